What follows belongs to an exercise in optimizing a design on an open flow for small area and a short achievable clock period; a production flow would make more cautious choices.
Where RTL was checked, it was by simulation tests only, not by an equivalence proof against the original.
Order is by start time. A run may have started before the one above it ended, and the first run may already hold edits.
Some runs may be left out. An edit can pass the tests and still lose a function that they never use.
Only the layout flow was run in runs 2 to 16, 18, 22, 23, 29 and 33; the RTL was not checked for function there.
Power and IR drop assume default switching activity.

==> design/flow/design.v <==
module mul_unpack(
    input [31:0] A,
    input [31:0] B,
    output sign_A,          
    output sign_B,
    output [7:0] exp_A,     
    output [7:0] exp_B,
    output [23:0] mant_A,   
    output [23:0] mant_B
);
    assign sign_A = A[31];
    assign sign_B = B[31];
    assign exp_A = A[30:23];
    assign exp_B = B[30:23];
    assign mant_A = {1'b1, A[22:0]};
    assign mant_B = {1'b1, B[22:0]};
endmodule
module sign_multiplication(
    input sign_A,
    input sign_B,
    input [7:0] exp_A,     
    input [7:0] exp_B,
    input [23:0] mant_A,   
    input [23:0] mant_B,
    output [47:0] mant_result,
    output [7:0] exp_result,
    output sign_result
);
    wire [23:0] sign_mant_A, sign_mant_B;
    assign mant_result = mant_A * mant_B;
    assign exp_result = exp_A + exp_B - 8'd127;
    assign sign_result = sign_A ^ sign_B;
endmodule
module mul_normalization(
    input [47:0] mant_conv,
    input [7:0] exp_result,
    output [22:0] mant_norm,
    output [7:0] exp_norm,
    output gaurd_bit,
    output round_bit,
    output sticky_bit
);
    assign mant_norm = mant_conv[47] ? mant_conv[46:24] : mant_conv[45:23];
    assign exp_norm  = mant_conv[47] ? exp_result + 1'b1 : exp_result;
    assign gaurd_bit  = mant_conv[47] ? mant_conv[23] : mant_conv[22];
    assign round_bit  = mant_conv[47] ? mant_conv[22] : mant_conv[21];
    assign sticky_bit  = mant_conv[47] ? mant_conv[21] : mant_conv[20];
endmodule
module mul_rounding(
    input [22:0] mant_norm,
    input round_bit,
    input sticky_bit,
    input gaurd_bit,
    output [22:0] mant_rounded
);
    wire [22:0] temp;
    wire sticky_temp;
    assign sticky_temp = (~mant_norm[0] && sticky_bit ) ? 23'b1 : 23'b0;
    assign mant_rounded = (gaurd_bit) ? 23'b1 + mant_norm : mant_norm;
endmodule
module mul_packing(
    input sign_result,
    input [7:0] exp_norm,
    input [22:0] mant_rounded,
    output [31:0] result
);
    assign result = {sign_result, exp_norm, mant_rounded[22:0]};
endmodule
module FLP_mul(
    input [31:0] A,
    input [31:0] B,
    output [31:0] result
);
    wire sign_A, sign_B, sign_result;
    wire [7:0] exp_A, exp_B, exp_result, exp_norm;
    wire [47:0] mant_result, mant_conv;
    wire [23:0] mant_A, mant_B;
    wire [24:0] mant_A_align, mant_B_align;
    wire [24:0] mant_sum;
    wire [22:0] mant_rounded;
    wire round_bit, sign_norm, sticky_bit, gaurd_bit;
    mul_unpack unpackAB(
        .A(A), .B(B), .sign_A(sign_A), .sign_B(sign_B), .exp_A(exp_A), .exp_B(exp_B), .mant_A(mant_A), .mant_B(mant_B)
    );
    sign_multiplication mulAB(
        .sign_A(sign_A), .sign_B(sign_B), .exp_A(exp_A), .exp_B(exp_B), .mant_A(mant_A), .mant_B(mant_B),
        .mant_result(mant_result), .exp_result(exp_result), .sign_result(sign_result)
    );
    wire [22:0] mant_norm;
    mul_normalization normAB(
        .mant_conv(mant_result), .exp_result(exp_result), 
        .mant_norm(mant_norm), .exp_norm(exp_norm),.gaurd_bit(gaurd_bit), .round_bit(round_bit),.sticky_bit(sticky_bit)
    );
    mul_rounding roundAB(
        .mant_norm(mant_norm),.round_bit(round_bit),.sticky_bit(sticky_bit),.gaurd_bit(gaurd_bit), .mant_rounded(mant_rounded)
    );
    mul_packing packAB(
        .sign_result(sign_result), .exp_norm(exp_norm), .mant_rounded(mant_rounded), .result(result)
    );
endmodule
module D_FF_unpack_mul(
    input sign_A,
    input sign_B,
    input [7:0] exp_A,     
    input [7:0] exp_B,
    input [23:0] mant_A,   
    input [23:0] mant_B,
    input clk,
    output reg sign_A_out,
    output reg sign_B_out,
    output reg [7:0] exp_A_out,     
    output reg [7:0] exp_B_out,
    output reg [23:0] mant_A_out,   
    output reg [23:0] mant_B_out
);
    always @( posedge clk) begin
        sign_A_out <= sign_A;
        sign_B_out <= sign_B;
        mant_A_out <= mant_A;
        mant_B_out <= mant_B;
        exp_A_out <= exp_A;
        exp_B_out <= exp_B;
    end
endmodule
module D_FF_multi(
    input [47:0] mant_result,
    input [7:0] exp_result,
    input sign_result,
    input clk,
    output reg [47:0] mant_result_out,
    output reg [7:0] exp_result_out,
    output reg sign_result_out
);
    always @( posedge clk ) begin
        mant_result_out <= mant_result;
        sign_result_out <= sign_result;
        exp_result_out <= exp_result;
    end
endmodule
module mul_stage3(
    input [47:0] mant_conv,
    input [7:0] exp_result,
    input sign_result,
    output [31:0] result
);
    wire [22:0] mant_norm;
    wire round_bit, sign_norm, sticky_bit, gaurd_bit;
    wire [7:0] exp_norm;
    wire [22:0] mant_rounded;
    mul_normalization normAB(
        .mant_conv(mant_conv), .exp_result(exp_result), 
        .mant_norm(mant_norm), .exp_norm(exp_norm),.gaurd_bit(gaurd_bit), .round_bit(round_bit),.sticky_bit(sticky_bit)
    );
    mul_rounding roundAB(
        .mant_norm(mant_norm),.round_bit(round_bit),.sticky_bit(sticky_bit),.gaurd_bit(gaurd_bit), .mant_rounded(mant_rounded)
    );
    mul_packing packAB(
        .sign_result(sign_result), .exp_norm(exp_norm), .mant_rounded(mant_rounded), .result(result)
    );
endmodule
module FLP_multiplier_4(
    input [31:0] A,
    input [31:0] B,
    input rst,
    input clk,
    output [31:0] result
);
    wire sign_A, sign_B, sign_result, sign_result_out, sign_result_out2;
    wire [7:0] exp_A, exp_B, exp_result, exp_norm, exp_A_out, exp_B_out, exp_result_out, exp_result_out2;
    wire [47:0] mant_result, mant_conv, mant_result_out, mant_result_out2;
    wire [23:0] mant_A, mant_B;
    wire [23:0] mant_A_out, mant_B_out;
    wire [24:0] mant_sum;
    wire [22:0] mant_rounded;
    wire round_bit, sign_norm, sticky_bit, gaurd_bit;
    wire sign_A_out, sign_B_out;
    mul_unpack unpackAB(
        .A(A), .B(B), .sign_A(sign_A), .sign_B(sign_B), .exp_A(exp_A), .exp_B(exp_B), .mant_A(mant_A), .mant_B(mant_B)
    );
    D_FF_unpack_mul pipe1(
        .sign_A(sign_A), .sign_B(sign_B), .exp_A(exp_A), .exp_B(exp_B), .mant_A(mant_A), .mant_B(mant_B), .clk(clk),
        .sign_A_out(sign_A_out), .sign_B_out(sign_B_out), .exp_A_out(exp_A_out), .exp_B_out(exp_B_out), .mant_A_out(mant_A_out), .mant_B_out(mant_B_out)        
    );
    sign_multiplication mulAB(
        .sign_A(sign_A_out), .sign_B(sign_B_out), .exp_A(exp_A_out), .exp_B(exp_B_out), .mant_A(mant_A_out), .mant_B(mant_B_out),
        .mant_result(mant_result), .exp_result(exp_result), .sign_result(sign_result)
    );
    D_FF_multi pipe2(
        .mant_result(mant_result), .exp_result(exp_result), .sign_result(sign_result), .clk(clk),
        .mant_result_out(mant_result_out2), .exp_result_out(exp_result_out2), .sign_result_out(sign_result_out2)
    );
    D_FF_multi pipe3(
        .mant_result(mant_result_out2), .exp_result(exp_result_out2), .sign_result(sign_result_out2), .clk(clk),
        .mant_result_out(mant_result_out), .exp_result_out(exp_result_out), .sign_result_out(sign_result_out)
    );
    wire [22:0] mant_norm;
    mul_stage3 mul_stage3(
        .mant_conv(mant_result_out), .exp_result(exp_result_out), .sign_result(sign_result_out),.result(result)
    );
endmodule
==> design/flow/run.sh <==
#!/bin/bash
# synth_recipe.tcl (not shown) runs the flow's synth.tcl, then flattens the netlist and writes it again
# the make line also repeats each setting of config.mk as NAME=value (left out here)
make -C /OpenROAD-flow-scripts/flow DESIGN_CONFIG=/design/flow/config.mk WORK_HOME=/design/flow/orfs CLKGATE_MAP_FILE= SYNTH_SCRIPT=/design/flow/synth_recipe.tcl finish
==> design/flow/config.mk <==
export PLATFORM = sky130hd
export DESIGN_NAME = FLP_multiplier_4
export DESIGN_NICKNAME = FLP_multiplier_4
export VERILOG_FILES = /design/flow/design.v
export SDC_FILE = /design/flow/constraint.sdc
export NUM_CORES = 4
export LEC_CHECK = 0
export CAP_MARGIN = 20
export CORE_MARGIN = 2
export CORE_UTILIZATION = 40
export SETUP_SLACK_MARGIN = 3.0
export SLEW_MARGIN = 20
==> design/flow/constraint.sdc <==
create_clock -name core_clock -period 7.0 [get_ports {clk}]
set_input_delay 1.4000 -clock core_clock [delete_from_list [all_inputs] [get_ports {clk}]]
set_output_delay 1.4000 -clock core_clock [all_outputs]
set_load 0.01 [all_outputs]
==> results of run 1 <==
final timing paths:
| kind | startpoint | slack [ns] | cells past startpoint | endpoint |
|---|---|---|---|---|
| worst max-delay path | pipe1.mant_A_out[19]$_DFF_P_ | 0.33 | 24 | pipe2.mant_result_out[46]$_DFF_P_ |
| worst min-delay path | pipe2.mant_result_out[27]$_DFF_P_ | 0.30 | 0 | pipe3.mant_result_out[27]$_DFF_P_ |
| worst max register to register | pipe1.mant_A_out[19]$_DFF_P_ | 0.33 | 24 | pipe2.mant_result_out[46]$_DFF_P_ |
| worst min register to register | pipe2.mant_result_out[27]$_DFF_P_ | 0.30 | 0 | pipe3.mant_result_out[27]$_DFF_P_ |
per-layer routing:
| metal | wire [um] | global-route usage, % |
|---|---|---|
| met1 | 26700 | 29.9 |
| met2 | 29900 | 38.0 |
| met3 | 4520 | 5.40 |
| met4 | 3890 | 12.7 |
| met5 | 0 | 0 |
critical path: cells and delay by family (launching register included):
family	cells	cell delay, ns
AOI/OAI and AO/OA	4	0.73
xor gates and xnor gates	1	0.14
adders and majority gates	8	3.83
buffers and inverters	6	0.44
DFF	1	0.39
and+or+nand+nor	5	0.99
cells in the final DEF (no fill, tap or decap), types with 8 or more instances in the layout:
cell / n
buf_4: 168
nand3_1: 21
fa_2: 20
o21ai_0: 12
dfxtp_4: 33
dfxtp_2: 8
ha_4: 16
buf_12: 36
nand4_1: 10
clkdlybuf4s50_1: 78
dfxtp_1: 93
a21oi_1: 45
fa_1: 462
mux2i_1: 9
a21o_1: 23
nand2_1: 283
and2_1: 229
clkbuf_16: 19
a21oi_2: 13
xnor2_1: 44
buf_6: 32
and3_1: 10
nor2b_1: 9
ha_1: 167
buf_2: 9
inv_2: 20
and2_4: 15
nand2_2: 10
xor2_1: 28
nor2_1: 46
inv_1: 569
per-stage QoR:
step	instance area, um2	hold slack (ns)
floorplan	23300	0.310
global route	28100	0.318
detailed placement	25700	0.312
global placement	25700	0.311
CTS	27600	0.302
finish	28100	0.301
layout make-up:
cell class              instances  area (um2)  share of cell area [%]
multi-input cells            1595       18000                    64.0
repair buffers                343        3530                    12.6
flip-flops and latches        134        2820                    10.0
inverters                     593        2230                    7.96
well taps                     748         936                    3.33
clock buffers                  17         425                    1.52
clock inverters                15         153                   0.544
cells by family after synthesis:
kind of cell	after synthesis
buf+inv	707
flops	134
xor+xnor	78
fa+ha+maj	666
mux	13
compound gates	148
simple gates	690
registers in the layout, indices dropped and copies added (netlist names):
name / cells
pipe2.exp_result_out: 8
pipe1.exp_B_out: 8
pipe2.sign_result_out: 1
pipe1.exp_A_out: 8
pipe3.exp_result_out: 8
pipe3.sign_result_out: 1
pipe3.mant_result_out: 26
pipe1.mant_B_out: 23
pipe1.sign_A_out: 1
pipe1.mant_A_out: 23
pipe1.sign_B_out: 1
pipe2.mant_result_out: 26
what timing repair did:
| action | in CTS | in global routing |
|---|---|---|
| cloned | 7 | 2 |
| resized for setup | 193 | 69 |
| buffers inserted | 77 | 16 |
| pin swaps | 64 | 43 |
| endpoints found under the setup margin | 47 | 42 |
==> impl_metrics.py, run 1 <==
metrics = {
    "outcome": {
        "run_status": "complete, no violations",
    },
    "route": {
        "detail_route.wirelength_um": 65000,
        "detail-route-antenna-nets": 0,
        "initialDrtViolationCount": 903,
        "drcViolationCount": 0,
        "route.detailed.vias_per_inst": 4.91,
        "avgRoutedWirePerCell_um": 18.9,
        "route.vias.total": 16900,
        "drt-pass1-iter-count": 7,
    },
    "worst_setup_path": {
        "critPathRequiredTime_ns": 7.36,
        "sequence_of_cells_on_the_critical_path": "buf_12 > buf_12 > and2_4 > fa_1 > fa_1 > inv_2 > fa_1 > inv_2 > fa_1 > fa_1 > fa_1 > inv_2 > fa_1 > inv_2 > ha_4 > and3_4 > nand2_2 > or4_4 > a31oi_4 > a211oi_4 > a21oi_2 > o2111a_1 > nor4_2 > xnor2_1",
        "slowest_delay_ns": 0.55,
        "crit_path_end_kind": "flop",
        "cp_max_fo": 5,
        "crit_path_arrival_time_ns": 7.02,
        "worstSetupStartpointType": "flop",
        "worst_path_max_delay_cell": "or4_4",
        "timing_worst_setup_path_type": "reg -> reg",
        "critical_path.most_common_cell": "fa_1",
    },
    "grt": {
        "global_route.overflow_total": 0,
        "first_pass_grt_wire_length_um": 103000,
        "number_of_antenna_violations_at_the_first_check_in_global_routing": 1,
        "groute.usage.overall_pct": 23.7,
        "first_global_vias": 18700,
        "pin_count_of_the_biggest_net_entering_global_routing": 32,
    },
    "synthesis": {
        "netlist_area_pre_place_mm2": 0.0225,
        "synth-xor-area-share_pct": 3.03,
        "synth_area_per_cell_um2": 9.24,
        "top_post_synthesis_cells_by_area": "fa_1, dfxtp_1, ha_1",
        "synth_fa_ha_area_share_pct": 53.1,
        "synth-simple-area-share_pct": 15.3,
        "yosysWarnings": 2,
        "ys_types": 60,
        "syn-instance-count": 2436,
        "yosys.area.top_type": "fa_1",
        "synth_enable_flop_cells": 0,
        "synth_nets": 3168,
        "synth_commonest_cells": "inv_1, fa_1, nand2_1",
        "synth-compound-area-share_pct": 4.26,
        "synth_seq_area_share_pct": 11.9,
        "yosys-mux-area-fraction_pct": 0.600,
        "share_of_flip_flops_with_an_asynchronous_set_or_reset_after_synthesis_pct": 0,
        "synthMostInstantiatedCell": "inv_1",
        "yosys_register_bits": 134,
        "dominantRegCellSynth": "dfxtp_1",
        "synth_top_family_by_area": "adder cells",
        "synth_top_area_share_pct": 42.8,
    },
    "sta": {
        "finalWorstSetupSlack_ns": 0.335,
        "post-route-min-period_ns": 6.67,
        "timing_max_transition_violations_final": 0,
        "rsz_0062_raised_after_global_routing": "true",
        "timing.slew.headroom_pct": 72.5,
        "timing_worst_slew_pin_value_ns": 0.411,
        "clock.fmax_ghz": 0.150,
        "timing_hold_violations_final": 0,
        "skew_ns": 0.0237,
        "setup_tns_ns": 0,
        "setup_viol": 0,
        "period_utilization_post_route_pct": 95.2,
    },
    "die": {
        "initial_utilization_pct": 40.6,
        "floorplan.die.width_um": 241,
        "die-height_um": 241,
        "core-area_mm2": 0.0554,
        "ios": 98,
        "number_of_placement_rows": 86,
        "die-area_mm2": 0.0582,
    },
    "placed_design": {
        "hpwl_um": 49200,
        "dp.cells": 3311,
        "gp_congestion": 0.894,
        "post_place_worst_slack_ns": 0.0927,
        "buffer_ports.inserted": 96,
    },
    "cells_and_area": {
        "final_util_pct": 50.7,
        "nets": 3416,
        "final_cells": 3445,
        "nFillCells": 5126,
        "antenna_cells": 0,
        "area_growth_pct": 24.7,
        "layout-drive-gt1-share_pct": 18.7,
    },
    "clocking": {
        "postCtsHoldBufs": 0,
        "tritoncts_num_sinks": 134,
        "ctsLongestPathBuffers": 2,
        "maximum_level_of_the_cts_h_tree": 4,
        "cts.clk_slew.worst_paths_ns": 0.09,
        "cts.root.buffer_cell": "clkbuf_16",
        "numCtsBuffers": 17,
        "insertion_delay_ns": 0.49,
        "cts_tree": "done",
    },
    "hold_path": {
        "min-delay-path-class": "reg -> reg",
    },
    "job": {
        "cap_violations": 0,
    },
}
Power of run 1 is not shown: default switching activity piles up to over one toggle a cycle in this logic, so the estimate is an artifact.
==> inputs of run 2 (changes only) <==
==> design/flow/design.v (replaced) <==
module mul_tree(
    input  [22:0] a,
    input  [22:0] b,
    output [47:22] s,
    output [47:22] c,
    output cin
);
    wire neg1 = b[1];
    wire one2 = b[0] ^ 1'b0;
    wire two3 = (b[1] & ~b[0] & ~1'b0) | (~b[1] & b[0] & 1'b0);
    wire pp4 = ((one2 & a[0])) ^ neg1;
    wire pp5 = ((one2 & a[1]) | (two3 & a[0])) ^ neg1;
    wire pp6 = ((one2 & a[2]) | (two3 & a[1])) ^ neg1;
    wire pp7 = ((one2 & a[3]) | (two3 & a[2])) ^ neg1;
    wire pp8 = ((one2 & a[4]) | (two3 & a[3])) ^ neg1;
    wire pp9 = ((one2 & a[5]) | (two3 & a[4])) ^ neg1;
    wire pp10 = ((one2 & a[6]) | (two3 & a[5])) ^ neg1;
    wire pp11 = ((one2 & a[7]) | (two3 & a[6])) ^ neg1;
    wire pp12 = ((one2 & a[8]) | (two3 & a[7])) ^ neg1;
    wire pp13 = ((one2 & a[9]) | (two3 & a[8])) ^ neg1;
    wire pp14 = ((one2 & a[10]) | (two3 & a[9])) ^ neg1;
    wire pp15 = ((one2 & a[11]) | (two3 & a[10])) ^ neg1;
    wire pp16 = ((one2 & a[12]) | (two3 & a[11])) ^ neg1;
    wire pp17 = ((one2 & a[13]) | (two3 & a[12])) ^ neg1;
    wire pp18 = ((one2 & a[14]) | (two3 & a[13])) ^ neg1;
    wire pp19 = ((one2 & a[15]) | (two3 & a[14])) ^ neg1;
    wire pp20 = ((one2 & a[16]) | (two3 & a[15])) ^ neg1;
    wire pp21 = ((one2 & a[17]) | (two3 & a[16])) ^ neg1;
    wire pp22 = ((one2 & a[18]) | (two3 & a[17])) ^ neg1;
    wire pp23 = ((one2 & a[19]) | (two3 & a[18])) ^ neg1;
    wire pp24 = ((one2 & a[20]) | (two3 & a[19])) ^ neg1;
    wire pp25 = ((one2 & a[21]) | (two3 & a[20])) ^ neg1;
    wire pp26 = ((one2 & a[22]) | (two3 & a[21])) ^ neg1;
    wire pp27 = (one2 | (two3 & a[22])) ^ neg1;
    wire pp28 = (two3) ^ neg1;
    wire nn29 = ~neg1;
    wire neg30 = b[3];
    wire one31 = b[2] ^ b[1];
    wire two32 = (b[3] & ~b[2] & ~b[1]) | (~b[3] & b[2] & b[1]);
    wire pp33 = ((one31 & a[0])) ^ neg30;
    wire pp34 = ((one31 & a[1]) | (two32 & a[0])) ^ neg30;
    wire pp35 = ((one31 & a[2]) | (two32 & a[1])) ^ neg30;
    wire pp36 = ((one31 & a[3]) | (two32 & a[2])) ^ neg30;
    wire pp37 = ((one31 & a[4]) | (two32 & a[3])) ^ neg30;
    wire pp38 = ((one31 & a[5]) | (two32 & a[4])) ^ neg30;
    wire pp39 = ((one31 & a[6]) | (two32 & a[5])) ^ neg30;
    wire pp40 = ((one31 & a[7]) | (two32 & a[6])) ^ neg30;
    wire pp41 = ((one31 & a[8]) | (two32 & a[7])) ^ neg30;
    wire pp42 = ((one31 & a[9]) | (two32 & a[8])) ^ neg30;
    wire pp43 = ((one31 & a[10]) | (two32 & a[9])) ^ neg30;
    wire pp44 = ((one31 & a[11]) | (two32 & a[10])) ^ neg30;
    wire pp45 = ((one31 & a[12]) | (two32 & a[11])) ^ neg30;
    wire pp46 = ((one31 & a[13]) | (two32 & a[12])) ^ neg30;
    wire pp47 = ((one31 & a[14]) | (two32 & a[13])) ^ neg30;
    wire pp48 = ((one31 & a[15]) | (two32 & a[14])) ^ neg30;
    wire pp49 = ((one31 & a[16]) | (two32 & a[15])) ^ neg30;
    wire pp50 = ((one31 & a[17]) | (two32 & a[16])) ^ neg30;
    wire pp51 = ((one31 & a[18]) | (two32 & a[17])) ^ neg30;
    wire pp52 = ((one31 & a[19]) | (two32 & a[18])) ^ neg30;
    wire pp53 = ((one31 & a[20]) | (two32 & a[19])) ^ neg30;
    wire pp54 = ((one31 & a[21]) | (two32 & a[20])) ^ neg30;
    wire pp55 = ((one31 & a[22]) | (two32 & a[21])) ^ neg30;
    wire pp56 = (one31 | (two32 & a[22])) ^ neg30;
    wire pp57 = (two32) ^ neg30;
    wire nn58 = ~neg30;
    wire neg59 = b[5];
    wire one60 = b[4] ^ b[3];
    wire two61 = (b[5] & ~b[4] & ~b[3]) | (~b[5] & b[4] & b[3]);
    wire pp62 = ((one60 & a[0])) ^ neg59;
    wire pp63 = ((one60 & a[1]) | (two61 & a[0])) ^ neg59;
    wire pp64 = ((one60 & a[2]) | (two61 & a[1])) ^ neg59;
    wire pp65 = ((one60 & a[3]) | (two61 & a[2])) ^ neg59;
    wire pp66 = ((one60 & a[4]) | (two61 & a[3])) ^ neg59;
    wire pp67 = ((one60 & a[5]) | (two61 & a[4])) ^ neg59;
    wire pp68 = ((one60 & a[6]) | (two61 & a[5])) ^ neg59;
    wire pp69 = ((one60 & a[7]) | (two61 & a[6])) ^ neg59;
    wire pp70 = ((one60 & a[8]) | (two61 & a[7])) ^ neg59;
    wire pp71 = ((one60 & a[9]) | (two61 & a[8])) ^ neg59;
    wire pp72 = ((one60 & a[10]) | (two61 & a[9])) ^ neg59;
    wire pp73 = ((one60 & a[11]) | (two61 & a[10])) ^ neg59;
    wire pp74 = ((one60 & a[12]) | (two61 & a[11])) ^ neg59;
    wire pp75 = ((one60 & a[13]) | (two61 & a[12])) ^ neg59;
    wire pp76 = ((one60 & a[14]) | (two61 & a[13])) ^ neg59;
    wire pp77 = ((one60 & a[15]) | (two61 & a[14])) ^ neg59;
    wire pp78 = ((one60 & a[16]) | (two61 & a[15])) ^ neg59;
    wire pp79 = ((one60 & a[17]) | (two61 & a[16])) ^ neg59;
    wire pp80 = ((one60 & a[18]) | (two61 & a[17])) ^ neg59;
    wire pp81 = ((one60 & a[19]) | (two61 & a[18])) ^ neg59;
    wire pp82 = ((one60 & a[20]) | (two61 & a[19])) ^ neg59;
    wire pp83 = ((one60 & a[21]) | (two61 & a[20])) ^ neg59;
    wire pp84 = ((one60 & a[22]) | (two61 & a[21])) ^ neg59;
    wire pp85 = (one60 | (two61 & a[22])) ^ neg59;
    wire pp86 = (two61) ^ neg59;
    wire nn87 = ~neg59;
    wire neg88 = b[7];
    wire one89 = b[6] ^ b[5];
    wire two90 = (b[7] & ~b[6] & ~b[5]) | (~b[7] & b[6] & b[5]);
    wire pp91 = ((one89 & a[0])) ^ neg88;
    wire pp92 = ((one89 & a[1]) | (two90 & a[0])) ^ neg88;
    wire pp93 = ((one89 & a[2]) | (two90 & a[1])) ^ neg88;
    wire pp94 = ((one89 & a[3]) | (two90 & a[2])) ^ neg88;
    wire pp95 = ((one89 & a[4]) | (two90 & a[3])) ^ neg88;
    wire pp96 = ((one89 & a[5]) | (two90 & a[4])) ^ neg88;
    wire pp97 = ((one89 & a[6]) | (two90 & a[5])) ^ neg88;
    wire pp98 = ((one89 & a[7]) | (two90 & a[6])) ^ neg88;
    wire pp99 = ((one89 & a[8]) | (two90 & a[7])) ^ neg88;
    wire pp100 = ((one89 & a[9]) | (two90 & a[8])) ^ neg88;
    wire pp101 = ((one89 & a[10]) | (two90 & a[9])) ^ neg88;
    wire pp102 = ((one89 & a[11]) | (two90 & a[10])) ^ neg88;
    wire pp103 = ((one89 & a[12]) | (two90 & a[11])) ^ neg88;
    wire pp104 = ((one89 & a[13]) | (two90 & a[12])) ^ neg88;
    wire pp105 = ((one89 & a[14]) | (two90 & a[13])) ^ neg88;
    wire pp106 = ((one89 & a[15]) | (two90 & a[14])) ^ neg88;
    wire pp107 = ((one89 & a[16]) | (two90 & a[15])) ^ neg88;
    wire pp108 = ((one89 & a[17]) | (two90 & a[16])) ^ neg88;
    wire pp109 = ((one89 & a[18]) | (two90 & a[17])) ^ neg88;
    wire pp110 = ((one89 & a[19]) | (two90 & a[18])) ^ neg88;
    wire pp111 = ((one89 & a[20]) | (two90 & a[19])) ^ neg88;
    wire pp112 = ((one89 & a[21]) | (two90 & a[20])) ^ neg88;
    wire pp113 = ((one89 & a[22]) | (two90 & a[21])) ^ neg88;
    wire pp114 = (one89 | (two90 & a[22])) ^ neg88;
    wire pp115 = (two90) ^ neg88;
    wire nn116 = ~neg88;
    wire neg117 = b[9];
    wire one118 = b[8] ^ b[7];
    wire two119 = (b[9] & ~b[8] & ~b[7]) | (~b[9] & b[8] & b[7]);
    wire pp120 = ((one118 & a[0])) ^ neg117;
    wire pp121 = ((one118 & a[1]) | (two119 & a[0])) ^ neg117;
    wire pp122 = ((one118 & a[2]) | (two119 & a[1])) ^ neg117;
    wire pp123 = ((one118 & a[3]) | (two119 & a[2])) ^ neg117;
    wire pp124 = ((one118 & a[4]) | (two119 & a[3])) ^ neg117;
    wire pp125 = ((one118 & a[5]) | (two119 & a[4])) ^ neg117;
    wire pp126 = ((one118 & a[6]) | (two119 & a[5])) ^ neg117;
    wire pp127 = ((one118 & a[7]) | (two119 & a[6])) ^ neg117;
    wire pp128 = ((one118 & a[8]) | (two119 & a[7])) ^ neg117;
    wire pp129 = ((one118 & a[9]) | (two119 & a[8])) ^ neg117;
    wire pp130 = ((one118 & a[10]) | (two119 & a[9])) ^ neg117;
    wire pp131 = ((one118 & a[11]) | (two119 & a[10])) ^ neg117;
    wire pp132 = ((one118 & a[12]) | (two119 & a[11])) ^ neg117;
    wire pp133 = ((one118 & a[13]) | (two119 & a[12])) ^ neg117;
    wire pp134 = ((one118 & a[14]) | (two119 & a[13])) ^ neg117;
    wire pp135 = ((one118 & a[15]) | (two119 & a[14])) ^ neg117;
    wire pp136 = ((one118 & a[16]) | (two119 & a[15])) ^ neg117;
    wire pp137 = ((one118 & a[17]) | (two119 & a[16])) ^ neg117;
    wire pp138 = ((one118 & a[18]) | (two119 & a[17])) ^ neg117;
    wire pp139 = ((one118 & a[19]) | (two119 & a[18])) ^ neg117;
    wire pp140 = ((one118 & a[20]) | (two119 & a[19])) ^ neg117;
    wire pp141 = ((one118 & a[21]) | (two119 & a[20])) ^ neg117;
    wire pp142 = ((one118 & a[22]) | (two119 & a[21])) ^ neg117;
    wire pp143 = (one118 | (two119 & a[22])) ^ neg117;
    wire pp144 = (two119) ^ neg117;
    wire nn145 = ~neg117;
    wire neg146 = b[11];
    wire one147 = b[10] ^ b[9];
    wire two148 = (b[11] & ~b[10] & ~b[9]) | (~b[11] & b[10] & b[9]);
    wire pp149 = ((one147 & a[0])) ^ neg146;
    wire pp150 = ((one147 & a[1]) | (two148 & a[0])) ^ neg146;
    wire pp151 = ((one147 & a[2]) | (two148 & a[1])) ^ neg146;
    wire pp152 = ((one147 & a[3]) | (two148 & a[2])) ^ neg146;
    wire pp153 = ((one147 & a[4]) | (two148 & a[3])) ^ neg146;
    wire pp154 = ((one147 & a[5]) | (two148 & a[4])) ^ neg146;
    wire pp155 = ((one147 & a[6]) | (two148 & a[5])) ^ neg146;
    wire pp156 = ((one147 & a[7]) | (two148 & a[6])) ^ neg146;
    wire pp157 = ((one147 & a[8]) | (two148 & a[7])) ^ neg146;
    wire pp158 = ((one147 & a[9]) | (two148 & a[8])) ^ neg146;
    wire pp159 = ((one147 & a[10]) | (two148 & a[9])) ^ neg146;
    wire pp160 = ((one147 & a[11]) | (two148 & a[10])) ^ neg146;
    wire pp161 = ((one147 & a[12]) | (two148 & a[11])) ^ neg146;
    wire pp162 = ((one147 & a[13]) | (two148 & a[12])) ^ neg146;
    wire pp163 = ((one147 & a[14]) | (two148 & a[13])) ^ neg146;
    wire pp164 = ((one147 & a[15]) | (two148 & a[14])) ^ neg146;
    wire pp165 = ((one147 & a[16]) | (two148 & a[15])) ^ neg146;
    wire pp166 = ((one147 & a[17]) | (two148 & a[16])) ^ neg146;
    wire pp167 = ((one147 & a[18]) | (two148 & a[17])) ^ neg146;
    wire pp168 = ((one147 & a[19]) | (two148 & a[18])) ^ neg146;
    wire pp169 = ((one147 & a[20]) | (two148 & a[19])) ^ neg146;
    wire pp170 = ((one147 & a[21]) | (two148 & a[20])) ^ neg146;
    wire pp171 = ((one147 & a[22]) | (two148 & a[21])) ^ neg146;
    wire pp172 = (one147 | (two148 & a[22])) ^ neg146;
    wire pp173 = (two148) ^ neg146;
    wire nn174 = ~neg146;
    wire neg175 = b[13];
    wire one176 = b[12] ^ b[11];
    wire two177 = (b[13] & ~b[12] & ~b[11]) | (~b[13] & b[12] & b[11]);
    wire pp178 = ((one176 & a[0])) ^ neg175;
    wire pp179 = ((one176 & a[1]) | (two177 & a[0])) ^ neg175;
    wire pp180 = ((one176 & a[2]) | (two177 & a[1])) ^ neg175;
    wire pp181 = ((one176 & a[3]) | (two177 & a[2])) ^ neg175;
    wire pp182 = ((one176 & a[4]) | (two177 & a[3])) ^ neg175;
    wire pp183 = ((one176 & a[5]) | (two177 & a[4])) ^ neg175;
    wire pp184 = ((one176 & a[6]) | (two177 & a[5])) ^ neg175;
    wire pp185 = ((one176 & a[7]) | (two177 & a[6])) ^ neg175;
    wire pp186 = ((one176 & a[8]) | (two177 & a[7])) ^ neg175;
    wire pp187 = ((one176 & a[9]) | (two177 & a[8])) ^ neg175;
    wire pp188 = ((one176 & a[10]) | (two177 & a[9])) ^ neg175;
    wire pp189 = ((one176 & a[11]) | (two177 & a[10])) ^ neg175;
    wire pp190 = ((one176 & a[12]) | (two177 & a[11])) ^ neg175;
    wire pp191 = ((one176 & a[13]) | (two177 & a[12])) ^ neg175;
    wire pp192 = ((one176 & a[14]) | (two177 & a[13])) ^ neg175;
    wire pp193 = ((one176 & a[15]) | (two177 & a[14])) ^ neg175;
    wire pp194 = ((one176 & a[16]) | (two177 & a[15])) ^ neg175;
    wire pp195 = ((one176 & a[17]) | (two177 & a[16])) ^ neg175;
    wire pp196 = ((one176 & a[18]) | (two177 & a[17])) ^ neg175;
    wire pp197 = ((one176 & a[19]) | (two177 & a[18])) ^ neg175;
    wire pp198 = ((one176 & a[20]) | (two177 & a[19])) ^ neg175;
    wire pp199 = ((one176 & a[21]) | (two177 & a[20])) ^ neg175;
    wire pp200 = ((one176 & a[22]) | (two177 & a[21])) ^ neg175;
    wire pp201 = (one176 | (two177 & a[22])) ^ neg175;
    wire pp202 = (two177) ^ neg175;
    wire nn203 = ~neg175;
    wire neg204 = b[15];
    wire one205 = b[14] ^ b[13];
    wire two206 = (b[15] & ~b[14] & ~b[13]) | (~b[15] & b[14] & b[13]);
    wire pp207 = ((one205 & a[0])) ^ neg204;
    wire pp208 = ((one205 & a[1]) | (two206 & a[0])) ^ neg204;
    wire pp209 = ((one205 & a[2]) | (two206 & a[1])) ^ neg204;
    wire pp210 = ((one205 & a[3]) | (two206 & a[2])) ^ neg204;
    wire pp211 = ((one205 & a[4]) | (two206 & a[3])) ^ neg204;
    wire pp212 = ((one205 & a[5]) | (two206 & a[4])) ^ neg204;
    wire pp213 = ((one205 & a[6]) | (two206 & a[5])) ^ neg204;
    wire pp214 = ((one205 & a[7]) | (two206 & a[6])) ^ neg204;
    wire pp215 = ((one205 & a[8]) | (two206 & a[7])) ^ neg204;
    wire pp216 = ((one205 & a[9]) | (two206 & a[8])) ^ neg204;
    wire pp217 = ((one205 & a[10]) | (two206 & a[9])) ^ neg204;
    wire pp218 = ((one205 & a[11]) | (two206 & a[10])) ^ neg204;
    wire pp219 = ((one205 & a[12]) | (two206 & a[11])) ^ neg204;
    wire pp220 = ((one205 & a[13]) | (two206 & a[12])) ^ neg204;
    wire pp221 = ((one205 & a[14]) | (two206 & a[13])) ^ neg204;
    wire pp222 = ((one205 & a[15]) | (two206 & a[14])) ^ neg204;
    wire pp223 = ((one205 & a[16]) | (two206 & a[15])) ^ neg204;
    wire pp224 = ((one205 & a[17]) | (two206 & a[16])) ^ neg204;
    wire pp225 = ((one205 & a[18]) | (two206 & a[17])) ^ neg204;
    wire pp226 = ((one205 & a[19]) | (two206 & a[18])) ^ neg204;
    wire pp227 = ((one205 & a[20]) | (two206 & a[19])) ^ neg204;
    wire pp228 = ((one205 & a[21]) | (two206 & a[20])) ^ neg204;
    wire pp229 = ((one205 & a[22]) | (two206 & a[21])) ^ neg204;
    wire pp230 = (one205 | (two206 & a[22])) ^ neg204;
    wire pp231 = (two206) ^ neg204;
    wire nn232 = ~neg204;
    wire neg233 = b[17];
    wire one234 = b[16] ^ b[15];
    wire two235 = (b[17] & ~b[16] & ~b[15]) | (~b[17] & b[16] & b[15]);
    wire pp236 = ((one234 & a[0])) ^ neg233;
    wire pp237 = ((one234 & a[1]) | (two235 & a[0])) ^ neg233;
    wire pp238 = ((one234 & a[2]) | (two235 & a[1])) ^ neg233;
    wire pp239 = ((one234 & a[3]) | (two235 & a[2])) ^ neg233;
    wire pp240 = ((one234 & a[4]) | (two235 & a[3])) ^ neg233;
    wire pp241 = ((one234 & a[5]) | (two235 & a[4])) ^ neg233;
    wire pp242 = ((one234 & a[6]) | (two235 & a[5])) ^ neg233;
    wire pp243 = ((one234 & a[7]) | (two235 & a[6])) ^ neg233;
    wire pp244 = ((one234 & a[8]) | (two235 & a[7])) ^ neg233;
    wire pp245 = ((one234 & a[9]) | (two235 & a[8])) ^ neg233;
    wire pp246 = ((one234 & a[10]) | (two235 & a[9])) ^ neg233;
    wire pp247 = ((one234 & a[11]) | (two235 & a[10])) ^ neg233;
    wire pp248 = ((one234 & a[12]) | (two235 & a[11])) ^ neg233;
    wire pp249 = ((one234 & a[13]) | (two235 & a[12])) ^ neg233;
    wire pp250 = ((one234 & a[14]) | (two235 & a[13])) ^ neg233;
    wire pp251 = ((one234 & a[15]) | (two235 & a[14])) ^ neg233;
    wire pp252 = ((one234 & a[16]) | (two235 & a[15])) ^ neg233;
    wire pp253 = ((one234 & a[17]) | (two235 & a[16])) ^ neg233;
    wire pp254 = ((one234 & a[18]) | (two235 & a[17])) ^ neg233;
    wire pp255 = ((one234 & a[19]) | (two235 & a[18])) ^ neg233;
    wire pp256 = ((one234 & a[20]) | (two235 & a[19])) ^ neg233;
    wire pp257 = ((one234 & a[21]) | (two235 & a[20])) ^ neg233;
    wire pp258 = ((one234 & a[22]) | (two235 & a[21])) ^ neg233;
    wire pp259 = (one234 | (two235 & a[22])) ^ neg233;
    wire pp260 = (two235) ^ neg233;
    wire nn261 = ~neg233;
    wire neg262 = b[19];
    wire one263 = b[18] ^ b[17];
    wire two264 = (b[19] & ~b[18] & ~b[17]) | (~b[19] & b[18] & b[17]);
    wire pp265 = ((one263 & a[0])) ^ neg262;
    wire pp266 = ((one263 & a[1]) | (two264 & a[0])) ^ neg262;
    wire pp267 = ((one263 & a[2]) | (two264 & a[1])) ^ neg262;
    wire pp268 = ((one263 & a[3]) | (two264 & a[2])) ^ neg262;
    wire pp269 = ((one263 & a[4]) | (two264 & a[3])) ^ neg262;
    wire pp270 = ((one263 & a[5]) | (two264 & a[4])) ^ neg262;
    wire pp271 = ((one263 & a[6]) | (two264 & a[5])) ^ neg262;
    wire pp272 = ((one263 & a[7]) | (two264 & a[6])) ^ neg262;
    wire pp273 = ((one263 & a[8]) | (two264 & a[7])) ^ neg262;
    wire pp274 = ((one263 & a[9]) | (two264 & a[8])) ^ neg262;
    wire pp275 = ((one263 & a[10]) | (two264 & a[9])) ^ neg262;
    wire pp276 = ((one263 & a[11]) | (two264 & a[10])) ^ neg262;
    wire pp277 = ((one263 & a[12]) | (two264 & a[11])) ^ neg262;
    wire pp278 = ((one263 & a[13]) | (two264 & a[12])) ^ neg262;
    wire pp279 = ((one263 & a[14]) | (two264 & a[13])) ^ neg262;
    wire pp280 = ((one263 & a[15]) | (two264 & a[14])) ^ neg262;
    wire pp281 = ((one263 & a[16]) | (two264 & a[15])) ^ neg262;
    wire pp282 = ((one263 & a[17]) | (two264 & a[16])) ^ neg262;
    wire pp283 = ((one263 & a[18]) | (two264 & a[17])) ^ neg262;
    wire pp284 = ((one263 & a[19]) | (two264 & a[18])) ^ neg262;
    wire pp285 = ((one263 & a[20]) | (two264 & a[19])) ^ neg262;
    wire pp286 = ((one263 & a[21]) | (two264 & a[20])) ^ neg262;
    wire pp287 = ((one263 & a[22]) | (two264 & a[21])) ^ neg262;
    wire pp288 = (one263 | (two264 & a[22])) ^ neg262;
    wire pp289 = (two264) ^ neg262;
    wire nn290 = ~neg262;
    wire neg291 = b[21];
    wire one292 = b[20] ^ b[19];
    wire two293 = (b[21] & ~b[20] & ~b[19]) | (~b[21] & b[20] & b[19]);
    wire pp294 = ((one292 & a[0])) ^ neg291;
    wire pp295 = ((one292 & a[1]) | (two293 & a[0])) ^ neg291;
    wire pp296 = ((one292 & a[2]) | (two293 & a[1])) ^ neg291;
    wire pp297 = ((one292 & a[3]) | (two293 & a[2])) ^ neg291;
    wire pp298 = ((one292 & a[4]) | (two293 & a[3])) ^ neg291;
    wire pp299 = ((one292 & a[5]) | (two293 & a[4])) ^ neg291;
    wire pp300 = ((one292 & a[6]) | (two293 & a[5])) ^ neg291;
    wire pp301 = ((one292 & a[7]) | (two293 & a[6])) ^ neg291;
    wire pp302 = ((one292 & a[8]) | (two293 & a[7])) ^ neg291;
    wire pp303 = ((one292 & a[9]) | (two293 & a[8])) ^ neg291;
    wire pp304 = ((one292 & a[10]) | (two293 & a[9])) ^ neg291;
    wire pp305 = ((one292 & a[11]) | (two293 & a[10])) ^ neg291;
    wire pp306 = ((one292 & a[12]) | (two293 & a[11])) ^ neg291;
    wire pp307 = ((one292 & a[13]) | (two293 & a[12])) ^ neg291;
    wire pp308 = ((one292 & a[14]) | (two293 & a[13])) ^ neg291;
    wire pp309 = ((one292 & a[15]) | (two293 & a[14])) ^ neg291;
    wire pp310 = ((one292 & a[16]) | (two293 & a[15])) ^ neg291;
    wire pp311 = ((one292 & a[17]) | (two293 & a[16])) ^ neg291;
    wire pp312 = ((one292 & a[18]) | (two293 & a[17])) ^ neg291;
    wire pp313 = ((one292 & a[19]) | (two293 & a[18])) ^ neg291;
    wire pp314 = ((one292 & a[20]) | (two293 & a[19])) ^ neg291;
    wire pp315 = ((one292 & a[21]) | (two293 & a[20])) ^ neg291;
    wire pp316 = ((one292 & a[22]) | (two293 & a[21])) ^ neg291;
    wire pp317 = (one292 | (two293 & a[22])) ^ neg291;
    wire pp318 = (two293) ^ neg291;
    wire nn319 = ~neg291;
    wire neg320 = 1'b1;
    wire one321 = b[22] ^ b[21];
    wire two322 = (1'b1 & ~b[22] & ~b[21]) | (~1'b1 & b[22] & b[21]);
    wire pp323 = ((one321 & a[0])) ^ neg320;
    wire pp324 = ((one321 & a[1]) | (two322 & a[0])) ^ neg320;
    wire pp325 = ((one321 & a[2]) | (two322 & a[1])) ^ neg320;
    wire pp326 = ((one321 & a[3]) | (two322 & a[2])) ^ neg320;
    wire pp327 = ((one321 & a[4]) | (two322 & a[3])) ^ neg320;
    wire pp328 = ((one321 & a[5]) | (two322 & a[4])) ^ neg320;
    wire pp329 = ((one321 & a[6]) | (two322 & a[5])) ^ neg320;
    wire pp330 = ((one321 & a[7]) | (two322 & a[6])) ^ neg320;
    wire pp331 = ((one321 & a[8]) | (two322 & a[7])) ^ neg320;
    wire pp332 = ((one321 & a[9]) | (two322 & a[8])) ^ neg320;
    wire pp333 = ((one321 & a[10]) | (two322 & a[9])) ^ neg320;
    wire pp334 = ((one321 & a[11]) | (two322 & a[10])) ^ neg320;
    wire pp335 = ((one321 & a[12]) | (two322 & a[11])) ^ neg320;
    wire pp336 = ((one321 & a[13]) | (two322 & a[12])) ^ neg320;
    wire pp337 = ((one321 & a[14]) | (two322 & a[13])) ^ neg320;
    wire pp338 = ((one321 & a[15]) | (two322 & a[14])) ^ neg320;
    wire pp339 = ((one321 & a[16]) | (two322 & a[15])) ^ neg320;
    wire pp340 = ((one321 & a[17]) | (two322 & a[16])) ^ neg320;
    wire pp341 = ((one321 & a[18]) | (two322 & a[17])) ^ neg320;
    wire pp342 = ((one321 & a[19]) | (two322 & a[18])) ^ neg320;
    wire pp343 = ((one321 & a[20]) | (two322 & a[19])) ^ neg320;
    wire pp344 = ((one321 & a[21]) | (two322 & a[20])) ^ neg320;
    wire pp345 = ((one321 & a[22]) | (two322 & a[21])) ^ neg320;
    wire pp346 = (one321 | (two322 & a[22])) ^ neg320;
    wire pp347 = (two322) ^ neg320;
    wire nn348 = ~neg320;
    wire s349 = neg30 ^ pp6;
    wire c350 = neg30 & pp6;
    wire s351 = pp7 ^ pp34;
    wire c352 = pp7 & pp34;
    wire s353 = neg59 ^ pp8 ^ pp35;
    wire c354 = (neg59 & pp8) | (pp35 & (neg59 ^ pp8));
    wire s355 = pp62 ^ c352;
    wire c356 = pp62 & c352;
    wire s357 = pp9 ^ pp36 ^ pp63;
    wire c358 = (pp9 & pp36) | (pp63 & (pp9 ^ pp36));
    wire s359 = c356 ^ c354;
    wire c360 = c356 & c354;
    wire s361 = neg88 ^ pp10 ^ pp37;
    wire c362 = (neg88 & pp10) | (pp37 & (neg88 ^ pp10));
    wire s363 = pp64 ^ pp91 ^ c358;
    wire c364 = (pp64 & pp91) | (c358 & (pp64 ^ pp91));
    wire s365 = s361 ^ c360;
    wire c366 = s361 & c360;
    wire s367 = pp11 ^ pp38 ^ pp65;
    wire c368 = (pp11 & pp38) | (pp65 & (pp11 ^ pp38));
    wire s369 = pp92 ^ c362 ^ s367;
    wire c370 = (pp92 & c362) | (s367 & (pp92 ^ c362));
    wire s371 = c366 ^ c364;
    wire c372 = c366 & c364;
    wire s373 = neg117 ^ pp12 ^ pp39;
    wire c374 = (neg117 & pp12) | (pp39 & (neg117 ^ pp12));
    wire s375 = pp66 ^ pp93 ^ pp120;
    wire c376 = (pp66 & pp93) | (pp120 & (pp66 ^ pp93));
    wire s377 = c368 ^ s373 ^ s375;
    wire c378 = (c368 & s373) | (s375 & (c368 ^ s373));
    wire s379 = c370 ^ s377;
    wire c380 = c370 & s377;
    wire s381 = pp13 ^ pp40 ^ pp67;
    wire c382 = (pp13 & pp40) | (pp67 & (pp13 ^ pp40));
    wire s383 = pp94 ^ pp121 ^ c374;
    wire c384 = (pp94 & pp121) | (c374 & (pp94 ^ pp121));
    wire s385 = c376 ^ s381 ^ c378;
    wire c386 = (c376 & s381) | (c378 & (c376 ^ s381));
    wire s387 = s383 ^ c380;
    wire c388 = s383 & c380;
    wire s389 = neg146 ^ pp14 ^ pp41;
    wire c390 = (neg146 & pp14) | (pp41 & (neg146 ^ pp14));
    wire s391 = pp68 ^ pp95 ^ pp122;
    wire c392 = (pp68 & pp95) | (pp122 & (pp68 ^ pp95));
    wire s393 = pp149 ^ c382 ^ s389;
    wire c394 = (pp149 & c382) | (s389 & (pp149 ^ c382));
    wire s395 = s391 ^ c384 ^ s393;
    wire c396 = (s391 & c384) | (s393 & (s391 ^ c384));
    wire s397 = c386 ^ c388;
    wire c398 = c386 & c388;
    wire s399 = pp15 ^ pp42 ^ pp69;
    wire c400 = (pp15 & pp42) | (pp69 & (pp15 ^ pp42));
    wire s401 = pp96 ^ pp123 ^ pp150;
    wire c402 = (pp96 & pp123) | (pp150 & (pp96 ^ pp123));
    wire s403 = c390 ^ c392 ^ s399;
    wire c404 = (c390 & c392) | (s399 & (c390 ^ c392));
    wire s405 = s401 ^ c394 ^ s403;
    wire c406 = (s401 & c394) | (s403 & (s401 ^ c394));
    wire s407 = c396 ^ s405;
    wire c408 = c396 & s405;
    wire s409 = neg175 ^ pp16 ^ pp43;
    wire c410 = (neg175 & pp16) | (pp43 & (neg175 ^ pp16));
    wire s411 = pp70 ^ pp97 ^ pp124;
    wire c412 = (pp70 & pp97) | (pp124 & (pp70 ^ pp97));
    wire s413 = pp151 ^ pp178 ^ c400;
    wire c414 = (pp151 & pp178) | (c400 & (pp151 ^ pp178));
    wire s415 = c402 ^ s409 ^ s411;
    wire c416 = (c402 & s409) | (s411 & (c402 ^ s409));
    wire s417 = c404 ^ s413 ^ s415;
    wire c418 = (c404 & s413) | (s415 & (c404 ^ s413));
    wire s419 = c406 ^ s417;
    wire c420 = c406 & s417;
    wire s421 = pp17 ^ pp44 ^ pp71;
    wire c422 = (pp17 & pp44) | (pp71 & (pp17 ^ pp44));
    wire s423 = pp98 ^ pp125 ^ pp152;
    wire c424 = (pp98 & pp125) | (pp152 & (pp98 ^ pp125));
    wire s425 = pp179 ^ c410 ^ c412;
    wire c426 = (pp179 & c410) | (c412 & (pp179 ^ c410));
    wire s427 = s421 ^ s423 ^ c414;
    wire c428 = (s421 & s423) | (c414 & (s421 ^ s423));
    wire s429 = c416 ^ s425 ^ s427;
    wire c430 = (c416 & s425) | (s427 & (c416 ^ s425));
    wire s431 = c418 ^ c420;
    wire c432 = c418 & c420;
    wire s433 = neg204 ^ pp18 ^ pp45;
    wire c434 = (neg204 & pp18) | (pp45 & (neg204 ^ pp18));
    wire s435 = pp72 ^ pp99 ^ pp126;
    wire c436 = (pp72 & pp99) | (pp126 & (pp72 ^ pp99));
    wire s437 = pp153 ^ pp180 ^ pp207;
    wire c438 = (pp153 & pp180) | (pp207 & (pp153 ^ pp180));
    wire s439 = c422 ^ c424 ^ s433;
    wire c440 = (c422 & c424) | (s433 & (c422 ^ c424));
    wire s441 = s435 ^ s437 ^ c426;
    wire c442 = (s435 & s437) | (c426 & (s435 ^ s437));
    wire s443 = s439 ^ c428 ^ s441;
    wire c444 = (s439 & c428) | (s441 & (s439 ^ c428));
    wire s445 = c430 ^ s443;
    wire c446 = c430 & s443;
    wire s447 = pp19 ^ pp46 ^ pp73;
    wire c448 = (pp19 & pp46) | (pp73 & (pp19 ^ pp46));
    wire s449 = pp100 ^ pp127 ^ pp154;
    wire c450 = (pp100 & pp127) | (pp154 & (pp100 ^ pp127));
    wire s451 = pp181 ^ pp208 ^ c434;
    wire c452 = (pp181 & pp208) | (c434 & (pp181 ^ pp208));
    wire s453 = c436 ^ c438 ^ s447;
    wire c454 = (c436 & c438) | (s447 & (c436 ^ c438));
    wire s455 = s449 ^ c440 ^ s451;
    wire c456 = (s449 & c440) | (s451 & (s449 ^ c440));
    wire s457 = s453 ^ c442 ^ s455;
    wire c458 = (s453 & c442) | (s455 & (s453 ^ c442));
    wire s459 = c444 ^ s457;
    wire c460 = c444 & s457;
    wire s461 = neg233 ^ pp20 ^ pp47;
    wire c462 = (neg233 & pp20) | (pp47 & (neg233 ^ pp20));
    wire s463 = pp74 ^ pp101 ^ pp128;
    wire c464 = (pp74 & pp101) | (pp128 & (pp74 ^ pp101));
    wire s465 = pp155 ^ pp182 ^ pp209;
    wire c466 = (pp155 & pp182) | (pp209 & (pp155 ^ pp182));
    wire s467 = pp236 ^ c448 ^ c450;
    wire c468 = (pp236 & c448) | (c450 & (pp236 ^ c448));
    wire s469 = s461 ^ s463 ^ s465;
    wire c470 = (s461 & s463) | (s465 & (s461 ^ s463));
    wire s471 = c452 ^ c454 ^ s467;
    wire c472 = (c452 & c454) | (s467 & (c452 ^ c454));
    wire s473 = s469 ^ c456 ^ s471;
    wire c474 = (s469 & c456) | (s471 & (s469 ^ c456));
    wire s475 = c458 ^ s473;
    wire c476 = c458 & s473;
    wire s477 = pp21 ^ pp48 ^ pp75;
    wire c478 = (pp21 & pp48) | (pp75 & (pp21 ^ pp48));
    wire s479 = pp102 ^ pp129 ^ pp156;
    wire c480 = (pp102 & pp129) | (pp156 & (pp102 ^ pp129));
    wire s481 = pp183 ^ pp210 ^ pp237;
    wire c482 = (pp183 & pp210) | (pp237 & (pp183 ^ pp210));
    wire s483 = c462 ^ c464 ^ c466;
    wire c484 = (c462 & c464) | (c466 & (c462 ^ c464));
    wire s485 = s477 ^ s479 ^ s481;
    wire c486 = (s477 & s479) | (s481 & (s477 ^ s479));
    wire s487 = c468 ^ c470 ^ s483;
    wire c488 = (c468 & c470) | (s483 & (c468 ^ c470));
    wire s489 = s485 ^ c472 ^ s487;
    wire c490 = (s485 & c472) | (s487 & (s485 ^ c472));
    wire s491 = c474 ^ s489;
    wire c492 = c474 & s489;
    wire s493 = neg262 ^ pp22 ^ pp49;
    wire c494 = (neg262 & pp22) | (pp49 & (neg262 ^ pp22));
    wire s495 = pp76 ^ pp103 ^ pp130;
    wire c496 = (pp76 & pp103) | (pp130 & (pp76 ^ pp103));
    wire s497 = pp157 ^ pp184 ^ pp211;
    wire c498 = (pp157 & pp184) | (pp211 & (pp157 ^ pp184));
    wire s499 = pp238 ^ pp265 ^ c478;
    wire c500 = (pp238 & pp265) | (c478 & (pp238 ^ pp265));
    wire s501 = c480 ^ c482 ^ s493;
    wire c502 = (c480 & c482) | (s493 & (c480 ^ c482));
    wire s503 = s495 ^ s497 ^ c484;
    wire c504 = (s495 & s497) | (c484 & (s495 ^ s497));
    wire s505 = c486 ^ s499 ^ s501;
    wire c506 = (c486 & s499) | (s501 & (c486 ^ s499));
    wire s507 = c488 ^ s503 ^ s505;
    wire c508 = (c488 & s503) | (s505 & (c488 ^ s503));
    wire s509 = c490 ^ s507;
    wire c510 = c490 & s507;
    wire s511 = pp23 ^ pp50 ^ pp77;
    wire c512 = (pp23 & pp50) | (pp77 & (pp23 ^ pp50));
    wire s513 = pp104 ^ pp131 ^ pp158;
    wire c514 = (pp104 & pp131) | (pp158 & (pp104 ^ pp131));
    wire s515 = pp185 ^ pp212 ^ pp239;
    wire c516 = (pp185 & pp212) | (pp239 & (pp185 ^ pp212));
    wire s517 = pp266 ^ c494 ^ c496;
    wire c518 = (pp266 & c494) | (c496 & (pp266 ^ c494));
    wire s519 = c498 ^ s511 ^ s513;
    wire c520 = (c498 & s511) | (s513 & (c498 ^ s511));
    wire s521 = s515 ^ c500 ^ c502;
    wire c522 = (s515 & c500) | (c502 & (s515 ^ c500));
    wire s523 = s517 ^ s519 ^ c504;
    wire c524 = (s517 & s519) | (c504 & (s517 ^ s519));
    wire s525 = c506 ^ s521 ^ s523;
    wire c526 = (c506 & s521) | (s523 & (c506 ^ s521));
    wire s527 = c508 ^ c510;
    wire c528 = c508 & c510;
    wire s529 = neg291 ^ pp24 ^ pp51;
    wire c530 = (neg291 & pp24) | (pp51 & (neg291 ^ pp24));
    wire s531 = pp78 ^ pp105 ^ pp132;
    wire c532 = (pp78 & pp105) | (pp132 & (pp78 ^ pp105));
    wire s533 = pp159 ^ pp186 ^ pp213;
    wire c534 = (pp159 & pp186) | (pp213 & (pp159 ^ pp186));
    wire s535 = pp240 ^ pp267 ^ pp294;
    wire c536 = (pp240 & pp267) | (pp294 & (pp240 ^ pp267));
    wire s537 = c512 ^ c514 ^ c516;
    wire c538 = (c512 & c514) | (c516 & (c512 ^ c514));
    wire s539 = s529 ^ s531 ^ s533;
    wire c540 = (s529 & s531) | (s533 & (s529 ^ s531));
    wire s541 = s535 ^ c518 ^ c520;
    wire c542 = (s535 & c518) | (c520 & (s535 ^ c518));
    wire s543 = s537 ^ s539 ^ c522;
    wire c544 = (s537 & s539) | (c522 & (s537 ^ s539));
    wire s545 = s541 ^ c524 ^ s543;
    wire c546 = (s541 & c524) | (s543 & (s541 ^ c524));
    wire s547 = c526 ^ s545;
    wire c548 = c526 & s545;
    wire s549 = pp25 ^ pp52 ^ pp79;
    wire c550 = (pp25 & pp52) | (pp79 & (pp25 ^ pp52));
    wire s551 = pp106 ^ pp133 ^ pp160;
    wire c552 = (pp106 & pp133) | (pp160 & (pp106 ^ pp133));
    wire s553 = pp187 ^ pp214 ^ pp241;
    wire c554 = (pp187 & pp214) | (pp241 & (pp187 ^ pp214));
    wire s555 = pp268 ^ pp295 ^ c530;
    wire c556 = (pp268 & pp295) | (c530 & (pp268 ^ pp295));
    wire s557 = c532 ^ c534 ^ c536;
    wire c558 = (c532 & c534) | (c536 & (c532 ^ c534));
    wire s559 = s549 ^ s551 ^ s553;
    wire c560 = (s549 & s551) | (s553 & (s549 ^ s551));
    wire s561 = c538 ^ c540 ^ s555;
    wire c562 = (c538 & c540) | (s555 & (c538 ^ c540));
    wire s563 = s557 ^ s559 ^ c542;
    wire c564 = (s557 & s559) | (c542 & (s557 ^ s559));
    wire s565 = s561 ^ c544 ^ s563;
    wire c566 = (s561 & c544) | (s563 & (s561 ^ c544));
    wire s567 = c546 ^ s565;
    wire c568 = c546 & s565;
    wire s569 = neg320 ^ pp26 ^ pp53;
    wire c570 = (neg320 & pp26) | (pp53 & (neg320 ^ pp26));
    wire s571 = pp80 ^ pp107 ^ pp134;
    wire c572 = (pp80 & pp107) | (pp134 & (pp80 ^ pp107));
    wire s573 = pp161 ^ pp188 ^ pp215;
    wire c574 = (pp161 & pp188) | (pp215 & (pp161 ^ pp188));
    wire s575 = pp242 ^ pp269 ^ pp296;
    wire c576 = (pp242 & pp269) | (pp296 & (pp242 ^ pp269));
    wire s577 = pp323 ^ c550 ^ c552;
    wire c578 = (pp323 & c550) | (c552 & (pp323 ^ c550));
    wire s579 = c554 ^ s569 ^ s571;
    wire c580 = (c554 & s569) | (s571 & (c554 ^ s569));
    wire s581 = s573 ^ s575 ^ c556;
    wire c582 = (s573 & s575) | (c556 & (s573 ^ s575));
    wire s583 = c558 ^ c560 ^ s577;
    wire c584 = (c558 & c560) | (s577 & (c558 ^ c560));
    wire s585 = s579 ^ c562 ^ s581;
    wire c586 = (s579 & c562) | (s581 & (s579 ^ c562));
    wire s587 = s583 ^ c564 ^ s585;
    wire c588 = (s583 & c564) | (s585 & (s583 ^ c564));
    wire s589 = c566 ^ s587;
    wire c590 = c566 & s587;
    wire s591 = pp27 ^ pp54 ^ pp81;
    wire c592 = (pp27 & pp54) | (pp81 & (pp27 ^ pp54));
    wire s593 = pp108 ^ pp135 ^ pp162;
    wire c594 = (pp108 & pp135) | (pp162 & (pp108 ^ pp135));
    wire s595 = pp189 ^ pp216 ^ pp243;
    wire c596 = (pp189 & pp216) | (pp243 & (pp189 ^ pp216));
    wire s597 = pp270 ^ pp297 ^ pp324;
    wire c598 = (pp270 & pp297) | (pp324 & (pp270 ^ pp297));
    wire s599 = c570 ^ c572 ^ c574;
    wire c600 = (c570 & c572) | (c574 & (c570 ^ c572));
    wire s601 = c576 ^ s591 ^ s593;
    wire c602 = (c576 & s591) | (s593 & (c576 ^ s591));
    wire s603 = s595 ^ s597 ^ c578;
    wire c604 = (s595 & s597) | (c578 & (s595 ^ s597));
    wire s605 = c580 ^ s599 ^ s601;
    wire c606 = (c580 & s599) | (s601 & (c580 ^ s599));
    wire s607 = c582 ^ c584 ^ s603;
    wire c608 = (c582 & c584) | (s603 & (c582 ^ c584));
    wire s609 = s605 ^ c586 ^ s607;
    wire c610 = (s605 & c586) | (s607 & (s605 ^ c586));
    wire s611 = c588 ^ s609;
    wire c612 = c588 & s609;
    wire s613 = a[0] ^ pp28 ^ pp55;
    wire c614 = (a[0] & pp28) | (pp55 & (a[0] ^ pp28));
    wire s615 = pp82 ^ pp109 ^ pp136;
    wire c616 = (pp82 & pp109) | (pp136 & (pp82 ^ pp109));
    wire s617 = pp163 ^ pp190 ^ pp217;
    wire c618 = (pp163 & pp190) | (pp217 & (pp163 ^ pp190));
    wire s619 = pp244 ^ pp271 ^ pp298;
    wire c620 = (pp244 & pp271) | (pp298 & (pp244 ^ pp271));
    wire s621 = pp325 ^ c592 ^ c594;
    wire c622 = (pp325 & c592) | (c594 & (pp325 ^ c592));
    wire s623 = c596 ^ c598 ^ s613;
    wire c624 = (c596 & c598) | (s613 & (c596 ^ c598));
    wire s625 = s615 ^ s617 ^ s619;
    wire c626 = (s615 & s617) | (s619 & (s615 ^ s617));
    wire s627 = c600 ^ c602 ^ s621;
    wire c628 = (c600 & c602) | (s621 & (c600 ^ c602));
    wire s629 = s623 ^ s625 ^ c604;
    wire c630 = (s623 & s625) | (c604 & (s623 ^ s625));
    wire s631 = c606 ^ s627 ^ c608;
    wire c632 = (c606 & s627) | (c608 & (c606 ^ s627));
    wire s633 = s629 ^ c610 ^ s631;
    wire c634 = (s629 & c610) | (s631 & (s629 ^ c610));
    wire s635 = a[1] ^ 1'b1 ^ nn29;
    wire c636 = (a[1] & 1'b1) | (nn29 & (a[1] ^ 1'b1));
    wire s637 = s635 ^ pp56 ^ pp83;
    wire c638 = (s635 & pp56) | (pp83 & (s635 ^ pp56));
    wire s639 = pp110 ^ pp137 ^ pp164;
    wire c640 = (pp110 & pp137) | (pp164 & (pp110 ^ pp137));
    wire s641 = pp191 ^ pp218 ^ pp245;
    wire c642 = (pp191 & pp218) | (pp245 & (pp191 ^ pp218));
    wire s643 = pp272 ^ pp299 ^ pp326;
    wire c644 = (pp272 & pp299) | (pp326 & (pp272 ^ pp299));
    wire s645 = c614 ^ c616 ^ c618;
    wire c646 = (c614 & c616) | (c618 & (c614 ^ c616));
    wire s647 = c620 ^ s637 ^ s639;
    wire c648 = (c620 & s637) | (s639 & (c620 ^ s637));
    wire s649 = s641 ^ s643 ^ c622;
    wire c650 = (s641 & s643) | (c622 & (s641 ^ s643));
    wire s651 = c624 ^ c626 ^ s645;
    wire c652 = (c624 & c626) | (s645 & (c624 ^ c626));
    wire s653 = s647 ^ c628 ^ s649;
    wire c654 = (s647 & c628) | (s649 & (s647 ^ c628));
    wire s655 = s651 ^ c630 ^ s653;
    wire c656 = (s651 & c630) | (s653 & (s651 ^ c630));
    wire s657 = c632 ^ s655;
    wire c658 = c632 & s655;
    wire s659 = a[2] ^ 1'b1 ^ c636;
    wire c660 = (a[2] & 1'b1) | (c636 & (a[2] ^ 1'b1));
    wire s661 = pp57 ^ pp84 ^ pp111;
    wire c662 = (pp57 & pp84) | (pp111 & (pp57 ^ pp84));
    wire s663 = pp138 ^ pp165 ^ pp192;
    wire c664 = (pp138 & pp165) | (pp192 & (pp138 ^ pp165));
    wire s665 = pp219 ^ pp246 ^ pp273;
    wire c666 = (pp219 & pp246) | (pp273 & (pp219 ^ pp246));
    wire s667 = pp300 ^ pp327 ^ s659;
    wire c668 = (pp300 & pp327) | (s659 & (pp300 ^ pp327));
    wire s669 = c638 ^ c640 ^ c642;
    wire c670 = (c638 & c640) | (c642 & (c638 ^ c640));
    wire s671 = c644 ^ s661 ^ s663;
    wire c672 = (c644 & s661) | (s663 & (c644 ^ s661));
    wire s673 = s665 ^ c646 ^ s667;
    wire c674 = (s665 & c646) | (s667 & (s665 ^ c646));
    wire s675 = c648 ^ s669 ^ s671;
    wire c676 = (c648 & s669) | (s671 & (c648 ^ s669));
    wire s677 = c650 ^ c652 ^ s673;
    wire c678 = (c650 & c652) | (s673 & (c650 ^ c652));
    wire s679 = s675 ^ c654 ^ s677;
    wire c680 = (s675 & c654) | (s677 & (s675 ^ c654));
    wire s681 = c656 ^ s679;
    wire c682 = c656 & s679;
    wire s683 = a[3] ^ nn58 ^ pp85;
    wire c684 = (a[3] & nn58) | (pp85 & (a[3] ^ nn58));
    wire s685 = pp112 ^ pp139 ^ pp166;
    wire c686 = (pp112 & pp139) | (pp166 & (pp112 ^ pp139));
    wire s687 = pp193 ^ pp220 ^ pp247;
    wire c688 = (pp193 & pp220) | (pp247 & (pp193 ^ pp220));
    wire s689 = pp274 ^ pp301 ^ pp328;
    wire c690 = (pp274 & pp301) | (pp328 & (pp274 ^ pp301));
    wire s691 = c660 ^ c662 ^ c664;
    wire c692 = (c660 & c662) | (c664 & (c660 ^ c662));
    wire s693 = c666 ^ s683 ^ s685;
    wire c694 = (c666 & s683) | (s685 & (c666 ^ s683));
    wire s695 = s687 ^ s689 ^ c668;
    wire c696 = (s687 & s689) | (c668 & (s687 ^ s689));
    wire s697 = c670 ^ c672 ^ s691;
    wire c698 = (c670 & c672) | (s691 & (c670 ^ c672));
    wire s699 = s693 ^ c674 ^ s695;
    wire c700 = (s693 & c674) | (s695 & (s693 ^ c674));
    wire s701 = c676 ^ s697 ^ c678;
    wire c702 = (c676 & s697) | (c678 & (c676 ^ s697));
    wire s703 = s699 ^ c680 ^ s701;
    wire c704 = (s699 & c680) | (s701 & (s699 ^ c680));
    wire s705 = a[4] ^ 1'b1 ^ pp86;
    wire c706 = (a[4] & 1'b1) | (pp86 & (a[4] ^ 1'b1));
    wire s707 = pp113 ^ pp140 ^ pp167;
    wire c708 = (pp113 & pp140) | (pp167 & (pp113 ^ pp140));
    wire s709 = pp194 ^ pp221 ^ pp248;
    wire c710 = (pp194 & pp221) | (pp248 & (pp194 ^ pp221));
    wire s711 = pp275 ^ pp302 ^ pp329;
    wire c712 = (pp275 & pp302) | (pp329 & (pp275 ^ pp302));
    wire s713 = c684 ^ c686 ^ c688;
    wire c714 = (c684 & c686) | (c688 & (c684 ^ c686));
    wire s715 = c690 ^ s705 ^ s707;
    wire c716 = (c690 & s705) | (s707 & (c690 ^ s705));
    wire s717 = s709 ^ s711 ^ c692;
    wire c718 = (s709 & s711) | (c692 & (s709 ^ s711));
    wire s719 = c694 ^ s713 ^ s715;
    wire c720 = (c694 & s713) | (s715 & (c694 ^ s713));
    wire s721 = c696 ^ c698 ^ s717;
    wire c722 = (c696 & c698) | (s717 & (c696 ^ c698));
    wire s723 = s719 ^ c700 ^ s721;
    wire c724 = (s719 & c700) | (s721 & (s719 ^ c700));
    wire s725 = c702 ^ s723;
    wire c726 = c702 & s723;
    wire s727 = a[5] ^ nn87 ^ pp114;
    wire c728 = (a[5] & nn87) | (pp114 & (a[5] ^ nn87));
    wire s729 = pp141 ^ pp168 ^ pp195;
    wire c730 = (pp141 & pp168) | (pp195 & (pp141 ^ pp168));
    wire s731 = pp222 ^ pp249 ^ pp276;
    wire c732 = (pp222 & pp249) | (pp276 & (pp222 ^ pp249));
    wire s733 = pp303 ^ pp330 ^ c706;
    wire c734 = (pp303 & pp330) | (c706 & (pp303 ^ pp330));
    wire s735 = c708 ^ c710 ^ c712;
    wire c736 = (c708 & c710) | (c712 & (c708 ^ c710));
    wire s737 = s727 ^ s729 ^ s731;
    wire c738 = (s727 & s729) | (s731 & (s727 ^ s729));
    wire s739 = c714 ^ c716 ^ s733;
    wire c740 = (c714 & c716) | (s733 & (c714 ^ c716));
    wire s741 = s735 ^ s737 ^ c718;
    wire c742 = (s735 & s737) | (c718 & (s735 ^ s737));
    wire s743 = c720 ^ s739 ^ c722;
    wire c744 = (c720 & s739) | (c722 & (c720 ^ s739));
    wire s745 = s741 ^ c724 ^ s743;
    wire c746 = (s741 & c724) | (s743 & (s741 ^ c724));
    wire s747 = a[6] ^ 1'b1 ^ pp115;
    wire c748 = (a[6] & 1'b1) | (pp115 & (a[6] ^ 1'b1));
    wire s749 = pp142 ^ pp169 ^ pp196;
    wire c750 = (pp142 & pp169) | (pp196 & (pp142 ^ pp169));
    wire s751 = pp223 ^ pp250 ^ pp277;
    wire c752 = (pp223 & pp250) | (pp277 & (pp223 ^ pp250));
    wire s753 = pp304 ^ pp331 ^ c728;
    wire c754 = (pp304 & pp331) | (c728 & (pp304 ^ pp331));
    wire s755 = c730 ^ c732 ^ s747;
    wire c756 = (c730 & c732) | (s747 & (c730 ^ c732));
    wire s757 = s749 ^ s751 ^ c734;
    wire c758 = (s749 & s751) | (c734 & (s749 ^ s751));
    wire s759 = c736 ^ c738 ^ s753;
    wire c760 = (c736 & c738) | (s753 & (c736 ^ c738));
    wire s761 = s755 ^ c740 ^ s757;
    wire c762 = (s755 & c740) | (s757 & (s755 ^ c740));
    wire s763 = s759 ^ c742 ^ s761;
    wire c764 = (s759 & c742) | (s761 & (s759 ^ c742));
    wire s765 = c744 ^ s763;
    wire c766 = c744 & s763;
    wire s767 = a[7] ^ nn116 ^ pp143;
    wire c768 = (a[7] & nn116) | (pp143 & (a[7] ^ nn116));
    wire s769 = pp170 ^ pp197 ^ pp224;
    wire c770 = (pp170 & pp197) | (pp224 & (pp170 ^ pp197));
    wire s771 = pp251 ^ pp278 ^ pp305;
    wire c772 = (pp251 & pp278) | (pp305 & (pp251 ^ pp278));
    wire s773 = pp332 ^ c748 ^ c750;
    wire c774 = (pp332 & c748) | (c750 & (pp332 ^ c748));
    wire s775 = c752 ^ s767 ^ s769;
    wire c776 = (c752 & s767) | (s769 & (c752 ^ s767));
    wire s777 = s771 ^ c754 ^ c756;
    wire c778 = (s771 & c754) | (c756 & (s771 ^ c754));
    wire s779 = s773 ^ s775 ^ c758;
    wire c780 = (s773 & s775) | (c758 & (s773 ^ s775));
    wire s781 = c760 ^ s777 ^ c762;
    wire c782 = (c760 & s777) | (c762 & (c760 ^ s777));
    wire s783 = s779 ^ c764 ^ s781;
    wire c784 = (s779 & c764) | (s781 & (s779 ^ c764));
    wire s785 = a[8] ^ 1'b1 ^ pp144;
    wire c786 = (a[8] & 1'b1) | (pp144 & (a[8] ^ 1'b1));
    wire s787 = pp171 ^ pp198 ^ pp225;
    wire c788 = (pp171 & pp198) | (pp225 & (pp171 ^ pp198));
    wire s789 = pp252 ^ pp279 ^ pp306;
    wire c790 = (pp252 & pp279) | (pp306 & (pp252 ^ pp279));
    wire s791 = pp333 ^ c768 ^ c770;
    wire c792 = (pp333 & c768) | (c770 & (pp333 ^ c768));
    wire s793 = c772 ^ s785 ^ s787;
    wire c794 = (c772 & s785) | (s787 & (c772 ^ s785));
    wire s795 = s789 ^ c774 ^ c776;
    wire c796 = (s789 & c774) | (c776 & (s789 ^ c774));
    wire s797 = s791 ^ s793 ^ c778;
    wire c798 = (s791 & s793) | (c778 & (s791 ^ s793));
    wire s799 = s795 ^ c780 ^ s797;
    wire c800 = (s795 & c780) | (s797 & (s795 ^ c780));
    wire s801 = c782 ^ s799;
    wire c802 = c782 & s799;
    wire s803 = a[9] ^ nn145 ^ pp172;
    wire c804 = (a[9] & nn145) | (pp172 & (a[9] ^ nn145));
    wire s805 = pp199 ^ pp226 ^ pp253;
    wire c806 = (pp199 & pp226) | (pp253 & (pp199 ^ pp226));
    wire s807 = pp280 ^ pp307 ^ pp334;
    wire c808 = (pp280 & pp307) | (pp334 & (pp280 ^ pp307));
    wire s809 = c786 ^ c788 ^ c790;
    wire c810 = (c786 & c788) | (c790 & (c786 ^ c788));
    wire s811 = s803 ^ s805 ^ s807;
    wire c812 = (s803 & s805) | (s807 & (s803 ^ s805));
    wire s813 = c792 ^ c794 ^ s809;
    wire c814 = (c792 & c794) | (s809 & (c792 ^ c794));
    wire s815 = s811 ^ c796 ^ s813;
    wire c816 = (s811 & c796) | (s813 & (s811 ^ c796));
    wire s817 = c798 ^ s815 ^ c800;
    wire c818 = (c798 & s815) | (c800 & (c798 ^ s815));
    wire s819 = a[10] ^ 1'b1 ^ pp173;
    wire c820 = (a[10] & 1'b1) | (pp173 & (a[10] ^ 1'b1));
    wire s821 = pp200 ^ pp227 ^ pp254;
    wire c822 = (pp200 & pp227) | (pp254 & (pp200 ^ pp227));
    wire s823 = pp281 ^ pp308 ^ pp335;
    wire c824 = (pp281 & pp308) | (pp335 & (pp281 ^ pp308));
    wire s825 = c804 ^ c806 ^ c808;
    wire c826 = (c804 & c806) | (c808 & (c804 ^ c806));
    wire s827 = s819 ^ s821 ^ s823;
    wire c828 = (s819 & s821) | (s823 & (s819 ^ s821));
    wire s829 = c810 ^ c812 ^ s825;
    wire c830 = (c810 & c812) | (s825 & (c810 ^ c812));
    wire s831 = s827 ^ c814 ^ s829;
    wire c832 = (s827 & c814) | (s829 & (s827 ^ c814));
    wire s833 = c816 ^ s831;
    wire c834 = c816 & s831;
    wire s835 = a[11] ^ nn174 ^ pp201;
    wire c836 = (a[11] & nn174) | (pp201 & (a[11] ^ nn174));
    wire s837 = pp228 ^ pp255 ^ pp282;
    wire c838 = (pp228 & pp255) | (pp282 & (pp228 ^ pp255));
    wire s839 = pp309 ^ pp336 ^ c820;
    wire c840 = (pp309 & pp336) | (c820 & (pp309 ^ pp336));
    wire s841 = c822 ^ c824 ^ s835;
    wire c842 = (c822 & c824) | (s835 & (c822 ^ c824));
    wire s843 = s837 ^ c826 ^ c828;
    wire c844 = (s837 & c826) | (c828 & (s837 ^ c826));
    wire s845 = s839 ^ s841 ^ c830;
    wire c846 = (s839 & s841) | (c830 & (s839 ^ s841));
    wire s847 = s843 ^ c832 ^ s845;
    wire c848 = (s843 & c832) | (s845 & (s843 ^ c832));
    wire s849 = a[12] ^ 1'b1 ^ pp202;
    wire c850 = (a[12] & 1'b1) | (pp202 & (a[12] ^ 1'b1));
    wire s851 = pp229 ^ pp256 ^ pp283;
    wire c852 = (pp229 & pp256) | (pp283 & (pp229 ^ pp256));
    wire s853 = pp310 ^ pp337 ^ c836;
    wire c854 = (pp310 & pp337) | (c836 & (pp310 ^ pp337));
    wire s855 = c838 ^ s849 ^ s851;
    wire c856 = (c838 & s849) | (s851 & (c838 ^ s849));
    wire s857 = c840 ^ c842 ^ s853;
    wire c858 = (c840 & c842) | (s853 & (c840 ^ c842));
    wire s859 = s855 ^ c844 ^ s857;
    wire c860 = (s855 & c844) | (s857 & (s855 ^ c844));
    wire s861 = c846 ^ s859;
    wire c862 = c846 & s859;
    wire s863 = a[13] ^ nn203 ^ pp230;
    wire c864 = (a[13] & nn203) | (pp230 & (a[13] ^ nn203));
    wire s865 = pp257 ^ pp284 ^ pp311;
    wire c866 = (pp257 & pp284) | (pp311 & (pp257 ^ pp284));
    wire s867 = pp338 ^ c850 ^ c852;
    wire c868 = (pp338 & c850) | (c852 & (pp338 ^ c850));
    wire s869 = s863 ^ s865 ^ c854;
    wire c870 = (s863 & s865) | (c854 & (s863 ^ s865));
    wire s871 = c856 ^ s867 ^ c858;
    wire c872 = (c856 & s867) | (c858 & (c856 ^ s867));
    wire s873 = s869 ^ c860 ^ s871;
    wire c874 = (s869 & c860) | (s871 & (s869 ^ c860));
    wire s875 = a[14] ^ 1'b1 ^ pp231;
    wire c876 = (a[14] & 1'b1) | (pp231 & (a[14] ^ 1'b1));
    wire s877 = pp258 ^ pp285 ^ pp312;
    wire c878 = (pp258 & pp285) | (pp312 & (pp258 ^ pp285));
    wire s879 = pp339 ^ c864 ^ c866;
    wire c880 = (pp339 & c864) | (c866 & (pp339 ^ c864));
    wire s881 = s875 ^ s877 ^ c868;
    wire c882 = (s875 & s877) | (c868 & (s875 ^ s877));
    wire s883 = s879 ^ c870 ^ s881;
    wire c884 = (s879 & c870) | (s881 & (s879 ^ c870));
    wire s885 = c872 ^ s883;
    wire c886 = c872 & s883;
    wire s887 = a[15] ^ nn232 ^ pp259;
    wire c888 = (a[15] & nn232) | (pp259 & (a[15] ^ nn232));
    wire s889 = pp286 ^ pp313 ^ pp340;
    wire c890 = (pp286 & pp313) | (pp340 & (pp286 ^ pp313));
    wire s891 = c876 ^ c878 ^ s887;
    wire c892 = (c876 & c878) | (s887 & (c876 ^ c878));
    wire s893 = s889 ^ c880 ^ s891;
    wire c894 = (s889 & c880) | (s891 & (s889 ^ c880));
    wire s895 = c882 ^ s893 ^ c884;
    wire c896 = (c882 & s893) | (c884 & (c882 ^ s893));
    wire s897 = a[16] ^ 1'b1 ^ pp260;
    wire c898 = (a[16] & 1'b1) | (pp260 & (a[16] ^ 1'b1));
    wire s899 = pp287 ^ pp314 ^ pp341;
    wire c900 = (pp287 & pp314) | (pp341 & (pp287 ^ pp314));
    wire s901 = c888 ^ c890 ^ s897;
    wire c902 = (c888 & c890) | (s897 & (c888 ^ c890));
    wire s903 = s899 ^ c892 ^ s901;
    wire c904 = (s899 & c892) | (s901 & (s899 ^ c892));
    wire s905 = c894 ^ s903;
    wire c906 = c894 & s903;
    wire s907 = a[17] ^ nn261 ^ pp288;
    wire c908 = (a[17] & nn261) | (pp288 & (a[17] ^ nn261));
    wire s909 = pp315 ^ pp342 ^ c898;
    wire c910 = (pp315 & pp342) | (c898 & (pp315 ^ pp342));
    wire s911 = c900 ^ s907 ^ c902;
    wire c912 = (c900 & s907) | (c902 & (c900 ^ s907));
    wire s913 = s909 ^ c904 ^ s911;
    wire c914 = (s909 & c904) | (s911 & (s909 ^ c904));
    wire s915 = a[18] ^ 1'b1 ^ pp289;
    wire c916 = (a[18] & 1'b1) | (pp289 & (a[18] ^ 1'b1));
    wire s917 = pp316 ^ pp343 ^ c908;
    wire c918 = (pp316 & pp343) | (c908 & (pp316 ^ pp343));
    wire s919 = s915 ^ c910 ^ s917;
    wire c920 = (s915 & c910) | (s917 & (s915 ^ c910));
    wire s921 = c912 ^ s919;
    wire c922 = c912 & s919;
    wire s923 = a[19] ^ nn290 ^ pp317;
    wire c924 = (a[19] & nn290) | (pp317 & (a[19] ^ nn290));
    wire s925 = pp344 ^ c916 ^ s923;
    wire c926 = (pp344 & c916) | (s923 & (pp344 ^ c916));
    wire s927 = c918 ^ s925 ^ c920;
    wire c928 = (c918 & s925) | (c920 & (c918 ^ s925));
    wire s929 = a[20] ^ 1'b1 ^ pp318;
    wire c930 = (a[20] & 1'b1) | (pp318 & (a[20] ^ 1'b1));
    wire s931 = pp345 ^ c924 ^ s929;
    wire c932 = (pp345 & c924) | (s929 & (pp345 ^ c924));
    wire s933 = c926 ^ s931;
    wire c934 = c926 & s931;
    wire s935 = a[21] ^ nn319 ^ pp346;
    wire c936 = (a[21] & nn319) | (pp346 & (a[21] ^ nn319));
    wire s937 = c930 ^ s935 ^ c932;
    wire c938 = (c930 & s935) | (c932 & (c930 ^ s935));
    wire s939 = a[22] ^ 1'b1 ^ pp347;
    wire c940 = (a[22] & 1'b1) | (pp347 & (a[22] ^ 1'b1));
    wire s941 = c936 ^ s939;
    wire c942 = c936 & s939;
    wire s943 = 1'b1 ^ nn348 ^ c940;
    wire c944 = (1'b1 & nn348) | (c940 & (1'b1 ^ nn348));
    wire [47:0] r0 = {c942, s941, c934, s933, c922, s921, c906, s905, c886, s885, c862, s861, c834, s833, c802, s801, c766, s765, c726, s725, c682, c658, s657, c612, c590, c568, c548, c528, s525, c492, c476, c460, c446, c432, s429, c408, c398, s395, s385, c372, s369, s365, s357, s355, c350, pp33, pp5, neg1};
    wire [47:0] r1 = {s943, c938, s937, c928, s927, c914, s913, c896, s895, c874, s873, c848, s847, c818, s817, c784, s783, c746, s745, c704, s703, s681, c634, s633, s611, s589, s567, s547, s527, s509, s491, s475, s459, s445, s431, s419, s407, s397, s387, s379, s371, s363, s359, s353, s351, s349, 1'b0, pp4};
    wire [22:0] lowsum = {1'b0, r0[21:0]} + {1'b0, r1[21:0]};
    assign cin = lowsum[22];
    assign s = r0[47:22];
    assign c = r1[47:22];
endmodule
module FLP_multiplier_4(
    input [31:0] A,
    input [31:0] B,
    input rst,
    input clk,
    output [31:0] result
);
    reg [22:0] a1, b1;
    reg [7:0] ea1, eb1;
    reg s1;
    always @(posedge clk) begin
        a1 <= A[22:0];
        b1 <= B[22:0];
        ea1 <= A[30:23];
        eb1 <= B[30:23];
        s1 <= A[31] ^ B[31];
    end
    wire [47:22] ts, tc;
    wire tcin;
    mul_tree tree(.a(a1), .b(b1), .s(ts), .c(tc), .cin(tcin));
    wire [7:0] e1 = ea1 + eb1 - 8'd127;
    reg [47:22] s2, c2;
    reg cin2;
    reg [7:0] e2;
    reg sg2;
    always @(posedge clk) begin
        s2 <= ts;
        c2 <= tc;
        cin2 <= tcin;
        e2 <= e1;
        sg2 <= s1;
    end
    wire [47:22] p = s2 + c2 + cin2;
    wire hi = p[47];
    wire [23:0] inc_hi = p[46:23] + 24'd1;
    wire [23:0] inc_lo = p[45:22] + 24'd1;
    wire [22:0] m = hi ? inc_hi[23:1] : inc_lo[23:1];
    wire [7:0] e = e2 + {7'd0, hi};
    reg [31:0] r3;
    always @(posedge clk) begin
        r3 <= {sg2, e, m};
    end
    assign result = r3;
endmodule
--- a/design/flow/config.mk
+++ b/design/flow/config.mk
@@ -6,7 +6,8 @@
 export NUM_CORES = 4
 export LEC_CHECK = 0
+export ABC_CLOCK_PERIOD_IN_PS = 2500
 export CAP_MARGIN = 20
 export CORE_MARGIN = 2
 export CORE_UTILIZATION = 40
-export SETUP_SLACK_MARGIN = 3.0
+export SETUP_SLACK_MARGIN = 4.5
 export SLEW_MARGIN = 20
==> run 2 against run 1 <==
Effect of this change: final cell count increased by 11%; synthesized cell count increased by 20%; worst setup slack gained 1.8 ns; design area grew 6.2%; maximum frequency increased by 37%; largest cell class unchanged.
==> impl_metrics.py, run 2 <==
metrics = {
    "outcome": {
        "run_status": "complete, no violations",
    },
    "clocking": {
        "cts.clk_slew.worst_paths_ns": 0.09,
        "ctsLongestPathBuffers": 2,
        "postCtsHoldBufs": 0,
        "cts.root.buffer_cell": "clkbuf_16",
        "maximum_level_of_the_cts_h_tree": 4,
        "numCtsBuffers": 17,
        "tritoncts_num_sinks": 157,
        "cts_tree": "done",
        "insertion_delay_ns": 0.49,
    },
    "cells_and_area": {
        "regMostFlops": "r3",
        "area_growth_pct": 31.7,
        "layout-drive-gt1-share_pct": 27.2,
        "final_util_pct": 53.1,
        "nFillCells": 5240,
        "max_ffs_per_register": 32,
        "nets": 3465,
        "final_common_cell": "nor2_1",
        "mostFrequentLayoutCells": "nor2_1, a21oi_1, inv_1",
        "largest_registers": "r3: 32 flops, c2: 26 flops, s2: 26 flops",
    },
    "power": {
        "pwr-share-comb_pct": 80.4,
        "power-per-cell-area_mw_per_mm2": 408,
        "switching_share_of_total_power_pct": 49.5,
        "irDropWorstVdd_v": 0.000290,
        "static-leakage-power_uw": 0.0118,
        "cell_internal_power_dissipation_uw": 6150,
        "p_switching_uw": 6020,
        "pwr-share-seq_pct": 11.7,
        "clkPwrFrac_pct": 7.9,
    },
    "worst_setup_path": {
        "critical_path_depth": 19,
        "startpoint_of_the_most_critical_register_to_register_path": "b1[4]$_DFF_P_",
        "endpoint": "cin2$_DFF_P_",
        "critPathRequiredTime_ns": 7.37,
        "worst-path-buf-inv": 5,
        "worst_path_max_delay_cell": "fa_1",
        "crit_path_end_kind": "flop",
        "sequence_of_cells_on_the_critical_path": "buf_12 > inv_8 > buf_12 > buf_8 > o311a_1 > o22ai_2 > fa_1 > fa_2 > fa_1 > inv_2 > fa_1 > ha_1 > ha_4 > nand4_1 > nor3_2 > a221oi_2 > o21ai_1 > nor2_1 > o21ai_1",
        "slowest_delay_ns": 0.52,
        "cp_top_family": "adder cells",
        "worst-r2r-cell-count": 19,
        "crit_path_arrival_time_ns": 5.25,
        "timing_worst_setup_path_type": "reg -> reg",
        "cp_max_fo": 7,
        "worstSetupStartpointType": "flop",
        "crit_start": "b1[4]$_DFF_P_",
        "worstReg2RegEnd": "cin2$_DFF_P_",
        "critical_path.most_common_cell": "fa_1",
        "setup.reg_to_reg.worst_slack_ns": 2.12,
    },
    "route": {
        "avgRoutedWirePerCell_um": 24.6,
        "route.detailed.vias_per_inst": 6.36,
        "detail_route.wirelength_um": 93500,
        "detail-route-antenna-nets": 0,
        "route.vias.total": 24200,
        "drt-pass1-iter-count": 7,
        "initialDrtViolationCount": 3205,
        "drcViolationCount": 0,
    },
    "synthesis": {
        "synth_area_per_cell_um2": 7.73,
        "dominantRegCellSynth": "dfxtp_1",
        "synth_nets": 3356,
        "synth_top_area_share_pct": 22.4,
        "yosys.area.top_type": "fa_1",
        "synth_commonest_cells": "nor2_1, clkbuf_1, fa_1",
        "synth_enable_flop_cells": 0,
        "netlist_area_pre_place_mm2": 0.0226,
        "syn-instance-count": 2928,
        "yosys_register_bits": 157,
        "ys_types": 79,
        "top_post_synthesis_cells_by_area": "fa_1, dfxtp_1, ha_1",
        "yosysWarnings": 1,
        "synthMostInstantiatedCell": "nor2_1",
        "synth_seq_area_share_pct": 13.9,
        "share_of_flip_flops_with_an_asynchronous_set_or_reset_after_synthesis_pct": 0,
    },
    "placed_design": {
        "hpwl_um": 58900,
        "gp_congestion": 0.967,
        "buffer_ports.inserted": 96,
    },
    "grt": {
        "first_pass_grt_wire_length_um": 140000,
        "global_route.overflow_total": 0,
        "number_of_antenna_violations_at_the_first_check_in_global_routing": 2,
        "groute.usage.overall_pct": 31.0,
        "pin_count_of_the_biggest_net_entering_global_routing": 72,
        "first_global_vias": 23100,
    },
    "sta": {
        "timing.slew.headroom_pct": 45.7,
        "skew_ns": 0.0213,
        "timing_worst_slew_pin_value_ns": 0.809,
        "setup_viol": 0,
        "timing_max_transition_violations_final": 0,
        "clock.fmax_ghz": 0.205,
        "rsz_0062_raised_after_global_routing": "true",
        "setup_tns_ns": 0,
        "timing_hold_violations_final": 0,
        "period_utilization_post_route_pct": 69.7,
        "post-route-min-period_ns": 4.88,
        "timing.hold.ws_ns": 0.331,
    },
    "die": {
        "die-area_mm2": 0.0585,
        "ios": 98,
        "initial_utilization_pct": 40.3,
        "core-area_mm2": 0.0562,
        "die-height_um": 242,
        "number_of_placement_rows": 87,
        "floorplan.die.width_um": 242,
    },
    "hold_path": {
        "number_of_stages_on_the_worst_hold_path": 0,
        "worst_hold_startpoint": "sg2$_DFF_P_",
        "min-delay-path-class": "reg -> reg",
    },
    "job": {
        "cap_violations": 0,
    },
}
==> run 2: final cells by class <==
type                            instances  area [um2]  area share (%)
Multi-Input combinational cell       2189       19300            64.8
Timing Repair Buffer                  419        4610            15.5
Sequential cell                       157        3290            11.0
Inverter                              253        1060            3.56
Tap cell                              756         946            3.17
Clock buffer                           17         425            1.43
Clock inverter                         15         169           0.567
Antenna cell                            1        2.50         0.00840
==> run 2: power by group through the flow <==
stage / Combinational, uW / Clock, uW / Sequential, uW
2_1_floorplan: 5910 / 0 / 1420
3_3_place_gp: 7780 / 0 / 1460
3_5_place_dp: 8010 / 0 / 1460
4_1_cts: 9290 / 1000 / 1420
5_1_grt: 10800 / 1040 / 1460
6_report: 9780 / 963 / 1430
==> run 2: worst min-delay path by stage <==
stage	endpoint	slack, ns
6_report	r3[31]$_DFF_P_	0.33
4_1_cts	r3[31]$_DFF_P_	0.33
5_1_grt	r3[31]$_DFF_P_	0.34
3_3_place_gp	r3[31]$_DFF_P_	0.31
3_5_place_dp	sg2$_DFF_P_	0.31
2_1_floorplan	r3[31]$_DFF_P_	0.31
==> run 2: what timing repair did <==
item                       CTS  global route
pin swaps                  105            94
cloned                      22             2
resized for setup          434           230
setup buffers              204            32
setup endpoints to repair  113            87
==> run 2: per-stage QoR <==
step           setup slack [ns]  total power [uW]  instance area (um2)  instances
3_3_place_gp               1.15              9240                24500       3514
3_5_place_dp               1.14              9470                24500       3514
6_report                   2.12             12200                29800       3807
2_1_floorplan              2.32              7320                24000       2928
5_1_grt                    1.94             13300                29800       3806
4_1_cts                    2.29             11700                28700       3772
==> run 2: logic make-up after synthesis <==
family,Yosys count,synth area share (%)
AOI/OAI and AO/OA,1031,29.7
xor gates and xnor gates,76,2.94
adders and majority gates,400,30.1
buffers and inverters,589,9.87
DFF,157,13.9
muxes,15,0.663
and+or+nand+nor,660,12.9
==> run 2: metal layers <==
metal	wire length [um]	GRT usage, %
met5	46	0
met3	10600	7.64
met4	7230	18.9
met1	34300	38.8
met2	41300	48.1
## Run 3: large edit since run 2, in outline
design/flow/design.v: 1002 -> 1599 lines; modules unchanged: 1
  mul_tree: edited, 958 -> 1555 lines, shown in part
==> module mul_tree as of run 3, first 64 of 1555 lines <==
module mul_tree(
    input  [22:0] a,
    input  [22:0] b,
    output [47:22] s,
    output [47:22] c,
    output cin
);
    wire pp1 = a[0] & b[0];
    wire pp2 = a[1] & b[0];
    wire pp3 = a[2] & b[0];
    wire pp4 = a[3] & b[0];
    wire pp5 = a[4] & b[0];
    wire pp6 = a[5] & b[0];
    wire pp7 = a[6] & b[0];
    wire pp8 = a[7] & b[0];
    wire pp9 = a[8] & b[0];
    wire pp10 = a[9] & b[0];
    wire pp11 = a[10] & b[0];
    wire pp12 = a[11] & b[0];
    wire pp13 = a[12] & b[0];
    wire pp14 = a[13] & b[0];
    wire pp15 = a[14] & b[0];
    wire pp16 = a[15] & b[0];
    wire pp17 = a[16] & b[0];
    wire pp18 = a[17] & b[0];
    wire pp19 = a[18] & b[0];
    wire pp20 = a[19] & b[0];
    wire pp21 = a[20] & b[0];
    wire pp22 = a[21] & b[0];
    wire pp23 = a[22] & b[0];
    wire pp24 = a[0] & b[1];
    wire pp25 = a[1] & b[1];
    wire pp26 = a[2] & b[1];
    wire pp27 = a[3] & b[1];
    wire pp28 = a[4] & b[1];
    wire pp29 = a[5] & b[1];
    wire pp30 = a[6] & b[1];
    wire pp31 = a[7] & b[1];
    wire pp32 = a[8] & b[1];
    wire pp33 = a[9] & b[1];
    wire pp34 = a[10] & b[1];
    wire pp35 = a[11] & b[1];
    wire pp36 = a[12] & b[1];
    wire pp37 = a[13] & b[1];
    wire pp38 = a[14] & b[1];
    wire pp39 = a[15] & b[1];
    wire pp40 = a[16] & b[1];
    wire pp41 = a[17] & b[1];
    wire pp42 = a[18] & b[1];
    wire pp43 = a[19] & b[1];
    wire pp44 = a[20] & b[1];
    wire pp45 = a[21] & b[1];
    wire pp46 = a[22] & b[1];
    wire pp47 = a[0] & b[2];
    wire pp48 = a[1] & b[2];
    wire pp49 = a[2] & b[2];
    wire pp50 = a[3] & b[2];
    wire pp51 = a[4] & b[2];
    wire pp52 = a[5] & b[2];
    wire pp53 = a[6] & b[2];
    wire pp54 = a[7] & b[2];
    wire pp55 = a[8] & b[2];
    wire pp56 = a[9] & b[2];
    wire pp57 = a[10] & b[2];
==> run 3 against run 2 <==
Effect of this change: global-route usage shrank 7.2 points; die area shrank 3.1%; maximum frequency shrank 2.5%; sequential share of layout area grew 1.0 points; largest cell class unchanged.
==> impl_metrics.py, run 3 <==
metrics = {
    "synthesis": {
        "synth_commonest_cells": "inv_1, fa_1, and2_1",
        "synthMostInstantiatedCell": "inv_1",
        "synth_nets": 2924,
        "yosysWarnings": 1,
        "synth_top_area_share_pct": 44.4,
        "synth_enable_flop_cells": 0,
        "netlist_area_pre_place_mm2": 0.0219,
        "dominantRegCellSynth": "dfxtp_1",
        "yosys_register_bits": 154,
        "share_of_flip_flops_with_an_asynchronous_set_or_reset_after_synthesis_pct": 0,
        "synth_area_per_cell_um2": 9.67,
        "syn-instance-count": 2268,
        "top_post_synthesis_cells_by_area": "fa_1, dfxtp_1, and2_1",
        "synth_seq_area_share_pct": 14.1,
        "yosys.area.top_type": "fa_1",
        "ys_types": 83,
    },
    "placed_design": {
        "hpwl_um": 42300,
        "gp_congestion": 0.887,
        "placement.cell_area_mm2": 0.0241,
        "dp.cells": 2971,
        "buffer_ports.inserted": 96,
    },
    "die": {
        "initial_utilization_pct": 40.6,
        "core-area_mm2": 0.0540,
        "number_of_placement_rows": 85,
        "ios": 98,
        "die-area_mm2": 0.0567,
        "floorplan.die.width_um": 238,
        "die-height_um": 238,
    },
    "cells_and_area": {
        "largest_registers": "r3: 32 flops, c2: 25 flops, s2: 24 flops",
        "max_ffs_per_register": 32,
        "regMostFlops": "r3",
        "nets": 3108,
        "layout-drive-gt1-share_pct": 24.5,
        "final_common_cell": "inv_1",
        "area_growth_pct": 22.6,
        "design_area_mm2": 0.0269,
        "final_cells": 3163,
        "mostFrequentLayoutCells": "inv_1, fa_1, and2_1",
        "nFillCells": 4958,
        "final_util_pct": 49.7,
    },
    "worst_setup_path": {
        "cp_max_fo": 12,
        "critical_path.most_common_cell": "fa_1",
        "slowest_delay_ns": 0.54,
        "critPathRequiredTime_ns": 7.36,
        "worstSetupStartpointType": "flop",
        "timing_worst_setup_path_type": "reg -> reg",
        "crit_path_arrival_time_ns": 5.36,
        "crit_path_end_kind": "flop",
        "sequence_of_cells_on_the_critical_path": "buf_4 > and2_1 > fa_1 > fa_1 > fa_1 > fa_1 > fa_2 > fa_1 > ha_1 > ha_1 > a21o_1 > a21oi_2 > nor2b_1 > a2111oi_2 > o211ai_1",
        "worst_path_max_delay_cell": "fa_2",
    },
    "grt": {
        "groute.usage.overall_pct": 23.7,
        "grt_util_met2_pct": 39.4,
        "first_global_vias": 17600,
        "number_of_antenna_violations_at_the_first_check_in_global_routing": 3,
        "first_pass_grt_wire_length_um": 100000,
        "grt-busiest-layer": "met2",
        "pin_count_of_the_biggest_net_entering_global_routing": 25,
        "global_route.overflow_total": 0,
        "globalRouteMet1Util_pct": 30.1,
        "groute.layer.met3.usage_pct": 5.11,
    },
    "clocking": {
        "numCtsBuffers": 17,
        "maximum_level_of_the_cts_h_tree": 4,
        "ctsLongestPathBuffers": 2,
        "insertion_delay_ns": 0.48,
        "postCtsHoldBufs": 0,
        "cts_tree": "done",
        "cts.root.buffer_cell": "clkbuf_16",
        "tritoncts_num_sinks": 154,
        "cts.clk_slew.worst_paths_ns": 0.08,
    },
    "sta": {
        "setup_tns_ns": 0,
        "timing.slew.headroom_pct": 44.0,
        "period_utilization_post_route_pct": 71.4,
        "setup_viol": 0,
        "clock.fmax_ghz": 0.200,
        "post-route-min-period_ns": 5.00,
        "timing_hold_violations_final": 0,
        "skew_ns": 0.0239,
        "timing_worst_slew_pin_value_ns": 0.819,
        "timing_max_transition_violations_final": 0,
        "rsz_0062_raised_after_global_routing": "true",
    },
    "outcome": {
        "run_status": "complete, no violations",
    },
    "hold_path": {
        "min-delay-path-class": "reg -> reg",
    },
    "route": {
        "route.detailed.vias_per_inst": 5.07,
        "drcViolationCount": 0,
        "initialDrtViolationCount": 914,
        "detail-route-antenna-nets": 0,
        "route.vias.total": 16000,
        "avgRoutedWirePerCell_um": 20.4,
        "detail_route.wirelength_um": 64500,
        "drt-pass1-iter-count": 6,
    },
    "power": {
        "irDropWorstVdd_v": 0.000368,
        "power-per-cell-area_mw_per_mm2": 431,
        "static-leakage-power_uw": 0.0119,
    },
    "job": {
        "cap_violations": 0,
    },
}
## run 3: worst paths after layout
check	start	to	slack (ns)	depth (start not counted)
hold reg to reg	sg2$_DFF_P_	r3[31]$_DFF_P_	0.33	0
setup / recovery	a1[9]$_DFF_P_	cin2$_DFF_P_	2.00	15
setup reg to reg	a1[9]$_DFF_P_	cin2$_DFF_P_	2.00	15
hold / removal	sg2$_DFF_P_	r3[31]$_DFF_P_	0.33	0
## run 3: power breakdown
group / internal, uW / switching (uW) / total (uW) / leakage, uW
logic: 4190 / 5020 / 9220 / 0.0103
registers: 1240 / 185 / 1430 / 0.00131
clock network: 533 / 415 / 949 / 0.000294
## run 3: what timing repair did
action / in CTS / in global routing
setup buffers: 115 / 41
cloned: 2 / 0
pin swaps: 52 / 79
resized for setup: 180 / 119
setup endpoints to repair: 110 / 86
## run 3: stage by stage
step / power (uW) / hold slack, ns / worst slack (ns)
global route: 12800 / 0.337 / 1.82
global placement: 9090 / 0.313 / 1.49
floorplan: 7220 / 0.310 / 2.11
finish: 11600 / 0.327 / 2.00
CTS: 11000 / 0.329 / 2.00
detailed placement: 9290 / 0.313 / 1.45
## run 3: kinds of logic after synthesis
logic type / synth area share (%)
and+or+nand+nor: 17.5
buffers and inverters: 10.5
adders and majority gates: 50.3
AOI/OAI and AO/OA: 5.10
DFF: 14.1
xor gates and xnor gates: 2.16
muxes: 0.342
## run 3: layout make-up
class | count | area (um2) | area share, %
multi-input cells | 1505 | 17600 | 65.6
flip-flops and latches | 154 | 3240 | 12.0
repair buffers | 274 | 2660 | 9.91
inverters | 499 | 1880 | 7.00
well taps | 696 | 871 | 3.24
clock buffers | 18 | 429 | 1.60
clock inverters | 14 | 160 | 0.596
repair inverters | 1 | 6.26 | 0.0233
diodes | 2 | 5.00 | 0.0186
## run 3: routing by layer
layer	vias up	wire length, um
li1	7068	-
met1	8282	26800
met2	562	30500
met3	121	4680
met4	2	2450
met5	-	12
## run 3: critical path, delay by kind of cell (launching register included)
kind,cells,cell delay (ns)
adders and majority gates,8,3.25
DFF,1,0.35
and+or+nand+nor,2,0.26
AOI/OAI and AO/OA,4,0.80
buffers and inverters,1,0.19
==> inputs of run 4 (changes only) <==
==> design/flow/flow/run.sh (new file) <==
#!/bin/bash
set -o pipefail
bash standard.sh ADDER_MAP_FILE= finish > flow_make.log 2>&1
==> design/flow/standard.sh (new file) <==
#!/bin/bash
# synth_recipe.tcl (not shown) runs the flow's synth.tcl, then flattens the netlist and writes it again
# the make line also repeats each setting of config.mk as NAME=value (left out here)
make -C /OpenROAD-flow-scripts/flow DESIGN_CONFIG=/design/flow/config.mk WORK_HOME=/design/flow/orfs CLKGATE_MAP_FILE= SYNTH_SCRIPT=/design/flow/synth_recipe.tcl "${@:-finish}"
removed: design/flow/run.sh
==> run 4 against run 3 <==
Effect of this change: still clean; non-clock buffer count rose by 147; hold slack better by 0.0051 ns; wire length grew 23%; core utilization increased by 3.7 points; global-route usage grew 1.2 points; via count is 40% higher; design area up 19%; clock power up 9%; critical endpoint unchanged; largest cell class unchanged; largest power group unchanged.
==> impl_metrics.py, run 4 <==
metrics = {
    "worst_setup_path": {
        "crit_path_arrival_time_ns": 4.65,
        "setup.reg_to_reg.worst_slack_ns": 2.74,
        "crit_path_end_kind": "flop",
        "worst_path_max_delay_cell": "xor3_2",
        "worstSetupStartpointType": "flop",
        "cp_max_fo": 5,
        "critical_path.most_common_cell": "maj3_2",
        "sequence_of_cells_on_the_critical_path": "buf_4 > nand2_1 > xnor3_1 > maj3_2 > maj3_2 > maj3_2 > xor2_2 > xor3_2 > or3b_1 > a221oi_2 > o21ai_4 > a21oi_1 > o2111ai_1 > nand4_1",
        "worstReg2RegEnd": "cin2$_DFF_P_",
        "timing_worst_setup_path_type": "reg -> reg",
        "critPathRequiredTime_ns": 7.39,
        "slowest_delay_ns": 0.44,
        "worst-r2r-cell-count": 14,
        "startpoint_of_the_most_critical_register_to_register_path": "a1[13]$_DFF_P_",
    },
    "power": {
        "static-leakage-power_uw": 0.0130,
        "irDropWorstVdd_v": 0.000289,
        "power-per-cell-area_mw_per_mm2": 436,
    },
    "synthesis": {
        "yosys.area.top_type": "xnor2_1",
        "share_of_flip_flops_with_an_asynchronous_set_or_reset_after_synthesis_pct": 0,
        "synth_nets": 3101,
        "synth_enable_flop_cells": 0,
        "yosys_register_bits": 154,
        "syn-instance-count": 3035,
        "ys_types": 79,
        "netlist_area_pre_place_mm2": 0.0242,
        "top_post_synthesis_cells_by_area": "xnor2_1, maj3_1, dfxtp_1",
        "synth_commonest_cells": "nand2_1, xnor2_1, maj3_1",
        "synth_seq_area_share_pct": 12.7,
        "synth_area_per_cell_um2": 7.97,
        "yosysWarnings": 1,
        "dominantRegCellSynth": "dfxtp_1",
        "synth_top_area_share_pct": 19.9,
        "synthMostInstantiatedCell": "nand2_1",
    },
    "sta": {
        "timing.slew.headroom_pct": 47.9,
        "clock.fmax_ghz": 0.235,
        "timing_worst_slew_pin_value_ns": 0.774,
        "post-route-min-period_ns": 4.26,
        "setup_tns_ns": 0,
        "timing_max_transition_violations_final": 0,
        "period_utilization_post_route_pct": 60.9,
        "timing_hold_violations_final": 0,
        "rsz_0062_raised_after_global_routing": "true",
        "skew_ns": 0.0281,
        "timing.hold.ws_ns": 0.332,
        "setup_viol": 0,
    },
    "hold_path": {
        "min-delay-path-class": "reg -> reg",
        "worst_hold_startpoint": "sg2$_DFF_P_",
        "number_of_stages_on_the_worst_hold_path": 0,
        "min_to": "r3[31]$_DFF_P_",
    },
    "outcome": {
        "run_status": "complete, no violations",
    },
    "cells_and_area": {
        "largest_registers": "r3: 32 flops, c2: 25 flops, s2: 24 flops",
        "nets": 3381,
        "mostFrequentLayoutCells": "nand2_1, xnor2_1, xor2_1",
        "final_util_pct": 53.4,
        "nFillCells": 5303,
        "regMostFlops": "r3",
        "antenna_cells": 0,
        "layout-drive-gt1-share_pct": 30.1,
        "final_common_cell": "nand2_1",
        "max_ffs_per_register": 32,
        "design_area_mm2": 0.0321,
        "area_growth_pct": 32.6,
    },
    "die": {
        "floorplan.die.width_um": 250,
        "number_of_placement_rows": 90,
        "die-area_mm2": 0.0624,
        "core-area_mm2": 0.0600,
        "initial_utilization_pct": 40.3,
        "die-height_um": 250,
        "ios": 98,
    },
    "grt": {
        "groute.usage.overall_pct": 24.9,
        "first_pass_grt_wire_length_um": 121000,
        "number_of_antenna_violations_at_the_first_check_in_global_routing": 4,
        "pin_count_of_the_biggest_net_entering_global_routing": 63,
        "first_global_vias": 21400,
        "global_route.overflow_total": 0,
    },
    "route": {
        "detail_route.wirelength_um": 79600,
        "route.vias.total": 22400,
        "drt-pass1-iter-count": 7,
        "detail-route-antenna-nets": 0,
        "route.detailed.vias_per_inst": 5.45,
        "initialDrtViolationCount": 1550,
        "avgRoutedWirePerCell_um": 19.4,
        "drcViolationCount": 0,
    },
    "placed_design": {
        "buffer_ports.inserted": 96,
        "gp_congestion": 0.845,
        "placement.cell_area_mm2": 0.0262,
        "hpwl_um": 47200,
    },
    "clocking": {
        "cts_tree": "done",
        "tritoncts_num_sinks": 154,
        "cts.root.buffer_cell": "clkbuf_16",
        "maximum_level_of_the_cts_h_tree": 4,
        "ctsLongestPathBuffers": 2,
        "insertion_delay_ns": 0.51,
        "numCtsBuffers": 17,
        "cts.clk_slew.worst_paths_ns": 0.08,
    },
    "job": {
        "cap_violations": 0,
    },
}
## run 4: kinds of logic (layout without fill, tap and decap cells)
| family | after synthesis | count (layout) | synth area share (%) |
|---|---|---|---|
| xor+xnor | 942 | 942 | 40.9 |
| fa+ha+maj | 365 | 365 | 15.2 |
| mux | 3 | 3 | 0.124 |
| buf+inv | 217 | 510 | 4.37 |
| compound gates | 339 | 339 | 8.76 |
| flops | 154 | 154 | 12.7 |
| simple gates | 1015 | 1015 | 17.9 |
## run 4: area by class of cell
class / count / area [um2] / area share, %
clock buffers: 18 / 439 / 1.37
well taps: 782 / 978 / 3.05
flip-flops and latches: 154 / 3240 / 10.1
multi-input cells: 2664 / 22500 / 70.2
inverters: 57 / 214 / 0.667
repair buffers: 421 / 4500 / 14.0
clock inverters: 14 / 185 / 0.577
## run 4: worst max-delay path: cells and delay by family (launching register included)
| family | cells | cell delay (ns) |
|---|---|---|
| flops | 1 | 0.38 |
| xor+xnor | 3 | 1.07 |
| compound gates | 4 | 0.73 |
| fa+ha+maj | 3 | 1.06 |
| simple gates | 3 | 0.73 |
| buf+inv | 1 | 0.17 |
## run 4: routing by layer
layer / vias to the layer above / track usage (%) / part of all wire (%)
li1: 10700 / - / -
met5: - / 0 / 0.014
met1: 10700 / 30.9 / 41
met3: 237 / 4.53 / 7.1
met2: 832 / 41.9 / 47
met4: 2 / 11.4 / 4.6
## run 4: how the worst max path moves through the flow
stage                         from        endpoint  slack, ns  cells after the start
finish              a1[13]$_DFF_P_    cin2$_DFF_P_       2.74                     14
global route         b1[4]$_DFF_P_    cin2$_DFF_P_       2.56                     16
CTS                  a1[3]$_DFF_P_    cin2$_DFF_P_       2.83                     15
detailed placement   b1[6]$_DFF_P_    cin2$_DFF_P_       1.97                     14
global placement     b1[2]$_DFF_P_    cin2$_DFF_P_       2.01                     15
floorplan            s2[9]$_DFF_P_  r3[22]$_DFF_P_       3.36                     14
## run 4: stage by stage
step | instances | power (uW) | setup slack [ns]
finish | 4110 | 14000 | 2.74
global route | 4110 | 15000 | 2.56
floorplan | 3035 | 8890 | 3.36
detailed placement | 3787 | 10400 | 1.97
CTS | 4063 | 13000 | 2.83
global placement | 3787 | 10300 | 2.01
## run 4: power by group
part / switching, uW / internal [uW] / total [uW] / leakage, uW
Combinational: 5750 / 5730 / 11500 / 0.0114
Clock: 479 / 551 / 1030 / 0.000308
Sequential: 239 / 1240 / 1470 / 0.00131
## run 4: timing repair
action	in CTS	in global routing
endpoints found under the setup margin	109	82
pin swaps	171	120
hold buffers	0	0
gates cloned	6	3
resized for setup	491	186
buffers inserted	238	44
## Run 5: large edit since run 4, in outline
design/flow/design.v: 1599 -> 1609 lines; modules unchanged: 0
  mul_s1: new, 1493 lines, shown in part
  mul_s2: new, 69 lines, not shown
  FLP_multiplier_4: edited, 44 -> 47 lines
  removed: mul_tree
==> module mul_s1 as of run 5, first 64 of 1493 lines <==
module mul_s1(
    input  [22:0] a,
    input  [22:0] b,
    output [89:0] z,
    output cout
);
    wire pp1 = a[0] & b[0];
    wire pp2 = a[1] & b[0];
    wire pp3 = a[2] & b[0];
    wire pp4 = a[3] & b[0];
    wire pp5 = a[4] & b[0];
    wire pp6 = a[5] & b[0];
    wire pp7 = a[6] & b[0];
    wire pp8 = a[7] & b[0];
    wire pp9 = a[8] & b[0];
    wire pp10 = a[9] & b[0];
    wire pp11 = a[10] & b[0];
    wire pp12 = a[11] & b[0];
    wire pp13 = a[12] & b[0];
    wire pp14 = a[13] & b[0];
    wire pp15 = a[14] & b[0];
    wire pp16 = a[15] & b[0];
    wire pp17 = a[16] & b[0];
    wire pp18 = a[17] & b[0];
    wire pp19 = a[18] & b[0];
    wire pp20 = a[19] & b[0];
    wire pp21 = a[20] & b[0];
    wire pp22 = a[21] & b[0];
    wire pp23 = a[22] & b[0];
    wire pp24 = a[0] & b[1];
    wire pp25 = a[1] & b[1];
    wire pp26 = a[2] & b[1];
    wire pp27 = a[3] & b[1];
    wire pp28 = a[4] & b[1];
    wire pp29 = a[5] & b[1];
    wire pp30 = a[6] & b[1];
    wire pp31 = a[7] & b[1];
    wire pp32 = a[8] & b[1];
    wire pp33 = a[9] & b[1];
    wire pp34 = a[10] & b[1];
    wire pp35 = a[11] & b[1];
    wire pp36 = a[12] & b[1];
    wire pp37 = a[13] & b[1];
    wire pp38 = a[14] & b[1];
    wire pp39 = a[15] & b[1];
    wire pp40 = a[16] & b[1];
    wire pp41 = a[17] & b[1];
    wire pp42 = a[18] & b[1];
    wire pp43 = a[19] & b[1];
    wire pp44 = a[20] & b[1];
    wire pp45 = a[21] & b[1];
    wire pp46 = a[22] & b[1];
    wire pp47 = a[0] & b[2];
    wire pp48 = a[1] & b[2];
    wire pp49 = a[2] & b[2];
    wire pp50 = a[3] & b[2];
    wire pp51 = a[4] & b[2];
    wire pp52 = a[5] & b[2];
    wire pp53 = a[6] & b[2];
    wire pp54 = a[7] & b[2];
    wire pp55 = a[8] & b[2];
    wire pp56 = a[9] & b[2];
    wire pp57 = a[10] & b[2];
    wire pp58 = a[11] & b[2];
==> module FLP_multiplier_4 as of run 5 <==
module FLP_multiplier_4(
    input [31:0] A,
    input [31:0] B,
    input rst,
    input clk,
    output [31:0] result
);
    reg [22:0] a1, b1;
    reg s1;
    reg [7:0] e1;
    wire [7:0] e0 = A[30:23] + B[30:23] + 8'd129;    
    always @(posedge clk) begin
        a1 <= A[22:0];
        b1 <= B[22:0];
        e1 <= e0;
        s1 <= A[31] ^ B[31];
    end
    wire [89:0] z;
    wire zc;
    mul_s1 st1(.a(a1), .b(b1), .z(z), .cout(zc));
    reg [89:0] z2;
    reg c2;
    reg [7:0] e2;
    reg sg2;
    always @(posedge clk) begin
        z2 <= z;
        c2 <= zc;
        e2 <= e1;
        sg2 <= s1;
    end
    wire [47:16] p;
    mul_s2 st2(.z(z2), .cin(c2), .p(p));
    reg [47:22] p3;
    reg [7:0] e3;
    reg sg3;
    always @(posedge clk) begin
        p3 <= p[47:22];
        e3 <= e2;
        sg3 <= sg2;
    end
    wire hi = p3[47];
    wire [23:0] inc_hi = p3[46:23] + 24'd1;
    wire [23:0] inc_lo = p3[45:22] + 24'd1;
    wire [22:0] m = hi ? inc_hi[23:1] : inc_lo[23:1];
    wire [7:0] e = e3 + {7'd0, hi};
    assign result = {sg3, e, m};
endmodule
removed: design/flow/flow/run.sh
removed: design/flow/standard.sh
==> design/flow/run.sh (new file) <==
#!/bin/bash
# synth_recipe.tcl (not shown) runs the flow's synth.tcl, then flattens the netlist and writes it again
# the make line also repeats each setting of config.mk as NAME=value (left out here)
make -C /OpenROAD-flow-scripts/flow DESIGN_CONFIG=/design/flow/config.mk WORK_HOME=/design/flow/orfs CLKGATE_MAP_FILE= SYNTH_SCRIPT=/design/flow/synth_recipe.tcl finish
--- a/design/flow/config.mk
+++ b/design/flow/config.mk
@@ -6,8 +6,7 @@
 export NUM_CORES = 4
 export LEC_CHECK = 0
-export ABC_CLOCK_PERIOD_IN_PS = 2500
 export CAP_MARGIN = 20
 export CORE_MARGIN = 2
 export CORE_UTILIZATION = 40
-export SETUP_SLACK_MARGIN = 4.5
+export SETUP_SLACK_MARGIN = 3.5
 export SLEW_MARGIN = 20
==> run 5 against run 4 <==
Effect of this change: worst setup slack improved by 0.042 ns; synthesized cell count decreased by 28%; first-iteration DRC count decreased by 32%; clock-buffer cell count decreased by 1; register-to-register slack improved by 0.04 ns; core utilization decreased by 3.5 points; sequential power increased by 27%; combinational power decreased by 37%; die area decreased by 9.1%; flip-flop and latch count increased by 36; maximum frequency increased by 0.99%; clock skew decreased by 0.0074 ns.
==> impl_metrics.py, run 5 <==
metrics = {
    "worst_setup_path": {
        "worstReg2RegEnd": "c2$_DFF_P_",
        "setup.reg_to_reg.worst_slack_ns": 2.78,
        "sequence_of_cells_on_the_critical_path": "buf_6 > nand2_1 > fa_2 > inv_2 > fa_1 > fa_2 > fa_1 > inv_1 > fa_1 > inv_1 > ha_4 > ha_4 > nor2b_1 > o21ai_1 > nand2b_1 > a221oi_2 > o21ai_1",
        "startpoint_of_the_most_critical_register_to_register_path": "b1[1]$_DFF_P_",
        "slowest_delay_ns": 0.51,
        "worst-r2r-cell-count": 17,
        "worstSetupStartpointType": "flop",
        "critPathRequiredTime_ns": 7.38,
        "worst_path_max_delay_cell": "fa_1",
        "critical_path.most_common_cell": "fa_1",
        "crit_path_arrival_time_ns": 4.60,
        "timing_worst_setup_path_type": "reg -> reg",
        "cp_max_fo": 4,
        "crit_path_end_kind": "flop",
    },
    "synthesis": {
        "yosysWarnings": 1,
        "yosys_register_bits": 190,
        "synth_nets": 2848,
        "synth_commonest_cells": "fa_1, inv_1, and2_1",
        "synth_seq_area_share_pct": 17.3,
        "syn-instance-count": 2195,
        "netlist_area_pre_place_mm2": 0.0219,
        "dominantRegCellSynth": "dfxtp_1",
        "ys_types": 63,
        "synthMostInstantiatedCell": "fa_1",
        "synth_area_per_cell_um2": 10.0,
        "synth_enable_flop_cells": 0,
        "share_of_flip_flops_with_an_asynchronous_set_or_reset_after_synthesis_pct": 0,
        "synth_top_area_share_pct": 44.2,
        "yosys.area.top_type": "fa_1",
        "top_post_synthesis_cells_by_area": "fa_1, dfxtp_1, and2_1",
    },
    "route": {
        "initialDrtViolationCount": 1056,
        "drt-pass1-iter-count": 5,
        "route.vias.total": 15900,
        "avgRoutedWirePerCell_um": 20.8,
        "route.detailed.vias_per_inst": 5.12,
        "detail_route.wirelength_um": 64400,
        "drcViolationCount": 0,
        "detail-route-antenna-nets": 0,
    },
    "job": {
        "cap_violations": 0,
    },
    "grt": {
        "groute.usage.overall_pct": 23.4,
        "first_global_vias": 17300,
        "pin_count_of_the_biggest_net_entering_global_routing": 27,
        "first_pass_grt_wire_length_um": 99000,
        "global_route.overflow_total": 0,
        "number_of_antenna_violations_at_the_first_check_in_global_routing": 4,
    },
    "cells_and_area": {
        "layout-drive-gt1-share_pct": 22.2,
        "area_growth_pct": 22.8,
        "regMostFlops": "z2",
        "nFillCells": 4863,
        "final_common_cell": "inv_1",
        "final_cells": 3099,
        "max_ffs_per_register": 90,
        "largest_registers": "z2: 90 flops, p3: 26 flops",
        "nets": 3041,
        "mostFrequentLayoutCells": "inv_1, fa_1, and2_1",
    },
    "power": {
        "irDropWorstVdd_v": 0.000261,
        "power-per-cell-area_mw_per_mm2": 374,
        "static-leakage-power_uw": 0.0123,
    },
    "sta": {
        "rsz_0062_raised_after_global_routing": "true",
        "skew_ns": 0.0207,
        "timing.slew.headroom_pct": 55.2,
        "setup_viol": 0,
        "timing_worst_slew_pin_value_ns": 0.667,
        "timing.hold.ws_ns": 0.328,
        "timing_hold_violations_final": 0,
        "post-route-min-period_ns": 4.22,
        "clock.fmax_ghz": 0.237,
        "finalWorstSetupSlack_ns": 2.78,
        "timing_max_transition_violations_final": 0,
        "setup_tns_ns": 0,
        "period_utilization_post_route_pct": 60.3,
    },
    "die": {
        "core-area_mm2": 0.0540,
        "floorplan.die.width_um": 238,
        "die-area_mm2": 0.0568,
        "number_of_placement_rows": 85,
        "initial_utilization_pct": 40.6,
        "ios": 98,
        "die-height_um": 238,
    },
    "hold_path": {
        "worst_hold_startpoint": "e2[2]$_DFF_P_",
        "min-delay-path-class": "reg -> reg",
        "number_of_stages_on_the_worst_hold_path": 0,
        "min_to": "e3[2]$_DFF_P_",
    },
    "clocking": {
        "cts.clk_slew.worst_paths_ns": 0.08,
        "maximum_level_of_the_cts_h_tree": 4,
        "tritoncts_num_sinks": 190,
        "numCtsBuffers": 17,
        "cts.root.buffer_cell": "clkbuf_16",
        "insertion_delay_ns": 0.50,
        "cts_tree": "done",
        "postCtsHoldBufs": 0,
        "ctsLongestPathBuffers": 2,
    },
    "placed_design": {
        "buffer_ports.inserted": 96,
        "dp.cells": 2914,
        "hpwl_um": 40700,
        "post_place_worst_slack_ns": 2.23,
        "gp_congestion": 0.812,
    },
    "outcome": {
        "run_status": "complete, no violations",
    },
}
[run 5: final cells by class]
class / count / area (um2) / area share (%)
Antenna cell: 2 / 5.00 / 0.0186
Clock buffer: 17 / 425 / 1.58
Clock inverter: 15 / 178 / 0.659
Inverter: 466 / 1750 / 6.50
Multi-Input combinational cell: 1439 / 16900 / 62.6
Sequential cell: 190 / 3930 / 14.6
Tap cell: 696 / 871 / 3.23
Timing Repair Buffer: 274 / 2920 / 10.8
[run 5: cells by family (layout without fill, tap and decap cells)]
| kind of cell | after synthesis | after routing | synth area share [%] |
|---|---|---|---|
| flops | 190 | 190 | 17.3 |
| fa+ha+maj | 587 | 587 | 50.1 |
| xor+xnor | 50 | 50 | 2.00 |
| other cells | 0 | 2 | 0 |
| compound gates | 159 | 159 | 5.08 |
| mux | 4 | 4 | 0.194 |
| simple gates | 639 | 639 | 15.6 |
| buf+inv | 566 | 772 | 9.78 |
[run 5: layer usage]
metal | share of wire (%) | global-route usage, % | vias to the layer above
li1 | - | - | 6861
met1 | 42 | 30.5 | 8164
met2 | 47 | 38.6 | 671
met3 | 7.5 | 4.07 | 176
met4 | 3.9 | 9.94 | 2
met5 | 0.019 | 0 | -
[run 5: power by group]
part	internal, uW	switching [uW]
clock	536	476
sequential	1560	306
combinational	3290	3910
[run 5: timing repair]
action | CTS | global route
cloned | 9 | 0
resized for setup | 328 | 166
setup buffers | 93 | 49
pin swaps | 88 | 107
setup endpoints to repair | 73 | 63
[run 5: stage by stage]
step	utilization (%)	total power (uW)	instance area (um2)
CTS	48.2	9760	26000
finish	49.9	10100	27000
floorplan	-	6470	22500
global placement	43.9	8190	23700
detailed placement	43.9	8340	23700
global route	49.9	11100	27000
[run 5: critical path, delay by kind of cell (launching register included)]
family | cells | cell delay [ns]
buf+inv | 4 | 0.29
fa+ha+maj | 7 | 2.65
simple gates | 3 | 0.29
flops | 1 | 0.38
compound gates | 3 | 0.50
[run 5: worst max path at each step]
stage | startpoint | to | slack (ns) | cells after the start
3_3_place_gp | a1[7]$_DFF_P_ | c2$_DFF_P_ | 2.23 | 16
2_1_floorplan | a1[8]$_DFF_P_ | c2$_DFF_P_ | 2.84 | 17
4_1_cts | b1[2]$_DFF_P_ | c2$_DFF_P_ | 2.79 | 17
3_5_place_dp | a1[7]$_DFF_P_ | c2$_DFF_P_ | 2.23 | 16
6_report | b1[1]$_DFF_P_ | c2$_DFF_P_ | 2.78 | 17
5_1_grt | b1[1]$_DFF_P_ | c2$_DFF_P_ | 2.61 | 17
==> run 6: too many edits to list; what changed since run 5 <==
design/flow/design.v: 1609 -> 1611 lines; modules unchanged: 0
  mul_s1: edited, 1493 -> 1421 lines, shown in part
  mul_s2: edited, 69 -> 143 lines, not shown
  FLP_multiplier_4: edited, 47 -> 47 lines
==> module mul_s1 as of run 6, first 64 of 1421 lines <==
module mul_s1(
    input  [22:0] a,
    input  [22:0] b,
    output [133:0] z,
    output cout
);
    wire pp1 = a[0] & b[0];
    wire pp2 = a[1] & b[0];
    wire pp3 = a[2] & b[0];
    wire pp4 = a[3] & b[0];
    wire pp5 = a[4] & b[0];
    wire pp6 = a[5] & b[0];
    wire pp7 = a[6] & b[0];
    wire pp8 = a[7] & b[0];
    wire pp9 = a[8] & b[0];
    wire pp10 = a[9] & b[0];
    wire pp11 = a[10] & b[0];
    wire pp12 = a[11] & b[0];
    wire pp13 = a[12] & b[0];
    wire pp14 = a[13] & b[0];
    wire pp15 = a[14] & b[0];
    wire pp16 = a[15] & b[0];
    wire pp17 = a[16] & b[0];
    wire pp18 = a[17] & b[0];
    wire pp19 = a[18] & b[0];
    wire pp20 = a[19] & b[0];
    wire pp21 = a[20] & b[0];
    wire pp22 = a[21] & b[0];
    wire pp23 = a[22] & b[0];
    wire pp24 = a[0] & b[1];
    wire pp25 = a[1] & b[1];
    wire pp26 = a[2] & b[1];
    wire pp27 = a[3] & b[1];
    wire pp28 = a[4] & b[1];
    wire pp29 = a[5] & b[1];
    wire pp30 = a[6] & b[1];
    wire pp31 = a[7] & b[1];
    wire pp32 = a[8] & b[1];
    wire pp33 = a[9] & b[1];
    wire pp34 = a[10] & b[1];
    wire pp35 = a[11] & b[1];
    wire pp36 = a[12] & b[1];
    wire pp37 = a[13] & b[1];
    wire pp38 = a[14] & b[1];
    wire pp39 = a[15] & b[1];
    wire pp40 = a[16] & b[1];
    wire pp41 = a[17] & b[1];
    wire pp42 = a[18] & b[1];
    wire pp43 = a[19] & b[1];
    wire pp44 = a[20] & b[1];
    wire pp45 = a[21] & b[1];
    wire pp46 = a[22] & b[1];
    wire pp47 = a[0] & b[2];
    wire pp48 = a[1] & b[2];
    wire pp49 = a[2] & b[2];
    wire pp50 = a[3] & b[2];
    wire pp51 = a[4] & b[2];
    wire pp52 = a[5] & b[2];
    wire pp53 = a[6] & b[2];
    wire pp54 = a[7] & b[2];
    wire pp55 = a[8] & b[2];
    wire pp56 = a[9] & b[2];
    wire pp57 = a[10] & b[2];
    wire pp58 = a[11] & b[2];
==> module FLP_multiplier_4, changes in run 6 <==
@@ -16,8 +16,8 @@
         s1 <= A[31] ^ B[31];
     end
-    wire [89:0] z;
+    wire [133:0] z;
     wire zc;
     mul_s1 st1(.a(a1), .b(b1), .z(z), .cout(zc));
-    reg [89:0] z2;
+    reg [133:0] z2;
     reg c2;
     reg [7:0] e2;
@@ -29,5 +29,5 @@
         sg2 <= s1;
     end
-    wire [47:16] p;
+    wire [47:12] p;
     mul_s2 st2(.z(z2), .cin(c2), .p(p));
     reg [47:22] p3;
--- a/design/flow/config.mk
+++ b/design/flow/config.mk
@@ -9,4 +9,4 @@
 export CORE_MARGIN = 2
 export CORE_UTILIZATION = 40
-export SETUP_SLACK_MARGIN = 3.5
+export SETUP_SLACK_MARGIN = 4.0
 export SLEW_MARGIN = 20
==> run 6 against run 5 <==
Effect of this change: still clean on timing, DRC and antenna; die area up 7.3%; wire length increased by 18%; flip-flop and latch count up 44; maximum frequency shrank 1.9%; final cell count up 13%; via count rose by 10%; core utilization increased by 2.9 points; hold slack got worse by 0.0068 ns; worst setup slack got worse by 0.081 ns; non-clock buffer count up 86; power is 43% higher; clock skew is 0.0081 ns higher; largest cell class unchanged; highest routed layer unchanged.
==> impl_metrics.py, run 6 <==
metrics = {
    "synthesis": {
        "synth_area_per_cell_um2": 9.73,
        "synth_seq_area_share_pct": 19.9,
        "synth_commonest_cells": "inv_1, fa_1, and2_1",
        "synth_fa_ha_area_share_pct": 46.6,
        "yosys.area.top_type": "fa_1",
        "share_of_flip_flops_with_an_asynchronous_set_or_reset_after_synthesis_pct": 0,
        "top_post_synthesis_cells_by_area": "fa_1, dfxtp_1, and2_1",
        "synth_top_family_by_area": "adder cells",
        "synth-simple-area-share_pct": 15.2,
        "yosys-mux-area-fraction_pct": 0.308,
        "synth_nets": 3075,
        "synth-compound-area-share_pct": 4.08,
        "synth_top_area_share_pct": 41.2,
        "ys_types": 58,
        "synthMostInstantiatedCell": "inv_1",
        "netlist_area_pre_place_mm2": 0.0236,
        "yosysWarnings": 1,
        "dominantRegCellSynth": "dfxtp_1",
        "synth_enable_flop_cells": 0,
        "synth-xor-area-share_pct": 1.93,
        "yosys_register_bits": 234,
        "syn-instance-count": 2422,
    },
    "power": {
        "power-per-cell-area_mw_per_mm2": 469,
        "design_power_total_uw": 14400,
        "static-leakage-power_uw": 0.0144,
        "irDropWorstVdd_v": 0.000472,
    },
    "worst_setup_path": {
        "critical_path.most_common_cell": "buf_6",
        "cp_top_family": "simple AND/OR/NAND/NOR gates",
        "timing_worst_setup_path_type": "reg -> out",
        "crit_path_arrival_time_ns": 2.90,
        "slowest_delay_ns": 0.37,
        "crit_path_end_kind": "output port",
        "worst_path_max_delay_cell": "dfxtp_4",
        "cp_max_fo": 6,
        "worstSetupStartpointType": "flop",
        "worst-path-buf-inv": 4,
        "sequence_of_cells_on_the_critical_path": "buf_6 > buf_12 > nand2b_4 > a211o_4 > nor4_4 > and3_4 > buf_6 > nand3_1 > xor2_1 > mux2i_1 > buf_2",
        "critPathRequiredTime_ns": 5.60,
    },
    "route": {
        "route.detailed.vias_per_inst": 5.01,
        "drcViolationCount": 0,
        "avgRoutedWirePerCell_um": 21.7,
        "drt-pass1-iter-count": 5,
        "detail_route.wirelength_um": 75800,
        "detail-route-antenna-nets": 0,
        "initialDrtViolationCount": 1301,
        "route.vias.total": 17500,
    },
    "cells_and_area": {
        "final_common_cell": "inv_1",
        "mostFrequentLayoutCells": "inv_1, fa_1, and2_1",
        "nets": 3360,
        "design_area_mm2": 0.0306,
        "final_util_pct": 52.8,
        "largest_registers": "z2: 134 flops, p3: 26 flops",
        "regMostFlops": "z2",
        "max_ffs_per_register": 134,
        "nFillCells": 5064,
        "layout-drive-gt1-share_pct": 28.4,
        "area_growth_pct": 30.0,
    },
    "die": {
        "floorplan.die.width_um": 247,
        "initial_utilization_pct": 40.6,
        "die-height_um": 247,
        "ios": 98,
        "die-area_mm2": 0.0609,
        "number_of_placement_rows": 88,
        "core-area_mm2": 0.0580,
    },
    "clocking": {
        "cts.clk_slew.worst_paths_ns": 0.06,
        "ctsLongestPathBuffers": 3,
        "cts.root.buffer_cell": "clkbuf_16",
        "maximum_level_of_the_cts_h_tree": 1,
        "cts_tree": "done",
        "insertion_delay_ns": 0.58,
        "postCtsHoldBufs": 0,
        "numCtsBuffers": 29,
        "tritoncts_num_sinks": 234,
    },
    "sta": {
        "timing.slew.headroom_pct": 70.5,
        "clock.fmax_ghz": 0.232,
        "post-route-min-period_ns": 4.30,
        "period_utilization_post_route_pct": 61.5,
        "setup_tns_ns": 0,
        "finalWorstSetupSlack_ns": 2.70,
        "timing_max_transition_violations_final": 0,
        "rsz_0062_raised_after_global_routing": "true",
        "setup_viol": 0,
        "timing_worst_slew_pin_value_ns": 0.438,
        "timing_hold_violations_final": 0,
        "skew_ns": 0.0288,
    },
    "grt": {
        "number_of_antenna_violations_at_the_first_check_in_global_routing": 6,
        "groute.usage.overall_pct": 25.2,
        "first_pass_grt_wire_length_um": 113000,
        "first_global_vias": 18900,
        "pin_count_of_the_biggest_net_entering_global_routing": 25,
        "global_route.overflow_total": 0,
    },
    "placed_design": {
        "placement.cell_area_mm2": 0.0256,
        "buffer_ports.inserted": 96,
        "hpwl_um": 42300,
        "post_place_worst_slack_ns": 2.04,
        "gp_congestion": 0.810,
    },
    "hold_path": {
        "min-delay-path-class": "reg -> reg",
    },
    "job": {
        "cap_violations": 0,
    },
    "outcome": {
        "run_status": "complete, no violations",
    },
}
## run 6: cell types whose count changed in the layout (fill, tap and decap cells not counted), sizes merged, moves of 12 or more
cell    change
a21oi      +12
and2       +54
inv       +176
buf        +90
clkbuf     +23
dfxtp      +44
nand2      -40
## run 6: cells by family (layout without fill, tap and decap cells)
kind of cell	count (synthesis)	in the layout
other	0	1
buffers and inverters	752	1058
AND/OR/NAND/NOR	645	645
AO/OA/AOI/OAI	145	145
adder cells (fa/ha/maj)	587	587
flip-flops	234	234
XOR/XNOR	52	52
multiplexers	7	7
## run 6: area by class of cell
class	count	area, um2	share of cell area (%)
multi-input combinational	1436	17400	56.8
sequential	234	4850	15.8
timing repair buffer	360	4060	13.3
inverter	646	2420	7.91
tap	765	957	3.12
clock buffer	38	810	2.64
clock inverter	14	138	0.449
antenna	1	2.50	0.00817
## run 6: power by group
group,switching (uW),internal (uW)
Sequential,291,1900
Combinational,5710,4970
Clock,615,885
## run 6: worst paths after layout
check	from	endpoint	slack, ns	cells after the start
worst max register to register	z2[40]$_DFF_P_	p3[47]$_DFF_P_	3.33	12
worst min register to register	e1[5]$_DFF_P_	e2[5]$_DFF_P_	0.32	0
worst min-delay path	e1[5]$_DFF_P_	e2[5]$_DFF_P_	0.32	0
worst max-delay path	p3[47]$_DFF_P_	result[19]	2.70	11
## run 6: through the flow
stage	hold slack [ns]	instances
after global placement	0.310	3192
final	0.321	3494
after global routing	0.326	3493
after detailed placement	0.314	3192
after CTS	0.323	3448
after floorplan	0.310	2422
## run 6: metal layers
| metal | global-route usage [%] | vias up | part of all wire, % |
|---|---|---|---|
| li1 | - | 7547 | - |
| met1 | 32.9 | 8907 | 40 |
| met2 | 41.3 | 827 | 46 |
| met3 | 4.72 | 209 | 9.0 |
| met4 | 9.99 | 2 | 5.2 |
| met5 | 0 | - | 0.021 |
## run 6: timing repair
item,4_1_cts,5_1_grt
resized for setup,476,185
endpoints found under the setup margin,126,129
cloned,10,2
hold endpoints to repair,0,0
pin swaps,143,137
setup buffers,194,43
## Run 7: large edit since run 6, in outline
design/flow/design.v: 1611 -> 1897 lines; modules unchanged: 0
  mul_s1: edited, 1421 -> 1485 lines, shown in part
  mul_s2: edited, 143 -> 374 lines, not shown
  FLP_multiplier_4: edited, 47 -> 38 lines
==> module mul_s1 as of run 7, first 64 of 1485 lines <==
module mul_s1(
    input  [22:0] a,
    input  [22:0] b,
    output [101:0] z,
    output cout
);
    wire pp1 = a[0] & b[0];
    wire pp2 = a[1] & b[0];
    wire pp3 = a[2] & b[0];
    wire pp4 = a[3] & b[0];
    wire pp5 = a[4] & b[0];
    wire pp6 = a[5] & b[0];
    wire pp7 = a[6] & b[0];
    wire pp8 = a[7] & b[0];
    wire pp9 = a[8] & b[0];
    wire pp10 = a[9] & b[0];
    wire pp11 = a[10] & b[0];
    wire pp12 = a[11] & b[0];
    wire pp13 = a[12] & b[0];
    wire pp14 = a[13] & b[0];
    wire pp15 = a[14] & b[0];
    wire pp16 = a[15] & b[0];
    wire pp17 = a[16] & b[0];
    wire pp18 = a[17] & b[0];
    wire pp19 = a[18] & b[0];
    wire pp20 = a[19] & b[0];
    wire pp21 = a[20] & b[0];
    wire pp22 = a[21] & b[0];
    wire pp23 = a[22] & b[0];
    wire pp24 = a[0] & b[1];
    wire pp25 = a[1] & b[1];
    wire pp26 = a[2] & b[1];
    wire pp27 = a[3] & b[1];
    wire pp28 = a[4] & b[1];
    wire pp29 = a[5] & b[1];
    wire pp30 = a[6] & b[1];
    wire pp31 = a[7] & b[1];
    wire pp32 = a[8] & b[1];
    wire pp33 = a[9] & b[1];
    wire pp34 = a[10] & b[1];
    wire pp35 = a[11] & b[1];
    wire pp36 = a[12] & b[1];
    wire pp37 = a[13] & b[1];
    wire pp38 = a[14] & b[1];
    wire pp39 = a[15] & b[1];
    wire pp40 = a[16] & b[1];
    wire pp41 = a[17] & b[1];
    wire pp42 = a[18] & b[1];
    wire pp43 = a[19] & b[1];
    wire pp44 = a[20] & b[1];
    wire pp45 = a[21] & b[1];
    wire pp46 = a[22] & b[1];
    wire pp47 = a[0] & b[2];
    wire pp48 = a[1] & b[2];
    wire pp49 = a[2] & b[2];
    wire pp50 = a[3] & b[2];
    wire pp51 = a[4] & b[2];
    wire pp52 = a[5] & b[2];
    wire pp53 = a[6] & b[2];
    wire pp54 = a[7] & b[2];
    wire pp55 = a[8] & b[2];
    wire pp56 = a[9] & b[2];
    wire pp57 = a[10] & b[2];
    wire pp58 = a[11] & b[2];
==> module FLP_multiplier_4 as of run 7 <==
module FLP_multiplier_4(
    input [31:0] A,
    input [31:0] B,
    input rst,
    input clk,
    output [31:0] result
);
    reg [22:0] a1, b1;
    reg s1;
    reg [7:0] e1;
    wire [7:0] e0 = A[30:23] + B[30:23] + 8'd129;    
    always @(posedge clk) begin
        a1 <= A[22:0];
        b1 <= B[22:0];
        e1 <= e0;
        s1 <= A[31] ^ B[31];
    end
    wire [101:0] z;
    wire zc;
    mul_s1 st1(.a(a1), .b(b1), .z(z), .cout(zc));
    reg [101:0] z2;
    reg c2;
    reg [7:0] e2;
    reg sg2;
    always @(posedge clk) begin
        z2 <= z;
        c2 <= zc;
        e2 <= e1;
        sg2 <= s1;
    end
    wire hi;
    wire [22:0] m;
    mul_s2 st2(.z(z2), .cin(c2), .hi(hi), .m(m));
    wire [7:0] e = e2 + {7'd0, hi};
    reg [31:0] r3;
    always @(posedge clk) r3 <= {sg2, e, m};
    assign result = r3;
endmodule
--- a/design/flow/config.mk
+++ b/design/flow/config.mk
@@ -9,4 +9,4 @@
 export CORE_MARGIN = 2
 export CORE_UTILIZATION = 40
-export SETUP_SLACK_MARGIN = 4.0
+export SETUP_SLACK_MARGIN = 3.5
 export SLEW_MARGIN = 20
==> run 7 against run 6 <==
Effect of this change: synthesized cell count is 3.8% lower; flip-flop and latch count decreased by 35; maximum frequency rose by 13%; still clean; critical endpoint is now r3[30]$_DFF_P_; non-clock buffer count is 38 lower; largest cell class unchanged.
==> impl_metrics.py, run 7 <==
metrics = {
    "worst_setup_path": {
        "critPathRequiredTime_ns": 7.39,
        "startpoint_of_the_most_critical_register_to_register_path": "z2[48]$_DFF_P_",
        "worst_path_max_delay_cell": "fa_1",
        "worstSetupStartpointType": "flop",
        "cp_max_fo": 4,
        "crit_path_arrival_time_ns": 4.20,
        "slowest_delay_ns": 0.51,
        "critical_path.most_common_cell": "ha_4",
        "crit_start": "z2[48]$_DFF_P_",
        "sequence_of_cells_on_the_critical_path": "fa_1 > ha_4 > ha_4 > a2111o_1 > a31o_4 > nand4_1 > a21oi_2 > a211oi_4 > mux2_4 > inv_8 > ha_4 > and3_4 > nand3_4 > or2_4 > xnor2_1",
        "crit_path_end_kind": "flop",
        "timing_worst_setup_path_type": "reg -> reg",
    },
    "cells_and_area": {
        "layout-drive-gt1-share_pct": 23.8,
        "largest_registers": "z2: 102 flops, r3: 32 flops",
        "nFillCells": 4963,
        "area.sequential_mm2": 0.00412,
        "final_common_cell": "inv_1",
        "multi_input_gate_area_in_the_final_layout_mm2": 0.0179,
        "final_cells": 3326,
        "nets": 3256,
        "regMostFlops": "z2",
        "mostFrequentLayoutCells": "inv_1, fa_1, and2_1",
        "area_growth_pct": 27.6,
        "max_ffs_per_register": 102,
    },
    "clocking": {
        "numCtsBuffers": 17,
        "ctsLongestPathBuffers": 2,
        "maximum_level_of_the_cts_h_tree": 4,
        "tritoncts_num_sinks": 199,
        "postCtsHoldBufs": 0,
        "cts.clk_slew.worst_paths_ns": 0.08,
        "cts_tree": "done",
        "cts.root.buffer_cell": "clkbuf_16",
        "insertion_delay_ns": 0.50,
    },
    "sta": {
        "timing.slew.headroom_pct": 69.5,
        "setup_tns_ns": 0,
        "period_utilization_post_route_pct": 54.4,
        "clock.fmax_ghz": 0.263,
        "rsz_0062_raised_after_global_routing": "true",
        "setup_viol": 0,
        "timing_worst_slew_pin_value_ns": 0.453,
        "finalWorstSetupSlack_ns": 3.19,
        "timing_hold_violations_final": 0,
        "timing_max_transition_violations_final": 0,
        "post-route-min-period_ns": 3.81,
        "skew_ns": 0.0154,
    },
    "grt": {
        "first_pass_grt_wire_length_um": 110000,
        "number_of_antenna_violations_at_the_first_check_in_global_routing": 1,
        "global_route.overflow_total": 0,
        "first_global_vias": 18200,
        "groute.usage.overall_pct": 25.1,
        "pin_count_of_the_biggest_net_entering_global_routing": 25,
    },
    "die": {
        "ios": 98,
        "initial_utilization_pct": 40.7,
        "die-area_mm2": 0.0595,
        "core-area_mm2": 0.0566,
        "floorplan.die.width_um": 244,
        "die-height_um": 244,
        "number_of_placement_rows": 87,
    },
    "placed_design": {
        "dp.cells": 3086,
        "buffer_ports.inserted": 96,
        "post_place_worst_slack_ns": 2.31,
        "hpwl_um": 42900,
        "gp_congestion": 0.862,
    },
    "synthesis": {
        "share_of_flip_flops_with_an_asynchronous_set_or_reset_after_synthesis_pct": 0,
        "synth_commonest_cells": "inv_1, fa_1, and2_1",
        "dominantRegCellSynth": "dfxtp_1",
        "ys_types": 62,
        "synth_top_area_share_pct": 42.4,
        "synthMostInstantiatedCell": "inv_1",
        "yosys.area.top_type": "fa_1",
        "top_post_synthesis_cells_by_area": "fa_1, dfxtp_1, and2_1",
        "synth_nets": 3031,
        "netlist_area_pre_place_mm2": 0.0230,
        "synth_enable_flop_cells": 0,
        "yosysWarnings": 1,
        "synth_seq_area_share_pct": 17.3,
        "synth_area_per_cell_um2": 9.88,
        "syn-instance-count": 2330,
        "yosys_register_bits": 199,
    },
    "hold_path": {
        "worst_hold_startpoint": "e1[1]$_DFF_P_",
        "min-delay-path-class": "reg -> reg",
    },
    "job": {
        "cap_violations": 0,
    },
    "route": {
        "drt-pass1-iter-count": 5,
        "avgRoutedWirePerCell_um": 22.2,
        "route.detailed.vias_per_inst": 5.11,
        "initialDrtViolationCount": 1499,
        "detail_route.wirelength_um": 73700,
        "detail-route-antenna-nets": 0,
        "drcViolationCount": 0,
        "route.vias.total": 17000,
    },
    "outcome": {
        "run_status": "complete, no violations",
    },
}
run 7: routing by layer:
metal | global-route usage, % | routed length [um] | share of wire (%)
met2 | 38.8 | 33300 | 45
met3 | 6.06 | 7280 | 9.9
met5 | 0 | 0 | 0
met1 | 33.7 | 29800 | 40
met4 | 10.8 | 3310 | 4.5
run 7: repair_timing:
action | in CTS | in global routing
buffers inserted | 147 | 43
resized for setup | 303 | 166
gates cloned | 11 | 5
endpoints found under the setup margin | 91 | 64
pin swaps | 83 | 85
run 7: final cells by class:
class                           count  share of cell area, %
Sequential cell                   199                   14.0
Antenna cell                        2                 0.0170
Multi-Input combinational cell   1493                   61.0
Timing Repair Buffer              322                   13.0
Tap cell                          756                   3.22
Inverter                          522                   6.71
Clock inverter                     15                  0.575
Clock buffer                       17                   1.45
run 7: worst paths after layout:
check | end | slack (ns) | cells past startpoint
max | r3[30]$_DFF_P_ | 3.19 | 15
min | e2[1]$_DFF_P_ | 0.33 | 0
max reg2reg | r3[30]$_DFF_P_ | 3.19 | 15
min reg2reg | e2[1]$_DFF_P_ | 0.33 | 0
run 7: worst max-delay path, delay by kind of cell, from the launching register on:
kind                     cells  cell delay [ns]
buffers and inverters        1             0.07
AND/OR/NAND/NOR              4             0.68
AO/OA/AOI/OAI                4             0.92
flip-flops                   1             0.33
multiplexers                 1             0.37
adder cells (fa/ha/maj)      4             1.21
XOR/XNOR                     1             0.11
run 7: cell families (layout without fill, tap and decap cells):
group                    count (synthesis)  after routing  share of synthesized area, %
AO/OA/AOI/OAI                          135            135                          3.97
XOR/XNOR                                70             70                          2.74
adder cells (fa/ha/maj)                635            635                          50.4
buffers and inverters                  641            876                          10.6
flip-flops                             199            199                          17.3
multiplexers                             7             10                         0.310
other                                    0              2                             0
AND/OR/NAND/NOR                        643            643                          14.7
run 7: through the flow:
stage	utilization (%)	instance area, um2	hold slack, ns
floorplan	-	23600	0.310
global placement	43.8	24800	0.311
detailed placement	43.8	24800	0.312
CTS	49.9	28300	0.331
global route	51.9	29400	0.338
finish	51.9	29400	0.330
Power of run 7 is not shown: the default activity estimate is doubtful for this run.
==> run 8: too many edits to list; what changed since run 7 <==
design/flow/design.v: 1897 -> 1276 lines; modules unchanged: 0
  mul_s1: edited, 1485 -> 852 lines, shown in part
  mul_s2: edited, 374 -> 386 lines, not shown
  FLP_multiplier_4: edited, 38 -> 38 lines
==> module mul_s1 as of run 8, first 39 of 852 lines <==
module mul_s1(
    input  [22:0] a,
    input  [22:0] b,
    output [117:0] z,
    output cout
);
    wire neg1 = b[1];
    wire one2 = b[0] ^ 1'b0;
    wire two3 = (b[1] & ~b[0] & ~1'b0) | (~b[1] & b[0] & 1'b0);
    wire pp4 = ((one2 & a[0])) ^ neg1;
    wire pp5 = ((one2 & a[1]) | (two3 & a[0])) ^ neg1;
    wire pp6 = ((one2 & a[2]) | (two3 & a[1])) ^ neg1;
    wire pp7 = ((one2 & a[3]) | (two3 & a[2])) ^ neg1;
    wire pp8 = ((one2 & a[4]) | (two3 & a[3])) ^ neg1;
    wire pp9 = ((one2 & a[5]) | (two3 & a[4])) ^ neg1;
    wire pp10 = ((one2 & a[6]) | (two3 & a[5])) ^ neg1;
    wire pp11 = ((one2 & a[7]) | (two3 & a[6])) ^ neg1;
    wire pp12 = ((one2 & a[8]) | (two3 & a[7])) ^ neg1;
    wire pp13 = ((one2 & a[9]) | (two3 & a[8])) ^ neg1;
    wire pp14 = ((one2 & a[10]) | (two3 & a[9])) ^ neg1;
    wire pp15 = ((one2 & a[11]) | (two3 & a[10])) ^ neg1;
    wire pp16 = ((one2 & a[12]) | (two3 & a[11])) ^ neg1;
    wire pp17 = ((one2 & a[13]) | (two3 & a[12])) ^ neg1;
    wire pp18 = ((one2 & a[14]) | (two3 & a[13])) ^ neg1;
    wire pp19 = ((one2 & a[15]) | (two3 & a[14])) ^ neg1;
    wire pp20 = ((one2 & a[16]) | (two3 & a[15])) ^ neg1;
    wire pp21 = ((one2 & a[17]) | (two3 & a[16])) ^ neg1;
    wire pp22 = ((one2 & a[18]) | (two3 & a[17])) ^ neg1;
    wire pp23 = ((one2 & a[19]) | (two3 & a[18])) ^ neg1;
    wire pp24 = ((one2 & a[20]) | (two3 & a[19])) ^ neg1;
    wire pp25 = ((one2 & a[21]) | (two3 & a[20])) ^ neg1;
    wire pp26 = ((one2 & a[22]) | (two3 & a[21])) ^ neg1;
    wire pp27 = (one2 | (two3 & a[22])) ^ neg1;
    wire pp28 = (two3) ^ neg1;
    wire nn29 = ~neg1;
    wire neg30 = b[3];
    wire one31 = b[2] ^ b[1];
    wire two32 = (b[3] & ~b[2] & ~b[1]) | (~b[3] & b[2] & b[1]);
    wire pp33 = ((one31 & a[0])) ^ neg30;
==> module FLP_multiplier_4, changes in run 8 <==
@@ -16,8 +16,8 @@
         s1 <= A[31] ^ B[31];
     end
-    wire [101:0] z;
+    wire [117:0] z;
     wire zc;
     mul_s1 st1(.a(a1), .b(b1), .z(z), .cout(zc));
-    reg [101:0] z2;
+    reg [117:0] z2;
     reg c2;
     reg [7:0] e2;
==> run 8 against run 7 <==
Effect of this change: non-clock buffer count rose by 98; wire length is 30% higher; clock-buffer cell count increased by 12; via count up 48%; critical path depth is 1 higher; register-to-register slack gained 0.06 ns; clock skew grew 0.041 ns; maximum frequency rose by 1.7%; design area rose by 10%; flip-flop and latch count rose by 15; hold slack lost 0.0033 ns; critical path type unchanged; critical endpoint is now z2[62]$_DFF_P_; highest routed layer unchanged.
==> impl_metrics.py, run 8 <==
metrics = {
    "die": {
        "die-height_um": 253,
        "ios": 98,
        "number_of_placement_rows": 91,
        "die-area_mm2": 0.0642,
        "floorplan.die.width_um": 253,
        "core-area_mm2": 0.0616,
        "initial_utilization_pct": 40.4,
    },
    "synthesis": {
        "synth_area_per_cell_um2": 7.77,
        "synth_seq_area_share_pct": 17.2,
        "share_of_flip_flops_with_an_asynchronous_set_or_reset_after_synthesis_pct": 0,
        "synth_nets": 3666,
        "yosys_register_bits": 214,
        "dominantRegCellSynth": "dfxtp_1",
        "top_post_synthesis_cells_by_area": "fa_1, dfxtp_1, ha_1",
        "yosysWarnings": 1,
        "netlist_area_pre_place_mm2": 0.0249,
        "yosys.area.top_type": "fa_1",
        "synth_top_area_share_pct": 20.4,
        "synth_enable_flop_cells": 0,
        "ys_types": 82,
        "syn-instance-count": 3206,
        "synthMostInstantiatedCell": "nand2_1",
        "synth_commonest_cells": "nand2_1, inv_1, nor2_1",
    },
    "clocking": {
        "cts.clk_slew.worst_paths_ns": 0.06,
        "maximum_level_of_the_cts_h_tree": 1,
        "numCtsBuffers": 26,
        "insertion_delay_ns": 0.60,
        "ctsLongestPathBuffers": 3,
        "cts_tree": "done",
        "cts.root.buffer_cell": "clkbuf_16",
        "tritoncts_num_sinks": 214,
    },
    "route": {
        "drcViolationCount": 0,
        "initialDrtViolationCount": 3393,
        "detail_route.wirelength_um": 96100,
        "avgRoutedWirePerCell_um": 23.0,
        "detail-route-antenna-nets": 0,
        "route.vias.total": 25100,
        "route.detailed.vias_per_inst": 6.01,
        "drt-pass1-iter-count": 6,
    },
    "cells_and_area": {
        "antenna_cells": 0,
        "nets": 3788,
        "area_growth_pct": 30.3,
        "max_ffs_per_register": 117,
        "design_area_mm2": 0.0324,
        "final_common_cell": "nand2_1",
        "final_cells": 4185,
        "area.sequential_mm2": 0.00443,
        "multi_input_gate_area_in_the_final_layout_mm2": 0.0198,
        "nFillCells": 5500,
        "mostFrequentLayoutCells": "nand2_1, nor2_1, inv_1",
        "largest_registers": "z2: 117 flops, r3: 32 flops",
        "regMostFlops": "z2",
        "layout-drive-gt1-share_pct": 22.3,
    },
    "worst_setup_path": {
        "crit_path_arrival_time_ns": 4.20,
        "cp_max_fo": 7,
        "timing_worst_setup_path_type": "reg -> reg",
        "crit_path_end_kind": "flop",
        "startpoint_of_the_most_critical_register_to_register_path": "b1[13]$_DFF_P_",
        "worstReg2RegEnd": "z2[62]$_DFF_P_",
        "setup.reg_to_reg.worst_slack_ns": 3.26,
        "worstSetupStartpointType": "flop",
        "worst-r2r-cell-count": 16,
        "critPathRequiredTime_ns": 7.46,
    },
    "sta": {
        "timing.hold.ws_ns": 0.327,
        "setup_tns_ns": 0,
        "setup_viol": 0,
        "timing.slew.headroom_pct": 45.2,
        "timing_worst_slew_pin_value_ns": 0.815,
        "timing_max_transition_violations_final": 0,
        "clock.fmax_ghz": 0.267,
        "skew_ns": 0.0567,
        "period_utilization_post_route_pct": 53.5,
        "rsz_0062_raised_after_global_routing": "true",
        "post-route-min-period_ns": 3.74,
        "timing_hold_violations_final": 0,
    },
    "grt": {
        "number_of_antenna_violations_at_the_first_check_in_global_routing": 0,
        "pin_count_of_the_biggest_net_entering_global_routing": 65,
        "global_route.overflow_total": 0,
        "first_global_vias": 23700,
        "first_pass_grt_wire_length_um": 141000,
        "groute.usage.overall_pct": 28.5,
    },
    "hold_path": {
        "number_of_stages_on_the_worst_hold_path": 0,
        "min_to": "e2[1]$_DFF_P_",
        "min-delay-path-class": "reg -> reg",
        "worst_hold_startpoint": "e1[1]$_DFF_P_",
    },
    "placed_design": {
        "placement.cell_area_mm2": 0.0262,
        "dp.cells": 3863,
        "buffer_ports.inserted": 96,
        "hpwl_um": 57400,
        "gp_congestion": 0.909,
    },
    "outcome": {
        "run_status": "complete, no violations",
    },
    "job": {
        "cap_violations": 0,
    },
}
-- run 8: changes by cell type after synthesis, sizes merged, moves of 229 or more --
| cell | previous run | this run |
|---|---|---|
| and2 | 325 | 22 |
| nor2 | 30 | 284 |
| o21ai | 28 | 268 |
| fa | 487 | 254 |
| a21oi | 43 | 273 |
| inv | 521 | 292 |
-- run 8: critical path: stages (launching register included) --
cell and delay [ns]:
dfxtp_4 0.47, buf_8 0.16, buf_6 0.10, nor2_4 0.04, a211oi_2 0.19, nor2_2 0.09
a221oi_4 0.21, fa_2 0.49, inv_2 0.08, fa_2 0.45, fa_2 0.35, inv_2 0.06
ha_2 0.16, ha_1 0.13, inv_1 0.05, fa_2 0.51, inv_1 0.04
-- run 8: logic make-up (layout without fill, tap and decap cells) --
group / Yosys count / in the layout / share of synthesized area [%]
mux: 10 / 10 / 0.457
fa+ha+maj: 466 / 466 / 30.4
simple gates: 775 / 779 / 13.3
buf+inv: 635 / 771 / 9.71
compound gates: 990 / 992 / 24.9
xor+xnor: 116 / 116 / 4.11
flops: 214 / 214 / 17.2
-- run 8: final cells by class --
class	instances	share of cell area, %
flip-flops and latches	214	13.6
repair buffers	420	15.5
multi-input cells	2363	61.0
clock buffers	29	2.13
well taps	837	3.23
repair inverters	2	0.0849
clock inverters	19	0.706
inverters	301	3.78
-- run 8: timing repair --
item,CTS,global route
endpoints found under the setup margin,122,63
buffers inserted,159,72
pin swaps,55,101
resized for setup,364,267
cloned,31,12
hold buffers,0,0
-- run 8: how the worst max path moves through the flow --
stage	cells after the start	end	from	slack [ns]
4_1_cts	15	r3[16]$_DFF_P_	z2[54]$_DFF_P_	3.25
3_3_place_gp	18	r3[29]$_DFF_P_	z2[72]$_DFF_P_	2.16
3_5_place_dp	18	r3[29]$_DFF_P_	z2[72]$_DFF_P_	2.07
6_report	16	z2[62]$_DFF_P_	b1[13]$_DFF_P_	3.26
5_1_grt	18	r3[29]$_DFF_P_	z2[74]$_DFF_P_	3.16
2_1_floorplan	20	r3[29]$_DFF_P_	z2[54]$_DFF_P_	3.13
-- run 8: stage by stage --
stage / setup WS (ns) / utilization (%)
floorplan: 3.13 / -
global placement: 2.16 / 42.5
detailed placement: 2.07 / 42.5
CTS: 3.25 / 49.8
global route: 3.16 / 52.7
finish: 3.26 / 52.7
-- run 8: routing by layer --
layer,vias up,routed length (um),global-route usage (%)
met1,11900,36600,37.2
met2,1669,41300,44.1
met3,358,11300,6.08
met5,-,0,0
li1,11200,-,-
met4,0,6880,14.9
Power of run 8 is not shown: the default activity estimate is doubtful for this run.
## Run 9: large edit since run 8, in outline
design/flow/design.v: 1276 -> 1898 lines; modules unchanged: 0
  mul_s1: edited, 852 -> 1485 lines, shown in part
  mul_s2: edited, 386 -> 374 lines, not shown
  FLP_multiplier_4: edited, 38 -> 39 lines
==> module mul_s1 as of run 9, first 64 of 1485 lines <==
module mul_s1(
    input  [22:0] a,
    input  [22:0] b,
    output [101:0] z,
    output cout
);
    wire pp1 = a[0] & b[0];
    wire pp2 = a[1] & b[0];
    wire pp3 = a[2] & b[0];
    wire pp4 = a[3] & b[0];
    wire pp5 = a[4] & b[0];
    wire pp6 = a[5] & b[0];
    wire pp7 = a[6] & b[0];
    wire pp8 = a[7] & b[0];
    wire pp9 = a[8] & b[0];
    wire pp10 = a[9] & b[0];
    wire pp11 = a[10] & b[0];
    wire pp12 = a[11] & b[0];
    wire pp13 = a[12] & b[0];
    wire pp14 = a[13] & b[0];
    wire pp15 = a[14] & b[0];
    wire pp16 = a[15] & b[0];
    wire pp17 = a[16] & b[0];
    wire pp18 = a[17] & b[0];
    wire pp19 = a[18] & b[0];
    wire pp20 = a[19] & b[0];
    wire pp21 = a[20] & b[0];
    wire pp22 = a[21] & b[0];
    wire pp23 = a[22] & b[0];
    wire pp24 = a[0] & b[1];
    wire pp25 = a[1] & b[1];
    wire pp26 = a[2] & b[1];
    wire pp27 = a[3] & b[1];
    wire pp28 = a[4] & b[1];
    wire pp29 = a[5] & b[1];
    wire pp30 = a[6] & b[1];
    wire pp31 = a[7] & b[1];
    wire pp32 = a[8] & b[1];
    wire pp33 = a[9] & b[1];
    wire pp34 = a[10] & b[1];
    wire pp35 = a[11] & b[1];
    wire pp36 = a[12] & b[1];
    wire pp37 = a[13] & b[1];
    wire pp38 = a[14] & b[1];
    wire pp39 = a[15] & b[1];
    wire pp40 = a[16] & b[1];
    wire pp41 = a[17] & b[1];
    wire pp42 = a[18] & b[1];
    wire pp43 = a[19] & b[1];
    wire pp44 = a[20] & b[1];
    wire pp45 = a[21] & b[1];
    wire pp46 = a[22] & b[1];
    wire pp47 = a[0] & b[2];
    wire pp48 = a[1] & b[2];
    wire pp49 = a[2] & b[2];
    wire pp50 = a[3] & b[2];
    wire pp51 = a[4] & b[2];
    wire pp52 = a[5] & b[2];
    wire pp53 = a[6] & b[2];
    wire pp54 = a[7] & b[2];
    wire pp55 = a[8] & b[2];
    wire pp56 = a[9] & b[2];
    wire pp57 = a[10] & b[2];
    wire pp58 = a[11] & b[2];
==> module FLP_multiplier_4, changes in run 9 <==
@@ -16,8 +16,8 @@
         s1 <= A[31] ^ B[31];
     end
-    wire [117:0] z;
+    wire [101:0] z;
     wire zc;
     mul_s1 st1(.a(a1), .b(b1), .z(z), .cout(zc));
-    reg [117:0] z2;
+    reg [101:0] z2;
     reg c2;
     reg [7:0] e2;
@@ -32,5 +32,6 @@
     wire [22:0] m;
     mul_s2 st2(.z(z2), .cin(c2), .hi(hi), .m(m));
-    wire [7:0] e = e2 + {7'd0, hi};
+    wire [7:0] e2i = e2 + 8'd1;
+    wire [7:0] e = hi ? e2i : e2;
     reg [31:0] r3;
     always @(posedge clk) r3 <= {sg2, e, m};
removed: design/flow/run.sh
==> design/flow/flow/run.sh (new file) <==
#!/bin/bash
set -o pipefail
bash standard.sh ADDER_MAP_FILE= finish > flow_make.log 2>&1
==> design/flow/standard.sh (new file) <==
#!/bin/bash
# synth_recipe.tcl (not shown) runs the flow's synth.tcl, then flattens the netlist and writes it again
# the make line also repeats each setting of config.mk as NAME=value (left out here)
make -C /OpenROAD-flow-scripts/flow DESIGN_CONFIG=/design/flow/config.mk WORK_HOME=/design/flow/orfs CLKGATE_MAP_FILE= SYNTH_SCRIPT=/design/flow/synth_recipe.tcl "${@:-finish}"
==> run 9 against run 8 <==
Effect of this change: critical path depth down 3; via count down 13%; clock skew down 0.037 ns; core utilization down 6.1 points; final cell count down 1.5%; highest routed layer unchanged.
==> impl_metrics.py, run 9 <==
metrics = {
    "outcome": {
        "run_status": "complete, no violations",
    },
    "clocking": {
        "cts.root.buffer_cell": "clkbuf_16",
        "tritoncts_num_sinks": 199,
        "ctsLongestPathBuffers": 2,
        "cts.clk_slew.worst_paths_ns": 0.08,
        "numCtsBuffers": 17,
        "cts_tree": "done",
        "postCtsHoldBufs": 0,
        "insertion_delay_ns": 0.50,
        "maximum_level_of_the_cts_h_tree": 4,
    },
    "worst_setup_path": {
        "timing_worst_setup_path_type": "reg -> reg",
        "cp_max_fo": 23,
        "crit_path_arrival_time_ns": 3.94,
        "worst_path_max_delay_cell": "xor3_2",
        "setup.reg_to_reg.worst_slack_ns": 3.44,
        "critPathRequiredTime_ns": 7.38,
        "crit_path_end_kind": "flop",
        "worstSetupStartpointType": "flop",
        "critical_path.most_common_cell": "buf_4",
        "slowest_delay_ns": 0.51,
        "sequence_of_cells_on_the_critical_path": "xor3_2 > o211ai_2 > a21oi_2 > a211oi_2 > maj3_2 > a21oi_4 > a221o_1 > buf_4 > o211ai_1 > a211oi_4 > buf_4 > bufbuf_16 > o211a_1",
    },
    "cells_and_area": {
        "regMostFlops": "z2",
        "area_growth_pct": 14.9,
        "antenna_cells": 0,
        "nets": 3338,
        "mostFrequentLayoutCells": "nand2_1, xnor2_1, maj3_1",
        "largest_registers": "z2: 102 flops, r3: 32 flops",
        "layout-drive-gt1-share_pct": 8.55,
        "max_ffs_per_register": 102,
        "final_common_cell": "nand2_1",
    },
    "die": {
        "floorplan.die.width_um": 254,
        "initial_utilization_pct": 40.5,
        "ios": 98,
        "die-area_mm2": 0.0646,
        "core-area_mm2": 0.0618,
        "number_of_placement_rows": 91,
        "die-height_um": 254,
    },
    "route": {
        "route.vias.total": 21900,
        "detail-route-antenna-nets": 0,
        "detail_route.wirelength_um": 74800,
        "drcViolationCount": 0,
        "drt-pass1-iter-count": 6,
        "route.detailed.vias_per_inst": 5.31,
        "initialDrtViolationCount": 1504,
        "avgRoutedWirePerCell_um": 18.2,
    },
    "synthesis": {
        "yosysWarnings": 1,
        "synth_seq_area_share_pct": 15.9,
        "synthMostInstantiatedCell": "nand2_1",
        "synth_enable_flop_cells": 0,
        "dominantRegCellSynth": "dfxtp_1",
        "share_of_flip_flops_with_an_asynchronous_set_or_reset_after_synthesis_pct": 0,
        "yosys.area.top_type": "xnor2_1",
        "synth_commonest_cells": "nand2_1, xnor2_1, maj3_1",
        "syn-instance-count": 3232,
        "top_post_synthesis_cells_by_area": "xnor2_1, dfxtp_1, maj3_1",
        "ys_types": 79,
        "synth_top_area_share_pct": 22.9,
        "yosys_register_bits": 199,
        "netlist_area_pre_place_mm2": 0.0250,
        "synth_area_per_cell_um2": 7.74,
        "synth_nets": 3298,
    },
    "grt": {
        "pin_count_of_the_biggest_net_entering_global_routing": 66,
        "groute.usage.overall_pct": 22.5,
        "first_pass_grt_wire_length_um": 113000,
        "first_global_vias": 20700,
        "number_of_antenna_violations_at_the_first_check_in_global_routing": 0,
        "global_route.overflow_total": 0,
    },
    "sta": {
        "timing_max_transition_violations_final": 0,
        "timing_hold_violations_final": 0,
        "skew_ns": 0.0193,
        "setup_viol": 0,
        "post-route-min-period_ns": 3.56,
        "timing.hold.ws_ns": 0.331,
        "timing.slew.headroom_pct": 51.1,
        "period_utilization_post_route_pct": 50.8,
        "setup_tns_ns": 0,
        "timing_worst_slew_pin_value_ns": 0.730,
        "rsz_0062_raised_after_global_routing": "true",
        "clock.fmax_ghz": 0.281,
        "finalWorstSetupSlack_ns": 3.44,
    },
    "placed_design": {
        "gp_congestion": 0.856,
        "buffer_ports.inserted": 96,
        "hpwl_um": 47700,
        "post_place_worst_slack_ns": 2.47,
    },
    "job": {
        "cap_violations": 0,
    },
    "hold_path": {
        "min-delay-path-class": "reg -> reg",
    },
}
-- run 9: cell count changes in the layout (fill, tap and decap cells not counted), moves of 62 or more --
| cell | delta |
|---|---|
| xnor2_1 | +576 |
| o22ai_1 | -76 |
| ha_1 | -108 |
| a21oi_1 | -154 |
| maj3_1 | +278 |
| fa_1 | -192 |
| nand2_1 | +362 |
| fa_2 | -62 |
| xor2_1 | +262 |
| a22oi_1 | -71 |
| inv_1 | -215 |
| o21ai_0 | -127 |
| buf_4 | -134 |
-- run 9: path summary, 6_finish.rpt --
kind,start,end,cells after the start
min,e1[5]$_DFF_P_,e2[5]$_DFF_P_,0
max reg2reg,z2[40]$_DFF_P_,r3[22]$_DFF_P_,13
max,z2[40]$_DFF_P_,r3[22]$_DFF_P_,13
min reg2reg,e1[5]$_DFF_P_,e2[5]$_DFF_P_,0
-- run 9: cells by family after synthesis --
| family | after synthesis | synth area share, % |
|---|---|---|
| adders and majority gates | 358 | 14.3 |
| xor gates and xnor gates | 1030 | 39.1 |
| and+or+nand+nor | 1062 | 17.6 |
| DFF | 199 | 15.9 |
| buffers and inverters | 203 | 3.47 |
| AOI/OAI and AO/OA | 368 | 9.09 |
| muxes | 12 | 0.495 |
-- run 9: stage by stage --
| stage | area [um2] | util, % | std cells |
|---|---|---|---|
| 6_report | 28800 | 46.5 | 4122 |
| 5_1_grt | 28800 | 46.5 | 4122 |
| 4_1_cts | 28000 | 45.3 | 4088 |
| 3_5_place_dp | 26500 | 42.9 | 4021 |
| 3_3_place_gp | 26500 | 42.9 | 4021 |
| 2_1_floorplan | 25000 | - | 3232 |
-- run 9: worst max-delay path: cells and delay by family (launching register included) --
kind / cells / cell delay [ns]
AOI/OAI and AO/OA: 8 / 1.67
buffers and inverters: 3 / 0.61
xor gates and xnor gates: 1 / 0.51
DFF: 1 / 0.34
adders and majority gates: 1 / 0.30
-- run 9: repair_timing --
item | CTS | global route
resized for setup | 131 | 65
gates cloned | 2 | 0
hold endpoints to repair | 0 | 0
pin swaps | 30 | 33
setup buffers | 33 | 34
endpoints found under the setup margin | 56 | 44
-- run 9: layout make-up --
class / instances / area [um2]
clock inverters: 13 / 149
fillers: 5971 / 33100
inverters: 42 / 158
multi-input cells: 2830 / 20800
well taps: 837 / 1050
flip-flops and latches: 199 / 4120
repair buffers: 182 / 2050
clock buffers: 19 / 443
-- run 9: per-layer routing --
metal  track usage, %  wire, um
met4             8.71      2770
met3             3.67      5550
met1             29.1     32700
met5                0         0
met2             37.4     33800
Power of run 9 is not shown: the default activity estimate is doubtful for this run.
==> inputs of run 10 (changes only) <==
==> design/flow/flow/run.sh (replaced) <==
#!/bin/bash
set -o pipefail
bash standard.sh SYNTH_ARGS=-noabc finish > flow_make.log 2>&1
==> run 10 against run 9 <==
Effect of this change: still clean on timing, DRC and antenna; via count shrank 28%; design area shrank 0.38%; worst setup slack lost 0.16 ns; hold slack gained 0.0028 ns; maximum frequency shrank 4.2%; non-clock buffer count grew 156; global-route usage grew 3.8 points; register-to-register slack lost 0.16 ns; first-iteration DRC count shrank 16%; core utilization grew 6.4 points; highest routed layer unchanged.
==> impl_metrics.py, run 10 <==
metrics = {
    "synthesis": {
        "netlist_area_pre_place_mm2": 0.0220,
        "synth-xor-area-share_pct": 2.98,
        "share_of_flip_flops_with_an_asynchronous_set_or_reset_after_synthesis_pct": 0,
        "ys_types": 68,
        "synthMostInstantiatedCell": "and2_1",
        "synth_nets": 2584,
        "top_post_synthesis_cells_by_area": "fa_1, dfxtp_1, and2_1",
        "yosys.area.top_type": "fa_1",
        "synth_seq_area_share_pct": 18.1,
        "synth-compound-area-share_pct": 4.67,
        "synth_top_area_share_pct": 44.3,
        "synth-simple-area-share_pct": 17.3,
        "syn-instance-count": 1883,
        "synth_area_per_cell_um2": 11.7,
        "synth_fa_ha_area_share_pct": 52.7,
        "synth_enable_flop_cells": 0,
        "yosysWarnings": 1,
        "yosys-mux-area-fraction_pct": 0.899,
        "synth_top_family_by_area": "adder cells",
        "dominantRegCellSynth": "dfxtp_1",
        "yosys_register_bits": 199,
        "synth_commonest_cells": "and2_1, fa_1, dfxtp_1",
    },
    "die": {
        "die-height_um": 239,
        "number_of_placement_rows": 85,
        "initial_utilization_pct": 40.6,
        "floorplan.die.width_um": 239,
        "die-area_mm2": 0.0569,
        "ios": 98,
        "core-area_mm2": 0.0541,
    },
    "cells_and_area": {
        "mostFrequentLayoutCells": "and2_1, fa_1, fa_2",
        "largest_registers": "z2: 102 flops, r3: 32 flops",
        "nets": 2834,
        "final_common_cell": "and2_1",
        "area_growth_pct": 30.3,
        "layout-drive-gt1-share_pct": 31.7,
        "max_ffs_per_register": 102,
        "regMostFlops": "z2",
    },
    "route": {
        "route.detailed.vias_per_inst": 5.50,
        "drcViolationCount": 0,
        "detail-route-antenna-nets": 0,
        "avgRoutedWirePerCell_um": 26.4,
        "drt-pass1-iter-count": 5,
        "initialDrtViolationCount": 1263,
        "detail_route.wirelength_um": 75200,
        "route.vias.total": 15700,
    },
    "sta": {
        "clock.fmax_ghz": 0.269,
        "post-route-min-period_ns": 3.71,
        "timing_worst_slew_pin_value_ns": 0.533,
        "skew_ns": 0.0186,
        "setup_tns_ns": 0,
        "timing.slew.headroom_pct": 64.1,
        "timing_hold_violations_final": 0,
        "period_utilization_post_route_pct": 53.1,
        "setup_viol": 0,
        "timing_max_transition_violations_final": 0,
        "rsz_0062_raised_after_global_routing": "true",
    },
    "grt": {
        "groute.usage.overall_pct": 26.3,
        "first_global_vias": 17200,
        "pin_count_of_the_biggest_net_entering_global_routing": 25,
        "first_pass_grt_wire_length_um": 108000,
        "global_route.overflow_total": 0,
        "number_of_antenna_violations_at_the_first_check_in_global_routing": 5,
    },
    "job": {
        "cap_violations": 0,
    },
    "clocking": {
        "maximum_level_of_the_cts_h_tree": 4,
        "cts_tree": "done",
        "ctsLongestPathBuffers": 2,
        "cts.root.buffer_cell": "clkbuf_16",
        "cts.clk_slew.worst_paths_ns": 0.09,
        "insertion_delay_ns": 0.51,
        "numCtsBuffers": 17,
        "tritoncts_num_sinks": 199,
        "postCtsHoldBufs": 0,
    },
    "worst_setup_path": {
        "critPathRequiredTime_ns": 7.38,
        "setup.reg_to_reg.worst_slack_ns": 3.29,
        "endpoint": "z2[41]$_DFF_P_",
        "crit_path_end_kind": "flop",
        "worstSetupStartpointType": "flop",
        "worstReg2RegEnd": "z2[41]$_DFF_P_",
        "timing_worst_setup_path_type": "reg -> reg",
        "cp_max_fo": 6,
        "startpoint_of_the_most_critical_register_to_register_path": "b1[7]$_DFF_P_",
        "crit_path_arrival_time_ns": 4.09,
        "worst-r2r-cell-count": 8,
        "crit_start": "b1[7]$_DFF_P_",
    },
    "placed_design": {
        "hpwl_um": 41200,
        "buffer_ports.inserted": 96,
        "gp_congestion": 0.906,
    },
    "outcome": {
        "run_status": "complete, no violations",
    },
    "hold_path": {
        "number_of_stages_on_the_worst_hold_path": 0,
        "min-delay-path-class": "reg -> reg",
    },
}
[run 10: cell families after synthesis]
group	Yosys count
buffers and inverters	185
adder cells (fa/ha/maj)	635
XOR/XNOR	74
multiplexers	19
AND/OR/NAND/NOR	626
flip-flops	199
AO/OA/AOI/OAI	145
[run 10: cell type report]
type | instances | area [um2]
timing repair buffer | 338 | 3780
tap | 696 | 871
multi-input combinational | 1504 | 18900
fill | 4434 | 25500
inverter | 73 | 302
sequential | 199 | 4160
clock buffer | 17 | 425
antenna | 3 | 7.51
clock inverter | 15 | 209
[run 10: how the worst min path moves through the flow]
stage	to	start
floorplan	e2[0]$_DFF_P_	e1[0]$_DFF_P_
global placement	sg2$_DFF_P_	s1$_DFF_P_
detailed placement	e2[1]$_DFF_P_	e1[1]$_DFF_P_
CTS	e2[1]$_DFF_P_	e1[1]$_DFF_P_
global route	e2[3]$_DFF_P_	e1[3]$_DFF_P_
finish	sg2$_DFF_P_	s1$_DFF_P_
[run 10: repair_timing]
| item | 4_1_cts | 5_1_grt |
|---|---|---|
| pin swaps | 132 | 153 |
| setup buffers | 146 | 66 |
| hold endpoints to repair | 0 | 0 |
| endpoints found under the setup margin | 93 | 64 |
| gates resized for setup | 331 | 193 |
| gates cloned | 14 | 4 |
[run 10: worst max-delay path, stage by stage (launching register included)]
cell     delay (ns)
dfxtp_4        0.39
buf_12         0.16
and2_4         0.15
fa_1           0.48
fa_1           0.53
fa_2           0.37
fa_1           0.47
fa_2           0.57
fa_2           0.46
[run 10: metrics by stage]
stage | hold slack [ns] | cells | area (um2) | util [%] | setup WS, ns
floorplan | 0.310 | 1883 | 22200 | - | 3.48
global placement | 0.311 | 2580 | 23700 | 43.7 | 2.32
detailed placement | 0.314 | 2580 | 23700 | 43.7 | 2.23
CTS | 0.333 | 2772 | 27300 | 50.4 | 3.32
global route | 0.339 | 2842 | 28700 | 52.9 | 3.26
finish | 0.334 | 2845 | 28700 | 52.9 | 3.29
[run 10: routing by layer]
| metal | up-vias | track usage (%) | share of wire [%] |
|---|---|---|---|
| met2 | 872 | 42.4 | 47 |
| met4 | 0 | 13.2 | 6.0 |
| li1 | 6456 | - | - |
| met3 | 232 | 6.00 | 8.5 |
| met1 | 8096 | 33.4 | 39 |
| met5 | - | 0 | 0 |
Power of run 10 is not shown: the default activity estimate is doubtful for this run.
==> run 11: too many edits to list; what changed since run 10 <==
design/flow/design.v: 1898 -> 2030 lines; modules unchanged: 0
  mul_s1: edited, 1485 -> 1544 lines, shown in part
  mul_s2: edited, 374 -> 446 lines, not shown
  FLP_multiplier_4: edited, 39 -> 40 lines
==> module mul_s1 as of run 11, first 58 of 1544 lines <==
module mul_s1(
    input  [22:0] a,
    input  [22:0] b,
    output [101:0] z,
    output cout
);
    wire pp1 = ~(a[0] & b[0]);
    wire pp2 = ~(a[1] & b[0]);
    wire pp3 = ~(a[2] & b[0]);
    wire pp4 = ~(a[3] & b[0]);
    wire pp5 = ~(a[4] & b[0]);
    wire pp6 = ~(a[5] & b[0]);
    wire pp7 = ~(a[6] & b[0]);
    wire pp8 = ~(a[7] & b[0]);
    wire pp9 = ~(a[8] & b[0]);
    wire pp10 = ~(a[9] & b[0]);
    wire pp11 = ~(a[10] & b[0]);
    wire pp12 = ~(a[11] & b[0]);
    wire pp13 = ~(a[12] & b[0]);
    wire pp14 = ~(a[13] & b[0]);
    wire pp15 = ~(a[14] & b[0]);
    wire pp16 = ~(a[15] & b[0]);
    wire pp17 = ~(a[16] & b[0]);
    wire pp18 = ~(a[17] & b[0]);
    wire pp19 = ~(a[18] & b[0]);
    wire pp20 = ~(a[19] & b[0]);
    wire pp21 = ~(a[20] & b[0]);
    wire pp22 = ~(a[21] & b[0]);
    wire pp23 = ~(a[22] & b[0]);
    wire pp24 = ~(a[0] & b[1]);
    wire pp25 = ~(a[1] & b[1]);
    wire pp26 = ~(a[2] & b[1]);
    wire pp27 = ~(a[3] & b[1]);
    wire pp28 = ~(a[4] & b[1]);
    wire pp29 = ~(a[5] & b[1]);
    wire pp30 = ~(a[6] & b[1]);
    wire pp31 = ~(a[7] & b[1]);
    wire pp32 = ~(a[8] & b[1]);
    wire pp33 = ~(a[9] & b[1]);
    wire pp34 = ~(a[10] & b[1]);
    wire pp35 = ~(a[11] & b[1]);
    wire pp36 = ~(a[12] & b[1]);
    wire pp37 = ~(a[13] & b[1]);
    wire pp38 = ~(a[14] & b[1]);
    wire pp39 = ~(a[15] & b[1]);
    wire pp40 = ~(a[16] & b[1]);
    wire pp41 = ~(a[17] & b[1]);
    wire pp42 = ~(a[18] & b[1]);
    wire pp43 = ~(a[19] & b[1]);
    wire pp44 = ~(a[20] & b[1]);
    wire pp45 = ~(a[21] & b[1]);
    wire pp46 = ~(a[22] & b[1]);
    wire pp47 = ~(a[0] & b[2]);
    wire pp48 = ~(a[1] & b[2]);
    wire pp49 = ~(a[2] & b[2]);
    wire pp50 = ~(a[3] & b[2]);
    wire pp51 = ~(a[4] & b[2]);
    wire pp52 = ~(a[5] & b[2]);
==> module FLP_multiplier_4, changes in run 11 <==
@@ -8,12 +8,13 @@
     reg [22:0] a1, b1;
     reg s1;
-    reg [7:0] e1;
-    wire [7:0] e0 = A[30:23] + B[30:23] + 8'd129;    
+    reg [7:0] ea1, eb1;
     always @(posedge clk) begin
         a1 <= A[22:0];
         b1 <= B[22:0];
-        e1 <= e0;
+        ea1 <= A[30:23];
+        eb1 <= B[30:23];
         s1 <= A[31] ^ B[31];
     end
+    wire [7:0] e1 = ea1 + eb1 + 8'd129;
     wire [101:0] z;
     wire zc;
==> design/flow/flow/run.sh (replaced) <==
#!/bin/bash
set -o pipefail
bash standard.sh ADDER_MAP_FILE= "BUFFER_PORTS_ARGS=-buffer_cell sky130_fd_sc_hd__buf_2" finish > flow_make.log 2>&1
==> run 11 against run 10 <==
Effect of this change: clock skew is 0.022 ns higher; die area up 15%; flip-flop and latch count increased by 8; via count increased by 42%; wire length hardly changed; critical path type unchanged; critical endpoint is now c2$_DFF_P_.
==> impl_metrics.py, run 11 <==
metrics = {
    "grt": {
        "groute.layer.met3.usage_pct": 2.98,
        "groute.usage.overall_pct": 21.3,
        "first_pass_grt_wire_length_um": 111000,
        "grt_util_met2_pct": 36.0,
        "number_of_antenna_violations_at_the_first_check_in_global_routing": 0,
        "global_route.overflow_total": 0,
        "pin_count_of_the_biggest_net_entering_global_routing": 40,
        "globalRouteMet1Util_pct": 27.5,
        "grt-busiest-layer": "met2",
        "first_global_vias": 20200,
    },
    "cells_and_area": {
        "mostFrequentLayoutCells": "nand2_1, xnor2_1, maj3_1",
        "nets": 3445,
        "regMostFlops": "z2",
        "layout-drive-gt1-share_pct": 14.3,
        "antenna_cells": 0,
        "max_ffs_per_register": 102,
        "largest_registers": "z2: 102 flops, r3: 32 flops",
        "final_common_cell": "nand2_1",
        "final_cells": 4244,
        "area_growth_pct": 17.1,
    },
    "placed_design": {
        "gp_congestion": 0.845,
        "dp.cells": 4112,
        "buffer_ports.inserted": 96,
        "hpwl_um": 48900,
    },
    "clocking": {
        "cts.root.buffer_cell": "clkbuf_16",
        "numCtsBuffers": 26,
        "ctsLongestPathBuffers": 3,
        "maximum_level_of_the_cts_h_tree": 1,
        "insertion_delay_ns": 0.59,
        "cts.clk_slew.worst_paths_ns": 0.06,
        "postCtsHoldBufs": 0,
        "tritoncts_num_sinks": 207,
        "cts_tree": "done",
    },
    "worst_setup_path": {
        "sequence_of_cells_on_the_critical_path": "buf_12 > nand2_2 > xor3_2 > xnor2_2 > buf_4 > xor2_1 > maj3_1 > or3_1 > or4b_1 > nand2_1 > nor2b_1 > o22ai_2",
        "crit_path_arrival_time_ns": 3.97,
        "cp_max_fo": 14,
        "critPathRequiredTime_ns": 7.46,
        "timing_worst_setup_path_type": "reg -> reg",
        "worstSetupStartpointType": "flop",
        "slowest_delay_ns": 0.60,
        "worst_path_max_delay_cell": "or4b_1",
        "crit_path_end_kind": "flop",
    },
    "synthesis": {
        "synthMostInstantiatedCell": "nand2_1",
        "ys_types": 85,
        "yosys_register_bits": 207,
        "syn-instance-count": 3295,
        "dominantRegCellSynth": "dfxtp_1",
        "netlist_area_pre_place_mm2": 0.0254,
        "yosys.area.top_type": "xnor2_1",
        "synth_seq_area_share_pct": 16.3,
        "yosysWarnings": 1,
        "synth_nets": 3361,
        "top_post_synthesis_cells_by_area": "xnor2_1, dfxtp_1, maj3_1",
        "synth_enable_flop_cells": 0,
        "synth_area_per_cell_um2": 7.70,
        "synth_commonest_cells": "nand2_1, xnor2_1, xor2_1",
        "synth_top_area_share_pct": 23.0,
        "share_of_flip_flops_with_an_asynchronous_set_or_reset_after_synthesis_pct": 0,
    },
    "die": {
        "core-area_mm2": 0.0629,
        "initial_utilization_pct": 40.4,
        "number_of_placement_rows": 92,
        "die-area_mm2": 0.0654,
        "ios": 98,
        "die-height_um": 256,
        "floorplan.die.width_um": 256,
    },
    "route": {
        "detail_route.wirelength_um": 75300,
        "detail-route-antenna-nets": 0,
        "drcViolationCount": 0,
        "drt-pass1-iter-count": 6,
        "route.vias.total": 22200,
        "avgRoutedWirePerCell_um": 17.7,
        "initialDrtViolationCount": 1599,
        "route.detailed.vias_per_inst": 5.23,
    },
    "sta": {
        "timing_worst_slew_pin_value_ns": 0.719,
        "period_utilization_post_route_pct": 50.2,
        "post-route-min-period_ns": 3.51,
        "rsz_0062_raised_after_global_routing": "true",
        "setup_viol": 0,
        "timing.slew.headroom_pct": 51.7,
        "clock.fmax_ghz": 0.285,
        "timing_max_transition_violations_final": 0,
        "timing.hold.ws_ns": 0.328,
        "timing_hold_violations_final": 0,
        "skew_ns": 0.0406,
        "setup_tns_ns": 0,
    },
    "job": {
        "cap_violations": 0,
    },
    "hold_path": {
        "min-delay-path-class": "reg -> reg",
    },
    "outcome": {
        "run_status": "complete, no violations",
    },
}
==> run 11: repair_timing <==
action / CTS / global route
pin swaps: 30 / 47
cloned: 5 / 2
setup buffers: 32 / 46
setup endpoints to repair: 68 / 35
gates resized for setup: 145 / 136
==> run 11: layer usage <==
metal  part of all wire [%]  vias to the layer above
li1                       -                    11000
met1                     44                    10300
met2                     45                      716
met3                    6.8                      178
met4                    4.3                        0
met5                      0                        -
==> run 11: cells by family after synthesis <==
group / synth area share (%)
xor gates and xnor gates: 38.5
and+or+nand+nor: 17.1
adders and majority gates: 14.7
AOI/OAI and AO/OA: 8.96
buffers and inverters: 3.86
DFF: 16.3
muxes: 0.636
==> run 11: cell type report <==
class	count	area, um2
fill	6099	33100
multi-input combinational	2853	21300
sequential	207	4270
timing repair buffer	212	1870
tap	846	1060
clock buffer	33	697
inverter	79	297
clock inverter	14	213
==> run 11: worst paths after layout <==
| kind | startpoint | end | slack (ns) | depth (start not counted) |
|---|---|---|---|---|
| worst max-delay path | a1[3]$_DFF_P_ | c2$_DFF_P_ | 3.49 | 12 |
| worst min-delay path | sg2$_DFF_P_ | r3[31]$_DFF_P_ | 0.33 | 0 |
| worst max register to register | a1[3]$_DFF_P_ | c2$_DFF_P_ | 3.49 | 12 |
| worst min register to register | sg2$_DFF_P_ | r3[31]$_DFF_P_ | 0.33 | 0 |
==> run 11: per-stage QoR <==
| stage | util (%) | setup slack [ns] | instance area, um2 |
|---|---|---|---|
| after floorplan | - | 3.65 | 25400 |
| after global placement | 42.1 | 2.54 | 26500 |
| after detailed placement | 42.1 | 2.58 | 26500 |
| after CTS | 45.3 | 3.33 | 28400 |
| after global routing | 47.3 | 3.35 | 29700 |
| final | 47.3 | 3.49 | 29700 |
==> run 11: critical path, delay by kind of cell (launching register included) <==
family,cells,cell delay [ns]
AO/OA/AOI/OAI,1,0.09
AND/OR/NAND/NOR,5,1.47
buffers and inverters,2,0.30
XOR/XNOR,3,0.75
adder cells (fa/ha/maj),1,0.38
flip-flops,1,0.37
Power of run 11 is not shown: the default activity estimate is doubtful for this run.
==> inputs of run 12 (changes only) <==
==> design/flow/flow/run.sh (replaced) <==
#!/bin/bash
set -o pipefail
bash standard.sh ADDER_MAP_FILE= finish > flow_make.log 2>&1
==> run 12 against run 11 <==
Effect of this change: worst setup slack improved by 0.064 ns; area after synthesis did not move; global-route usage rose by 0.20 points; sequential share of layout area fell by 0.24 points; die area did not move; first-iteration DRC count fell by 2.1%; clock skew fell by 0.015 ns; core utilization rose by 0.92 points; still clean on timing, DRC and antenna; non-clock buffer count rose by 7; flip-flop and latch count did not move; largest cell class unchanged; wire length rose by 1.5%; design area rose by 1.9%.
==> impl_metrics.py, run 12 <==
metrics = {
    "sta": {
        "setup_tns_ns": 0,
        "clock.fmax_ghz": 0.290,
        "setup_viol": 0,
        "timing_hold_violations_final": 0,
        "post-route-min-period_ns": 3.45,
        "timing_max_transition_violations_final": 0,
        "period_utilization_post_route_pct": 49.3,
        "rsz_0062_raised_after_global_routing": "true",
        "timing_worst_slew_pin_value_ns": 0.758,
        "skew_ns": 0.0261,
        "timing.slew.headroom_pct": 49.0,
    },
    "worst_setup_path": {
        "slowest_delay_ns": 0.47,
        "crit_path_end_kind": "flop",
        "cp_top_family": "XOR/XNOR gates",
        "worstSetupStartpointType": "flop",
        "worst-path-buf-inv": 6,
        "timing_worst_setup_path_type": "reg -> reg",
        "cp_max_fo": 14,
        "crit_path_arrival_time_ns": 3.91,
        "worst_path_max_delay_cell": "xor3_1",
        "critical_path.most_common_cell": "buf_4",
        "critPathRequiredTime_ns": 7.46,
        "sequence_of_cells_on_the_critical_path": "buf_12 > nand2_1 > xnor2_2 > xnor2_2 > xor3_1 > xnor2_2 > buf_4 > buf_4 > maj3_1 > o32a_1 > o21ai_2 > buf_4 > buf_4 > buf_4 > o21a_1 > o21ai_1 > a31oi_1 > o22ai_1",
    },
    "die": {
        "die-height_um": 256,
        "core-area_mm2": 0.0629,
        "initial_utilization_pct": 40.4,
        "floorplan.die.width_um": 256,
        "number_of_placement_rows": 92,
        "die-area_mm2": 0.0654,
        "ios": 98,
    },
    "synthesis": {
        "synth_enable_flop_cells": 0,
        "top_post_synthesis_cells_by_area": "xnor2_1, dfxtp_1, maj3_1",
        "synth_commonest_cells": "nand2_1, xnor2_1, xor2_1",
        "ys_types": 85,
        "synth_nets": 3361,
        "share_of_flip_flops_with_an_asynchronous_set_or_reset_after_synthesis_pct": 0,
        "synth_fa_ha_area_share_pct": 14.7,
        "yosys.area.top_type": "xnor2_1",
        "netlist_area_pre_place_mm2": 0.0254,
        "synth-xor-area-share_pct": 38.5,
        "syn-instance-count": 3295,
        "yosys_register_bits": 207,
        "synth_top_area_share_pct": 23.0,
        "synth_area_per_cell_um2": 7.70,
        "synth-compound-area-share_pct": 8.96,
        "yosysWarnings": 1,
        "synth-simple-area-share_pct": 17.1,
        "yosys-mux-area-fraction_pct": 0.636,
        "synth_top_family_by_area": "XOR/XNOR gates",
        "synthMostInstantiatedCell": "nand2_1",
        "synth_seq_area_share_pct": 16.3,
        "dominantRegCellSynth": "dfxtp_1",
    },
    "clocking": {
        "numCtsBuffers": 28,
        "tritoncts_num_sinks": 207,
        "ctsLongestPathBuffers": 3,
        "insertion_delay_ns": 0.59,
        "maximum_level_of_the_cts_h_tree": 1,
        "cts.root.buffer_cell": "clkbuf_16",
        "cts_tree": "done",
        "cts.clk_slew.worst_paths_ns": 0.06,
    },
    "placed_design": {
        "hpwl_um": 49400,
        "gp_congestion": 0.839,
        "buffer_ports.inserted": 96,
    },
    "hold_path": {
        "min-delay-path-class": "reg -> reg",
    },
    "route": {
        "initialDrtViolationCount": 1565,
        "drcViolationCount": 0,
        "drt-pass1-iter-count": 7,
        "avgRoutedWirePerCell_um": 18.0,
        "route.vias.total": 22200,
        "route.detailed.vias_per_inst": 5.23,
        "detail-route-antenna-nets": 0,
        "detail_route.wirelength_um": 76500,
    },
    "cells_and_area": {
        "max_ffs_per_register": 102,
        "mostFrequentLayoutCells": "nand2_1, xnor2_1, maj3_1",
        "largest_registers": "z2: 102 flops, r3: 32 flops",
        "final_common_cell": "nand2_1",
        "nFillCells": 5983,
        "regMostFlops": "z2",
        "multi_input_gate_area_in_the_final_layout_mm2": 0.0212,
        "nets": 3454,
        "area.sequential_mm2": 0.00428,
        "area_growth_pct": 19.4,
        "layout-drive-gt1-share_pct": 11.4,
        "antenna_cells": 0,
    },
    "grt": {
        "first_pass_grt_wire_length_um": 113000,
        "global_route.overflow_total": 0,
        "first_global_vias": 20300,
        "pin_count_of_the_biggest_net_entering_global_routing": 40,
        "number_of_antenna_violations_at_the_first_check_in_global_routing": 0,
        "groute.usage.overall_pct": 21.5,
    },
    "job": {
        "cap_violations": 0,
    },
    "outcome": {
        "run_status": "complete, no violations",
    },
}
[run 12: final timing paths]
check	startpoint	end	slack [ns]	cells after the start
hold / removal	sg2$_DFF_P_	r3[31]$_DFF_P_	0.33	0
setup / recovery	a1[0]$_DFF_P_	c2$_DFF_P_	3.55	18
setup reg to reg	a1[0]$_DFF_P_	c2$_DFF_P_	3.55	18
hold reg to reg	sg2$_DFF_P_	r3[31]$_DFF_P_	0.33	0
[run 12: layer usage]
layer	GRT usage, %	share of wire [%]
met2	36.6	45
met5	0	0
met1	27.5	43
met4	7.91	4.4
met3	2.99	7.2
[run 12: worst reg2reg max path: stages, from the launching register on]
cell,delay [ns]
dfxtp_4,0.40
buf_12,0.17
nand2_1,0.13
xnor2_2,0.17
xnor2_2,0.18
xor3_1,0.47
xnor2_2,0.18
buf_4,0.15
buf_4,0.12
maj3_1,0.32
o32a_1,0.20
o21ai_2,0.09
buf_4,0.14
buf_4,0.09
buf_4,0.09
o21a_1,0.10
o21ai_1,0.06
a31oi_1,0.17
o22ai_1,0.10
[run 12: timing repair]
action / CTS / global route
endpoints found under the setup margin: 73 / 34
gates cloned: 4 / 6
gates resized for setup: 138 / 130
hold buffers: 0 / 0
pin swaps: 23 / 36
setup buffers: 26 / 55
hold endpoints to repair: 0 / 0
[run 12: stage by stage]
step	worst slack (ns)	instance area, um2	hold WS [ns]	utilization [%]	instances
6_report	3.55	30300	0.327	48.2	4254
3_5_place_dp	2.68	27000	0.316	42.9	4113
5_1_grt	3.38	30300	0.343	48.2	4254
4_1_cts	3.41	28900	0.329	45.9	4193
3_3_place_gp	2.75	27000	0.313	42.9	4113
2_1_floorplan	3.65	25400	0.310	-	3295
[run 12: cell type report]
class	instances	area share, %
flip-flops and latches	207	14.1
repair buffers	219	8.20
clock buffers	37	2.59
clock inverters	13	0.599
inverters	79	0.979
well taps	846	3.49
multi-input cells	2853	70.0
[run 12: cell families after synthesis]
kind of cell	Yosys count
adders and majority gates	372
and+or+nand+nor	1033
AOI/OAI and AO/OA	361
muxes	16
buffers and inverters	235
xor gates and xnor gates	1071
DFF	207
Power of run 12 is not shown: the default activity estimate is doubtful for this run.
--- run 13: outline of the changes from run 12 ---
design/flow/design.v: 2030 -> 1048 lines; modules unchanged: 0
  mul_s1: edited, 1544 -> 531 lines, shown in part
  mul_s2: edited, 446 -> 408 lines, not shown
  booth8_enc: new, 62 lines, not shown
  FLP_multiplier_4: edited, 40 -> 47 lines
==> module mul_s1 as of run 13, first 25 of 531 lines <==
module mul_s1(
    input  [22:0] a,
    input  [25:0] a3,
    input  [39:0] dg,
    output [110:0] z,
    output cout
);
    wire pp1 = ((dg[0] & a[0]) | (dg[2] & a3[0])) ^ dg[4];
    wire pp2 = ((dg[0] & a[1]) | (dg[1] & a[0]) | (dg[2] & a3[1])) ^ dg[4];
    wire pp3 = ((dg[0] & a[2]) | (dg[1] & a[1]) | (dg[2] & a3[2]) | (dg[3] & a[0])) ^ dg[4];
    wire pp4 = ((dg[0] & a[3]) | (dg[1] & a[2]) | (dg[2] & a3[3]) | (dg[3] & a[1])) ^ dg[4];
    wire pp5 = ((dg[0] & a[4]) | (dg[1] & a[3]) | (dg[2] & a3[4]) | (dg[3] & a[2])) ^ dg[4];
    wire pp6 = ((dg[0] & a[5]) | (dg[1] & a[4]) | (dg[2] & a3[5]) | (dg[3] & a[3])) ^ dg[4];
    wire pp7 = ((dg[0] & a[6]) | (dg[1] & a[5]) | (dg[2] & a3[6]) | (dg[3] & a[4])) ^ dg[4];
    wire pp8 = ((dg[0] & a[7]) | (dg[1] & a[6]) | (dg[2] & a3[7]) | (dg[3] & a[5])) ^ dg[4];
    wire pp9 = ((dg[0] & a[8]) | (dg[1] & a[7]) | (dg[2] & a3[8]) | (dg[3] & a[6])) ^ dg[4];
    wire pp10 = ((dg[0] & a[9]) | (dg[1] & a[8]) | (dg[2] & a3[9]) | (dg[3] & a[7])) ^ dg[4];
    wire pp11 = ((dg[0] & a[10]) | (dg[1] & a[9]) | (dg[2] & a3[10]) | (dg[3] & a[8])) ^ dg[4];
    wire pp12 = ((dg[0] & a[11]) | (dg[1] & a[10]) | (dg[2] & a3[11]) | (dg[3] & a[9])) ^ dg[4];
    wire pp13 = ((dg[0] & a[12]) | (dg[1] & a[11]) | (dg[2] & a3[12]) | (dg[3] & a[10])) ^ dg[4];
    wire pp14 = ((dg[0] & a[13]) | (dg[1] & a[12]) | (dg[2] & a3[13]) | (dg[3] & a[11])) ^ dg[4];
    wire pp15 = ((dg[0] & a[14]) | (dg[1] & a[13]) | (dg[2] & a3[14]) | (dg[3] & a[12])) ^ dg[4];
    wire pp16 = ((dg[0] & a[15]) | (dg[1] & a[14]) | (dg[2] & a3[15]) | (dg[3] & a[13])) ^ dg[4];
    wire pp17 = ((dg[0] & a[16]) | (dg[1] & a[15]) | (dg[2] & a3[16]) | (dg[3] & a[14])) ^ dg[4];
    wire pp18 = ((dg[0] & a[17]) | (dg[1] & a[16]) | (dg[2] & a3[17]) | (dg[3] & a[15])) ^ dg[4];
==> module FLP_multiplier_4 as of run 13 <==
module FLP_multiplier_4(
    input [31:0] A,
    input [31:0] B,
    input rst,
    input clk,
    output [31:0] result
);
    reg [22:0] a1, b1;
    reg s1;
    reg [7:0] ea1, eb1;
    always @(posedge clk) begin
        a1 <= A[22:0];
        b1 <= B[22:0];
        ea1 <= A[30:23];
        eb1 <= B[30:23];
        s1 <= A[31] ^ B[31];
    end
    wire [7:0] e1 = ea1 + eb1 + 8'd129;
    wire [25:0] a3_0 = {2'b01, A[22:0]} + {1'b1, A[22:0], 1'b0};
    reg [25:0] a3_1;
    always @(posedge clk) a3_1 <= a3_0;
    wire [39:0] dg0;
    booth8_enc enc(.b(B[22:0]), .dg(dg0));
    reg [39:0] dg1;
    always @(posedge clk) dg1 <= dg0;
    wire [110:0] z;
    wire zc;
    mul_s1 st1(.a(a1), .a3(a3_1), .dg(dg1), .z(z), .cout(zc));
    reg [110:0] z2;
    reg c2;
    reg [7:0] e2;
    reg sg2;
    always @(posedge clk) begin
        z2 <= z;
        c2 <= zc;
        e2 <= e1;
        sg2 <= s1;
    end
    wire hi;
    wire [22:0] m, ml, mh;
    mul_s2 st2(.z(z2), .cin(c2), .hi(hi), .ml(ml), .mh(mh), .m(m));
    wire [7:0] e2i = e2 + 8'd1;
    wire [7:0] e = hi ? e2i : e2;
    reg [31:0] r3;
    always @(posedge clk) r3 <= {sg2, e, m};
    assign result = r3;
endmodule
==> design/flow/flow/run.sh (replaced) <==
#!/bin/bash
set -o pipefail
bash standard.sh ADDER_MAP_FILE= "BUFFER_PORTS_ARGS=-buffer_cell sky130_fd_sc_hd__buf_2" finish > flow_make.log 2>&1
==> run 13 against run 12 <==
Effect of this change: non-clock buffer count down 2; design area down 17%; via count down 12%; first-iteration DRC count up 26%; synthesized cell count down 25%; global-route usage up 2.6 points; hold slack better by 0.00070 ns; clock-buffer cell count up 2; clock skew down 0.012 ns; critical path depth down 5; highest routed layer unchanged.
==> impl_metrics.py, run 13 <==
metrics = {
    "synthesis": {
        "netlist_area_pre_place_mm2": 0.0216,
        "dominantRegCellSynth": "dfxtp_1",
        "yosys.area.top_type": "dfxtp_1",
        "top_post_synthesis_cells_by_area": "dfxtp_1, xnor2_1, maj3_1",
        "synth_commonest_cells": "xnor2_1, dfxtp_1, clkbuf_1",
        "synthMostInstantiatedCell": "xnor2_1",
        "synth_nets": 2552,
        "ys_types": 84,
        "yosysWarnings": 1,
        "yosys_register_bits": 256,
        "synth_enable_flop_cells": 0,
        "synth_area_per_cell_um2": 8.69,
        "share_of_flip_flops_with_an_asynchronous_set_or_reset_after_synthesis_pct": 0,
        "synth_top_area_share_pct": 23.7,
        "syn-instance-count": 2486,
        "synth_seq_area_share_pct": 23.7,
    },
    "sta": {
        "skew_ns": 0.0137,
        "post-route-min-period_ns": 3.66,
        "timing_max_transition_violations_final": 0,
        "setup_viol": 0,
        "rsz_0062_raised_after_global_routing": "true",
        "clock.fmax_ghz": 0.273,
        "setup_tns_ns": 0,
        "timing_worst_slew_pin_value_ns": 1.20,
        "timing_hold_violations_final": 0,
        "timing.slew.headroom_pct": 20.1,
        "period_utilization_post_route_pct": 52.2,
        "timing.hold.ws_ns": 0.328,
    },
    "route": {
        "drt-pass1-iter-count": 7,
        "avgRoutedWirePerCell_um": 21.6,
        "route.vias.total": 19700,
        "route.detailed.vias_per_inst": 6.08,
        "drcViolationCount": 0,
        "detail_route.wirelength_um": 69900,
        "initialDrtViolationCount": 1977,
        "detail-route-antenna-nets": 0,
    },
    "worst_setup_path": {
        "crit_path_arrival_time_ns": 4.12,
        "crit_path_end_kind": "flop",
        "critPathRequiredTime_ns": 7.46,
        "cp_max_fo": 5,
        "worst-path-buf-inv": 2,
        "slowest_delay_ns": 0.57,
        "cp_top_family": "simple AND/OR/NAND/NOR gates",
        "worstSetupStartpointType": "flop",
        "timing_worst_setup_path_type": "reg -> reg",
        "sequence_of_cells_on_the_critical_path": "xnor3_1 > or3_1 > a21oi_2 > o211a_1 > or4b_4 > a31oi_2 > a2111oi_4 > or2_4 > buf_6 > buf_4 > a211oi_1 > xor2_1 > mux2i_1",
        "worst_path_max_delay_cell": "or4b_4",
    },
    "die": {
        "number_of_placement_rows": 85,
        "die-height_um": 236,
        "initial_utilization_pct": 40.3,
        "core-area_mm2": 0.0536,
        "floorplan.die.width_um": 236,
        "die-area_mm2": 0.0559,
        "ios": 98,
    },
    "placed_design": {
        "hpwl_um": 46900,
        "buffer_ports.inserted": 96,
        "gp_congestion": 0.935,
    },
    "clocking": {
        "ctsLongestPathBuffers": 3,
        "postCtsHoldBufs": 0,
        "insertion_delay_ns": 0.58,
        "cts_tree": "done",
        "maximum_level_of_the_cts_h_tree": 1,
        "cts.root.buffer_cell": "clkbuf_16",
        "tritoncts_num_sinks": 256,
        "numCtsBuffers": 29,
        "cts.clk_slew.worst_paths_ns": 0.06,
    },
    "cells_and_area": {
        "final_common_cell": "xnor2_1",
        "area_growth_pct": 17.1,
        "mostFrequentLayoutCells": "xnor2_1, dfxtp_1, a221oi_1",
        "final_util_pct": 47.2,
        "largest_registers": "z2: 110 flops, dg1: 39 flops, r3: 32 flops",
        "max_ffs_per_register": 110,
        "nets": 2583,
        "antenna_cells": 0,
        "regMostFlops": "z2",
        "layout-drive-gt1-share_pct": 17.7,
    },
    "outcome": {
        "run_status": "complete, no violations",
    },
    "grt": {
        "groute.usage.overall_pct": 24.1,
        "pin_count_of_the_biggest_net_entering_global_routing": 31,
        "global_route.overflow_total": 0,
        "first_pass_grt_wire_length_um": 107000,
        "number_of_antenna_violations_at_the_first_check_in_global_routing": 0,
        "first_global_vias": 18900,
    },
    "hold_path": {
        "min-delay-path-class": "reg -> reg",
    },
    "job": {
        "cap_violations": 0,
    },
}
run 13: worst register-to-register path, stage by stage (launching register included):
cell	delay, ns
dfxtp_2	0.33
xnor3_1	0.42
or3_1	0.34
a21oi_2	0.17
o211a_1	0.22
or4b_4	0.57
a31oi_2	0.26
a2111oi_4	0.07
or2_4	0.31
buf_6	0.13
buf_4	0.12
a211oi_1	0.31
xor2_1	0.22
mux2i_1	0.10
run 13: worst paths after layout:
check / from / end / slack [ns] / depth (start not counted)
setup / recovery: z2[32]$_DFF_P_ / r3[21]$_DFF_P_ / 3.34 / 13
hold / removal: s1$_DFF_P_ / sg2$_DFF_P_ / 0.33 / 0
setup reg to reg: z2[32]$_DFF_P_ / r3[21]$_DFF_P_ / 3.34 / 13
hold reg to reg: s1$_DFF_P_ / sg2$_DFF_P_ / 0.33 / 0
run 13: repair_timing:
item,CTS,global route
gates resized for setup,144,111
buffers inserted,43,26
endpoints found under the setup margin,31,34
gates cloned,2,0
pin swaps,44,65
run 13: stage by stage:
step / worst slack [ns] / instance area, um2 / instances
finish: 3.34 / 25300 / 3234
global route: 3.22 / 25300 / 3234
CTS: 3.37 / 24600 / 3208
detailed placement: 2.07 / 22500 / 3111
global placement: 2.06 / 22500 / 3111
floorplan: 3.29 / 21600 / 2486
run 13: per-layer routing:
layer  track usage, %  share of wire (%)
met5                0                  0
met4             14.5                6.7
met3             4.06                8.3
met2             39.1                 45
met1             30.0                 40
run 13: cell families (layout without fill, tap and decap cells):
kind of cell               after synthesis  in the layout  synth area share, %
muxes                                   22             22                 1.03
AOI/OAI and AO/OA                      683            684                 23.9
xor gates and xnor gates               657            657                 29.2
DFF                                    256            256                 23.7
and+or+nand+nor                        436            436                 9.73
buffers and inverters                  265            316                 4.68
adders and majority gates              167            167                 7.76
run 13: layout make-up:
cell class                 count  area (um2)
fill                        5084       28300
sequential                   256        5140
clock buffer                  39         803
tap                          696         871
clock inverter                13         184
timing repair buffer         217        1530
inverter                      47         176
multi-input combinational   1966       16600
Power of run 13 is not shown: the default activity estimate is doubtful for this run.
==> run 14: too many edits to list; what changed since run 13 <==
design/flow/design.v: 1048 -> 1070 lines; modules unchanged: 1
  mul_s1: edited, 531 -> 605 lines, shown in part
  mul_s2: edited, 408 -> 356 lines, not shown
  FLP_multiplier_4: edited, 47 -> 47 lines
==> module mul_s1 as of run 14, first 25 of 605 lines <==
module mul_s1(
    input  [22:0] a,
    input  [25:0] a3,
    input  [39:0] dg,
    output [71:0] z,
    output cout
);
    wire pp1 = ((dg[0] & a[0]) | (dg[2] & a3[0])) ^ dg[4];
    wire pp2 = ((dg[0] & a[1]) | (dg[1] & a[0]) | (dg[2] & a3[1])) ^ dg[4];
    wire pp3 = ((dg[0] & a[2]) | (dg[1] & a[1]) | (dg[2] & a3[2]) | (dg[3] & a[0])) ^ dg[4];
    wire pp4 = ((dg[0] & a[3]) | (dg[1] & a[2]) | (dg[2] & a3[3]) | (dg[3] & a[1])) ^ dg[4];
    wire pp5 = ((dg[0] & a[4]) | (dg[1] & a[3]) | (dg[2] & a3[4]) | (dg[3] & a[2])) ^ dg[4];
    wire pp6 = ((dg[0] & a[5]) | (dg[1] & a[4]) | (dg[2] & a3[5]) | (dg[3] & a[3])) ^ dg[4];
    wire pp7 = ((dg[0] & a[6]) | (dg[1] & a[5]) | (dg[2] & a3[6]) | (dg[3] & a[4])) ^ dg[4];
    wire pp8 = ((dg[0] & a[7]) | (dg[1] & a[6]) | (dg[2] & a3[7]) | (dg[3] & a[5])) ^ dg[4];
    wire pp9 = ((dg[0] & a[8]) | (dg[1] & a[7]) | (dg[2] & a3[8]) | (dg[3] & a[6])) ^ dg[4];
    wire pp10 = ((dg[0] & a[9]) | (dg[1] & a[8]) | (dg[2] & a3[9]) | (dg[3] & a[7])) ^ dg[4];
    wire pp11 = ((dg[0] & a[10]) | (dg[1] & a[9]) | (dg[2] & a3[10]) | (dg[3] & a[8])) ^ dg[4];
    wire pp12 = ((dg[0] & a[11]) | (dg[1] & a[10]) | (dg[2] & a3[11]) | (dg[3] & a[9])) ^ dg[4];
    wire pp13 = ((dg[0] & a[12]) | (dg[1] & a[11]) | (dg[2] & a3[12]) | (dg[3] & a[10])) ^ dg[4];
    wire pp14 = ((dg[0] & a[13]) | (dg[1] & a[12]) | (dg[2] & a3[13]) | (dg[3] & a[11])) ^ dg[4];
    wire pp15 = ((dg[0] & a[14]) | (dg[1] & a[13]) | (dg[2] & a3[14]) | (dg[3] & a[12])) ^ dg[4];
    wire pp16 = ((dg[0] & a[15]) | (dg[1] & a[14]) | (dg[2] & a3[15]) | (dg[3] & a[13])) ^ dg[4];
    wire pp17 = ((dg[0] & a[16]) | (dg[1] & a[15]) | (dg[2] & a3[16]) | (dg[3] & a[14])) ^ dg[4];
    wire pp18 = ((dg[0] & a[17]) | (dg[1] & a[16]) | (dg[2] & a3[17]) | (dg[3] & a[15])) ^ dg[4];
==> module FLP_multiplier_4, changes in run 14 <==
@@ -24,8 +24,8 @@
     reg [39:0] dg1;
     always @(posedge clk) dg1 <= dg0;
-    wire [110:0] z;
+    wire [71:0] z;
     wire zc;
     mul_s1 st1(.a(a1), .a3(a3_1), .dg(dg1), .z(z), .cout(zc));
-    reg [110:0] z2;
+    reg [71:0] z2;
     reg c2;
     reg [7:0] e2;
==> run 14 against run 13 <==
Effect of this change: still clean; first-iteration DRC count shrank 3.6%; sequential share of layout area shrank 1.8 points; maximum frequency grew 5.9%; synthesized cell count grew 8.1%; worst setup slack gained 0.20 ns; final cell count grew 3.3%; core utilization shrank 2.1 points; hold slack lost 0.0020 ns; design area shrank 5.9%; via count grew 2.7%; flip-flop and latch count shrank 39; highest routed layer is now met5.
==> impl_metrics.py, run 14 <==
metrics = {
    "outcome": {
        "run_status": "complete, no violations",
    },
    "die": {
        "initial_utilization_pct": 40.7,
        "core-area_mm2": 0.0528,
        "ios": 98,
        "die-height_um": 236,
        "die-area_mm2": 0.0555,
        "number_of_placement_rows": 84,
        "floorplan.die.width_um": 236,
    },
    "synthesis": {
        "yosys.area.top_type": "xnor2_1",
        "synth_nets": 2754,
        "synth_top_area_share_pct": 21.2,
        "dominantRegCellSynth": "dfxtp_1",
        "yosys_register_bits": 217,
        "syn-instance-count": 2688,
        "netlist_area_pre_place_mm2": 0.0215,
        "top_post_synthesis_cells_by_area": "xnor2_1, dfxtp_1, a22o_1",
        "synth_area_per_cell_um2": 7.99,
        "share_of_flip_flops_with_an_asynchronous_set_or_reset_after_synthesis_pct": 0,
        "yosysWarnings": 1,
        "synth_commonest_cells": "xnor2_1, dfxtp_1, nand2_1",
        "ys_types": 85,
        "synth_enable_flop_cells": 0,
        "synth_seq_area_share_pct": 20.2,
        "synthMostInstantiatedCell": "xnor2_1",
    },
    "route": {
        "route.detailed.vias_per_inst": 6.05,
        "drcViolationCount": 0,
        "avgRoutedWirePerCell_um": 20.6,
        "route.vias.total": 20200,
        "detail_route.wirelength_um": 68800,
        "initialDrtViolationCount": 1905,
        "detail-route-antenna-nets": 0,
        "drt-pass1-iter-count": 9,
    },
    "sta": {
        "post-route-min-period_ns": 3.45,
        "setup_viol": 0,
        "timing_max_transition_violations_final": 0,
        "skew_ns": 0.0177,
        "clock.fmax_ghz": 0.290,
        "timing_hold_violations_final": 0,
        "timing_worst_slew_pin_value_ns": 0.803,
        "period_utilization_post_route_pct": 49.3,
        "timing.slew.headroom_pct": 46.4,
        "rsz_0062_raised_after_global_routing": "true",
        "setup_tns_ns": 0,
    },
    "grt": {
        "global_route.overflow_total": 0,
        "first_global_vias": 19100,
        "number_of_antenna_violations_at_the_first_check_in_global_routing": 0,
        "groute.usage.overall_pct": 23.7,
        "first_pass_grt_wire_length_um": 107000,
        "pin_count_of_the_biggest_net_entering_global_routing": 30,
    },
    "hold_path": {
        "min-delay-path-class": "reg -> reg",
    },
    "clocking": {
        "insertion_delay_ns": 0.56,
        "postCtsHoldBufs": 0,
        "cts.clk_slew.worst_paths_ns": 0.06,
        "ctsLongestPathBuffers": 3,
        "tritoncts_num_sinks": 217,
        "cts_tree": "done",
        "cts.root.buffer_cell": "clkbuf_16",
        "numCtsBuffers": 26,
        "maximum_level_of_the_cts_h_tree": 1,
    },
    "cells_and_area": {
        "max_ffs_per_register": 71,
        "area.sequential_mm2": 0.00440,
        "final_cells": 3340,
        "mostFrequentLayoutCells": "xnor2_1, dfxtp_1, nand2_1",
        "nets": 2698,
        "final_common_cell": "xnor2_1",
        "layout-drive-gt1-share_pct": 13.8,
        "nFillCells": 5230,
        "multi_input_gate_area_in_the_final_layout_mm2": 0.0164,
        "regMostFlops": "z2",
        "final_util_pct": 45.1,
        "antenna_cells": 0,
        "area_growth_pct": 10.9,
        "largest_registers": "z2: 71 flops, dg1: 39 flops, r3: 32 flops",
    },
    "power": {
        "power-per-cell-area_mw_per_mm2": 539,
        "irDropWorstVdd_v": 0.000305,
        "static-leakage-power_uw": 0.00853,
    },
    "placed_design": {
        "dp.cells": 3282,
        "hpwl_um": 48300,
        "buffer_ports.inserted": 96,
        "gp_congestion": 0.951,
    },
    "worst_setup_path": {
        "crit_path_end_kind": "flop",
        "cp_max_fo": 17,
        "setup.reg_to_reg.worst_slack_ns": 3.55,
        "worstSetupStartpointType": "flop",
        "timing_worst_setup_path_type": "reg -> reg",
        "critPathRequiredTime_ns": 7.42,
        "crit_path_arrival_time_ns": 3.88,
    },
    "job": {
        "cap_violations": 0,
    },
}
[run 14: worst paths after layout]
path                                        to  cells past startpoint      startpoint
worst max register to register  r3[20]$_DFF_P_                     13  z2[19]$_DFF_P_
worst min-delay path               sg2$_DFF_P_                      0      s1$_DFF_P_
worst max-delay path            r3[20]$_DFF_P_                     13  z2[19]$_DFF_P_
worst min register to register     sg2$_DFF_P_                      0      s1$_DFF_P_
[run 14: where the power goes]
part / internal (uW) / switching (uW)
Combinational: 3980 / 5120
Sequential: 1730 / 592
Clock: 850 / 552
[run 14: cells by family (layout without fill, tap and decap cells)]
kind of cell               after synthesis  after routing  synth area share [%]
AOI/OAI and AO/OA                      794            794                  27.4
buffers and inverters                  304            268                  5.67
xor gates and xnor gates               667            667                  27.5
adders and majority gates              131            131                  6.11
muxes                                   18             18                 0.857
and+or+nand+nor                        557            557                  12.3
DFF                                    217            217                  20.2
[run 14: cell type report]
class                           instances  area share [%]
Inverter                               50           0.804
Tap cell                              688            3.62
Clock inverter                         19           0.983
Sequential cell                       217            18.5
Clock buffer                           29            2.82
Multi-Input combinational cell       2167            68.9
Timing Repair Buffer                  170            4.35
[run 14: timing repair]
item	CTS	global route
pin swaps	5	3
gates resized for setup	32	92
buffers inserted	6	4
endpoints found under the setup margin	35	42
[run 14: stage by stage]
stage	power [uW]	hold WS, ns	cell area, um2	setup slack [ns]
CTS	12500	0.326	23400	3.49
detailed placement	10900	0.312	22300	2.45
global route	13900	0.334	23800	3.41
global placement	10800	0.310	22300	2.62
floorplan	9100	0.310	21500	3.49
finish	12800	0.326	23800	3.55
[run 14: metal layers]
layer	wire length (um)	vias to the layer above	GRT usage, %
met5	56	-	0.693
met2	29200	1006	36.7
li1	-	9561	-
met4	3280	2	10.7
met1	29900	9391	31.3
met3	6410	234	5.61
[run 14: worst max-delay path: stages (launching register included)]
cell	delay [ns]
dfxtp_2	0.43
xor2_4	0.22
and3_1	0.22
a311oi_2	0.08
or4_1	0.56
o311a_2	0.24
o311ai_4	0.30
and4b_1	0.30
nor4b_4	0.06
buf_4	0.16
buf_4	0.19
nor3b_2	0.17
a211oi_1	0.25
o221ai_1	0.14
==> run 15: too many edits to list; what changed since run 14 <==
design/flow/design.v: 1070 -> 1056 lines; modules unchanged: 1
  mul_s1: edited, 605 -> 531 lines, shown in part
  mul_s2: edited, 356 -> 408 lines, not shown
  FLP_multiplier_4: edited, 47 -> 55 lines
==> module mul_s1 as of run 15, first 25 of 531 lines <==
module mul_s1(
    input  [22:0] a,
    input  [25:0] a3,
    input  [39:0] dg,
    output [110:0] z,
    output cout
);
    wire pp1 = ((dg[0] & a[0]) | (dg[2] & a3[0])) ^ dg[4];
    wire pp2 = ((dg[0] & a[1]) | (dg[1] & a[0]) | (dg[2] & a3[1])) ^ dg[4];
    wire pp3 = ((dg[0] & a[2]) | (dg[1] & a[1]) | (dg[2] & a3[2]) | (dg[3] & a[0])) ^ dg[4];
    wire pp4 = ((dg[0] & a[3]) | (dg[1] & a[2]) | (dg[2] & a3[3]) | (dg[3] & a[1])) ^ dg[4];
    wire pp5 = ((dg[0] & a[4]) | (dg[1] & a[3]) | (dg[2] & a3[4]) | (dg[3] & a[2])) ^ dg[4];
    wire pp6 = ((dg[0] & a[5]) | (dg[1] & a[4]) | (dg[2] & a3[5]) | (dg[3] & a[3])) ^ dg[4];
    wire pp7 = ((dg[0] & a[6]) | (dg[1] & a[5]) | (dg[2] & a3[6]) | (dg[3] & a[4])) ^ dg[4];
    wire pp8 = ((dg[0] & a[7]) | (dg[1] & a[6]) | (dg[2] & a3[7]) | (dg[3] & a[5])) ^ dg[4];
    wire pp9 = ((dg[0] & a[8]) | (dg[1] & a[7]) | (dg[2] & a3[8]) | (dg[3] & a[6])) ^ dg[4];
    wire pp10 = ((dg[0] & a[9]) | (dg[1] & a[8]) | (dg[2] & a3[9]) | (dg[3] & a[7])) ^ dg[4];
    wire pp11 = ((dg[0] & a[10]) | (dg[1] & a[9]) | (dg[2] & a3[10]) | (dg[3] & a[8])) ^ dg[4];
    wire pp12 = ((dg[0] & a[11]) | (dg[1] & a[10]) | (dg[2] & a3[11]) | (dg[3] & a[9])) ^ dg[4];
    wire pp13 = ((dg[0] & a[12]) | (dg[1] & a[11]) | (dg[2] & a3[12]) | (dg[3] & a[10])) ^ dg[4];
    wire pp14 = ((dg[0] & a[13]) | (dg[1] & a[12]) | (dg[2] & a3[13]) | (dg[3] & a[11])) ^ dg[4];
    wire pp15 = ((dg[0] & a[14]) | (dg[1] & a[13]) | (dg[2] & a3[14]) | (dg[3] & a[12])) ^ dg[4];
    wire pp16 = ((dg[0] & a[15]) | (dg[1] & a[14]) | (dg[2] & a3[15]) | (dg[3] & a[13])) ^ dg[4];
    wire pp17 = ((dg[0] & a[16]) | (dg[1] & a[15]) | (dg[2] & a3[16]) | (dg[3] & a[14])) ^ dg[4];
    wire pp18 = ((dg[0] & a[17]) | (dg[1] & a[16]) | (dg[2] & a3[17]) | (dg[3] & a[15])) ^ dg[4];
==> module FLP_multiplier_4, changes in run 15 <==
@@ -24,8 +24,8 @@
     reg [39:0] dg1;
     always @(posedge clk) dg1 <= dg0;
-    wire [71:0] z;
+    wire [110:0] z;
     wire zc;
     mul_s1 st1(.a(a1), .a3(a3_1), .dg(dg1), .z(z), .cout(zc));
-    reg [71:0] z2;
+    reg [110:0] z2;
     reg c2;
     reg [7:0] e2;
@@ -41,7 +41,15 @@
     mul_s2 st2(.z(z2), .cin(c2), .hi(hi), .ml(ml), .mh(mh), .m(m));
     wire [7:0] e2i = e2 + 8'd1;
-    wire [7:0] e = hi ? e2i : e2;
-    reg [31:0] r3;
-    always @(posedge clk) r3 <= {sg2, e, m};
-    assign result = r3;
+    reg [22:0] ml3, mh3;
+    reg [7:0] e3, e3i;
+    reg hi3, sg3;
+    always @(posedge clk) begin
+        ml3 <= ml;
+        mh3 <= mh;
+        e3 <= e2;
+        e3i <= e2i;
+        hi3 <= hi;
+        sg3 <= sg2;
+    end
+    assign result = {sg3, hi3 ? e3i : e3, hi3 ? mh3 : ml3};
 endmodule
==> run 15 against run 14 <==
Effect of this change: still clean; area after synthesis rose by 3.2%; non-clock buffer count decreased by 14; critical path depth is 2 lower; clock-buffer cell count is 11 higher; first-iteration DRC count is 3.3% lower; worst setup slack better by 0.043 ns; flip-flop and latch count grew 71; maximum frequency increased by 1.3%; core utilization fell by 0.89 points; synthesized cell count decreased by 7.1%; critical path type is now in -> reg; highest routed layer is now met4.
==> impl_metrics.py, run 15 <==
metrics = {
    "worst_setup_path": {
        "critPathRequiredTime_ns": 7.47,
        "startpoint_of_the_most_critical_register_to_register_path": "z2[16]$_DFF_P_",
        "crit_path_end_kind": "flop",
        "cp_max_fo": 10,
        "setup.reg_to_reg.worst_slack_ns": 3.66,
        "worstSetupStartpointType": "primary input",
        "crit_path_arrival_time_ns": 3.88,
        "worst-r2r-cell-count": 10,
        "endpoint": "a3_1[23]$_DFF_P_",
        "worstReg2RegEnd": "mh3[6]$_DFF_P_",
        "timing_worst_setup_path_type": "in -> reg",
        "crit_start": "A[1]",
    },
    "die": {
        "die-area_mm2": 0.0573,
        "die-height_um": 239,
        "number_of_placement_rows": 86,
        "initial_utilization_pct": 40.3,
        "core-area_mm2": 0.0550,
        "ios": 98,
        "floorplan.die.width_um": 239,
    },
    "sta": {
        "post-route-min-period_ns": 3.41,
        "rsz_0062_raised_after_global_routing": "true",
        "setup_tns_ns": 0,
        "timing_hold_violations_final": 0,
        "period_utilization_post_route_pct": 48.7,
        "setup_viol": 0,
        "skew_ns": 0.0137,
        "timing_max_transition_violations_final": 0,
        "timing.slew.headroom_pct": 21.4,
        "clock.fmax_ghz": 0.293,
        "timing_worst_slew_pin_value_ns": 1.18,
    },
    "route": {
        "route.detailed.vias_per_inst": 5.84,
        "detail-route-antenna-nets": 0,
        "drt-pass1-iter-count": 7,
        "route.vias.total": 18900,
        "detail_route.wirelength_um": 65400,
        "avgRoutedWirePerCell_um": 20.2,
        "drcViolationCount": 0,
        "initialDrtViolationCount": 1842,
    },
    "grt": {
        "number_of_antenna_violations_at_the_first_check_in_global_routing": 0,
        "first_pass_grt_wire_length_um": 101000,
        "global_route.overflow_total": 0,
        "groute.usage.overall_pct": 22.3,
        "first_global_vias": 18000,
        "pin_count_of_the_biggest_net_entering_global_routing": 32,
    },
    "cells_and_area": {
        "regMostFlops": "z2",
        "nFillCells": 5377,
        "final_util_pct": 44.2,
        "largest_registers": "z2: 110 flops, dg1: 39 flops, a3_1: 25 flops",
        "mostFrequentLayoutCells": "xnor2_1, dfxtp_1, a221oi_1",
        "nets": 2536,
        "max_ffs_per_register": 110,
        "antenna_cells": 0,
        "area_growth_pct": 9.70,
        "layout-drive-gt1-share_pct": 11.9,
        "final_common_cell": "xnor2_1",
    },
    "synthesis": {
        "synth_top_area_share_pct": 26.0,
        "synth_area_per_cell_um2": 8.87,
        "synth_nets": 2564,
        "netlist_area_pre_place_mm2": 0.0222,
        "yosys.area.top_type": "dfxtp_1",
        "ys_types": 82,
        "synth_seq_area_share_pct": 26.0,
        "top_post_synthesis_cells_by_area": "dfxtp_1, xnor2_1, maj3_1",
        "dominantRegCellSynth": "dfxtp_1",
        "yosys_register_bits": 288,
        "syn-instance-count": 2498,
        "synth_commonest_cells": "xnor2_1, dfxtp_1, a221oi_1",
        "share_of_flip_flops_with_an_asynchronous_set_or_reset_after_synthesis_pct": 0,
        "synth_enable_flop_cells": 0,
        "synthMostInstantiatedCell": "xnor2_1",
        "yosysWarnings": 1,
    },
    "placed_design": {
        "hpwl_um": 45700,
        "gp_congestion": 0.940,
        "buffer_ports.inserted": 96,
    },
    "outcome": {
        "run_status": "complete, no violations",
    },
    "hold_path": {
        "number_of_stages_on_the_worst_hold_path": 0,
        "min-delay-path-class": "reg -> reg",
    },
    "clocking": {
        "cts.clk_slew.worst_paths_ns": 0.06,
        "cts.root.buffer_cell": "clkbuf_16",
        "maximum_level_of_the_cts_h_tree": 1,
        "cts_tree": "done",
        "tritoncts_num_sinks": 288,
        "insertion_delay_ns": 0.58,
        "postCtsHoldBufs": 0,
        "numCtsBuffers": 30,
        "ctsLongestPathBuffers": 3,
    },
    "job": {
        "cap_violations": 0,
    },
}
-- run 15: cell types whose count changed in the layout (fill, tap and decap cells not counted), sizes merged, moves of 19 or more --
| cell | previous run | this run |
|---|---|---|
| xnor2 | 520 | 488 |
| o21ai | 110 | 85 |
| mux2 | 3 | 33 |
| nand2 | 180 | 143 |
| maj3 | 131 | 155 |
| xor2 | 144 | 120 |
| nor2 | 160 | 118 |
| dfxtp | 217 | 288 |
| inv | 55 | 36 |
| a21oi | 135 | 84 |
-- run 15: cell type report --
| type | count | area (um2) | share of cell area, % |
|---|---|---|---|
| multi-input combinational | 1961 | 15500 | 63.9 |
| tap | 748 | 936 | 3.85 |
| sequential | 288 | 5770 | 23.7 |
| clock inverter | 12 | 171 | 0.705 |
| clock buffer | 40 | 848 | 3.49 |
| inverter | 33 | 124 | 0.509 |
| timing repair buffer | 156 | 931 | 3.83 |
-- run 15: worst min-delay path by stage --
| stage | startpoint | to | slack (ns) |
|---|---|---|---|
| final | sg2$_DFF_P_ | sg3$_DFF_P_ | 0.33 |
| after global routing | sg2$_DFF_P_ | sg3$_DFF_P_ | 0.34 |
| after CTS | sg2$_DFF_P_ | sg3$_DFF_P_ | 0.33 |
| after detailed placement | sg2$_DFF_P_ | sg3$_DFF_P_ | 0.31 |
| after global placement | sg2$_DFF_P_ | sg3$_DFF_P_ | 0.32 |
| after floorplan | s1$_DFF_P_ | sg2$_DFF_P_ | 0.31 |
-- run 15: metal layers --
metal / track usage (%) / part of all wire, %
met2: 34.7 / 43
met3: 4.55 / 9.7
met5: 0 / 0
met4: 9.30 / 3.9
met1: 30.0 / 43
-- run 15: kinds of logic after synthesis --
kind of cell / count (synthesis) / synth area share, %
simple gates: 479 / 10.3
compound gates: 646 / 22.3
fa+ha+maj: 155 / 7.02
flops: 288 / 26.0
mux: 37 / 1.86
buf+inv: 249 / 4.32
xor+xnor: 644 / 28.2
-- run 15: repair_timing --
item,in CTS,in global routing
endpoints found under the setup margin,28,24
resized for setup,7,8
setup buffers,0,3
pin swaps,0,2
-- run 15: worst max-delay path: stages --
cell and delay (ns):
buf_2 0.16, a21o_1 0.21, a221o_1 0.38, a21oi_2 0.22, nor3_1 0.11, a311oi_1 0.41
a21oi_1 0.16, nor2_2 0.22, o21ai_0 0.14, a21o_1 0.19, mux2_2 0.25
-- run 15: stage by stage --
step / instances / worst slack, ns / hold WS, ns / instance area, um2
final: 3238 / 3.59 / 0.326 / 24300
after global routing: 3238 / 3.46 / 0.339 / 24300
after CTS: 3235 / 3.47 / 0.330 / 24300
after detailed placement: 3183 / 2.98 / 0.314 / 23200
after global placement: 3183 / 3.04 / 0.316 / 23200
after floorplan: 2498 / 3.45 / 0.310 / 22200
Power of run 15 is not shown: the default activity estimate is doubtful for this run.
==> inputs of run 16 (changes only) <==
==> design/flow/design.v: back to that of run 14 <==
--- a/design/flow/config.mk
+++ b/design/flow/config.mk
@@ -9,4 +9,4 @@
 export CORE_MARGIN = 2
 export CORE_UTILIZATION = 40
-export SETUP_SLACK_MARGIN = 3.5
+export SETUP_SLACK_MARGIN = 4.0
 export SLEW_MARGIN = 20
==> run 16 against run 15 <==
Effect of this change: critical path depth up 1; register-to-register slack improved by 0.11 ns; worst setup slack better by 0.18 ns; core utilization increased by 6.0 points; synthesized cell count is 7.6% higher; flip-flop and latch count decreased by 71; clock-buffer cell count is 5 lower; non-clock buffer count grew 118; maximum frequency is 5.7% higher.
==> impl_metrics.py, run 16 <==
metrics = {
    "cells_and_area": {
        "layout-drive-gt1-share_pct": 25.3,
        "mostFrequentLayoutCells": "xnor2_1, nand2_1, a22o_1",
        "final_cells": 3445,
        "regMostFlops": "z2",
        "largest_registers": "z2: 71 flops, dg1: 39 flops, r3: 32 flops",
        "nFillCells": 5014,
        "nets": 2802,
        "area_growth_pct": 23.5,
        "max_ffs_per_register": 71,
        "final_common_cell": "xnor2_1",
    },
    "route": {
        "drt-pass1-iter-count": 6,
        "route.detailed.vias_per_inst": 6.06,
        "drcViolationCount": 0,
        "avgRoutedWirePerCell_um": 21.3,
        "initialDrtViolationCount": 2111,
        "detail_route.wirelength_um": 73400,
        "detail-route-antenna-nets": 0,
        "route.vias.total": 20900,
    },
    "sta": {
        "clock.fmax_ghz": 0.310,
        "rsz_0062_raised_after_global_routing": "true",
        "post-route-min-period_ns": 3.23,
        "setup_tns_ns": 0,
        "timing.slew.headroom_pct": 53.3,
        "skew_ns": 0.0211,
        "setup_viol": 0,
        "timing_worst_slew_pin_value_ns": 0.695,
        "timing_max_transition_violations_final": 0,
        "finalWorstSetupSlack_ns": 3.77,
        "timing_hold_violations_final": 0,
        "period_utilization_post_route_pct": 46.1,
        "timing.hold.ws_ns": 0.326,
    },
    "worst_setup_path": {
        "critical_path_depth": 12,
        "slowest_delay_ns": 0.53,
        "worst-path-buf-inv": 1,
        "crit_start": "z2[18]$_DFF_P_",
        "startpoint_of_the_most_critical_register_to_register_path": "z2[18]$_DFF_P_",
        "cp_top_family": "simple AND/OR/NAND/NOR gates",
        "crit_path_arrival_time_ns": 3.68,
        "timing_worst_setup_path_type": "reg -> reg",
        "setup.reg_to_reg.worst_slack_ns": 3.77,
        "cp_max_fo": 7,
        "worst-r2r-cell-count": 12,
        "endpoint": "r3[29]$_DFF_P_",
        "worstSetupStartpointType": "flop",
        "critPathRequiredTime_ns": 7.45,
        "worst_path_max_delay_cell": "or4_4",
        "sequence_of_cells_on_the_critical_path": "xor2_4 > and3_4 > a311oi_4 > or4_4 > o311a_4 > o311ai_4 > nor2_2 > nor4b_4 > buf_12 > and3_4 > nand3_2 > xnor2_1",
        "critical_path.most_common_cell": "and3_4",
        "worstReg2RegEnd": "r3[29]$_DFF_P_",
        "crit_path_end_kind": "flop",
    },
    "grt": {
        "pin_count_of_the_biggest_net_entering_global_routing": 30,
        "groute.usage.overall_pct": 24.4,
        "number_of_antenna_violations_at_the_first_check_in_global_routing": 0,
        "global_route.overflow_total": 0,
        "first_global_vias": 19600,
        "first_pass_grt_wire_length_um": 110000,
    },
    "synthesis": {
        "synth_seq_area_share_pct": 20.2,
        "synth_area_per_cell_um2": 7.99,
        "synth_commonest_cells": "xnor2_1, dfxtp_1, nand2_1",
        "ys_types": 85,
        "yosysWarnings": 1,
        "synth_top_area_share_pct": 21.2,
        "top_post_synthesis_cells_by_area": "xnor2_1, dfxtp_1, a22o_1",
        "netlist_area_pre_place_mm2": 0.0215,
        "syn-instance-count": 2688,
        "dominantRegCellSynth": "dfxtp_1",
        "synth_enable_flop_cells": 0,
        "synth_nets": 2754,
        "yosys_register_bits": 217,
        "yosys.area.top_type": "xnor2_1",
        "synthMostInstantiatedCell": "xnor2_1",
        "share_of_flip_flops_with_an_asynchronous_set_or_reset_after_synthesis_pct": 0,
    },
    "die": {
        "die-area_mm2": 0.0555,
        "floorplan.die.width_um": 236,
        "number_of_placement_rows": 84,
        "ios": 98,
        "die-height_um": 236,
        "initial_utilization_pct": 40.7,
        "core-area_mm2": 0.0528,
    },
    "clocking": {
        "numCtsBuffers": 26,
        "cts_tree": "done",
        "cts.root.buffer_cell": "clkbuf_16",
        "insertion_delay_ns": 0.56,
        "tritoncts_num_sinks": 217,
        "maximum_level_of_the_cts_h_tree": 1,
        "cts.clk_slew.worst_paths_ns": 0.06,
        "ctsLongestPathBuffers": 3,
        "postCtsHoldBufs": 0,
    },
    "placed_design": {
        "dp.cells": 3282,
        "gp_congestion": 0.945,
        "hpwl_um": 48200,
        "buffer_ports.inserted": 96,
        "post_place_worst_slack_ns": 2.85,
    },
    "outcome": {
        "run_status": "complete, no violations",
    },
    "job": {
        "cap_violations": 0,
    },
    "hold_path": {
        "worst_hold_startpoint": "s1$_DFF_P_",
        "min-delay-path-class": "reg -> reg",
    },
}
## run 16: cell families (layout without fill, tap and decap cells)
logic type / Yosys count / after routing / share of synthesized area [%]
and+or+nand+nor: 557 / 557 / 12.3
muxes: 18 / 18 / 0.857
adders and majority gates: 131 / 131 / 6.11
DFF: 217 / 217 / 20.2
xor gates and xnor gates: 667 / 667 / 27.5
buffers and inverters: 304 / 372 / 5.67
other: 0 / 1 / 0
AOI/OAI and AO/OA: 794 / 794 / 27.4
## run 16: cell type report
| type | instances | area (um2) | share of cell area, % |
|---|---|---|---|
| inverters | 50 | 189 | 0.713 |
| flip-flops and latches | 217 | 4490 | 16.9 |
| well taps | 688 | 861 | 3.25 |
| diodes | 1 | 2.50 | 0.00944 |
| multi-input cells | 2167 | 17600 | 66.4 |
| repair buffers | 274 | 2550 | 9.63 |
| clock buffers | 35 | 734 | 2.77 |
| clock inverters | 13 | 96.3 | 0.363 |
## run 16: how the worst min path moves through the flow
stage / cells past startpoint / to / slack (ns)
2_1_floorplan: 0 / r3[31]$_DFF_P_ / 0.31
3_3_place_gp: 0 / r3[31]$_DFF_P_ / 0.31
3_5_place_dp: 0 / sg2$_DFF_P_ / 0.31
4_1_cts: 0 / sg2$_DFF_P_ / 0.33
5_1_grt: 0 / sg2$_DFF_P_ / 0.33
6_report: 0 / sg2$_DFF_P_ / 0.33
## run 16: layer usage
metal | up-vias | global-route usage, % | share of wire, %
met5 | - | 0 | 0
met4 | 0 | 12.9 | 6.0
met3 | 291 | 4.80 | 10
met2 | 1069 | 37.6 | 43
met1 | 9733 | 32.3 | 41
li1 | 9794 | - | -
## run 16: timing repair
item,4_1_cts,5_1_grt
cloned,6,12
setup endpoints to repair,67,72
setup buffers,59,37
pin swaps,81,106
gates resized for setup,278,239
## run 16: per-stage QoR
step / area (um2) / util (%)
after floorplan: 21600 / -
after global placement: 22300 / 42.3
after detailed placement: 22300 / 42.3
after CTS: 24900 / 47.2
after global routing: 26500 / 50.2
final: 26500 / 50.3
Power of run 16 is not shown: the default activity estimate is doubtful for this run.
==> inputs of run 17 (changes only) <==
--- a/design/flow/design.v
+++ b/design/flow/design.v
@@ -1064,7 +1064,15 @@
     mul_s2 st2(.z(z2), .cin(c2), .hi(hi), .ml(ml), .mh(mh), .m(m));
     wire [7:0] e2i = e2 + 8'd1;
-    wire [7:0] e = hi ? e2i : e2;
-    reg [31:0] r3;
-    always @(posedge clk) r3 <= {sg2, e, m};
-    assign result = r3;
+    reg [22:0] ml3, mh3;
+    reg [7:0] e3, e3i;
+    reg hi3, sg3;
+    always @(posedge clk) begin
+        ml3 <= ml;
+        mh3 <= mh;
+        e3 <= e2;
+        e3i <= e2i;
+        hi3 <= hi;
+        sg3 <= sg2;
+    end
+    assign result = {sg3, hi3 ? e3i : e3, hi3 ? mh3 : ml3};
 endmodule
--- a/design/flow/config.mk
+++ b/design/flow/config.mk
@@ -9,4 +9,4 @@
 export CORE_MARGIN = 2
 export CORE_UTILIZATION = 40
-export SETUP_SLACK_MARGIN = 4.0
+export SETUP_SLACK_MARGIN = 3.5
 export SLEW_MARGIN = 20
==> run 17 against run 16 <==
Effect of this change: via count shrank 5.5%; clock skew is 0.0019 ns higher; critical path type unchanged; largest cell class unchanged; hold slack worse by 0.00069 ns; wire length decreased by 8.4%; clock-buffer cell count increased by 1; synthesized cell count shrank 1.6%; die area rose by 4.4%; still clean.
==> impl_metrics.py, run 17 <==
metrics = {
    "outcome": {
        "run_status": "complete, no violations",
    },
    "route": {
        "drcViolationCount": 0,
        "avgRoutedWirePerCell_um": 20.1,
        "detail_route.wirelength_um": 67200,
        "detail-route-antenna-nets": 0,
        "route.detailed.vias_per_inst": 5.90,
        "route.vias.total": 19700,
        "initialDrtViolationCount": 1940,
        "drt-pass1-iter-count": 8,
    },
    "power": {
        "static-leakage-power_uw": 0.00855,
        "power-per-cell-area_mw_per_mm2": 518,
        "irDropWorstVdd_v": 0.000229,
    },
    "worst_setup_path": {
        "critPathRequiredTime_ns": 7.43,
        "crit_path_arrival_time_ns": 3.82,
        "timing_worst_setup_path_type": "reg -> reg",
        "worstSetupStartpointType": "flop",
        "startpoint_of_the_most_critical_register_to_register_path": "dg1[29]$_DFF_P_",
        "worstReg2RegEnd": "z2[32]$_DFF_P_",
        "worst-r2r-cell-count": 11,
        "cp_max_fo": 25,
        "crit_path_end_kind": "flop",
        "setup.reg_to_reg.worst_slack_ns": 3.62,
    },
    "synthesis": {
        "synth_top_family_by_area": "XOR/XNOR gates",
        "synth_commonest_cells": "xnor2_1, dfxtp_1, nand2_1",
        "synth_seq_area_share_pct": 22.2,
        "synth-compound-area-share_pct": 25.4,
        "ys_types": 90,
        "synth_fa_ha_area_share_pct": 6.08,
        "synthMostInstantiatedCell": "xnor2_1",
        "synth-simple-area-share_pct": 10.2,
        "yosys_register_bits": 249,
        "top_post_synthesis_cells_by_area": "dfxtp_1, xnor2_1, a22o_1",
        "share_of_flip_flops_with_an_asynchronous_set_or_reset_after_synthesis_pct": 0,
        "synth_enable_flop_cells": 0,
        "yosys.area.top_type": "dfxtp_1",
        "syn-instance-count": 2644,
        "netlist_area_pre_place_mm2": 0.0224,
        "dominantRegCellSynth": "dfxtp_1",
        "yosys-mux-area-fraction_pct": 2.14,
        "yosysWarnings": 1,
        "synth-xor-area-share_pct": 27.4,
        "synth_top_area_share_pct": 22.2,
        "synth_area_per_cell_um2": 8.49,
        "synth_nets": 2710,
    },
    "die": {
        "initial_utilization_pct": 40.6,
        "number_of_placement_rows": 86,
        "die-area_mm2": 0.0580,
        "floorplan.die.width_um": 241,
        "die-height_um": 241,
        "core-area_mm2": 0.0553,
        "ios": 98,
    },
    "clocking": {
        "insertion_delay_ns": 0.57,
        "ctsLongestPathBuffers": 3,
        "tritoncts_num_sinks": 249,
        "cts.root.buffer_cell": "clkbuf_16",
        "postCtsHoldBufs": 0,
        "numCtsBuffers": 28,
        "cts_tree": "done",
        "maximum_level_of_the_cts_h_tree": 1,
        "cts.clk_slew.worst_paths_ns": 0.06,
    },
    "placed_design": {
        "buffer_ports.inserted": 96,
        "gp_congestion": 0.894,
        "dp.cells": 3290,
        "hpwl_um": 47100,
        "placement.cell_area_mm2": 0.0229,
    },
    "sta": {
        "clock.fmax_ghz": 0.296,
        "timing.hold.ws_ns": 0.326,
        "period_utilization_post_route_pct": 48.3,
        "timing_hold_violations_final": 0,
        "timing_max_transition_violations_final": 0,
        "timing_worst_slew_pin_value_ns": 1.21,
        "timing.slew.headroom_pct": 19.3,
        "setup_tns_ns": 0,
        "skew_ns": 0.0230,
        "setup_viol": 0,
        "rsz_0062_raised_after_global_routing": "true",
        "post-route-min-period_ns": 3.38,
    },
    "cells_and_area": {
        "max_ffs_per_register": 71,
        "design_area_mm2": 0.0240,
        "nFillCells": 5500,
        "layout-drive-gt1-share_pct": 13.9,
        "final_common_cell": "xnor2_1",
        "antenna_cells": 0,
        "final_cells": 3345,
        "area_growth_pct": 7.03,
        "regMostFlops": "z2",
        "nets": 2643,
        "largest_registers": "z2: 71 flops, dg1: 39 flops, a3_1: 25 flops",
        "mostFrequentLayoutCells": "xnor2_1, dfxtp_1, nand2_1",
    },
    "job": {
        "cap_violations": 0,
    },
    "grt": {
        "number_of_antenna_violations_at_the_first_check_in_global_routing": 0,
        "groute.usage.overall_pct": 22.4,
        "first_global_vias": 18400,
        "first_pass_grt_wire_length_um": 105000,
        "pin_count_of_the_biggest_net_entering_global_routing": 32,
        "global_route.overflow_total": 0,
    },
    "hold_path": {
        "worst_hold_startpoint": "s1$_DFF_P_",
        "min-delay-path-class": "reg -> reg",
        "number_of_stages_on_the_worst_hold_path": 0,
        "min_to": "sg2$_DFF_P_",
    },
}
-- run 17: cell count changes in the layout (fill, tap and decap cells not counted), moves of 23 or more --
| cell | change |
|---|---|
| xnor2_2 | -30 |
| dfxtp_2 | -30 |
| dfxtp_1 | +85 |
| a21oi_2 | -23 |
| buf_6 | -27 |
| mux2_2 | +28 |
| dfxtp_4 | -23 |
| buf_4 | -57 |
| xnor2_1 | +55 |
-- run 17: repair_timing --
| action | CTS | global route |
|---|---|---|
| gates cloned | 0 | 0 |
| pin swaps | 1 | 2 |
| setup endpoints to repair | 7 | 29 |
| buffers inserted | 2 | 3 |
| resized for setup | 3 | 19 |
-- run 17: cell families after synthesis --
kind of cell               after synthesis
AOI/OAI and AO/OA                      742
xor gates and xnor gates               684
and+or+nand+nor                        496
buffers and inverters                  297
DFF                                    249
adders and majority gates              132
muxes                                   44
-- run 17: worst max path at each step --
stage | startpoint | end | slack (ns)
after CTS | a1[19]$_DFF_P_ | z2[29]$_DFF_P_ | 3.45
after global placement | A[2] | a3_1[19]$_DFF_P_ | 3.04
after floorplan | A[1] | a3_1[21]$_DFF_P_ | 3.39
after detailed placement | A[2] | a3_1[19]$_DFF_P_ | 3.06
final | dg1[29]$_DFF_P_ | z2[32]$_DFF_P_ | 3.62
after global routing | c2$_DFF_P_ | mh3[17]$_DFF_P_ | 3.47
-- run 17: stage by stage --
stage	util (%)	setup slack (ns)	power [uW]
after floorplan	-	3.39	9140
after global placement	41.5	3.04	10700
after detailed placement	41.5	3.06	10800
after global routing	43.4	3.47	13500
final	43.4	3.62	12400
after CTS	43.3	3.45	12400
-- run 17: final cells by class --
| cell class | instances | area, um2 | area share (%) |
|---|---|---|---|
| Tap cell | 748 | 936 | 3.90 |
| Sequential cell | 249 | 5000 | 20.8 |
| Clock buffer | 36 | 792 | 3.30 |
| Multi-Input combinational cell | 2098 | 16000 | 66.7 |
| Inverter | 50 | 199 | 0.828 |
| Clock inverter | 14 | 169 | 0.703 |
| Timing Repair Buffer | 150 | 890 | 3.70 |
-- run 17: layer usage --
layer,up-vias,track usage [%],part of all wire (%)
li1,9307,-,-
met1,9318,29.3,43
met2,890,36.5,45
met3,223,3.56,7.5
met4,0,9.86,4.3
met5,-,0,0
-- run 17: critical path: stages, from the launching register on --
cell        delay [ns]
dfxtp_1           0.31
buf_4             0.44
clkinvlp_4        0.49
xnor2_1           0.40
xnor2_1           0.17
xnor2_1           0.12
maj3_1            0.41
xor2_1            0.17
xnor2_1           0.20
inv_1             0.07
maj3_2            0.31
nor2b_1           0.13
-- run 17: power by group --
group / switching [uW] / internal, uW / leakage [uW]
sequential: 564 / 2000 / 0.00210
clock: 582 / 907 / 0.000457
combinational: 4620 / 3780 / 0.00600
==> inputs of run 18 (changes only) <==
--- a/design/flow/design.v
+++ b/design/flow/design.v
@@ -1031,13 +1031,12 @@
     reg [22:0] a1, b1;
     reg s1;
-    reg [7:0] ea1, eb1;
+    reg [7:0] e1;
+    wire [7:0] e0 = A[30:23] + B[30:23] + 8'd129;    
     always @(posedge clk) begin
         a1 <= A[22:0];
         b1 <= B[22:0];
-        ea1 <= A[30:23];
-        eb1 <= B[30:23];
+        e1 <= e0;
         s1 <= A[31] ^ B[31];
     end
-    wire [7:0] e1 = ea1 + eb1 + 8'd129;
     wire [25:0] a3_0 = {2'b01, A[22:0]} + {1'b1, A[22:0], 1'b0};
     reg [25:0] a3_1;
==> run 18 against run 17 <==
Effect of this change: combinational power fell by 1%; largest cell class unchanged; critical endpoint is now mh3[17]$_DFF_P_; register-to-register slack barely moved; synthesized cell count fell by 0.30%; clock skew rose by 0.0047 ns; clock-buffer cell count fell by 1; via count fell by 0.50%; wire length fell by 3.4%; worst setup slack improved by 0.0068 ns; power fell by 1.6%; core utilization fell by 0.20 points; non-clock buffer count fell by 3.
==> impl_metrics.py, run 18 <==
metrics = {
    "synthesis": {
        "synth-xor-area-share_pct": 27.6,
        "yosysWarnings": 1,
        "synth_top_family_by_area": "XOR/XNOR gates",
        "synth_area_per_cell_um2": 8.45,
        "synth-simple-area-share_pct": 10.3,
        "synth_nets": 2702,
        "synth-compound-area-share_pct": 25.6,
        "synth_top_area_share_pct": 21.7,
        "yosys.area.top_type": "dfxtp_1",
        "synth_seq_area_share_pct": 21.7,
        "top_post_synthesis_cells_by_area": "dfxtp_1, xnor2_1, a22o_1",
        "synth_commonest_cells": "xnor2_1, dfxtp_1, nand2_1",
        "yosys-mux-area-fraction_pct": 2.15,
        "yosys_register_bits": 241,
        "netlist_area_pre_place_mm2": 0.0223,
        "synthMostInstantiatedCell": "xnor2_1",
        "syn-instance-count": 2636,
        "synth_fa_ha_area_share_pct": 6.13,
        "ys_types": 90,
        "dominantRegCellSynth": "dfxtp_1",
        "synth_enable_flop_cells": 0,
        "share_of_flip_flops_with_an_asynchronous_set_or_reset_after_synthesis_pct": 0,
    },
    "worst_setup_path": {
        "sequence_of_cells_on_the_critical_path": "maj3_1 > o311ai_4 > a221oi_1 > o32ai_2 > a32oi_1 > buf_4 > nor4b_1 > nor4_2 > o21a_2 > nor2_1 > o311a_1 > xnor2_1",
        "startpoint_of_the_most_critical_register_to_register_path": "c2$_DFF_P_",
        "crit_start": "c2$_DFF_P_",
        "slowest_delay_ns": 0.43,
        "worst_path_max_delay_cell": "nor4_2",
        "worstSetupStartpointType": "flop",
        "cp_max_fo": 12,
        "crit_path_end_kind": "flop",
        "timing_worst_setup_path_type": "reg -> reg",
        "crit_path_arrival_time_ns": 3.80,
        "critPathRequiredTime_ns": 7.42,
    },
    "grt": {
        "global_route.overflow_total": 0,
        "number_of_antenna_violations_at_the_first_check_in_global_routing": 1,
        "pin_count_of_the_biggest_net_entering_global_routing": 32,
        "first_global_vias": 18300,
        "first_pass_grt_wire_length_um": 102000,
        "groute.usage.overall_pct": 21.8,
    },
    "die": {
        "ios": 98,
        "number_of_placement_rows": 86,
        "die-height_um": 240,
        "initial_utilization_pct": 40.4,
        "floorplan.die.width_um": 240,
        "core-area_mm2": 0.0551,
        "die-area_mm2": 0.0576,
    },
    "clocking": {
        "numCtsBuffers": 27,
        "maximum_level_of_the_cts_h_tree": 1,
        "postCtsHoldBufs": 0,
        "cts.clk_slew.worst_paths_ns": 0.06,
        "cts_tree": "done",
        "tritoncts_num_sinks": 241,
        "insertion_delay_ns": 0.57,
        "ctsLongestPathBuffers": 3,
        "cts.root.buffer_cell": "clkbuf_16",
    },
    "route": {
        "detail_route.wirelength_um": 64900,
        "detail-route-antenna-nets": 0,
        "drcViolationCount": 0,
        "route.detailed.vias_per_inst": 5.90,
        "avgRoutedWirePerCell_um": 19.5,
        "route.vias.total": 19600,
        "drt-pass1-iter-count": 8,
        "initialDrtViolationCount": 1740,
    },
    "cells_and_area": {
        "final_common_cell": "xnor2_1",
        "largest_registers": "z2: 71 flops, dg1: 39 flops, a3_1: 25 flops",
        "mostFrequentLayoutCells": "xnor2_1, dfxtp_1, nand2_1",
        "final_util_pct": 43.2,
        "regMostFlops": "z2",
        "antenna_cells": 0,
        "nets": 2631,
        "area_growth_pct": 6.89,
        "max_ffs_per_register": 71,
        "layout-drive-gt1-share_pct": 14.4,
    },
    "power": {
        "irDropWorstVdd_v": 0.000235,
        "power-per-cell-area_mw_per_mm2": 515,
        "static-leakage-power_uw": 0.00847,
    },
    "outcome": {
        "run_status": "complete, no violations",
    },
    "hold_path": {
        "worst_hold_startpoint": "e1[2]$_DFF_P_",
        "min-delay-path-class": "reg -> reg",
    },
    "sta": {
        "setup_viol": 0,
        "post-route-min-period_ns": 3.38,
        "timing_max_transition_violations_final": 0,
        "period_utilization_post_route_pct": 48.2,
        "clock.fmax_ghz": 0.296,
        "timing.slew.headroom_pct": 22.0,
        "timing_worst_slew_pin_value_ns": 1.17,
        "timing_hold_violations_final": 0,
        "rsz_0062_raised_after_global_routing": "false",
        "skew_ns": 0.0276,
        "setup_tns_ns": 0,
    },
    "placed_design": {
        "hpwl_um": 46000,
        "gp_congestion": 0.890,
        "buffer_ports.inserted": 96,
    },
    "job": {
        "cap_violations": 0,
    },
}
run 18: cell types whose count changed in the layout (fill, tap and decap cells not counted), moves of 2 or more:
| cell | delta |
|---|---|
| clkinv_2 | +2 |
| clkbuf_1 | -2 |
| dfxtp_2 | +5 |
| clkbuf_16 | -2 |
| dfxtp_1 | -13 |
| maj3_2 | +2 |
| maj3_1 | -2 |
| buf_4 | -3 |
| clkbuf_8 | +3 |
| clkinvlp_4 | -3 |
run 18: final cells by class:
class                      count  area (um2)
clock buffer                  35         776
tap                          748         936
sequential                   241        4850
fill                        5521       31300
multi-input combinational   2098       16100
timing repair buffer         147         867
clock inverter                12         130
inverter                      50         203
run 18: where the power goes:
| part | switching (uW) | internal (uW) | leakage (uW) |
|---|---|---|---|
| sequential | 573 | 1950 | 0.00203 |
| combinational | 4540 | 3760 | 0.00599 |
| clock | 569 | 852 | 0.000451 |
| total | 5690 | 6570 | 0.00847 |
run 18: critical path: cells and delay by family (launching register included):
family	cells	cell delay, ns
AO/OA/AOI/OAI	6	1.51
flip-flops	1	0.30
XOR/XNOR	1	0.13
AND/OR/NAND/NOR	3	0.64
buffers and inverters	1	0.23
adder cells (fa/ha/maj)	1	0.42
run 18: cells by family (layout without fill, tap and decap cells):
group | count (synthesis) | count (layout)
flip-flops | 241 | 241
adder cells (fa/ha/maj) | 132 | 132
AO/OA/AOI/OAI | 742 | 742
AND/OR/NAND/NOR | 496 | 496
buffers and inverters | 297 | 244
XOR/XNOR | 684 | 684
multiplexers | 44 | 44
run 18: layer usage:
metal	track usage [%]	vias to the layer above	routed length [um]
li1	-	9282	-
met3	3.73	210	5440
met1	28.6	9223	27600
met5	0	-	9
met4	9.47	2	2740
met2	35.1	922	29100
run 18: timing repair:
| item | in CTS | in global routing |
|---|---|---|
| gates resized for setup | 5 | 29 |
| setup buffers | 0 | 7 |
| pin swaps | 0 | 3 |
| hold endpoints to repair | 0 | 0 |
| endpoints found under the setup margin | 7 | 27 |
run 18: worst paths after layout:
path	end	slack (ns)	cells past startpoint
worst min-delay path	e2[2]$_DFF_P_	0.33	0
worst max register to register	mh3[17]$_DFF_P_	3.62	12
worst min register to register	e2[2]$_DFF_P_	0.33	0
worst max-delay path	mh3[17]$_DFF_P_	3.62	12
run 18: stage by stage:
stage	hold WS [ns]	std cells	power, uW	worst slack, ns	cell area, um2
after detailed placement	0.312	3277	10700	3.07	22800
after global routing	0.330	3331	13300	3.51	23800
after global placement	0.313	3277	10600	3.05	22800
after CTS	0.326	3324	12200	3.44	23700
final	0.326	3331	12300	3.62	23800
after floorplan	0.310	2636	9100	3.40	22300
==> inputs of run 19 (changes only) <==
--- a/design/flow/design.v
+++ b/design/flow/design.v
@@ -1031,12 +1031,13 @@
     reg [22:0] a1, b1;
     reg s1;
-    reg [7:0] e1;
-    wire [7:0] e0 = A[30:23] + B[30:23] + 8'd129;    
+    reg [7:0] ea1, eb1;
     always @(posedge clk) begin
         a1 <= A[22:0];
         b1 <= B[22:0];
-        e1 <= e0;
+        ea1 <= A[30:23];
+        eb1 <= B[30:23];
         s1 <= A[31] ^ B[31];
     end
+    wire [7:0] e1 = ea1 + eb1 + 8'd129;
     wire [25:0] a3_0 = {2'b01, A[22:0]} + {1'b1, A[22:0], 1'b0};
     reg [25:0] a3_1;
--- a/design/flow/config.mk
+++ b/design/flow/config.mk
@@ -8,5 +8,5 @@
 export CAP_MARGIN = 20
 export CORE_MARGIN = 2
-export CORE_UTILIZATION = 40
+export CORE_UTILIZATION = 60
 export SETUP_SLACK_MARGIN = 3.5
 export SLEW_MARGIN = 20
==> run 19 against run 18 <==
Effect of this change: power grew 2.2%; sequential share of layout area grew 0.76 points; clock-buffer cell count is the same; non-clock buffer count grew 11; area after synthesis grew 0.72%; die area shrank 32%; critical path type unchanged; register-to-register slack lost 0.02 ns; design area shrank 0.59%; hold slack gained 0.0040 ns; maximum frequency shrank 0.47%; clock power is essentially flat; sequential power is essentially flat.
==> impl_metrics.py, run 19 <==
metrics = {
    "worst_setup_path": {
        "cp_top_family": "compound AO/OA/AOI/OAI gates",
        "worstSetupStartpointType": "flop",
        "timing_worst_setup_path_type": "reg -> reg",
        "cp_max_fo": 8,
        "worst-r2r-cell-count": 10,
        "crit_path_end_kind": "flop",
        "critical_path_depth": 10,
        "slowest_delay_ns": 0.80,
        "sequence_of_cells_on_the_critical_path": "a22o_1 > a221oi_1 > xnor2_1 > xnor3_1 > nand2b_1 > nand2_1 > nand2_1 > a21oi_1 > o21ai_1 > a221oi_1",
        "crit_path_arrival_time_ns": 3.78,
        "worst_path_max_delay_cell": "dfxtp_1",
        "worst-path-buf-inv": 0,
        "critPathRequiredTime_ns": 7.38,
    },
    "power": {
        "power-per-cell-area_mw_per_mm2": 529,
        "design_power_total_uw": 12500,
        "static-leakage-power_uw": 0.00857,
        "irDropWorstVdd_v": 0.000246,
    },
    "synthesis": {
        "dominantRegCellSynth": "dfxtp_1",
        "synth_area_per_cell_um2": 8.49,
        "ys_types": 90,
        "synth_nets": 2710,
        "synth_enable_flop_cells": 0,
        "synth_top_area_share_pct": 22.2,
        "yosysWarnings": 1,
        "synth_commonest_cells": "xnor2_1, dfxtp_1, nand2_1",
        "yosys.area.top_type": "dfxtp_1",
        "synth_seq_area_share_pct": 22.2,
        "syn-instance-count": 2644,
        "synthMostInstantiatedCell": "xnor2_1",
        "netlist_area_pre_place_mm2": 0.0224,
        "top_post_synthesis_cells_by_area": "dfxtp_1, xnor2_1, a22o_1",
        "yosys_register_bits": 249,
        "share_of_flip_flops_with_an_asynchronous_set_or_reset_after_synthesis_pct": 0,
    },
    "cells_and_area": {
        "max_ffs_per_register": 71,
        "area_growth_pct": 5.50,
        "largest_registers": "z2: 71 flops, dg1: 39 flops, a3_1: 25 flops",
        "final_common_cell": "xnor2_1",
        "regMostFlops": "z2",
        "multi_input_gate_area_in_the_final_layout_mm2": 0.0160,
        "antenna_cells": 0,
        "layout-drive-gt1-share_pct": 14.0,
        "design_area_mm2": 0.0237,
        "area.sequential_mm2": 0.00500,
        "mostFrequentLayoutCells": "xnor2_1, dfxtp_1, nand2_1",
        "nFillCells": 3249,
        "nets": 2649,
    },
    "sta": {
        "period_utilization_post_route_pct": 48.5,
        "clock.fmax_ghz": 0.295,
        "setup_tns_ns": 0,
        "timing_max_transition_violations_final": 0,
        "post-route-min-period_ns": 3.39,
        "timing.slew.headroom_pct": 47.0,
        "finalWorstSetupSlack_ns": 3.61,
        "rsz_0062_raised_after_global_routing": "false",
        "timing_hold_violations_final": 0,
        "setup_viol": 0,
        "timing_worst_slew_pin_value_ns": 0.794,
        "skew_ns": 0.0141,
    },
    "grt": {
        "groute.usage.overall_pct": 33.3,
        "number_of_antenna_violations_at_the_first_check_in_global_routing": 0,
        "global_route.overflow_total": 0,
        "pin_count_of_the_biggest_net_entering_global_routing": 32,
        "first_pass_grt_wire_length_um": 103000,
        "first_global_vias": 18400,
    },
    "job": {
        "cap_violations": 0,
    },
    "die": {
        "ios": 98,
        "initial_utilization_pct": 61.1,
        "number_of_placement_rows": 70,
        "die-area_mm2": 0.0390,
        "floorplan.die.width_um": 197,
        "core-area_mm2": 0.0367,
        "die-height_um": 197,
    },
    "placed_design": {
        "post_place_worst_slack_ns": 2.92,
        "placement.cell_area_mm2": 0.0226,
        "hpwl_um": 45800,
        "gp_congestion": 0.963,
        "buffer_ports.inserted": 96,
    },
    "clocking": {
        "cts.clk_slew.worst_paths_ns": 0.06,
        "insertion_delay_ns": 0.55,
        "cts.root.buffer_cell": "clkbuf_16",
        "ctsLongestPathBuffers": 3,
        "cts_tree": "done",
        "maximum_level_of_the_cts_h_tree": 1,
        "tritoncts_num_sinks": 249,
        "postCtsHoldBufs": 0,
        "numCtsBuffers": 26,
    },
    "route": {
        "route.detailed.vias_per_inst": 6.47,
        "route.vias.total": 19800,
        "drt-pass1-iter-count": 9,
        "drcViolationCount": 0,
        "avgRoutedWirePerCell_um": 21.6,
        "detail_route.wirelength_um": 66300,
        "detail-route-antenna-nets": 0,
        "initialDrtViolationCount": 1859,
    },
    "hold_path": {
        "number_of_stages_on_the_worst_hold_path": 0,
        "min-delay-path-class": "reg -> reg",
    },
    "outcome": {
        "run_status": "complete, no violations",
    },
}
run 19: cell count changes in the layout (fill, tap and decap cells not counted), moves of 3 or more:
cell,previous run,this run
dfxtp_1,222,237
clkinv_2,5,2
dfxtp_2,19,12
buf_4,50,62
run 19: kinds of logic after synthesis:
group | synth area share [%]
flip-flops | 22.2
AO/OA/AOI/OAI | 25.4
adder cells (fa/ha/maj) | 6.08
XOR/XNOR | 27.4
AND/OR/NAND/NOR | 10.2
buffers and inverters | 6.54
multiplexers | 2.14
run 19: power by group:
group	leakage (uW)	switching [uW]	total (uW)	internal, uW
logic	0.00603	4740	8510	3780
registers	0.00210	557	2550	2000
clock network	0.000443	557	1450	893
total	0.00857	5850	12500	6670
run 19: area by class of cell:
class	count	share of cell area [%]
clock buffers	35	3.15
clock inverters	12	0.782
inverters	50	0.841
multi-input cells	2098	67.6
flip-flops and latches	249	21.1
well taps	468	2.47
repair buffers	158	4.00
run 19: what timing repair did:
action / 4_1_cts / 5_1_grt
resized for setup: 1 / 17
pin swaps: 1 / 1
buffers inserted: 2 / 5
setup endpoints to repair: 2 / 20
run 19: per-stage QoR:
step	cells	hold WS, ns	utilization (%)
6_report	3070	0.330	64.5
5_1_grt	3070	0.336	64.5
4_1_cts	3065	0.332	64.3
3_5_place_dp	3016	0.315	61.7
3_3_place_gp	3016	0.311	61.7
2_1_floorplan	2644	0.310	-
run 19: metal layers:
| metal | routed length [um] | global-route usage, % | share of wire [%] |
|---|---|---|---|
| met1 | 26300 | 40.7 | 40 |
| met2 | 30600 | 55.8 | 46 |
| met3 | 5750 | 6.85 | 8.7 |
| met4 | 3640 | 16.2 | 5.5 |
| met5 | 0 | 0 | 0 |
run 19: path summary, 6_finish.rpt:
check / from / to / slack [ns]
worst min-delay path: sg2$_DFF_P_ / sg3$_DFF_P_ / 0.33
worst max register to register: a3_1[2]$_DFF_P_ / c2$_DFF_P_ / 3.61
worst min register to register: sg2$_DFF_P_ / sg3$_DFF_P_ / 0.33
worst max-delay path: a3_1[2]$_DFF_P_ / c2$_DFF_P_ / 3.61
==> inputs of run 20 (changes only) <==
--- a/design/flow/design.v
+++ b/design/flow/design.v
@@ -1031,13 +1031,12 @@
     reg [22:0] a1, b1;
     reg s1;
-    reg [7:0] ea1, eb1;
+    reg [7:0] e1;
+    wire [7:0] e0 = A[30:23] + B[30:23] + 8'd129;    
     always @(posedge clk) begin
         a1 <= A[22:0];
         b1 <= B[22:0];
-        ea1 <= A[30:23];
-        eb1 <= B[30:23];
+        e1 <= e0;
         s1 <= A[31] ^ B[31];
     end
-    wire [7:0] e1 = ea1 + eb1 + 8'd129;
     wire [25:0] a3_0 = {2'b01, A[22:0]} + {1'b1, A[22:0], 1'b0};
     reg [25:0] a3_1;
@@ -1065,5 +1064,5 @@
     wire [7:0] e2i = e2 + 8'd1;
     reg [22:0] ml3, mh3;
-    reg [7:0] e3, e3i;
+    reg [7:0] e3;
     reg hi3, sg3;
     always @(posedge clk) begin
@@ -1071,8 +1070,8 @@
         mh3 <= mh;
         e3 <= e2;
-        e3i <= e2i;
         hi3 <= hi;
         sg3 <= sg2;
     end
+    wire [7:0] e3i = e3 + 8'd1;
     assign result = {sg3, hi3 ? e3i : e3, hi3 ? mh3 : ml3};
 endmodule
--- a/design/flow/config.mk
+++ b/design/flow/config.mk
@@ -8,5 +8,5 @@
 export CAP_MARGIN = 20
 export CORE_MARGIN = 2
-export CORE_UTILIZATION = 60
+export CORE_UTILIZATION = 40
 export SETUP_SLACK_MARGIN = 3.5
 export SLEW_MARGIN = 20
==> run 20 against run 19 <==
Effect of this change: critical endpoint is now z2[37]$_DFF_P_; synthesized cell count increased by 1.3%; register-to-register slack improved by 0.02 ns; hold slack got worse by 0.0057 ns; wire length increased by 2.1%; maximum frequency increased by 0.51%; global-route usage decreased by 10 points; sequential share of layout area decreased by 1.4 points; combinational power increased by 0.7%.
==> impl_metrics.py, run 20 <==
metrics = {
    "outcome": {
        "run_status": "complete, no violations",
    },
    "sta": {
        "timing_worst_slew_pin_value_ns": 1.10,
        "skew_ns": 0.0129,
        "setup_tns_ns": 0,
        "timing_hold_violations_final": 0,
        "timing.hold.ws_ns": 0.324,
        "rsz_0062_raised_after_global_routing": "false",
        "setup_viol": 0,
        "period_utilization_post_route_pct": 48.2,
        "post-route-min-period_ns": 3.38,
        "clock.fmax_ghz": 0.296,
        "timing_max_transition_violations_final": 0,
        "timing.slew.headroom_pct": 26.6,
    },
    "die": {
        "initial_utilization_pct": 40.5,
        "die-area_mm2": 0.0564,
        "core-area_mm2": 0.0539,
        "floorplan.die.width_um": 238,
        "number_of_placement_rows": 85,
        "ios": 98,
        "die-height_um": 238,
    },
    "hold_path": {
        "min_to": "e3[5]$_DFF_P_",
        "worst_hold_startpoint": "e2[5]$_DFF_P_",
        "number_of_stages_on_the_worst_hold_path": 0,
        "min-delay-path-class": "reg -> reg",
    },
    "power": {
        "irDropWorstVdd_v": 0.000249,
        "static-leakage-power_uw": 0.00840,
        "power-per-cell-area_mw_per_mm2": 524,
    },
    "worst_setup_path": {
        "crit_path_arrival_time_ns": 3.82,
        "worstReg2RegEnd": "z2[37]$_DFF_P_",
        "worstSetupStartpointType": "flop",
        "crit_path_end_kind": "flop",
        "critPathRequiredTime_ns": 7.45,
        "startpoint_of_the_most_critical_register_to_register_path": "dg1[14]$_DFF_P_",
        "timing_worst_setup_path_type": "reg -> reg",
        "cp_max_fo": 33,
        "setup.reg_to_reg.worst_slack_ns": 3.62,
        "worst-r2r-cell-count": 11,
    },
    "clocking": {
        "cts.root.buffer_cell": "clkbuf_16",
        "cts.clk_slew.worst_paths_ns": 0.06,
        "cts_tree": "done",
        "ctsLongestPathBuffers": 3,
        "numCtsBuffers": 27,
        "maximum_level_of_the_cts_h_tree": 1,
        "insertion_delay_ns": 0.58,
        "postCtsHoldBufs": 0,
        "tritoncts_num_sinks": 233,
    },
    "grt": {
        "groute.usage.overall_pct": 23.1,
        "first_global_vias": 18800,
        "global_route.overflow_total": 0,
        "first_pass_grt_wire_length_um": 105000,
        "pin_count_of_the_biggest_net_entering_global_routing": 34,
        "number_of_antenna_violations_at_the_first_check_in_global_routing": 1,
    },
    "cells_and_area": {
        "nFillCells": 5364,
        "max_ffs_per_register": 71,
        "nets": 2685,
        "layout-drive-gt1-share_pct": 12.6,
        "regMostFlops": "z2",
        "mostFrequentLayoutCells": "xnor2_1, dfxtp_1, nand2_1",
        "final_common_cell": "xnor2_1",
        "area_growth_pct": 9.03,
        "antenna_cells": 0,
        "largest_registers": "z2: 71 flops, dg1: 39 flops, a3_1: 25 flops",
    },
    "synthesis": {
        "dominantRegCellSynth": "dfxtp_1",
        "syn-instance-count": 2678,
        "synth_top_area_share_pct": 21.4,
        "yosys_register_bits": 233,
        "synth_commonest_cells": "xnor2_1, dfxtp_1, nand2_1",
        "yosys.area.top_type": "dfxtp_1",
        "synth_nets": 2744,
        "synth_enable_flop_cells": 0,
        "synth_area_per_cell_um2": 8.15,
        "netlist_area_pre_place_mm2": 0.0218,
        "ys_types": 90,
        "synth_seq_area_share_pct": 21.4,
        "yosysWarnings": 1,
        "top_post_synthesis_cells_by_area": "dfxtp_1, xnor2_1, a22o_1",
        "share_of_flip_flops_with_an_asynchronous_set_or_reset_after_synthesis_pct": 0,
        "synthMostInstantiatedCell": "xnor2_1",
    },
    "route": {
        "detail_route.wirelength_um": 67600,
        "route.detailed.vias_per_inst": 5.97,
        "avgRoutedWirePerCell_um": 20.3,
        "detail-route-antenna-nets": 0,
        "initialDrtViolationCount": 1894,
        "drt-pass1-iter-count": 6,
        "route.vias.total": 19900,
        "drcViolationCount": 0,
    },
    "placed_design": {
        "gp_congestion": 0.914,
        "buffer_ports.inserted": 96,
        "hpwl_um": 47100,
    },
    "job": {
        "cap_violations": 0,
    },
}
run 20: cell types whose count changed after synthesis, sizes merged, moves of 10 or more:
cell,delta
buf,-45
clkbuf,+41
o21ai,+25
dfxtp,-16
nor2,+12
inv,+10
run 20: metal layers:
layer	track usage [%]	routed length, um
met5	0	13
met4	9.36	2910
met3	4.97	6190
met2	36.4	29200
met1	30.7	29300
run 20: how the worst max path moves through the flow:
stage | startpoint | to | slack [ns] | depth (start not counted)
floorplan | B[23] | e1[7]$_DFF_P_ | 3.48 | 8
global placement | A[5] | a3_1[23]$_DFF_P_ | 3.13 | 13
detailed placement | A[5] | a3_1[23]$_DFF_P_ | 3.12 | 13
CTS | dg1[28]$_DFF_P_ | z2[38]$_DFF_P_ | 3.51 | 11
global route | z2[26]$_DFF_P_ | mh3[19]$_DFF_P_ | 3.50 | 12
finish | dg1[14]$_DFF_P_ | z2[37]$_DFF_P_ | 3.62 | 11
run 20: layout make-up:
class | count | area, um2 | area share (%)
clock buffers | 36 | 759 | 3.19
multi-input cells | 2144 | 16100 | 67.6
clock inverters | 14 | 184 | 0.773
flip-flops and latches | 233 | 4700 | 19.8
well taps | 696 | 871 | 3.66
inverters | 58 | 219 | 0.920
repair buffers | 155 | 981 | 4.12
run 20: metrics by stage:
stage	utilization, %	std cells	worst slack [ns]	power, uW	instance area [um2]
after global placement	41.8	3279	3.13	10600	22600
after detailed placement	41.8	3279	3.12	10800	22600
after floorplan	-	2678	3.48	9030	21900
after CTS	43.7	3330	3.51	12300	23500
after global routing	44.1	3336	3.50	13500	23800
final	44.1	3336	3.62	12500	23800
run 20: kinds of logic (layout without fill, tap and decap cells):
family | count (synthesis) | after routing | share of synthesized area (%)
adders and majority gates | 134 | 134 | 6.23
DFF | 233 | 233 | 21.4
AOI/OAI and AO/OA | 780 | 780 | 26.5
xor gates and xnor gates | 674 | 674 | 27.2
buffers and inverters | 301 | 263 | 5.79
muxes | 33 | 33 | 1.67
and+or+nand+nor | 523 | 523 | 11.2
run 20: critical path, stage by stage, from the launching register on:
cell and delay [ns]:
dfxtp_1 0.30, buf_4 0.47, inv_1 0.40, xnor2_1 0.28, o21ai_0 0.16, a21boi_1 0.34, xnor2_1 0.15, xnor2_1 0.43
xnor2_1 0.18, xnor2_2 0.18, xor2_1 0.17, xnor2_1 0.14
run 20: timing repair:
item,4_1_cts,5_1_grt
pin swaps,1,5
buffers inserted,1,5
gates resized for setup,12,51
endpoints found under the setup margin,7,23
cloned,0,1
run 20: where the power goes:
group	switching [uW]	total (uW)	leakage (uW)	internal [uW]
Sequential	557	2460	0.00196	1900
Combinational	4760	8570	0.00598	3810
Clock	562	1440	0.000459	880
Total	5880	12500	0.00840	6590
==> inputs of run 21 (changes only) <==
--- a/design/flow/design.v
+++ b/design/flow/design.v
@@ -1031,12 +1031,13 @@
     reg [22:0] a1, b1;
     reg s1;
-    reg [7:0] e1;
-    wire [7:0] e0 = A[30:23] + B[30:23] + 8'd129;    
+    reg [7:0] ea1, eb1;
     always @(posedge clk) begin
         a1 <= A[22:0];
         b1 <= B[22:0];
-        e1 <= e0;
+        ea1 <= A[30:23];
+        eb1 <= B[30:23];
         s1 <= A[31] ^ B[31];
     end
+    wire [7:0] e1 = ea1 + eb1 + 8'd129;
     wire [25:0] a3_0 = {2'b01, A[22:0]} + {1'b1, A[22:0], 1'b0};
     reg [25:0] a3_1;
@@ -1064,5 +1065,5 @@
     wire [7:0] e2i = e2 + 8'd1;
     reg [22:0] ml3, mh3;
-    reg [7:0] e3;
+    reg [7:0] e3, e3i;
     reg hi3, sg3;
     always @(posedge clk) begin
@@ -1070,8 +1071,8 @@
         mh3 <= mh;
         e3 <= e2;
+        e3i <= e2i;
         hi3 <= hi;
         sg3 <= sg2;
     end
-    wire [7:0] e3i = e3 + 8'd1;
     assign result = {sg3, hi3 ? e3i : e3, hi3 ? mh3 : ml3};
 endmodule
--- a/design/flow/config.mk
+++ b/design/flow/config.mk
@@ -11,2 +11,3 @@
 export SETUP_SLACK_MARGIN = 3.5
 export SLEW_MARGIN = 20
+export SYNTH_HIERARCHICAL = 1
==> run 21 against run 20 <==
Effect of this change: worst setup slack improved by 0.0035 ns; clock-buffer cell count grew 5; design area grew 5.8%; synthesized cell count grew 4.9%; critical path depth shrank 3; wire length is 11% higher; first-iteration DRC count up 3.6%; clock skew grew 0.0068 ns; clock power grew 8%; sequential power is 7% higher.
==> impl_metrics.py, run 21 <==
metrics = {
    "die": {
        "initial_utilization_pct": 40.7,
        "core-area_mm2": 0.0592,
        "die-height_um": 249,
        "number_of_placement_rows": 89,
        "ios": 98,
        "die-area_mm2": 0.0622,
        "floorplan.die.width_um": 249,
    },
    "cells_and_area": {
        "regMostFlops": "z2",
        "final_common_cell": "xnor2_1",
        "nets": 2717,
        "largest_registers": "z2: 72 flops, dg1: 40 flops, a3_1: 25 flops",
        "area.sequential_mm2": 0.00503,
        "multi_input_gate_area_in_the_final_layout_mm2": 0.0170,
        "max_ffs_per_register": 72,
        "nFillCells": 5859,
        "mostFrequentLayoutCells": "xnor2_1, dfxtp_1, nand2_1, a22o_1, a221oi_1",
        "antenna_cells": 0,
        "layout-drive-gt1-share_pct": 13.6,
        "final_util_pct": 42.5,
        "area_growth_pct": 4.49,
    },
    "worst_setup_path": {
        "worst-r2r-cell-count": 8,
        "worstReg2RegEnd": "z2[39]$_DFF_P_",
        "timing_worst_setup_path_type": "reg -> reg",
        "slowest_delay_ns": 0.54,
        "crit_path_arrival_time_ns": 3.82,
        "worst_path_max_delay_cell": "xnor3_1",
        "worstSetupStartpointType": "flop",
        "cp_max_fo": 26,
        "critical_path.most_common_cell": "maj3_2",
        "critPathRequiredTime_ns": 7.45,
        "worst-path-buf-inv": 2,
        "sequence_of_cells_on_the_critical_path": "buf_4 > clkinvlp_4 > xnor2_1 > xnor3_1 > maj3_2 > maj3_2 > xnor2_2 > maj3_2",
        "crit_path_end_kind": "flop",
        "setup.reg_to_reg.worst_slack_ns": 3.63,
        "startpoint_of_the_most_critical_register_to_register_path": "dg1[24]$_DFF_P_",
        "cp_top_family": "XOR/XNOR gates",
    },
    "grt": {
        "groute.layer.met3.usage_pct": 6.08,
        "globalRouteMet1Util_pct": 30.2,
        "first_global_vias": 19800,
        "pin_count_of_the_biggest_net_entering_global_routing": 37,
        "grt_util_met2_pct": 36.0,
        "groute.usage.overall_pct": 23.1,
        "grt-busiest-layer": "met2",
        "number_of_antenna_violations_at_the_first_check_in_global_routing": 1,
        "first_pass_grt_wire_length_um": 116000,
        "global_route.overflow_total": 0,
    },
    "hold_path": {
        "worst_hold_startpoint": "s1$_DFF_P_",
        "number_of_stages_on_the_worst_hold_path": 0,
        "min_to": "sg2$_DFF_P_",
        "min-delay-path-class": "reg -> reg",
    },
    "route": {
        "detail_route.wirelength_um": 74900,
        "avgRoutedWirePerCell_um": 21.8,
        "detail-route-antenna-nets": 0,
        "drcViolationCount": 0,
        "drt-pass1-iter-count": 8,
        "route.vias.total": 20800,
        "route.detailed.vias_per_inst": 6.04,
        "initialDrtViolationCount": 1962,
    },
    "power": {
        "pwr-share-seq_pct": 19.8,
        "irDropWorstVdd_v": 0.000233,
        "static-leakage-power_uw": 0.00913,
        "clkPwrFrac_pct": 11.8,
        "power-per-cell-area_mw_per_mm2": 528,
        "p_switching_uw": 6120,
        "pwr-share-comb_pct": 68.4,
        "switching_share_of_total_power_pct": 46.1,
        "cell_internal_power_dissipation_uw": 7160,
    },
    "clocking": {
        "numCtsBuffers": 29,
        "cts.root.buffer_cell": "clkbuf_16",
        "postCtsHoldBufs": 0,
        "insertion_delay_ns": 0.58,
        "cts_tree": "done",
        "maximum_level_of_the_cts_h_tree": 1,
        "cts.clk_slew.worst_paths_ns": 0.06,
        "ctsLongestPathBuffers": 3,
        "tritoncts_num_sinks": 251,
    },
    "sta": {
        "rsz_0062_raised_after_global_routing": "false",
        "timing_max_transition_violations_final": 0,
        "setup_tns_ns": 0,
        "clock.fmax_ghz": 0.297,
        "post-route-min-period_ns": 3.37,
        "skew_ns": 0.0197,
        "timing_worst_slew_pin_value_ns": 0.962,
        "period_utilization_post_route_pct": 48.2,
        "timing_hold_violations_final": 0,
        "timing.slew.headroom_pct": 35.4,
        "setup_viol": 0,
    },
    "synthesis": {
        "synth_nets": 2875,
        "netlist_area_pre_place_mm2": 0.0241,
        "yosysWarnings": 7,
        "syn-instance-count": 2809,
        "synth_area_per_cell_um2": 8.58,
    },
    "placed_design": {
        "hpwl_um": 51200,
        "buffer_ports.inserted": 96,
        "gp_congestion": 0.924,
    },
    "job": {
        "cap_violations": 0,
    },
    "outcome": {
        "run_status": "complete, no violations",
    },
}
[run 21: changes by cell type in the layout (fill, tap and decap cells not counted), moves of 22 or more]
cell     delta
o21ai_0    -43
maj3_2     +31
dfxtp_1    +32
a21oi_1    -28
xnor3_1    +22
maj3_1     -27
[run 21: worst max path at each step]
stage               startpoint                to  cells past startpoint
3_3_place_gp              A[9]  a3_1[23]$_DFF_P_                      8
4_1_cts        dg1[13]$_DFF_P_    z2[26]$_DFF_P_                      9
3_5_place_dp              A[9]  a3_1[23]$_DFF_P_                      8
2_1_floorplan            A[10]  a3_1[23]$_DFF_P_                      7
6_report       dg1[24]$_DFF_P_    z2[39]$_DFF_P_                      8
5_1_grt         z2[14]$_DFF_P_    mh3[2]$_DFF_P_                     12
[run 21: timing repair]
item                                    4_1_cts  5_1_grt
endpoints found under the hold margin         0        0
resized for setup                             4        6
setup buffers                                 0        4
pin swaps                                     1        2
endpoints found under the setup margin        9       31
[run 21: routing by layer]
metal | part of all wire, % | wire length, um
met2 | 43 | 32100
met3 | 10 | 7680
met4 | 4.5 | 3360
met5 | 0.019 | 14
met1 | 42 | 31700
[run 21: final cells by class]
type / instances / share of cell area, %
Clock inverter: 10 / 0.572
Sequential cell: 251 / 20.0
Timing Repair Buffer: 160 / 3.87
Inverter: 42 / 0.656
Clock buffer: 41 / 3.42
Tap cell: 773 / 3.84
Multi-Input combinational cell: 2167 / 67.7
[run 21: power groups by stage]
stage                     Combinational [uW]  Clock, uW  Sequential [uW]
final                                   9080       1560             2630
after global routing                    9950       1670             2690
after CTS                               9000       1610             2610
after detailed placement                8950          0             2640
after global placement                  8830          0             2610
after floorplan                         8840          0             2210
[run 21: stage by stage]
step           cell area (um2)  worst slack, ns  instances  power, uW  hold WS, ns
5_1_grt                  25200             3.48       3444      14300        0.336
3_3_place_gp             24100             3.28       3389      11400        0.311
2_1_floorplan            24100             3.82       2809      11000        0.310
6_report                 25200             3.63       3444      13300        0.326
4_1_cts                  25100             3.52       3440      13200        0.329
3_5_place_dp             24100             3.24       3389      11600        0.315
==> inputs of run 22 (changes only) <==
--- a/design/flow/design.v
+++ b/design/flow/design.v
@@ -3,5 +3,5 @@
     input  [25:0] a3,
     input  [39:0] dg,
-    output [71:0] z,
+    output [63:0] z,
     output cout
 );
@@ -598,12 +598,12 @@
     wire s591 = a[22] ^ pp215;
     wire c592 = a[22] & pp215;
-    wire [11:0] lr0 = {c246, s243, s237, c230, s227, s225, c220, c218, pp28, pp3, pp2, dg[4]};
-    wire [11:0] lr1 = {s251, s245, s239, s233, s229, s223, s221, s219, s217, 1'b0, 1'b0, pp1};
-    wire [12:0] lsum = {1'b0, lr0} + {1'b0, lr1};
-    assign cout = lsum[12];
-    assign z = {c592, nn216, c590, s591, s589, c588, s587, c584, c580, s583, s579, c576, s575, c570, c564, s569, s563, c558, s557, c550, c542, s549, s541, c534, s533, c524, c514, s523, s513, c504, s503, c492, c480, s491, s479, c468, s467, c454, s453, c440, s439, s437, c412, s425, s411, c398, s397, c384, s383, c370, s369, c356, s355, c342, s341, s339, s329, s327, s317, c306, s305, c296, s295, c286, s285, c276, s275, s273, s267, s265, s259, c252};
+    wire [15:0] lr0 = {c276, s273, s265, c252, c246, s243, s237, c230, s227, s225, c220, c218, pp28, pp3, pp2, dg[4]};
+    wire [15:0] lr1 = {s285, s275, s267, s259, s251, s245, s239, s233, s229, s223, s221, s219, s217, 1'b0, 1'b0, pp1};
+    wire [16:0] lsum = {1'b0, lr0} + {1'b0, lr1};
+    assign cout = lsum[16];
+    assign z = {c592, nn216, c590, s591, s589, c588, s587, c584, c580, s583, s579, c576, s575, c570, c564, s569, s563, c558, s557, c550, c542, s549, s541, c534, s533, c524, c514, s523, s513, c504, s503, c492, c480, s491, s479, c468, s467, c454, s453, c440, s439, s437, c412, s425, s411, c398, s397, c384, s383, c370, s369, c356, s355, c342, s341, s339, s329, s327, s317, c306, s305, c296, s295, c286};
 endmodule
 module mul_s2(
-    input  [71:0] z,
+    input  [63:0] z,
     input  cin,
     output hi,
@@ -624,20 +624,20 @@
     wire s603 = z[10] ^ z[11];
     wire c604 = z[10] & z[11];
-    wire s605 = z[12] ^ z[13];
-    wire c606 = z[12] & z[13];
-    wire s607 = z[14] ^ z[15];
-    wire c608 = z[14] & z[15];
-    wire s609 = z[16] ^ z[17];
-    wire c610 = z[16] & z[17];
-    wire s611 = z[18] ^ z[19];
-    wire c612 = z[18] & z[19];
-    wire s613 = (z[20] ^ z[21]) ^ 1'b1;
-    wire c614 = (z[20] & z[21]) | (1'b1 & (z[20] ^ z[21]));
-    wire s615 = c612 ^ s613;
-    wire c616 = c612 & s613;
-    wire s617 = (z[22] ^ z[23]) ^ c614;
-    wire c618 = (z[22] & z[23]) | (c614 & (z[22] ^ z[23]));
-    wire s619 = z[24] ^ z[25];
-    wire c620 = z[24] & z[25];
+    wire s605 = (z[12] ^ z[13]) ^ 1'b1;
+    wire c606 = (z[12] & z[13]) | (1'b1 & (z[12] ^ z[13]));
+    wire s607 = c604 ^ s605;
+    wire c608 = c604 & s605;
+    wire s609 = (z[14] ^ z[15]) ^ c606;
+    wire c610 = (z[14] & z[15]) | (c606 & (z[14] ^ z[15]));
+    wire s611 = z[16] ^ z[17];
+    wire c612 = z[16] & z[17];
+    wire s613 = z[18] ^ z[19];
+    wire c614 = z[18] & z[19];
+    wire s615 = (z[20] ^ z[21]) ^ 1'b1;
+    wire c616 = (z[20] & z[21]) | (1'b1 & (z[20] ^ z[21]));
+    wire s617 = (z[22] ^ z[23]) ^ 1'b1;
+    wire c618 = (z[22] & z[23]) | (1'b1 & (z[22] ^ z[23]));
+    wire s619 = (z[24] ^ z[25]) ^ 1'b1;
+    wire c620 = (z[24] & z[25]) | (1'b1 & (z[24] ^ z[25]));
     wire s621 = z[26] ^ z[27];
     wire c622 = z[26] & z[27];
@@ -646,49 +646,41 @@
     wire s625 = (z[30] ^ z[31]) ^ 1'b1;
     wire c626 = (z[30] & z[31]) | (1'b1 & (z[30] ^ z[31]));
-    wire s627 = (z[32] ^ z[33]) ^ 1'b1;
-    wire c628 = (z[32] & z[33]) | (1'b1 & (z[32] ^ z[33]));
-    wire s629 = z[34] ^ z[35];
-    wire c630 = z[34] & z[35];
+    wire s627 = z[32] ^ z[33];
+    wire c628 = z[32] & z[33];
+    wire s629 = (z[34] ^ z[35]) ^ 1'b1;
+    wire c630 = (z[34] & z[35]) | (1'b1 & (z[34] ^ z[35]));
     wire s631 = (z[36] ^ z[37]) ^ 1'b1;
     wire c632 = (z[36] & z[37]) | (1'b1 & (z[36] ^ z[37]));
-    wire s633 = (z[38] ^ z[39]) ^ 1'b1;
-    wire c634 = (z[38] & z[39]) | (1'b1 & (z[38] ^ z[39]));
-    wire s635 = z[40] ^ z[41];
-    wire c636 = z[40] & z[41];
+    wire s633 = z[38] ^ z[39];
+    wire c634 = z[38] & z[39];
+    wire s635 = (z[40] ^ z[41]) ^ 1'b1;
+    wire c636 = (z[40] & z[41]) | (1'b1 & (z[40] ^ z[41]));
     wire s637 = (z[42] ^ z[43]) ^ 1'b1;
     wire c638 = (z[42] & z[43]) | (1'b1 & (z[42] ^ z[43]));
-    wire s639 = (z[44] ^ z[45]) ^ 1'b1;
-    wire c640 = (z[44] & z[45]) | (1'b1 & (z[44] ^ z[45]));
-    wire s641 = z[46] ^ z[47];
-    wire c642 = z[46] & z[47];
+    wire s639 = z[44] ^ z[45];
+    wire c640 = z[44] & z[45];
+    wire s641 = (z[46] ^ z[47]) ^ 1'b1;
+    wire c642 = (z[46] & z[47]) | (1'b1 & (z[46] ^ z[47]));
     wire s643 = (z[48] ^ z[49]) ^ 1'b1;
     wire c644 = (z[48] & z[49]) | (1'b1 & (z[48] ^ z[49]));
-    wire s645 = (z[50] ^ z[51]) ^ 1'b1;
-    wire c646 = (z[50] & z[51]) | (1'b1 & (z[50] ^ z[51]));
-    wire s647 = z[52] ^ z[53];
-    wire c648 = z[52] & z[53];
+    wire s645 = z[50] ^ z[51];
+    wire c646 = z[50] & z[51];
+    wire s647 = (z[52] ^ z[53]) ^ 1'b1;
+    wire c648 = (z[52] & z[53]) | (1'b1 & (z[52] ^ z[53]));
     wire s649 = (z[54] ^ z[55]) ^ 1'b1;
     wire c650 = (z[54] & z[55]) | (1'b1 & (z[54] ^ z[55]));
-    wire s651 = (z[56] ^ z[57]) ^ 1'b1;
-    wire c652 = (z[56] & z[57]) | (1'b1 & (z[56] ^ z[57]));
-    wire s653 = z[58] ^ z[59];
-    wire c654 = z[58] & z[59];
+    wire s651 = z[56] ^ z[57];
+    wire c652 = z[56] & z[57];
+    wire s653 = (z[58] ^ z[59]) ^ 1'b1;
+    wire c654 = (z[58] & z[59]) | (1'b1 & (z[58] ^ z[59]));
     wire s655 = (z[60] ^ z[61]) ^ 1'b1;
     wire c656 = (z[60] & z[61]) | (1'b1 & (z[60] ^ z[61]));
     wire s657 = (z[62] ^ z[63]) ^ 1'b1;
     wire c658 = (z[62] & z[63]) | (1'b1 & (z[62] ^ z[63]));
-    wire s659 = z[64] ^ z[65];
-    wire c660 = z[64] & z[65];
-    wire s661 = (z[66] ^ z[67]) ^ 1'b1;
-    wire c662 = (z[66] & z[67]) | (1'b1 & (z[66] ^ z[67]));
-    wire s663 = (z[68] ^ z[69]) ^ 1'b1;
-    wire c664 = (z[68] & z[69]) | (1'b1 & (z[68] ^ z[69]));
-    wire s665 = (z[70] ^ z[71]) ^ 1'b1;
-    wire c666 = (z[70] & z[71]) | (1'b1 & (z[70] ^ z[71]));
-    wire [47:12] x = {c664, c662, c660, s659, c656, c654, s653, c650, c648, s647, c644, c642, s641, c638, c636, s635, c632, c630, s629, c626, c624, c622, c620, s619, c616, s615, c610, c608, c606, c604, c602, c600, c598, c596, c594, cin};
-    wire [47:12] y = {s665, s663, s661, c658, s657, s655, c652, s651, s649, c646, s645, s643, c640, s639, s637, c634, s633, s631, c628, s627, s625, s623, s621, c618, s617, 1'b0, s611, s609, s607, s605, s603, s601, s599, s597, s595, s593};
-    wire [13:0] lp = x[24:12] + y[24:12];
-    wire [13:0] lhi = lp + 14'd1024;
-    wire kp = lp[13], khi = lhi[13];
+    wire [47:16] x = {c656, c654, c652, s651, c648, c646, s645, c642, c640, s639, c636, c634, s633, c630, c628, s627, c624, c622, s621, c618, c616, c614, c612, s611, c608, s607, c602, c600, c598, c596, c594, cin};
+    wire [47:16] y = {s657, s655, s653, c650, s649, s647, c644, s643, s641, c638, s637, s635, c632, s631, s629, c626, s625, s623, c620, s619, s617, s615, s613, c610, s609, 1'b0, s603, s601, s599, s597, s595, s593};
+    wire [9:0] lp = x[24:16] + y[24:16];
+    wire [9:0] lhi = lp + 10'd64;
+    wire kp = lp[9], khi = lhi[9];
     wire g25_25 = x[25] & y[25];
     wire p25_25 = x[25] ^ y[25];
@@ -905,6 +897,6 @@
     wire G47_25 = G47_32 | (P47_32 & G31_25);
     wire P47_25 = P47_32 & P31_25;
-    wire [10:0] lz = x[21:12] + y[21:12];
-    wire c22 = lz[10];    
+    wire [6:0] lz = x[21:16] + y[21:16];
+    wire c22 = lz[6];    
     wire [46:22] xp = x[46:22] ^ y[46:22];
     wire [46:22] xo = x[46:22] | y[46:22];
@@ -912,7 +904,7 @@
     wire plo47 = (p47_47 ^ (G46_25 | (P46_25 & kp)));
     assign hi = plo47 & ~zero;
-    assign ml[0] = lp[11];
-    assign mh[0] = lhi[12];
-    assign ml[1] = lp[12];
+    assign ml[0] = lp[7];
+    assign mh[0] = lhi[8];
+    assign ml[1] = lp[8];
     assign mh[1] = (p25_25 ^ khi);
     assign ml[2] = (p25_25 ^ kp);
@@ -1031,13 +1023,12 @@
     reg [22:0] a1, b1;
     reg s1;
-    reg [7:0] ea1, eb1;
+    reg [7:0] e1;
+    wire [7:0] e0 = A[30:23] + B[30:23] + 8'd129;    
     always @(posedge clk) begin
         a1 <= A[22:0];
         b1 <= B[22:0];
-        ea1 <= A[30:23];
-        eb1 <= B[30:23];
+        e1 <= e0;
         s1 <= A[31] ^ B[31];
     end
-    wire [7:0] e1 = ea1 + eb1 + 8'd129;
     wire [25:0] a3_0 = {2'b01, A[22:0]} + {1'b1, A[22:0], 1'b0};
     reg [25:0] a3_1;
@@ -1047,8 +1038,8 @@
     reg [39:0] dg1;
     always @(posedge clk) dg1 <= dg0;
-    wire [71:0] z;
+    wire [63:0] z;
     wire zc;
     mul_s1 st1(.a(a1), .a3(a3_1), .dg(dg1), .z(z), .cout(zc));
-    reg [71:0] z2;
+    reg [63:0] z2;
     reg c2;
     reg [7:0] e2;
@@ -1065,5 +1056,5 @@
     wire [7:0] e2i = e2 + 8'd1;
     reg [22:0] ml3, mh3;
-    reg [7:0] e3, e3i;
+    reg [7:0] e3;
     reg hi3, sg3;
     always @(posedge clk) begin
@@ -1071,8 +1062,8 @@
         mh3 <= mh;
         e3 <= e2;
-        e3i <= e2i;
         hi3 <= hi;
         sg3 <= sg2;
     end
+    wire [7:0] e3i = e3 + 8'd1;
     assign result = {sg3, hi3 ? e3i : e3, hi3 ? mh3 : ml3};
 endmodule
--- a/design/flow/config.mk
+++ b/design/flow/config.mk
@@ -11,3 +11,2 @@
 export SETUP_SLACK_MARGIN = 3.5
 export SLEW_MARGIN = 20
-export SYNTH_HIERARCHICAL = 1
==> run 22 against run 21 <==
Effect of this change: maximum frequency is 1.8% lower; sequential share of layout area is 0.60 points lower; die area is 9.3% lower; critical path depth is 2 higher; clock power is 9.6% lower; global-route usage is 0.38 points higher; core utilization is 0.82 points higher; critical path type unchanged; largest power group unchanged; power is 8.0% lower; hold slack worse by 0.00064 ns; non-clock buffer count is 12 lower.
==> impl_metrics.py, run 22 <==
metrics = {
    "die": {
        "die-area_mm2": 0.0564,
        "number_of_placement_rows": 85,
        "core-area_mm2": 0.0539,
        "ios": 98,
        "floorplan.die.width_um": 238,
        "die-height_um": 238,
        "initial_utilization_pct": 40.5,
    },
    "synthesis": {
        "synth_commonest_cells": "xnor2_1, dfxtp_1, nand2_1",
        "ys_types": 95,
        "synth_enable_flop_cells": 0,
        "top_post_synthesis_cells_by_area": "xnor2_1, dfxtp_1, a22o_1",
        "netlist_area_pre_place_mm2": 0.0218,
        "yosys_register_bits": 225,
        "synth_top_area_share_pct": 21.2,
        "dominantRegCellSynth": "dfxtp_1",
        "synth_area_per_cell_um2": 8.40,
        "synth_nets": 2662,
        "syn-instance-count": 2596,
        "share_of_flip_flops_with_an_asynchronous_set_or_reset_after_synthesis_pct": 0,
        "yosys.area.top_type": "xnor2_1",
        "yosysWarnings": 1,
        "synth_seq_area_share_pct": 20.6,
        "synthMostInstantiatedCell": "xnor2_1",
    },
    "worst_setup_path": {
        "worst_path_max_delay_cell": "dfxtp_2",
        "critPathRequiredTime_ns": 7.49,
        "sequence_of_cells_on_the_critical_path": "clkinv_1 > xnor2_1 > xnor2_1 > xnor2_1 > xnor2_1 > nand2_2 > or2_2 > o21bai_1 > a32oi_1 > a32oi_1",
        "cp_max_fo": 15,
        "crit_path_end_kind": "flop",
        "worst-path-buf-inv": 1,
        "critical_path.most_common_cell": "xnor2_1",
        "setup.reg_to_reg.worst_slack_ns": 3.56,
        "crit_path_arrival_time_ns": 3.93,
        "timing_worst_setup_path_type": "reg -> reg",
        "slowest_delay_ns": 0.68,
        "cp_top_family": "XOR/XNOR gates",
        "worstSetupStartpointType": "flop",
    },
    "placed_design": {
        "buffer_ports.inserted": 96,
        "gp_congestion": 0.898,
        "hpwl_um": 47100,
        "placement.cell_area_mm2": 0.0223,
    },
    "cells_and_area": {
        "largest_registers": "z2: 63 flops, dg1: 39 flops, a3_1: 25 flops",
        "area_growth_pct": 7.06,
        "final_util_pct": 43.3,
        "design_area_mm2": 0.0234,
        "layout-drive-gt1-share_pct": 15.3,
        "regMostFlops": "z2",
        "max_ffs_per_register": 63,
        "nets": 2602,
        "mostFrequentLayoutCells": "xnor2_1, dfxtp_1, nand2_1",
        "final_common_cell": "xnor2_1",
    },
    "sta": {
        "timing_hold_violations_final": 0,
        "timing.slew.headroom_pct": 26.6,
        "timing_worst_slew_pin_value_ns": 1.10,
        "timing.hold.ws_ns": 0.325,
        "post-route-min-period_ns": 3.44,
        "setup_viol": 0,
        "setup_tns_ns": 0,
        "timing_max_transition_violations_final": 0,
        "skew_ns": 0.0125,
        "period_utilization_post_route_pct": 49.1,
        "clock.fmax_ghz": 0.291,
        "rsz_0062_raised_after_global_routing": "true",
    },
    "clocking": {
        "ctsLongestPathBuffers": 3,
        "tritoncts_num_sinks": 225,
        "cts_tree": "done",
        "numCtsBuffers": 26,
        "maximum_level_of_the_cts_h_tree": 1,
        "postCtsHoldBufs": 0,
        "cts.clk_slew.worst_paths_ns": 0.06,
        "insertion_delay_ns": 0.57,
        "cts.root.buffer_cell": "clkbuf_16",
    },
    "route": {
        "route.vias.total": 19700,
        "detail_route.wirelength_um": 69000,
        "avgRoutedWirePerCell_um": 21.2,
        "detail-route-antenna-nets": 0,
        "initialDrtViolationCount": 2173,
        "drcViolationCount": 0,
        "drt-pass1-iter-count": 6,
        "route.detailed.vias_per_inst": 6.04,
    },
    "grt": {
        "first_pass_grt_wire_length_um": 106000,
        "first_global_vias": 18700,
        "number_of_antenna_violations_at_the_first_check_in_global_routing": 1,
        "global_route.overflow_total": 0,
        "pin_count_of_the_biggest_net_entering_global_routing": 30,
        "groute.usage.overall_pct": 23.5,
    },
    "outcome": {
        "run_status": "complete, no violations",
    },
    "power": {
        "irDropWorstVdd_v": 0.000239,
        "static-leakage-power_uw": 0.00826,
        "power-per-cell-area_mw_per_mm2": 523,
    },
    "hold_path": {
        "min-delay-path-class": "reg -> reg",
    },
    "job": {
        "cap_violations": 0,
    },
}
-- run 22: worst register-to-register path: cells and delay by family, from the launching register on --
family / cells / cell delay (ns)
and+or+nand+nor: 2 / 0.45
buffers and inverters: 1 / 0.52
xor gates and xnor gates: 4 / 1.32
DFF: 1 / 0.68
AOI/OAI and AO/OA: 3 / 0.40
-- run 22: report_power, final --
part	switching (uW)	internal, uW
combinational	4690	3720
clock	603	807
sequential	564	1830
-- run 22: cell type report --
| cell class | instances | area, um2 |
|---|---|---|
| fill | 5350 | 30600 |
| multi-input combinational | 2077 | 16000 |
| sequential | 225 | 4530 |
| timing repair buffer | 148 | 871 |
| tap | 696 | 871 |
| clock buffer | 30 | 706 |
| inverter | 58 | 221 |
| clock inverter | 18 | 193 |
| antenna | 1 | 2.50 |
-- run 22: path summary, 6_finish.rpt --
kind,from,end,depth (start not counted)
worst min-delay path,e2[6]$_DFF_P_,e3[6]$_DFF_P_,0
worst max-delay path,dg1[19]$_DFF_P_,c2$_DFF_P_,10
worst max register to register,dg1[19]$_DFF_P_,c2$_DFF_P_,10
worst min register to register,e2[6]$_DFF_P_,e3[6]$_DFF_P_,0
-- run 22: kinds of logic after synthesis --
logic type,after synthesis,synth area share [%]
fa+ha+maj,138,6.57
mux,29,1.47
flops,225,20.6
xor+xnor,675,27.7
simple gates,506,10.8
compound gates,729,25.8
buf+inv,294,6.91
-- run 22: stage by stage --
step	worst slack, ns	std cells	total power (uW)
after CTS	3.41	3249	12200
final	3.56	3253	12200
after global placement	3.13	3201	10600
after detailed placement	3.04	3201	10700
after floorplan	3.50	2596	8880
after global routing	3.40	3253	13200
-- run 22: what timing repair did --
| action | 4_1_cts | 5_1_grt |
|---|---|---|
| gates resized for setup | 14 | 25 |
| endpoints found under the setup margin | 16 | 23 |
| cloned | 0 | 0 |
| pin swaps | 0 | 1 |
| buffers inserted | 0 | 3 |
-- run 22: routing by layer --
layer | global-route usage (%) | vias to the layer above | part of all wire [%]
met5 | 0 | - | 0
li1 | - | 9174 | -
met4 | 11.3 | 0 | 5.5
met1 | 29.1 | 9198 | 41
met3 | 4.39 | 257 | 8.4
met2 | 39.3 | 1024 | 46
==> inputs of run 23 (changes only) <==
--- a/design/flow/design.v
+++ b/design/flow/design.v
@@ -3,5 +3,5 @@
     input  [25:0] a3,
     input  [39:0] dg,
-    output [63:0] z,
+    output [71:0] z,
     output cout
 );
@@ -598,12 +598,12 @@
     wire s591 = a[22] ^ pp215;
     wire c592 = a[22] & pp215;
-    wire [15:0] lr0 = {c276, s273, s265, c252, c246, s243, s237, c230, s227, s225, c220, c218, pp28, pp3, pp2, dg[4]};
-    wire [15:0] lr1 = {s285, s275, s267, s259, s251, s245, s239, s233, s229, s223, s221, s219, s217, 1'b0, 1'b0, pp1};
-    wire [16:0] lsum = {1'b0, lr0} + {1'b0, lr1};
-    assign cout = lsum[16];
-    assign z = {c592, nn216, c590, s591, s589, c588, s587, c584, c580, s583, s579, c576, s575, c570, c564, s569, s563, c558, s557, c550, c542, s549, s541, c534, s533, c524, c514, s523, s513, c504, s503, c492, c480, s491, s479, c468, s467, c454, s453, c440, s439, s437, c412, s425, s411, c398, s397, c384, s383, c370, s369, c356, s355, c342, s341, s339, s329, s327, s317, c306, s305, c296, s295, c286};
+    wire [11:0] lr0 = {c246, s243, s237, c230, s227, s225, c220, c218, pp28, pp3, pp2, dg[4]};
+    wire [11:0] lr1 = {s251, s245, s239, s233, s229, s223, s221, s219, s217, 1'b0, 1'b0, pp1};
+    wire [12:0] lsum = {1'b0, lr0} + {1'b0, lr1};
+    assign cout = lsum[12];
+    assign z = {c592, nn216, c590, s591, s589, c588, s587, c584, c580, s583, s579, c576, s575, c570, c564, s569, s563, c558, s557, c550, c542, s549, s541, c534, s533, c524, c514, s523, s513, c504, s503, c492, c480, s491, s479, c468, s467, c454, s453, c440, s439, s437, c412, s425, s411, c398, s397, c384, s383, c370, s369, c356, s355, c342, s341, s339, s329, s327, s317, c306, s305, c296, s295, c286, s285, c276, s275, s273, s267, s265, s259, c252};
 endmodule
 module mul_s2(
-    input  [63:0] z,
+    input  [71:0] z,
     input  cin,
     output hi,
@@ -624,20 +624,20 @@
     wire s603 = z[10] ^ z[11];
     wire c604 = z[10] & z[11];
-    wire s605 = (z[12] ^ z[13]) ^ 1'b1;
-    wire c606 = (z[12] & z[13]) | (1'b1 & (z[12] ^ z[13]));
-    wire s607 = c604 ^ s605;
-    wire c608 = c604 & s605;
-    wire s609 = (z[14] ^ z[15]) ^ c606;
-    wire c610 = (z[14] & z[15]) | (c606 & (z[14] ^ z[15]));
-    wire s611 = z[16] ^ z[17];
-    wire c612 = z[16] & z[17];
-    wire s613 = z[18] ^ z[19];
-    wire c614 = z[18] & z[19];
-    wire s615 = (z[20] ^ z[21]) ^ 1'b1;
-    wire c616 = (z[20] & z[21]) | (1'b1 & (z[20] ^ z[21]));
-    wire s617 = (z[22] ^ z[23]) ^ 1'b1;
-    wire c618 = (z[22] & z[23]) | (1'b1 & (z[22] ^ z[23]));
-    wire s619 = (z[24] ^ z[25]) ^ 1'b1;
-    wire c620 = (z[24] & z[25]) | (1'b1 & (z[24] ^ z[25]));
+    wire s605 = z[12] ^ z[13];
+    wire c606 = z[12] & z[13];
+    wire s607 = z[14] ^ z[15];
+    wire c608 = z[14] & z[15];
+    wire s609 = z[16] ^ z[17];
+    wire c610 = z[16] & z[17];
+    wire s611 = z[18] ^ z[19];
+    wire c612 = z[18] & z[19];
+    wire s613 = (z[20] ^ z[21]) ^ 1'b1;
+    wire c614 = (z[20] & z[21]) | (1'b1 & (z[20] ^ z[21]));
+    wire s615 = c612 ^ s613;
+    wire c616 = c612 & s613;
+    wire s617 = (z[22] ^ z[23]) ^ c614;
+    wire c618 = (z[22] & z[23]) | (c614 & (z[22] ^ z[23]));
+    wire s619 = z[24] ^ z[25];
+    wire c620 = z[24] & z[25];
     wire s621 = z[26] ^ z[27];
     wire c622 = z[26] & z[27];
@@ -646,41 +646,53 @@
     wire s625 = (z[30] ^ z[31]) ^ 1'b1;
     wire c626 = (z[30] & z[31]) | (1'b1 & (z[30] ^ z[31]));
-    wire s627 = z[32] ^ z[33];
-    wire c628 = z[32] & z[33];
-    wire s629 = (z[34] ^ z[35]) ^ 1'b1;
-    wire c630 = (z[34] & z[35]) | (1'b1 & (z[34] ^ z[35]));
+    wire s627 = (z[32] ^ z[33]) ^ 1'b1;
+    wire c628 = (z[32] & z[33]) | (1'b1 & (z[32] ^ z[33]));
+    wire s629 = z[34] ^ z[35];
+    wire c630 = z[34] & z[35];
     wire s631 = (z[36] ^ z[37]) ^ 1'b1;
     wire c632 = (z[36] & z[37]) | (1'b1 & (z[36] ^ z[37]));
-    wire s633 = z[38] ^ z[39];
-    wire c634 = z[38] & z[39];
-    wire s635 = (z[40] ^ z[41]) ^ 1'b1;
-    wire c636 = (z[40] & z[41]) | (1'b1 & (z[40] ^ z[41]));
+    wire s633 = (z[38] ^ z[39]) ^ 1'b1;
+    wire c634 = (z[38] & z[39]) | (1'b1 & (z[38] ^ z[39]));
+    wire s635 = z[40] ^ z[41];
+    wire c636 = z[40] & z[41];
     wire s637 = (z[42] ^ z[43]) ^ 1'b1;
     wire c638 = (z[42] & z[43]) | (1'b1 & (z[42] ^ z[43]));
-    wire s639 = z[44] ^ z[45];
-    wire c640 = z[44] & z[45];
-    wire s641 = (z[46] ^ z[47]) ^ 1'b1;
-    wire c642 = (z[46] & z[47]) | (1'b1 & (z[46] ^ z[47]));
+    wire s639 = (z[44] ^ z[45]) ^ 1'b1;
+    wire c640 = (z[44] & z[45]) | (1'b1 & (z[44] ^ z[45]));
+    wire s641 = z[46] ^ z[47];
+    wire c642 = z[46] & z[47];
     wire s643 = (z[48] ^ z[49]) ^ 1'b1;
     wire c644 = (z[48] & z[49]) | (1'b1 & (z[48] ^ z[49]));
-    wire s645 = z[50] ^ z[51];
-    wire c646 = z[50] & z[51];
-    wire s647 = (z[52] ^ z[53]) ^ 1'b1;
-    wire c648 = (z[52] & z[53]) | (1'b1 & (z[52] ^ z[53]));
+    wire s645 = (z[50] ^ z[51]) ^ 1'b1;
+    wire c646 = (z[50] & z[51]) | (1'b1 & (z[50] ^ z[51]));
+    wire s647 = z[52] ^ z[53];
+    wire c648 = z[52] & z[53];
     wire s649 = (z[54] ^ z[55]) ^ 1'b1;
     wire c650 = (z[54] & z[55]) | (1'b1 & (z[54] ^ z[55]));
-    wire s651 = z[56] ^ z[57];
-    wire c652 = z[56] & z[57];
-    wire s653 = (z[58] ^ z[59]) ^ 1'b1;
-    wire c654 = (z[58] & z[59]) | (1'b1 & (z[58] ^ z[59]));
+    wire s651 = (z[56] ^ z[57]) ^ 1'b1;
+    wire c652 = (z[56] & z[57]) | (1'b1 & (z[56] ^ z[57]));
+    wire s653 = z[58] ^ z[59];
+    wire c654 = z[58] & z[59];
     wire s655 = (z[60] ^ z[61]) ^ 1'b1;
     wire c656 = (z[60] & z[61]) | (1'b1 & (z[60] ^ z[61]));
     wire s657 = (z[62] ^ z[63]) ^ 1'b1;
     wire c658 = (z[62] & z[63]) | (1'b1 & (z[62] ^ z[63]));
-    wire [47:16] x = {c656, c654, c652, s651, c648, c646, s645, c642, c640, s639, c636, c634, s633, c630, c628, s627, c624, c622, s621, c618, c616, c614, c612, s611, c608, s607, c602, c600, c598, c596, c594, cin};
-    wire [47:16] y = {s657, s655, s653, c650, s649, s647, c644, s643, s641, c638, s637, s635, c632, s631, s629, c626, s625, s623, c620, s619, s617, s615, s613, c610, s609, 1'b0, s603, s601, s599, s597, s595, s593};
-    wire [9:0] lp = x[24:16] + y[24:16];
-    wire [9:0] lhi = lp + 10'd64;
-    wire kp = lp[9], khi = lhi[9];
+    wire s659 = z[64] ^ z[65];
+    wire c660 = z[64] & z[65];
+    wire s661 = (z[66] ^ z[67]) ^ 1'b1;
+    wire c662 = (z[66] & z[67]) | (1'b1 & (z[66] ^ z[67]));
+    wire s663 = (z[68] ^ z[69]) ^ 1'b1;
+    wire c664 = (z[68] & z[69]) | (1'b1 & (z[68] ^ z[69]));
+    wire s665 = (z[70] ^ z[71]) ^ 1'b1;
+    wire c666 = (z[70] & z[71]) | (1'b1 & (z[70] ^ z[71]));
+    wire [47:12] x = {c664, c662, c660, s659, c656, c654, s653, c650, c648, s647, c644, c642, s641, c638, c636, s635, c632, c630, s629, c626, c624, c622, c620, s619, c616, s615, c610, c608, c606, c604, c602, c600, c598, c596, c594, cin};
+    wire [47:12] y = {s665, s663, s661, c658, s657, s655, c652, s651, s649, c646, s645, s643, c640, s639, s637, c634, s633, s631, c628, s627, s625, s623, s621, c618, s617, 1'b0, s611, s609, s607, s605, s603, s601, s599, s597, s595, s593};
+    wire [10:0] lz = x[21:12] + y[21:12];
+    wire c22 = lz[10];    
+    wire kp = x[22] & c22, khi = x[22] | c22;
+    wire g23_23 = x[23] & y[23];
+    wire p23_23 = x[23] ^ y[23];
+    wire g24_24 = x[24] & y[24];
+    wire p24_24 = x[24] ^ y[24];
     wire g25_25 = x[25] & y[25];
     wire p25_25 = x[25] ^ y[25];
@@ -729,4 +741,8 @@
     wire g47_47 = x[47] & y[47];
     wire p47_47 = x[47] ^ y[47];
+    wire G24_23 = g24_24 | (p24_24 & g23_23);
+    wire P24_23 = p24_24 & p23_23;
+    wire G25_24 = g25_25 | (p25_25 & g24_24);
+    wire P25_24 = p25_25 & p24_24;
     wire G26_25 = g26_26 | (p26_26 & g25_25);
     wire P26_25 = p26_26 & p25_25;
@@ -773,6 +789,10 @@
     wire G47_46 = g47_47 | (p47_47 & g46_46);
     wire P47_46 = p47_47 & p46_46;
-    wire G27_25 = G27_26 | (P27_26 & g25_25);
-    wire P27_25 = P27_26 & p25_25;
+    wire G25_23 = G25_24 | (P25_24 & g23_23);
+    wire P25_23 = P25_24 & p23_23;
+    wire G26_23 = G26_25 | (P26_25 & G24_23);
+    wire P26_23 = P26_25 & P24_23;
+    wire G27_24 = G27_26 | (P27_26 & G25_24);
+    wire P27_24 = P27_26 & P25_24;
     wire G28_25 = G28_27 | (P28_27 & G26_25);
     wire P28_25 = P28_27 & P26_25;
@@ -815,10 +835,14 @@
     wire G47_44 = G47_46 | (P47_46 & G45_44);
     wire P47_44 = P47_46 & P45_44;
-    wire G29_25 = G29_26 | (P29_26 & g25_25);
-    wire P29_25 = P29_26 & p25_25;
-    wire G30_25 = G30_27 | (P30_27 & G26_25);
-    wire P30_25 = P30_27 & P26_25;
-    wire G31_25 = G31_28 | (P31_28 & G27_25);
-    wire P31_25 = P31_28 & P27_25;
+    wire G27_23 = G27_24 | (P27_24 & g23_23);
+    wire P27_23 = P27_24 & p23_23;
+    wire G28_23 = G28_25 | (P28_25 & G24_23);
+    wire P28_23 = P28_25 & P24_23;
+    wire G29_23 = G29_26 | (P29_26 & G25_23);
+    wire P29_23 = P29_26 & P25_23;
+    wire G30_23 = G30_27 | (P30_27 & G26_23);
+    wire P30_23 = P30_27 & P26_23;
+    wire G31_24 = G31_28 | (P31_28 & G27_24);
+    wire P31_24 = P31_28 & P27_24;
     wire G32_25 = G32_29 | (P32_29 & G28_25);
     wire P32_25 = P32_29 & P28_25;
@@ -853,18 +877,22 @@
     wire G47_40 = G47_44 | (P47_44 & G43_40);
     wire P47_40 = P47_44 & P43_40;
-    wire G33_25 = G33_26 | (P33_26 & g25_25);
-    wire P33_25 = P33_26 & p25_25;
-    wire G34_25 = G34_27 | (P34_27 & G26_25);
-    wire P34_25 = P34_27 & P26_25;
-    wire G35_25 = G35_28 | (P35_28 & G27_25);
-    wire P35_25 = P35_28 & P27_25;
-    wire G36_25 = G36_29 | (P36_29 & G28_25);
-    wire P36_25 = P36_29 & P28_25;
-    wire G37_25 = G37_30 | (P37_30 & G29_25);
-    wire P37_25 = P37_30 & P29_25;
-    wire G38_25 = G38_31 | (P38_31 & G30_25);
-    wire P38_25 = P38_31 & P30_25;
-    wire G39_25 = G39_32 | (P39_32 & G31_25);
-    wire P39_25 = P39_32 & P31_25;
+    wire G31_23 = G31_24 | (P31_24 & g23_23);
+    wire P31_23 = P31_24 & p23_23;
+    wire G32_23 = G32_25 | (P32_25 & G24_23);
+    wire P32_23 = P32_25 & P24_23;
+    wire G33_23 = G33_26 | (P33_26 & G25_23);
+    wire P33_23 = P33_26 & P25_23;
+    wire G34_23 = G34_27 | (P34_27 & G26_23);
+    wire P34_23 = P34_27 & P26_23;
+    wire G35_23 = G35_28 | (P35_28 & G27_23);
+    wire P35_23 = P35_28 & P27_23;
+    wire G36_23 = G36_29 | (P36_29 & G28_23);
+    wire P36_23 = P36_29 & P28_23;
+    wire G37_23 = G37_30 | (P37_30 & G29_23);
+    wire P37_23 = P37_30 & P29_23;
+    wire G38_23 = G38_31 | (P38_31 & G30_23);
+    wire P38_23 = P38_31 & P30_23;
+    wire G39_24 = G39_32 | (P39_32 & G31_24);
+    wire P39_24 = P39_32 & P31_24;
     wire G40_25 = G40_33 | (P40_33 & G32_25);
     wire P40_25 = P40_33 & P32_25;
@@ -883,71 +911,73 @@
     wire G47_32 = G47_40 | (P47_40 & G39_32);
     wire P47_32 = P47_40 & P39_32;
-    wire G41_25 = G41_26 | (P41_26 & g25_25);
-    wire P41_25 = P41_26 & p25_25;
-    wire G42_25 = G42_27 | (P42_27 & G26_25);
-    wire P42_25 = P42_27 & P26_25;
-    wire G43_25 = G43_28 | (P43_28 & G27_25);
-    wire P43_25 = P43_28 & P27_25;
-    wire G44_25 = G44_29 | (P44_29 & G28_25);
-    wire P44_25 = P44_29 & P28_25;
-    wire G45_25 = G45_30 | (P45_30 & G29_25);
-    wire P45_25 = P45_30 & P29_25;
-    wire G46_25 = G46_31 | (P46_31 & G30_25);
-    wire P46_25 = P46_31 & P30_25;
-    wire G47_25 = G47_32 | (P47_32 & G31_25);
-    wire P47_25 = P47_32 & P31_25;
-    wire [6:0] lz = x[21:16] + y[21:16];
-    wire c22 = lz[6];    
+    wire G39_23 = G39_24 | (P39_24 & g23_23);
+    wire P39_23 = P39_24 & p23_23;
+    wire G40_23 = G40_25 | (P40_25 & G24_23);
+    wire P40_23 = P40_25 & P24_23;
+    wire G41_23 = G41_26 | (P41_26 & G25_23);
+    wire P41_23 = P41_26 & P25_23;
+    wire G42_23 = G42_27 | (P42_27 & G26_23);
+    wire P42_23 = P42_27 & P26_23;
+    wire G43_23 = G43_28 | (P43_28 & G27_23);
+    wire P43_23 = P43_28 & P27_23;
+    wire G44_23 = G44_29 | (P44_29 & G28_23);
+    wire P44_23 = P44_29 & P28_23;
+    wire G45_23 = G45_30 | (P45_30 & G29_23);
+    wire P45_23 = P45_30 & P29_23;
+    wire G46_23 = G46_31 | (P46_31 & G30_23);
+    wire P46_23 = P46_31 & P30_23;
+    wire G47_23 = G47_32 | (P47_32 & G31_23);
+    wire P47_23 = P47_32 & P31_23;
     wire [46:22] xp = x[46:22] ^ y[46:22];
     wire [46:22] xo = x[46:22] | y[46:22];
     wire zero = (xp[22] == c22) & (xp[46:23] == xo[45:22]);
-    wire plo47 = (p47_47 ^ (G46_25 | (P46_25 & kp)));
+    wire plo47 = (p47_47 ^ (G46_23 | (P46_23 & kp)));
     assign hi = plo47 & ~zero;
-    assign ml[0] = lp[7];
-    assign mh[0] = lhi[8];
-    assign ml[1] = lp[8];
-    assign mh[1] = (p25_25 ^ khi);
-    assign ml[2] = (p25_25 ^ kp);
-    assign mh[2] = (p26_26 ^ (g25_25 | (p25_25 & khi)));
-    assign ml[3] = (p26_26 ^ (g25_25 | (p25_25 & kp)));
-    assign mh[3] = (p27_27 ^ (G26_25 | (P26_25 & khi)));
-    assign ml[4] = (p27_27 ^ (G26_25 | (P26_25 & kp)));
-    assign mh[4] = (p28_28 ^ (G27_25 | (P27_25 & khi)));
-    assign ml[5] = (p28_28 ^ (G27_25 | (P27_25 & kp)));
-    assign mh[5] = (p29_29 ^ (G28_25 | (P28_25 & khi)));
-    assign ml[6] = (p29_29 ^ (G28_25 | (P28_25 & kp)));
-    assign mh[6] = (p30_30 ^ (G29_25 | (P29_25 & khi)));
-    assign ml[7] = (p30_30 ^ (G29_25 | (P29_25 & kp)));
-    assign mh[7] = (p31_31 ^ (G30_25 | (P30_25 & khi)));
-    assign ml[8] = (p31_31 ^ (G30_25 | (P30_25 & kp)));
-    assign mh[8] = (p32_32 ^ (G31_25 | (P31_25 & khi)));
-    assign ml[9] = (p32_32 ^ (G31_25 | (P31_25 & kp)));
-    assign mh[9] = (p33_33 ^ (G32_25 | (P32_25 & khi)));
-    assign ml[10] = (p33_33 ^ (G32_25 | (P32_25 & kp)));
-    assign mh[10] = (p34_34 ^ (G33_25 | (P33_25 & khi)));
-    assign ml[11] = (p34_34 ^ (G33_25 | (P33_25 & kp)));
-    assign mh[11] = (p35_35 ^ (G34_25 | (P34_25 & khi)));
-    assign ml[12] = (p35_35 ^ (G34_25 | (P34_25 & kp)));
-    assign mh[12] = (p36_36 ^ (G35_25 | (P35_25 & khi)));
-    assign ml[13] = (p36_36 ^ (G35_25 | (P35_25 & kp)));
-    assign mh[13] = (p37_37 ^ (G36_25 | (P36_25 & khi)));
-    assign ml[14] = (p37_37 ^ (G36_25 | (P36_25 & kp)));
-    assign mh[14] = (p38_38 ^ (G37_25 | (P37_25 & khi)));
-    assign ml[15] = (p38_38 ^ (G37_25 | (P37_25 & kp)));
-    assign mh[15] = (p39_39 ^ (G38_25 | (P38_25 & khi)));
-    assign ml[16] = (p39_39 ^ (G38_25 | (P38_25 & kp)));
-    assign mh[16] = (p40_40 ^ (G39_25 | (P39_25 & khi)));
-    assign ml[17] = (p40_40 ^ (G39_25 | (P39_25 & kp)));
-    assign mh[17] = (p41_41 ^ (G40_25 | (P40_25 & khi)));
-    assign ml[18] = (p41_41 ^ (G40_25 | (P40_25 & kp)));
-    assign mh[18] = (p42_42 ^ (G41_25 | (P41_25 & khi)));
-    assign ml[19] = (p42_42 ^ (G41_25 | (P41_25 & kp)));
-    assign mh[19] = (p43_43 ^ (G42_25 | (P42_25 & khi)));
-    assign ml[20] = (p43_43 ^ (G42_25 | (P42_25 & kp)));
-    assign mh[20] = (p44_44 ^ (G43_25 | (P43_25 & khi)));
-    assign ml[21] = (p44_44 ^ (G43_25 | (P43_25 & kp)));
-    assign mh[21] = (p45_45 ^ (G44_25 | (P44_25 & khi)));
-    assign ml[22] = (p45_45 ^ (G44_25 | (P44_25 & kp)));
-    assign mh[22] = (p46_46 ^ (G45_25 | (P45_25 & khi)));
+    assign ml[0] = (p23_23 ^ kp);
+    assign mh[0] = (p24_24 ^ (g23_23 | (p23_23 & khi)));
+    assign ml[1] = (p24_24 ^ (g23_23 | (p23_23 & kp)));
+    assign mh[1] = (p25_25 ^ (G24_23 | (P24_23 & khi)));
+    assign ml[2] = (p25_25 ^ (G24_23 | (P24_23 & kp)));
+    assign mh[2] = (p26_26 ^ (G25_23 | (P25_23 & khi)));
+    assign ml[3] = (p26_26 ^ (G25_23 | (P25_23 & kp)));
+    assign mh[3] = (p27_27 ^ (G26_23 | (P26_23 & khi)));
+    assign ml[4] = (p27_27 ^ (G26_23 | (P26_23 & kp)));
+    assign mh[4] = (p28_28 ^ (G27_23 | (P27_23 & khi)));
+    assign ml[5] = (p28_28 ^ (G27_23 | (P27_23 & kp)));
+    assign mh[5] = (p29_29 ^ (G28_23 | (P28_23 & khi)));
+    assign ml[6] = (p29_29 ^ (G28_23 | (P28_23 & kp)));
+    assign mh[6] = (p30_30 ^ (G29_23 | (P29_23 & khi)));
+    assign ml[7] = (p30_30 ^ (G29_23 | (P29_23 & kp)));
+    assign mh[7] = (p31_31 ^ (G30_23 | (P30_23 & khi)));
+    assign ml[8] = (p31_31 ^ (G30_23 | (P30_23 & kp)));
+    assign mh[8] = (p32_32 ^ (G31_23 | (P31_23 & khi)));
+    assign ml[9] = (p32_32 ^ (G31_23 | (P31_23 & kp)));
+    assign mh[9] = (p33_33 ^ (G32_23 | (P32_23 & khi)));
+    assign ml[10] = (p33_33 ^ (G32_23 | (P32_23 & kp)));
+    assign mh[10] = (p34_34 ^ (G33_23 | (P33_23 & khi)));
+    assign ml[11] = (p34_34 ^ (G33_23 | (P33_23 & kp)));
+    assign mh[11] = (p35_35 ^ (G34_23 | (P34_23 & khi)));
+    assign ml[12] = (p35_35 ^ (G34_23 | (P34_23 & kp)));
+    assign mh[12] = (p36_36 ^ (G35_23 | (P35_23 & khi)));
+    assign ml[13] = (p36_36 ^ (G35_23 | (P35_23 & kp)));
+    assign mh[13] = (p37_37 ^ (G36_23 | (P36_23 & khi)));
+    assign ml[14] = (p37_37 ^ (G36_23 | (P36_23 & kp)));
+    assign mh[14] = (p38_38 ^ (G37_23 | (P37_23 & khi)));
+    assign ml[15] = (p38_38 ^ (G37_23 | (P37_23 & kp)));
+    assign mh[15] = (p39_39 ^ (G38_23 | (P38_23 & khi)));
+    assign ml[16] = (p39_39 ^ (G38_23 | (P38_23 & kp)));
+    assign mh[16] = (p40_40 ^ (G39_23 | (P39_23 & khi)));
+    assign ml[17] = (p40_40 ^ (G39_23 | (P39_23 & kp)));
+    assign mh[17] = (p41_41 ^ (G40_23 | (P40_23 & khi)));
+    assign ml[18] = (p41_41 ^ (G40_23 | (P40_23 & kp)));
+    assign mh[18] = (p42_42 ^ (G41_23 | (P41_23 & khi)));
+    assign ml[19] = (p42_42 ^ (G41_23 | (P41_23 & kp)));
+    assign mh[19] = (p43_43 ^ (G42_23 | (P42_23 & khi)));
+    assign ml[20] = (p43_43 ^ (G42_23 | (P42_23 & kp)));
+    assign mh[20] = (p44_44 ^ (G43_23 | (P43_23 & khi)));
+    assign ml[21] = (p44_44 ^ (G43_23 | (P43_23 & kp)));
+    assign mh[21] = (p45_45 ^ (G44_23 | (P44_23 & khi)));
+    assign ml[22] = (p45_45 ^ (G44_23 | (P44_23 & kp)));
+    assign mh[22] = (p46_46 ^ (G45_23 | (P45_23 & khi)));
     assign m = hi ? mh : ml;
 endmodule
@@ -1038,8 +1068,8 @@
     reg [39:0] dg1;
     always @(posedge clk) dg1 <= dg0;
-    wire [63:0] z;
+    wire [71:0] z;
     wire zc;
     mul_s1 st1(.a(a1), .a3(a3_1), .dg(dg1), .z(z), .cout(zc));
-    reg [63:0] z2;
+    reg [71:0] z2;
     reg c2;
     reg [7:0] e2;
==> run 23 against run 22 <==
Effect of this change: final cell count is 2.1% higher; register-to-register slack better by 0.05 ns; design area is 2.3% higher; via count is 0.35% lower; clock power hardly changed; flip-flop and latch count is 8 higher; synthesized cell count is 1.2% higher; hold slack worse by 0.0010 ns; critical path type unchanged; largest cell class unchanged; largest power group unchanged.
==> impl_metrics.py, run 23 <==
metrics = {
    "outcome": {
        "run_status": "complete, no violations",
    },
    "grt": {
        "groute.usage.overall_pct": 22.1,
        "number_of_antenna_violations_at_the_first_check_in_global_routing": 0,
        "pin_count_of_the_biggest_net_entering_global_routing": 32,
        "first_pass_grt_wire_length_um": 103000,
        "global_route.overflow_total": 0,
        "first_global_vias": 18400,
    },
    "clocking": {
        "tritoncts_num_sinks": 233,
        "numCtsBuffers": 27,
        "cts_setup_buffers": 0,
        "ctsLongestPathBuffers": 3,
        "postCtsHoldBufs": 0,
        "maximum_level_of_the_cts_h_tree": 1,
        "cts_tree": "done",
        "cts.root.buffer_cell": "clkbuf_16",
        "cts.clk_slew.worst_paths_ns": 0.06,
        "insertion_delay_ns": 0.58,
    },
    "die": {
        "floorplan.die.width_um": 241,
        "ios": 98,
        "die-area_mm2": 0.0580,
        "number_of_placement_rows": 86,
        "initial_utilization_pct": 40.6,
        "die-height_um": 241,
        "core-area_mm2": 0.0553,
    },
    "route": {
        "drcViolationCount": 0,
        "drt-pass1-iter-count": 6,
        "avgRoutedWirePerCell_um": 19.8,
        "detail_route.wirelength_um": 65900,
        "route.detailed.vias_per_inst": 5.90,
        "route.vias.total": 19600,
        "initialDrtViolationCount": 1670,
        "detail-route-antenna-nets": 0,
    },
    "sta": {
        "rsz_0062_raised_after_global_routing": "true",
        "skew_ns": 0.0275,
        "timing.hold.ws_ns": 0.324,
        "timing_hold_violations_final": 0,
        "timing_worst_slew_pin_value_ns": 1.17,
        "setup_viol": 0,
        "post-route-min-period_ns": 3.39,
        "period_utilization_post_route_pct": 48.4,
        "clock.fmax_ghz": 0.295,
        "setup_tns_ns": 0,
        "timing_max_transition_violations_final": 0,
        "timing.slew.headroom_pct": 22.0,
    },
    "synthesis": {
        "ys_types": 91,
        "yosys.area.top_type": "dfxtp_1",
        "syn-instance-count": 2626,
        "netlist_area_pre_place_mm2": 0.0224,
        "synth_top_area_share_pct": 20.8,
        "synth_enable_flop_cells": 0,
        "synth_nets": 2692,
        "yosys_register_bits": 233,
        "dominantRegCellSynth": "dfxtp_1",
        "synth_seq_area_share_pct": 20.8,
        "yosysWarnings": 1,
        "synth_commonest_cells": "xnor2_1, dfxtp_1, nand2_1",
        "top_post_synthesis_cells_by_area": "dfxtp_1, xnor2_1, a22o_1",
        "synthMostInstantiatedCell": "xnor2_1",
        "synth_area_per_cell_um2": 8.54,
        "share_of_flip_flops_with_an_asynchronous_set_or_reset_after_synthesis_pct": 0,
    },
    "placed_design": {
        "placement.cell_area_mm2": 0.0229,
        "hpwl_um": 46300,
        "dp.cells": 3273,
        "buffer_ports.inserted": 96,
        "gp_congestion": 0.901,
    },
    "cells_and_area": {
        "mostFrequentLayoutCells": "xnor2_1, dfxtp_1, nand2_1",
        "nets": 2621,
        "layout-drive-gt1-share_pct": 14.5,
        "nFillCells": 5574,
        "final_cells": 3322,
        "regMostFlops": "z2",
        "area.sequential_mm2": 0.00469,
        "multi_input_gate_area_in_the_final_layout_mm2": 0.0163,
        "largest_registers": "z2: 71 flops, dg1: 39 flops, a3_1: 25 flops",
        "final_common_cell": "xnor2_1",
        "max_ffs_per_register": 71,
        "antenna_cells": 0,
        "design_area_mm2": 0.0239,
        "area_growth_pct": 6.53,
    },
    "worst_setup_path": {
        "setup.reg_to_reg.worst_slack_ns": 3.61,
        "crit_path_arrival_time_ns": 3.83,
        "worstReg2RegEnd": "z2[29]$_DFF_P_",
        "worst-r2r-cell-count": 8,
        "critPathRequiredTime_ns": 7.44,
        "startpoint_of_the_most_critical_register_to_register_path": "dg1[14]$_DFF_P_",
        "crit_path_end_kind": "flop",
        "cp_max_fo": 15,
        "timing_worst_setup_path_type": "reg -> reg",
        "worstSetupStartpointType": "flop",
    },
    "hold_path": {
        "min_to": "sg3$_DFF_P_",
        "number_of_stages_on_the_worst_hold_path": 0,
        "min-delay-path-class": "reg -> reg",
        "worst_hold_startpoint": "sg2$_DFF_P_",
    },
    "job": {
        "cap_violations": 0,
    },
    "power": {
        "irDropWorstVdd_v": 0.000195,
        "power-per-cell-area_mw_per_mm2": 522,
        "static-leakage-power_uw": 0.00854,
    },
}
-- run 23: power by group --
group	switching (uW)	leakage, uW	internal, uW
Clock	569	0.000420	809
Sequential	566	0.00196	1900
Combinational	4730	0.00616	3910
-- run 23: metal layers --
metal / share of wire [%] / GRT usage [%]
met5: 0 / 0
met4: 4.3 / 9.41
met3: 8.4 / 4.52
met2: 44 / 34.9
met1: 44 / 29.3
-- run 23: final cells by class --
type / instances / area share, %
timing repair buffer: 144 / 3.64
inverter: 53 / 0.832
multi-input combinational: 2096 / 68.3
clock inverter: 14 / 0.654
clock buffer: 34 / 3.02
sequential: 233 / 19.6
tap: 748 / 3.92
-- run 23: worst max-delay path: stages, from the launching register on --
cell     delay [ns]
dfxtp_1        0.94
buf_4          0.43
xnor2_1        0.16
maj3_1         0.41
nor2_1         0.15
a21oi_1        0.10
maj3_2         0.37
maj3_2         0.33
maj3_1         0.33
-- run 23: worst max path at each step --
stage                     from          endpoint  slack, ns  cells after the start
6_report       dg1[14]$_DFF_P_    z2[29]$_DFF_P_       3.61                      8
5_1_grt         dg1[4]$_DFF_P_        c2$_DFF_P_       3.48                     11
4_1_cts            hi3$_DFF_P_        result[29]       3.49                      6
3_5_place_dp              A[2]  a3_1[22]$_DFF_P_       3.12                     10
3_3_place_gp              A[3]  a3_1[22]$_DFF_P_       3.17                     10
2_1_floorplan             A[2]  a3_1[23]$_DFF_P_       3.37                     11
-- run 23: repair_timing --
item	CTS	global route
gates cloned	0	1
resized for setup	5	20
endpoints found under the setup margin	5	17
-- run 23: cells by family (layout without fill, tap and decap cells) --
family	after synthesis	in the layout	synth area share, %
AO/OA/AOI/OAI	744	744	25.8
XOR/XNOR	677	677	27.7
AND/OR/NAND/NOR	485	485	10.1
buffers and inverters	297	245	6.80
flip-flops	233	233	20.8
adder cells (fa/ha/maj)	150	150	6.92
multiplexers	40	40	1.92
-- run 23: per-stage QoR --
stage	setup slack (ns)	util [%]	power [uW]
floorplan	3.37	-	9290
global placement	3.17	41.4	10800
detailed placement	3.12	41.4	11000
CTS	3.49	43.0	12400
global route	3.48	43.2	13600
finish	3.61	43.2	12500
==> inputs of run 24 (changes only) <==
==> design/flow/design.v: back to that of run 20 <==
--- a/design/flow/config.mk
+++ b/design/flow/config.mk
@@ -6,4 +6,5 @@
 export NUM_CORES = 4
 export LEC_CHECK = 0
+export ABC_AREA = 1
 export CAP_MARGIN = 20
 export CORE_MARGIN = 2
==> run 24 against run 23 <==
Effect of this change: non-clock buffer count is 21 lower; register-to-register slack about the same; critical endpoint is now result[30]; wire length increased by 28%; sequential power shrank 14%; sequential share of layout area down 1.0 points; critical path depth unchanged; critical path type is now reg -> out; clock power grew 6%.
==> impl_metrics.py, run 24 <==
metrics = {
    "grt": {
        "groute.usage.overall_pct": 26.9,
        "pin_count_of_the_biggest_net_entering_global_routing": 28,
        "global_route.overflow_total": 0,
        "first_pass_grt_wire_length_um": 127000,
        "number_of_antenna_violations_at_the_first_check_in_global_routing": 0,
        "first_global_vias": 22800,
    },
    "power": {
        "static-leakage-power_uw": 0.0130,
        "power-per-cell-area_mw_per_mm2": 430,
        "irDropWorstVdd_v": 0.000351,
    },
    "cells_and_area": {
        "max_ffs_per_register": 71,
        "regMostFlops": "z2",
        "layout-drive-gt1-share_pct": 10.6,
        "mostFrequentLayoutCells": "nand2_1, nor2_1, inv_1",
        "nets": 4050,
        "design_area_mm2": 0.0252,
        "final_util_pct": 43.5,
        "final_common_cell": "nand2_1",
        "largest_registers": "z2: 71 flops, dg1: 39 flops, a3_1: 25 flops",
        "area_growth_pct": 6.90,
    },
    "worst_setup_path": {
        "worst-r2r-cell-count": 13,
        "worst_path_max_delay_cell": "dfxtp_4",
        "critPathRequiredTime_ns": 5.60,
        "timing_worst_setup_path_type": "reg -> out",
        "sequence_of_cells_on_the_critical_path": "buf_12 > nand4_1 > nor2_2 > nand2_2 > nor2_2 > nand2_1 > xnor2_1 > buf_2",
        "critical_path.most_common_cell": "nor2_2",
        "crit_path_arrival_time_ns": 2.00,
        "crit_path_end_kind": "output port",
        "worstReg2RegEnd": "z2[30]$_DFF_P_",
        "slowest_delay_ns": 0.38,
        "cp_max_fo": 13,
        "setup.reg_to_reg.worst_slack_ns": 3.62,
        "worstSetupStartpointType": "flop",
        "startpoint_of_the_most_critical_register_to_register_path": "dg1[17]$_DFF_P_",
    },
    "synthesis": {
        "netlist_area_pre_place_mm2": 0.0236,
        "synth_top_area_share_pct": 19.8,
        "share_of_flip_flops_with_an_asynchronous_set_or_reset_after_synthesis_pct": 0,
        "synth_commonest_cells": "nand2_1, nor2_1, inv_1",
        "synth-compound-area-share_pct": 17.6,
        "synth_enable_flop_cells": 0,
        "synth_top_family_by_area": "simple AND/OR/NAND/NOR gates",
        "yosys.area.top_type": "dfxtp_1",
        "ys_types": 63,
        "synth_seq_area_share_pct": 19.8,
        "synthMostInstantiatedCell": "nand2_1",
        "synth-simple-area-share_pct": 36.5,
        "synth_fa_ha_area_share_pct": 0.0425,
        "yosys-mux-area-fraction_pct": 1.10,
        "yosys_register_bits": 233,
        "synth_area_per_cell_um2": 5.93,
        "dominantRegCellSynth": "dfxtp_1",
        "synth-xor-area-share_pct": 12.6,
        "syn-instance-count": 3973,
        "top_post_synthesis_cells_by_area": "dfxtp_1, nand2_1, xor2_1",
        "synth_nets": 4039,
        "yosysWarnings": 1,
    },
    "die": {
        "ios": 98,
        "core-area_mm2": 0.0579,
        "floorplan.die.width_um": 247,
        "die-area_mm2": 0.0609,
        "initial_utilization_pct": 40.7,
        "number_of_placement_rows": 88,
        "die-height_um": 247,
    },
    "sta": {
        "timing_hold_violations_final": 0,
        "timing_worst_slew_pin_value_ns": 1.05,
        "rsz_0062_raised_after_global_routing": "true",
        "timing.hold.ws_ns": 0.323,
        "clock.fmax_ghz": 0.295,
        "finalWorstSetupSlack_ns": 3.60,
        "timing_max_transition_violations_final": 0,
        "period_utilization_post_route_pct": 48.5,
        "setup_viol": 0,
        "setup_tns_ns": 0,
        "skew_ns": 0.0130,
        "timing.slew.headroom_pct": 29.7,
        "post-route-min-period_ns": 3.40,
    },
    "route": {
        "detail_route.wirelength_um": 84200,
        "route.vias.total": 25200,
        "drt-pass1-iter-count": 8,
        "avgRoutedWirePerCell_um": 17.6,
        "route.detailed.vias_per_inst": 5.28,
        "initialDrtViolationCount": 2236,
        "drcViolationCount": 0,
        "detail-route-antenna-nets": 0,
    },
    "hold_path": {
        "min_to": "e3[5]$_DFF_P_",
        "number_of_stages_on_the_worst_hold_path": 0,
        "min-delay-path-class": "reg -> reg",
        "worst_hold_startpoint": "e2[5]$_DFF_P_",
    },
    "placed_design": {
        "post_place_worst_slack_ns": 3.39,
        "gp_congestion": 1.03,
        "buffer_ports.inserted": 96,
        "hpwl_um": 62600,
        "placement.cell_area_mm2": 0.0241,
    },
    "clocking": {
        "cts_tree": "done",
        "insertion_delay_ns": 0.57,
        "numCtsBuffers": 27,
        "maximum_level_of_the_cts_h_tree": 1,
        "cts.clk_slew.worst_paths_ns": 0.06,
        "ctsLongestPathBuffers": 3,
        "cts.root.buffer_cell": "clkbuf_16",
        "tritoncts_num_sinks": 233,
        "postCtsHoldBufs": 0,
    },
    "outcome": {
        "run_status": "complete, no violations",
    },
    "job": {
        "cap_violations": 0,
    },
}
[run 24: cell types whose count changed after synthesis, moves of 105 or more]
cell / delta
nand3_1: +179
nand2_1: +1073
a221oi_1: -105
a22o_1: -155
o22ai_1: +214
xnor2_1: -459
maj3_1: -108
nor2_1: +328
inv_1: +361
xor2_1: +138
[run 24: cells by family (layout without fill, tap and decap cells)]
| logic type | count (synthesis) | after routing |
|---|---|---|
| other | 0 | 1 |
| muxes | 23 | 23 |
| and+or+nand+nor | 2083 | 2083 |
| buffers and inverters | 632 | 664 |
| xor gates and xnor gates | 334 | 334 |
| adders and majority gates | 1 | 1 |
| AOI/OAI and AO/OA | 667 | 667 |
| DFF | 233 | 233 |
[run 24: stage by stage]
stage | std cells | total power (uW)
finish | 4771 | 10800
detailed placement | 4707 | 9270
floorplan | 3973 | 7660
global placement | 4707 | 9190
global route | 4770 | 11900
CTS | 4757 | 10800
[run 24: critical path, delay by kind of cell (launching register included)]
family	cells	cell delay, ns
flops	1	0.38
buf+inv	2	0.28
xor+xnor	1	0.12
simple gates	5	0.63
[run 24: layout make-up]
cell class,instances,area (um2)
antenna,1,2.50
multi-input combinational,3108,16000
clock inverter,16,178
sequential,233,4670
timing repair buffer,123,713
clock buffer,34,752
fill,6416,32700
tap,765,957
inverter,491,1900
[run 24: worst max path at each step]
stage               cells after the start          endpoint             from
finish                                  8        result[30]      hi3$_DFF_P_
global route                            8        result[30]      hi3$_DFF_P_
CTS                                     8        result[30]      hi3$_DFF_P_
detailed placement                     13    z2[19]$_DFF_P_  dg1[24]$_DFF_P_
global placement                       13    z2[19]$_DFF_P_  dg1[24]$_DFF_P_
floorplan                              15  a3_1[20]$_DFF_P_             A[6]
[run 24: repair_timing]
item | 4_1_cts | 5_1_grt
pin swaps | 0 | 2
endpoints found under the hold margin | 0 | 0
setup buffers | 0 | 12
resized for setup | 5 | 11
setup endpoints to repair | 11 | 20
gates cloned | 0 | 1
[run 24: per-layer routing]
layer	GRT usage [%]	part of all wire (%)	wire length [um]	vias to the layer above
met5	0	0	0	-
li1	-	-	-	12700
met3	4.93	8.8	7440	277
met2	43.8	44	36800	1082
met1	33.9	42	35300	11100
met4	14.2	5.5	4630	0
[run 24: power by group]
group	internal (uW)	switching, uW
Sequential	1830	293
Combinational	2480	4760
Clock	875	589
==> inputs of run 25 (changes only) <==
--- a/design/flow/config.mk
+++ b/design/flow/config.mk
@@ -6,8 +6,8 @@
 export NUM_CORES = 4
 export LEC_CHECK = 0
-export ABC_AREA = 1
 export CAP_MARGIN = 20
 export CORE_MARGIN = 2
 export CORE_UTILIZATION = 40
+export CTS_BUF_LIST = sky130_fd_sc_hd__clkbuf_4 sky130_fd_sc_hd__clkbuf_8
 export SETUP_SLACK_MARGIN = 3.5
 export SLEW_MARGIN = 20
==> run 25 against run 24 <==
Effect of this change: die area shrank 7.2%; wire length shrank 19%; synthesized cell count shrank 33%; maximum frequency grew 1.2%; non-clock buffer count grew 34; clock power shrank 6%; register-to-register slack gained 0.06 ns; flip-flop and latch count is the same; highest routed layer is now met5; still clean; clock skew grew 0.031 ns; critical path depth shrank 2; hold slack gained 0.00077 ns.
==> impl_metrics.py, run 25 <==
metrics = {
    "cells_and_area": {
        "area_growth_pct": 9.02,
        "final_common_cell": "xnor2_1",
        "nets": 2700,
        "largest_registers": "z2: 71 flops, dg1: 39 flops, a3_1: 25 flops",
        "mostFrequentLayoutCells": "xnor2_1, dfxtp_1, nand2_1",
        "max_ffs_per_register": 71,
        "final_cells": 3361,
        "layout-drive-gt1-share_pct": 13.7,
        "antenna_cells": 0,
        "regMostFlops": "z2",
    },
    "synthesis": {
        "synth_enable_flop_cells": 0,
        "yosys_register_bits": 233,
        "synth_commonest_cells": "xnor2_1, dfxtp_1, nand2_1",
        "synth_seq_area_share_pct": 21.4,
        "ys_types": 90,
        "yosysWarnings": 1,
        "synthMostInstantiatedCell": "xnor2_1",
        "syn-instance-count": 2678,
        "synth_top_area_share_pct": 21.4,
        "synth_area_per_cell_um2": 8.15,
        "yosys.area.top_type": "dfxtp_1",
        "dominantRegCellSynth": "dfxtp_1",
        "share_of_flip_flops_with_an_asynchronous_set_or_reset_after_synthesis_pct": 0,
        "synth_nets": 2744,
        "netlist_area_pre_place_mm2": 0.0218,
        "top_post_synthesis_cells_by_area": "dfxtp_1, xnor2_1, a22o_1",
    },
    "power": {
        "pwr-share-seq_pct": 19.8,
        "switching_share_of_total_power_pct": 47.5,
        "static-leakage-power_uw": 0.00842,
        "pwr-share-comb_pct": 69.2,
        "power-per-cell-area_mw_per_mm2": 523,
        "clkPwrFrac_pct": 11.0,
        "irDropWorstVdd_v": 0.000217,
        "cell_internal_power_dissipation_uw": 6540,
        "p_switching_uw": 5910,
    },
    "job": {
        "cap_violations": 0,
    },
    "outcome": {
        "run_status": "complete, no violations",
    },
    "worst_setup_path": {
        "worst-path-buf-inv": 2,
        "cp_max_fo": 13,
        "slowest_delay_ns": 0.39,
        "critical_path.most_common_cell": "and3_4",
        "timing_worst_setup_path_type": "reg -> out",
        "worstSetupStartpointType": "flop",
        "sequence_of_cells_on_the_critical_path": "buf_12 > and3_4 > and3_4 > nand4_1 > xnor2_1 > buf_2",
        "critPathRequiredTime_ns": 5.60,
        "critical_path_depth": 6,
        "crit_path_end_kind": "output port",
        "crit_path_arrival_time_ns": 1.96,
        "worst_path_max_delay_cell": "dfxtp_4",
        "cp_top_family": "simple AND/OR/NAND/NOR gates",
        "worst-r2r-cell-count": 13,
    },
    "grt": {
        "global_route.overflow_total": 0,
        "number_of_antenna_violations_at_the_first_check_in_global_routing": 1,
        "first_pass_grt_wire_length_um": 106000,
        "first_global_vias": 18900,
        "pin_count_of_the_biggest_net_entering_global_routing": 34,
        "groute.usage.overall_pct": 23.4,
    },
    "route": {
        "drcViolationCount": 0,
        "detail-route-antenna-nets": 0,
        "initialDrtViolationCount": 1913,
        "detail_route.wirelength_um": 68100,
        "drt-pass1-iter-count": 9,
        "route.detailed.vias_per_inst": 5.97,
        "route.vias.total": 20100,
        "avgRoutedWirePerCell_um": 20.3,
    },
    "sta": {
        "timing_worst_slew_pin_value_ns": 1.08,
        "period_utilization_post_route_pct": 47.9,
        "timing_max_transition_violations_final": 0,
        "timing.slew.headroom_pct": 27.6,
        "clock.fmax_ghz": 0.298,
        "setup_viol": 0,
        "timing_hold_violations_final": 0,
        "finalWorstSetupSlack_ns": 3.64,
        "post-route-min-period_ns": 3.36,
        "skew_ns": 0.0437,
        "rsz_0062_raised_after_global_routing": "true",
        "setup_tns_ns": 0,
    },
    "die": {
        "ios": 98,
        "die-height_um": 238,
        "core-area_mm2": 0.0539,
        "number_of_placement_rows": 85,
        "floorplan.die.width_um": 238,
        "initial_utilization_pct": 40.5,
        "die-area_mm2": 0.0564,
    },
    "hold_path": {
        "number_of_stages_on_the_worst_hold_path": 0,
        "min-delay-path-class": "reg -> reg",
    },
    "clocking": {
        "ctsLongestPathBuffers": 3,
        "cts_tree": "done",
        "numCtsBuffers": 40,
        "cts.clk_slew.worst_paths_ns": 0.06,
        "cts.root.buffer_cell": "clkbuf_8",
        "postCtsHoldBufs": 0,
        "insertion_delay_ns": 0.64,
        "maximum_level_of_the_cts_h_tree": 2,
        "tritoncts_num_sinks": 233,
    },
    "placed_design": {
        "dp.cells": 3279,
        "buffer_ports.inserted": 96,
        "gp_congestion": 0.914,
        "post_place_worst_slack_ns": 3.12,
        "hpwl_um": 47100,
    },
}
-- run 25: cell count changes after synthesis, moves of 48 or more --
cell      before  now
xnor2_1       52  529
a22oi_1        0   57
inv_2         62    0
xor2_1       276  142
nand3_1      208   23
nand2_1     1241  176
a22o_1         0  158
a221oi_1      11  152
clkbuf_1       8  132
inv_1        409   55
maj3_1         1  120
o21ai_1       57    9
nor2_1       458  152
o22ai_1      224   16
-- run 25: repair_timing --
action | in CTS | in global routing
endpoints found under the hold margin | 0 | 0
pin swaps | 1 | 5
cloned | 0 | 1
setup buffers | 1 | 7
gates resized for setup | 13 | 49
setup endpoints to repair | 9 | 21
-- run 25: layout make-up --
class	count	area (um2)
Tap cell	696	871
Fill cell	5366	30100
Multi-Input combinational cell	2144	16100
Clock buffer	55	713
Inverter	58	219
Timing Repair Buffer	157	1010
Sequential cell	233	4700
Clock inverter	18	194
-- run 25: cell families after synthesis --
group / synth area share (%)
compound gates: 26.5
xor+xnor: 27.2
mux: 1.67
flops: 21.4
buf+inv: 5.79
fa+ha+maj: 6.23
simple gates: 11.2
-- run 25: worst paths after layout --
check | endpoint | from | slack [ns]
setup / recovery | result[30] | hi3$_DFF_P_ | 3.64
hold / removal | sg3$_DFF_P_ | sg2$_DFF_P_ | 0.32
setup reg to reg | mh3[5]$_DFF_P_ | c2$_DFF_P_ | 3.68
hold reg to reg | sg3$_DFF_P_ | sg2$_DFF_P_ | 0.32
-- run 25: routing by layer --
| layer | GRT usage (%) | vias up | part of all wire [%] |
|---|---|---|---|
| met3 | 5.77 | 199 | 9.1 |
| met2 | 36.6 | 946 | 44 |
| met5 | 0 | - | 0.019 |
| li1 | - | 9513 | - |
| met1 | 30.8 | 9390 | 44 |
| met4 | 9.82 | 2 | 3.8 |
-- run 25: worst reg2reg max path, cell delays in order (launching register included) --
cell and delay, ns:
dfxtp_1 0.30, maj3_1 0.37, o2bb2ai_1 0.23, maj3_1 0.41, nand3_1 0.10, o211a_1 0.22, nand4b_2 0.24, o21ai_4 0.38
buf_12 0.15, a2111oi_4 0.04, a2111oi_1 0.40, nor3_1 0.11, mux2i_1 0.19, xor2_1 0.09
-- run 25: per-stage QoR --
step           hold WS [ns]  area, um2  total power (uW)  utilization, %
6_report              0.323      23800             12500            44.1
4_1_cts               0.324      23500             12200            43.6
2_1_floorplan         0.310      21900              9030               -
5_1_grt               0.329      23800             13500            44.1
3_3_place_gp          0.310      22600             10600            41.8
3_5_place_dp          0.312      22600             10800            41.8
-- run 25: power groups by stage --
stage / Sequential [uW] / Combinational, uW / Clock, uW
floorplan: 2100 / 6930 / 0
global placement: 2420 / 8200 / 0
detailed placement: 2440 / 8350 / 0
CTS: 2420 / 8390 / 1420
global route: 2520 / 9500 / 1470
finish: 2470 / 8620 / 1370
==> inputs of run 26 (changes only) <==
--- a/design/flow/design.v
+++ b/design/flow/design.v
@@ -688,7 +688,11 @@
     wire [47:12] x = {c664, c662, c660, s659, c656, c654, s653, c650, c648, s647, c644, c642, s641, c638, c636, s635, c632, c630, s629, c626, c624, c622, c620, s619, c616, s615, c610, c608, c606, c604, c602, c600, c598, c596, c594, cin};
     wire [47:12] y = {s665, s663, s661, c658, s657, s655, c652, s651, s649, c646, s645, s643, c640, s639, s637, c634, s633, s631, c628, s627, s625, s623, s621, c618, s617, 1'b0, s611, s609, s607, s605, s603, s601, s599, s597, s595, s593};
-    wire [13:0] lp = x[24:12] + y[24:12];
-    wire [13:0] lhi = lp + 14'd1024;
-    wire kp = lp[13], khi = lhi[13];
+    wire [10:0] lz = x[21:12] + y[21:12];
+    wire c22 = lz[10];    
+    wire kp = x[22] & c22, khi = x[22] | c22;
+    wire g23_23 = x[23] & y[23];
+    wire p23_23 = x[23] ^ y[23];
+    wire g24_24 = x[24] & y[24];
+    wire p24_24 = x[24] ^ y[24];
     wire g25_25 = x[25] & y[25];
     wire p25_25 = x[25] ^ y[25];
@@ -737,4 +741,8 @@
     wire g47_47 = x[47] & y[47];
     wire p47_47 = x[47] ^ y[47];
+    wire G24_23 = g24_24 | (p24_24 & g23_23);
+    wire P24_23 = p24_24 & p23_23;
+    wire G25_24 = g25_25 | (p25_25 & g24_24);
+    wire P25_24 = p25_25 & p24_24;
     wire G26_25 = g26_26 | (p26_26 & g25_25);
     wire P26_25 = p26_26 & p25_25;
@@ -781,6 +789,10 @@
     wire G47_46 = g47_47 | (p47_47 & g46_46);
     wire P47_46 = p47_47 & p46_46;
-    wire G27_25 = G27_26 | (P27_26 & g25_25);
-    wire P27_25 = P27_26 & p25_25;
+    wire G25_23 = G25_24 | (P25_24 & g23_23);
+    wire P25_23 = P25_24 & p23_23;
+    wire G26_23 = G26_25 | (P26_25 & G24_23);
+    wire P26_23 = P26_25 & P24_23;
+    wire G27_24 = G27_26 | (P27_26 & G25_24);
+    wire P27_24 = P27_26 & P25_24;
     wire G28_25 = G28_27 | (P28_27 & G26_25);
     wire P28_25 = P28_27 & P26_25;
@@ -823,10 +835,14 @@
     wire G47_44 = G47_46 | (P47_46 & G45_44);
     wire P47_44 = P47_46 & P45_44;
-    wire G29_25 = G29_26 | (P29_26 & g25_25);
-    wire P29_25 = P29_26 & p25_25;
-    wire G30_25 = G30_27 | (P30_27 & G26_25);
-    wire P30_25 = P30_27 & P26_25;
-    wire G31_25 = G31_28 | (P31_28 & G27_25);
-    wire P31_25 = P31_28 & P27_25;
+    wire G27_23 = G27_24 | (P27_24 & g23_23);
+    wire P27_23 = P27_24 & p23_23;
+    wire G28_23 = G28_25 | (P28_25 & G24_23);
+    wire P28_23 = P28_25 & P24_23;
+    wire G29_23 = G29_26 | (P29_26 & G25_23);
+    wire P29_23 = P29_26 & P25_23;
+    wire G30_23 = G30_27 | (P30_27 & G26_23);
+    wire P30_23 = P30_27 & P26_23;
+    wire G31_24 = G31_28 | (P31_28 & G27_24);
+    wire P31_24 = P31_28 & P27_24;
     wire G32_25 = G32_29 | (P32_29 & G28_25);
     wire P32_25 = P32_29 & P28_25;
@@ -861,18 +877,22 @@
     wire G47_40 = G47_44 | (P47_44 & G43_40);
     wire P47_40 = P47_44 & P43_40;
-    wire G33_25 = G33_26 | (P33_26 & g25_25);
-    wire P33_25 = P33_26 & p25_25;
-    wire G34_25 = G34_27 | (P34_27 & G26_25);
-    wire P34_25 = P34_27 & P26_25;
-    wire G35_25 = G35_28 | (P35_28 & G27_25);
-    wire P35_25 = P35_28 & P27_25;
-    wire G36_25 = G36_29 | (P36_29 & G28_25);
-    wire P36_25 = P36_29 & P28_25;
-    wire G37_25 = G37_30 | (P37_30 & G29_25);
-    wire P37_25 = P37_30 & P29_25;
-    wire G38_25 = G38_31 | (P38_31 & G30_25);
-    wire P38_25 = P38_31 & P30_25;
-    wire G39_25 = G39_32 | (P39_32 & G31_25);
-    wire P39_25 = P39_32 & P31_25;
+    wire G31_23 = G31_24 | (P31_24 & g23_23);
+    wire P31_23 = P31_24 & p23_23;
+    wire G32_23 = G32_25 | (P32_25 & G24_23);
+    wire P32_23 = P32_25 & P24_23;
+    wire G33_23 = G33_26 | (P33_26 & G25_23);
+    wire P33_23 = P33_26 & P25_23;
+    wire G34_23 = G34_27 | (P34_27 & G26_23);
+    wire P34_23 = P34_27 & P26_23;
+    wire G35_23 = G35_28 | (P35_28 & G27_23);
+    wire P35_23 = P35_28 & P27_23;
+    wire G36_23 = G36_29 | (P36_29 & G28_23);
+    wire P36_23 = P36_29 & P28_23;
+    wire G37_23 = G37_30 | (P37_30 & G29_23);
+    wire P37_23 = P37_30 & P29_23;
+    wire G38_23 = G38_31 | (P38_31 & G30_23);
+    wire P38_23 = P38_31 & P30_23;
+    wire G39_24 = G39_32 | (P39_32 & G31_24);
+    wire P39_24 = P39_32 & P31_24;
     wire G40_25 = G40_33 | (P40_33 & G32_25);
     wire P40_25 = P40_33 & P32_25;
@@ -891,71 +911,73 @@
     wire G47_32 = G47_40 | (P47_40 & G39_32);
     wire P47_32 = P47_40 & P39_32;
-    wire G41_25 = G41_26 | (P41_26 & g25_25);
-    wire P41_25 = P41_26 & p25_25;
-    wire G42_25 = G42_27 | (P42_27 & G26_25);
-    wire P42_25 = P42_27 & P26_25;
-    wire G43_25 = G43_28 | (P43_28 & G27_25);
-    wire P43_25 = P43_28 & P27_25;
-    wire G44_25 = G44_29 | (P44_29 & G28_25);
-    wire P44_25 = P44_29 & P28_25;
-    wire G45_25 = G45_30 | (P45_30 & G29_25);
-    wire P45_25 = P45_30 & P29_25;
-    wire G46_25 = G46_31 | (P46_31 & G30_25);
-    wire P46_25 = P46_31 & P30_25;
-    wire G47_25 = G47_32 | (P47_32 & G31_25);
-    wire P47_25 = P47_32 & P31_25;
-    wire [10:0] lz = x[21:12] + y[21:12];
-    wire c22 = lz[10];    
+    wire G39_23 = G39_24 | (P39_24 & g23_23);
+    wire P39_23 = P39_24 & p23_23;
+    wire G40_23 = G40_25 | (P40_25 & G24_23);
+    wire P40_23 = P40_25 & P24_23;
+    wire G41_23 = G41_26 | (P41_26 & G25_23);
+    wire P41_23 = P41_26 & P25_23;
+    wire G42_23 = G42_27 | (P42_27 & G26_23);
+    wire P42_23 = P42_27 & P26_23;
+    wire G43_23 = G43_28 | (P43_28 & G27_23);
+    wire P43_23 = P43_28 & P27_23;
+    wire G44_23 = G44_29 | (P44_29 & G28_23);
+    wire P44_23 = P44_29 & P28_23;
+    wire G45_23 = G45_30 | (P45_30 & G29_23);
+    wire P45_23 = P45_30 & P29_23;
+    wire G46_23 = G46_31 | (P46_31 & G30_23);
+    wire P46_23 = P46_31 & P30_23;
+    wire G47_23 = G47_32 | (P47_32 & G31_23);
+    wire P47_23 = P47_32 & P31_23;
     wire [46:22] xp = x[46:22] ^ y[46:22];
     wire [46:22] xo = x[46:22] | y[46:22];
     wire zero = (xp[22] == c22) & (xp[46:23] == xo[45:22]);
-    wire plo47 = (p47_47 ^ (G46_25 | (P46_25 & kp)));
+    wire plo47 = (p47_47 ^ (G46_23 | (P46_23 & kp)));
     assign hi = plo47 & ~zero;
-    assign ml[0] = lp[11];
-    assign mh[0] = lhi[12];
-    assign ml[1] = lp[12];
-    assign mh[1] = (p25_25 ^ khi);
-    assign ml[2] = (p25_25 ^ kp);
-    assign mh[2] = (p26_26 ^ (g25_25 | (p25_25 & khi)));
-    assign ml[3] = (p26_26 ^ (g25_25 | (p25_25 & kp)));
-    assign mh[3] = (p27_27 ^ (G26_25 | (P26_25 & khi)));
-    assign ml[4] = (p27_27 ^ (G26_25 | (P26_25 & kp)));
-    assign mh[4] = (p28_28 ^ (G27_25 | (P27_25 & khi)));
-    assign ml[5] = (p28_28 ^ (G27_25 | (P27_25 & kp)));
-    assign mh[5] = (p29_29 ^ (G28_25 | (P28_25 & khi)));
-    assign ml[6] = (p29_29 ^ (G28_25 | (P28_25 & kp)));
-    assign mh[6] = (p30_30 ^ (G29_25 | (P29_25 & khi)));
-    assign ml[7] = (p30_30 ^ (G29_25 | (P29_25 & kp)));
-    assign mh[7] = (p31_31 ^ (G30_25 | (P30_25 & khi)));
-    assign ml[8] = (p31_31 ^ (G30_25 | (P30_25 & kp)));
-    assign mh[8] = (p32_32 ^ (G31_25 | (P31_25 & khi)));
-    assign ml[9] = (p32_32 ^ (G31_25 | (P31_25 & kp)));
-    assign mh[9] = (p33_33 ^ (G32_25 | (P32_25 & khi)));
-    assign ml[10] = (p33_33 ^ (G32_25 | (P32_25 & kp)));
-    assign mh[10] = (p34_34 ^ (G33_25 | (P33_25 & khi)));
-    assign ml[11] = (p34_34 ^ (G33_25 | (P33_25 & kp)));
-    assign mh[11] = (p35_35 ^ (G34_25 | (P34_25 & khi)));
-    assign ml[12] = (p35_35 ^ (G34_25 | (P34_25 & kp)));
-    assign mh[12] = (p36_36 ^ (G35_25 | (P35_25 & khi)));
-    assign ml[13] = (p36_36 ^ (G35_25 | (P35_25 & kp)));
-    assign mh[13] = (p37_37 ^ (G36_25 | (P36_25 & khi)));
-    assign ml[14] = (p37_37 ^ (G36_25 | (P36_25 & kp)));
-    assign mh[14] = (p38_38 ^ (G37_25 | (P37_25 & khi)));
-    assign ml[15] = (p38_38 ^ (G37_25 | (P37_25 & kp)));
-    assign mh[15] = (p39_39 ^ (G38_25 | (P38_25 & khi)));
-    assign ml[16] = (p39_39 ^ (G38_25 | (P38_25 & kp)));
-    assign mh[16] = (p40_40 ^ (G39_25 | (P39_25 & khi)));
-    assign ml[17] = (p40_40 ^ (G39_25 | (P39_25 & kp)));
-    assign mh[17] = (p41_41 ^ (G40_25 | (P40_25 & khi)));
-    assign ml[18] = (p41_41 ^ (G40_25 | (P40_25 & kp)));
-    assign mh[18] = (p42_42 ^ (G41_25 | (P41_25 & khi)));
-    assign ml[19] = (p42_42 ^ (G41_25 | (P41_25 & kp)));
-    assign mh[19] = (p43_43 ^ (G42_25 | (P42_25 & khi)));
-    assign ml[20] = (p43_43 ^ (G42_25 | (P42_25 & kp)));
-    assign mh[20] = (p44_44 ^ (G43_25 | (P43_25 & khi)));
-    assign ml[21] = (p44_44 ^ (G43_25 | (P43_25 & kp)));
-    assign mh[21] = (p45_45 ^ (G44_25 | (P44_25 & khi)));
-    assign ml[22] = (p45_45 ^ (G44_25 | (P44_25 & kp)));
-    assign mh[22] = (p46_46 ^ (G45_25 | (P45_25 & khi)));
+    assign ml[0] = (p23_23 ^ kp);
+    assign mh[0] = (p24_24 ^ (g23_23 | (p23_23 & khi)));
+    assign ml[1] = (p24_24 ^ (g23_23 | (p23_23 & kp)));
+    assign mh[1] = (p25_25 ^ (G24_23 | (P24_23 & khi)));
+    assign ml[2] = (p25_25 ^ (G24_23 | (P24_23 & kp)));
+    assign mh[2] = (p26_26 ^ (G25_23 | (P25_23 & khi)));
+    assign ml[3] = (p26_26 ^ (G25_23 | (P25_23 & kp)));
+    assign mh[3] = (p27_27 ^ (G26_23 | (P26_23 & khi)));
+    assign ml[4] = (p27_27 ^ (G26_23 | (P26_23 & kp)));
+    assign mh[4] = (p28_28 ^ (G27_23 | (P27_23 & khi)));
+    assign ml[5] = (p28_28 ^ (G27_23 | (P27_23 & kp)));
+    assign mh[5] = (p29_29 ^ (G28_23 | (P28_23 & khi)));
+    assign ml[6] = (p29_29 ^ (G28_23 | (P28_23 & kp)));
+    assign mh[6] = (p30_30 ^ (G29_23 | (P29_23 & khi)));
+    assign ml[7] = (p30_30 ^ (G29_23 | (P29_23 & kp)));
+    assign mh[7] = (p31_31 ^ (G30_23 | (P30_23 & khi)));
+    assign ml[8] = (p31_31 ^ (G30_23 | (P30_23 & kp)));
+    assign mh[8] = (p32_32 ^ (G31_23 | (P31_23 & khi)));
+    assign ml[9] = (p32_32 ^ (G31_23 | (P31_23 & kp)));
+    assign mh[9] = (p33_33 ^ (G32_23 | (P32_23 & khi)));
+    assign ml[10] = (p33_33 ^ (G32_23 | (P32_23 & kp)));
+    assign mh[10] = (p34_34 ^ (G33_23 | (P33_23 & khi)));
+    assign ml[11] = (p34_34 ^ (G33_23 | (P33_23 & kp)));
+    assign mh[11] = (p35_35 ^ (G34_23 | (P34_23 & khi)));
+    assign ml[12] = (p35_35 ^ (G34_23 | (P34_23 & kp)));
+    assign mh[12] = (p36_36 ^ (G35_23 | (P35_23 & khi)));
+    assign ml[13] = (p36_36 ^ (G35_23 | (P35_23 & kp)));
+    assign mh[13] = (p37_37 ^ (G36_23 | (P36_23 & khi)));
+    assign ml[14] = (p37_37 ^ (G36_23 | (P36_23 & kp)));
+    assign mh[14] = (p38_38 ^ (G37_23 | (P37_23 & khi)));
+    assign ml[15] = (p38_38 ^ (G37_23 | (P37_23 & kp)));
+    assign mh[15] = (p39_39 ^ (G38_23 | (P38_23 & khi)));
+    assign ml[16] = (p39_39 ^ (G38_23 | (P38_23 & kp)));
+    assign mh[16] = (p40_40 ^ (G39_23 | (P39_23 & khi)));
+    assign ml[17] = (p40_40 ^ (G39_23 | (P39_23 & kp)));
+    assign mh[17] = (p41_41 ^ (G40_23 | (P40_23 & khi)));
+    assign ml[18] = (p41_41 ^ (G40_23 | (P40_23 & kp)));
+    assign mh[18] = (p42_42 ^ (G41_23 | (P41_23 & khi)));
+    assign ml[19] = (p42_42 ^ (G41_23 | (P41_23 & kp)));
+    assign mh[19] = (p43_43 ^ (G42_23 | (P42_23 & khi)));
+    assign ml[20] = (p43_43 ^ (G42_23 | (P42_23 & kp)));
+    assign mh[20] = (p44_44 ^ (G43_23 | (P43_23 & khi)));
+    assign ml[21] = (p44_44 ^ (G43_23 | (P43_23 & kp)));
+    assign mh[21] = (p45_45 ^ (G44_23 | (P44_23 & khi)));
+    assign ml[22] = (p45_45 ^ (G44_23 | (P44_23 & kp)));
+    assign mh[22] = (p46_46 ^ (G45_23 | (P45_23 & khi)));
     assign m = hi ? mh : ml;
 endmodule
@@ -1063,15 +1085,7 @@
     mul_s2 st2(.z(z2), .cin(c2), .hi(hi), .ml(ml), .mh(mh), .m(m));
     wire [7:0] e2i = e2 + 8'd1;
-    reg [22:0] ml3, mh3;
-    reg [7:0] e3;
-    reg hi3, sg3;
-    always @(posedge clk) begin
-        ml3 <= ml;
-        mh3 <= mh;
-        e3 <= e2;
-        hi3 <= hi;
-        sg3 <= sg2;
-    end
-    wire [7:0] e3i = e3 + 8'd1;
-    assign result = {sg3, hi3 ? e3i : e3, hi3 ? mh3 : ml3};
+    wire [7:0] e = hi ? e2i : e2;
+    reg [31:0] r3;
+    always @(posedge clk) r3 <= {sg2, e, m};
+    assign result = r3;
 endmodule
==> run 26 against run 25 <==
Effect of this change: still clean; clock skew increased by 0.024 ns; combinational power is 2% higher; area after synthesis fell by 3.4%; flip-flop and latch count down 24; clock power is 6% lower; register-to-register slack got worse by 0.09 ns; critical path type is now reg -> reg; critical endpoint is now c2$_DFF_P_; largest cell class unchanged.
==> impl_metrics.py, run 26 <==
metrics = {
    "outcome": {
        "run_status": "complete, no violations",
    },
    "clocking": {
        "cts_tree": "done",
        "cts.root.buffer_cell": "clkbuf_8",
        "insertion_delay_ns": 0.62,
        "numCtsBuffers": 40,
        "tritoncts_num_sinks": 209,
        "maximum_level_of_the_cts_h_tree": 2,
        "cts.clk_slew.worst_paths_ns": 0.06,
        "postCtsHoldBufs": 0,
        "ctsLongestPathBuffers": 3,
    },
    "grt": {
        "pin_count_of_the_biggest_net_entering_global_routing": 49,
        "first_global_vias": 19000,
        "number_of_antenna_violations_at_the_first_check_in_global_routing": 1,
        "groute.usage.overall_pct": 25.0,
        "global_route.overflow_total": 0,
        "first_pass_grt_wire_length_um": 108000,
    },
    "synthesis": {
        "share_of_flip_flops_with_an_asynchronous_set_or_reset_after_synthesis_pct": 0,
        "yosys_register_bits": 209,
        "yosys.area.top_type": "xnor2_1",
        "synth_enable_flop_cells": 0,
        "yosysWarnings": 1,
        "synth_nets": 2720,
        "netlist_area_pre_place_mm2": 0.0211,
        "synth_area_per_cell_um2": 7.95,
        "synth_seq_area_share_pct": 19.8,
        "syn-instance-count": 2654,
        "ys_types": 83,
        "synthMostInstantiatedCell": "xnor2_1",
        "synth_commonest_cells": "xnor2_1, dfxtp_1, nand2_1",
        "dominantRegCellSynth": "dfxtp_1",
        "synth_top_area_share_pct": 22.1,
        "top_post_synthesis_cells_by_area": "xnor2_1, dfxtp_1, a221oi_1",
    },
    "route": {
        "detail_route.wirelength_um": 69800,
        "drcViolationCount": 0,
        "route.vias.total": 20100,
        "route.detailed.vias_per_inst": 6.06,
        "initialDrtViolationCount": 2058,
        "avgRoutedWirePerCell_um": 21.0,
        "detail-route-antenna-nets": 0,
        "drt-pass1-iter-count": 6,
    },
    "sta": {
        "clock.fmax_ghz": 0.293,
        "setup_viol": 0,
        "timing_max_transition_violations_final": 0,
        "rsz_0062_raised_after_global_routing": "true",
        "skew_ns": 0.0681,
        "finalWorstSetupSlack_ns": 3.59,
        "timing.hold.ws_ns": 0.326,
        "period_utilization_post_route_pct": 48.7,
        "timing_hold_violations_final": 0,
        "post-route-min-period_ns": 3.41,
        "setup_tns_ns": 0,
        "timing.slew.headroom_pct": 45.0,
        "timing_worst_slew_pin_value_ns": 0.822,
    },
    "worst_setup_path": {
        "crit_path_end_kind": "flop",
        "cp_max_fo": 8,
        "crit_path_arrival_time_ns": 3.88,
        "setup.reg_to_reg.worst_slack_ns": 3.59,
        "critPathRequiredTime_ns": 7.47,
        "worstSetupStartpointType": "flop",
        "startpoint_of_the_most_critical_register_to_register_path": "a3_1[2]$_DFF_P_",
        "timing_worst_setup_path_type": "reg -> reg",
        "worstReg2RegEnd": "c2$_DFF_P_",
        "worst-r2r-cell-count": 11,
    },
    "cells_and_area": {
        "final_common_cell": "xnor2_1",
        "regMostFlops": "z2",
        "max_ffs_per_register": 71,
        "area_growth_pct": 9.49,
        "layout-drive-gt1-share_pct": 12.3,
        "design_area_mm2": 0.0231,
        "nets": 2672,
        "mostFrequentLayoutCells": "xnor2_1, nand2_1, dfxtp_1",
        "final_cells": 3326,
        "largest_registers": "z2: 71 flops, dg1: 39 flops, r3: 32 flops",
    },
    "placed_design": {
        "placement.cell_area_mm2": 0.0219,
        "gp_congestion": 0.939,
        "buffer_ports.inserted": 96,
        "dp.cells": 3245,
        "post_place_worst_slack_ns": 3.13,
        "hpwl_um": 48000,
    },
    "die": {
        "ios": 98,
        "core-area_mm2": 0.0523,
        "floorplan.die.width_um": 234,
        "initial_utilization_pct": 40.3,
        "die-height_um": 234,
        "die-area_mm2": 0.0546,
        "number_of_placement_rows": 84,
    },
    "hold_path": {
        "min-delay-path-class": "reg -> reg",
        "number_of_stages_on_the_worst_hold_path": 0,
        "worst_hold_startpoint": "e1[1]$_DFF_P_",
        "min_to": "e2[1]$_DFF_P_",
    },
    "job": {
        "cap_violations": 0,
    },
    "power": {
        "power-per-cell-area_mw_per_mm2": 534,
        "irDropWorstVdd_v": 0.000209,
        "static-leakage-power_uw": 0.00821,
    },
}
-- run 26: per-layer routing --
layer	global-route usage, %	part of all wire, %	wire length (um)	up-vias
li1	-	-	-	9401
met5	0	0	0	-
met4	12.6	5.1	3530	0
met2	40.7	45	31400	1002
met1	31.5	42	29100	9492
met3	4.47	8.3	5810	254
-- run 26: what timing repair did --
| item | CTS | global route |
|---|---|---|
| cloned | 0 | 1 |
| endpoints found under the setup margin | 34 | 34 |
| buffers inserted | 1 | 5 |
| pin swaps | 1 | 6 |
| gates resized for setup | 22 | 55 |
-- run 26: worst max path at each step --
stage	from	to	slack (ns)
6_report	a3_1[2]$_DFF_P_	c2$_DFF_P_	3.59
5_1_grt	a1[1]$_DFF_P_	c2$_DFF_P_	3.32
4_1_cts	dg1[14]$_DFF_P_	c2$_DFF_P_	3.49
3_5_place_dp	z2[19]$_DFF_P_	r3[28]$_DFF_P_	3.13
3_3_place_gp	z2[19]$_DFF_P_	r3[28]$_DFF_P_	3.18
2_1_floorplan	B[23]	e1[7]$_DFF_P_	3.52
-- run 26: cell families after synthesis --
group                      Yosys count  share of synthesized area [%]
AOI/OAI and AO/OA                  775                           26.9
xor gates and xnor gates           681                           28.3
and+or+nand+nor                    539                           11.9
buffers and inverters              296                           5.66
DFF                                209                           19.8
adders and majority gates          133                           6.31
muxes                               21                           1.02
-- run 26: cell type report --
type / count / area [um2]
clock inverters: 20 / 198
diodes: 1 / 2.50
clock buffers: 53 / 679
flip-flops and latches: 209 / 4240
well taps: 688 / 861
inverters: 50 / 188
repair buffers: 156 / 965
fillers: 5250 / 29200
multi-input cells: 2149 / 16000
-- run 26: where the power goes --
group	switching [uW]	internal, uW
Combinational	4890	3860
Clock	563	725
Sequential	606	1680
Total	6060	6270
-- run 26: critical path, stage by stage (launching register included) --
cell and delay, ns:
dfxtp_1 0.74, a22oi_1 0.15, nand2_1 0.16, xnor2_1 0.10
nor3_1 0.34, nand2_1 0.21, maj3_1 0.38, a221oi_1 0.27
a31oi_1 0.09, o221ai_2 0.22, or3b_1 0.38, a211oi_1 0.24
-- run 26: metrics by stage --
stage / total power, uW / utilization, %
floorplan: 8960 / -
global placement: 10600 / 41.8
detailed placement: 10700 / 41.8
CTS: 12100 / 43.6
global route: 13400 / 44.1
finish: 12300 / 44.1
==> inputs of run 27 (changes only) <==
==> design/flow/design.v: back to that of run 20 <==
==> design/flow/flow/run.sh (replaced) <==
#!/bin/bash
set -o pipefail
bash standard.sh ADDER_MAP_FILE= SYNTH_ARGS=-noabc "BUFFER_PORTS_ARGS=-buffer_cell sky130_fd_sc_hd__buf_2" finish > flow_make.log 2>&1
==> run 27 against run 26 <==
Effect of this change: still clean on timing, DRC and antenna; non-clock buffer count down 15; area after synthesis increased by 1.5%; wire length down 5.9%; sequential power rose by 8%; combinational power down 4.9%; flip-flop and latch count grew 24; clock skew decreased by 0.032 ns; critical path type unchanged; critical endpoint is now hi3$_DFF_P_; largest cell class unchanged.
==> impl_metrics.py, run 27 <==
metrics = {
    "synthesis": {
        "synth_nets": 2658,
        "synth_commonest_cells": "xnor2_1, dfxtp_1, nand2_1",
        "synth-compound-area-share_pct": 25.1,
        "synth_enable_flop_cells": 0,
        "yosys.area.top_type": "dfxtp_1",
        "top_post_synthesis_cells_by_area": "dfxtp_1, xnor2_1, a221oi_1",
        "synthMostInstantiatedCell": "xnor2_1",
        "yosys_register_bits": 233,
        "synth_seq_area_share_pct": 21.8,
        "synth-simple-area-share_pct": 11.4,
        "synth_area_per_cell_um2": 8.25,
        "dominantRegCellSynth": "dfxtp_1",
        "synth_top_area_share_pct": 21.8,
        "synth-xor-area-share_pct": 28.2,
        "synth_top_family_by_area": "XOR/XNOR gates",
        "ys_types": 90,
        "yosys-mux-area-fraction_pct": 1.90,
        "synth_fa_ha_area_share_pct": 6.17,
        "yosysWarnings": 1,
        "share_of_flip_flops_with_an_asynchronous_set_or_reset_after_synthesis_pct": 0,
        "syn-instance-count": 2592,
        "netlist_area_pre_place_mm2": 0.0214,
    },
    "clocking": {
        "insertion_delay_ns": 0.60,
        "cts.clk_slew.worst_paths_ns": 0.06,
        "postCtsHoldBufs": 0,
        "ctsLongestPathBuffers": 3,
        "maximum_level_of_the_cts_h_tree": 2,
        "cts.root.buffer_cell": "clkbuf_8",
        "numCtsBuffers": 43,
        "cts_tree": "done",
        "tritoncts_num_sinks": 233,
    },
    "cells_and_area": {
        "mostFrequentLayoutCells": "xnor2_1, dfxtp_1, nand2_1",
        "regMostFlops": "z2",
        "nets": 2610,
        "final_util_pct": 44.2,
        "largest_registers": "z2: 71 flops, dg1: 39 flops, a3_1: 25 flops",
        "layout-drive-gt1-share_pct": 13.5,
        "max_ffs_per_register": 71,
        "final_common_cell": "xnor2_1",
        "area_growth_pct": 8.90,
    },
    "die": {
        "ios": 98,
        "initial_utilization_pct": 40.6,
        "die-height_um": 235,
        "floorplan.die.width_um": 235,
        "number_of_placement_rows": 84,
        "die-area_mm2": 0.0554,
        "core-area_mm2": 0.0528,
    },
    "route": {
        "drt-pass1-iter-count": 7,
        "drcViolationCount": 0,
        "avgRoutedWirePerCell_um": 20.1,
        "route.detailed.vias_per_inst": 5.94,
        "detail-route-antenna-nets": 0,
        "detail_route.wirelength_um": 65600,
        "initialDrtViolationCount": 1998,
        "route.vias.total": 19400,
    },
    "worst_setup_path": {
        "worstSetupStartpointType": "flop",
        "crit_path_arrival_time_ns": 3.89,
        "crit_path_end_kind": "flop",
        "critPathRequiredTime_ns": 7.47,
        "slowest_delay_ns": 0.50,
        "worst-path-buf-inv": 0,
        "worst_path_max_delay_cell": "o41a_1",
        "cp_max_fo": 5,
        "timing_worst_setup_path_type": "reg -> reg",
        "cp_top_family": "compound AO/OA/AOI/OAI gates",
        "sequence_of_cells_on_the_critical_path": "xnor2_2 > mux2i_2 > o22ai_2 > o41a_1 > a2111oi_4 > o21ai_1 > a21o_1 > o31a_1 > o211ai_2 > nand3_1 > mux2_4",
    },
    "power": {
        "switching_share_of_total_power_pct": 47.3,
        "pwr-share-seq_pct": 20.3,
        "p_switching_uw": 5760,
        "cell_internal_power_dissipation_uw": 6420,
        "power-per-cell-area_mw_per_mm2": 523,
        "irDropWorstVdd_v": 0.000196,
        "pwr-share-comb_pct": 68.4,
        "static-leakage-power_uw": 0.00824,
        "clkPwrFrac_pct": 11.3,
    },
    "job": {
        "cap_violations": 0,
    },
    "sta": {
        "skew_ns": 0.0359,
        "rsz_0062_raised_after_global_routing": "true",
        "timing_worst_slew_pin_value_ns": 1.18,
        "setup_viol": 0,
        "timing_hold_violations_final": 0,
        "setup_tns_ns": 0,
        "post-route-min-period_ns": 3.43,
        "period_utilization_post_route_pct": 49.0,
        "timing_max_transition_violations_final": 0,
        "timing.slew.headroom_pct": 21.1,
        "clock.fmax_ghz": 0.292,
    },
    "outcome": {
        "run_status": "complete, no violations",
    },
    "placed_design": {
        "buffer_ports.inserted": 96,
        "hpwl_um": 46000,
        "gp_congestion": 0.909,
    },
    "grt": {
        "first_pass_grt_wire_length_um": 104000,
        "pin_count_of_the_biggest_net_entering_global_routing": 32,
        "number_of_antenna_violations_at_the_first_check_in_global_routing": 0,
        "global_route.overflow_total": 0,
        "groute.usage.overall_pct": 23.0,
        "first_global_vias": 18500,
    },
    "hold_path": {
        "min-delay-path-class": "reg -> reg",
    },
}
[run 27: layout make-up]
| class | count | area, um2 |
|---|---|---|
| fill | 5254 | 29500 |
| multi-input combinational | 2086 | 15800 |
| sequential | 233 | 4690 |
| tap | 688 | 861 |
| timing repair buffer | 141 | 842 |
| clock buffer | 62 | 797 |
| inverter | 39 | 150 |
| clock inverter | 17 | 146 |
| antenna | 1 | 2.50 |
[run 27: cells by family (layout without fill, tap and decap cells)]
group	Yosys count	after routing
buffers and inverters	273	259
and+or+nand+nor	520	520
other	0	1
DFF	233	233
xor gates and xnor gates	685	685
adders and majority gates	131	131
AOI/OAI and AO/OA	713	713
muxes	37	37
[run 27: path summary, 6_finish.rpt]
kind / from / to / slack, ns / cells past startpoint
setup / recovery: z2[19]$_DFF_P_ / hi3$_DFF_P_ / 3.57 / 11
hold / removal: e2[6]$_DFF_P_ / e3[6]$_DFF_P_ / 0.30 / 0
setup reg to reg: z2[19]$_DFF_P_ / hi3$_DFF_P_ / 3.57 / 11
hold reg to reg: e2[6]$_DFF_P_ / e3[6]$_DFF_P_ / 0.30 / 0
[run 27: per-layer routing]
metal	global-route usage, %	share of wire [%]
met5	0	0
met1	30.0	43
met2	35.9	43
met3	5.44	8.8
met4	10.7	4.3
[run 27: timing repair]
action | CTS | global route
resized for setup | 14 | 30
pin swaps | 0 | 5
buffers inserted | 0 | 1
endpoints found under the setup margin | 15 | 31
[run 27: power by group through the flow]
stage          logic (uW)  clock network (uW)  registers [uW]
6_report             8320                1380            2470
5_1_grt              9220                1490            2530
4_1_cts              8240                1430            2440
3_5_place_dp         8180                   0            2460
3_3_place_gp         8050                   0            2440
2_1_floorplan        6850                   0            2120
[run 27: through the flow]
stage / cells / instance area (um2) / hold WS (ns) / total power (uW) / setup WS, ns
6_report: 3267 / 23300 / 0.300 / 12200 / 3.57
5_1_grt: 3266 / 23300 / 0.300 / 13200 / 3.39
4_1_cts: 3264 / 23200 / 0.297 / 12100 / 3.45
3_5_place_dp: 3185 / 22100 / 0.312 / 10600 / 3.16
3_3_place_gp: 3185 / 22100 / 0.310 / 10500 / 3.21
2_1_floorplan: 2592 / 21500 / 0.310 / 8970 / 3.47
==> inputs of run 28 (changes only) <==
==> design/flow/flow/run.sh (replaced) <==
#!/bin/bash
set -o pipefail
bash standard.sh SYNTH_ARGS=-noabc "BUFFER_PORTS_ARGS=-buffer_cell sky130_fd_sc_hd__buf_2" finish > flow_make.log 2>&1
==> run 28 against run 27 <==
Effect of this change: still clean on timing, DRC and antenna; non-clock buffer count is 24 higher; core utilization is 1.6 points higher; die area is 5.2% lower; clock-buffer cell count is 6 lower; design area is 1.7% lower; critical path type unchanged.
==> impl_metrics.py, run 28 <==
metrics = {
    "outcome": {
        "run_status": "complete, no violations",
    },
    "synthesis": {
        "synth_enable_flop_cells": 0,
        "top_post_synthesis_cells_by_area": "dfxtp_1, fa_1, ha_1",
        "synth_top_area_share_pct": 23.0,
        "syn-instance-count": 2102,
        "netlist_area_pre_place_mm2": 0.0203,
        "synth_seq_area_share_pct": 23.0,
        "synth_commonest_cells": "dfxtp_1, xnor2_1, inv_1",
        "dominantRegCellSynth": "dfxtp_1",
        "yosys.area.top_type": "dfxtp_1",
        "synth_area_per_cell_um2": 9.64,
        "yosys_register_bits": 233,
        "ys_types": 72,
        "share_of_flip_flops_with_an_asynchronous_set_or_reset_after_synthesis_pct": 0,
        "yosysWarnings": 1,
        "synthMostInstantiatedCell": "dfxtp_1",
        "synth_nets": 2527,
    },
    "route": {
        "initialDrtViolationCount": 1213,
        "route.vias.total": 16300,
        "drcViolationCount": 0,
        "route.detailed.vias_per_inst": 5.79,
        "detail-route-antenna-nets": 0,
        "avgRoutedWirePerCell_um": 20.5,
        "drt-pass1-iter-count": 6,
        "detail_route.wirelength_um": 57500,
    },
    "worst_setup_path": {
        "worstSetupStartpointType": "flop",
        "crit_path_end_kind": "flop",
        "cp_max_fo": 8,
        "slowest_delay_ns": 0.63,
        "crit_path_arrival_time_ns": 4.08,
        "worst_path_max_delay_cell": "dfxtp_1",
        "timing_worst_setup_path_type": "reg -> reg",
        "worst-r2r-cell-count": 8,
        "sequence_of_cells_on_the_critical_path": "a22o_1 > a221oi_2 > xnor2_1 > fa_2 > fa_2 > fa_2 > fa_1 > fa_2",
        "critical_path.most_common_cell": "fa_2",
        "critPathRequiredTime_ns": 7.48,
        "crit_start": "a3_1[16]$_DFF_P_",
        "startpoint_of_the_most_critical_register_to_register_path": "a3_1[16]$_DFF_P_",
    },
    "hold_path": {
        "worst_hold_startpoint": "s1$_DFF_P_",
        "min-delay-path-class": "reg -> reg",
        "number_of_stages_on_the_worst_hold_path": 0,
    },
    "grt": {
        "first_pass_grt_wire_length_um": 90000,
        "global_route.overflow_total": 0,
        "first_global_vias": 16300,
        "groute.usage.overall_pct": 21.4,
        "pin_count_of_the_biggest_net_entering_global_routing": 29,
        "number_of_antenna_violations_at_the_first_check_in_global_routing": 1,
    },
    "placed_design": {
        "placement.cell_area_mm2": 0.0212,
        "buffer_ports.inserted": 96,
        "hpwl_um": 39800,
        "gp_congestion": 0.874,
    },
    "cells_and_area": {
        "nets": 2536,
        "area.sequential_mm2": 0.00473,
        "multi_input_gate_area_in_the_final_layout_mm2": 0.0145,
        "max_ffs_per_register": 71,
        "area_growth_pct": 13.0,
        "design_area_mm2": 0.0229,
        "layout-drive-gt1-share_pct": 18.7,
        "nFillCells": 4786,
        "final_common_cell": "xnor2_1",
        "mostFrequentLayoutCells": "xnor2_1, dfxtp_1, inv_1",
        "largest_registers": "z2: 71 flops, dg1: 39 flops, a3_1: 25 flops",
        "regMostFlops": "z2",
    },
    "die": {
        "floorplan.die.width_um": 229,
        "initial_utilization_pct": 40.5,
        "die-height_um": 229,
        "ios": 98,
        "number_of_placement_rows": 82,
        "die-area_mm2": 0.0525,
        "core-area_mm2": 0.0501,
    },
    "clocking": {
        "numCtsBuffers": 40,
        "cts.root.buffer_cell": "clkbuf_8",
        "tritoncts_num_sinks": 233,
        "postCtsHoldBufs": 0,
        "cts.clk_slew.worst_paths_ns": 0.06,
        "cts_tree": "done",
        "ctsLongestPathBuffers": 3,
        "insertion_delay_ns": 0.62,
        "maximum_level_of_the_cts_h_tree": 2,
    },
    "sta": {
        "timing_hold_violations_final": 0,
        "clock.fmax_ghz": 0.278,
        "setup_tns_ns": 0,
        "timing_worst_slew_pin_value_ns": 0.667,
        "post-route-min-period_ns": 3.60,
        "skew_ns": 0.0323,
        "setup_viol": 0,
        "timing.slew.headroom_pct": 55.5,
        "timing.hold.ws_ns": 0.325,
        "period_utilization_post_route_pct": 51.4,
        "rsz_0062_raised_after_global_routing": "true",
        "timing_max_transition_violations_final": 0,
    },
    "job": {
        "cap_violations": 0,
    },
}
run 28: per-stage QoR:
stage | utilization, % | instances | worst slack [ns]
after floorplan | - | 2102 | 3.47
after global placement | 42.3 | 2723 | 2.97
after detailed placement | 42.3 | 2723 | 2.96
after CTS | 44.9 | 2805 | 3.46
after global routing | 45.7 | 2811 | 3.34
final | 45.7 | 2811 | 3.40
run 28: worst paths after layout:
check | endpoint | slack, ns
max | z2[25]$_DFF_P_ | 3.40
min | sg2$_DFF_P_ | 0.32
max reg2reg | z2[25]$_DFF_P_ | 3.40
min reg2reg | sg2$_DFF_P_ | 0.32
run 28: per-layer routing:
metal | vias to the layer above | GRT usage [%] | part of all wire, %
met2 | 754 | 35.1 | 46
met5 | - | 0 | 0
met4 | 0 | 9.74 | 3.8
met3 | 157 | 4.12 | 8.1
li1 | 7450 | - | -
met1 | 7914 | 27.3 | 42
run 28: critical path: cells and delay by family (launching register included):
| family | cells | cell delay [ns] |
|---|---|---|
| flops | 1 | 0.63 |
| xor+xnor | 1 | 0.25 |
| fa+ha+maj | 5 | 2.31 |
| compound gates | 2 | 0.28 |
run 28: layout make-up:
| type | instances | area share (%) |
|---|---|---|
| Timing Repair Buffer | 165 | 5.18 |
| Multi-Input combinational cell | 1461 | 63.3 |
| Tap cell | 672 | 3.67 |
| Sequential cell | 233 | 20.7 |
| Antenna cell | 1 | 0.0109 |
| Inverter | 210 | 3.46 |
| Clock inverter | 13 | 0.628 |
| Clock buffer | 56 | 3.12 |
run 28: logic make-up (layout without fill, tap and decap cells):
kind of cell | after synthesis | count (layout) | synth area share [%]
compound gates | 563 | 563 | 21.8
xor+xnor | 282 | 282 | 12.3
fa+ha+maj | 359 | 359 | 28.0
buf+inv | 408 | 444 | 7.88
flops | 233 | 233 | 23.0
mux | 27 | 27 | 1.48
other cells | 0 | 1 | 0
simple gates | 230 | 230 | 5.57
run 28: repair_timing:
| item | in CTS | in global routing |
|---|---|---|
| gates cloned | 0 | 2 |
| pin swaps | 22 | 33 |
| endpoints found under the setup margin | 53 | 45 |
| setup buffers | 13 | 3 |
| resized for setup | 84 | 82 |
Power of run 28 is not shown: the default activity estimate is doubtful for this run.
==> inputs of run 29 (changes only) <==
--- a/design/flow/design.v
+++ b/design/flow/design.v
@@ -3,5 +3,5 @@
     input  [25:0] a3,
     input  [39:0] dg,
-    output [71:0] z,
+    output [75:0] z,
     output cout
 );
@@ -598,12 +598,12 @@
     wire s591 = a[22] ^ pp215;
     wire c592 = a[22] & pp215;
-    wire [11:0] lr0 = {c246, s243, s237, c230, s227, s225, c220, c218, pp28, pp3, pp2, dg[4]};
-    wire [11:0] lr1 = {s251, s245, s239, s233, s229, s223, s221, s219, s217, 1'b0, 1'b0, pp1};
-    wire [12:0] lsum = {1'b0, lr0} + {1'b0, lr1};
-    assign cout = lsum[12];
-    assign z = {c592, nn216, c590, s591, s589, c588, s587, c584, c580, s583, s579, c576, s575, c570, c564, s569, s563, c558, s557, c550, c542, s549, s541, c534, s533, c524, c514, s523, s513, c504, s503, c492, c480, s491, s479, c468, s467, c454, s453, c440, s439, s437, c412, s425, s411, c398, s397, c384, s383, c370, s369, c356, s355, c342, s341, s339, s329, s327, s317, c306, s305, c296, s295, c286, s285, c276, s275, s273, s267, s265, s259, c252};
+    wire [9:0] lr0 = {s237, c230, s227, s225, c220, c218, pp28, pp3, pp2, dg[4]};
+    wire [9:0] lr1 = {s239, s233, s229, s223, s221, s219, s217, 1'b0, 1'b0, pp1};
+    wire [10:0] lsum = {1'b0, lr0} + {1'b0, lr1};
+    assign cout = lsum[10];
+    assign z = {c592, nn216, c590, s591, s589, c588, s587, c584, c580, s583, s579, c576, s575, c570, c564, s569, s563, c558, s557, c550, c542, s549, s541, c534, s533, c524, c514, s523, s513, c504, s503, c492, c480, s491, s479, c468, s467, c454, s453, c440, s439, s437, c412, s425, s411, c398, s397, c384, s383, c370, s369, c356, s355, c342, s341, s339, s329, s327, s317, c306, s305, c296, s295, c286, s285, c276, s275, s273, s267, s265, s259, c252, s251, c246, s245, s243};
 endmodule
 module mul_s2(
-    input  [71:0] z,
+    input  [75:0] z,
     input  cin,
     output hi,
@@ -632,63 +632,71 @@
     wire s611 = z[18] ^ z[19];
     wire c612 = z[18] & z[19];
-    wire s613 = (z[20] ^ z[21]) ^ 1'b1;
-    wire c614 = (z[20] & z[21]) | (1'b1 & (z[20] ^ z[21]));
-    wire s615 = c612 ^ s613;
-    wire c616 = c612 & s613;
-    wire s617 = (z[22] ^ z[23]) ^ c614;
-    wire c618 = (z[22] & z[23]) | (c614 & (z[22] ^ z[23]));
-    wire s619 = z[24] ^ z[25];
-    wire c620 = z[24] & z[25];
-    wire s621 = z[26] ^ z[27];
-    wire c622 = z[26] & z[27];
-    wire s623 = (z[28] ^ z[29]) ^ 1'b1;
-    wire c624 = (z[28] & z[29]) | (1'b1 & (z[28] ^ z[29]));
-    wire s625 = (z[30] ^ z[31]) ^ 1'b1;
-    wire c626 = (z[30] & z[31]) | (1'b1 & (z[30] ^ z[31]));
+    wire s613 = z[20] ^ z[21];
+    wire c614 = z[20] & z[21];
+    wire s615 = z[22] ^ z[23];
+    wire c616 = z[22] & z[23];
+    wire s617 = (z[24] ^ z[25]) ^ 1'b1;
+    wire c618 = (z[24] & z[25]) | (1'b1 & (z[24] ^ z[25]));
+    wire s619 = c616 ^ s617;
+    wire c620 = c616 & s617;
+    wire s621 = (z[26] ^ z[27]) ^ c618;
+    wire c622 = (z[26] & z[27]) | (c618 & (z[26] ^ z[27]));
+    wire s623 = z[28] ^ z[29];
+    wire c624 = z[28] & z[29];
+    wire s625 = z[30] ^ z[31];
+    wire c626 = z[30] & z[31];
     wire s627 = (z[32] ^ z[33]) ^ 1'b1;
     wire c628 = (z[32] & z[33]) | (1'b1 & (z[32] ^ z[33]));
-    wire s629 = z[34] ^ z[35];
-    wire c630 = z[34] & z[35];
+    wire s629 = (z[34] ^ z[35]) ^ 1'b1;
+    wire c630 = (z[34] & z[35]) | (1'b1 & (z[34] ^ z[35]));
     wire s631 = (z[36] ^ z[37]) ^ 1'b1;
     wire c632 = (z[36] & z[37]) | (1'b1 & (z[36] ^ z[37]));
-    wire s633 = (z[38] ^ z[39]) ^ 1'b1;
-    wire c634 = (z[38] & z[39]) | (1'b1 & (z[38] ^ z[39]));
-    wire s635 = z[40] ^ z[41];
-    wire c636 = z[40] & z[41];
+    wire s633 = z[38] ^ z[39];
+    wire c634 = z[38] & z[39];
+    wire s635 = (z[40] ^ z[41]) ^ 1'b1;
+    wire c636 = (z[40] & z[41]) | (1'b1 & (z[40] ^ z[41]));
     wire s637 = (z[42] ^ z[43]) ^ 1'b1;
     wire c638 = (z[42] & z[43]) | (1'b1 & (z[42] ^ z[43]));
-    wire s639 = (z[44] ^ z[45]) ^ 1'b1;
-    wire c640 = (z[44] & z[45]) | (1'b1 & (z[44] ^ z[45]));
-    wire s641 = z[46] ^ z[47];
-    wire c642 = z[46] & z[47];
+    wire s639 = z[44] ^ z[45];
+    wire c640 = z[44] & z[45];
+    wire s641 = (z[46] ^ z[47]) ^ 1'b1;
+    wire c642 = (z[46] & z[47]) | (1'b1 & (z[46] ^ z[47]));
     wire s643 = (z[48] ^ z[49]) ^ 1'b1;
     wire c644 = (z[48] & z[49]) | (1'b1 & (z[48] ^ z[49]));
-    wire s645 = (z[50] ^ z[51]) ^ 1'b1;
-    wire c646 = (z[50] & z[51]) | (1'b1 & (z[50] ^ z[51]));
-    wire s647 = z[52] ^ z[53];
-    wire c648 = z[52] & z[53];
+    wire s645 = z[50] ^ z[51];
+    wire c646 = z[50] & z[51];
+    wire s647 = (z[52] ^ z[53]) ^ 1'b1;
+    wire c648 = (z[52] & z[53]) | (1'b1 & (z[52] ^ z[53]));
     wire s649 = (z[54] ^ z[55]) ^ 1'b1;
     wire c650 = (z[54] & z[55]) | (1'b1 & (z[54] ^ z[55]));
-    wire s651 = (z[56] ^ z[57]) ^ 1'b1;
-    wire c652 = (z[56] & z[57]) | (1'b1 & (z[56] ^ z[57]));
-    wire s653 = z[58] ^ z[59];
-    wire c654 = z[58] & z[59];
+    wire s651 = z[56] ^ z[57];
+    wire c652 = z[56] & z[57];
+    wire s653 = (z[58] ^ z[59]) ^ 1'b1;
+    wire c654 = (z[58] & z[59]) | (1'b1 & (z[58] ^ z[59]));
     wire s655 = (z[60] ^ z[61]) ^ 1'b1;
     wire c656 = (z[60] & z[61]) | (1'b1 & (z[60] ^ z[61]));
-    wire s657 = (z[62] ^ z[63]) ^ 1'b1;
-    wire c658 = (z[62] & z[63]) | (1'b1 & (z[62] ^ z[63]));
-    wire s659 = z[64] ^ z[65];
-    wire c660 = z[64] & z[65];
+    wire s657 = z[62] ^ z[63];
+    wire c658 = z[62] & z[63];
+    wire s659 = (z[64] ^ z[65]) ^ 1'b1;
+    wire c660 = (z[64] & z[65]) | (1'b1 & (z[64] ^ z[65]));
     wire s661 = (z[66] ^ z[67]) ^ 1'b1;
     wire c662 = (z[66] & z[67]) | (1'b1 & (z[66] ^ z[67]));
-    wire s663 = (z[68] ^ z[69]) ^ 1'b1;
-    wire c664 = (z[68] & z[69]) | (1'b1 & (z[68] ^ z[69]));
+    wire s663 = z[68] ^ z[69];
+    wire c664 = z[68] & z[69];
     wire s665 = (z[70] ^ z[71]) ^ 1'b1;
     wire c666 = (z[70] & z[71]) | (1'b1 & (z[70] ^ z[71]));
-    wire [47:12] x = {c664, c662, c660, s659, c656, c654, s653, c650, c648, s647, c644, c642, s641, c638, c636, s635, c632, c630, s629, c626, c624, c622, c620, s619, c616, s615, c610, c608, c606, c604, c602, c600, c598, c596, c594, cin};
-    wire [47:12] y = {s665, s663, s661, c658, s657, s655, c652, s651, s649, c646, s645, s643, c640, s639, s637, c634, s633, s631, c628, s627, s625, s623, s621, c618, s617, 1'b0, s611, s609, s607, s605, s603, s601, s599, s597, s595, s593};
-    wire [13:0] lp = x[24:12] + y[24:12];
-    wire [13:0] lhi = lp + 14'd1024;
-    wire kp = lp[13], khi = lhi[13];
+    wire s667 = (z[72] ^ z[73]) ^ 1'b1;
+    wire c668 = (z[72] & z[73]) | (1'b1 & (z[72] ^ z[73]));
+    wire s669 = (z[74] ^ z[75]) ^ 1'b1;
+    wire c670 = (z[74] & z[75]) | (1'b1 & (z[74] ^ z[75]));
+    wire [47:10] x = {c668, c666, c664, s663, c660, c658, s657, c654, c652, s651, c648, c646, s645, c642, c640, s639, c636, c634, s633, c630, c628, c626, c624, s623, c620, s619, c614, c612, c610, c608, c606, c604, c602, c600, c598, c596, c594, cin};
+    wire [47:10] y = {s669, s667, s665, c662, s661, s659, c656, s655, s653, c650, s649, s647, c644, s643, s641, c638, s637, s635, c632, s631, s629, s627, s625, c622, s621, 1'b0, s615, s613, s611, s609, s607, s605, s603, s601, s599, s597, s595, s593};
+    wire [12:0] lz = x[21:10] + y[21:10];
+    wire c22 = lz[12];    
+    wire kp = x[22] & c22, khi = x[22] | c22;
+    wire g23_23 = x[23] & y[23];
+    wire p23_23 = x[23] ^ y[23];
+    wire g24_24 = x[24] & y[24];
+    wire p24_24 = x[24] ^ y[24];
     wire g25_25 = x[25] & y[25];
     wire p25_25 = x[25] ^ y[25];
@@ -737,4 +745,8 @@
     wire g47_47 = x[47] & y[47];
     wire p47_47 = x[47] ^ y[47];
+    wire G24_23 = g24_24 | (p24_24 & g23_23);
+    wire P24_23 = p24_24 & p23_23;
+    wire G25_24 = g25_25 | (p25_25 & g24_24);
+    wire P25_24 = p25_25 & p24_24;
     wire G26_25 = g26_26 | (p26_26 & g25_25);
     wire P26_25 = p26_26 & p25_25;
@@ -781,6 +793,10 @@
     wire G47_46 = g47_47 | (p47_47 & g46_46);
     wire P47_46 = p47_47 & p46_46;
-    wire G27_25 = G27_26 | (P27_26 & g25_25);
-    wire P27_25 = P27_26 & p25_25;
+    wire G25_23 = G25_24 | (P25_24 & g23_23);
+    wire P25_23 = P25_24 & p23_23;
+    wire G26_23 = G26_25 | (P26_25 & G24_23);
+    wire P26_23 = P26_25 & P24_23;
+    wire G27_24 = G27_26 | (P27_26 & G25_24);
+    wire P27_24 = P27_26 & P25_24;
     wire G28_25 = G28_27 | (P28_27 & G26_25);
     wire P28_25 = P28_27 & P26_25;
@@ -823,10 +839,14 @@
     wire G47_44 = G47_46 | (P47_46 & G45_44);
     wire P47_44 = P47_46 & P45_44;
-    wire G29_25 = G29_26 | (P29_26 & g25_25);
-    wire P29_25 = P29_26 & p25_25;
-    wire G30_25 = G30_27 | (P30_27 & G26_25);
-    wire P30_25 = P30_27 & P26_25;
-    wire G31_25 = G31_28 | (P31_28 & G27_25);
-    wire P31_25 = P31_28 & P27_25;
+    wire G27_23 = G27_24 | (P27_24 & g23_23);
+    wire P27_23 = P27_24 & p23_23;
+    wire G28_23 = G28_25 | (P28_25 & G24_23);
+    wire P28_23 = P28_25 & P24_23;
+    wire G29_23 = G29_26 | (P29_26 & G25_23);
+    wire P29_23 = P29_26 & P25_23;
+    wire G30_23 = G30_27 | (P30_27 & G26_23);
+    wire P30_23 = P30_27 & P26_23;
+    wire G31_24 = G31_28 | (P31_28 & G27_24);
+    wire P31_24 = P31_28 & P27_24;
     wire G32_25 = G32_29 | (P32_29 & G28_25);
     wire P32_25 = P32_29 & P28_25;
@@ -861,18 +881,22 @@
     wire G47_40 = G47_44 | (P47_44 & G43_40);
     wire P47_40 = P47_44 & P43_40;
-    wire G33_25 = G33_26 | (P33_26 & g25_25);
-    wire P33_25 = P33_26 & p25_25;
-    wire G34_25 = G34_27 | (P34_27 & G26_25);
-    wire P34_25 = P34_27 & P26_25;
-    wire G35_25 = G35_28 | (P35_28 & G27_25);
-    wire P35_25 = P35_28 & P27_25;
-    wire G36_25 = G36_29 | (P36_29 & G28_25);
-    wire P36_25 = P36_29 & P28_25;
-    wire G37_25 = G37_30 | (P37_30 & G29_25);
-    wire P37_25 = P37_30 & P29_25;
-    wire G38_25 = G38_31 | (P38_31 & G30_25);
-    wire P38_25 = P38_31 & P30_25;
-    wire G39_25 = G39_32 | (P39_32 & G31_25);
-    wire P39_25 = P39_32 & P31_25;
+    wire G31_23 = G31_24 | (P31_24 & g23_23);
+    wire P31_23 = P31_24 & p23_23;
+    wire G32_23 = G32_25 | (P32_25 & G24_23);
+    wire P32_23 = P32_25 & P24_23;
+    wire G33_23 = G33_26 | (P33_26 & G25_23);
+    wire P33_23 = P33_26 & P25_23;
+    wire G34_23 = G34_27 | (P34_27 & G26_23);
+    wire P34_23 = P34_27 & P26_23;
+    wire G35_23 = G35_28 | (P35_28 & G27_23);
+    wire P35_23 = P35_28 & P27_23;
+    wire G36_23 = G36_29 | (P36_29 & G28_23);
+    wire P36_23 = P36_29 & P28_23;
+    wire G37_23 = G37_30 | (P37_30 & G29_23);
+    wire P37_23 = P37_30 & P29_23;
+    wire G38_23 = G38_31 | (P38_31 & G30_23);
+    wire P38_23 = P38_31 & P30_23;
+    wire G39_24 = G39_32 | (P39_32 & G31_24);
+    wire P39_24 = P39_32 & P31_24;
     wire G40_25 = G40_33 | (P40_33 & G32_25);
     wire P40_25 = P40_33 & P32_25;
@@ -891,71 +915,73 @@
     wire G47_32 = G47_40 | (P47_40 & G39_32);
     wire P47_32 = P47_40 & P39_32;
-    wire G41_25 = G41_26 | (P41_26 & g25_25);
-    wire P41_25 = P41_26 & p25_25;
-    wire G42_25 = G42_27 | (P42_27 & G26_25);
-    wire P42_25 = P42_27 & P26_25;
-    wire G43_25 = G43_28 | (P43_28 & G27_25);
-    wire P43_25 = P43_28 & P27_25;
-    wire G44_25 = G44_29 | (P44_29 & G28_25);
-    wire P44_25 = P44_29 & P28_25;
-    wire G45_25 = G45_30 | (P45_30 & G29_25);
-    wire P45_25 = P45_30 & P29_25;
-    wire G46_25 = G46_31 | (P46_31 & G30_25);
-    wire P46_25 = P46_31 & P30_25;
-    wire G47_25 = G47_32 | (P47_32 & G31_25);
-    wire P47_25 = P47_32 & P31_25;
-    wire [10:0] lz = x[21:12] + y[21:12];
-    wire c22 = lz[10];    
+    wire G39_23 = G39_24 | (P39_24 & g23_23);
+    wire P39_23 = P39_24 & p23_23;
+    wire G40_23 = G40_25 | (P40_25 & G24_23);
+    wire P40_23 = P40_25 & P24_23;
+    wire G41_23 = G41_26 | (P41_26 & G25_23);
+    wire P41_23 = P41_26 & P25_23;
+    wire G42_23 = G42_27 | (P42_27 & G26_23);
+    wire P42_23 = P42_27 & P26_23;
+    wire G43_23 = G43_28 | (P43_28 & G27_23);
+    wire P43_23 = P43_28 & P27_23;
+    wire G44_23 = G44_29 | (P44_29 & G28_23);
+    wire P44_23 = P44_29 & P28_23;
+    wire G45_23 = G45_30 | (P45_30 & G29_23);
+    wire P45_23 = P45_30 & P29_23;
+    wire G46_23 = G46_31 | (P46_31 & G30_23);
+    wire P46_23 = P46_31 & P30_23;
+    wire G47_23 = G47_32 | (P47_32 & G31_23);
+    wire P47_23 = P47_32 & P31_23;
     wire [46:22] xp = x[46:22] ^ y[46:22];
     wire [46:22] xo = x[46:22] | y[46:22];
     wire zero = (xp[22] == c22) & (xp[46:23] == xo[45:22]);
-    wire plo47 = (p47_47 ^ (G46_25 | (P46_25 & kp)));
+    wire plo47 = (p47_47 ^ (G46_23 | (P46_23 & kp)));
     assign hi = plo47 & ~zero;
-    assign ml[0] = lp[11];
-    assign mh[0] = lhi[12];
-    assign ml[1] = lp[12];
-    assign mh[1] = (p25_25 ^ khi);
-    assign ml[2] = (p25_25 ^ kp);
-    assign mh[2] = (p26_26 ^ (g25_25 | (p25_25 & khi)));
-    assign ml[3] = (p26_26 ^ (g25_25 | (p25_25 & kp)));
-    assign mh[3] = (p27_27 ^ (G26_25 | (P26_25 & khi)));
-    assign ml[4] = (p27_27 ^ (G26_25 | (P26_25 & kp)));
-    assign mh[4] = (p28_28 ^ (G27_25 | (P27_25 & khi)));
-    assign ml[5] = (p28_28 ^ (G27_25 | (P27_25 & kp)));
-    assign mh[5] = (p29_29 ^ (G28_25 | (P28_25 & khi)));
-    assign ml[6] = (p29_29 ^ (G28_25 | (P28_25 & kp)));
-    assign mh[6] = (p30_30 ^ (G29_25 | (P29_25 & khi)));
-    assign ml[7] = (p30_30 ^ (G29_25 | (P29_25 & kp)));
-    assign mh[7] = (p31_31 ^ (G30_25 | (P30_25 & khi)));
-    assign ml[8] = (p31_31 ^ (G30_25 | (P30_25 & kp)));
-    assign mh[8] = (p32_32 ^ (G31_25 | (P31_25 & khi)));
-    assign ml[9] = (p32_32 ^ (G31_25 | (P31_25 & kp)));
-    assign mh[9] = (p33_33 ^ (G32_25 | (P32_25 & khi)));
-    assign ml[10] = (p33_33 ^ (G32_25 | (P32_25 & kp)));
-    assign mh[10] = (p34_34 ^ (G33_25 | (P33_25 & khi)));
-    assign ml[11] = (p34_34 ^ (G33_25 | (P33_25 & kp)));
-    assign mh[11] = (p35_35 ^ (G34_25 | (P34_25 & khi)));
-    assign ml[12] = (p35_35 ^ (G34_25 | (P34_25 & kp)));
-    assign mh[12] = (p36_36 ^ (G35_25 | (P35_25 & khi)));
-    assign ml[13] = (p36_36 ^ (G35_25 | (P35_25 & kp)));
-    assign mh[13] = (p37_37 ^ (G36_25 | (P36_25 & khi)));
-    assign ml[14] = (p37_37 ^ (G36_25 | (P36_25 & kp)));
-    assign mh[14] = (p38_38 ^ (G37_25 | (P37_25 & khi)));
-    assign ml[15] = (p38_38 ^ (G37_25 | (P37_25 & kp)));
-    assign mh[15] = (p39_39 ^ (G38_25 | (P38_25 & khi)));
-    assign ml[16] = (p39_39 ^ (G38_25 | (P38_25 & kp)));
-    assign mh[16] = (p40_40 ^ (G39_25 | (P39_25 & khi)));
-    assign ml[17] = (p40_40 ^ (G39_25 | (P39_25 & kp)));
-    assign mh[17] = (p41_41 ^ (G40_25 | (P40_25 & khi)));
-    assign ml[18] = (p41_41 ^ (G40_25 | (P40_25 & kp)));
-    assign mh[18] = (p42_42 ^ (G41_25 | (P41_25 & khi)));
-    assign ml[19] = (p42_42 ^ (G41_25 | (P41_25 & kp)));
-    assign mh[19] = (p43_43 ^ (G42_25 | (P42_25 & khi)));
-    assign ml[20] = (p43_43 ^ (G42_25 | (P42_25 & kp)));
-    assign mh[20] = (p44_44 ^ (G43_25 | (P43_25 & khi)));
-    assign ml[21] = (p44_44 ^ (G43_25 | (P43_25 & kp)));
-    assign mh[21] = (p45_45 ^ (G44_25 | (P44_25 & khi)));
-    assign ml[22] = (p45_45 ^ (G44_25 | (P44_25 & kp)));
-    assign mh[22] = (p46_46 ^ (G45_25 | (P45_25 & khi)));
+    assign ml[0] = (p23_23 ^ kp);
+    assign mh[0] = (p24_24 ^ (g23_23 | (p23_23 & khi)));
+    assign ml[1] = (p24_24 ^ (g23_23 | (p23_23 & kp)));
+    assign mh[1] = (p25_25 ^ (G24_23 | (P24_23 & khi)));
+    assign ml[2] = (p25_25 ^ (G24_23 | (P24_23 & kp)));
+    assign mh[2] = (p26_26 ^ (G25_23 | (P25_23 & khi)));
+    assign ml[3] = (p26_26 ^ (G25_23 | (P25_23 & kp)));
+    assign mh[3] = (p27_27 ^ (G26_23 | (P26_23 & khi)));
+    assign ml[4] = (p27_27 ^ (G26_23 | (P26_23 & kp)));
+    assign mh[4] = (p28_28 ^ (G27_23 | (P27_23 & khi)));
+    assign ml[5] = (p28_28 ^ (G27_23 | (P27_23 & kp)));
+    assign mh[5] = (p29_29 ^ (G28_23 | (P28_23 & khi)));
+    assign ml[6] = (p29_29 ^ (G28_23 | (P28_23 & kp)));
+    assign mh[6] = (p30_30 ^ (G29_23 | (P29_23 & khi)));
+    assign ml[7] = (p30_30 ^ (G29_23 | (P29_23 & kp)));
+    assign mh[7] = (p31_31 ^ (G30_23 | (P30_23 & khi)));
+    assign ml[8] = (p31_31 ^ (G30_23 | (P30_23 & kp)));
+    assign mh[8] = (p32_32 ^ (G31_23 | (P31_23 & khi)));
+    assign ml[9] = (p32_32 ^ (G31_23 | (P31_23 & kp)));
+    assign mh[9] = (p33_33 ^ (G32_23 | (P32_23 & khi)));
+    assign ml[10] = (p33_33 ^ (G32_23 | (P32_23 & kp)));
+    assign mh[10] = (p34_34 ^ (G33_23 | (P33_23 & khi)));
+    assign ml[11] = (p34_34 ^ (G33_23 | (P33_23 & kp)));
+    assign mh[11] = (p35_35 ^ (G34_23 | (P34_23 & khi)));
+    assign ml[12] = (p35_35 ^ (G34_23 | (P34_23 & kp)));
+    assign mh[12] = (p36_36 ^ (G35_23 | (P35_23 & khi)));
+    assign ml[13] = (p36_36 ^ (G35_23 | (P35_23 & kp)));
+    assign mh[13] = (p37_37 ^ (G36_23 | (P36_23 & khi)));
+    assign ml[14] = (p37_37 ^ (G36_23 | (P36_23 & kp)));
+    assign mh[14] = (p38_38 ^ (G37_23 | (P37_23 & khi)));
+    assign ml[15] = (p38_38 ^ (G37_23 | (P37_23 & kp)));
+    assign mh[15] = (p39_39 ^ (G38_23 | (P38_23 & khi)));
+    assign ml[16] = (p39_39 ^ (G38_23 | (P38_23 & kp)));
+    assign mh[16] = (p40_40 ^ (G39_23 | (P39_23 & khi)));
+    assign ml[17] = (p40_40 ^ (G39_23 | (P39_23 & kp)));
+    assign mh[17] = (p41_41 ^ (G40_23 | (P40_23 & khi)));
+    assign ml[18] = (p41_41 ^ (G40_23 | (P40_23 & kp)));
+    assign mh[18] = (p42_42 ^ (G41_23 | (P41_23 & khi)));
+    assign ml[19] = (p42_42 ^ (G41_23 | (P41_23 & kp)));
+    assign mh[19] = (p43_43 ^ (G42_23 | (P42_23 & khi)));
+    assign ml[20] = (p43_43 ^ (G42_23 | (P42_23 & kp)));
+    assign mh[20] = (p44_44 ^ (G43_23 | (P43_23 & khi)));
+    assign ml[21] = (p44_44 ^ (G43_23 | (P43_23 & kp)));
+    assign mh[21] = (p45_45 ^ (G44_23 | (P44_23 & khi)));
+    assign ml[22] = (p45_45 ^ (G44_23 | (P44_23 & kp)));
+    assign mh[22] = (p46_46 ^ (G45_23 | (P45_23 & khi)));
     assign m = hi ? mh : ml;
 endmodule
@@ -1046,8 +1072,8 @@
     reg [39:0] dg1;
     always @(posedge clk) dg1 <= dg0;
-    wire [71:0] z;
+    wire [75:0] z;
     wire zc;
     mul_s1 st1(.a(a1), .a3(a3_1), .dg(dg1), .z(z), .cout(zc));
-    reg [71:0] z2;
+    reg [75:0] z2;
     reg c2;
     reg [7:0] e2;
@@ -1063,15 +1089,7 @@
     mul_s2 st2(.z(z2), .cin(c2), .hi(hi), .ml(ml), .mh(mh), .m(m));
     wire [7:0] e2i = e2 + 8'd1;
-    reg [22:0] ml3, mh3;
-    reg [7:0] e3;
-    reg hi3, sg3;
-    always @(posedge clk) begin
-        ml3 <= ml;
-        mh3 <= mh;
-        e3 <= e2;
-        hi3 <= hi;
-        sg3 <= sg2;
-    end
-    wire [7:0] e3i = e3 + 8'd1;
-    assign result = {sg3, hi3 ? e3i : e3, hi3 ? mh3 : ml3};
+    wire [7:0] e = hi ? e2i : e2;
+    reg [31:0] r3;
+    always @(posedge clk) r3 <= {sg2, e, m};
+    assign result = r3;
 endmodule
==> design/flow/flow/run.sh (replaced) <==
#!/bin/bash
set -o pipefail
bash standard.sh ADDER_MAP_FILE= "BUFFER_PORTS_ARGS=-buffer_cell sky130_fd_sc_hd__buf_2" finish > flow_make.log 2>&1
==> run 29 against run 28 <==
Effect of this change: still clean on timing, DRC and antenna; wire length grew 20%; first-iteration DRC count grew 95%; global-route usage grew 3.2 points; design area grew 3.0%; final cell count grew 19%; via count grew 24%; sequential share of layout area shrank 2.3 points; clock skew shrank 0.012 ns; hold slack gained 0.00063 ns; synthesized cell count grew 27%; critical path depth grew 6; critical path type unchanged; critical endpoint is now r3[30]$_DFF_P_; largest cell class unchanged.
==> impl_metrics.py, run 29 <==
metrics = {
    "die": {
        "number_of_placement_rows": 84,
        "core-area_mm2": 0.0524,
        "die-area_mm2": 0.0547,
        "initial_utilization_pct": 40.3,
        "floorplan.die.width_um": 234,
        "ios": 98,
        "die-height_um": 234,
    },
    "grt": {
        "first_pass_grt_wire_length_um": 106000,
        "global_route.overflow_total": 0,
        "pin_count_of_the_biggest_net_entering_global_routing": 29,
        "groute.usage.overall_pct": 24.6,
        "first_global_vias": 18800,
        "number_of_antenna_violations_at_the_first_check_in_global_routing": 1,
    },
    "worst_setup_path": {
        "worstSetupStartpointType": "flop",
        "timing_worst_setup_path_type": "reg -> reg",
        "slowest_delay_ns": 0.39,
        "startpoint_of_the_most_critical_register_to_register_path": "z2[27]$_DFF_P_",
        "sequence_of_cells_on_the_critical_path": "xnor2_4 > mux2_4 > maj3_4 > o211ai_1 > o31ai_4 > a21oi_2 > o21ai_2 > a21oi_2 > xnor2_2 > a31o_4 > buf_12 > or3_4 > nor3_4 > xor2_1",
        "crit_path_end_kind": "flop",
        "setup.reg_to_reg.worst_slack_ns": 3.53,
        "endpoint": "r3[30]$_DFF_P_",
        "worstReg2RegEnd": "r3[30]$_DFF_P_",
        "critPathRequiredTime_ns": 7.53,
        "worst_path_max_delay_cell": "maj3_4",
        "crit_start": "z2[27]$_DFF_P_",
        "critical_path.most_common_cell": "a21oi_2",
        "crit_path_arrival_time_ns": 4.00,
        "cp_max_fo": 6,
        "worst-r2r-cell-count": 14,
    },
    "clocking": {
        "ctsLongestPathBuffers": 3,
        "tritoncts_num_sinks": 213,
        "cts_tree": "done",
        "cts.root.buffer_cell": "clkbuf_8",
        "numCtsBuffers": 38,
        "insertion_delay_ns": 0.60,
        "maximum_level_of_the_cts_h_tree": 2,
        "cts.clk_slew.worst_paths_ns": 0.07,
    },
    "sta": {
        "setup_viol": 0,
        "timing_worst_slew_pin_value_ns": 0.743,
        "period_utilization_post_route_pct": 49.6,
        "skew_ns": 0.0203,
        "timing_max_transition_violations_final": 0,
        "clock.fmax_ghz": 0.288,
        "timing.slew.headroom_pct": 49.0,
        "timing_hold_violations_final": 0,
        "setup_tns_ns": 0,
        "timing.hold.ws_ns": 0.325,
        "rsz_0062_raised_after_global_routing": "true",
        "post-route-min-period_ns": 3.47,
    },
    "cells_and_area": {
        "largest_registers": "z2: 75 flops, dg1: 39 flops, r3: 32 flops",
        "mostFrequentLayoutCells": "xnor2_1, dfxtp_1, nor2_1",
        "area_growth_pct": 11.5,
        "final_common_cell": "xnor2_1",
        "regMostFlops": "z2",
        "layout-drive-gt1-share_pct": 14.8,
        "max_ffs_per_register": 75,
        "nets": 2689,
    },
    "power": {
        "p_switching_uw": 6180,
        "design_power_total_uw": 12800,
        "pwr-share-seq_pct": 18.0,
        "pwr-share-comb_pct": 71.8,
        "switching_share_of_total_power_pct": 48.3,
        "cell_internal_power_dissipation_uw": 6620,
        "static-leakage-power_uw": 0.00839,
        "irDropWorstVdd_v": 0.000280,
        "power-per-cell-area_mw_per_mm2": 542,
        "clkPwrFrac_pct": 10.2,
    },
    "synthesis": {
        "netlist_area_pre_place_mm2": 0.0212,
        "syn-instance-count": 2661,
        "share_of_flip_flops_with_an_asynchronous_set_or_reset_after_synthesis_pct": 0,
        "yosys.area.top_type": "xnor2_1",
        "synth_top_area_share_pct": 21.6,
        "synth_area_per_cell_um2": 7.95,
        "synth_fa_ha_area_share_pct": 6.40,
        "synth_enable_flop_cells": 0,
        "yosysWarnings": 1,
        "yosys-mux-area-fraction_pct": 0.840,
        "synth_nets": 2727,
        "synth_top_family_by_area": "XOR/XNOR gates",
        "synth-compound-area-share_pct": 26.7,
        "dominantRegCellSynth": "dfxtp_1",
        "yosys_register_bits": 213,
        "top_post_synthesis_cells_by_area": "xnor2_1, dfxtp_1, a221oi_1",
        "synth_commonest_cells": "xnor2_1, dfxtp_1, clkbuf_1",
        "ys_types": 83,
        "synth_seq_area_share_pct": 20.2,
        "synth-xor-area-share_pct": 28.5,
        "synthMostInstantiatedCell": "xnor2_1",
        "synth-simple-area-share_pct": 11.7,
    },
    "route": {
        "detail_route.wirelength_um": 69000,
        "route.detailed.vias_per_inst": 6.03,
        "avgRoutedWirePerCell_um": 20.7,
        "detail-route-antenna-nets": 0,
        "route.vias.total": 20100,
        "drt-pass1-iter-count": 8,
        "drcViolationCount": 0,
        "initialDrtViolationCount": 2371,
    },
    "job": {
        "cap_violations": 0,
    },
    "outcome": {
        "run_status": "complete, no violations",
    },
    "hold_path": {
        "min-delay-path-class": "reg -> reg",
    },
    "placed_design": {
        "hpwl_um": 46000,
        "gp_congestion": 0.941,
        "buffer_ports.inserted": 96,
    },
}
run 29: cell types whose count changed after synthesis, moves of 90 or more:
cell     previous run  this run
inv_1             209        50
ha_1              202         0
nor2_1             66       177
nand2_1            69       171
xor2_1             69       159
fa_1              157         0
maj3_1              0       133
xnor2_1           212       521
run 29: how the worst min path moves through the flow:
stage                       start        endpoint  slack (ns)  depth (start not counted)
finish                sg2$_DFF_P_  r3[31]$_DFF_P_        0.33                          0
global route        e1[7]$_DFF_P_   e2[7]$_DFF_P_        0.33                          0
CTS                 e1[4]$_DFF_P_   e2[4]$_DFF_P_        0.33                          0
detailed placement  e1[4]$_DFF_P_   e2[4]$_DFF_P_        0.31                          0
global placement       s1$_DFF_P_     sg2$_DFF_P_        0.31                          0
floorplan           e1[0]$_DFF_P_   e2[0]$_DFF_P_        0.31                          0
run 29: kinds of logic (layout without fill, tap and decap cells):
kind of cell | after synthesis | count (layout)
compound gates | 767 | 767
xor+xnor | 684 | 684
simple gates | 537 | 537
buf+inv | 308 | 300
flops | 213 | 213
fa+ha+maj | 135 | 135
mux | 17 | 17
other cells | 0 | 1
run 29: stage by stage:
| step | setup slack [ns] | cells | cell area, um2 | utilization, % |
|---|---|---|---|---|
| 3_5_place_dp | 2.71 | 3240 | 21900 | 41.8 |
| 3_3_place_gp | 2.74 | 3240 | 21900 | 41.8 |
| 4_1_cts | 3.44 | 3331 | 23300 | 44.4 |
| 6_report | 3.53 | 3342 | 23600 | 45.0 |
| 2_1_floorplan | 3.29 | 2661 | 21200 | - |
| 5_1_grt | 3.37 | 3342 | 23600 | 45.0 |
run 29: timing repair:
item | in CTS | in global routing
hold buffers | 0 | 0
endpoints found under the setup margin | 47 | 46
resized for setup | 72 | 50
hold endpoints to repair | 0 | 0
setup buffers | 19 | 10
pin swaps | 18 | 15
cloned | 2 | 0
run 29: per-layer routing:
layer	vias to the layer above	track usage (%)	share of wire, %
li1	9426	-	-
met1	9321	31.7	41
met2	1122	37.6	43
met3	275	6.63	11
met4	0	12.5	5.0
met5	-	0	0
run 29: critical path: cells and delay by family (launching register included):
| family | cells | cell delay, ns |
|---|---|---|
| adder cells (fa/ha/maj) | 1 | 0.39 |
| buffers and inverters | 1 | 0.12 |
| XOR/XNOR | 3 | 0.49 |
| AND/OR/NAND/NOR | 2 | 0.53 |
| multiplexers | 1 | 0.33 |
| AO/OA/AOI/OAI | 6 | 1.18 |
| flip-flops | 1 | 0.37 |
run 29: final cells by class:
class | count | area (um2)
Sequential cell | 213 | 4330
Clock buffer | 53 | 686
Clock inverter | 17 | 188
Antenna cell | 1 | 2.50
Inverter | 50 | 188
Multi-Input combinational cell | 2140 | 16200
Timing Repair Buffer | 180 | 1170
Tap cell | 688 | 861
Fill cell | 5167 | 28900
run 29: power by group through the flow:
stage                     Sequential (uW)  Clock, uW  Combinational (uW)
after floorplan                      1900          0                7100
after global placement               2230          0                8260
after detailed placement             2250          0                8410
after CTS                            2260       1360                8970
after global routing                 2360       1410               10100
final                                2300       1300                9190
==> inputs of run 30 (changes only) <==
==> design/flow/design.v: back to that of run 26 <==
==> design/flow/flow/run.sh (replaced) <==
#!/bin/bash
set -o pipefail
bash standard.sh ADDER_MAP_FILE= SYNTH_ARGS=-noabc "BUFFER_PORTS_ARGS=-buffer_cell sky130_fd_sc_hd__buf_2" finish > flow_make.log 2>&1
==> run 30 against run 29 <==
Effect of this change: hold slack got worse by 0.00052 ns; die area shrank 0.28%; final cell count shrank 0.72%; register-to-register slack better by 0.14 ns; largest cell class unchanged; flip-flop and latch count shrank 4; critical endpoint is now z2[29]$_DFF_P_; wire length shrank 6.1%.
==> impl_metrics.py, run 30 <==
metrics = {
    "power": {
        "design_power_total_uw": 12000,
        "power-per-cell-area_mw_per_mm2": 521,
        "static-leakage-power_uw": 0.00817,
        "irDropWorstVdd_v": 0.000182,
    },
    "cells_and_area": {
        "area_growth_pct": 9.48,
        "largest_registers": "z2: 71 flops, dg1: 39 flops, r3: 32 flops",
        "nFillCells": 5278,
        "max_ffs_per_register": 71,
        "layout-drive-gt1-share_pct": 12.3,
        "final_util_pct": 44.1,
        "antenna_cells": 0,
        "final_common_cell": "xnor2_1",
        "nets": 2669,
        "mostFrequentLayoutCells": "xnor2_1, dfxtp_1, nor2_1",
        "regMostFlops": "z2",
        "design_area_mm2": 0.0231,
    },
    "worst_setup_path": {
        "worstSetupStartpointType": "flop",
        "sequence_of_cells_on_the_critical_path": "buf_4 > a22o_1 > a221oi_1 > xnor2_1 > xor2_1 > xnor2_1 > a21oi_1 > maj3_1 > maj3_1 > maj3_1",
        "critical_path.most_common_cell": "maj3_1",
        "cp_max_fo": 26,
        "setup.reg_to_reg.worst_slack_ns": 3.67,
        "timing_worst_setup_path_type": "reg -> reg",
        "slowest_delay_ns": 0.44,
        "worst-r2r-cell-count": 10,
        "crit_path_arrival_time_ns": 3.77,
        "crit_start": "a1[21]$_DFF_P_",
        "startpoint_of_the_most_critical_register_to_register_path": "a1[21]$_DFF_P_",
        "critPathRequiredTime_ns": 7.44,
        "worstReg2RegEnd": "z2[29]$_DFF_P_",
        "crit_path_end_kind": "flop",
        "worst_path_max_delay_cell": "xnor2_1",
    },
    "die": {
        "core-area_mm2": 0.0523,
        "initial_utilization_pct": 40.3,
        "number_of_placement_rows": 84,
        "ios": 98,
        "floorplan.die.width_um": 234,
        "die-height_um": 234,
        "die-area_mm2": 0.0546,
    },
    "job": {
        "cap_violations": 0,
    },
    "clocking": {
        "maximum_level_of_the_cts_h_tree": 2,
        "ctsLongestPathBuffers": 3,
        "cts.root.buffer_cell": "clkbuf_8",
        "insertion_delay_ns": 0.61,
        "numCtsBuffers": 37,
        "tritoncts_num_sinks": 209,
        "cts_tree": "done",
        "cts.clk_slew.worst_paths_ns": 0.06,
        "postCtsHoldBufs": 0,
    },
    "route": {
        "route.vias.total": 19700,
        "avgRoutedWirePerCell_um": 19.5,
        "drt-pass1-iter-count": 7,
        "detail-route-antenna-nets": 0,
        "route.detailed.vias_per_inst": 5.95,
        "detail_route.wirelength_um": 64800,
        "initialDrtViolationCount": 1783,
        "drcViolationCount": 0,
    },
    "outcome": {
        "run_status": "complete, no violations",
    },
    "placed_design": {
        "placement.cell_area_mm2": 0.0220,
        "hpwl_um": 45800,
        "buffer_ports.inserted": 96,
        "gp_congestion": 0.929,
    },
    "synthesis": {
        "synth_top_area_share_pct": 21.0,
        "ys_types": 86,
        "yosys.area.top_type": "xnor2_1",
        "synth_area_per_cell_um2": 7.96,
        "yosys_register_bits": 209,
        "netlist_area_pre_place_mm2": 0.0211,
        "synthMostInstantiatedCell": "xnor2_1",
        "dominantRegCellSynth": "dfxtp_1",
        "yosysWarnings": 1,
        "syn-instance-count": 2652,
        "synth_seq_area_share_pct": 19.8,
        "synth_nets": 2718,
        "synth_commonest_cells": "xnor2_1, dfxtp_1, clkbuf_1, nor2_1, nand2_1",
        "share_of_flip_flops_with_an_asynchronous_set_or_reset_after_synthesis_pct": 0,
        "synth_enable_flop_cells": 0,
        "top_post_synthesis_cells_by_area": "xnor2_1, dfxtp_1, a221oi_1",
    },
    "sta": {
        "timing_hold_violations_final": 0,
        "rsz_0062_raised_after_global_routing": "true",
        "clock.fmax_ghz": 0.301,
        "timing_worst_slew_pin_value_ns": 0.970,
        "post-route-min-period_ns": 3.33,
        "timing.slew.headroom_pct": 35.2,
        "setup_viol": 0,
        "skew_ns": 0.0560,
        "setup_tns_ns": 0,
        "period_utilization_post_route_pct": 47.5,
        "timing_max_transition_violations_final": 0,
    },
    "grt": {
        "groute.usage.overall_pct": 23.2,
        "global_route.overflow_total": 0,
        "pin_count_of_the_biggest_net_entering_global_routing": 40,
        "first_global_vias": 18200,
        "first_pass_grt_wire_length_um": 102000,
        "number_of_antenna_violations_at_the_first_check_in_global_routing": 1,
    },
    "hold_path": {
        "min_to": "e2[6]$_DFF_P_",
        "min-delay-path-class": "reg -> reg",
        "number_of_stages_on_the_worst_hold_path": 0,
        "worst_hold_startpoint": "e1[6]$_DFF_P_",
    },
}
-- run 30: cell types whose count changed in the layout (fill, tap and decap cells not counted), moves of 9 or more --
| cell | change |
|---|---|
| o21ai_1 | +10 |
| dfxtp_1 | +19 |
| inv_1 | -18 |
| buf_4 | -17 |
| o21ai_0 | -20 |
| dfxtp_4 | -10 |
| a22oi_1 | +9 |
| maj3_1 | -11 |
| dfxtp_2 | -13 |
| a21oi_1 | +16 |
| xnor2_1 | -13 |
-- run 30: how the worst max path moves through the flow --
stage                                  end  slack (ns)  cells past startpoint
after floorplan           a3_1[21]$_DFF_P_        3.46                     11
after global placement    a3_1[22]$_DFF_P_        3.08                     12
after detailed placement  a3_1[22]$_DFF_P_        3.02                     12
after CTS                    r3[0]$_DFF_P_        3.46                     11
after global routing         r3[0]$_DFF_P_        3.48                     11
final                       z2[29]$_DFF_P_        3.67                     10
-- run 30: stage by stage --
step | hold WS, ns | instances | setup slack, ns
floorplan | 0.310 | 2652 | 3.46
global placement | 0.310 | 3245 | 3.08
detailed placement | 0.313 | 3245 | 3.02
CTS | 0.328 | 3311 | 3.46
global route | 0.329 | 3318 | 3.48
finish | 0.325 | 3318 | 3.67
-- run 30: cell type report --
| cell class | count | area (um2) | area share, % |
|---|---|---|---|
| clock buffer | 56 | 696 | 3.01 |
| multi-input combinational | 2152 | 16100 | 69.5 |
| tap | 688 | 861 | 3.73 |
| timing repair buffer | 165 | 1030 | 4.44 |
| inverter | 38 | 148 | 0.639 |
| sequential | 209 | 4200 | 18.2 |
| clock inverter | 10 | 108 | 0.466 |
-- run 30: cells by family (layout without fill, tap and decap cells) --
family	count (synthesis)	after routing	share of synthesized area (%)
buf+inv	291	269	5.44
mux	24	24	1.16
flops	209	209	19.8
xor+xnor	677	677	28.5
compound gates	781	781	27.2
simple gates	547	547	12.0
fa+ha+maj	123	123	5.84
-- run 30: where the power goes --
group          switching (uW)  internal [uW]  leakage, uW  total, uW
Sequential                511           1670      0.00176       2180
Combinational            4780           3850      0.00600       8630
Clock                     508            710     0.000420       1220
-- run 30: metal layers --
metal  GRT usage [%]  vias to the layer above  part of all wire, %
li1                -                     9438                    -
met1            31.1                     9113                   44
met2            35.4                      951                   43
met3            5.25                      228                  9.0
met4            10.4                        2                  4.5
met5               0                        -                0.020
-- run 30: repair_timing --
| action | 4_1_cts | 5_1_grt |
|---|---|---|
| buffers inserted | 0 | 7 |
| resized for setup | 9 | 50 |
| setup endpoints to repair | 37 | 38 |
| pin swaps | 1 | 6 |
-- run 30: worst max-delay path, delay by kind of cell, from the launching register on --
kind	cells	cell delay, ns
xor+xnor	3	0.77
buf+inv	1	0.24
fa+ha+maj	3	1.16
compound gates	3	0.72
flops	1	0.29
==> inputs of run 31 (changes only) <==
--- a/design/flow/config.mk
+++ b/design/flow/config.mk
@@ -10,4 +10,4 @@
 export CORE_UTILIZATION = 40
 export CTS_BUF_LIST = sky130_fd_sc_hd__clkbuf_4 sky130_fd_sc_hd__clkbuf_8
-export SETUP_SLACK_MARGIN = 3.5
+export SETUP_SLACK_MARGIN = 3.75
 export SLEW_MARGIN = 20
==> run 31 against run 30 <==
Effect of this change: power grew 2.9%; critical endpoint is now r3[27]$_DFF_P_; first-iteration DRC count grew 13%; clock-buffer cell count is 6 lower; die area is the same; largest cell class unchanged; sequential share of layout area is 0.44 points lower; maximum frequency grew 4.3%; via count rose by 1.2%; combinational power increased by 3.6%; still clean; highest routed layer unchanged; design area up 3.0%.
==> impl_metrics.py, run 31 <==
metrics = {
    "synthesis": {
        "yosysWarnings": 1,
        "synth_seq_area_share_pct": 19.8,
        "netlist_area_pre_place_mm2": 0.0211,
        "synth_top_area_share_pct": 21.0,
        "share_of_flip_flops_with_an_asynchronous_set_or_reset_after_synthesis_pct": 0,
        "yosys.area.top_type": "xnor2_1",
        "synthMostInstantiatedCell": "xnor2_1",
        "top_post_synthesis_cells_by_area": "xnor2_1, dfxtp_1, a221oi_1",
        "synth_nets": 2718,
        "synth_area_per_cell_um2": 7.96,
        "synth_commonest_cells": "xnor2_1, dfxtp_1, clkbuf_1, nor2_1, nand2_1",
        "ys_types": 86,
        "synth_enable_flop_cells": 0,
        "syn-instance-count": 2652,
        "yosys_register_bits": 209,
        "dominantRegCellSynth": "dfxtp_1",
    },
    "die": {
        "number_of_placement_rows": 84,
        "core-area_mm2": 0.0523,
        "initial_utilization_pct": 40.3,
        "die-area_mm2": 0.0546,
        "ios": 98,
        "die-height_um": 234,
        "floorplan.die.width_um": 234,
    },
    "grt": {
        "groute.usage.overall_pct": 23.8,
        "number_of_antenna_violations_at_the_first_check_in_global_routing": 1,
        "first_pass_grt_wire_length_um": 104000,
        "global_route.overflow_total": 0,
        "first_global_vias": 18800,
        "pin_count_of_the_biggest_net_entering_global_routing": 32,
    },
    "hold_path": {
        "min-delay-path-class": "reg -> reg",
    },
    "sta": {
        "timing_worst_slew_pin_value_ns": 0.928,
        "skew_ns": 0.0328,
        "timing_max_transition_violations_final": 0,
        "period_utilization_post_route_pct": 45.6,
        "rsz_0062_raised_after_global_routing": "true",
        "timing_hold_violations_final": 0,
        "setup_viol": 0,
        "setup_tns_ns": 0,
        "post-route-min-period_ns": 3.19,
        "timing.slew.headroom_pct": 37.7,
        "clock.fmax_ghz": 0.313,
    },
    "power": {
        "design_power_total_uw": 12400,
        "cell_internal_power_dissipation_uw": 6420,
        "pwr-share-comb_pct": 72.2,
        "p_switching_uw": 5950,
        "static-leakage-power_uw": 0.00844,
        "switching_share_of_total_power_pct": 48.1,
        "power-per-cell-area_mw_per_mm2": 520,
        "irDropWorstVdd_v": 0.000219,
        "clkPwrFrac_pct": 9.8,
        "pwr-share-seq_pct": 18.0,
    },
    "clocking": {
        "cts.root.buffer_cell": "clkbuf_8",
        "tritoncts_num_sinks": 209,
        "numCtsBuffers": 38,
        "cts.clk_slew.worst_paths_ns": 0.05,
        "insertion_delay_ns": 0.58,
        "ctsLongestPathBuffers": 3,
        "cts_tree": "done",
        "postCtsHoldBufs": 0,
        "maximum_level_of_the_cts_h_tree": 2,
    },
    "job": {
        "cap_violations": 0,
    },
    "placed_design": {
        "buffer_ports.inserted": 96,
        "dp.cells": 3245,
        "hpwl_um": 46300,
        "gp_congestion": 0.933,
    },
    "cells_and_area": {
        "max_ffs_per_register": 71,
        "largest_registers": "z2: 71 flops, dg1: 39 flops, r3: 32 flops",
        "final_common_cell": "xnor2_1",
        "mostFrequentLayoutCells": "xnor2_1, dfxtp_1, nor2_1",
        "final_cells": 3328,
        "final_util_pct": 45.5,
        "nFillCells": 5151,
        "layout-drive-gt1-share_pct": 14.7,
        "multi_input_gate_area_in_the_final_layout_mm2": 0.0164,
        "antenna_cells": 0,
        "nets": 2685,
        "regMostFlops": "z2",
        "area_growth_pct": 12.8,
        "area.sequential_mm2": 0.00422,
    },
    "route": {
        "route.vias.total": 20000,
        "detail_route.wirelength_um": 67500,
        "drt-pass1-iter-count": 6,
        "route.detailed.vias_per_inst": 6.00,
        "detail-route-antenna-nets": 0,
        "drcViolationCount": 0,
        "initialDrtViolationCount": 2008,
        "avgRoutedWirePerCell_um": 20.3,
    },
    "worst_setup_path": {
        "worst-r2r-cell-count": 11,
        "worstSetupStartpointType": "flop",
        "endpoint": "r3[27]$_DFF_P_",
        "setup.reg_to_reg.worst_slack_ns": 3.81,
        "worstReg2RegEnd": "r3[27]$_DFF_P_",
        "crit_start": "z2[44]$_DFF_P_",
        "crit_path_arrival_time_ns": 3.66,
        "startpoint_of_the_most_critical_register_to_register_path": "z2[44]$_DFF_P_",
        "timing_worst_setup_path_type": "reg -> reg",
        "critPathRequiredTime_ns": 7.47,
        "cp_max_fo": 8,
        "crit_path_end_kind": "flop",
    },
    "outcome": {
        "run_status": "complete, no violations",
    },
}
## run 31: cell counts after synthesis
No cell type changed its count.
## run 31: worst min-delay path by stage
stage,start,endpoint,slack (ns),cells past startpoint
final,e1[2]$_DFF_P_,e2[2]$_DFF_P_,0.32,0
after global routing,s1$_DFF_P_,sg2$_DFF_P_,0.34,0
after CTS,e1[5]$_DFF_P_,e2[5]$_DFF_P_,0.33,0
after detailed placement,e1[5]$_DFF_P_,e2[5]$_DFF_P_,0.31,0
after global placement,s1$_DFF_P_,sg2$_DFF_P_,0.31,0
after floorplan,e1[0]$_DFF_P_,e2[0]$_DFF_P_,0.31,0
## run 31: cells by family after synthesis
group	count (synthesis)	share of synthesized area, %
buf+inv	291	5.44
xor+xnor	677	28.5
simple gates	547	12.0
flops	209	19.8
mux	24	1.16
fa+ha+maj	123	5.84
compound gates	781	27.2
## run 31: per-layer routing
layer	GRT usage, %	vias up	wire length, um
met1	31.2	9293	28800
li1	-	9460	-
met5	0	-	13
met3	5.11	238	6060
met4	10.7	2	3090
met2	37.5	966	29500
## run 31: cell type report
cell class                      instances  share of cell area, %
Multi-Input combinational cell       2153                   69.1
Sequential cell                       209                   17.7
Timing Repair Buffer                  179                   5.62
Tap cell                              688                   3.62
Clock buffer                           50                   2.73
Inverter                               38                  0.641
Clock inverter                         11                  0.589
## run 31: what timing repair did
action | 4_1_cts | 5_1_grt
pin swaps | 6 | 17
endpoints found under the setup margin | 53 | 51
buffers inserted | 5 | 14
cloned | 1 | 2
gates resized for setup | 77 | 101
hold endpoints to repair | 0 | 0
## run 31: metrics by stage
step | area, um2 | hold WS, ns | setup WS, ns
floorplan | 21200 | 0.310 | 3.46
global placement | 22000 | 0.311 | 2.81
detailed placement | 22000 | 0.312 | 2.74
CTS | 23200 | 0.325 | 3.74
global route | 23800 | 0.337 | 3.64
finish | 23800 | 0.324 | 3.81
## run 31: power groups by stage
stage / clock, uW / combinational, uW / sequential (uW)
floorplan: 0 / 7050 / 1890
global placement: 0 / 8350 / 2140
detailed placement: 0 / 8470 / 2150
CTS: 1260 / 8680 / 2170
global route: 1300 / 9890 / 2280
finish: 1210 / 8940 / 2230
## run 31: worst max-delay path: stages (launching register included)
cell	delay [ns]
dfxtp_1	0.41
nor2_4	0.26
a211oi_1	0.13
maj3_1	0.37
o22ai_2	0.24
o221a_2	0.30
a21boi_2	0.08
a311oi_4	0.34
mux2i_4	0.42
and2_4	0.26
nand4_1	0.12
xnor2_1	0.14
==> inputs of run 32 (changes only) <==
--- a/design/flow/config.mk
+++ b/design/flow/config.mk
@@ -10,4 +10,4 @@
 export CORE_UTILIZATION = 40
 export CTS_BUF_LIST = sky130_fd_sc_hd__clkbuf_4 sky130_fd_sc_hd__clkbuf_8
-export SETUP_SLACK_MARGIN = 3.75
+export SETUP_SLACK_MARGIN = 4.0
 export SLEW_MARGIN = 20
==> run 32 against run 31 <==
Effect of this change: clock skew is 0.017 ns lower; non-clock buffer count is 148 higher; maximum frequency is 1.7% higher; clock power hardly changed; worst setup slack better by 0.055 ns; power is 12% higher; final cell count is 4.6% higher; first-iteration DRC count is 0.75% lower; hold slack better by 0.0016 ns.
==> impl_metrics.py, run 32 <==
metrics = {
    "outcome": {
        "run_status": "complete, no violations",
    },
    "route": {
        "avgRoutedWirePerCell_um": 21.5,
        "route.vias.total": 21200,
        "initialDrtViolationCount": 1993,
        "detail_route.wirelength_um": 74900,
        "drcViolationCount": 0,
        "detail-route-antenna-nets": 0,
        "drt-pass1-iter-count": 9,
        "route.detailed.vias_per_inst": 6.08,
    },
    "synthesis": {
        "top_post_synthesis_cells_by_area": "xnor2_1, dfxtp_1, a221oi_1",
        "synth_enable_flop_cells": 0,
        "synthMostInstantiatedCell": "xnor2_1",
        "synth_seq_area_share_pct": 19.8,
        "yosys_register_bits": 209,
        "synth_top_area_share_pct": 21.0,
        "yosys.area.top_type": "xnor2_1",
        "netlist_area_pre_place_mm2": 0.0211,
        "synth_area_per_cell_um2": 7.96,
        "share_of_flip_flops_with_an_asynchronous_set_or_reset_after_synthesis_pct": 0,
        "syn-instance-count": 2652,
        "ys_types": 86,
        "dominantRegCellSynth": "dfxtp_1",
        "yosysWarnings": 1,
        "synth_commonest_cells": "xnor2_1, dfxtp_1, clkbuf_1, nor2_1, nand2_1",
        "synth_nets": 2718,
    },
    "power": {
        "clkPwrFrac_pct": 8.9,
        "irDropWorstVdd_v": 0.000237,
        "p_switching_uw": 6600,
        "pwr-share-seq_pct": 16.5,
        "pwr-share-comb_pct": 74.6,
        "switching_share_of_total_power_pct": 47.6,
        "cell_internal_power_dissipation_uw": 7270,
        "power-per-cell-area_mw_per_mm2": 511,
        "static-leakage-power_uw": 0.0100,
    },
    "cells_and_area": {
        "regMostFlops": "z2",
        "final_common_cell": "xnor2_1",
        "mostFrequentLayoutCells": "xnor2_1, nor2_1, nand2_1",
        "nets": 2832,
        "layout-drive-gt1-share_pct": 28.9,
        "final_cells": 3481,
        "area_growth_pct": 28.6,
        "largest_registers": "z2: 71 flops, dg1: 39 flops, r3: 32 flops",
        "max_ffs_per_register": 71,
        "nFillCells": 4841,
    },
    "clocking": {
        "insertion_delay_ns": 0.60,
        "maximum_level_of_the_cts_h_tree": 2,
        "ctsLongestPathBuffers": 3,
        "postCtsHoldBufs": 0,
        "cts_tree": "done",
        "tritoncts_num_sinks": 209,
        "cts.clk_slew.worst_paths_ns": 0.06,
        "cts.root.buffer_cell": "clkbuf_8",
        "numCtsBuffers": 38,
    },
    "grt": {
        "first_global_vias": 19600,
        "number_of_antenna_violations_at_the_first_check_in_global_routing": 2,
        "groute.usage.overall_pct": 25.1,
        "first_pass_grt_wire_length_um": 109000,
        "pin_count_of_the_biggest_net_entering_global_routing": 32,
        "global_route.overflow_total": 0,
    },
    "worst_setup_path": {
        "critPathRequiredTime_ns": 7.48,
        "worstSetupStartpointType": "flop",
        "startpoint_of_the_most_critical_register_to_register_path": "z2[22]$_DFF_P_",
        "worst-r2r-cell-count": 12,
        "crit_path_arrival_time_ns": 3.62,
        "cp_max_fo": 7,
        "crit_path_end_kind": "flop",
        "worstReg2RegEnd": "r3[27]$_DFF_P_",
        "setup.reg_to_reg.worst_slack_ns": 3.86,
        "timing_worst_setup_path_type": "reg -> reg",
    },
    "sta": {
        "timing_max_transition_violations_final": 0,
        "timing.slew.headroom_pct": 37.8,
        "period_utilization_post_route_pct": 44.8,
        "timing_worst_slew_pin_value_ns": 0.930,
        "setup_viol": 0,
        "finalWorstSetupSlack_ns": 3.86,
        "clock.fmax_ghz": 0.319,
        "skew_ns": 0.0153,
        "rsz_0062_raised_after_global_routing": "true",
        "timing_hold_violations_final": 0,
        "post-route-min-period_ns": 3.14,
        "setup_tns_ns": 0,
    },
    "die": {
        "floorplan.die.width_um": 234,
        "die-height_um": 234,
        "die-area_mm2": 0.0546,
        "core-area_mm2": 0.0523,
        "ios": 98,
        "number_of_placement_rows": 84,
        "initial_utilization_pct": 40.3,
    },
    "placed_design": {
        "buffer_ports.inserted": 96,
        "gp_congestion": 0.917,
        "hpwl_um": 46300,
        "dp.cells": 3247,
        "post_place_worst_slack_ns": 3.06,
    },
    "hold_path": {
        "min_to": "e2[4]$_DFF_P_",
        "number_of_stages_on_the_worst_hold_path": 0,
        "worst_hold_startpoint": "e1[4]$_DFF_P_",
        "min-delay-path-class": "reg -> reg",
    },
    "job": {
        "cap_violations": 0,
    },
}
[run 32: cell counts after synthesis]
Identical to the previous run, type by type.
[run 32: metal layers]
layer  vias to the layer above  GRT usage (%)  wire [um]
met5                         -          0.368         13
met4                         2           13.8       4400
met1                      9852           31.9      29700
met2                      1180           38.5      32700
li1                       9775              -          -
met3                       358           6.40       8080
[run 32: through the flow]
stage                     cell area [um2]  hold WS [ns]  util [%]  total power (uW)
after floorplan                     21300         0.310         -              8960
after global placement              22000         0.310      42.1             10500
after detailed placement            22000         0.312      42.1             10700
after CTS                           24600         0.326      47.0             12700
after global routing                27100         0.331      51.8             14900
final                               27100         0.326      51.8             13900
[run 32: worst max-delay path by stage]
stage,startpoint,to,cells after the start
3_3_place_gp,z2[20]$_DFF_P_,r3[30]$_DFF_P_,12
3_5_place_dp,z2[57]$_DFF_P_,r3[30]$_DFF_P_,12
4_1_cts,z2[22]$_DFF_P_,r3[27]$_DFF_P_,12
2_1_floorplan,A[1],a3_1[21]$_DFF_P_,11
5_1_grt,z2[45]$_DFF_P_,r3[30]$_DFF_P_,12
6_report,z2[22]$_DFF_P_,r3[27]$_DFF_P_,12
[run 32: what timing repair did]
action | in CTS | in global routing
buffers inserted | 58 | 85
pin swaps | 51 | 132
endpoints found under the setup margin | 78 | 74
gates resized for setup | 242 | 350
cloned | 10 | 14
[run 32: kinds of logic (layout without fill, tap and decap cells)]
logic type | Yosys count | after routing | share of synthesized area, %
flip-flops | 209 | 209 | 19.8
adder cells (fa/ha/maj) | 123 | 123 | 5.84
AO/OA/AOI/OAI | 781 | 781 | 27.2
buffers and inverters | 291 | 431 | 5.44
multiplexers | 24 | 24 | 1.16
XOR/XNOR | 677 | 677 | 28.5
other | 0 | 1 | 0
AND/OR/NAND/NOR | 547 | 547 | 12.0
[run 32: layout make-up]
type,count,area (um2),area share [%]
Antenna cell,1,2.50,0.00923
Inverter,38,160,0.590
Multi-Input combinational cell,2152,17700,65.2
Clock inverter,9,106,0.392
Clock buffer,57,709,2.62
Timing Repair Buffer,327,3250,12.0
Sequential cell,209,4350,16.0
Tap cell,688,861,3.17
[run 32: worst max-delay path, cell delays in order, from the launching register on]
cell and delay [ns]:
dfxtp_4 0.36, xnor2_4 0.18, mux2_4 0.32, a21o_1 0.18
a31o_1 0.20, a211o_1 0.32, o2bb2ai_4 0.19, a311oi_4 0.35
mux2i_4 0.34, buf_12 0.15, and2_4 0.18, nand4_1 0.12
xnor2_1 0.14
[run 32: power by group through the flow]
| stage | clock (uW) | combinational, uW | sequential [uW] |
|---|---|---|---|
| finish | 1230 | 10300 | 2280 |
| global route | 1330 | 11300 | 2340 |
| CTS | 1280 | 9240 | 2210 |
| detailed placement | 0 | 8540 | 2140 |
| global placement | 0 | 8380 | 2120 |
| floorplan | 0 | 7070 | 1900 |
==> inputs of run 33 (changes only) <==
--- a/design/flow/design.v
+++ b/design/flow/design.v
@@ -1085,7 +1085,15 @@
     mul_s2 st2(.z(z2), .cin(c2), .hi(hi), .ml(ml), .mh(mh), .m(m));
     wire [7:0] e2i = e2 + 8'd1;
-    wire [7:0] e = hi ? e2i : e2;
-    reg [31:0] r3;
-    always @(posedge clk) r3 <= {sg2, e, m};
-    assign result = r3;
+    reg [22:0] ml3, mh3;
+    reg [7:0] e3;
+    reg hi3, sg3;
+    always @(posedge clk) begin
+        ml3 <= ml;
+        mh3 <= mh;
+        e3 <= e2;
+        hi3 <= hi;
+        sg3 <= sg2;
+    end
+    wire [7:0] e3i = e3 + 8'd1;
+    assign result = {sg3, hi3 ? e3i : e3, hi3 ? mh3 : ml3};
 endmodule
--- a/design/flow/config.mk
+++ b/design/flow/config.mk
@@ -10,4 +10,4 @@
 export CORE_UTILIZATION = 40
 export CTS_BUF_LIST = sky130_fd_sc_hd__clkbuf_4 sky130_fd_sc_hd__clkbuf_8
-export SETUP_SLACK_MARGIN = 4.0
+export SETUP_SLACK_MARGIN = 3.75
 export SLEW_MARGIN = 20
==> run 33 against run 32 <==
Effect of this change: still clean on timing, DRC and antenna; die area increased by 6.0%; worst setup slack got worse by 0.13 ns; sequential power increased by 9.2%; register-to-register slack got worse by 0.13 ns; clock-buffer cell count unchanged; design area decreased by 10%; combinational power decreased by 14%.
==> impl_metrics.py, run 33 <==
metrics = {
    "worst_setup_path": {
        "worst-r2r-cell-count": 12,
        "critPathRequiredTime_ns": 7.48,
        "crit_path_end_kind": "flop",
        "worstSetupStartpointType": "flop",
        "crit_path_arrival_time_ns": 3.74,
        "timing_worst_setup_path_type": "reg -> reg",
        "cp_max_fo": 26,
        "setup.reg_to_reg.worst_slack_ns": 3.74,
    },
    "synthesis": {
        "synth_top_area_share_pct": 20.8,
        "share_of_flip_flops_with_an_asynchronous_set_or_reset_after_synthesis_pct": 0,
        "syn-instance-count": 2637,
        "synth_nets": 2703,
        "ys_types": 105,
        "synth_seq_area_share_pct": 20.8,
        "yosys.area.top_type": "dfxtp_1",
        "yosysWarnings": 1,
        "synthMostInstantiatedCell": "xnor2_1",
        "dominantRegCellSynth": "dfxtp_1",
        "synth_commonest_cells": "xnor2_1, dfxtp_1, a22o_1",
        "top_post_synthesis_cells_by_area": "dfxtp_1, xnor2_1, a22o_1",
        "netlist_area_pre_place_mm2": 0.0224,
        "yosys_register_bits": 233,
        "synth_area_per_cell_um2": 8.49,
        "synth_enable_flop_cells": 0,
    },
    "die": {
        "initial_utilization_pct": 40.6,
        "ios": 98,
        "core-area_mm2": 0.0552,
        "die-area_mm2": 0.0579,
        "floorplan.die.width_um": 241,
        "number_of_placement_rows": 86,
        "die-height_um": 241,
    },
    "power": {
        "power-per-cell-area_mw_per_mm2": 522,
        "irDropWorstVdd_v": 0.000233,
        "static-leakage-power_uw": 0.00870,
    },
    "route": {
        "drt-pass1-iter-count": 7,
        "avgRoutedWirePerCell_um": 20.1,
        "route.vias.total": 20000,
        "initialDrtViolationCount": 2079,
        "detail_route.wirelength_um": 67500,
        "drcViolationCount": 0,
        "route.detailed.vias_per_inst": 5.94,
        "detail-route-antenna-nets": 0,
    },
    "placed_design": {
        "buffer_ports.inserted": 96,
        "hpwl_um": 46800,
        "post_place_worst_slack_ns": 3.27,
        "gp_congestion": 0.916,
    },
    "sta": {
        "setup_tns_ns": 0,
        "rsz_0062_raised_after_global_routing": "true",
        "timing_hold_violations_final": 0,
        "post-route-min-period_ns": 3.26,
        "finalWorstSetupSlack_ns": 3.74,
        "timing.slew.headroom_pct": 26.0,
        "setup_viol": 0,
        "timing.hold.ws_ns": 0.324,
        "timing_worst_slew_pin_value_ns": 1.11,
        "clock.fmax_ghz": 0.306,
        "period_utilization_post_route_pct": 46.6,
        "skew_ns": 0.0235,
        "timing_max_transition_violations_final": 0,
    },
    "cells_and_area": {
        "nets": 2657,
        "mostFrequentLayoutCells": "xnor2_1, dfxtp_1, a22o_1",
        "nFillCells": 5480,
        "regMostFlops": "z2",
        "max_ffs_per_register": 71,
        "area_growth_pct": 8.62,
        "area.sequential_mm2": 0.00471,
        "multi_input_gate_area_in_the_final_layout_mm2": 0.0166,
        "final_common_cell": "xnor2_1",
        "layout-drive-gt1-share_pct": 16.8,
        "largest_registers": "z2: 71 flops, dg1: 39 flops, a3_1: 25 flops",
    },
    "clocking": {
        "cts_tree": "done",
        "cts.root.buffer_cell": "clkbuf_8",
        "cts.clk_slew.worst_paths_ns": 0.06,
        "postCtsHoldBufs": 0,
        "ctsLongestPathBuffers": 3,
        "numCtsBuffers": 41,
        "tritoncts_num_sinks": 233,
        "insertion_delay_ns": 0.60,
        "maximum_level_of_the_cts_h_tree": 2,
    },
    "grt": {
        "global_route.overflow_total": 0,
        "grt-busiest-layer": "met2",
        "first_global_vias": 18700,
        "number_of_antenna_violations_at_the_first_check_in_global_routing": 1,
        "grt_util_met2_pct": 36.6,
        "pin_count_of_the_biggest_net_entering_global_routing": 32,
        "globalRouteMet1Util_pct": 29.1,
        "groute.usage.overall_pct": 22.7,
        "first_pass_grt_wire_length_um": 105000,
        "groute.layer.met3.usage_pct": 4.48,
    },
    "job": {
        "cap_violations": 0,
    },
    "outcome": {
        "run_status": "complete, no violations",
    },
    "hold_path": {
        "min-delay-path-class": "reg -> reg",
        "number_of_stages_on_the_worst_hold_path": 0,
    },
}
run 33: path summary, 6_finish.rpt:
path                                    start          end
worst max-delay path            a1[3]$_DFF_P_   c2$_DFF_P_
worst min-delay path              sg2$_DFF_P_  sg3$_DFF_P_
worst max register to register  a1[3]$_DFF_P_   c2$_DFF_P_
worst min register to register    sg2$_DFF_P_  sg3$_DFF_P_
run 33: metal layers:
metal	wire length, um	part of all wire (%)
met1	28600	42
met4	2920	4.3
met5	0	0
met3	5560	8.2
met2	30500	45
run 33: cells by family after synthesis:
group           after synthesis  synth area share (%)
mux                          35                  1.72
simple gates                510                  10.9
buf+inv                     302                  6.50
fa+ha+maj                   138                  6.36
xor+xnor                    675                  27.6
flops                       233                  20.8
compound gates              744                  26.0
run 33: timing repair:
item | CTS | global route
endpoints found under the setup margin | 41 | 52
pin swaps | 5 | 11
setup buffers | 8 | 4
gates resized for setup | 37 | 56
cloned | 1 | 0
run 33: stage by stage:
step	std cells	utilization [%]	total power (uW)	area, um2
after CTS	3360	43.6	12600	24100
after floorplan	2637	-	9330	22400
final	3365	44.1	12700	24300
after detailed placement	3283	41.6	11000	23000
after global placement	3283	41.6	10900	23000
after global routing	3365	44.1	13700	24300
run 33: critical path: stages, from the launching register on:
cell and delay [ns]:
dfxtp_1 0.31, buf_4 0.35, a22oi_1 0.21, a21o_1 0.22, and2_0 0.15, a222oi_1 0.33, buf_4 0.19, and2b_1 0.21
a211oi_2 0.22, a2111oi_4 0.09, a2111oi_4 0.34, a221oi_1 0.14, or3_1 0.37
run 33: power by group:
group	total [uW]	switching, uW	leakage, uW	internal [uW]
Clock	1310	552	0.000445	756
Sequential	2490	574	0.00196	1910
Combinational	8900	4840	0.00629	4050
Total	12700	5970	0.00870	6720
run 33: cell type report:
cell class	instances	area share (%)
multi-input cells	2102	68.2
flip-flops and latches	233	19.4
repair buffers	159	4.23
well taps	748	3.85
clock buffers	57	3.04
inverters	54	0.844
clock inverters	11	0.494
diodes	1	0.0103
==> inputs of run 34 (changes only) <==
--- a/design/flow/design.v
+++ b/design/flow/design.v
@@ -1085,15 +1085,7 @@
     mul_s2 st2(.z(z2), .cin(c2), .hi(hi), .ml(ml), .mh(mh), .m(m));
     wire [7:0] e2i = e2 + 8'd1;
-    reg [22:0] ml3, mh3;
-    reg [7:0] e3;
-    reg hi3, sg3;
-    always @(posedge clk) begin
-        ml3 <= ml;
-        mh3 <= mh;
-        e3 <= e2;
-        hi3 <= hi;
-        sg3 <= sg2;
-    end
-    wire [7:0] e3i = e3 + 8'd1;
-    assign result = {sg3, hi3 ? e3i : e3, hi3 ? mh3 : ml3};
+    wire [7:0] e = hi ? e2i : e2;
+    reg [31:0] r3;
+    always @(posedge clk) r3 <= {sg2, e, m};
+    assign result = r3;
 endmodule
--- a/design/flow/config.mk
+++ b/design/flow/config.mk
@@ -10,4 +10,4 @@
 export CORE_UTILIZATION = 40
 export CTS_BUF_LIST = sky130_fd_sc_hd__clkbuf_4 sky130_fd_sc_hd__clkbuf_8
-export SETUP_SLACK_MARGIN = 3.75
+export SETUP_SLACK_MARGIN = 3.85
 export SLEW_MARGIN = 20
==> run 34 against run 33 <==
Effect of this change: non-clock buffer count rose by 49; flip-flop and latch count down 24; synthesized cell count grew 0.57%; sequential power shrank 9.2%; design area rose by 1.2%; global-route usage rose by 1.5 points; register-to-register slack improved by 0.096 ns; critical path type unchanged.
==> impl_metrics.py, run 34 <==
metrics = {
    "outcome": {
        "run_status": "complete, no violations",
    },
    "power": {
        "pwr-share-seq_pct": 17.3,
        "pwr-share-comb_pct": 72.7,
        "cell_internal_power_dissipation_uw": 6840,
        "p_switching_uw": 6220,
        "switching_share_of_total_power_pct": 47.6,
        "static-leakage-power_uw": 0.00884,
        "clkPwrFrac_pct": 9.9,
        "power-per-cell-area_mw_per_mm2": 530,
        "irDropWorstVdd_v": 0.000210,
    },
    "placed_design": {
        "hpwl_um": 46100,
        "gp_congestion": 0.941,
        "dp.cells": 3247,
        "buffer_ports.inserted": 96,
    },
    "clocking": {
        "cts.root.buffer_cell": "clkbuf_8",
        "numCtsBuffers": 40,
        "ctsLongestPathBuffers": 3,
        "insertion_delay_ns": 0.61,
        "cts.clk_slew.worst_paths_ns": 0.06,
        "maximum_level_of_the_cts_h_tree": 2,
        "cts_tree": "done",
        "tritoncts_num_sinks": 209,
    },
    "cells_and_area": {
        "area_growth_pct": 16.7,
        "final_cells": 3367,
        "mostFrequentLayoutCells": "xnor2_1, nor2_1, nand2_1",
        "max_ffs_per_register": 71,
        "layout-drive-gt1-share_pct": 19.2,
        "final_common_cell": "xnor2_1",
        "largest_registers": "z2: 71 flops, dg1: 39 flops, r3: 32 flops",
        "nets": 2715,
        "regMostFlops": "z2",
    },
    "route": {
        "initialDrtViolationCount": 1931,
        "route.vias.total": 20200,
        "route.detailed.vias_per_inst": 6.00,
        "detail-route-antenna-nets": 0,
        "drcViolationCount": 0,
        "drt-pass1-iter-count": 8,
        "detail_route.wirelength_um": 68200,
        "avgRoutedWirePerCell_um": 20.3,
    },
    "job": {
        "cap_violations": 0,
    },
    "worst_setup_path": {
        "timing_worst_setup_path_type": "reg -> reg",
        "crit_path_arrival_time_ns": 3.69,
        "setup.reg_to_reg.worst_slack_ns": 3.83,
        "worstSetupStartpointType": "flop",
        "cp_max_fo": 5,
        "crit_path_end_kind": "flop",
        "critPathRequiredTime_ns": 7.52,
    },
    "synthesis": {
        "synthMostInstantiatedCell": "xnor2_1",
        "yosysWarnings": 1,
        "syn-instance-count": 2652,
        "ys_types": 86,
        "yosys.area.top_type": "xnor2_1",
        "synth_commonest_cells": "xnor2_1, dfxtp_1, clkbuf_1, nor2_1, nand2_1",
        "dominantRegCellSynth": "dfxtp_1",
        "synth_seq_area_share_pct": 19.8,
        "netlist_area_pre_place_mm2": 0.0211,
        "synth_enable_flop_cells": 0,
        "synth_nets": 2718,
        "yosys_register_bits": 209,
        "top_post_synthesis_cells_by_area": "xnor2_1, dfxtp_1, a221oi_1",
        "synth_area_per_cell_um2": 7.96,
        "synth_top_area_share_pct": 21.0,
        "share_of_flip_flops_with_an_asynchronous_set_or_reset_after_synthesis_pct": 0,
    },
    "die": {
        "number_of_placement_rows": 84,
        "ios": 98,
        "floorplan.die.width_um": 234,
        "die-height_um": 234,
        "die-area_mm2": 0.0546,
        "initial_utilization_pct": 40.3,
        "core-area_mm2": 0.0523,
    },
    "grt": {
        "global_route.overflow_total": 0,
        "first_pass_grt_wire_length_um": 105000,
        "number_of_antenna_violations_at_the_first_check_in_global_routing": 2,
        "pin_count_of_the_biggest_net_entering_global_routing": 32,
        "first_global_vias": 19000,
        "groute.usage.overall_pct": 24.2,
    },
    "sta": {
        "setup_tns_ns": 0,
        "skew_ns": 0.0388,
        "period_utilization_post_route_pct": 45.2,
        "timing.slew.headroom_pct": 45.6,
        "timing_hold_violations_final": 0,
        "rsz_0062_raised_after_global_routing": "true",
        "timing_worst_slew_pin_value_ns": 0.812,
        "post-route-min-period_ns": 3.17,
        "clock.fmax_ghz": 0.316,
        "setup_viol": 0,
        "timing_max_transition_violations_final": 0,
    },
    "hold_path": {
        "min-delay-path-class": "reg -> reg",
    },
}
==> run 34: changes by cell type after synthesis, moves of 18 or more <==
| cell | previous run | this run |
|---|---|---|
| o21ai_0 | 85 | 104 |
| a221oi_1 | 136 | 164 |
| dfxtp_1 | 233 | 209 |
| mux2_2 | 23 | 3 |
| maj3_2 | 34 | 1 |
| buf_1 | 13 | 33 |
| buf_2 | 131 | 33 |
| maj3_1 | 104 | 122 |
| nor2_1 | 145 | 181 |
| clkbuf_1 | 75 | 181 |
| a21oi_1 | 104 | 135 |
| xor2_1 | 145 | 163 |
| a221oi_2 | 28 | 1 |
==> run 34: layout make-up <==
cell class / count / area [um2]
inverters: 38 / 159
flip-flops and latches: 209 / 4270
repair buffers: 208 / 1700
clock buffers: 59 / 749
clock inverters: 11 / 116
fillers: 5096 / 27700
multi-input cells: 2152 / 16800
well taps: 688 / 861
diodes: 2 / 5.00
==> run 34: final timing paths <==
path / from / to / depth (start not counted)
min reg2reg: sg2$_DFF_P_ / r3[31]$_DFF_P_ / 0
max reg2reg: z2[23]$_DFF_P_ / r3[14]$_DFF_P_ / 12
max: z2[23]$_DFF_P_ / r3[14]$_DFF_P_ / 12
min: sg2$_DFF_P_ / r3[31]$_DFF_P_ / 0
==> run 34: per-stage QoR <==
step	setup slack, ns	power (uW)	hold WS, ns	cell area (um2)	util, %
floorplan	3.46	8950	0.310	21200	-
global route	3.75	14100	0.334	24600	47.0
global placement	3.03	10500	0.312	22000	42.1
CTS	3.75	12500	0.328	23600	45.1
finish	3.83	13100	0.324	24600	47.0
detailed placement	2.99	10600	0.314	22000	42.1
==> run 34: power groups by stage <==
stage,clock network (uW),logic [uW],registers (uW)
2_1_floorplan,0,7050,1900
3_3_place_gp,0,8370,2130
3_5_place_dp,0,8500,2150
4_1_cts,1340,8950,2180
5_1_grt,1400,10400,2320
6_report,1300,9500,2260
==> run 34: logic make-up (layout without fill, tap and decap cells) <==
kind of cell	count (synthesis)	count (layout)	synth area share, %
AND/OR/NAND/NOR	547	547	12.0
multiplexers	24	24	1.16
adder cells (fa/ha/maj)	123	123	5.84
flip-flops	209	209	19.8
buffers and inverters	291	316	5.44
AO/OA/AOI/OAI	781	781	27.2
other	0	2	0
XOR/XNOR	677	677	28.5
==> run 34: worst max-delay path: stages (launching register included) <==
cell     delay [ns]
dfxtp_4        0.37
xnor2_4        0.17
mux2_4         0.32
a21o_1         0.18
a31o_1         0.19
a211o_1        0.34
buf_6          0.15
a31o_1         0.23
maj3_2         0.35
a22oi_2        0.36
o21ai_2        0.12
xor2_1         0.16
o21ai_1        0.16
==> run 34: timing repair <==
item / CTS / global route
setup endpoints to repair: 63 / 58
buffers inserted: 23 / 20
pin swaps: 15 / 40
hold buffers: 0 / 0
gates resized for setup: 107 / 200
hold endpoints to repair: 0 / 0
cloned: 3 / 2
==> run 34: per-layer routing <==
layer | vias up | share of wire, % | GRT usage, %
li1 | 9523 | - | -
met1 | 9397 | 42 | 31.4
met2 | 1039 | 45 | 38.1
met3 | 239 | 8.7 | 4.90
met4 | 2 | 4.7 | 11.5
met5 | - | 0.019 | 0

## static timing again, ports no longer ideal
In the flow no input, the clock included, has a driving cell. The finished layouts below were timed again as built, in two steps.
Step 1 (the two cells are an assumption about what drives the block):
set clk [get_ports {clk}]
set_driving_cell -lib_cell sky130_fd_sc_hd__clkbuf_16 $clk
set_driving_cell -lib_cell sky130_fd_sc_hd__buf_2 [delete_from_list [all_inputs] $clk]
Step 2, shift: input delay + t, output delay - t, t = (earliest + latest rising clock arrival at the registers) / 2. This alone moves slack from input paths to output paths.
Three values: ideal ports, drivers, drivers and shift; two values: the first two.
| run | shift t [ns] | setup WS [ns] | worst setup path at the end | latest minus earliest clock arrival (ns) | worst slew at a driven data input, ns |
|---|---|---|---|---|---|
| run 1 | 0.536 | 0.335 / 0.335 / 0.335 | register to register | 0.025 / 0.025 | 0.04 |
| run 2 | 0.539 | 2.122 / 2.122 / 2.122 | register to register | 0.022 / 0.022 | 0.07 |
| run 3 | 0.530 | 1.999 / 1.999 / 1.999 | register to register | 0.025 / 0.025 | 0.06 |
| run 4 | 0.552 | 2.736 / 2.736 / 2.736 | register to register | 0.028 / 0.028 | 0.05 |
| run 5 | 0.546 | 2.778 / 2.771 / 2.778 | register to register | 0.021 / 0.020 | 0.04 |
| run 6 | 0.622 | 2.697 / 2.641 / 3.263 | register to output | 0.030 / 0.030 | 0.04 |
| run 7 | 0.552 | 3.192 / 3.192 / 3.192 | register to register | 0.016 / 0.017 | 0.07 |
| run 8 | 0.633 | 3.257 / 3.257 / 3.257 | register to register | 0.056 / 0.057 | 0.04 |
| run 9 | 0.552 | 3.442 / 3.442 / 3.038 | input to register | 0.022 / 0.022 | 0.05 |
| run 10 | 0.558 | 3.286 / 3.286 / 3.286 | register to register | 0.019 / 0.019 | 0.05 |
| run 11 | 0.634 | 3.487 / 3.487 / 3.487 | register to register | 0.040 / 0.040 | 0.03 |
| run 12 | 0.637 | 3.550 / 3.550 / 3.550 | register to register | 0.026 / 0.026 | 0.04 |
| run 13 | 0.639 | 3.343 / 3.343 / 2.995 | input to register | 0.014 / 0.014 | 0.04 |
| run 14 | 0.613 | 3.546 / 3.546 / 3.115 | input to register | 0.019 / 0.019 | 0.05 |
| run 15 | 0.633 | 3.589 / 3.612 / 2.979 | input to register | 0.016 / 0.015 | 0.04 |
| run 16 | 0.615 | 3.772 / 3.772 / 3.236 | input to register | 0.021 / 0.021 | 0.06 |
| run 17 | 0.619 | 3.616 / 3.616 / 3.102 | input to register | 0.023 / 0.023 | 0.05 |
| run 18 | 0.610 | 3.623 / 3.623 / 3.086 | input to register | 0.028 / 0.028 | 0.04 |
| run 19 | 0.603 | 3.607 / 3.607 / 3.118 | input to register | 0.014 / 0.015 | 0.03 |
| run 20 | 0.627 | 3.624 / 3.606 / 3.099 | input to register | 0.015 / 0.015 | 0.06 |
| run 21 | 0.621 | 3.628 / 3.628 / 3.249 | input to register | 0.022 / 0.022 | 0.06 |
| run 22 | 0.619 | 3.564 / 3.564 / 3.112 | input to register | 0.012 / 0.013 | 0.04 |
| run 23 | 0.632 | 3.611 / 3.585 / 3.127 | input to register | 0.028 / 0.028 | 0.05 |
| run 24 | 0.637 | 3.605 / 3.534 / 3.428 | input to register | 0.013 / 0.013 | 0.05 |
| run 25 | 0.672 | 3.644 / 3.584 / 3.062 | input to register | 0.047 / 0.047 | 0.06 |
| run 26 | 0.646 | 3.590 / 3.590 / 3.300 | input to register | 0.074 / 0.074 | 0.03 |
| run 27 | 0.641 | 3.573 / 3.559 / 3.167 | input to register | 0.038 / 0.038 | 0.05 |
| run 28 | 0.659 | 3.401 / 3.401 / 3.075 | input to register | 0.034 / 0.033 | 0.04 |
| run 29 | 0.641 | 3.531 / 3.531 / 2.938 | input to register | 0.020 / 0.020 | 0.04 |
| run 30 | 0.635 | 3.673 / 3.673 / 3.101 | input to register | 0.057 / 0.057 | 0.06 |
| run 31 | 0.623 | 3.810 / 3.810 / 3.264 | input to register | 0.033 / 0.033 | 0.07 |
| run 32 | 0.649 | 3.865 / 3.865 / 3.241 | input to register | 0.015 / 0.015 | 0.07 |
| run 33 | 0.643 | 3.737 / 3.713 / 3.390 | input to register | 0.023 / 0.023 | 0.06 |
| run 34 | 0.651 | 3.833 / 3.833 / 3.212 | input to register | 0.039 / 0.039 | 0.06 |
After both steps every run listed still meets setup and hold. For run 32, which loses most, drivers alone change the setup slack by 0.000 ns; drivers and shift together by -0.624 ns.
